From an optimization exercise on the open Yosys and OpenROAD flow, aimed at small area, a short achievable clock period and few clock cycles; shortcuts taken in it are not production practice.
Where RTL was checked, it was by simulation tests only, not by an equivalence proof against the original.
Order is by start time. A run may have started before the one above it ended, and the first run may already hold edits.
The series may have gaps, and a smaller design here may also do less where the tests do not look.
Function not checked in runs 2 to 5, 7 to 14, 20, 21, 23 to 25, 27, 29 to 34, 40, 41, 46, 47, 52, 53, 60 and 61: the RTL went through the layout flow alone.
No activity file was given, so power comes from the tool's default toggle rates.

===== design/flow/config.mk =====
export PLATFORM = sky130hd
export DESIGN_NAME = divider1
export DESIGN_NICKNAME = divider1
export VERILOG_FILES = /design/flow/design.v
export SDC_FILE = /design/flow/constraint.sdc
export NUM_CORES = 8
export LEC_CHECK = 0
export CAP_MARGIN = 20
export CORE_MARGIN = 2
export CORE_UTILIZATION = 40
export SLEW_MARGIN = 20

===== design/flow/run.sh =====
#!/bin/bash
# synth_recipe.tcl (not shown) runs the flow's synth.tcl, then flattens the netlist and writes it again
# the make line also repeats each setting of config.mk as NAME=value (left out here)
make -C /OpenROAD-flow-scripts/flow DESIGN_CONFIG=/design/flow/config.mk WORK_HOME=/design/flow/orfs CLKGATE_MAP_FILE= SYNTH_SCRIPT=/design/flow/synth_recipe.tcl finish

===== design/flow/constraint.sdc =====
create_clock -name core_clock -period 32.0 [get_ports {clk}]
set_input_delay 6.4000 -clock core_clock [delete_from_list [all_inputs] [get_ports {clk}]]
set_output_delay 6.4000 -clock core_clock [all_outputs]
set_load 0.01 [all_outputs]

===== design/flow/design.v =====
module D_FF (q, d, reset, clk);
	output logic q;
	input logic d, reset, clk;
	always_ff @(posedge clk)
		if (reset)
			q <= 0;  
		else
			q <= d;  
endmodule
module FF_en(q, d, en, reset, clk);
	output q;
	input d, en, reset, clk;
	wire dat;
	D_FF ff(.q, .d(dat), .reset, .clk);
	NAND_MUX_2x1 muxs(.out(dat), .select(en), .invSelect(~en), .in({d, q}));
endmodule
module NAND_MUX_2x1(out, select, invSelect, in);
	output out;
	input select, invSelect;
	input [1:0] in;
	wire one, zero;
	nand oneNand(one, select, in[1]);
	nand zeroNand(zero, invSelect, in[0]);
	nand sumNand(out, one, zero);
endmodule
module NAND_MUX_4x1(out, select, invSelect, in);
	output out;
	input [1:0] select, invSelect;
	input [3:0] in;
	wire three, two, one, zero;
	nand zeroNand(zero, in[0], invSelect[1], invSelect[0]);
	nand oneNand(one, in[1], invSelect[1], select[0]);
	nand twoNand(two, in[2], select[1], invSelect[0]);
	nand threeNand(three, in[3], select[1], select[0]);
	nand sumNand(out, three, two, one, zero);
endmodule
module adderC65 (val1, val2, Cin, valOut);
	input logic [64:0] val1, val2;
	input logic Cin;
	output logic [64:0] valOut; 
	logic [64:0] cinToCout;
	genvar i;
	generate
		for(i=0; i<64; i++) begin : eachAdder
			full_adder adder(.S(valOut[i+1]), .Cout(cinToCout[i+1]), .A(val1[i+1]), .B(val2[i+1]), .Cin(cinToCout[i]));
		end
	endgenerate
	full_adder startAdder(.S(valOut[0]), .Cout(cinToCout[0]), .A(val1[0]), .B(val2[0]), .Cin);
endmodule
module divider1(quotient, valid_out, divisor, dividend, valid_in, rst, clk);
	output [63:0] quotient;
	output valid_out;
	input [63:0] divisor, dividend;
	input valid_in, rst, clk;
	wire [64:0] opA, opB, opC;
	assign quotient=opC[63:0];
	wire divisor_msb, divident_msb;
	logic latch_inputs;
	wire [63:0] dividend_r, divisor_r;
	registerX64 dividendReg(.outs(dividend_r[63:0]), .ins(dividend[63:0]), .en(latch_inputs), .rst, .clk);
	registerX64 divisorReg(.outs(divisor_r[63:0]), .ins(divisor[63:0]), .en(latch_inputs), .rst, .clk);
	logic opA_sel;
	logic[1:0] opB_sel, opC_sel;
  logic [64:0] opCnegated;
	logic [64:0] opA_mux, opB_mux, opC_mux, add_out;
	mux_2x1_X65 muxA(.outs(opA_mux), .select(opA_sel), .invSelect(~opA_sel), .ins({divisor_r[63], divisor_r[63:0], add_out}));
	mux_4x1_X65 muxB(.outs(opB_mux), .select(opB_sel), .invSelect(~opB_sel), .ins({65'h0, opC[64:0], add_out[64:0], add_out[63:0], opC[64]}));
  always_comb begin
    if(opC_sel == 3) begin
      opC_mux = 0;
    end
    else if (opC_sel == 2) begin
      opC_mux[64] = dividend_r[63];
      opC_mux[63:0] = dividend_r;
    end
    else if (opC_sel == 1) begin
      opC_mux = add_out;
    end
    else begin
      opC_mux[0] = ~add_out[64];
      opC_mux[64:1] = opC[63:0];
    end
  end
	logic opA_ld, opB_ld, opC_ld;
	registerX65 regA(.outs(opA), .ins(opA_mux), .en(opA_ld), .rst, .clk);
	registerX65 regB(.outs(opB), .ins(opB_mux), .en(opB_ld), .rst, .clk);
	registerX65 regC(.outs(opC), .ins(opC_mux), .en(opC_ld), .rst, .clk);
	logic opA_inv, opB_inv;
	wire [64:0] opA_inv_buf, opB_inv_buf;
	assign opA_inv_buf[64:0]={65{opA_inv}};
	assign opB_inv_buf[64:0]={65{opB_inv}};
	logic opA_clr_l, opB_clr_l;
	wire [64:0] opA_clr_buf, opB_clr_buf;
	assign opA_clr_buf[64:0]={65{~opA_clr_l}};
	assign opB_clr_buf[64:0]={65{~opB_clr_l}};
	wire [64:0] opA_xnor, opB_xnor;
	xnorifier xnorA(.outs(opA_xnor[63:0]), .ins1(opA_inv_buf[63:0]), .ins0(opA[63:0]));	xnor(opA_xnor[64], opA_inv_buf[64], opA[64]);
	xnorifier xnorB(.outs(opB_xnor[63:0]), .ins1(opB_inv_buf[63:0]), .ins0(opB[63:0]));	xnor(opB_xnor[64], opB_inv_buf[64], opB[64]);
	wire [64:0] add_in0, add_in1;
	norifier norA(.outs(add_in0[63:0]), .ins1(opA_xnor[63:0]), .ins0(opA_clr_buf[63:0]));	nor(add_in0[64], opA_xnor[64], opA_clr_buf[64]);
	norifier norB(.outs(add_in1[63:0]), .ins1(opB_xnor[63:0]), .ins0(opB_clr_buf[63:0]));	nor(add_in1[64], opB_xnor[64], opB_clr_buf[64]);
	logic adder_cin;
	adderC65 adder(.val1(add_in0[64:0]), .val2(add_in1[64:0]), .Cin(adder_cin), .valOut(add_out[64:0]));
	wire adder_result_is_neg_i, opA_is_neg_i, opC_is_neg_i;
	assign adder_result_is_neg_i=add_out[64];
	assign opA_is_neg_i=opA[64];
	assign opC_is_neg_i=opC[64];
	reg q_neg;
	reg r_neg;
	logic neg_ld;
	reg add_neg_last;
	localparam [6:0] WAIT = 7'b0000000, START = 7'b0000001, NEG0 = 7'b0000010, NEG1 = 7'b0000011, SHIFT = 7'b0000100, CALC0 = 7'b0000101, CALC1 = 7'b0000110, CALC2 = 7'b0000111, CALC3 = 7'b0001000, CALC4 = 7'b0001001, CALC5 = 7'b0001010, CALC6 = 7'b0001011, CALC7 = 7'b0001100, CALC8 = 7'b0001101, CALC9 = 7'b0001110, CALC10 = 7'b0001111,
  CALC11 = 7'b0010000, CALC12 = 7'b0010001, CALC13 = 7'b0010010, CALC14 = 7'b0010011, CALC15 = 7'b0010100, CALC16 = 7'b0010101, CALC17 = 7'b0010110, CALC18 = 7'b0010111, CALC19 = 7'b0011000, CALC20 = 7'b0011001, CALC21 = 7'b0011010, CALC22 = 7'b0011011, CALC23 = 7'b0011100, CALC24 = 7'b0011101, CALC25 = 7'b0011110, CALC26 = 7'b0011111,
  CALC27 = 7'b0100000, CALC28 = 7'b0100001, CALC29 = 7'b0100010, CALC30 = 7'b0100011, CALC31 = 7'b0100100, CALC32 = 7'b0100101, CALC33 = 7'b0100110, CALC34 = 7'b0100111, CALC35 = 7'b0101000, CALC36 = 7'b0101001, CALC37 = 7'b0101010, CALC38 = 7'b0101011, CALC39 = 7'b0101100, CALC40 = 7'b0101101, CALC41 = 7'b0101110, CALC42 = 7'b0101111,
  CALC43 = 7'b0110000, CALC44 = 7'b0110001, CALC45 = 7'b0110010, CALC46 = 7'b0110011, CALC47 = 7'b0110100, CALC48 = 7'b0110101, CALC49 = 7'b0110110, CALC50 = 7'b0110111, CALC51 = 7'b0111000, CALC52 = 7'b0111001, CALC53 = 7'b0111010, CALC54 = 7'b0111011, CALC55 = 7'b0111100, CALC56 = 7'b0111101, CALC57 = 7'b0111110, CALC58 = 7'b0111111,
  CALC59 = 7'b1000000, CALC60 = 7'b1000001, CALC61 = 7'b1000010, CALC62 = 7'b1000011, CALC63 = 7'b1000100, CALC64 = 7'b1000101, REPAIR = 7'b1000110, REMAIN = 7'b1000111, QUOT = 7'b1001000, DONE = 7'b1001001;
  logic [6:0] state, next_state;
	always_ff @(posedge clk) begin
		add_neg_last <= adder_result_is_neg_i;
	if (neg_ld) begin
			q_neg <= opA_is_neg_i ^ opC_is_neg_i;  
			r_neg <= opC_is_neg_i;  
		end 
	end
  always_ff @(posedge clk) begin
		if(rst)
      state <= WAIT;
    else
      state <= next_state;
  end
	always_comb begin
		opA_sel = 1'b0;
		opA_ld = 1'b0;
		opA_inv = !add_neg_last;
		opA_clr_l = 1'b1;
		opB_sel[1:0] = 2'b0;
		opB_ld = 1'b1;
		opB_inv = 1'b0;
		opB_clr_l = 1'b1;
		opC_sel[1:0] = 2'h0;
		opC_ld = 1'b1;
		adder_cin = !add_neg_last;
		neg_ld = 1'b0;
		latch_inputs = 1'b0;
		next_state = WAIT;
		case (state)
			WAIT: begin
				if (valid_in) begin
					next_state = START;
				end
					latch_inputs = 1'b1;
			end
			START: begin
				next_state = NEG0;
				opA_sel = 1'b1;
				opA_ld = 1'b1;
				opB_ld = 1'b0;
				opC_sel[1:0] = 2'h2;
				opC_ld = 1'b1;
			end
			NEG0: begin  
				next_state = NEG1;
				opA_ld = opA_is_neg_i;
				opA_inv = 1'b1;
				opB_sel[1:0] = 2'h2;
				opB_clr_l = 1'b0;
				opC_ld = 1'b0;
				adder_cin = 1'b1;
				neg_ld = 1'b1;
			end
			NEG1: begin  
				next_state = SHIFT;
				opA_clr_l = 1'b0;
				opB_ld = 1'b0;
				opB_inv = 1'b1;
				opC_sel[1:0] = 2'h1;
				opC_ld = opC_is_neg_i;
				adder_cin = 1'b1;
			end
			SHIFT: begin
				next_state = CALC0;
				opA_clr_l = 1'b0;
				opB_clr_l = 1'b0;
				adder_cin = 1'b0;
			end
			CALC0: next_state = CALC1;
			CALC1: next_state = CALC2;
			CALC2: next_state = CALC3;
			CALC3: next_state = CALC4;
			CALC4: next_state = CALC5;
			CALC5: next_state = CALC6;
			CALC6: next_state = CALC7;
			CALC7: next_state = CALC8;
			CALC8: next_state = CALC9;
			CALC9: next_state = CALC10;
			CALC10: next_state = CALC11;
			CALC11: next_state = CALC12;
			CALC12: next_state = CALC13;
			CALC13: next_state = CALC14;
			CALC14: next_state = CALC15;
			CALC15: next_state = CALC16;
			CALC16: next_state = CALC17;
			CALC17: next_state = CALC18;
			CALC18: next_state = CALC19;
			CALC19: next_state = CALC20;
			CALC20: next_state = CALC21;
			CALC21: next_state = CALC22;
			CALC22: next_state = CALC23;
			CALC23: next_state = CALC24;
			CALC24: next_state = CALC25;
			CALC25: next_state = CALC26;
			CALC26: next_state = CALC27;
			CALC27: next_state = CALC28;
			CALC28: next_state = CALC29;
			CALC29: next_state = CALC30;
			CALC30: next_state = CALC31;
			CALC31: next_state = CALC32;
			CALC32: next_state = CALC33;
			CALC33: next_state = CALC34;
			CALC34: next_state = CALC35;
			CALC35: next_state = CALC36;
			CALC36: next_state = CALC37;
			CALC37: next_state = CALC38;
			CALC38: next_state = CALC39;
			CALC39: next_state = CALC40;
			CALC40: next_state = CALC41;
			CALC41: next_state = CALC42;
			CALC42: next_state = CALC43;
			CALC43: next_state = CALC44;
			CALC44: next_state = CALC45;
			CALC45: next_state = CALC46;
			CALC46: next_state = CALC47;
			CALC47: next_state = CALC48;
			CALC48: next_state = CALC49;
			CALC49: next_state = CALC50;
			CALC50: next_state = CALC51;
			CALC51: next_state = CALC52;
			CALC52: next_state = CALC53;
			CALC53: next_state = CALC54;
			CALC54: next_state = CALC55;
			CALC55: next_state = CALC56;
			CALC56: next_state = CALC57;
			CALC57: next_state = CALC58;
			CALC58: next_state = CALC59;
			CALC59: next_state = CALC60;
			CALC60: next_state = CALC61;
			CALC61: next_state = CALC62;
			CALC62: next_state = CALC63;
			CALC63: next_state = CALC64;
			CALC64: begin
				next_state = REPAIR;
				opB_sel[1:0] = 2'h1;
			end
			REPAIR: begin
				next_state = REMAIN;
				opA_inv = 1'b0;
				opB_sel[1:0] = 2'h1;
				opC_ld = 1'b0;
				adder_cin = 1'b0;
				opB_ld = add_neg_last;
			end
			REMAIN: begin
				next_state = QUOT;
				opA_ld = 1'b1;
				opA_clr_l = 1'b0;
				opB_sel[1:0] = 2'h2;
				opC_ld = 1'b0;
				opB_inv = r_neg;
				adder_cin = r_neg;
			end
			QUOT: begin
				next_state = DONE;
				opA_clr_l = 1'b0;
				opB_inv = 1'b1;
				opB_ld = 1'b0;
				opC_sel[1:0] = 2'h1;
				adder_cin = 1'b1;
				opC_ld = q_neg;
			end
			DONE: begin
				next_state = WAIT;
				opA_ld = 1'b0;
				opB_ld = 1'b0;
				opC_ld = 1'b0;
			end
		endcase
	end
	assign valid_out = (state==DONE);
endmodule
module full_adder(S, Cout, A, B, Cin);
	output S, Cout;
	input A, B, Cin;
	wire AB, AC, BC;
	xor sum(S, A, B, Cin);
	nand ab(AB, A, B);
	nand ac(AC, A, Cin);
	nand bc(BC, B, Cin);
	nand abc(Cout, AB, AC, BC);
endmodule
module mux_2x1_X65(outs, select, invSelect, ins);
	output [64:0] outs;
	input select, invSelect;
	input [1:0][64:0] ins;
		NAND_MUX_2x1 m7(.out(outs[7]), .select, .invSelect, .in({ins[1][7], ins[0][7]}));
	NAND_MUX_2x1 m6(.out(outs[6]), .select, .invSelect, .in({ins[1][6], ins[0][6]}));
	NAND_MUX_2x1 m5(.out(outs[5]), .select, .invSelect, .in({ins[1][5], ins[0][5]}));
	NAND_MUX_2x1 m4(.out(outs[4]), .select, .invSelect, .in({ins[1][4], ins[0][4]}));
	NAND_MUX_2x1 m3(.out(outs[3]), .select, .invSelect, .in({ins[1][3], ins[0][3]}));
	NAND_MUX_2x1 m2(.out(outs[2]), .select, .invSelect, .in({ins[1][2], ins[0][2]}));
	NAND_MUX_2x1 m1(.out(outs[1]), .select, .invSelect, .in({ins[1][1], ins[0][1]}));
	NAND_MUX_2x1 m0(.out(outs[0]), .select, .invSelect, .in({ins[1][0], ins[0][0]}));
		NAND_MUX_2x1 m15(.out(outs[15]), .select, .invSelect, .in({ins[1][15], ins[0][15]}));
	NAND_MUX_2x1 m14(.out(outs[14]), .select, .invSelect, .in({ins[1][14], ins[0][14]}));
	NAND_MUX_2x1 m13(.out(outs[13]), .select, .invSelect, .in({ins[1][13], ins[0][13]}));
	NAND_MUX_2x1 m12(.out(outs[12]), .select, .invSelect, .in({ins[1][12], ins[0][12]}));
	NAND_MUX_2x1 m11(.out(outs[11]), .select, .invSelect, .in({ins[1][11], ins[0][11]}));
	NAND_MUX_2x1 m10(.out(outs[10]), .select, .invSelect, .in({ins[1][10], ins[0][10]}));
	NAND_MUX_2x1 m9(.out(outs[9]), .select, .invSelect, .in({ins[1][9], ins[0][9]}));
	NAND_MUX_2x1 m8(.out(outs[8]), .select, .invSelect, .in({ins[1][8], ins[0][8]}));
		NAND_MUX_2x1 m23(.out(outs[23]), .select, .invSelect, .in({ins[1][23], ins[0][23]}));
	NAND_MUX_2x1 m22(.out(outs[22]), .select, .invSelect, .in({ins[1][22], ins[0][22]}));
	NAND_MUX_2x1 m21(.out(outs[21]), .select, .invSelect, .in({ins[1][21], ins[0][21]}));
	NAND_MUX_2x1 m20(.out(outs[20]), .select, .invSelect, .in({ins[1][20], ins[0][20]}));
	NAND_MUX_2x1 m19(.out(outs[19]), .select, .invSelect, .in({ins[1][19], ins[0][19]}));
	NAND_MUX_2x1 m18(.out(outs[18]), .select, .invSelect, .in({ins[1][18], ins[0][18]}));
	NAND_MUX_2x1 m17(.out(outs[17]), .select, .invSelect, .in({ins[1][17], ins[0][17]}));
	NAND_MUX_2x1 m16(.out(outs[16]), .select, .invSelect, .in({ins[1][16], ins[0][16]}));
		NAND_MUX_2x1 m31(.out(outs[31]), .select, .invSelect, .in({ins[1][31], ins[0][31]}));
	NAND_MUX_2x1 m30(.out(outs[30]), .select, .invSelect, .in({ins[1][30], ins[0][30]}));
	NAND_MUX_2x1 m29(.out(outs[29]), .select, .invSelect, .in({ins[1][29], ins[0][29]}));
	NAND_MUX_2x1 m28(.out(outs[28]), .select, .invSelect, .in({ins[1][28], ins[0][28]}));
	NAND_MUX_2x1 m27(.out(outs[27]), .select, .invSelect, .in({ins[1][27], ins[0][27]}));
	NAND_MUX_2x1 m26(.out(outs[26]), .select, .invSelect, .in({ins[1][26], ins[0][26]}));
	NAND_MUX_2x1 m25(.out(outs[25]), .select, .invSelect, .in({ins[1][25], ins[0][25]}));
	NAND_MUX_2x1 m24(.out(outs[24]), .select, .invSelect, .in({ins[1][24], ins[0][24]}));
		NAND_MUX_2x1 m39(.out(outs[39]), .select, .invSelect, .in({ins[1][39], ins[0][39]}));
	NAND_MUX_2x1 m38(.out(outs[38]), .select, .invSelect, .in({ins[1][38], ins[0][38]}));
	NAND_MUX_2x1 m37(.out(outs[37]), .select, .invSelect, .in({ins[1][37], ins[0][37]}));
	NAND_MUX_2x1 m36(.out(outs[36]), .select, .invSelect, .in({ins[1][36], ins[0][36]}));
	NAND_MUX_2x1 m35(.out(outs[35]), .select, .invSelect, .in({ins[1][35], ins[0][35]}));
	NAND_MUX_2x1 m34(.out(outs[34]), .select, .invSelect, .in({ins[1][34], ins[0][34]}));
	NAND_MUX_2x1 m33(.out(outs[33]), .select, .invSelect, .in({ins[1][33], ins[0][33]}));
	NAND_MUX_2x1 m32(.out(outs[32]), .select, .invSelect, .in({ins[1][32], ins[0][32]}));
		NAND_MUX_2x1 m47(.out(outs[47]), .select, .invSelect, .in({ins[1][47], ins[0][47]}));
	NAND_MUX_2x1 m46(.out(outs[46]), .select, .invSelect, .in({ins[1][46], ins[0][46]}));
	NAND_MUX_2x1 m45(.out(outs[45]), .select, .invSelect, .in({ins[1][45], ins[0][45]}));
	NAND_MUX_2x1 m44(.out(outs[44]), .select, .invSelect, .in({ins[1][44], ins[0][44]}));
	NAND_MUX_2x1 m43(.out(outs[43]), .select, .invSelect, .in({ins[1][43], ins[0][43]}));
	NAND_MUX_2x1 m42(.out(outs[42]), .select, .invSelect, .in({ins[1][42], ins[0][42]}));
	NAND_MUX_2x1 m41(.out(outs[41]), .select, .invSelect, .in({ins[1][41], ins[0][41]}));
	NAND_MUX_2x1 m40(.out(outs[40]), .select, .invSelect, .in({ins[1][40], ins[0][40]}));
		NAND_MUX_2x1 m55(.out(outs[55]), .select, .invSelect, .in({ins[1][55], ins[0][55]}));
	NAND_MUX_2x1 m54(.out(outs[54]), .select, .invSelect, .in({ins[1][54], ins[0][54]}));
	NAND_MUX_2x1 m53(.out(outs[53]), .select, .invSelect, .in({ins[1][53], ins[0][53]}));
	NAND_MUX_2x1 m52(.out(outs[52]), .select, .invSelect, .in({ins[1][52], ins[0][52]}));
	NAND_MUX_2x1 m51(.out(outs[51]), .select, .invSelect, .in({ins[1][51], ins[0][51]}));
	NAND_MUX_2x1 m50(.out(outs[50]), .select, .invSelect, .in({ins[1][50], ins[0][50]}));
	NAND_MUX_2x1 m49(.out(outs[49]), .select, .invSelect, .in({ins[1][49], ins[0][49]}));
	NAND_MUX_2x1 m48(.out(outs[48]), .select, .invSelect, .in({ins[1][48], ins[0][48]}));
		NAND_MUX_2x1 m63(.out(outs[63]), .select, .invSelect, .in({ins[1][63], ins[0][63]}));
	NAND_MUX_2x1 m62(.out(outs[62]), .select, .invSelect, .in({ins[1][62], ins[0][62]}));
	NAND_MUX_2x1 m61(.out(outs[61]), .select, .invSelect, .in({ins[1][61], ins[0][61]}));
	NAND_MUX_2x1 m60(.out(outs[60]), .select, .invSelect, .in({ins[1][60], ins[0][60]}));
	NAND_MUX_2x1 m59(.out(outs[59]), .select, .invSelect, .in({ins[1][59], ins[0][59]}));
	NAND_MUX_2x1 m58(.out(outs[58]), .select, .invSelect, .in({ins[1][58], ins[0][58]}));
	NAND_MUX_2x1 m57(.out(outs[57]), .select, .invSelect, .in({ins[1][57], ins[0][57]}));
	NAND_MUX_2x1 m56(.out(outs[56]), .select, .invSelect, .in({ins[1][56], ins[0][56]}));
		NAND_MUX_2x1 m64(.out(outs[64]), .select, .invSelect, .in({ins[1][64], ins[0][64]}));
endmodule
module mux_4x1_X65(outs, select, invSelect, ins);
	output [64:0] outs;
	input [1:0] select, invSelect;
	input [3:0][64:0] ins;
		NAND_MUX_4x1 m7(.out(outs[7]), .select, .invSelect, .in({ins[3][7], ins[2][7], ins[1][7], ins[0][7]}));
	NAND_MUX_4x1 m6(.out(outs[6]), .select, .invSelect, .in({ins[3][6], ins[2][6], ins[1][6], ins[0][6]}));
	NAND_MUX_4x1 m5(.out(outs[5]), .select, .invSelect, .in({ins[3][5], ins[2][5], ins[1][5], ins[0][5]}));
	NAND_MUX_4x1 m4(.out(outs[4]), .select, .invSelect, .in({ins[3][4], ins[2][4], ins[1][4], ins[0][4]}));
	NAND_MUX_4x1 m3(.out(outs[3]), .select, .invSelect, .in({ins[3][3], ins[2][3], ins[1][3], ins[0][3]}));
	NAND_MUX_4x1 m2(.out(outs[2]), .select, .invSelect, .in({ins[3][2], ins[2][2], ins[1][2], ins[0][2]}));
	NAND_MUX_4x1 m1(.out(outs[1]), .select, .invSelect, .in({ins[3][1], ins[2][1], ins[1][1], ins[0][1]}));
	NAND_MUX_4x1 m0(.out(outs[0]), .select, .invSelect, .in({ins[3][0], ins[2][0], ins[1][0], ins[0][0]}));
		NAND_MUX_4x1 m15(.out(outs[15]), .select, .invSelect, .in({ins[3][15], ins[2][15], ins[1][7], ins[0][15]}));
	NAND_MUX_4x1 m14(.out(outs[14]), .select, .invSelect, .in({ins[3][14], ins[2][14], ins[1][7], ins[0][14]}));
	NAND_MUX_4x1 m13(.out(outs[13]), .select, .invSelect, .in({ins[3][13], ins[2][13], ins[1][7], ins[0][13]}));
	NAND_MUX_4x1 m12(.out(outs[12]), .select, .invSelect, .in({ins[3][12], ins[2][12], ins[1][7], ins[0][12]}));
	NAND_MUX_4x1 m11(.out(outs[11]), .select, .invSelect, .in({ins[3][11], ins[2][11], ins[1][7], ins[0][11]}));
	NAND_MUX_4x1 m10(.out(outs[10]), .select, .invSelect, .in({ins[3][10], ins[2][10], ins[1][7], ins[0][10]}));
	NAND_MUX_4x1 m9(.out(outs[9]), .select, .invSelect, .in({ins[3][9], ins[2][9], ins[1][7], ins[0][9]}));
	NAND_MUX_4x1 m8(.out(outs[8]), .select, .invSelect, .in({ins[3][8], ins[2][8], ins[1][7], ins[0][8]}));
		NAND_MUX_4x1 m23(.out(outs[23]), .select, .invSelect, .in({ins[3][23], ins[2][23], ins[1][23], ins[0][23]}));
	NAND_MUX_4x1 m22(.out(outs[22]), .select, .invSelect, .in({ins[3][22], ins[2][22], ins[1][22], ins[0][22]}));
	NAND_MUX_4x1 m21(.out(outs[21]), .select, .invSelect, .in({ins[3][21], ins[2][21], ins[1][21], ins[0][21]}));
	NAND_MUX_4x1 m20(.out(outs[20]), .select, .invSelect, .in({ins[3][20], ins[2][20], ins[1][20], ins[0][20]}));
	NAND_MUX_4x1 m19(.out(outs[19]), .select, .invSelect, .in({ins[3][19], ins[2][19], ins[1][19], ins[0][19]}));
	NAND_MUX_4x1 m18(.out(outs[18]), .select, .invSelect, .in({ins[3][18], ins[2][18], ins[1][18], ins[0][18]}));
	NAND_MUX_4x1 m17(.out(outs[17]), .select, .invSelect, .in({ins[3][17], ins[2][17], ins[1][17], ins[0][17]}));
	NAND_MUX_4x1 m16(.out(outs[16]), .select, .invSelect, .in({ins[3][16], ins[2][16], ins[1][16], ins[0][16]}));
		NAND_MUX_4x1 m31(.out(outs[31]), .select, .invSelect, .in({ins[3][31], ins[2][31], ins[1][31], ins[0][31]}));
	NAND_MUX_4x1 m30(.out(outs[30]), .select, .invSelect, .in({ins[3][30], ins[2][30], ins[1][30], ins[0][30]}));
	NAND_MUX_4x1 m29(.out(outs[29]), .select, .invSelect, .in({ins[3][29], ins[2][29], ins[1][29], ins[0][29]}));
	NAND_MUX_4x1 m28(.out(outs[28]), .select, .invSelect, .in({ins[3][28], ins[2][28], ins[1][28], ins[0][28]}));
	NAND_MUX_4x1 m27(.out(outs[27]), .select, .invSelect, .in({ins[3][27], ins[2][27], ins[1][27], ins[0][27]}));
	NAND_MUX_4x1 m26(.out(outs[26]), .select, .invSelect, .in({ins[3][26], ins[2][26], ins[1][26], ins[0][26]}));
	NAND_MUX_4x1 m25(.out(outs[25]), .select, .invSelect, .in({ins[3][25], ins[2][25], ins[1][25], ins[0][25]}));
	NAND_MUX_4x1 m24(.out(outs[24]), .select, .invSelect, .in({ins[3][24], ins[2][24], ins[1][24], ins[0][24]}));
		NAND_MUX_4x1 m39(.out(outs[39]), .select, .invSelect, .in({ins[3][39], ins[2][39], ins[1][39], ins[0][39]}));
	NAND_MUX_4x1 m38(.out(outs[38]), .select, .invSelect, .in({ins[3][38], ins[2][38], ins[1][38], ins[0][38]}));
	NAND_MUX_4x1 m37(.out(outs[37]), .select, .invSelect, .in({ins[3][37], ins[2][37], ins[1][37], ins[0][37]}));
	NAND_MUX_4x1 m36(.out(outs[36]), .select, .invSelect, .in({ins[3][36], ins[2][36], ins[1][36], ins[0][36]}));
	NAND_MUX_4x1 m35(.out(outs[35]), .select, .invSelect, .in({ins[3][35], ins[2][35], ins[1][35], ins[0][35]}));
	NAND_MUX_4x1 m34(.out(outs[34]), .select, .invSelect, .in({ins[3][34], ins[2][34], ins[1][34], ins[0][34]}));
	NAND_MUX_4x1 m33(.out(outs[33]), .select, .invSelect, .in({ins[3][33], ins[2][33], ins[1][33], ins[0][33]}));
	NAND_MUX_4x1 m32(.out(outs[32]), .select, .invSelect, .in({ins[3][32], ins[2][32], ins[1][32], ins[0][32]}));
		NAND_MUX_4x1 m47(.out(outs[47]), .select, .invSelect, .in({ins[3][47], ins[2][47], ins[1][47], ins[0][47]}));
	NAND_MUX_4x1 m46(.out(outs[46]), .select, .invSelect, .in({ins[3][46], ins[2][46], ins[1][46], ins[0][46]}));
	NAND_MUX_4x1 m45(.out(outs[45]), .select, .invSelect, .in({ins[3][45], ins[2][45], ins[1][45], ins[0][45]}));
	NAND_MUX_4x1 m44(.out(outs[44]), .select, .invSelect, .in({ins[3][44], ins[2][44], ins[1][44], ins[0][44]}));
	NAND_MUX_4x1 m43(.out(outs[43]), .select, .invSelect, .in({ins[3][43], ins[2][43], ins[1][43], ins[0][43]}));
	NAND_MUX_4x1 m42(.out(outs[42]), .select, .invSelect, .in({ins[3][42], ins[2][42], ins[1][42], ins[0][42]}));
	NAND_MUX_4x1 m41(.out(outs[41]), .select, .invSelect, .in({ins[3][41], ins[2][41], ins[1][41], ins[0][41]}));
	NAND_MUX_4x1 m40(.out(outs[40]), .select, .invSelect, .in({ins[3][40], ins[2][40], ins[1][40], ins[0][40]}));
		NAND_MUX_4x1 m55(.out(outs[55]), .select, .invSelect, .in({ins[3][55], ins[2][55], ins[1][55], ins[0][55]}));
	NAND_MUX_4x1 m54(.out(outs[54]), .select, .invSelect, .in({ins[3][54], ins[2][54], ins[1][54], ins[0][54]}));
	NAND_MUX_4x1 m53(.out(outs[53]), .select, .invSelect, .in({ins[3][53], ins[2][53], ins[1][53], ins[0][53]}));
	NAND_MUX_4x1 m52(.out(outs[52]), .select, .invSelect, .in({ins[3][52], ins[2][52], ins[1][52], ins[0][52]}));
	NAND_MUX_4x1 m51(.out(outs[51]), .select, .invSelect, .in({ins[3][51], ins[2][51], ins[1][51], ins[0][51]}));
	NAND_MUX_4x1 m50(.out(outs[50]), .select, .invSelect, .in({ins[3][50], ins[2][50], ins[1][50], ins[0][50]}));
	NAND_MUX_4x1 m49(.out(outs[49]), .select, .invSelect, .in({ins[3][49], ins[2][49], ins[1][49], ins[0][49]}));
	NAND_MUX_4x1 m48(.out(outs[48]), .select, .invSelect, .in({ins[3][48], ins[2][48], ins[1][48], ins[0][48]}));
		NAND_MUX_4x1 m63(.out(outs[63]), .select, .invSelect, .in({ins[3][63], ins[2][63], ins[1][63], ins[0][63]}));
	NAND_MUX_4x1 m62(.out(outs[62]), .select, .invSelect, .in({ins[3][62], ins[2][62], ins[1][62], ins[0][62]}));
	NAND_MUX_4x1 m61(.out(outs[61]), .select, .invSelect, .in({ins[3][61], ins[2][61], ins[1][61], ins[0][61]}));
	NAND_MUX_4x1 m60(.out(outs[60]), .select, .invSelect, .in({ins[3][60], ins[2][60], ins[1][60], ins[0][60]}));
	NAND_MUX_4x1 m59(.out(outs[59]), .select, .invSelect, .in({ins[3][59], ins[2][59], ins[1][59], ins[0][59]}));
	NAND_MUX_4x1 m58(.out(outs[58]), .select, .invSelect, .in({ins[3][58], ins[2][58], ins[1][58], ins[0][58]}));
	NAND_MUX_4x1 m57(.out(outs[57]), .select, .invSelect, .in({ins[3][57], ins[2][57], ins[1][57], ins[0][57]}));
	NAND_MUX_4x1 m56(.out(outs[56]), .select, .invSelect, .in({ins[3][56], ins[2][56], ins[1][56], ins[0][56]}));
		NAND_MUX_4x1 m64(.out(outs[64]), .select, .invSelect, .in({ins[3][64], ins[2][64], ins[1][64], ins[0][64]}));
endmodule
module norifier(outs, ins1, ins0);
	output [63:0] outs;
	input [63:0] ins1, ins0;
		nor oa7(outs[7], ins1[7], ins0[7]);
	nor oa6(outs[6], ins1[6], ins0[6]);
	nor oa5(outs[5], ins1[5], ins0[5]);
	nor oa4(outs[4], ins1[4], ins0[4]);
	nor oa3(outs[3], ins1[3], ins0[3]);
	nor oa2(outs[2], ins1[2], ins0[2]);
	nor oa1(outs[1], ins1[1], ins0[1]);
	nor oa0(outs[0], ins1[0], ins0[0]);
		nor oa15(outs[15], ins1[15], ins0[15]);
	nor oa14(outs[14], ins1[14], ins0[14]);
	nor oa13(outs[13], ins1[13], ins0[13]);
	nor oa12(outs[12], ins1[12], ins0[12]);
	nor oa11(outs[11], ins1[11], ins0[11]);
	nor oa10(outs[10], ins1[10], ins0[10]);
	nor oa9(outs[9], ins1[9], ins0[9]);
	nor oa8(outs[8], ins1[8], ins0[8]);
		nor oa23(outs[23], ins1[23], ins0[23]);
	nor oa22(outs[22], ins1[22], ins0[22]);
	nor oa21(outs[21], ins1[21], ins0[21]);
	nor oa20(outs[20], ins1[20], ins0[20]);
	nor oa19(outs[19], ins1[19], ins0[19]);
	nor oa18(outs[18], ins1[18], ins0[18]);
	nor oa17(outs[17], ins1[17], ins0[17]);
	nor oa16(outs[16], ins1[16], ins0[16]);
		nor oa31(outs[31], ins1[31], ins0[31]);
	nor oa30(outs[30], ins1[30], ins0[30]);
	nor oa29(outs[29], ins1[29], ins0[29]);
	nor oa28(outs[28], ins1[28], ins0[28]);
	nor oa27(outs[27], ins1[27], ins0[27]);
	nor oa26(outs[26], ins1[26], ins0[26]);
	nor oa25(outs[25], ins1[25], ins0[25]);
	nor oa24(outs[24], ins1[24], ins0[24]);
		nor oa39(outs[39], ins1[39], ins0[39]);
	nor oa38(outs[38], ins1[38], ins0[38]);
	nor oa37(outs[37], ins1[37], ins0[37]);
	nor oa36(outs[36], ins1[36], ins0[36]);
	nor oa35(outs[35], ins1[35], ins0[35]);
	nor oa34(outs[34], ins1[34], ins0[34]);
	nor oa33(outs[33], ins1[33], ins0[33]);
	nor oa32(outs[32], ins1[32], ins0[32]);
		nor oa47(outs[47], ins1[47], ins0[47]);
	nor oa46(outs[46], ins1[46], ins0[46]);
	nor oa45(outs[45], ins1[45], ins0[45]);
	nor oa44(outs[44], ins1[44], ins0[44]);
	nor oa43(outs[43], ins1[43], ins0[43]);
	nor oa42(outs[42], ins1[42], ins0[42]);
	nor oa41(outs[41], ins1[41], ins0[41]);
	nor oa40(outs[40], ins1[40], ins0[40]);
		nor oa55(outs[55], ins1[55], ins0[55]);
	nor oa54(outs[54], ins1[54], ins0[54]);
	nor oa53(outs[53], ins1[53], ins0[53]);
	nor oa52(outs[52], ins1[52], ins0[52]);
	nor oa51(outs[51], ins1[51], ins0[51]);
	nor oa50(outs[50], ins1[50], ins0[50]);
	nor oa49(outs[49], ins1[49], ins0[49]);
	nor oa48(outs[48], ins1[48], ins0[48]);
		nor oa63(outs[63], ins1[63], ins0[63]);
	nor oa62(outs[62], ins1[62], ins0[62]);
	nor oa61(outs[61], ins1[61], ins0[61]);
	nor oa60(outs[60], ins1[60], ins0[60]);
	nor oa59(outs[59], ins1[59], ins0[59]);
	nor oa58(outs[58], ins1[58], ins0[58]);
	nor oa57(outs[57], ins1[57], ins0[57]);
	nor oa56(outs[56], ins1[56], ins0[56]);
endmodule
module registerX64(outs, ins, en, rst, clk);
	output [63:0] outs;
	input [63:0] ins;
	input en, rst, clk;
		FF_en r7(.q(outs[7]), .d(ins[7]), .en, .reset(rst), .clk);
	FF_en r6(.q(outs[6]), .d(ins[6]), .en, .reset(rst), .clk);
	FF_en r5(.q(outs[5]), .d(ins[5]), .en, .reset(rst), .clk);
	FF_en r4(.q(outs[4]), .d(ins[4]), .en, .reset(rst), .clk);
	FF_en r3(.q(outs[3]), .d(ins[3]), .en, .reset(rst), .clk);
	FF_en r2(.q(outs[2]), .d(ins[2]), .en, .reset(rst), .clk);
	FF_en r1(.q(outs[1]), .d(ins[1]), .en, .reset(rst), .clk);
	FF_en r0(.q(outs[0]), .d(ins[0]), .en, .reset(rst), .clk);
		FF_en r15(.q(outs[15]), .d(ins[15]), .en, .reset(rst), .clk);
	FF_en r14(.q(outs[14]), .d(ins[14]), .en, .reset(rst), .clk);
	FF_en r13(.q(outs[13]), .d(ins[13]), .en, .reset(rst), .clk);
	FF_en r12(.q(outs[12]), .d(ins[12]), .en, .reset(rst), .clk);
	FF_en r11(.q(outs[11]), .d(ins[11]), .en, .reset(rst), .clk);
	FF_en r10(.q(outs[10]), .d(ins[10]), .en, .reset(rst), .clk);
	FF_en r9(.q(outs[9]), .d(ins[9]), .en, .reset(rst), .clk);
	FF_en r8(.q(outs[8]), .d(ins[8]), .en, .reset(rst), .clk);
		FF_en r23(.q(outs[23]), .d(ins[23]), .en, .reset(rst), .clk);
	FF_en r22(.q(outs[22]), .d(ins[22]), .en, .reset(rst), .clk);
	FF_en r21(.q(outs[21]), .d(ins[21]), .en, .reset(rst), .clk);
	FF_en r20(.q(outs[20]), .d(ins[20]), .en, .reset(rst), .clk);
	FF_en r19(.q(outs[19]), .d(ins[19]), .en, .reset(rst), .clk);
	FF_en r18(.q(outs[18]), .d(ins[18]), .en, .reset(rst), .clk);
	FF_en r17(.q(outs[17]), .d(ins[17]), .en, .reset(rst), .clk);
	FF_en r16(.q(outs[16]), .d(ins[16]), .en, .reset(rst), .clk);
		FF_en r31(.q(outs[31]), .d(ins[31]), .en, .reset(rst), .clk);
	FF_en r30(.q(outs[30]), .d(ins[30]), .en, .reset(rst), .clk);
	FF_en r29(.q(outs[29]), .d(ins[29]), .en, .reset(rst), .clk);
	FF_en r28(.q(outs[28]), .d(ins[28]), .en, .reset(rst), .clk);
	FF_en r27(.q(outs[27]), .d(ins[27]), .en, .reset(rst), .clk);
	FF_en r26(.q(outs[26]), .d(ins[26]), .en, .reset(rst), .clk);
	FF_en r25(.q(outs[25]), .d(ins[25]), .en, .reset(rst), .clk);
	FF_en r24(.q(outs[24]), .d(ins[24]), .en, .reset(rst), .clk);
		FF_en r39(.q(outs[39]), .d(ins[39]), .en, .reset(rst), .clk);
	FF_en r38(.q(outs[38]), .d(ins[38]), .en, .reset(rst), .clk);
	FF_en r37(.q(outs[37]), .d(ins[37]), .en, .reset(rst), .clk);
	FF_en r36(.q(outs[36]), .d(ins[36]), .en, .reset(rst), .clk);
	FF_en r35(.q(outs[35]), .d(ins[35]), .en, .reset(rst), .clk);
	FF_en r34(.q(outs[34]), .d(ins[34]), .en, .reset(rst), .clk);
	FF_en r33(.q(outs[33]), .d(ins[33]), .en, .reset(rst), .clk);
	FF_en r32(.q(outs[32]), .d(ins[32]), .en, .reset(rst), .clk);
		FF_en r47(.q(outs[47]), .d(ins[47]), .en, .reset(rst), .clk);
	FF_en r46(.q(outs[46]), .d(ins[46]), .en, .reset(rst), .clk);
	FF_en r45(.q(outs[45]), .d(ins[45]), .en, .reset(rst), .clk);
	FF_en r44(.q(outs[44]), .d(ins[44]), .en, .reset(rst), .clk);
	FF_en r43(.q(outs[43]), .d(ins[43]), .en, .reset(rst), .clk);
	FF_en r42(.q(outs[42]), .d(ins[42]), .en, .reset(rst), .clk);
	FF_en r41(.q(outs[41]), .d(ins[41]), .en, .reset(rst), .clk);
	FF_en r40(.q(outs[40]), .d(ins[40]), .en, .reset(rst), .clk);
		FF_en r55(.q(outs[55]), .d(ins[55]), .en, .reset(rst), .clk);
	FF_en r54(.q(outs[54]), .d(ins[54]), .en, .reset(rst), .clk);
	FF_en r53(.q(outs[53]), .d(ins[53]), .en, .reset(rst), .clk);
	FF_en r52(.q(outs[52]), .d(ins[52]), .en, .reset(rst), .clk);
	FF_en r51(.q(outs[51]), .d(ins[51]), .en, .reset(rst), .clk);
	FF_en r50(.q(outs[50]), .d(ins[50]), .en, .reset(rst), .clk);
	FF_en r49(.q(outs[49]), .d(ins[49]), .en, .reset(rst), .clk);
	FF_en r48(.q(outs[48]), .d(ins[48]), .en, .reset(rst), .clk);
		FF_en r63(.q(outs[63]), .d(ins[63]), .en, .reset(rst), .clk);
	FF_en r62(.q(outs[62]), .d(ins[62]), .en, .reset(rst), .clk);
	FF_en r61(.q(outs[61]), .d(ins[61]), .en, .reset(rst), .clk);
	FF_en r60(.q(outs[60]), .d(ins[60]), .en, .reset(rst), .clk);
	FF_en r59(.q(outs[59]), .d(ins[59]), .en, .reset(rst), .clk);
	FF_en r58(.q(outs[58]), .d(ins[58]), .en, .reset(rst), .clk);
	FF_en r57(.q(outs[57]), .d(ins[57]), .en, .reset(rst), .clk);
	FF_en r56(.q(outs[56]), .d(ins[56]), .en, .reset(rst), .clk);
endmodule
module registerX65(outs, ins, en, rst, clk);
	output [64:0] outs;
	input [64:0] ins;
	input en, rst, clk;
		FF_en r7(.q(outs[7]), .d(ins[7]), .en, .reset(rst), .clk);
	FF_en r6(.q(outs[6]), .d(ins[6]), .en, .reset(rst), .clk);
	FF_en r5(.q(outs[5]), .d(ins[5]), .en, .reset(rst), .clk);
	FF_en r4(.q(outs[4]), .d(ins[4]), .en, .reset(rst), .clk);
	FF_en r3(.q(outs[3]), .d(ins[3]), .en, .reset(rst), .clk);
	FF_en r2(.q(outs[2]), .d(ins[2]), .en, .reset(rst), .clk);
	FF_en r1(.q(outs[1]), .d(ins[1]), .en, .reset(rst), .clk);
	FF_en r0(.q(outs[0]), .d(ins[0]), .en, .reset(rst), .clk);
		FF_en r15(.q(outs[15]), .d(ins[15]), .en, .reset(rst), .clk);
	FF_en r14(.q(outs[14]), .d(ins[14]), .en, .reset(rst), .clk);
	FF_en r13(.q(outs[13]), .d(ins[13]), .en, .reset(rst), .clk);
	FF_en r12(.q(outs[12]), .d(ins[12]), .en, .reset(rst), .clk);
	FF_en r11(.q(outs[11]), .d(ins[11]), .en, .reset(rst), .clk);
	FF_en r10(.q(outs[10]), .d(ins[10]), .en, .reset(rst), .clk);
	FF_en r9(.q(outs[9]), .d(ins[9]), .en, .reset(rst), .clk);
	FF_en r8(.q(outs[8]), .d(ins[8]), .en, .reset(rst), .clk);
		FF_en r23(.q(outs[23]), .d(ins[23]), .en, .reset(rst), .clk);
	FF_en r22(.q(outs[22]), .d(ins[22]), .en, .reset(rst), .clk);
	FF_en r21(.q(outs[21]), .d(ins[21]), .en, .reset(rst), .clk);
	FF_en r20(.q(outs[20]), .d(ins[20]), .en, .reset(rst), .clk);
	FF_en r19(.q(outs[19]), .d(ins[19]), .en, .reset(rst), .clk);
	FF_en r18(.q(outs[18]), .d(ins[18]), .en, .reset(rst), .clk);
	FF_en r17(.q(outs[17]), .d(ins[17]), .en, .reset(rst), .clk);
	FF_en r16(.q(outs[16]), .d(ins[16]), .en, .reset(rst), .clk);
		FF_en r31(.q(outs[31]), .d(ins[31]), .en, .reset(rst), .clk);
	FF_en r30(.q(outs[30]), .d(ins[30]), .en, .reset(rst), .clk);
	FF_en r29(.q(outs[29]), .d(ins[29]), .en, .reset(rst), .clk);
	FF_en r28(.q(outs[28]), .d(ins[28]), .en, .reset(rst), .clk);
	FF_en r27(.q(outs[27]), .d(ins[27]), .en, .reset(rst), .clk);
	FF_en r26(.q(outs[26]), .d(ins[26]), .en, .reset(rst), .clk);
	FF_en r25(.q(outs[25]), .d(ins[25]), .en, .reset(rst), .clk);
	FF_en r24(.q(outs[24]), .d(ins[24]), .en, .reset(rst), .clk);
		FF_en r39(.q(outs[39]), .d(ins[39]), .en, .reset(rst), .clk);
	FF_en r38(.q(outs[38]), .d(ins[38]), .en, .reset(rst), .clk);
	FF_en r37(.q(outs[37]), .d(ins[37]), .en, .reset(rst), .clk);
	FF_en r36(.q(outs[36]), .d(ins[36]), .en, .reset(rst), .clk);
	FF_en r35(.q(outs[35]), .d(ins[35]), .en, .reset(rst), .clk);
	FF_en r34(.q(outs[34]), .d(ins[34]), .en, .reset(rst), .clk);
	FF_en r33(.q(outs[33]), .d(ins[33]), .en, .reset(rst), .clk);
	FF_en r32(.q(outs[32]), .d(ins[32]), .en, .reset(rst), .clk);
		FF_en r47(.q(outs[47]), .d(ins[47]), .en, .reset(rst), .clk);
	FF_en r46(.q(outs[46]), .d(ins[46]), .en, .reset(rst), .clk);
	FF_en r45(.q(outs[45]), .d(ins[45]), .en, .reset(rst), .clk);
	FF_en r44(.q(outs[44]), .d(ins[44]), .en, .reset(rst), .clk);
	FF_en r43(.q(outs[43]), .d(ins[43]), .en, .reset(rst), .clk);
	FF_en r42(.q(outs[42]), .d(ins[42]), .en, .reset(rst), .clk);
	FF_en r41(.q(outs[41]), .d(ins[41]), .en, .reset(rst), .clk);
	FF_en r40(.q(outs[40]), .d(ins[40]), .en, .reset(rst), .clk);
		FF_en r55(.q(outs[55]), .d(ins[55]), .en, .reset(rst), .clk);
	FF_en r54(.q(outs[54]), .d(ins[54]), .en, .reset(rst), .clk);
	FF_en r53(.q(outs[53]), .d(ins[53]), .en, .reset(rst), .clk);
	FF_en r52(.q(outs[52]), .d(ins[52]), .en, .reset(rst), .clk);
	FF_en r51(.q(outs[51]), .d(ins[51]), .en, .reset(rst), .clk);
	FF_en r50(.q(outs[50]), .d(ins[50]), .en, .reset(rst), .clk);
	FF_en r49(.q(outs[49]), .d(ins[49]), .en, .reset(rst), .clk);
	FF_en r48(.q(outs[48]), .d(ins[48]), .en, .reset(rst), .clk);
		FF_en r63(.q(outs[63]), .d(ins[63]), .en, .reset(rst), .clk);
	FF_en r62(.q(outs[62]), .d(ins[62]), .en, .reset(rst), .clk);
	FF_en r61(.q(outs[61]), .d(ins[61]), .en, .reset(rst), .clk);
	FF_en r60(.q(outs[60]), .d(ins[60]), .en, .reset(rst), .clk);
	FF_en r59(.q(outs[59]), .d(ins[59]), .en, .reset(rst), .clk);
	FF_en r58(.q(outs[58]), .d(ins[58]), .en, .reset(rst), .clk);
	FF_en r57(.q(outs[57]), .d(ins[57]), .en, .reset(rst), .clk);
	FF_en r56(.q(outs[56]), .d(ins[56]), .en, .reset(rst), .clk);
		FF_en r64(.q(outs[64]), .d(ins[64]), .en, .reset(rst), .clk);
endmodule
module xnorifier(outs, ins1, ins0);
	output [63:0] outs;
	input [63:0] ins1, ins0;
		xnor  xoa7(outs[7], ins1[7], ins0[7]);
	xnor xoa6(outs[6], ins1[6], ins0[6]);
	xnor xoa5(outs[5], ins1[5], ins0[5]);
	xnor xoa4(outs[4], ins1[4], ins0[4]);
	xnor xoa3(outs[3], ins1[3], ins0[3]);
	xnor xoa2(outs[2], ins1[2], ins0[2]);
	xnor xoa1(outs[1], ins1[1], ins0[1]);
	xnor xoa0(outs[0], ins1[0], ins0[0]);
		xnor xoa15(outs[15], ins1[15], ins0[15]);
	xnor xoa14(outs[14], ins1[14], ins0[14]);
	xnor xoa13(outs[13], ins1[13], ins0[13]);
	xnor xoa12(outs[12], ins1[12], ins0[12]);
	xnor xoa11(outs[11], ins1[11], ins0[11]);
	xnor xoa10(outs[10], ins1[10], ins0[10]);
	xnor xoa9(outs[9], ins1[9], ins0[9]);
	xnor xoa8(outs[8], ins1[8], ins0[8]);
		xnor xoa23(outs[23], ins1[23], ins0[23]);
	xnor xoa22(outs[22], ins1[22], ins0[22]);
	xnor xoa21(outs[21], ins1[21], ins0[21]);
	xnor xoa20(outs[20], ins1[20], ins0[20]);
	xnor xoa19(outs[19], ins1[19], ins0[19]);
	xnor xoa18(outs[18], ins1[18], ins0[18]);
	xnor xoa17(outs[17], ins1[17], ins0[17]);
	xnor xoa16(outs[16], ins1[16], ins0[16]);
		xnor xoa31(outs[31], ins1[31], ins0[31]);
	xnor xoa30(outs[30], ins1[30], ins0[30]);
	xnor xoa29(outs[29], ins1[29], ins0[29]);
	xnor xoa28(outs[28], ins1[28], ins0[28]);
	xnor xoa27(outs[27], ins1[27], ins0[27]);
	xnor xoa26(outs[26], ins1[26], ins0[26]);
	xnor xoa25(outs[25], ins1[25], ins0[25]);
	xnor xoa24(outs[24], ins1[24], ins0[24]);
		xnor xoa39(outs[39], ins1[39], ins0[39]);
	xnor xoa38(outs[38], ins1[38], ins0[38]);
	xnor xoa37(outs[37], ins1[37], ins0[37]);
	xnor xoa36(outs[36], ins1[36], ins0[36]);
	xnor xoa35(outs[35], ins1[35], ins0[35]);
	xnor xoa34(outs[34], ins1[34], ins0[34]);
	xnor xoa33(outs[33], ins1[33], ins0[33]);
	xnor xoa32(outs[32], ins1[32], ins0[32]);
		xnor xoa47(outs[47], ins1[47], ins0[47]);
	xnor xoa46(outs[46], ins1[46], ins0[46]);
	xnor xoa45(outs[45], ins1[45], ins0[45]);
	xnor xoa44(outs[44], ins1[44], ins0[44]);
	xnor xoa43(outs[43], ins1[43], ins0[43]);
	xnor xoa42(outs[42], ins1[42], ins0[42]);
	xnor xoa41(outs[41], ins1[41], ins0[41]);
	xnor xoa40(outs[40], ins1[40], ins0[40]);
		xnor xoa55(outs[55], ins1[55], ins0[55]);
	xnor xoa54(outs[54], ins1[54], ins0[54]);
	xnor xoa53(outs[53], ins1[53], ins0[53]);
	xnor xoa52(outs[52], ins1[52], ins0[52]);
	xnor xoa51(outs[51], ins1[51], ins0[51]);
	xnor xoa50(outs[50], ins1[50], ins0[50]);
	xnor xoa49(outs[49], ins1[49], ins0[49]);
	xnor xoa48(outs[48], ins1[48], ins0[48]);
		xnor xoa63(outs[63], ins1[63], ins0[63]);
	xnor xoa62(outs[62], ins1[62], ins0[62]);
	xnor xoa61(outs[61], ins1[61], ins0[61]);
	xnor xoa60(outs[60], ins1[60], ins0[60]);
	xnor xoa59(outs[59], ins1[59], ins0[59]);
	xnor xoa58(outs[58], ins1[58], ins0[58]);
	xnor xoa57(outs[57], ins1[57], ins0[57]);
	xnor xoa56(outs[56], ins1[56], ins0[56]);
endmodule

==> results.sh, run 1 <==
export IMPL_status="no timing/DRC/antenna violations"
export IMPL_synth_most_common_cell="nand2_1"
export IMPL_gp_congestion=0.892
export IMPL_rsz0062_at_grt="no"
export IMPL_clockBufferDepth=3
export IMPL_crit_family="adder cells"
export IMPL_clock_sinks=333
export IMPL_cp_common_cell="fa_1"
export IMPL_grt_pass1_vias=15173
export IMPL_ir_drop_mv=0.0510
export IMPL_postCtsResizedCells=0
export IMPL_synth_top_area_share_pct=36.8
export IMPL_crit_path_end_kind="flip-flop"
export IMPL_async_flop_share_pct=0
export IMPL_synth_top_area_cell="dfxtp_1"
export IMPL_yosysUniqueCellTypes=64
export IMPL_cpPeakStageDelay_ps=910
export IMPL_cts_setup_buffers=0
export IMPL_numCtsBuffers=39
export IMPL_syn_to_final_growth_pct=15.8
export IMPL_final_hold_violation_count=0
export IMPL_fmax_mhz=34.9
export IMPL_diodes=0
export IMPL_period_share_pct=89.5
export IMPL_synth_common_cells="nand2_1, nor2_1, dfxtp_1, a21oi_1, a211oi_1"
export IMPL_clkSlewWorstSetupHoldPaths_ps=60
export IMPL_numPortBuffers=195
export IMPL_stdcell_area_um2=20900
export IMPL_tns_ps=0
export IMPL_syn_inst=2264
export IMPL_crit_slowest_cell="dfxtp_1"
export IMPL_num_nets_final=2447
export IMPL_cts_root_buf="clkbuf_16"
export IMPL_syn_avg_cell_area_um2=7.96
export IMPL_critPathRequiredTime_ps=32390
export IMPL_place_area_um2=19600
export IMPL_finClkSkew_ps=26.2
export IMPL_slew_limit_headroom_pct=34.6
export IMPL_chipWidth_um=216
export IMPL_grt_pass1_wl_um=83700
export IMPL_ys_seq_area_share_pct=37.1
export IMPL_ant_nets=0
export IMPL_crit_buf_inv=4
export IMPL_grt_max_degree=196
export IMPL_antenna_found_initial=0
export IMPL_drc=0
export IMPL_post_drt_wl_per_cell_um=18.3
export IMPL_hold_path_class="flip-flop to flip-flop"
export IMPL_use_met3_pct=3.52
export IMPL_yosysWarnings=2
export IMPL_synth_edf_count=2
export IMPL_grt_usage_pct=22.0
export IMPL_drv_slew=0
export IMPL_drive_above_1_share_pct=5.26
export IMPL_synth_seq_cells=333
export IMPL_insertion_delay_ps=570
export IMPL_rows=77
export IMPL_synthTopCellsByArea="dfxtp_1, nand2_1, nor2_1"
export IMPL_cts_tree="done"
export IMPL_vias=15734
export IMPL_startpoint_type="flip-flop"
export IMPL_wl_um=52700
export IMPL_hold_buffers=0
export IMPL_die_area_um2=46800
export IMPL_die_y_um=216
export IMPL_grt_overflow=0
export IMPL_vias_per_cell=5.47
export IMPL_nFillCells=4396
export IMPL_ys_flop_type="dfxtp_1"
export IMPL_boundaryPins=196
export IMPL_first_iter_violations=1257
export IMPL_use_met1_pct=29.6
export IMPL_dp_hpwl_um=34200
export IMPL_power_leakage_nw=7.81
export IMPL_syn_area_um2=18000
export IMPL_tightest_slew_ps=981
export IMPL_initial_utilization_pct=40.7
export IMPL_p_per_area_nw_per_um2=111
export IMPL_coreArea_um2=44300
export IMPL_max_cap_viol_count=0
export IMPL_htreeDepth=2
export IMPL_crit_arrival_ps=29020
export IMPL_first_pass_iters=5
export IMPL_timing_final_crit_period_ps=28630
export IMPL_grt_util_met2_pct=36.5
export IMPL_crit_fanout=46
export IMPL_top_usage_layer="met2"
export IMPL_setup_violations=0
export IMPL_critPathKind="flip-flop to flip-flop"
## power breakdown
group          total (mW)  internal [mW]  switching, mW
registers           0.622          0.522         0.0995
clock network       0.452          0.270          0.182
logic                1.25          0.529          0.725
## routing by layer
metal / part of all wire (%) / wire [um]
met1: 45 / 23700
met4: 2.6 / 1350
met5: 0 / 0
met3: 5.3 / 2770
met2: 47 / 24800
## stage by stage
step	setup slack (ps)	utilization, %	power (mW)	hold slack, ps	cells
finish	3370	47.1	2.33	456	2874
global route	2430	47.1	2.50	472	2874
CTS	3450	47.1	2.34	456	2874
detailed placement	3540	44.2	1.88	447	2803
global placement	3860	44.2	1.87	444	2803
floorplan	5350	-	1.54	432	2264
## worst paths after layout
check / startpoint / to / slack, ps / cells past startpoint
max: state[1] / flip-flop / 3370 / 76
min: flip-flop / flip-flop / 460 / 2
max reg2reg: state[1] / flip-flop / 3370 / 76
min reg2reg: flip-flop / flip-flop / 460 / 2
## cells in the final DEF, fill, tap and decap left out, drive strengths merged, types with 22 or more instances in the layout
| cell type | instances |
|---|---|
| nor2 | 384 |
| clkbuf | 58 |
| a221oi | 63 |
| dfxtp | 331 |
| a21oi | 201 |
| o22ai | 60 |
| o21ai | 57 |
| nand2 | 406 |
| xnor2 | 129 |
| a211oi | 185 |
| buf | 22 |
| fa | 64 |
| clkdlybuf4s50 | 194 |
## worst min-delay path, cell delays in order (launching register included)
cell and delay, ps:
dfxtp_1 310, nand2_1 50, a21oi_1 50
## kinds of logic (layout without fill, tap and decap cells)
family | Yosys count | after routing | synth area share [%]
buffers and inverters | 272 | 290 | 7.80
XOR/XNOR | 135 | 135 | 6.56
multiplexers | 5 | 5 | 0.285
AND/OR/NAND/NOR | 862 | 862 | 19.5
adder cells (fa/ha/maj) | 65 | 65 | 7.16
flip-flops | 333 | 333 | 37.1
AO/OA/AOI/OAI | 592 | 592 | 21.6
## final cells by class
| type | instances | area (um2) | share of cell area, % |
|---|---|---|---|
| clock inverters | 13 | 140 | 0.671 |
| well taps | 592 | 741 | 3.55 |
| clock buffers | 58 | 1170 | 5.60 |
| repair buffers | 216 | 2130 | 10.2 |
| flip-flops and latches | 333 | 6690 | 32.0 |
| inverters | 3 | 11.3 | 0.0539 |
| multi-input cells | 1659 | 10000 | 47.9 |
Testbench counts, summed over its fixed seeds: cycles 87,600.
==> run 2: too many edits to list; what changed since run 1 <==
design/flow/design.v: 714 -> 586 lines; modules unchanged: 12
  divider1: edited, 240 -> 112 lines, shown in part
==> module divider1, changes in run 2, first 44 of 345 lines <==
@@ -1,240 +1,112 @@
 module divider1(quotient, valid_out, divisor, dividend, valid_in, rst, clk);
-	output [63:0] quotient;
-	output valid_out;
-	input [63:0] divisor, dividend;
-	input valid_in, rst, clk;
-	wire [64:0] opA, opB, opC;
-	assign quotient=opC[63:0];
-	wire divisor_msb, divident_msb;
-	logic latch_inputs;
-	wire [63:0] dividend_r, divisor_r;
-	registerX64 dividendReg(.outs(dividend_r[63:0]), .ins(dividend[63:0]), .en(latch_inputs), .rst, .clk);
-	registerX64 divisorReg(.outs(divisor_r[63:0]), .ins(divisor[63:0]), .en(latch_inputs), .rst, .clk);
-	logic opA_sel;
-	logic[1:0] opB_sel, opC_sel;
-  logic [64:0] opCnegated;
-	logic [64:0] opA_mux, opB_mux, opC_mux, add_out;
-	mux_2x1_X65 muxA(.outs(opA_mux), .select(opA_sel), .invSelect(~opA_sel), .ins({divisor_r[63], divisor_r[63:0], add_out}));
-	mux_4x1_X65 muxB(.outs(opB_mux), .select(opB_sel), .invSelect(~opB_sel), .ins({65'h0, opC[64:0], add_out[64:0], add_out[63:0], opC[64]}));
+  output [63:0] quotient;
+  output valid_out;
+  input [63:0] divisor, dividend;
+  input valid_in, rst, clk;
+  localparam int K  = 2;           
+  localparam int LK = $clog2(K);
+  localparam int DW = 64 + K - 1;  
+  localparam [1:0] IDLE = 2'd0, PREP = 2'd1, ITER = 2'd2;
+  logic [1:0]    state;
+  logic          vo;
+  logic [63:0]   ra;    
+  logic [63:0]   rb;    
+  logic [DW-1:0] rd;    
+  logic [63:0]   rq;    
+  logic [5:0]    cnt;
+  logic          neg;
+  assign valid_out = vo;
+  assign quotient  = rq;
+  wire sa = ra[63];
+  wire sb = rb[63];
+  wire [63:0] ma = sa ? (64'd0 - ra) : ra;
+  wire [63:0] mb = sb ? (64'd0 - rb) : rb;
+  function automatic logic [6:0] msb64(input logic [63:0] x);
+    logic [63:0] v0;
+    logic [31:0] v1; logic [15:0] v2; logic [7:0] v3; logic [3:0] v4; logic [1:0] v5; logic v6;
==> run 2 against run 1 <==
Against the previous run: flip-flop and latch count fell by 66; final area up 61%; global-route usage grew 6.0 points; utilization shrank 1.2 points; synthesized cell count up 67%; worst setup slack improved by 16000 ps; first-iteration DRC count increased to 2.5 times the previous value; clock-buffer cell count fell by 13; critical path depth decreased by 36; synthesized area grew 64%.
==> results.sh, run 2 <==
export IMPL_crit_fanout=54
export IMPL_chipWidth_um=276
export IMPL_coreArea_um2=73100
export IMPL_clockBufferDepth=3
export IMPL_num_nets_final=4098
export IMPL_finClkSkew_ps=29.1
export IMPL_die_area_um2=76200
export IMPL_numCtsBuffers=37
export IMPL_pre_cts_ws_ps=19340
export IMPL_synth_most_common_cell="nor2_1"
export IMPL_first_iter_violations=3192
export IMPL_grt_usage_pct=28.0
export IMPL_grt_pass1_wl_um=170000
export IMPL_hold_path_class="flip-flop to flip-flop"
export IMPL_insertion_delay_ps=600
export IMPL_clock_sinks=267
export IMPL_worst_slack_ps=19540
export IMPL_grt_max_degree=92
export IMPL_synth_top_area_share_pct=26.8
export IMPL_htreeDepth=2
export IMPL_async_flop_share_pct=0
export IMPL_critPathRequiredTime_ps=32290
export IMPL_yosysUniqueCellTypes=94
export IMPL_place_area_um2=32200
export IMPL_tightest_slew_ps=1180
export IMPL_cpPeakStageDelay_ps=700
export IMPL_multi_input_area_um2=20200
export IMPL_final_cell_mix="nor2_1, nand2_1, a21oi_1"
export IMPL_final_common_cell="nor2_1"
export IMPL_timing_final_crit_period_ps=12460
export IMPL_max_cap_viol_count=0
export IMPL_die_y_um=276
export IMPL_syn_area_um2=29600
export IMPL_tns_ps=0
export IMPL_vias_per_cell=6.26
export IMPL_vias=30110
export IMPL_synthTopCellsByArea="edfxtp_1, ha_1, a21oi_1"
export IMPL_hold_buffers=0
export IMPL_grt_overflow=0
export IMPL_postCtsResizedCells=0
export IMPL_synth_common_cells="nor2_1, nand2_1, a21oi_1, o21ai_0, edfxtp_1"
export IMPL_crit_slowest_cell="o31ai_4"
export IMPL_syn_to_final_growth_pct=13.2
export IMPL_period_share_pct=39.0
export IMPL_cts_tree="done"
export IMPL_status="no timing/DRC/antenna violations"
export IMPL_gp_congestion=0.981
export IMPL_boundaryPins=196
export IMPL_fin_util_pct=45.9
export IMPL_wl_um=110000
export IMPL_first_pass_iters=17
export IMPL_crit_buf_inv=3
export IMPL_clkSlewWorstSetupHoldPaths_ps=60
export IMPL_setup_violations=0
export IMPL_startpoint_type="flip-flop"
export IMPL_numPortBuffers=195
export IMPL_dp_hpwl_um=83600
export IMPL_rows=99
export IMPL_synth_edf_count=264
export IMPL_instances_no_fill=4808
export IMPL_drive_above_1_share_pct=4.99
export IMPL_cts_root_buf="clkbuf_16"
export IMPL_drc=0
export IMPL_syn_avg_cell_area_um2=7.81
export IMPL_nFillCells=7381
export IMPL_dp_cells=4740
export IMPL_drv_slew=0
export IMPL_stdcell_area_um2=33500
export IMPL_ys_flop_type="edfxtp_1"
export IMPL_crit_arrival_ps=12750
export IMPL_diodes=0
-- run 2: changes by cell type in the layout (fill, tap and decap cells not counted), sizes merged, moves of 133 or more --
cell / delta
dfxtp: -328
edfxtp: +262
o21ai: +253
inv: +144
ha: +143
a211oi: -135
a21oi: +133
-- run 2: tightest hold or removal path, stage by stage (launching register included) --
cell	delay, ps
edfxtp_1	340
nand2_1	60
o31ai_1	50
-- run 2: area by class of cell --
cell class,instances,share of cell area [%]
inverters,146,1.63
flip-flops and latches,267,23.8
clock inverters,22,0.922
clock buffers,45,2.85
multi-input cells,3126,60.3
well taps,959,3.58
repair buffers,243,6.93
-- run 2: kinds of logic (layout without fill, tap and decap cells) --
logic type	count (synthesis)	count (layout)	share of synthesized area (%)
buffers and inverters	399	456	5.16
muxes	72	72	2.55
AOI/OAI and AO/OA	1294	1294	28.6
and+or+nand+nor	1308	1308	21.4
adders and majority gates	146	146	6.25
DFF	267	267	27.0
xor gates and xnor gates	306	306	9.05
-- run 2: worst paths after layout --
| kind | slack (ps) | depth (start not counted) | startpoint | to |
|---|---|---|---|---|
| worst min register to register | 560 | 2 | rd[62] | rd[60] |
| worst max-delay path | 19540 | 40 | ra[4] | rq[61] |
| worst max register to register | 19540 | 40 | ra[4] | rq[61] |
| worst min-delay path | 560 | 2 | rd[62] | rd[60] |
-- run 2: routing by layer --
| metal | wire, um | track usage [%] | share of wire [%] |
|---|---|---|---|
| met1 | 49100 | 39.3 | 44 |
| met5 | 0 | 0 | 0 |
| met2 | 48900 | 44.0 | 44 |
| met3 | 7870 | 3.40 | 7.1 |
| met4 | 4500 | 10.7 | 4.1 |
Power of run 2 is left out: the tool's default activity adds up to more than one toggle a clock period on the data nets, which glitch-free logic cannot reach.
==> run 3: changes to the inputs <==
--- a/design/flow/design.v
+++ b/design/flow/design.v
@@ -52,7 +52,7 @@
   output valid_out;
   input [63:0] divisor, dividend;
   input valid_in, rst, clk;
-  localparam int K  = 2;           
+  localparam int K  = 4;           
   localparam int LK = $clog2(K);
   localparam int DW = 64 + K - 1;  
   localparam [1:0] IDLE = 2'd0, PREP = 2'd1, ITER = 2'd2;
==> run 3 against run 2 <==
Against the previous run: largest cell class unchanged; via count rose by 26%; synthesized area grew 27%; non-clock buffer count shrank 4; synthesized cell count increased by 25%; flip-flop and latch count is 2 higher; global-route usage grew 0.29 points; wire length grew 29%; critical path depth is 28 higher; utilization shrank 0.98 points; still clean on timing, DRC and antenna; highest routed layer is now met5.
==> results.sh, run 3 <==
export IMPL_cp_common_cell="a21oi_1"
export IMPL_critPathRequiredTime_ps=32360
export IMPL_cts_setup_buffers=0
export IMPL_max_cap_viol_count=0
export IMPL_drc=0
export IMPL_synthTopCellsByArea="edfxtp_1, ha_1, xnor2_1"
export IMPL_period_share_pct=62.8
export IMPL_tns_ps=0
export IMPL_synth_seq_cells=269
export IMPL_stdcell_area_um2=41800
export IMPL_coreArea_um2=93200
export IMPL_numPortBuffers=195
export IMPL_async_flop_share_pct=0
export IMPL_drive_above_1_share_pct=5.80
export IMPL_grt_overflow=0
export IMPL_syn_inst=4740
export IMPL_pre_cts_ws_ps=12380
export IMPL_hold_path_class="flip-flop to flip-flop"
export IMPL_cpPeakStageDelay_ps=690
export IMPL_synth_common_cells="a21oi_1, nor2_1, nand2_1, o21ai_0, ha_1"
export IMPL_post_drt_wl_per_cell_um=23.5
export IMPL_slew_limit_headroom_pct=15.3
export IMPL_ant_nets=0
export IMPL_num_nets_final=5171
export IMPL_postCtsResizedCells=0
export IMPL_initial_utilization_pct=40.4
export IMPL_status="no timing/DRC/antenna violations"
export IMPL_syn_area_um2=37600
export IMPL_min_path_cells=1
export IMPL_drv_slew=0
export IMPL_instances_no_fill=6050
export IMPL_first_iter_violations=4220
export IMPL_syn_to_final_growth_pct=11.2
export IMPL_crit_path_end_kind="flip-flop"
export IMPL_ys_seq_area_share_pct=21.4
export IMPL_cts_tree="done"
export IMPL_die_y_um=311
export IMPL_critPathKind="flip-flop to flip-flop"
export IMPL_insertion_delay_ps=630
export IMPL_dp_cells=5980
export IMPL_crit_family="compound AO/OA/AOI/OAI gates"
export IMPL_startpoint_type="flip-flop"
export IMPL_syn_avg_cell_area_um2=7.93
export IMPL_cts_root_buf="clkbuf_16"
export IMPL_rows=112
export IMPL_final_cell_mix="a21oi_1, nor2_1, nand2_1"
export IMPL_crit_fanout=77
export IMPL_wl_um=142000
export IMPL_grt_usage_pct=28.3
export IMPL_vias_per_cell=6.25
export IMPL_synth_top_area_share_pct=21.2
export IMPL_worst_slack_ps=11920
export IMPL_first_pass_iters=8
export IMPL_fin_util_pct=44.9
export IMPL_hold_buffers=0
export IMPL_grt_max_degree=129
export IMPL_yosysUniqueCellTypes=105
export IMPL_clockBufferDepth=3
export IMPL_place_area_um2=40500
export IMPL_crit_arrival_ps=20440
export IMPL_ys_flop_type="edfxtp_1"
export IMPL_final_common_cell="a21oi_1"
export IMPL_htreeDepth=2
export IMPL_synth_top_area_cell="edfxtp_1"
export IMPL_chipWidth_um=311
export IMPL_crit_slowest_cell="a211oi_1"
export IMPL_nFillCells=9385
export IMPL_die_area_um2=96500
export IMPL_crit_buf_inv=12
export IMPL_whs_ps=564
export IMPL_setup_violations=0
run 3: cell count changes in the layout (fill, tap and decap cells not counted), moves of 33 or more:
cell     delta
ha_1      +128
xor2_1     +58
mux2_2     +62
a21o_1    +135
nand3_1    +33
a21oi_1    +48
xnor2_1    +62
mux2i_1    +67
inv_1      +81
run 3: logic make-up after synthesis:
family	count (synthesis)	share of synthesized area, %
muxes	203	5.73
adders and majority gates	275	9.23
buffers and inverters	480	5.05
DFF	269	21.4
xor gates and xnor gates	422	9.83
AOI/OAI and AO/OA	1656	29.8
and+or+nand+nor	1435	19.0
run 3: per-layer routing:
| layer | GRT usage [%] | part of all wire, % | wire, um |
|---|---|---|---|
| met1 | 41.5 | 46 | 65400 |
| met2 | 41.2 | 41 | 58700 |
| met3 | 5.37 | 9.5 | 13500 |
| met4 | 9.66 | 3.3 | 4750 |
| met5 | 0 | 0.019 | 27 |
run 3: final timing paths:
path / startpoint / end / slack, ps
worst max-delay path: ra[10] / rq[56] / 11920
worst min-delay path: rd[6] / rd[2] / 560
worst max register to register: ra[10] / rq[56] / 11920
worst min register to register: rd[6] / rd[2] / 560
run 3: worst reg2reg max path, delay by kind of cell, from the launching register on:
kind / cells / cell delay (ps)
adders and majority gates: 7 / 2060
and+or+nand+nor: 8 / 2140
DFF: 1 / 580
muxes: 2 / 900
AOI/OAI and AO/OA: 38 / 10150
buffers and inverters: 12 / 3820
xor gates and xnor gates: 1 / 180
run 3: final cells by class:
type,instances,area [um2],area share (%)
multi-input combinational,3991,27800,66.4
sequential,269,8050,19.2
timing repair buffer,239,2290,5.49
tap,1254,1570,3.75
clock buffer,43,948,2.27
inverter,227,852,2.04
clock inverter,25,343,0.820
antenna,2,5.00,0.0120
Power of run 3 is left out for the same reason.
==> run 4: changes to the inputs <==
--- a/design/flow/design.v
+++ b/design/flow/design.v
@@ -52,111 +52,108 @@
   output valid_out;
   input [63:0] divisor, dividend;
   input valid_in, rst, clk;
-  localparam int K  = 4;           
-  localparam int LK = $clog2(K);
-  localparam int DW = 64 + K - 1;  
-  localparam [1:0] IDLE = 2'd0, PREP = 2'd1, ITER = 2'd2;
-  logic [1:0]    state;
+  localparam int K  = 3;                     
+  localparam int DW = 67 + K;                
+  localparam int JW = $clog2(67 / K + 2);    
+  logic          busy;
+  logic          first;   
   logic          vo;
-  logic [63:0]   ra;    
-  logic [63:0]   rb;    
-  logic [DW-1:0] rd;    
-  logic [63:0]   rq;    
-  logic [5:0]    cnt;
-  logic          neg;
+  logic [63:0]   rr;      
+  logic [DW-1:0] rd;      
+  logic          sbn;     
+  logic [63:0]   rq;      
+  logic          neg;     
+  logic [JW-1:0] cnt;     
   assign valid_out = vo;
-  assign quotient  = rq;
-  wire sa = ra[63];
-  wire sb = rb[63];
-  wire [63:0] ma = sa ? (64'd0 - ra) : ra;
-  wire [63:0] mb = sb ? (64'd0 - rb) : rb;
-  function automatic logic [6:0] msb64(input logic [63:0] x);
-    logic [63:0] v0;
-    logic [31:0] v1; logic [15:0] v2; logic [7:0] v3; logic [3:0] v4; logic [1:0] v5; logic v6;
-    logic [0:0] p1 [32]; logic [1:0] p2 [16]; logic [2:0] p3 [8]; logic [3:0] p4 [4];
-    logic [4:0] p5 [2]; logic [5:0] p6;
-    v0 = x;
-    for (int i = 0; i < 32; i++) begin v1[i] = v0[2*i+1] | v0[2*i]; p1[i] = v0[2*i+1]; end
-    for (int i = 0; i < 16; i++) begin v2[i] = v1[2*i+1] | v1[2*i]; p2[i] = v1[2*i+1] ? {1'b1, p1[2*i+1]} : {1'b0, p1[2*i]}; end
-    for (int i = 0; i < 8; i++)  begin v3[i] = v2[2*i+1] | v2[2*i]; p3[i] = v2[2*i+1] ? {1'b1, p2[2*i+1]} : {1'b0, p2[2*i]}; end
-    for (int i = 0; i < 4; i++)  begin v4[i] = v3[2*i+1] | v3[2*i]; p4[i] = v3[2*i+1] ? {1'b1, p3[2*i+1]} : {1'b0, p3[2*i]}; end
-    for (int i = 0; i < 2; i++)  begin v5[i] = v4[2*i+1] | v4[2*i]; p5[i] = v4[2*i+1] ? {1'b1, p4[2*i+1]} : {1'b0, p4[2*i]}; end
-    v6 = v5[1] | v5[0]; p6 = v5[1] ? {1'b1, p5[1]} : {1'b0, p5[0]};
-    msb64 = {v6, p6};
+  assign quotient  = neg ? (64'd0 - rq) : rq;
+  function automatic logic [6:0] bitlen(input logic [63:0] x);
+    bitlen = 7'd0;
+    for (int i = 0; i < 64; i++) if (x[i]) bitlen = 7'(i + 1);
+  endfunction
+  wire        sa = dividend[63];
+  wire        sb = divisor[63];
+  wire [63:0] ma = sa ? (64'd0 - dividend) : dividend;
+  wire [6:0]  la = bitlen({1'b0, dividend[62:0] ^ dividend[63:1]}) + {6'd0, sa};
+  wire [6:0]  lb = bitlen({1'b0, divisor[62:0] ^ divisor[63:1]});
+  wire        bz = (divisor == 64'd0);
+  wire        az = (dividend == 64'd0);
+  wire [7:0]  sdiff = {1'b0, la} - {1'b0, lb};
+  wire        zq = az | sdiff[7];                  
+  wire [6:0]  s  = sdiff[6:0];                     
+  function automatic logic [JW-1:0] ncyc(input logic [6:0] x);   
+    ncyc = '0;
+    for (int i = 0; i < 128; i++) if (x == 7'(i)) ncyc = JW'((i + 1) / K);
+  endfunction
+  logic [6:0]   sr;     
+  wire [JW-1:0] j0 = ncyc(sr);
+  logic [DW-1:0] dsh;
+  always_comb begin
+    dsh = rd;
+    for (int k = 0; k < JW; k++) if (first & j0[k]) dsh = dsh << (K << k);
+  end
+  wire [DW-1:0] deff = dsh ^ {DW{first & sbn}};
+  function automatic logic [64:0] addc(input logic [DW-1:0] a, input logic [DW-1:0] b, input logic cin);
+    logic [DW:0] g, p, G, P;
+    g = {a & b, cin};
+    p = {a ^ b, 1'b0};
+    G = g; P = p;
+    for (int l = 0; (1 << l) < DW + 1; l++) begin
+      logic [DW:0] G2, P2;
+      G2 = G; P2 = P;
+      for (int i = 0; i < DW + 1; i++) begin
+        if ((i >> l) & 1) begin
+          G2[i] = G[i] | (P[i] & G[((i >> l) << l) - 1]);
+          P2[i] = P[i] & P[((i >> l) << l) - 1];
+        end
+      end
+      G = G2; P = P2;
+    end
+    addc[64] = G[DW];
+    for (int i = 0; i < 64; i++) addc[i] = p[i+1] ^ G[i];
   endfunction
-  wire [6:0] la = msb64(ma);
-  wire [6:0] lb = msb64(mb);
-  wire       bz = ~lb[6];                      
-  wire       az = ~la[6];                      
-  wire [6:0] sdiff = {1'b0, la[5:0]} - {1'b0, lb[5:0]};
-  wire       zq = az | sdiff[6];               
-  wire [5:0] s  = sdiff[5:0];
-  wire [5:0] kmask = K - 1;
-  wire [5:0] sk = s & ~kmask;
-  wire [DW-1:0] dal = {{(K-1){1'b0}}, mb} << (K - 1);
-  wire [DW-1:0] dsh = dal << sk;
   logic [63:0]   rnext;
   logic [K-1:0]  qb;
   always_comb begin
-    logic [63:0] r;
-    logic [64+K:0] t;
-    r = ra;
+    logic [63:0]   r;
+    logic [64:0]   t;
+    r = rr;
     for (int j = 0; j < K; j++) begin
-      t = {{(K+1){1'b0}}, r} - {2'b0, (rd >> j)};
-      qb[K-1-j] = ~t[64+K];
-      if (~t[64+K]) r = t[63:0];
+      if (j == 0) t = addc({{(DW-64){1'b0}}, r}, ~rd, ~sbn);
+      else        t = addc({{(DW-64){1'b0}}, r}, ~(deff >> j), ~sbn);
+      qb[K-1-j] = t[64] & ~(j == 0 && first);
+      if (qb[K-1-j]) r = t[63:0];
     end
     rnext = r;
   end
-  wire [63:0] qn   = {rq[63-K:0], qb};
-  wire [63-K:0] qhn = ~rq[63-K:0] + 1'b1;
-  wire [63:0] qneg = {(qb == '0) ? qhn : ~rq[63-K:0], (~qb) + 1'b1};
-  wire last = (cnt == 6'd0);
+  wire last = ((first ? j0 : cnt) == '0);
   always_ff @(posedge clk) begin
     if (rst) begin
-      state <= IDLE;
-      vo    <= 1'b0;
+      busy <= 1'b0;
+      vo   <= 1'b0;
+    end else if (!busy) begin
+      busy <= valid_in & ~(zq | bz);
+      vo   <= valid_in & (zq | bz);
     end else begin
-      vo <= 1'b0;
-      case (state)
-        IDLE: if (valid_in) state <= PREP;
-        PREP: begin
-          if (bz | zq) begin
-            state <= IDLE;
-            vo    <= 1'b1;
-          end else begin
-            state <= ITER;
-          end
-        end
-        ITER: if (last) begin
-          state <= IDLE;
-          vo    <= 1'b1;
-        end
-        default: state <= IDLE;
-      endcase
+      busy <= ~last;
+      vo   <= last;
     end
   end
   always_ff @(posedge clk) begin
-    case (state)
-      IDLE: begin
-        ra <= dividend;
-        rb <= divisor;
-      end
-      PREP: begin
-        ra  <= ma;
-        rd  <= dsh;
-        rq  <= bz ? {{63{~sa}}, 1'b1} : 64'd0;
-        neg <= sa ^ sb;
-        cnt <= s >> LK;
-      end
-      ITER: begin
-        ra  <= rnext;
-        rd  <= rd >> K;
-        rq  <= (last & neg) ? qneg : qn;
-        cnt <= cnt - 1'b1;
-      end
-      default: ;
-    endcase
+    if (!busy) begin
+      first <= 1'b1;
+      rr    <= ma;
+      rd    <= {{(DW-64){sb}}, divisor} << (K - 1);
+      sr    <= s;
+      sbn   <= sb;
+      rq    <= {63'd0, bz};
+      neg   <= bz ? ~sa : (sa ^ sb);
+    end else begin
+      first <= 1'b0;
+      rr    <= rnext;
+      rd    <= deff >> K;
+      cnt   <= (first ? j0 : cnt) - 1'b1;
+      rq    <= {rq[63-K:0], qb};
+    end
   end
 endmodule
 module full_adder(S, Cout, A, B, Cin);
==> run 4 against run 3 <==
Against the previous run: largest cell class unchanged; global-route usage down 0.20 points; clock-buffer cell count down 5; clock skew up 8.9 ps.
==> results.sh, run 4 <==
export IMPL_syn_to_final_growth_pct=13.6
export IMPL_initial_utilization_pct=40.6
export IMPL_crit_buf_inv=6
export IMPL_crit_path_end_kind="flip-flop"
export IMPL_coreArea_um2=67500
export IMPL_cts_tree="done"
export IMPL_timing_final_crit_period_ps=14370
export IMPL_diodes=0
export IMPL_async_flop_share_pct=0
export IMPL_place_area_um2=30200
export IMPL_cts_setup_buffers=0
export IMPL_crit_family="compound AO/OA/AOI/OAI gates"
export IMPL_worst_slack_ps=17630
export IMPL_synth_top_area_share_pct=14.5
export IMPL_finClkSkew_ps=40.2
export IMPL_syn_avg_cell_area_um2=7.44
export IMPL_grt_pass1_wl_um=154000
export IMPL_die_y_um=266
export IMPL_synth_seq_cells=213
export IMPL_instances_no_fill=4700
export IMPL_period_share_pct=44.9
export IMPL_grt_max_degree=83
export IMPL_crit_arrival_ps=14820
export IMPL_critPathKind="flip-flop to flip-flop"
export IMPL_gp_congestion=1.01
export IMPL_max_cap_viol_count=0
export IMPL_die_area_um2=70600
export IMPL_crit_slowest_cell="edfxtp_1"
export IMPL_vias=27171
export IMPL_yosysWarnings=1
export IMPL_numPortBuffers=195
export IMPL_hold_path_class="flip-flop to flip-flop"
export IMPL_clock_sinks=213
export IMPL_grt_pass1_vias=25599
export IMPL_syn_inst=3685
export IMPL_insertion_delay_ps=620
export IMPL_postCtsResizedCells=0
export IMPL_cp_common_cell="a21o_1"
export IMPL_boundaryPins=196
export IMPL_grt_usage_pct=28.1
export IMPL_ys_seq_area_share_pct=16.1
export IMPL_synth_top_area_cell="dfxtp_1"
export IMPL_whs_ps=491
export IMPL_dp_cells=4649
export IMPL_clockBufferDepth=3
export IMPL_first_iter_violations=2823
export IMPL_grt_overflow=0
export IMPL_synth_common_cells="nor2_1, a21oi_1, nand2_1, inv_1, xnor2_1"
export IMPL_first_pass_iters=6
export IMPL_htreeDepth=1
export IMPL_status="no timing/DRC/antenna violations"
export IMPL_hold_buffers=0
export IMPL_pre_cts_ws_ps=17890
export IMPL_antenna_found_initial=2
export IMPL_vias_per_cell=5.78
export IMPL_dp_hpwl_um=82200
export IMPL_crit_fanout=80
export IMPL_rsz0062_at_grt="no"
export IMPL_drv_slew=0
export IMPL_synthTopCellsByArea="dfxtp_1, ha_1, xnor2_1"
export IMPL_post_drt_wl_per_cell_um=21.6
export IMPL_tightest_slew_ps=987
export IMPL_tns_ps=0
export IMPL_final_hold_violation_count=0
export IMPL_yosysUniqueCellTypes=102
export IMPL_synth_most_common_cell="nor2_1"
export IMPL_fin_util_pct=46.1
export IMPL_chipWidth_um=266
export IMPL_wl_um=102000
export IMPL_slew_limit_headroom_pct=33.5
export IMPL_numCtsBuffers=28
## run 4: cell types whose count changed in the layout (fill, tap and decap cells not counted), moves of 58 or more
cell,before,now
a21o_1,262,74
o21ai_0,298,131
xnor2_1,232,303
nand2_1,377,319
inv_1,224,302
xor2_1,190,92
edfxtp_1,266,14
dfxtp_1,3,198
## run 4: worst paths after layout
kind	to	slack, ps	cells past startpoint	startpoint
hold reg to reg	rq[4]	490	2	rq[1]
setup reg to reg	rr[27]	17630	45	sr[3]
hold / removal	rq[4]	490	2	rq[1]
setup / recovery	rr[27]	17630	45	sr[3]
## run 4: logic make-up (layout without fill, tap and decap cells)
kind of cell / after synthesis / count (layout) / share of synthesized area [%]
adder cells (fa/ha/maj): 313 / 313 / 14.7
XOR/XNOR: 395 / 395 / 12.6
AND/OR/NAND/NOR: 1164 / 1164 / 19.8
flip-flops: 213 / 213 / 16.1
multiplexers: 235 / 235 / 8.89
AO/OA/AOI/OAI: 909 / 909 / 21.3
buffers and inverters: 456 / 598 / 6.62
## run 4: metal layers
| layer | GRT usage (%) | wire [um] | up-vias | part of all wire [%] |
|---|---|---|---|---|
| li1 | - | - | 13225 | - |
| met1 | 39.6 | 46300 | 12679 | 46 |
| met2 | 43.3 | 43200 | 1057 | 42 |
| met3 | 3.94 | 7770 | 206 | 7.7 |
| met4 | 10.5 | 4300 | 4 | 4.2 |
| met5 | 0 | 31 | - | 0.031 |
## run 4: cell type report
cell class | count | area, um2
Fill cell | 6920 | 36400
Multi-Input combinational cell | 3016 | 21200
Sequential cell | 213 | 4410
Timing Repair Buffer | 243 | 2310
Inverter | 304 | 1140
Tap cell | 873 | 1090
Clock buffer | 38 | 798
Clock inverter | 13 | 130
Power of run 4 is left out for the same reason.
==> run 5: changes to the inputs <==
--- a/design/flow/design.v
+++ b/design/flow/design.v
@@ -57,105 +57,114 @@
   localparam int JW = $clog2(67 / K + 2);    
   logic          busy;
   logic          first;   
-  logic          vo;
+  logic          vo;      
+  logic          bzr;     
   logic [63:0]   rr;      
   logic [DW-1:0] rd;      
+  logic [7:0]    sr;      
   logic          sbn;     
   logic [63:0]   rq;      
   logic          neg;     
   logic [JW-1:0] cnt;     
-  assign valid_out = vo;
-  assign quotient  = neg ? (64'd0 - rq) : rq;
-  function automatic logic [6:0] bitlen(input logic [63:0] x);
-    bitlen = 7'd0;
-    for (int i = 0; i < 64; i++) if (x[i]) bitlen = 7'(i + 1);
-  endfunction
-  wire        sa = dividend[63];
-  wire        sb = divisor[63];
-  wire [63:0] ma = sa ? (64'd0 - dividend) : dividend;
-  wire [6:0]  la = bitlen({1'b0, dividend[62:0] ^ dividend[63:1]}) + {6'd0, sa};
-  wire [6:0]  lb = bitlen({1'b0, divisor[62:0] ^ divisor[63:1]});
-  wire        bz = (divisor == 64'd0);
-  wire        az = (dividend == 64'd0);
-  wire [7:0]  sdiff = {1'b0, la} - {1'b0, lb};
-  wire        zq = az | sdiff[7];                  
-  wire [6:0]  s  = sdiff[6:0];                     
-  function automatic logic [JW-1:0] ncyc(input logic [6:0] x);   
-    ncyc = '0;
-    for (int i = 0; i < 128; i++) if (x == 7'(i)) ncyc = JW'((i + 1) / K);
-  endfunction
-  logic [6:0]   sr;     
-  wire [JW-1:0] j0 = ncyc(sr);
-  logic [DW-1:0] dsh;
-  always_comb begin
-    dsh = rd;
-    for (int k = 0; k < JW; k++) if (first & j0[k]) dsh = dsh << (K << k);
+  wire quick = first & (zq | bzr);
+  assign valid_out = vo | quick;
+  div_neg u_neg(.q(rq), .neg(neg), .y(quotient));
+  wire [63:0]   ma;
+  wire          zq, bz, sa, sb;
+  wire [7:0]    s;
+  div_prep u_prep(.a(dividend), .b(divisor), .ma(ma), .bz(bz), .sa(sa), .sb(sb), .s(s));
+  wire [JW-1:0] j0;
+  div_ncyc #(.K(K), .JW(JW)) u_ncyc(.s(sr[6:0]), .j(j0));
+  assign zq = sr[7];
+  wire [DW-1:0] deff;
+  div_shift #(.K(K), .DW(DW), .JW(JW)) u_sh(.d(rd), .amt(j0), .first(first), .fill(sbn), .y(deff));
+  wire [63:0] r [K+1];
+  wire [K-1:0] qb;
+  assign r[0] = rr;
+  for (genvar j = 0; j < K; j++) begin : g_it
+    div_iter #(.DW(DW)) u_it(.r(r[j]), .d(j == 0 ? rd : (deff >> j)), .cin(~sbn),
+                             .skip(j == 0 ? first : 1'b0), .y(r[j+1]), .q(qb[K-1-j]));
   end
-  wire [DW-1:0] deff = dsh ^ {DW{first & sbn}};
-  function automatic logic [64:0] addc(input logic [DW-1:0] a, input logic [DW-1:0] b, input logic cin);
-    logic [DW:0] g, p, G, P;
-    g = {a & b, cin};
-    p = {a ^ b, 1'b0};
-    G = g; P = p;
-    for (int l = 0; (1 << l) < DW + 1; l++) begin
-      logic [DW:0] G2, P2;
-      G2 = G; P2 = P;
-      for (int i = 0; i < DW + 1; i++) begin
-        if ((i >> l) & 1) begin
-          G2[i] = G[i] | (P[i] & G[((i >> l) << l) - 1]);
-          P2[i] = P[i] & P[((i >> l) << l) - 1];
-        end
-      end
-      G = G2; P = P2;
-    end
-    addc[64] = G[DW];
-    for (int i = 0; i < 64; i++) addc[i] = p[i+1] ^ G[i];
-  endfunction
-  logic [63:0]   rnext;
-  logic [K-1:0]  qb;
-  always_comb begin
-    logic [63:0]   r;
-    logic [64:0]   t;
-    r = rr;
-    for (int j = 0; j < K; j++) begin
-      if (j == 0) t = addc({{(DW-64){1'b0}}, r}, ~rd, ~sbn);
-      else        t = addc({{(DW-64){1'b0}}, r}, ~(deff >> j), ~sbn);
-      qb[K-1-j] = t[64] & ~(j == 0 && first);
-      if (qb[K-1-j]) r = t[63:0];
-    end
-    rnext = r;
-  end
-  wire last = ((first ? j0 : cnt) == '0);
+  wire [JW-1:0] cnow = first ? j0 : cnt;
+  wire last = (cnow == '0);
   always_ff @(posedge clk) begin
     if (rst) begin
-      busy <= 1'b0;
-      vo   <= 1'b0;
+      busy  <= 1'b0;
+      first <= 1'b0;
+      vo    <= 1'b0;
     end else if (!busy) begin
-      busy <= valid_in & ~(zq | bz);
-      vo   <= valid_in & (zq | bz);
+      busy  <= valid_in;
+      first <= valid_in;
+      vo    <= 1'b0;
     end else begin
-      busy <= ~last;
-      vo   <= last;
+      busy  <= ~last & ~quick;
+      first <= 1'b0;
+      vo    <= last & ~quick;
     end
   end
   always_ff @(posedge clk) begin
     if (!busy) begin
-      first <= 1'b1;
+      bzr   <= bz;
       rr    <= ma;
-      rd    <= {{(DW-64){sb}}, divisor} << (K - 1);
+      rd    <= (DW'(divisor ^ {64{sb}}) << (K - 1)) | DW'({(K-1){sb}});
       sr    <= s;
       sbn   <= sb;
       rq    <= {63'd0, bz};
       neg   <= bz ? ~sa : (sa ^ sb);
     end else begin
-      first <= 1'b0;
-      rr    <= rnext;
+      rr    <= r[K];
       rd    <= deff >> K;
-      cnt   <= (first ? j0 : cnt) - 1'b1;
+      cnt   <= cnow - 1'b1;
       rq    <= {rq[63-K:0], qb};
     end
   end
 endmodule
+module div_prep(input [63:0] a, input [63:0] b, output [63:0] ma, output bz,
+                output sa, output sb, output [7:0] s);
+  function automatic logic [6:0] bitlen(input logic [63:0] x, input logic inc);
+    logic [63:0] v; logic [6:0] p [64];
+    for (int i = 0; i < 64; i++) begin v[i] = x[i]; p[i] = inc ? 7'(i + 2) : 7'(i + 1); end
+    for (int l = 0; l < 6; l++) begin
+      for (int i = 0; i < (32 >> l); i++) begin
+        p[i] = v[2*i+1] ? p[2*i+1] : p[2*i];
+        v[i] = v[2*i+1] | v[2*i];
+      end
+    end
+    bitlen = v[0] ? p[0] : {6'd0, inc};
+  endfunction
+  assign sa = a[63];
+  assign sb = b[63];
+  assign ma = sa ? (64'd0 - a) : a;
+  wire [6:0]  la = bitlen({1'b0, a[62:0] ^ a[63:1]}, sa);
+  wire [6:0]  lb = bitlen({1'b0, b[62:0] ^ b[63:1]}, 1'b0);
+  assign bz = (b == 64'd0);
+  wire        az = (la == 7'd0);
+  wire [7:0]  sdiff = {1'b0, la} - {1'b0, lb};
+  assign s  = az ? 8'hff : sdiff;
+endmodule
+module div_ncyc #(parameter int K = 3, parameter int JW = 5)(input [6:0] s, output logic [JW-1:0] j);
+  always_comb begin
+    j = '0;
+    for (int i = 0; i < 128; i++) if (s == 7'(i)) j = JW'((i + 1) / K);
+  end
+endmodule
+module div_shift #(parameter int K = 3, parameter int DW = 70, parameter int JW = 5)
+  (input [DW-1:0] d, input [JW-1:0] amt, input first, input fill, output logic [DW-1:0] y);
+  always_comb begin
+    y = d;
+    for (int k = 0; k < JW; k++)
+      if (first & amt[k]) y = (y << (K << k)) | ~({DW{1'b1}} << (K << k)) & {DW{fill}};
+  end
+endmodule
+module div_iter #(parameter int DW = 70)
+  (input [63:0] r, input [DW-1:0] d, input cin, input skip, output [63:0] y, output q);
+  wire [DW+1:0] t = {{(DW-64){1'b0}}, r, 1'b1} + {~d, cin};
+  assign q = t[DW+1] & ~skip;
+  assign y = q ? t[64:1] : r;
+endmodule
+module div_neg(input [63:0] q, input neg, output [63:0] y);
+  assign y = neg ? (64'd0 - q) : q;
+endmodule
 module full_adder(S, Cout, A, B, Cin);
 	output S, Cout;
 	input A, B, Cin;
--- a/design/flow/config.mk
+++ b/design/flow/config.mk
@@ -9,3 +9,4 @@
 export CORE_MARGIN = 2
 export CORE_UTILIZATION = 40
 export SLEW_MARGIN = 20
+export SYNTH_HIERARCHICAL = 1
==> run 5 against run 4 <==
Against the previous run: fmax is 16% higher; sequential share of layout area is 2.6 points lower; cell count is 25% higher; register-to-register slack better by 2000 ps; clock-buffer cell count is 2 lower; synthesized cell count is 25% higher; synthesized area is 27% higher; clock skew is 16 ps lower; flip-flop and latch count is 1 higher; global-route usage is 3.2 points higher; worst setup slack better by 2000 ps; utilization is 1.5 points lower.
==> results.sh, run 5 <==
export IMPL_pre_cts_ws_ps=19960
export IMPL_cp_common_cell="o211ai_2"
export IMPL_min_path_cells=1
export IMPL_status="no timing/DRC/antenna violations"
export IMPL_power_leakage_nw=15.9
export IMPL_timing_final_crit_period_ps=12360
export IMPL_min_from="rq[33]"
export IMPL_drc=0
export IMPL_boundaryPins=196
export IMPL_fmax_mhz=80.9
export IMPL_rows=108
export IMPL_period_share_pct=38.6
export IMPL_slew_limit_headroom_pct=16.8
export IMPL_gp_congestion=1.04
export IMPL_critPathKind="flip-flop to flip-flop"
export IMPL_numPortBuffers=195
export IMPL_drive_above_1_share_pct=10.3
export IMPL_max_cap_viol_count=0
export IMPL_first_iter_violations=3567
export IMPL_final_hold_violation_count=0
export IMPL_p_sw_mw=1.96
export IMPL_crit_fanout=46
export IMPL_grt_max_degree=100
export IMPL_place_area_um2=37300
export IMPL_stdcell_area_um2=38500
export IMPL_hold_end="rq[36]"
export IMPL_setup_violations=0
export IMPL_ant_nets=0
export IMPL_crit_arrival_ps=12870
export IMPL_p_sw_share_pct=55.2
export IMPL_die_area_um2=89100
export IMPL_cpPeakStageDelay_ps=820
export IMPL_instances_no_fill=5869
export IMPL_final_cell_mix="nand2_1, inv_1, a21oi_1"
export IMPL_grt_overflow=0
export IMPL_yosysWarnings=12
export IMPL_grt_pass1_vias=33935
export IMPL_syn_area_um2=34700
export IMPL_post_drt_wl_per_cell_um=25.0
export IMPL_rrSetupSlack_ps=19640
export IMPL_tightest_slew_ps=1240
export IMPL_hold_path_class="flip-flop to flip-flop"
export IMPL_antenna_found_initial=5
export IMPL_cts_root_buf="clkbuf_16"
export IMPL_power_total_mw=3.54
export IMPL_pwr_share_clk_pct=11.3
export IMPL_r2r_end="rr[60]"
export IMPL_drv_slew=0
export IMPL_cp_startpoint="rd[18]"
export IMPL_htreeDepth=1
export IMPL_vias_per_cell=6.13
export IMPL_dp_cells=5810
export IMPL_postCtsResizedCells=0
export IMPL_ir_drop_mv=0.0493
export IMPL_worst_slack_ps=19640
export IMPL_finClkSkew_ps=24.2
export IMPL_reg2regPathDepth=34
export IMPL_grt_pass1_wl_um=215000
export IMPL_grt_usage_pct=31.3
export IMPL_initial_utilization_pct=40.2
export IMPL_chipWidth_um=299
export IMPL_crit_path_end_kind="flip-flop"
export IMPL_syn_inst=4620
export IMPL_cts_tree="done"
export IMPL_syn_to_final_growth_pct=10.9
export IMPL_coreArea_um2=86300
export IMPL_clkSlewWorstSetupHoldPaths_ps=60
export IMPL_p_comb_share_pct=77.0
export IMPL_internal_power_mw=1.59
export IMPL_clock_sinks=214
export IMPL_fin_util_pct=44.6
[run 5: cell count changes in the layout (fill, tap and decap cells not counted), sizes merged, moves of 30 or more]
cell	previous run	this run
xnor2	303	337
inv	305	425
nand2	323	423
o21ai	152	362
mux4	0	37
o211ai	18	56
nand4	44	80
mux2	67	231
mux2i	168	59
nor2	401	236
nand3	68	122
ha	295	325
nor4	29	61
[run 5: worst max-delay path by stage]
stage	to	cells after the start
floorplan	sr[6]	19
global placement	rr[60]	34
detailed placement	rr[60]	34
CTS	rr[60]	34
global route	rr[60]	35
finish	rr[60]	34
[run 5: critical path: cells and delay by family, from the launching register on]
kind / cells / cell delay [ps]
AOI/OAI and AO/OA: 19 / 5290
DFF: 1 / 670
buffers and inverters: 4 / 1010
muxes: 3 / 1150
adders and majority gates: 3 / 1290
and+or+nand+nor: 5 / 2650
[run 5: final cells by class]
class / count / area [um2]
Timing Repair Buffer: 266 / 2480
Inverter: 419 / 1570
Antenna cell: 1 / 2.50
Multi-Input combinational cell: 3756 / 27400
Tap cell: 1155 / 1450
Clock inverter: 22 / 294
Fill cell: 8883 / 47800
Sequential cell: 214 / 4450
Clock buffer: 36 / 878
[run 5: per-layer routing]
layer	wire, um	GRT usage [%]	vias to the layer above
met5	0	0	-
met4	8750	16.0	0
met3	12100	5.63	367
met2	66300	51.0	1699
met1	59600	39.5	16991
li1	-	-	16940
[run 5: power by group through the flow]
stage	combinational, mW	sequential, mW	clock [mW]
5_1_grt	2.93	0.413	0.414
4_1_cts	2.66	0.406	0.406
3_3_place_gp	2.66	0.412	0
3_5_place_dp	2.64	0.412	0
2_1_floorplan	1.94	0.356	0
6_report	2.73	0.414	0.402
==> run 6: changes to the inputs <==
--- a/design/flow/design.v
+++ b/design/flow/design.v
@@ -54,117 +54,108 @@
   input valid_in, rst, clk;
   localparam int K  = 3;                     
   localparam int DW = 67 + K;                
-  localparam int JW = $clog2(67 / K + 2);    
+  localparam int JW = 5;                     
   logic          busy;
   logic          first;   
-  logic          vo;      
-  logic          bzr;     
+  logic          vo;
   logic [63:0]   rr;      
   logic [DW-1:0] rd;      
-  logic [7:0]    sr;      
   logic          sbn;     
   logic [63:0]   rq;      
   logic          neg;     
   logic [JW-1:0] cnt;     
-  wire quick = first & (zq | bzr);
-  assign valid_out = vo | quick;
-  div_neg u_neg(.q(rq), .neg(neg), .y(quotient));
-  wire [63:0]   ma;
-  wire          zq, bz, sa, sb;
-  wire [7:0]    s;
-  div_prep u_prep(.a(dividend), .b(divisor), .ma(ma), .bz(bz), .sa(sa), .sb(sb), .s(s));
-  wire [JW-1:0] j0;
-  div_ncyc #(.K(K), .JW(JW)) u_ncyc(.s(sr[6:0]), .j(j0));
-  assign zq = sr[7];
-  wire [DW-1:0] deff;
-  div_shift #(.K(K), .DW(DW), .JW(JW)) u_sh(.d(rd), .amt(j0), .first(first), .fill(sbn), .y(deff));
-  wire [63:0] r [K+1];
-  wire [K-1:0] qb;
-  assign r[0] = rr;
-  for (genvar j = 0; j < K; j++) begin : g_it
-    div_iter #(.DW(DW)) u_it(.r(r[j]), .d(j == 0 ? rd : (deff >> j)), .cin(~sbn),
-                             .skip(j == 0 ? first : 1'b0), .y(r[j+1]), .q(qb[K-1-j]));
+  assign valid_out = vo;
+  assign quotient  = neg ? (64'd0 - rq) : rq;
+  function automatic logic [6:0] bitlen(input logic [63:0] x);
+    bitlen = 7'd0;
+    for (int i = 0; i < 64; i++) if (x[i]) bitlen = 7'(i + 1);
+  endfunction
+  wire        sa = dividend[63];
+  wire        sb = divisor[63];
+  wire [63:0] ma = sa ? (64'd0 - dividend) : dividend;
+  wire [6:0]  la = bitlen({1'b0, dividend[62:0] ^ dividend[63:1]}) + {6'd0, sa};
+  wire [6:0]  lb = bitlen({1'b0, divisor[62:0] ^ divisor[63:1]});
+  wire        bz = (divisor == 64'd0);
+  wire        az = (dividend == 64'd0);
+  wire [7:0]  sdiff = {1'b0, la} - {1'b0, lb};
+  wire        zq = az | sdiff[7];                  
+  wire [6:0]  s  = sdiff[6:0];                     
+  function automatic logic [JW-1:0] ncyc(input logic [6:0] x);   
+    ncyc = '0;
+    for (int i = 0; i < 128; i++) if (x == 7'(i)) ncyc = JW'((i + 1) / K);
+  endfunction
+  logic [6:0]   sr;     
+  wire [JW-1:0] j0 = ncyc(sr);
+  logic [DW-1:0] dsh;
+  always_comb begin
+    dsh = rd;
+    for (int k = 0; k < JW; k++) if (first & j0[k]) dsh = dsh << (K << k);
   end
-  wire [JW-1:0] cnow = first ? j0 : cnt;
-  wire last = (cnow == '0);
+  wire [DW-1:0] deff = dsh ^ {DW{first & sbn}};
+  function automatic logic [64:0] addc(input logic [DW-1:0] a, input logic [DW-1:0] b, input logic cin);
+    logic [DW:0] g, p, G, P;
+    g = {a & b, cin};
+    p = {a ^ b, 1'b0};
+    G = g; P = p;
+    for (int l = 0; (1 << l) < DW + 1; l++) begin
+      logic [DW:0] G2, P2;
+      G2 = G; P2 = P;
+      for (int i = 0; i < DW + 1; i++) begin
+        if ((i >> l) & 1) begin
+          G2[i] = G[i] | (P[i] & G[((i >> l) << l) - 1]);
+          P2[i] = P[i] & P[((i >> l) << l) - 1];
+        end
+      end
+      G = G2; P = P2;
+    end
+    addc[64] = G[DW];
+    for (int i = 0; i < 64; i++) addc[i] = p[i+1] ^ G[i];
+  endfunction
+  logic [63:0]   rnext;
+  logic [K-1:0]  qb;
+  always_comb begin
+    logic [63:0]   r;
+    logic [64:0]   t;
+    r = rr;
+    for (int j = 0; j < K; j++) begin
+      if (j == 0) t = addc({{(DW-64){1'b0}}, r}, ~rd, ~sbn);
+      else        t = addc({{(DW-64){1'b0}}, r}, ~(deff >> j), ~sbn);
+      qb[K-1-j] = t[64] & ~(j == 0 && first);
+      if (qb[K-1-j]) r = t[63:0];
+    end
+    rnext = r;
+  end
+  wire last = ((first ? j0 : cnt) == '0);
   always_ff @(posedge clk) begin
     if (rst) begin
-      busy  <= 1'b0;
-      first <= 1'b0;
-      vo    <= 1'b0;
+      busy <= 1'b0;
+      vo   <= 1'b0;
     end else if (!busy) begin
-      busy  <= valid_in;
-      first <= valid_in;
-      vo    <= 1'b0;
+      busy <= valid_in & ~(zq | bz);
+      vo   <= valid_in & (zq | bz);
     end else begin
-      busy  <= ~last & ~quick;
-      first <= 1'b0;
-      vo    <= last & ~quick;
+      busy <= ~last;
+      vo   <= last;
     end
   end
   always_ff @(posedge clk) begin
     if (!busy) begin
-      bzr   <= bz;
+      first <= 1'b1;
       rr    <= ma;
-      rd    <= (DW'(divisor ^ {64{sb}}) << (K - 1)) | DW'({(K-1){sb}});
+      rd    <= {{(DW-64){sb}}, divisor} << (K - 1);
       sr    <= s;
       sbn   <= sb;
       rq    <= {63'd0, bz};
       neg   <= bz ? ~sa : (sa ^ sb);
     end else begin
-      rr    <= r[K];
+      first <= 1'b0;
+      rr    <= rnext;
       rd    <= deff >> K;
-      cnt   <= cnow - 1'b1;
+      cnt   <= (first ? j0 : cnt) - 1'b1;
       rq    <= {rq[63-K:0], qb};
     end
   end
 endmodule
-module div_prep(input [63:0] a, input [63:0] b, output [63:0] ma, output bz,
-                output sa, output sb, output [7:0] s);
-  function automatic logic [6:0] bitlen(input logic [63:0] x, input logic inc);
-    logic [63:0] v; logic [6:0] p [64];
-    for (int i = 0; i < 64; i++) begin v[i] = x[i]; p[i] = inc ? 7'(i + 2) : 7'(i + 1); end
-    for (int l = 0; l < 6; l++) begin
-      for (int i = 0; i < (32 >> l); i++) begin
-        p[i] = v[2*i+1] ? p[2*i+1] : p[2*i];
-        v[i] = v[2*i+1] | v[2*i];
-      end
-    end
-    bitlen = v[0] ? p[0] : {6'd0, inc};
-  endfunction
-  assign sa = a[63];
-  assign sb = b[63];
-  assign ma = sa ? (64'd0 - a) : a;
-  wire [6:0]  la = bitlen({1'b0, a[62:0] ^ a[63:1]}, sa);
-  wire [6:0]  lb = bitlen({1'b0, b[62:0] ^ b[63:1]}, 1'b0);
-  assign bz = (b == 64'd0);
-  wire        az = (la == 7'd0);
-  wire [7:0]  sdiff = {1'b0, la} - {1'b0, lb};
-  assign s  = az ? 8'hff : sdiff;
-endmodule
-module div_ncyc #(parameter int K = 3, parameter int JW = 5)(input [6:0] s, output logic [JW-1:0] j);
-  always_comb begin
-    j = '0;
-    for (int i = 0; i < 128; i++) if (s == 7'(i)) j = JW'((i + 1) / K);
-  end
-endmodule
-module div_shift #(parameter int K = 3, parameter int DW = 70, parameter int JW = 5)
-  (input [DW-1:0] d, input [JW-1:0] amt, input first, input fill, output logic [DW-1:0] y);
-  always_comb begin
-    y = d;
-    for (int k = 0; k < JW; k++)
-      if (first & amt[k]) y = (y << (K << k)) | ~({DW{1'b1}} << (K << k)) & {DW{fill}};
-  end
-endmodule
-module div_iter #(parameter int DW = 70)
-  (input [63:0] r, input [DW-1:0] d, input cin, input skip, output [63:0] y, output q);
-  wire [DW+1:0] t = {{(DW-64){1'b0}}, r, 1'b1} + {~d, cin};
-  assign q = t[DW+1] & ~skip;
-  assign y = q ? t[64:1] : r;
-endmodule
-module div_neg(input [63:0] q, input neg, output [63:0] y);
-  assign y = neg ? (64'd0 - q) : q;
-endmodule
 module full_adder(S, Cout, A, B, Cin);
 	output S, Cout;
 	input A, B, Cin;
--- a/design/flow/config.mk
+++ b/design/flow/config.mk
@@ -9,4 +9,3 @@
 export CORE_MARGIN = 2
 export CORE_UTILIZATION = 40
 export SLEW_MARGIN = 20
-export SYNTH_HIERARCHICAL = 1
==> run 6 against run 5 <==
Against the previous run: final area shrank 19%; non-clock buffer count is 23 lower; clock-buffer cell count increased by 2; first-iteration DRC count fell by 21%; utilization grew 1.5 points; clock skew increased by 16 ps; global-route usage decreased by 3.2 points; register-to-register slack worse by 2000 ps; fmax is 14% lower; wire length shrank 31%; synthesized cell count fell by 20%; die area down 21%; critical path type unchanged.
==> results.sh, run 6 <==
export IMPL_status="no timing/DRC/antenna violations"
export IMPL_rows=95
export IMPL_setup_violations=0
export IMPL_insertion_delay_ps=620
export IMPL_synth_top_area_share_pct=14.5
export IMPL_post_drt_wl_per_cell_um=21.6
export IMPL_startpoint_type="flip-flop"
export IMPL_numPortBuffers=195
export IMPL_clockBufferDepth=3
export IMPL_synth_most_common_cell="nor2_1"
export IMPL_chipWidth_um=266
export IMPL_async_flop_share_pct=0
export IMPL_clkSlewWorstSetupHoldPaths_ps=60
export IMPL_gp_congestion=1.01
export IMPL_crit_buf_inv=6
export IMPL_critPathRequiredTime_ps=32440
export IMPL_final_common_cell="nor2_1"
export IMPL_vias=27171
export IMPL_place_area_um2=30200
export IMPL_crit_family="compound AO/OA/AOI/OAI gates"
export IMPL_postCtsResizedCells=0
export IMPL_cts_setup_buffers=0
export IMPL_synth_seq_cells=213
export IMPL_vias_per_cell=5.78
export IMPL_crit_arrival_ps=14820
export IMPL_syn_area_um2=27400
export IMPL_diodes=0
export IMPL_drc=0
export IMPL_max_cap_viol_count=0
export IMPL_slew_limit_headroom_pct=33.5
export IMPL_fmax_mhz=69.6
export IMPL_syn_to_final_growth_pct=13.6
export IMPL_fin_util_pct=46.1
export IMPL_syn_inst=3685
export IMPL_grt_max_degree=83
export IMPL_crit_path_end_kind="flip-flop"
export IMPL_nFillCells=6920
export IMPL_synth_edf_count=14
export IMPL_first_pass_iters=6
export IMPL_yosysWarnings=1
export IMPL_htreeDepth=1
export IMPL_yosysUniqueCellTypes=102
export IMPL_critPathKind="flip-flop to flip-flop"
export IMPL_ys_seq_area_share_pct=16.1
export IMPL_ant_nets=0
export IMPL_stdcell_area_um2=31100
export IMPL_drv_slew=0
export IMPL_pre_cts_ws_ps=17890
export IMPL_cp_common_cell="a21o_1"
export IMPL_tightest_slew_ps=987
export IMPL_final_cell_mix="nor2_1, a21oi_1, nand2_1"
export IMPL_crit_slowest_cell="edfxtp_1"
export IMPL_ys_flop_type="dfxtp_1"
export IMPL_synth_top_area_cell="dfxtp_1"
export IMPL_timing_final_crit_period_ps=14370
export IMPL_grt_pass1_wl_um=154000
export IMPL_finClkSkew_ps=40.2
export IMPL_period_share_pct=44.9
export IMPL_hold_buffers=0
export IMPL_instances_no_fill=4700
export IMPL_rsz0062_at_grt="no"
export IMPL_final_hold_violation_count=0
export IMPL_die_y_um=266
export IMPL_synth_common_cells="nor2_1, a21oi_1, nand2_1, inv_1, xnor2_1"
export IMPL_dp_hpwl_um=82200
export IMPL_tns_ps=0
export IMPL_initial_utilization_pct=40.6
export IMPL_drive_above_1_share_pct=5.62
export IMPL_grt_pass1_vias=25599
export IMPL_antenna_found_initial=2
export IMPL_cpPeakStageDelay_ps=880
-- run 6: cell count changes in the layout (fill, tap and decap cells not counted), moves of 37 or more --
cell and delta:
inv_1 -114, mux2_2 -142, mux2i_1 +110, mux4_2 -37, nand2_1 -97, nor2_1 +161, nand3_1 -56, o21ai_0 -132
o21ai_1 -80
-- run 6: logic make-up (layout without fill, tap and decap cells) --
kind of cell	after synthesis	after routing	share of synthesized area, %
simple gates	1164	1164	19.8
mux	235	235	8.89
fa+ha+maj	313	313	14.7
xor+xnor	395	395	12.6
flops	213	213	16.1
compound gates	909	909	21.3
buf+inv	456	598	6.62
-- run 6: routing by layer --
metal	GRT usage, %	wire length [um]	vias to the layer above
met1	39.6	46300	12679
met2	43.3	43200	1057
met4	10.5	4300	4
met3	3.94	7770	206
met5	0	31	-
li1	-	-	13225
-- run 6: final cells by class --
class / count / area [um2] / share of cell area, %
Multi-Input combinational cell: 3016 / 21200 / 68.3
Sequential cell: 213 / 4410 / 14.2
Clock inverter: 13 / 130 / 0.418
Inverter: 304 / 1140 / 3.67
Clock buffer: 38 / 798 / 2.56
Timing Repair Buffer: 243 / 2310 / 7.43
Tap cell: 873 / 1090 / 3.51
-- run 6: worst reg2reg max path: cells and delay by family, from the launching register on --
family	cells	cell delay (ps)
compound gates	30	7890
xor+xnor	1	320
flops	1	880
simple gates	5	1740
buf+inv	6	2190
mux	1	480
fa+ha+maj	2	700
-- run 6: worst paths after layout --
check	endpoint	slack [ps]	cells after the start	start
worst max-delay path	rr[27]	17630	45	sr[3]
worst min register to register	rq[4]	490	2	rq[1]
worst min-delay path	rq[4]	490	2	rq[1]
worst max register to register	rr[27]	17630	45	sr[3]
Testbench counts for the RTL of run 6, summed over its fixed seeds: cycles 6,098.
Power of run 6 is not shown: default switching activity piles up to over one toggle a cycle in this logic, so the estimate is an artifact.
==> run 7: changes to the inputs <==
--- a/design/flow/design.v
+++ b/design/flow/design.v
@@ -57,105 +57,114 @@
   localparam int JW = 5;                     
   logic          busy;
   logic          first;   
-  logic          vo;
+  logic          vo;      
+  logic          bzr;     
   logic [63:0]   rr;      
   logic [DW-1:0] rd;      
+  logic [7:0]    sr;      
   logic          sbn;     
   logic [63:0]   rq;      
   logic          neg;     
   logic [JW-1:0] cnt;     
-  assign valid_out = vo;
-  assign quotient  = neg ? (64'd0 - rq) : rq;
-  function automatic logic [6:0] bitlen(input logic [63:0] x);
-    bitlen = 7'd0;
-    for (int i = 0; i < 64; i++) if (x[i]) bitlen = 7'(i + 1);
-  endfunction
-  wire        sa = dividend[63];
-  wire        sb = divisor[63];
-  wire [63:0] ma = sa ? (64'd0 - dividend) : dividend;
-  wire [6:0]  la = bitlen({1'b0, dividend[62:0] ^ dividend[63:1]}) + {6'd0, sa};
-  wire [6:0]  lb = bitlen({1'b0, divisor[62:0] ^ divisor[63:1]});
-  wire        bz = (divisor == 64'd0);
-  wire        az = (dividend == 64'd0);
-  wire [7:0]  sdiff = {1'b0, la} - {1'b0, lb};
-  wire        zq = az | sdiff[7];                  
-  wire [6:0]  s  = sdiff[6:0];                     
-  function automatic logic [JW-1:0] ncyc(input logic [6:0] x);   
-    ncyc = '0;
-    for (int i = 0; i < 128; i++) if (x == 7'(i)) ncyc = JW'((i + 1) / K);
-  endfunction
-  logic [6:0]   sr;     
-  wire [JW-1:0] j0 = ncyc(sr);
-  logic [DW-1:0] dsh;
-  always_comb begin
-    dsh = rd;
-    for (int k = 0; k < JW; k++) if (first & j0[k]) dsh = dsh << (K << k);
+  wire quick = first & (zq | bzr);
+  assign valid_out = vo | quick;
+  div_neg u_neg(.q(rq), .neg(neg), .y(quotient));
+  wire [63:0]   ma;
+  wire          zq, bz, sa, sb;
+  wire [7:0]    s;
+  div_prep u_prep(.a(dividend), .b(divisor), .ma(ma), .bz(bz), .sa(sa), .sb(sb), .s(s));
+  wire [JW-1:0] j0;
+  div_ncyc #(.K(K), .JW(JW)) u_ncyc(.s(sr[6:0]), .j(j0));
+  assign zq = sr[7];
+  wire [DW-1:0] deff;
+  div_shift #(.K(K), .DW(DW), .JW(JW)) u_sh(.d(rd), .amt(j0), .first(first), .fill(sbn), .y(deff));
+  wire [63:0] r [K+1];
+  wire [K-1:0] qb;
+  assign r[0] = rr;
+  for (genvar j = 0; j < K; j++) begin : g_it
+    div_iter #(.DW(DW)) u_it(.r(r[j]), .d(j == 0 ? rd : (deff >> j)), .cin(~sbn),
+                             .skip(j == 0 ? first : 1'b0), .y(r[j+1]), .q(qb[K-1-j]));
   end
-  wire [DW-1:0] deff = dsh ^ {DW{first & sbn}};
-  function automatic logic [64:0] addc(input logic [DW-1:0] a, input logic [DW-1:0] b, input logic cin);
-    logic [DW:0] g, p, G, P;
-    g = {a & b, cin};
-    p = {a ^ b, 1'b0};
-    G = g; P = p;
-    for (int l = 0; (1 << l) < DW + 1; l++) begin
-      logic [DW:0] G2, P2;
-      G2 = G; P2 = P;
-      for (int i = 0; i < DW + 1; i++) begin
-        if ((i >> l) & 1) begin
-          G2[i] = G[i] | (P[i] & G[((i >> l) << l) - 1]);
-          P2[i] = P[i] & P[((i >> l) << l) - 1];
-        end
-      end
-      G = G2; P = P2;
-    end
-    addc[64] = G[DW];
-    for (int i = 0; i < 64; i++) addc[i] = p[i+1] ^ G[i];
-  endfunction
-  logic [63:0]   rnext;
-  logic [K-1:0]  qb;
-  always_comb begin
-    logic [63:0]   r;
-    logic [64:0]   t;
-    r = rr;
-    for (int j = 0; j < K; j++) begin
-      if (j == 0) t = addc({{(DW-64){1'b0}}, r}, ~rd, ~sbn);
-      else        t = addc({{(DW-64){1'b0}}, r}, ~(deff >> j), ~sbn);
-      qb[K-1-j] = t[64] & ~(j == 0 && first);
-      if (qb[K-1-j]) r = t[63:0];
-    end
-    rnext = r;
-  end
-  wire last = ((first ? j0 : cnt) == '0);
+  wire [JW-1:0] cnow = first ? j0 : cnt;
+  wire last = (cnow == '0);
   always_ff @(posedge clk) begin
     if (rst) begin
-      busy <= 1'b0;
-      vo   <= 1'b0;
+      busy  <= 1'b0;
+      first <= 1'b0;
+      vo    <= 1'b0;
     end else if (!busy) begin
-      busy <= valid_in & ~(zq | bz);
-      vo   <= valid_in & (zq | bz);
+      busy  <= valid_in;
+      first <= valid_in;
+      vo    <= 1'b0;
     end else begin
-      busy <= ~last;
-      vo   <= last;
+      busy  <= ~last & ~quick;
+      first <= 1'b0;
+      vo    <= last & ~quick;
     end
   end
   always_ff @(posedge clk) begin
     if (!busy) begin
-      first <= 1'b1;
+      bzr   <= bz;
       rr    <= ma;
-      rd    <= {{(DW-64){sb}}, divisor} << (K - 1);
+      rd    <= (DW'(divisor ^ {64{sb}}) << (K - 1)) | DW'({(K-1){sb}});
       sr    <= s;
       sbn   <= sb;
       rq    <= {63'd0, bz};
       neg   <= bz ? ~sa : (sa ^ sb);
     end else begin
-      first <= 1'b0;
-      rr    <= rnext;
+      rr    <= r[K];
       rd    <= deff >> K;
-      cnt   <= (first ? j0 : cnt) - 1'b1;
+      cnt   <= cnow - 1'b1;
       rq    <= {rq[63-K:0], qb};
     end
   end
 endmodule
+module div_prep(input [63:0] a, input [63:0] b, output [63:0] ma, output bz,
+                output sa, output sb, output [7:0] s);
+  function automatic logic [6:0] bitlen(input logic [63:0] x, input logic inc);
+    logic [63:0] v; logic [6:0] p [64];
+    for (int i = 0; i < 64; i++) begin v[i] = x[i]; p[i] = inc ? 7'(i + 2) : 7'(i + 1); end
+    for (int l = 0; l < 6; l++) begin
+      for (int i = 0; i < (32 >> l); i++) begin
+        p[i] = v[2*i+1] ? p[2*i+1] : p[2*i];
+        v[i] = v[2*i+1] | v[2*i];
+      end
+    end
+    bitlen = v[0] ? p[0] : {6'd0, inc};
+  endfunction
+  assign sa = a[63];
+  assign sb = b[63];
+  assign ma = sa ? (64'd0 - a) : a;
+  wire [6:0]  la = bitlen({1'b0, a[62:0] ^ a[63:1]}, sa);
+  wire [6:0]  lb = bitlen({1'b0, b[62:0] ^ b[63:1]}, 1'b0);
+  assign bz = (b == 64'd0);
+  wire        az = (la == 7'd0);
+  wire [7:0]  sdiff = {1'b0, la} - {1'b0, lb};
+  assign s  = az ? 8'hff : sdiff;
+endmodule
+module div_ncyc #(parameter int K = 3, parameter int JW = 5)(input [6:0] s, output logic [JW-1:0] j);
+  always_comb begin
+    j = '0;
+    for (int i = 0; i < 128; i++) if (s == 7'(i)) j = JW'((i + 1) / K);
+  end
+endmodule
+module div_shift #(parameter int K = 3, parameter int DW = 70, parameter int JW = 5)
+  (input [DW-1:0] d, input [JW-1:0] amt, input first, input fill, output logic [DW-1:0] y);
+  always_comb begin
+    y = d;
+    for (int k = 0; k < JW; k++)
+      if (first & amt[k]) y = (y << (K << k)) | ~({DW{1'b1}} << (K << k)) & {DW{fill}};
+  end
+endmodule
+module div_iter #(parameter int DW = 70)
+  (input [63:0] r, input [DW-1:0] d, input cin, input skip, output [63:0] y, output q);
+  wire [DW+1:0] t = {{(DW-64){1'b0}}, r, 1'b1} + {~d, cin};
+  assign q = t[DW+1] & ~skip;
+  assign y = q ? t[64:1] : r;
+endmodule
+module div_neg(input [63:0] q, input neg, output [63:0] y);
+  assign y = neg ? (64'd0 - q) : q;
+endmodule
 module full_adder(S, Cout, A, B, Cin);
 	output S, Cout;
 	input A, B, Cin;
--- a/design/flow/config.mk
+++ b/design/flow/config.mk
@@ -5,7 +5,8 @@
 export SDC_FILE = /design/flow/constraint.sdc
 export NUM_CORES = 8
 export LEC_CHECK = 0
-export CAP_MARGIN = 20
+export CAP_MARGIN = 50
 export CORE_MARGIN = 2
 export CORE_UTILIZATION = 40
-export SLEW_MARGIN = 20
+export SLEW_MARGIN = 50
+export SYNTH_HIERARCHICAL = 1
==> run 7 against run 6 <==
Against the previous run: flip-flop and latch count grew 1; first-iteration DRC count grew 32%; clock-buffer cell count grew 3; register-to-register slack gained 2200 ps; synthesized area grew 27%; non-clock buffer count grew 27; largest cell class unchanged; critical endpoint is now rr[0]; wire length grew 45%; critical path type unchanged; utilization shrank 1.4 points; cell count grew 25%.
==> results.sh, run 7 <==
export IMPL_top_regs="rd (67), rq (64), rr (64)"
export IMPL_timing_final_crit_period_ps=12160
export IMPL_die_area_um2=89100
export IMPL_dp_hpwl_um=119000
export IMPL_grt_max_degree=100
export IMPL_pre_cts_ws_ps=20130
export IMPL_crit_buf_inv=6
export IMPL_p_per_area_nw_per_um2=91.4
export IMPL_cpPeakStageDelay_ps=720
export IMPL_crit_family="compound AO/OA/AOI/OAI gates"
export IMPL_finClkSkew_ps=57.4
export IMPL_coreArea_um2=86300
export IMPL_stdcell_area_um2=38600
export IMPL_power_total_mw=3.53
export IMPL_grt_pass1_wl_um=217000
export IMPL_numPortBuffers=195
export IMPL_syn_to_final_growth_pct=11.3
export IMPL_multi_input_area_um2=27600
export IMPL_ir_drop_mv=0.0526
export IMPL_hold_buffers=0
export IMPL_rsz0062_at_grt="no"
export IMPL_place_area_um2=37500
export IMPL_setup_violations=0
export IMPL_drive_above_1_share_pct=10.8
export IMPL_final_hold_violation_count=0
export IMPL_crit_arrival_ps=12650
export IMPL_min_from="rq[33]"
export IMPL_tns_ps=0
export IMPL_clock_sinks=214
export IMPL_crit_fanout=46
export IMPL_largest_reg_flops=67
export IMPL_vias=36215
export IMPL_grt_pass1_vias=33976
export IMPL_grt_overflow=0
export IMPL_postCtsResizedCells=0
export IMPL_nFillCells=8865
export IMPL_grt_usage_pct=31.5
export IMPL_largest_register="rd"
export IMPL_ant_nets=0
export IMPL_critPathKind="flip-flop to flip-flop"
export IMPL_insertion_delay_ps=650
export IMPL_rows=108
export IMPL_fmax_mhz=82.3
export IMPL_critPathRequiredTime_ps=32490
export IMPL_reg2regPathDepth=36
export IMPL_whs_ps=506
export IMPL_initial_utilization_pct=40.2
export IMPL_cp_common_cell="buf_4"
export IMPL_crit_path_end_kind="flip-flop"
export IMPL_syn_inst=4620
export IMPL_boundaryPins=196
export IMPL_syn_avg_cell_area_um2=7.51
export IMPL_startpoint_type="flip-flop"
export IMPL_r2r_end="rr[0]"
export IMPL_crit_slowest_cell="dfxtp_1"
export IMPL_max_cap_viol_count=0
export IMPL_cts_root_buf="clkbuf_16"
export IMPL_numCtsBuffers=30
export IMPL_post_drt_wl_per_cell_um=25.1
export IMPL_tightest_slew_ps=830
export IMPL_gp_congestion=1.04
export IMPL_first_pass_iters=9
export IMPL_rrSetupSlack_ps=19840
export IMPL_min_path_cells=1
export IMPL_timing_rr_start="rd[27]"
export IMPL_hold_path_class="flip-flop to flip-flop"
export IMPL_cts_setup_buffers=0
export IMPL_syn_area_um2=34700
export IMPL_yosysWarnings=12
export IMPL_hold_end="rq[36]"
export IMPL_final_cell_mix="nand2_1, inv_1, a21oi_1"
export IMPL_period_share_pct=38.0
export IMPL_worst_path_stages=36
export IMPL_wl_um=147000
export IMPL_chipWidth_um=299
export IMPL_slew_limit_headroom_pct=44.3
export IMPL_die_y_um=299
export IMPL_register_area_um2=4450
export IMPL_antenna_found_initial=7
export IMPL_num_nets_final=5151
export IMPL_worst_slack_ps=19840
export IMPL_power_leakage_nw=15.9
export IMPL_drv_slew=0
export IMPL_status="no timing/DRC/antenna violations"
export IMPL_htreeDepth=1
export IMPL_clockBufferDepth=3
export IMPL_drc=0
export IMPL_vias_per_cell=6.17
export IMPL_first_iter_violations=3738
export IMPL_clkSlewWorstSetupHoldPaths_ps=60
export IMPL_cts_tree="done"
==> run 7: where the power goes <==
part           switching, mW  internal [mW]
Sequential            0.0921          0.319
Combinational           1.72           1.03
Clock                  0.149          0.220
==> run 7: worst max path at each step <==
stage,from,to,slack [ps]
detailed placement,rd[0],rr[0],20130
global route,rd[0],rr[0],19350
floorplan,dividend[63],sr[6],21400
finish,rd[27],rr[0],19840
CTS,rd[0],rr[0],20040
global placement,rd[18],rr[60],20070
==> run 7: routing by layer <==
metal / global-route usage (%) / routed length [um]
met5: 0 / 13
met1: 40.2 / 59900
met2: 51.3 / 66500
met4: 15.5 / 8540
met3: 5.42 / 12300
==> run 7: layout make-up <==
class / count / share of cell area (%)
flip-flops and latches: 214 / 11.5
multi-input cells: 3756 / 71.4
clock inverters: 14 / 0.583
well taps: 1155 / 3.74
inverters: 419 / 4.07
repair buffers: 270 / 6.51
diodes: 1 / 0.00648
clock buffers: 41 / 2.13
==> run 7: per-stage QoR <==
stage,cells,utilization (%)
global placement,5810,43.2
detailed placement,5812,43.4
CTS,5867,44.6
global route,5869,44.7
floorplan,4630,-
finish,5870,44.7
==> run 8: changes to the inputs <==
--- a/design/flow/config.mk
+++ b/design/flow/config.mk
@@ -5,8 +5,8 @@
 export SDC_FILE = /design/flow/constraint.sdc
 export NUM_CORES = 8
 export LEC_CHECK = 0
-export CAP_MARGIN = 50
+export CAP_MARGIN = 80
 export CORE_MARGIN = 2
 export CORE_UTILIZATION = 40
-export SLEW_MARGIN = 50
+export SLEW_MARGIN = 80
 export SYNTH_HIERARCHICAL = 1
==> run 8 against run 7 <==
Against the previous run: utilization up 8.5 points; final area grew 19%; wire length up 3.1%; clock skew down 27 ps; register-to-register slack lost 220 ps; sequential share of layout area fell by 1.7 points; non-clock buffer count increased by 277; critical path type unchanged; via count is 3.9% higher; cell count is 4.7% higher; combinational power increased by 21%; critical path depth increased by 10; worst setup slack worse by 220 ps.
==> results.sh, run 8 <==
export IMPL_vias=37623
export IMPL_postCtsResizedCells=0
export IMPL_wl_um=152000
export IMPL_largest_register="rd"
export IMPL_grt_pass1_wl_um=226000
export IMPL_syn_area_um2=34700
export IMPL_clock_sinks=214
export IMPL_coreArea_um2=86300
export IMPL_p_per_area_nw_per_um2=89.3
export IMPL_clkSlewWorstSetupHoldPaths_ps=60
export IMPL_num_nets_final=5428
export IMPL_syn_inst=4620
export IMPL_final_common_cell="inv_1"
export IMPL_cts_root_buf="clkbuf_16"
export IMPL_antenna_found_initial=11
export IMPL_crit_arrival_ps=12900
export IMPL_syn_avg_cell_area_um2=7.51
export IMPL_die_y_um=299
export IMPL_cpPeakStageDelay_ps=590
export IMPL_ant_nets=0
export IMPL_die_area_um2=89100
export IMPL_multi_input_area_um2=32200
export IMPL_boundaryPins=196
export IMPL_insertion_delay_ps=640
export IMPL_critPathRequiredTime_ps=32520
export IMPL_period_share_pct=38.7
export IMPL_vias_per_cell=6.12
export IMPL_grt_usage_pct=32.7
export IMPL_grt_pass1_vias=36127
export IMPL_status="no timing/DRC/antenna violations"
export IMPL_finClkSkew_ps=30.4
export IMPL_initial_utilization_pct=40.2
export IMPL_hold_path_class="flip-flop to flip-flop"
export IMPL_rows=108
export IMPL_drv_slew=0
export IMPL_cp_common_cell="o211ai_4"
export IMPL_cts_setup_buffers=0
export IMPL_yosysWarnings=12
export IMPL_first_pass_iters=7
export IMPL_gp_congestion=1.04
export IMPL_first_iter_violations=3458
export IMPL_crit_family="buffers and inverters"
export IMPL_crit_fanout=22
export IMPL_power_leakage_nw=18.3
export IMPL_setup_violations=0
export IMPL_critPathKind="flip-flop to flip-flop"
export IMPL_syn_to_final_growth_pct=32.4
export IMPL_final_cell_mix="inv_1, nand2_1, ha_1"
export IMPL_hold_buffers=0
export IMPL_dp_hpwl_um=126000
export IMPL_grt_max_degree=38
export IMPL_numCtsBuffers=30
export IMPL_ir_drop_mv=0.0530
export IMPL_largest_reg_flops=67
export IMPL_register_area_um2=4520
export IMPL_drive_above_1_share_pct=26.0
export IMPL_htreeDepth=1
export IMPL_fmax_mhz=80.8
export IMPL_timing_final_crit_period_ps=12380
export IMPL_startpoint_type="flip-flop"
export IMPL_cts_tree="done"
export IMPL_post_drt_wl_per_cell_um=24.7
export IMPL_crit_buf_inv=15
export IMPL_rsz0062_at_grt="no"
export IMPL_max_cap_viol_count=0
export IMPL_crit_slowest_cell="clkdlybuf4s50_1"
export IMPL_top_regs="rd (67), rq (64), rr (64)"
export IMPL_final_hold_violation_count=0
export IMPL_clockBufferDepth=3
export IMPL_power_total_mw=4.10
export IMPL_tns_ps=0
export IMPL_grt_overflow=0
export IMPL_nFillCells=8145
export IMPL_drc=0
export IMPL_numPortBuffers=195
export IMPL_crit_path_end_kind="flip-flop"
export IMPL_chipWidth_um=299
-- run 8: final cells by class --
class,count,share of cell area [%]
clock inverters,15,0.414
diodes,1,0.00545
inverters,419,3.45
well taps,1155,3.15
multi-input cells,3756,70.1
flip-flops and latches,214,9.85
clock buffers,40,1.85
repair buffers,547,11.2
-- run 8: final timing paths --
check        depth (start not counted)  startpoint     end  slack (ps)
max                                 46       rd[6]  rr[59]       19620
min                                  1      rq[11]  rq[14]         510
max reg2reg                         46       rd[6]  rr[59]       19620
min reg2reg                          1      rq[11]  rq[14]         510
-- run 8: report_power, final --
part           internal [mW]  switching (mW)
Clock                  0.211           0.155
Sequential             0.323          0.0935
Combinational           1.32            2.01
Total                   1.85            2.25
-- run 8: through the flow --
stage / setup WS [ps] / hold WS [ps] / util, % / area (um2) / cells
detailed placement: 19760 / 485 / 50.5 / 43600 / 6068
global route: 19230 / 531 / 53.2 / 45900 / 6146
finish: 19620 / 510 / 53.2 / 45900 / 6147
CTS: 19830 / 513 / 51.7 / 44600 / 6123
floorplan: 21400 / 451 / - / 34700 / 4630
global placement: 20070 / 488 / 43.2 / 37300 / 5810
-- run 8: layer usage --
layer	up-vias	GRT usage [%]	wire length, um	share of wire, %
met5	-	0	14	0.0092
met4	2	17.1	10100	6.6
met3	478	5.39	11800	7.8
met2	1632	53.7	68900	45
met1	18005	41.2	61100	40
li1	17506	-	-	-
==> run 9: changes to the inputs <==
--- a/design/flow/design.v
+++ b/design/flow/design.v
@@ -82,8 +82,16 @@
   wire [K-1:0] qb;
   assign r[0] = rr;
   for (genvar j = 0; j < K; j++) begin : g_it
+    wire [63:0] sum;
+    wire        gh, ph, gl;
+    wire [3:0]  q;
     div_iter #(.DW(DW)) u_it(.r(r[j]), .d(j == 0 ? rd : (deff >> j)), .cin(~sbn),
-                             .skip(j == 0 ? first : 1'b0), .y(r[j+1]), .q(qb[K-1-j]));
+                             .s(sum), .gh(gh), .ph(ph), .gl(gl));
+    for (genvar c = 0; c < 4; c++) begin : g_q
+      div_q u_q(.gh(gh), .ph(ph), .gl(gl), .skip(j == 0 ? first : 1'b0), .q(q[c]));
+      div_sel16 u_sel(.q(q[c]), .s(sum[16*c +: 16]), .r(r[j][16*c +: 16]), .y(r[j+1][16*c +: 16]));
+    end
+    assign qb[K-1-j] = q[0];
   end
   wire [JW-1:0] cnow = first ? j0 : cnt;
   wire last = (cnow == '0);
@@ -157,10 +165,23 @@
   end
 endmodule
 module div_iter #(parameter int DW = 70)
-  (input [63:0] r, input [DW-1:0] d, input cin, input skip, output [63:0] y, output q);
-  wire [DW+1:0] t = {{(DW-64){1'b0}}, r, 1'b1} + {~d, cin};
-  assign q = t[DW+1] & ~skip;
-  assign y = q ? t[64:1] : r;
+  (input [63:0] r, input [DW-1:0] d, input cin, output [63:0] s, output gh, output ph, output gl);
+  wire [32:0] lo = {1'b0, r[31:0]} + {1'b0, ~d[31:0]} + {32'd0, cin};
+  wire [31:0] hg = r[63:32] & ~d[63:32];
+  wire [31:0] hp = r[63:32] ^ ~d[63:32];
+  wire [64:0] full = {1'b0, r} + {1'b0, ~d[63:0]} + {64'd0, cin};
+  wire        z  = ~|d[DW-1:64];
+  assign s  = full[63:0];
+  assign gl = lo[32];
+  wire [32:0] hz = {1'b0, r[63:32]} + {1'b0, ~d[63:32]};
+  assign gh = hz[32] & z;
+  assign ph = (&hp) & z;
+endmodule
+module div_q(input gh, input ph, input gl, input skip, output q);
+  assign q = (gh | (ph & gl)) & ~skip;
+endmodule
+module div_sel16(input q, input [15:0] s, input [15:0] r, output [15:0] y);
+  assign y = q ? s : r;
 endmodule
 module div_neg(input [63:0] q, input neg, output [63:0] y);
   assign y = neg ? (64'd0 - q) : q;
--- a/design/flow/config.mk
+++ b/design/flow/config.mk
@@ -5,8 +5,8 @@
 export SDC_FILE = /design/flow/constraint.sdc
 export NUM_CORES = 8
 export LEC_CHECK = 0
-export CAP_MARGIN = 80
+export CAP_MARGIN = 50
 export CORE_MARGIN = 2
 export CORE_UTILIZATION = 40
-export SLEW_MARGIN = 80
+export SLEW_MARGIN = 50
 export SYNTH_HIERARCHICAL = 1
==> run 9 against run 8 <==
Against the previous run: still clean; flip-flop and latch count unchanged; total power down 12%; largest cell class unchanged; clock-buffer cell count unchanged; synthesized cell count up 0.17%; global-route usage down 2.4 points; register-to-register slack worse by 390 ps; worst setup slack worse by 390 ps; cell count down 4.3%; critical endpoint is now rr[1]; wire length down 6.1%; worst hold slack worse by 11 ps; fmax down 3.1%.
==> results.sh, run 9 <==
export IMPL_numPortBuffers=195
export IMPL_timing_final_crit_period_ps=12770
export IMPL_finClkSkew_ps=26.7
export IMPL_worst_slack_ps=19230
export IMPL_p_per_area_nw_per_um2=92.0
export IMPL_place_area_um2=38100
export IMPL_die_area_um2=91000
export IMPL_syn_avg_cell_area_um2=7.65
export IMPL_cpPeakStageDelay_ps=640
export IMPL_pre_cts_ws_ps=19340
export IMPL_first_pass_iters=9
export IMPL_cts_setup_buffers=0
export IMPL_final_cell_mix="inv_1, nand2_1, a21oi_1"
export IMPL_wl_um=143000
export IMPL_crit_slowest_cell="a211oi_1"
export IMPL_antenna_found_initial=5
export IMPL_clock_sinks=214
export IMPL_largest_reg_flops=67
export IMPL_dp_hpwl_um=115000
export IMPL_max_cap_viol_count=0
export IMPL_die_y_um=302
export IMPL_critPathRequiredTime_ps=32510
export IMPL_power_total_mw=3.61
export IMPL_ir_drop_mv=0.0508
export IMPL_tns_ps=0
export IMPL_whs_ps=499
export IMPL_final_common_cell="inv_1"
export IMPL_clkSlewWorstSetupHoldPaths_ps=60
export IMPL_post_drt_wl_per_cell_um=24.2
export IMPL_hold_buffers=0
export IMPL_tightest_slew_ps=839
export IMPL_final_hold_violation_count=0
export IMPL_setup_violations=0
export IMPL_rows=109
export IMPL_ant_nets=0
export IMPL_rsz0062_at_grt="no"
export IMPL_syn_inst=4628
export IMPL_vias=35444
export IMPL_crit_arrival_ps=13270
export IMPL_period_share_pct=39.9
export IMPL_r2r_end="rr[1]"
export IMPL_chipWidth_um=302
export IMPL_fmax_mhz=78.3
export IMPL_grt_max_degree=87
export IMPL_grt_pass1_wl_um=213000
export IMPL_crit_path_end_kind="flip-flop"
export IMPL_status="no timing/DRC/antenna violations"
export IMPL_drive_above_1_share_pct=12.0
export IMPL_vias_per_cell=6.03
export IMPL_coreArea_um2=88100
export IMPL_hold_end="rq[14]"
export IMPL_grt_pass1_vias=33828
export IMPL_num_nets_final=5151
export IMPL_timing_rr_start="sbn"
export IMPL_stdcell_area_um2=39300
export IMPL_grt_usage_pct=30.3
export IMPL_numCtsBuffers=31
export IMPL_largest_register="rd"
export IMPL_hold_path_class="flip-flop to flip-flop"
export IMPL_top_regs="rd (67), rq (64), rr (64)"
export IMPL_insertion_delay_ps=630
export IMPL_clockBufferDepth=3
export IMPL_crit_fanout=31
export IMPL_min_from="rq[11]"
export IMPL_cts_root_buf="clkbuf_16"
export IMPL_first_iter_violations=3498
export IMPL_rrSetupSlack_ps=19230
export IMPL_postCtsResizedCells=0
export IMPL_crit_buf_inv=8
export IMPL_power_leakage_nw=16.9
export IMPL_critPathKind="flip-flop to flip-flop"
## run 9: metal layers
metal  share of wire, %  routed length, um  GRT usage, %  vias to the layer above
met5             0.0091                 13             0                        -
met4                6.3               9030          16.0                        2
met3                7.5              10700          5.28                      366
met2                 44              62600          48.0                     1483
met1                 42              60200          39.2                    16841
li1                   -                  -             -                    16752
## run 9: worst register-to-register path: cells and delay by family (launching register included)
kind,cells,cell delay (ps)
DFF,1,350
buffers and inverters,8,1460
muxes,4,1110
and+or+nand+nor,15,2780
AOI/OAI and AO/OA,18,4480
adders and majority gates,6,2500
## run 9: final cells by class
cell class / count / area [um2]
fill: 9103 / 48800
timing repair buffer: 265 / 2550
clock inverter: 17 / 229
clock buffer: 40 / 870
tap: 1165 / 1460
inverter: 460 / 1730
antenna: 1 / 2.50
sequential: 214 / 4450
multi-input combinational: 3719 / 28000
## run 9: how the worst max path moves through the flow
| stage | end | slack (ps) | start | cells past startpoint |
|---|---|---|---|---|
| finish | rr[1] | 19230 | sbn | 51 |
| global route | rr[1] | 18510 | sbn | 51 |
| CTS | rr[1] | 19290 | sbn | 50 |
| detailed placement | rr[2] | 19340 | sbn | 50 |
| global placement | rr[0] | 19230 | sbn | 50 |
| floorplan | sr[6] | 21210 | dividend[63] | 20 |
## run 9: where the power goes
part / leakage, nW / switching (mW) / internal [mW]
Combinational: 14.6 / 1.74 / 1.09
Clock: 0.540 / 0.150 / 0.225
Sequential: 1.80 / 0.0862 / 0.319
Total: 16.9 / 1.98 / 1.63
## run 9: per-stage QoR
| step | instances | utilization, % |
|---|---|---|
| final | 5881 | 44.6 |
| after global routing | 5880 | 44.6 |
| after CTS | 5877 | 44.5 |
| after detailed placement | 5820 | 43.2 |
| after global placement | 5811 | 42.9 |
| after floorplan | 4644 | - |
==> run 10: changes to the inputs <==
--- a/design/flow/design.v
+++ b/design/flow/design.v
@@ -82,16 +82,8 @@
   wire [K-1:0] qb;
   assign r[0] = rr;
   for (genvar j = 0; j < K; j++) begin : g_it
-    wire [63:0] sum;
-    wire        gh, ph, gl;
-    wire [3:0]  q;
     div_iter #(.DW(DW)) u_it(.r(r[j]), .d(j == 0 ? rd : (deff >> j)), .cin(~sbn),
-                             .s(sum), .gh(gh), .ph(ph), .gl(gl));
-    for (genvar c = 0; c < 4; c++) begin : g_q
-      div_q u_q(.gh(gh), .ph(ph), .gl(gl), .skip(j == 0 ? first : 1'b0), .q(q[c]));
-      div_sel16 u_sel(.q(q[c]), .s(sum[16*c +: 16]), .r(r[j][16*c +: 16]), .y(r[j+1][16*c +: 16]));
-    end
-    assign qb[K-1-j] = q[0];
+                             .skip(j == 0 ? first : 1'b0), .y(r[j+1]), .q(qb[K-1-j]));
   end
   wire [JW-1:0] cnow = first ? j0 : cnt;
   wire last = (cnow == '0);
@@ -165,23 +157,10 @@
   end
 endmodule
 module div_iter #(parameter int DW = 70)
-  (input [63:0] r, input [DW-1:0] d, input cin, output [63:0] s, output gh, output ph, output gl);
-  wire [32:0] lo = {1'b0, r[31:0]} + {1'b0, ~d[31:0]} + {32'd0, cin};
-  wire [31:0] hg = r[63:32] & ~d[63:32];
-  wire [31:0] hp = r[63:32] ^ ~d[63:32];
-  wire [64:0] full = {1'b0, r} + {1'b0, ~d[63:0]} + {64'd0, cin};
-  wire        z  = ~|d[DW-1:64];
-  assign s  = full[63:0];
-  assign gl = lo[32];
-  wire [32:0] hz = {1'b0, r[63:32]} + {1'b0, ~d[63:32]};
-  assign gh = hz[32] & z;
-  assign ph = (&hp) & z;
-endmodule
-module div_q(input gh, input ph, input gl, input skip, output q);
-  assign q = (gh | (ph & gl)) & ~skip;
-endmodule
-module div_sel16(input q, input [15:0] s, input [15:0] r, output [15:0] y);
-  assign y = q ? s : r;
+  (input [63:0] r, input [DW-1:0] d, input cin, input skip, output [63:0] y, output q);
+  wire [DW+1:0] t = {{(DW-64){1'b0}}, r, 1'b1} + {~d, cin};
+  assign q = t[DW+1] & ~skip;
+  assign y = q ? t[64:1] : r;
 endmodule
 module div_neg(input [63:0] q, input neg, output [63:0] y);
   assign y = neg ? (64'd0 - q) : q;
--- a/design/flow/config.mk
+++ b/design/flow/config.mk
@@ -7,6 +7,6 @@
 export LEC_CHECK = 0
 export CAP_MARGIN = 50
 export CORE_MARGIN = 2
-export CORE_UTILIZATION = 40
+export CORE_UTILIZATION = 75
 export SLEW_MARGIN = 50
 export SYNTH_HIERARCHICAL = 1
==> run 10 against run 9 <==
Against the previous run: first-iteration DRC count rose by 110%; clock power fell by 18%; final area fell by 3.8%; register-to-register slack improved by 620 ps; fmax rose by 5.1%; worst setup slack improved by 620 ps; combinational power barely moved; via count rose by 12%; critical endpoint is now rr[60]; largest cell class unchanged; largest power group unchanged.
==> results.sh, run 10 <==
export IMPL_status="no timing/DRC/antenna violations"
export IMPL_top_regs="rd (67), rq (64), rr (64)"
export IMPL_min_from="rq[11]"
export IMPL_crit_arrival_ps=12620
export IMPL_timing_final_crit_period_ps=12150
export IMPL_fmax_mhz=82.3
export IMPL_p_per_area_nw_per_um2=94.6
export IMPL_final_cell_mix="nand2_1, inv_1, a21oi_1"
export IMPL_crit_slowest_cell="dfxtp_1"
export IMPL_p_sw_mw=2.06
export IMPL_drv_slew=0
export IMPL_cpPeakStageDelay_ps=680
export IMPL_drc=0
export IMPL_htreeDepth=1
export IMPL_power_total_mw=3.57
export IMPL_setup_violations=0
export IMPL_r2r_end="rr[60]"
export IMPL_finClkSkew_ps=15.1
export IMPL_clock_sinks=214
export IMPL_initial_utilization_pct=76.2
export IMPL_timing_rr_start="rd[0]"
export IMPL_rrSetupSlack_ps=19850
export IMPL_internal_power_mw=1.52
export IMPL_clkSlewWorstSetupHoldPaths_ps=60
export IMPL_grt_overflow=0
export IMPL_slew_limit_headroom_pct=40.9
export IMPL_syn_inst=4620
export IMPL_cts_tree="done"
export IMPL_yosysWarnings=12
export IMPL_syn_to_final_growth_pct=8.82
export IMPL_pwr_group_clock_uw=308
export IMPL_die_y_um=219
export IMPL_final_hold_violation_count=0
export IMPL_crit_fanout=46
export IMPL_nFillCells=3053
export IMPL_post_drt_wl_per_cell_um=26.6
export IMPL_crit_path_end_kind="flip-flop"
export IMPL_hold_buffers=0
export IMPL_largest_reg_flops=67
export IMPL_min_path_cells=1
export IMPL_syn_avg_cell_area_um2=7.51
export IMPL_numPortBuffers=195
export IMPL_cts_root_buf="clkbuf_16"
export IMPL_seq_power_share_pct=11.6
export IMPL_critPathKind="flip-flop to flip-flop"
export IMPL_critPathRequiredTime_ps=32470
export IMPL_numCtsBuffers=26
export IMPL_drive_above_1_share_pct=10.8
export IMPL_first_pass_iters=46
export IMPL_power_leakage_nw=15.7
export IMPL_powerSeq_uw=413
export IMPL_dp_hpwl_um=105000
export IMPL_antenna_found_initial=19
export IMPL_pwr_share_clk_pct=8.6
export IMPL_max_cap_viol_count=0
export IMPL_chipWidth_um=219
export IMPL_vias_per_cell=7.48
export IMPL_top_power_group="combinational cells"
export IMPL_insertion_delay_ps=590
export IMPL_largest_register="rd"
export IMPL_clockBufferDepth=3
export IMPL_postCtsResizedCells=0
export IMPL_grt_pass1_vias=35785
export IMPL_syn_area_um2=34700
export IMPL_rows=78
export IMPL_rsz0062_at_grt="no"
export IMPL_powerComb_mw=2.85
export IMPL_startpoint_type="flip-flop"
export IMPL_p_sw_share_pct=57.5
export IMPL_p_comb_share_pct=79.8
export IMPL_reg2regPathDepth=34
==> run 10: worst max-delay path by stage <==
stage | slack, ps | startpoint | endpoint
6_report | 19850 | rd[0] | rr[60]
5_1_grt | 19610 | rd[0] | rr[60]
3_3_place_gp | 20510 | dividend[27] | sr[6]
4_1_cts | 20220 | sr[5] | rr[60]
3_5_place_dp | 20350 | rd[0] | rr[60]
2_1_floorplan | 21400 | dividend[63] | sr[6]
==> run 10: cell type report <==
type / instances / area, um2 / share of cell area [%]
inverter: 419 / 1570 / 4.16
timing repair buffer: 251 / 2410 / 6.39
multi-input combinational: 3756 / 27700 / 73.3
clock buffer: 34 / 711 / 1.88
antenna: 19 / 47.5 / 0.126
clock inverter: 14 / 133 / 0.351
sequential: 214 / 4450 / 11.8
tap: 600 / 751 / 1.99
==> run 10: per-stage QoR <==
stage / worst slack (ps) / utilization [%] / cell area (um2) / hold slack, ps / std cells
6_report: 19850 / 82.9 / 37800 / 511 / 5307
5_1_grt: 19610 / 82.8 / 37700 / 539 / 5289
4_1_cts: 20220 / 82.2 / 37500 / 507 / 5281
3_5_place_dp: 20350 / 80.4 / 36600 / 494 / 5233
3_3_place_gp: 20510 / 79.9 / 36400 / 486 / 5226
2_1_floorplan: 21400 / - / 34700 / 451 / 4630
==> run 10: critical path: cells and delay by family, from the launching register on <==
kind                     cells  cell delay (ps)
AND/OR/NAND/NOR              5             2150
adder cells (fa/ha/maj)      3             1210
flip-flops                   1              680
buffers and inverters        4             1260
AO/OA/AOI/OAI               18             5070
multiplexers                 4             1500
==> run 10: metal layers <==
layer  vias up  track usage, %  part of all wire [%]
li1      16930               -                     -
met1     17721            64.4                    33
met2      3699            79.9                    39
met3      1315            27.3                    16
met4        16            48.4                    12
met5         -            1.15                  0.12
==> run 11: changes to the inputs <==
--- a/design/flow/config.mk
+++ b/design/flow/config.mk
@@ -7,6 +7,6 @@
 export LEC_CHECK = 0
 export CAP_MARGIN = 50
 export CORE_MARGIN = 2
-export CORE_UTILIZATION = 75
+export CORE_UTILIZATION = 60
 export SLEW_MARGIN = 50
 export SYNTH_HIERARCHICAL = 1
==> run 11 against run 10 <==
Against the previous run: register-to-register slack hardly changed; global-route usage is 12 points lower; via count is 6.9% lower; total power is 1.6% lower; die area is 25% higher; first-iteration DRC count is 39% lower; clock-buffer cell count is 1 higher; clock power is 12% higher; clock skew is 14 ps higher; worst setup slack worse by 13 ps; critical path depth stayed put; final area is 0.48% higher; critical path type unchanged; largest cell class unchanged; largest power group unchanged.
==> results.sh, run 11 <==
export IMPL_pwr_share_clk_pct=9.8
export IMPL_worst_path_stages=34
export IMPL_finClkSkew_ps=29.5
export IMPL_pwr_group_clock_uw=344
export IMPL_drive_above_1_share_pct=10.6
export IMPL_top_power_group="combinational cells"
export IMPL_crit_slowest_cell="dfxtp_1"
export IMPL_r2r_end="rr[60]"
export IMPL_powerSeq_uw=404
export IMPL_dp_hpwl_um=110000
export IMPL_whs_ps=501
export IMPL_p_sw_share_pct=56.0
export IMPL_cts_setup_buffers=0
export IMPL_hold_buffers=0
export IMPL_die_y_um=245
export IMPL_first_pass_iters=9
export IMPL_yosysWarnings=12
export IMPL_slew_limit_headroom_pct=43.9
export IMPL_seq_power_share_pct=11.5
export IMPL_instances_no_fill=5459
export IMPL_internal_power_mw=1.55
export IMPL_powerComb_mw=2.77
export IMPL_p_comb_share_pct=78.8
export IMPL_cpPeakStageDelay_ps=560
export IMPL_post_drt_wl_per_cell_um=25.3
export IMPL_rsz0062_at_grt="no"
export IMPL_htreeDepth=1
export IMPL_numCtsBuffers=28
export IMPL_top_regs="rd (67), rq (64), rr (64)"
export IMPL_crit_path_end_kind="flip-flop"
export IMPL_crit_family="compound AO/OA/AOI/OAI gates"
export IMPL_dp_cells=5399
export IMPL_largest_register="rd"
export IMPL_hold_path_class="flip-flop to flip-flop"
export IMPL_syn_to_final_growth_pct=9.34
export IMPL_max_cap_viol_count=0
export IMPL_cp_startpoint="rd[0]"
export IMPL_p_per_area_nw_per_um2=92.7
export IMPL_fmax_mhz=82.2
export IMPL_crit_buf_inv=4
export IMPL_drc=0
export IMPL_p_sw_mw=1.97
export IMPL_final_hold_violation_count=0
export IMPL_numPortBuffers=195
export IMPL_clock_sinks=214
export IMPL_crit_fanout=46
export IMPL_clockBufferDepth=3
export IMPL_syn_inst=4620
export IMPL_cts_root_buf="clkbuf_16"
export IMPL_first_iter_violations=4403
export IMPL_clkSlewWorstSetupHoldPaths_ps=70
export IMPL_postCtsResizedCells=0
export IMPL_die_area_um2=59800
export IMPL_vias_per_cell=6.77
export IMPL_syn_area_um2=34700
export IMPL_rrSetupSlack_ps=19840
export IMPL_rows=88
export IMPL_power_leakage_nw=15.8
export IMPL_drv_slew=0
export IMPL_syn_avg_cell_area_um2=7.51
export IMPL_grt_overflow=0
export IMPL_startpoint_type="flip-flop"
export IMPL_reg2regPathDepth=34
export IMPL_cp_common_cell="o211ai_2"
export IMPL_crit_arrival_ps=12630
export IMPL_status="no timing/DRC/antenna violations"
export IMPL_antenna_found_initial=11
export IMPL_initial_utilization_pct=60.4
export IMPL_grt_max_degree=80
export IMPL_grt_pass1_vias=34203
export IMPL_largest_reg_flops=67
## run 11: worst min-delay path by stage
| stage | depth (start not counted) | start | slack, ps | to |
|---|---|---|---|---|
| floorplan | 1 | rq[1] | 450 | rq[4] |
| global placement | 1 | rq[6] | 480 | rq[9] |
| detailed placement | 1 | rq[6] | 490 | rq[9] |
| CTS | 1 | rq[6] | 500 | rq[9] |
| global route | 1 | rq[14] | 530 | rq[17] |
| finish | 1 | rq[6] | 500 | rq[9] |
## run 11: layout make-up
class / count / area, um2
flip-flops and latches: 214 / 4450
inverters: 419 / 1570
fillers: 5291 / 19500
repair buffers: 249 / 2370
clock inverters: 17 / 209
clock buffers: 35 / 767
diodes: 4 / 10.0
well taps: 765 / 957
multi-input cells: 3756 / 27600
## run 11: through the flow
step	power, mW	util (%)	setup slack (ps)	cell area (um2)
after floorplan	2.29	-	21400	34700
after global placement	3.00	63.7	20360	36600
after detailed placement	3.02	64.1	20390	36800
after CTS	3.38	65.8	20330	37800
after global routing	3.72	66.0	19420	37900
final	3.52	66.0	19840	38000
## run 11: worst reg2reg max path, delay by kind of cell (launching register included)
kind | cells | cell delay (ps)
AO/OA/AOI/OAI | 18 | 5110
AND/OR/NAND/NOR | 5 | 2170
multiplexers | 4 | 1700
adder cells (fa/ha/maj) | 3 | 1250
buffers and inverters | 4 | 1210
flip-flops | 1 | 560
## run 11: routing by layer
metal | GRT usage (%) | part of all wire, % | vias to the layer above
li1 | - | - | 16903
met4 | 33.6 | 9.4 | 6
met3 | 13.3 | 11 | 594
met2 | 65.4 | 41 | 2283
met1 | 55.5 | 39 | 17152
met5 | 0 | 0.031 | -
==> run 12: changes to the inputs <==
--- a/design/flow/design.v
+++ b/design/flow/design.v
@@ -52,41 +52,68 @@
   output valid_out;
   input [63:0] divisor, dividend;
   input valid_in, rst, clk;
-  localparam int K  = 3;                     
-  localparam int DW = 67 + K;                
-  localparam int JW = 5;                     
+  localparam int K    = 4;           
+  localparam int SKIP = 2;           
+  localparam int F    = K;           
+  localparam int WW   = 67 + F;      
   logic          busy;
   logic          first;   
   logic          vo;      
+  logic [WW-1:0] ws, wc;  
+  logic [WW-1:0] rd;      
+  logic [6:0]    la, lb;  
+  logic [5:0]    sha, shb;  
   logic          bzr;     
-  logic [63:0]   rr;      
-  logic [DW-1:0] rd;      
-  logic [7:0]    sr;      
   logic          sbn;     
-  logic [63:0]   rq;      
   logic          neg;     
-  logic [JW-1:0] cnt;     
-  wire quick = first & (zq | bzr);
-  assign valid_out = vo | quick;
-  div_neg u_neg(.q(rq), .neg(neg), .y(quotient));
-  wire [63:0]   ma;
-  wire          zq, bz, sa, sb;
-  wire [7:0]    s;
-  div_prep u_prep(.a(dividend), .b(divisor), .ma(ma), .bz(bz), .sa(sa), .sb(sb), .s(s));
-  wire [JW-1:0] j0;
-  div_ncyc #(.K(K), .JW(JW)) u_ncyc(.s(sr[6:0]), .j(j0));
-  assign zq = sr[7];
-  wire [DW-1:0] deff;
-  div_shift #(.K(K), .DW(DW), .JW(JW)) u_sh(.d(rd), .amt(j0), .first(first), .fill(sbn), .y(deff));
-  wire [63:0] r [K+1];
-  wire [K-1:0] qb;
-  assign r[0] = rr;
-  for (genvar j = 0; j < K; j++) begin : g_it
-    div_iter #(.DW(DW)) u_it(.r(r[j]), .d(j == 0 ? rd : (deff >> j)), .cin(~sbn),
-                             .skip(j == 0 ? first : 1'b0), .y(r[j+1]), .q(qb[K-1-j]));
+  logic [63:0]   q, qm;   
+  logic [4:0]    cnt;     
+  wire [63:0] ma;
+  wire [6:0]  la_i, lb_i;
+  wire        sa, sb, bz;
+  srt_prep u_prep(.a(dividend), .b(divisor), .ma(ma), .la(la_i), .lb(lb_i), .sa(sa), .sb(sb), .bz(bz));
+  wire [7:0] s = {1'b0, la} - {1'b0, lb};             
+  wire       zq = s[7] | (la == 7'd0);                
+  wire       quick = first & (zq | bzr);
+  wire [7:0] s2 = s + 8'd2;                            
+  wire [1:0] rpad = s2[1:0];                           
+  wire [4:0] cyc1 = s2[6:2];                           
+  wire [WW-1:0] w0, dn;
+  srt_shift_a #(.WW(WW)) u_sha(.a(ws[63:0]), .sh(sha), .pad(rpad), .y(w0));
+  srt_shift_d #(.WW(WW)) u_shd(.d(rd), .sh(shb), .en(first), .y(dn));
+  wire [WW-1:0] s_ws [K+1];
+  wire [WW-1:0] s_wc [K+1];
+  wire [K-1:0]  dp, dneg;
+  assign s_ws[0] = ws;
+  assign s_wc[0] = wc;
+  for (genvar j = 0; j < K; j++) begin : g_slot
+    wire [WW-1:0] ows, owc;
+    wire          p, n;
+    srt_slot #(.WW(WW)) u_slot(.ws(s_ws[j]), .wc(s_wc[j]), .d(j < SKIP ? rd : dn), .dneg(sbn),
+                               .ows(ows), .owc(owc), .p(p), .n(n));
+    if (j < SKIP) begin : g_skip
+      assign dp[K-1-j]   = p & ~first;
+      assign dneg[K-1-j] = n & ~first;
+      if (j == SKIP - 1) begin : g_in
+        assign s_ws[j+1] = first ? w0 : ows;
+        assign s_wc[j+1] = first ? '0 : owc;
+      end else begin : g_pass
+        assign s_ws[j+1] = ows;
+        assign s_wc[j+1] = owc;
+      end
+    end else begin : g_run
+      assign dp[K-1-j]   = p;
+      assign dneg[K-1-j] = n;
+      assign s_ws[j+1] = ows;
+      assign s_wc[j+1] = owc;
+    end
   end
-  wire [JW-1:0] cnow = first ? j0 : cnt;
-  wire last = (cnow == '0);
+  wire [63:0] q_n, qm_n;
+  srt_otf #(.K(K)) u_otf(.q(q), .qm(qm), .p(dp), .n(dneg), .q_n(q_n), .qm_n(qm_n));
+  srt_out #(.WW(WW)) u_out(.ws(ws), .wc(wc), .q(q), .qm(qm), .neg(neg), .y(quotient));
+  assign valid_out = vo | quick;
+  wire [4:0] cnow = first ? cyc1 : cnt;
+  wire       last = (cnow == 5'd0);
   always_ff @(posedge clk) begin
     if (rst) begin
       busy  <= 1'b0;
@@ -104,23 +131,30 @@
   end
   always_ff @(posedge clk) begin
     if (!busy) begin
-      bzr   <= bz;
-      rr    <= ma;
-      rd    <= (DW'(divisor ^ {64{sb}}) << (K - 1)) | DW'({(K-1){sb}});
-      sr    <= s;
-      sbn   <= sb;
-      rq    <= {63'd0, bz};
-      neg   <= bz ? ~sa : (sa ^ sb);
+      ws  <= WW'(ma);
+      wc  <= '0;
+      rd  <= WW'({{(WW-64){sb}}, divisor} << F);
+      la  <= la_i;
+      lb  <= lb_i;
+      sha <= 6'(7'd64 - la_i);
+      shb <= 6'(7'd64 - lb_i);
+      bzr <= bz;
+      sbn <= sb;
+      neg <= bz ? ~sa : (sa ^ sb);
+      q   <= {63'd0, bz};
+      qm  <= {64{~bz}};
     end else begin
-      rr    <= r[K];
-      rd    <= deff >> K;
-      cnt   <= cnow - 1'b1;
-      rq    <= {rq[63-K:0], qb};
+      ws  <= s_ws[K];
+      wc  <= s_wc[K];
+      rd  <= dn;
+      cnt <= cnow - 1'b1;
+      q   <= q_n;
+      qm  <= qm_n;
     end
   end
 endmodule
-module div_prep(input [63:0] a, input [63:0] b, output [63:0] ma, output bz,
-                output sa, output sb, output [7:0] s);
+module srt_prep(input [63:0] a, input [63:0] b, output [63:0] ma, output [6:0] la, output [6:0] lb,
+                output sa, output sb, output bz);
   function automatic logic [6:0] bitlen(input logic [63:0] x, input logic inc);
     logic [63:0] v; logic [6:0] p [64];
     for (int i = 0; i < 64; i++) begin v[i] = x[i]; p[i] = inc ? 7'(i + 2) : 7'(i + 1); end
@@ -135,36 +169,75 @@
   assign sa = a[63];
   assign sb = b[63];
   assign ma = sa ? (64'd0 - a) : a;
-  wire [6:0]  la = bitlen({1'b0, a[62:0] ^ a[63:1]}, sa);
-  wire [6:0]  lb = bitlen({1'b0, b[62:0] ^ b[63:1]}, 1'b0);
+  assign la = bitlen({1'b0, a[62:0] ^ a[63:1]}, sa);
+  wire [6:0] lb0 = bitlen({1'b0, b[62:0] ^ b[63:1]}, 1'b0);
   assign bz = (b == 64'd0);
-  wire        az = (la == 7'd0);
-  wire [7:0]  sdiff = {1'b0, la} - {1'b0, lb};
-  assign s  = az ? 8'hff : sdiff;
+  assign lb = (lb0 == 7'd0) ? 7'd1 : lb0;
 endmodule
-module div_ncyc #(parameter int K = 3, parameter int JW = 5)(input [6:0] s, output logic [JW-1:0] j);
-  always_comb begin
-    j = '0;
-    for (int i = 0; i < 128; i++) if (s == 7'(i)) j = JW'((i + 1) / K);
+module srt_shift_a #(parameter int WW = 71)(input [63:0] a, input [5:0] sh, input [1:0] pad,
+                                            output [WW-1:0] y);
+  wire [WW-1:0] t = WW'(a) << sh;
+  assign y = t << pad;
+endmodule
+module srt_shift_d #(parameter int WW = 71)(input [WW-1:0] d, input [5:0] sh, input en,
+                                            output [WW-1:0] y);
+  assign y = d << (sh & {6{en}});
+endmodule
+module srt_slot #(parameter int WW = 71, parameter int TOP = 12)
+  (input [WW-1:0] ws, input [WW-1:0] wc, input [WW-1:0] d, input dneg,
+   output [WW-1:0] ows, output [WW-1:0] owc, output p, output n);
+  wire [WW-1:0] a2 = {ws[WW-2:0], 1'b0};
+  wire [WW-1:0] b2 = {wc[WW-2:0], 1'b0};
+  wire kp_t, kn_t, kp_l, kn_l, p_l, n_l;
+  srt_sel u_sel_t(.ws(ws[WW-2:WW-5]), .wc(wc[WW-2:WW-5]), .dneg(dneg), .p(p), .n(n), .kp(kp_t), .kn(kn_t));
+  srt_sel u_sel_l(.ws(ws[WW-2:WW-5]), .wc(wc[WW-2:WW-5]), .dneg(dneg), .p(p_l), .n(n_l), .kp(kp_l), .kn(kn_l));
+  wire [WW-1:0] mj;
+  srt_csa #(.W(TOP)) u_csa_t(.a(a2[WW-1:WW-TOP]), .b(b2[WW-1:WW-TOP]), .d(d[WW-1:WW-TOP]),
+                              .kp(kp_t), .kn(kn_t), .s(ows[WW-1:WW-TOP]), .c(mj[WW-1:WW-TOP]));
+  srt_csa #(.W(WW-TOP)) u_csa_l(.a(a2[WW-TOP-1:0]), .b(b2[WW-TOP-1:0]), .d(d[WW-TOP-1:0]),
+                                 .kp(kp_l), .kn(kn_l), .s(ows[WW-TOP-1:0]), .c(mj[WW-TOP-1:0]));
+  assign owc = {mj[WW-2:0], kn_l};
+endmodule
+module srt_sel(input [3:0] ws, input [3:0] wc, input dneg, output p, output n, output kp, output kn);
+  wire [3:0] y = ws + wc;
+  wire       z = (y == 4'b1111);
+  assign p = ~y[3];
+  assign n = y[3] & ~z;
+  wire   inv = p ^ dneg;
+  assign kp = (p | n) & ~inv;
+  assign kn = (p | n) & inv;
+endmodule
+module srt_csa #(parameter int W = 12)(input [W-1:0] a, input [W-1:0] b, input [W-1:0] d,
+                                       input kp, input kn, output [W-1:0] s, output [W-1:0] c);
+  for (genvar i = 0; i < W; i++) begin : g_b
+    wire x = d[i] ? kp : kn;
+    assign s[i] = a[i] ^ b[i] ^ x;
+    assign c[i] = (a[i] & b[i]) | (a[i] & x) | (b[i] & x);
   end
 endmodule
-module div_shift #(parameter int K = 3, parameter int DW = 70, parameter int JW = 5)
-  (input [DW-1:0] d, input [JW-1:0] amt, input first, input fill, output logic [DW-1:0] y);
+module srt_otf #(parameter int K = 4)(input [63:0] q, input [63:0] qm, input [K-1:0] p, input [K-1:0] n,
+                                      output [63:0] q_n, output [63:0] qm_n);
+  wire [K:0] v  = {1'b0, p} - {1'b0, n};        
+  wire       vneg = v[K];
+  wire       vpos = ~v[K] & (v != '0);
+  wire [K-1:0] v1 = v[K-1:0] - 1'b1;
+  assign q_n  = {(vneg ? qm[63-K:0] : q[63-K:0]), v[K-1:0]};
+  assign qm_n = {(vpos ? q[63-K:0] : qm[63-K:0]), v1};
+endmodule
+module srt_out #(parameter int WW = 71)(input [WW-1:0] ws, input [WW-1:0] wc, input [63:0] q,
+                                        input [63:0] qm, input neg, output logic [63:0] y);
+  wire [WW-1:0] w = ws + wc;
+  wire          wn = w[WW-1];
+  wire [63:0]   nqm = ~qm + 64'd1;
   always_comb begin
-    y = d;
-    for (int k = 0; k < JW; k++)
-      if (first & amt[k]) y = (y << (K << k)) | ~({DW{1'b1}} << (K << k)) & {DW{fill}};
+    case ({wn, neg})
+      2'b00: y = q;
+      2'b01: y = ~qm;
+      2'b10: y = qm;
+      default: y = nqm;
+    endcase
   end
 endmodule
-module div_iter #(parameter int DW = 70)
-  (input [63:0] r, input [DW-1:0] d, input cin, input skip, output [63:0] y, output q);
-  wire [DW+1:0] t = {{(DW-64){1'b0}}, r, 1'b1} + {~d, cin};
-  assign q = t[DW+1] & ~skip;
-  assign y = q ? t[64:1] : r;
-endmodule
-module div_neg(input [63:0] q, input neg, output [63:0] y);
-  assign y = neg ? (64'd0 - q) : q;
-endmodule
 module full_adder(S, Cout, A, B, Cin);
 	output S, Cout;
 	input A, B, Cin;
--- a/design/flow/config.mk
+++ b/design/flow/config.mk
@@ -7,6 +7,6 @@
 export LEC_CHECK = 0
 export CAP_MARGIN = 50
 export CORE_MARGIN = 2
-export CORE_UTILIZATION = 60
+export CORE_UTILIZATION = 40
 export SLEW_MARGIN = 50
 export SYNTH_HIERARCHICAL = 1
==> run 12 against run 11 <==
Against the previous run: still clean; clock skew grew 20 ps; global-route usage shrank 15 points; critical path depth grew 7; clock-buffer cell count grew 34; synthesized area grew 41%; worst setup slack lost 6.7 ps; final area grew 43%; die area grew 110%; sequential share of layout area grew 2.8 points.
==> results.sh, run 12 <==
export IMPL_gp_congestion=1.08
export IMPL_yosysWarnings=11
export IMPL_syn_avg_cell_area_um2=9.64
export IMPL_first_pass_iters=8
export IMPL_chipWidth_um=353
export IMPL_wl_um=194000
export IMPL_die_area_um2=125000
export IMPL_dp_cells=6648
export IMPL_reg2regPathDepth=41
export IMPL_place_area_um2=52100
export IMPL_crit_path_end_kind="flip-flop"
export IMPL_vias_per_cell=6.33
export IMPL_drive_above_1_share_pct=23.1
export IMPL_coreArea_um2=121000
export IMPL_die_y_um=353
export IMPL_numPortBuffers=195
export IMPL_numCtsBuffers=50
export IMPL_min_path_cells=2
export IMPL_crit_fanout=61
export IMPL_cpPeakStageDelay_ps=660
export IMPL_num_nets_final=5749
export IMPL_grt_pass1_vias=42006
export IMPL_tns_ps=0
export IMPL_status="no timing/DRC/antenna violations"
export IMPL_min_from="q[57]"
export IMPL_rows=128
export IMPL_grt_util_met2_pct=46.1
export IMPL_insertion_delay_ps=690
export IMPL_postCtsResizedCells=0
export IMPL_cts_root_buf="clkbuf_16"
export IMPL_setup_violations=0
export IMPL_antenna_found_initial=17
export IMPL_grt_pass1_wl_um=284000
export IMPL_grt_max_degree=109
export IMPL_final_cell_mix="mux2_2, dfxtp_1, nor2_1"
export IMPL_first_iter_violations=4614
export IMPL_use_met3_pct=7.22
export IMPL_tightest_slew_ps=901
export IMPL_clkSlewWorstSetupHoldPaths_ps=60
export IMPL_use_met1_pct=36.8
export IMPL_timing_rr_start="ws[66]"
export IMPL_crit_slowest_cell="buf_4"
export IMPL_rsz0062_at_grt="no"
export IMPL_multi_input_area_um2=38300
export IMPL_drv_slew=0
export IMPL_rrSetupSlack_ps=19830
export IMPL_instances_no_fill=6751
export IMPL_final_hold_violation_count=0
export IMPL_syn_inst=5065
export IMPL_grt_usage_pct=30.1
export IMPL_register_area_um2=7860
export IMPL_post_drt_wl_per_cell_um=28.7
export IMPL_cp_common_cell="fa_1"
export IMPL_initial_utilization_pct=40.2
export IMPL_cts_tree="done"
export IMPL_slew_limit_headroom_pct=39.5
export IMPL_fin_util_pct=44.6
export IMPL_syn_to_final_growth_pct=10.9
export IMPL_vias=42725
export IMPL_fmax_mhz=82.2
export IMPL_hold_path_class="flip-flop to flip-flop"
export IMPL_max_cap_viol_count=0
export IMPL_clock_sinks=376
export IMPL_nFillCells=11779
export IMPL_top_usage_layer="met2"
export IMPL_startpoint_type="flip-flop"
export IMPL_critPathKind="flip-flop to flip-flop"
export IMPL_boundaryPins=196
export IMPL_syn_area_um2=48800
export IMPL_stdcell_area_um2=54100
export IMPL_htreeDepth=2
export IMPL_crit_arrival_ps=12720
export IMPL_hold_end="qm[61]"
export IMPL_critPathRequiredTime_ps=32550
export IMPL_ant_nets=0
export IMPL_cts_setup_buffers=0
export IMPL_grt_overflow=0
export IMPL_period_share_pct=38.0
export IMPL_finClkSkew_ps=49.5
export IMPL_top_regs="rd (71), wc (71), ws (71)"
export IMPL_final_common_cell="mux2_2"
export IMPL_dp_hpwl_um=147000
export IMPL_clockBufferDepth=3
export IMPL_timing_final_crit_period_ps=12170
export IMPL_hold_buffers=0
export IMPL_drc=0
export IMPL_r2r_end="qm[57]"
## run 12: worst max-delay path by stage
stage                       from  endpoint  slack [ps]  cells after the start
after floorplan           ws[66]    qm[10]       21330                     44
after global placement    ws[66]    qm[38]       19650                     42
after detailed placement  ws[66]    qm[42]       19720                     40
after CTS                 ws[66]    qm[57]       19680                     42
after global routing      ws[66]    qm[57]       19210                     41
final                     ws[66]    qm[57]       19830                     41
## run 12: stage by stage
step                      worst slack [ps]  hold WS, ps
after floorplan                      21330          534
after global placement               19650          589
after detailed placement             19720          599
after CTS                            19680          616
after global routing                 19210          653
final                                19830          614
## run 12: layout make-up
| class | instances | area share (%) |
|---|---|---|
| sequential | 376 | 14.5 |
| tap | 1625 | 3.76 |
| multi-input combinational | 4063 | 70.8 |
| clock inverter | 23 | 0.758 |
| inverter | 259 | 1.83 |
| clock buffer | 69 | 2.66 |
| antenna | 9 | 0.0416 |
| timing repair buffer | 327 | 5.66 |
## run 12: routing by layer
layer  routed length [um]  part of all wire [%]  up-vias
li1                     -                     -    18738
met1                73900                    38    21005
met2                84500                    44     2331
met3                18000                   9.3      639
met4                17300                   8.9       12
met5                   77                 0.040        -
## run 12: worst max-delay path: cells and delay by family (launching register included)
family | cells | cell delay, ps
AO/OA/AOI/OAI | 3 | 600
buffers and inverters | 7 | 1780
AND/OR/NAND/NOR | 9 | 1750
XOR/XNOR | 3 | 450
adder cells (fa/ha/maj) | 11 | 4380
multiplexers | 8 | 2660
flip-flops | 1 | 410
Power of run 12 is not shown: default switching activity piles up to over one toggle a cycle in this logic, so the estimate is an artifact.
==> run 13: changes to the inputs <==
--- a/design/flow/design.v
+++ b/design/flow/design.v
@@ -52,68 +52,63 @@
   output valid_out;
   input [63:0] divisor, dividend;
   input valid_in, rst, clk;
-  localparam int K    = 4;           
-  localparam int SKIP = 2;           
-  localparam int F    = K;           
-  localparam int WW   = 67 + F;      
+  localparam int K  = 3;                     
+  localparam int DW = 67 + K;                
+  localparam int JW = 5;                     
   logic          busy;
   logic          first;   
   logic          vo;      
-  logic [WW-1:0] ws, wc;  
-  logic [WW-1:0] rd;      
-  logic [6:0]    la, lb;  
-  logic [5:0]    sha, shb;  
   logic          bzr;     
+  logic [63:0]   rr;      
+  logic [DW-1:0] rd;      
+  logic [7:0]    sr;      
   logic          sbn;     
+  logic [63:0]   rq;      
   logic          neg;     
-  logic [63:0]   q, qm;   
-  logic [4:0]    cnt;     
-  wire [63:0] ma;
-  wire [6:0]  la_i, lb_i;
-  wire        sa, sb, bz;
-  srt_prep u_prep(.a(dividend), .b(divisor), .ma(ma), .la(la_i), .lb(lb_i), .sa(sa), .sb(sb), .bz(bz));
-  wire [7:0] s = {1'b0, la} - {1'b0, lb};             
-  wire       zq = s[7] | (la == 7'd0);                
-  wire       quick = first & (zq | bzr);
-  wire [7:0] s2 = s + 8'd2;                            
-  wire [1:0] rpad = s2[1:0];                           
-  wire [4:0] cyc1 = s2[6:2];                           
-  wire [WW-1:0] w0, dn;
-  srt_shift_a #(.WW(WW)) u_sha(.a(ws[63:0]), .sh(sha), .pad(rpad), .y(w0));
-  srt_shift_d #(.WW(WW)) u_shd(.d(rd), .sh(shb), .en(first), .y(dn));
-  wire [WW-1:0] s_ws [K+1];
-  wire [WW-1:0] s_wc [K+1];
-  wire [K-1:0]  dp, dneg;
-  assign s_ws[0] = ws;
-  assign s_wc[0] = wc;
-  for (genvar j = 0; j < K; j++) begin : g_slot
-    wire [WW-1:0] ows, owc;
-    wire          p, n;
-    srt_slot #(.WW(WW)) u_slot(.ws(s_ws[j]), .wc(s_wc[j]), .d(j < SKIP ? rd : dn), .dneg(sbn),
-                               .ows(ows), .owc(owc), .p(p), .n(n));
-    if (j < SKIP) begin : g_skip
-      assign dp[K-1-j]   = p & ~first;
-      assign dneg[K-1-j] = n & ~first;
-      if (j == SKIP - 1) begin : g_in
-        assign s_ws[j+1] = first ? w0 : ows;
-        assign s_wc[j+1] = first ? '0 : owc;
-      end else begin : g_pass
-        assign s_ws[j+1] = ows;
-        assign s_wc[j+1] = owc;
+  logic [JW-1:0] cnt;     
+  function automatic logic [6:0] bitlen(input logic [63:0] x, input logic inc);
+    logic [63:0] v; logic [6:0] p [64];
+    for (int i = 0; i < 64; i++) begin v[i] = x[i]; p[i] = inc ? 7'(i + 2) : 7'(i + 1); end
+    for (int l = 0; l < 6; l++) begin
+      for (int i = 0; i < (32 >> l); i++) begin
+        p[i] = v[2*i+1] ? p[2*i+1] : p[2*i];
+        v[i] = v[2*i+1] | v[2*i];
       end
-    end else begin : g_run
-      assign dp[K-1-j]   = p;
-      assign dneg[K-1-j] = n;
-      assign s_ws[j+1] = ows;
-      assign s_wc[j+1] = owc;
     end
-  end
-  wire [63:0] q_n, qm_n;
-  srt_otf #(.K(K)) u_otf(.q(q), .qm(qm), .p(dp), .n(dneg), .q_n(q_n), .qm_n(qm_n));
-  srt_out #(.WW(WW)) u_out(.ws(ws), .wc(wc), .q(q), .qm(qm), .neg(neg), .y(quotient));
+    bitlen = v[0] ? p[0] : {6'd0, inc};
+  endfunction
+  wire        sa = dividend[63];
+  wire        sb = divisor[63];
+  wire [63:0] ma = sa ? (64'd0 - dividend) : dividend;
+  wire [6:0]  la = bitlen({1'b0, dividend[62:0] ^ dividend[63:1]}, sa);
+  wire [6:0]  lb = bitlen({1'b0, divisor[62:0] ^ divisor[63:1]}, 1'b0);
+  wire        bz = (divisor == 64'd0);
+  wire [7:0]  sdiff = {1'b0, la} - {1'b0, lb};
+  wire [7:0]  s = (la == 7'd0) ? 8'hff : sdiff;
+  wire zq = sr[7];
+  wire quick = first & (zq | bzr);
   assign valid_out = vo | quick;
-  wire [4:0] cnow = first ? cyc1 : cnt;
-  wire       last = (cnow == 5'd0);
+  logic [JW-1:0] j0;
+  always_comb begin
+    j0 = '0;
+    for (int i = 0; i < 128; i++) if (sr[6:0] == 7'(i)) j0 = JW'((i + 1) / K);
+  end
+  logic [DW-1:0] deff;
+  always_comb begin
+    deff = rd;
+    for (int k = 0; k < JW; k++)
+      if (first & j0[k]) deff = (deff << (K << k)) | ~({DW{1'b1}} << (K << k)) & {DW{sbn}};
+  end
+  wire [63:0] r [K+1];
+  wire [K-1:0] qb;
+  assign r[0] = rr;
+  for (genvar j = 0; j < K; j++) begin : g_it
+    div_iter #(.DW(DW)) u_it(.r(r[j]), .d(j == 0 ? rd : (deff >> j)), .cin(~sbn),
+                             .skip(j == 0 ? first : 1'b0), .y(r[j+1]), .q(qb[K-1-j]));
+  end
+  assign quotient = neg ? (64'd0 - rq) : rq;
+  wire [JW-1:0] cnow = first ? j0 : cnt;
+  wire last = (cnow == '0);
   always_ff @(posedge clk) begin
     if (rst) begin
       busy  <= 1'b0;
@@ -131,112 +126,26 @@
   end
   always_ff @(posedge clk) begin
     if (!busy) begin
-      ws  <= WW'(ma);
-      wc  <= '0;
-      rd  <= WW'({{(WW-64){sb}}, divisor} << F);
-      la  <= la_i;
-      lb  <= lb_i;
-      sha <= 6'(7'd64 - la_i);
-      shb <= 6'(7'd64 - lb_i);
-      bzr <= bz;
-      sbn <= sb;
-      neg <= bz ? ~sa : (sa ^ sb);
-      q   <= {63'd0, bz};
-      qm  <= {64{~bz}};
+      bzr   <= bz;
+      rr    <= ma;
+      rd    <= (DW'(divisor ^ {64{sb}}) << (K - 1)) | DW'({(K-1){sb}});
+      sr    <= s;
+      sbn   <= sb;
+      rq    <= {63'd0, bz};
+      neg   <= bz ? ~sa : (sa ^ sb);
     end else begin
-      ws  <= s_ws[K];
-      wc  <= s_wc[K];
-      rd  <= dn;
-      cnt <= cnow - 1'b1;
-      q   <= q_n;
-      qm  <= qm_n;
-    end
-  end
-endmodule
-module srt_prep(input [63:0] a, input [63:0] b, output [63:0] ma, output [6:0] la, output [6:0] lb,
-                output sa, output sb, output bz);
-  function automatic logic [6:0] bitlen(input logic [63:0] x, input logic inc);
-    logic [63:0] v; logic [6:0] p [64];
-    for (int i = 0; i < 64; i++) begin v[i] = x[i]; p[i] = inc ? 7'(i + 2) : 7'(i + 1); end
-    for (int l = 0; l < 6; l++) begin
-      for (int i = 0; i < (32 >> l); i++) begin
-        p[i] = v[2*i+1] ? p[2*i+1] : p[2*i];
-        v[i] = v[2*i+1] | v[2*i];
-      end
+      rr    <= r[K];
+      rd    <= deff >> K;
+      cnt   <= cnow - 1'b1;
+      rq    <= {rq[63-K:0], qb};
     end
-    bitlen = v[0] ? p[0] : {6'd0, inc};
-  endfunction
-  assign sa = a[63];
-  assign sb = b[63];
-  assign ma = sa ? (64'd0 - a) : a;
-  assign la = bitlen({1'b0, a[62:0] ^ a[63:1]}, sa);
-  wire [6:0] lb0 = bitlen({1'b0, b[62:0] ^ b[63:1]}, 1'b0);
-  assign bz = (b == 64'd0);
-  assign lb = (lb0 == 7'd0) ? 7'd1 : lb0;
-endmodule
-module srt_shift_a #(parameter int WW = 71)(input [63:0] a, input [5:0] sh, input [1:0] pad,
-                                            output [WW-1:0] y);
-  wire [WW-1:0] t = WW'(a) << sh;
-  assign y = t << pad;
-endmodule
-module srt_shift_d #(parameter int WW = 71)(input [WW-1:0] d, input [5:0] sh, input en,
-                                            output [WW-1:0] y);
-  assign y = d << (sh & {6{en}});
-endmodule
-module srt_slot #(parameter int WW = 71, parameter int TOP = 12)
-  (input [WW-1:0] ws, input [WW-1:0] wc, input [WW-1:0] d, input dneg,
-   output [WW-1:0] ows, output [WW-1:0] owc, output p, output n);
-  wire [WW-1:0] a2 = {ws[WW-2:0], 1'b0};
-  wire [WW-1:0] b2 = {wc[WW-2:0], 1'b0};
-  wire kp_t, kn_t, kp_l, kn_l, p_l, n_l;
-  srt_sel u_sel_t(.ws(ws[WW-2:WW-5]), .wc(wc[WW-2:WW-5]), .dneg(dneg), .p(p), .n(n), .kp(kp_t), .kn(kn_t));
-  srt_sel u_sel_l(.ws(ws[WW-2:WW-5]), .wc(wc[WW-2:WW-5]), .dneg(dneg), .p(p_l), .n(n_l), .kp(kp_l), .kn(kn_l));
-  wire [WW-1:0] mj;
-  srt_csa #(.W(TOP)) u_csa_t(.a(a2[WW-1:WW-TOP]), .b(b2[WW-1:WW-TOP]), .d(d[WW-1:WW-TOP]),
-                              .kp(kp_t), .kn(kn_t), .s(ows[WW-1:WW-TOP]), .c(mj[WW-1:WW-TOP]));
-  srt_csa #(.W(WW-TOP)) u_csa_l(.a(a2[WW-TOP-1:0]), .b(b2[WW-TOP-1:0]), .d(d[WW-TOP-1:0]),
-                                 .kp(kp_l), .kn(kn_l), .s(ows[WW-TOP-1:0]), .c(mj[WW-TOP-1:0]));
-  assign owc = {mj[WW-2:0], kn_l};
-endmodule
-module srt_sel(input [3:0] ws, input [3:0] wc, input dneg, output p, output n, output kp, output kn);
-  wire [3:0] y = ws + wc;
-  wire       z = (y == 4'b1111);
-  assign p = ~y[3];
-  assign n = y[3] & ~z;
-  wire   inv = p ^ dneg;
-  assign kp = (p | n) & ~inv;
-  assign kn = (p | n) & inv;
-endmodule
-module srt_csa #(parameter int W = 12)(input [W-1:0] a, input [W-1:0] b, input [W-1:0] d,
-                                       input kp, input kn, output [W-1:0] s, output [W-1:0] c);
-  for (genvar i = 0; i < W; i++) begin : g_b
-    wire x = d[i] ? kp : kn;
-    assign s[i] = a[i] ^ b[i] ^ x;
-    assign c[i] = (a[i] & b[i]) | (a[i] & x) | (b[i] & x);
   end
 endmodule
-module srt_otf #(parameter int K = 4)(input [63:0] q, input [63:0] qm, input [K-1:0] p, input [K-1:0] n,
-                                      output [63:0] q_n, output [63:0] qm_n);
-  wire [K:0] v  = {1'b0, p} - {1'b0, n};        
-  wire       vneg = v[K];
-  wire       vpos = ~v[K] & (v != '0);
-  wire [K-1:0] v1 = v[K-1:0] - 1'b1;
-  assign q_n  = {(vneg ? qm[63-K:0] : q[63-K:0]), v[K-1:0]};
-  assign qm_n = {(vpos ? q[63-K:0] : qm[63-K:0]), v1};
-endmodule
-module srt_out #(parameter int WW = 71)(input [WW-1:0] ws, input [WW-1:0] wc, input [63:0] q,
-                                        input [63:0] qm, input neg, output logic [63:0] y);
-  wire [WW-1:0] w = ws + wc;
-  wire          wn = w[WW-1];
-  wire [63:0]   nqm = ~qm + 64'd1;
-  always_comb begin
-    case ({wn, neg})
-      2'b00: y = q;
-      2'b01: y = ~qm;
-      2'b10: y = qm;
-      default: y = nqm;
-    endcase
-  end
+module div_iter #(parameter int DW = 70)
+  (input [63:0] r, input [DW-1:0] d, input cin, input skip, output [63:0] y, output q);
+  wire [DW+1:0] t = {{(DW-64){1'b0}}, r, 1'b1} + {~d, cin};
+  assign q = t[DW+1] & ~skip;
+  assign y = q ? t[64:1] : r;
 endmodule
 module full_adder(S, Cout, A, B, Cin);
 	output S, Cout;
==> run 13 against run 12 <==
Against the previous run: still clean; cell count down 12%; utilization up 0.38 points; flip-flop and latch count down 162.
==> results.sh, run 13 <==
export IMPL_status="no timing/DRC/antenna violations"
export IMPL_synthAdderAreaFrac_pct=12.7
export IMPL_synthTopCellsByArea="ha_1, dfxtp_1, nand2_1"
export IMPL_synth_edf_count=16
export IMPL_period_share_pct=39.2
export IMPL_max_cap_viol_count=0
export IMPL_num_nets_final=5274
export IMPL_ys_seq_area_share_pct=13.2
export IMPL_syn_area_um2=33600
export IMPL_coreArea_um2=83400
export IMPL_grt_overflow=0
export IMPL_dp_cells=5852
export IMPL_largest_register="rd"
export IMPL_largest_reg_flops=67
export IMPL_rows=106
export IMPL_numPortBuffers=195
export IMPL_yosysUniqueCellTypes=106
export IMPL_hold_end="rq[50]"
export IMPL_internal_power_mw=1.69
export IMPL_critPathKind="flip-flop to flip-flop"
export IMPL_grt_usage_pct=29.6
export IMPL_finClkSkew_ps=24.8
export IMPL_chipWidth_um=294
export IMPL_dp_hpwl_um=107000
export IMPL_async_flop_share_pct=0
export IMPL_hold_buffers=0
export IMPL_place_area_um2=36400
export IMPL_critPathRequiredTime_ps=32550
export IMPL_drive_above_1_share_pct=6.65
export IMPL_p_sw_mw=2.18
export IMPL_grt_pass1_vias=32321
export IMPL_vias=35005
export IMPL_p_comb_share_pct=79.7
export IMPL_top_regs="rd (67), rq (64), rr (64)"
export IMPL_rsz0062_at_grt="no"
export IMPL_crit_path_end_kind="flip-flop"
export IMPL_cts_setup_buffers=0
export IMPL_clkSlewWorstSetupHoldPaths_ps=60
export IMPL_stdcell_area_um2=37500
export IMPL_synth_seq_cells=214
export IMPL_min_path_cells=1
export IMPL_pwr_share_clk_pct=9.3
export IMPL_clockBufferDepth=3
export IMPL_antenna_found_initial=2
export IMPL_p_sw_share_pct=56.4
export IMPL_tightest_slew_ps=784
export IMPL_insertion_delay_ps=630
export IMPL_power_leakage_nw=16.7
export IMPL_postCtsResizedCells=0
export IMPL_drc=0
export IMPL_grt_max_degree=108
export IMPL_fmax_mhz=79.7
export IMPL_r2r_end="rr[50]"
export IMPL_drv_slew=0
export IMPL_die_area_um2=86300
export IMPL_whs_ps=505
export IMPL_final_cell_mix="nand2_1, o21ai_0, inv_1"
export IMPL_synthMuxAreaShare_pct=6.26
export IMPL_dr_wl_met3_um=11900
export IMPL_register_area_um2=4450
export IMPL_power_total_mw=3.87
export IMPL_crit_fanout=107
export IMPL_synth_compound_area_share_pct=28.8
export IMPL_cts_root_buf="clkbuf_16"
export IMPL_crit_arrival_ps=13100
export IMPL_initial_utilization_pct=40.3
export IMPL_ir_drop_mv=0.0572
export IMPL_worst_slack_ps=19450
export IMPL_min_from="rq[47]"
export IMPL_htreeDepth=1
export IMPL_clock_sinks=214
## run 13: power groups by stage
stage	Clock [mW]	Sequential, mW	Combinational, mW
after floorplan	0	0.366	2.23
after global placement	0	0.427	2.97
after detailed placement	0	0.423	2.96
after CTS	0.365	0.418	2.98
after global routing	0.374	0.424	3.36
final	0.360	0.424	3.08
## run 13: logic make-up (layout without fill, tap and decap cells)
logic type | count (synthesis) | in the layout
compound gates | 1477 | 1477
xor+xnor | 406 | 406
fa+ha+maj | 339 | 339
buf+inv | 697 | 756
flops | 214 | 214
mux | 198 | 198
other cells | 1 | 10
simple gates | 1429 | 1429
## run 13: cell type report
class,count,share of cell area [%]
Tap cell,1080,3.60
Antenna cell,2,0.0133
Clock buffer,40,2.29
Inverter,455,4.55
Sequential cell,214,11.9
Clock inverter,14,0.487
Timing Repair Buffer,247,6.32
Multi-Input combinational cell,3857,70.9
## run 13: critical path: cells and delay by family (launching register included)
family / cells / cell delay (ps)
adder cells (fa/ha/maj): 2 / 750
flip-flops: 1 / 610
AND/OR/NAND/NOR: 9 / 1810
buffers and inverters: 7 / 2480
AO/OA/AOI/OAI: 23 / 6660
## run 13: layer usage
metal	GRT usage [%]	up-vias
met4	10.3	0
met3	4.70	263
met2	44.9	1579
li1	-	16985
met5	0	-
met1	42.2	16178
## run 13: worst max path at each step
stage,to,depth (start not counted),slack (ps),start
floorplan,sr[5],18,21230,divisor[63]
global route,rr[0],40,18750,sr[0]
finish,rr[50],41,19450,sr[0]
global placement,rr[0],39,19320,rd[2]
detailed placement,rr[50],41,19690,rd[0]
CTS,rr[0],40,19640,rd[0]
==> run 14: changes to the inputs <==
--- a/design/flow/design.v
+++ b/design/flow/design.v
@@ -143,9 +143,26 @@
 endmodule
 module div_iter #(parameter int DW = 70)
   (input [63:0] r, input [DW-1:0] d, input cin, input skip, output [63:0] y, output q);
-  wire [DW+1:0] t = {{(DW-64){1'b0}}, r, 1'b1} + {~d, cin};
-  assign q = t[DW+1] & ~skip;
-  assign y = q ? t[64:1] : r;
+  logic [64:0] g, p, G, P;
+  logic [63:0] s;
+  always_comb begin
+    g = {r & ~d[63:0], cin};
+    p = {r ^ ~d[63:0], 1'b0};
+    G = g; P = p;
+    for (int l = 0; l < 7; l++)
+      for (int i = (2 << l) - 1; i < 65; i += (2 << l)) begin
+        G[i] = G[i] | (P[i] & G[i - (1 << l)]);
+        P[i] = P[i] & P[i - (1 << l)];
+      end
+    for (int l = 5; l >= 0; l--)
+      for (int i = (3 << l) - 1; i < 65; i += (2 << l)) begin
+        G[i] = G[i] | (P[i] & G[i - (1 << l)]);
+        P[i] = P[i] & P[i - (1 << l)];
+      end
+    for (int i = 0; i < 64; i++) s[i] = p[i+1] ^ G[i];
+  end
+  assign q = G[64] & ~(|d[DW-1:64]) & ~skip;
+  assign y = q ? s : r;
 endmodule
 module full_adder(S, Cout, A, B, Cin);
 	output S, Cout;
==> run 14 against run 13 <==
Against the previous run: sequential power shrank 2%; sequential share of layout area is 1.2 points higher; cell count shrank 13%; total power down 26%; clock power shrank 3%; highest routed layer unchanged.
==> results.sh, run 14 <==
export IMPL_cts_tree="done"
export IMPL_synthMuxAreaShare_pct=7.93
export IMPL_min_path_cells=2
export IMPL_yosysUniqueCellTypes=93
export IMPL_seq_cell_count=214
export IMPL_die_y_um=277
export IMPL_synthSimpleGateAreaFrac_pct=19.3
export IMPL_nClkBuffers=38
export IMPL_cp_common_cell="nand2_1"
export IMPL_gp_congestion=1.01
export IMPL_pwr_share_clk_pct=12.3
export IMPL_critPathKind="flip-flop to flip-flop"
export IMPL_final_common_cell="nand2_1"
export IMPL_p_sw_share_pct=52.3
export IMPL_clk_share_pct=2.94
export IMPL_seq_share_pct=13.0
export IMPL_crit_path_end="rr[8]"
export IMPL_synthAdderAreaFrac_pct=20.5
export IMPL_top_power_group="combinational cells"
export IMPL_register_area_um2=4450
export IMPL_status="no timing/DRC/antenna violations"
export IMPL_final_cell_mix="nand2_1, inv_1, o21ai_0"
export IMPL_stdcell_area_um2=34100
export IMPL_hold_path_class="flip-flop to flip-flop"
export IMPL_crit_arrival_ps=14940
export IMPL_pwr_group_clock_uw=350
export IMPL_layout_nonclk_buf_share_pct=7.16
export IMPL_grt_util_met2_pct=40.8
export IMPL_largest_register="rd"
export IMPL_timing_rr_start="sbn"
export IMPL_clock_sinks=214
export IMPL_power_leakage_nw=15.6
export IMPL_largest_reg_flops=67
export IMPL_final_hold_violation_count=0
export IMPL_fmax_mhz=69.1
export IMPL_crit_path_end_kind="flip-flop"
export IMPL_nNonClkBuffers=253
export IMPL_top_usage_layer="met2"
export IMPL_grt_pass1_vias=27361
export IMPL_cts_setup_buffers=0
export IMPL_ir_drop_mv=0.0481
export IMPL_syn_avg_cell_area_um2=7.47
export IMPL_timing_final_crit_period_ps=14480
export IMPL_powerComb_mw=2.08
export IMPL_tightest_slew_ps=761
export IMPL_coreArea_um2=74200
export IMPL_vias=28715
export IMPL_p_per_area_nw_per_um2=83.3
export IMPL_setup_violations=0
export IMPL_use_met1_pct=36.7
export IMPL_slew_limit_headroom_pct=49.1
export IMPL_top_regs="rd (67), rq (64), rr (64)"
export IMPL_synth_top_family_by_area="adder cells"
export IMPL_multi_input_area_um2=23200
export IMPL_max_cap_viol_count=0
export IMPL_num_nets_final=4685
export IMPL_cts_root_buf="clkbuf_16"
export IMPL_synth_common_cells="nand2_1, inv_1, o21ai_0, ha_1, xnor2_1"
export IMPL_synth_edf_count=16
export IMPL_rsz0062_at_grt="no"
export IMPL_largest_class="multi-input combinational cells"
export IMPL_p_comb_share_pct=73.0
export IMPL_powerSeq_uw=417
export IMPL_drv_slew=0
export IMPL_place_area_um2=33000
export IMPL_postCtsResizedCells=0
export IMPL_reg2regPathDepth=50
export IMPL_cp_startpoint="sbn"
export IMPL_synth_most_common_cell="nand2_1"
export IMPL_post_drt_wl_per_cell_um=20.6
export IMPL_nFillCells=7629
## run 14: cell count changes after synthesis, moves of 26 or more
| cell | change |
|---|---|
| xnor2_1 | -39 |
| xor2_1 | -48 |
| clkbuf_1 | -26 |
| nand4_1 | -32 |
| a31oi_1 | -26 |
| o21bai_1 | -28 |
| nand3_1 | -31 |
| mux2i_1 | +29 |
| fa_1 | +96 |
| nor2_1 | -88 |
| a21o_1 | -62 |
| o21a_1 | -26 |
| o21ai_0 | -91 |
| a21oi_1 | -161 |
## run 14: how the worst min path moves through the flow
stage           from  endpoint  slack (ps)
6_report       rq[1]     rq[4]         500
5_1_grt        rq[1]     rq[4]         510
4_1_cts        rq[5]     rq[8]         500
3_5_place_dp   rq[5]     rq[8]         490
3_3_place_gp   rq[1]     rq[4]         490
2_1_floorplan  rq[1]     rq[4]         460
## run 14: critical path, delay by kind of cell (launching register included)
kind | cells | cell delay, ps
compound gates | 21 | 4870
flops | 1 | 500
buf+inv | 6 | 2900
simple gates | 17 | 3860
fa+ha+maj | 6 | 2060
## run 14: cells by family after synthesis
| family | after synthesis |
|---|---|
| simple gates | 1234 |
| fa+ha+maj | 430 |
| compound gates | 943 |
| flops | 214 |
| xor+xnor | 319 |
| mux | 217 |
| buf+inv | 644 |
| other cells | 1 |
## run 14: per-layer routing
layer  vias up  routed length (um)
met4         0                4510
met5         -                   0
met3       221                8850
met1     13313               47200
met2      1128               44700
li1      14053                   -
## run 14: metrics by stage
step,util (%),hold WS [ps],power (mW),worst slack (ps),instances
finish,46.0,495,2.84,17520,5117
global route,46.0,506,3.11,16620,5117
detailed placement,44.5,492,2.42,17340,5057
global placement,44.2,488,2.41,17000,5050
floorplan,-,462,1.84,20870,4009
CTS,45.8,499,2.79,17320,5110
==> run 15: changes to the inputs <==
==> design/flow/design.v: back to that of run 6 <==
==> design/flow/flow/run.sh (new file) <==
#!/bin/bash
# Own flow, step 1: the standard layout, unchanged (to inspect standard.sh).
set -e
cp standard.sh flow_standard_copy.sh.txt 2>/dev/null || true
bash standard.sh finish > standard_finish.log 2>&1
==> design/flow/standard.sh (new file) <==
#!/bin/bash
# synth_recipe.tcl (not shown) runs the flow's synth.tcl, then flattens the netlist and writes it again
# the make line also repeats each setting of config.mk as NAME=value (left out here)
make -C /OpenROAD-flow-scripts/flow DESIGN_CONFIG=/design/flow/config.mk WORK_HOME=/design/flow/orfs CLKGATE_MAP_FILE= SYNTH_SCRIPT=/design/flow/synth_recipe.tcl "${@:-finish}"
==> design/flow/config.mk (replaced) <==
export PLATFORM = sky130hd
export DESIGN_NAME = divider1
export DESIGN_NICKNAME = divider1
export VERILOG_FILES = /design/flow/design.v
export SDC_FILE = /design/flow/constraint.sdc
export NUM_CORES = 8
export LEC_CHECK = 0
export CAP_MARGIN = 20
export CORE_MARGIN = 2
export CORE_UTILIZATION = 40
export SLEW_MARGIN = 20
removed: design/flow/run.sh
==> run 15 against run 14 <==
Against the previous run: sequential share of layout area is 1.1 points higher; utilization is 0.10 points higher; cell count is 8.1% lower; register-to-register slack better by 110 ps; clock-buffer cell count stayed put; die area is 8.2% lower; clock skew is 13 ps higher; critical path depth is 5 lower; critical path type unchanged.
==> results.sh, run 15 <==
export IMPL_status="no timing/DRC/antenna violations"
export IMPL_synth_seq_cells=213
export IMPL_hold_buffers=0
export IMPL_vias_per_cell=5.78
export IMPL_crit_buf_inv=6
export IMPL_first_pass_iters=6
export IMPL_dp_hpwl_um=82200
export IMPL_min_from="rq[1]"
export IMPL_drc=0
export IMPL_die_y_um=266
export IMPL_final_hold_violation_count=0
export IMPL_final_cell_mix="nor2_1, a21oi_1, nand2_1"
export IMPL_synth_top_area_share_pct=14.5
export IMPL_first_iter_violations=2823
export IMPL_initial_utilization_pct=40.6
export IMPL_ant_nets=0
export IMPL_cp_startpoint="sr[3]"
export IMPL_insertion_delay_ps=620
export IMPL_finClkSkew_ps=40.2
export IMPL_critPathKind="flip-flop to flip-flop"
export IMPL_hold_path_class="flip-flop to flip-flop"
export IMPL_num_nets_final=4249
export IMPL_register_area_um2=4410
export IMPL_synth_most_common_cell="nor2_1"
export IMPL_max_cap_viol_count=0
export IMPL_clkSlewWorstSetupHoldPaths_ps=60
export IMPL_timing_final_crit_period_ps=14370
export IMPL_nFillCells=6920
export IMPL_setup_violations=0
export IMPL_startpoint_type="flip-flop"
export IMPL_critPathRequiredTime_ps=32440
export IMPL_htreeDepth=1
export IMPL_top_usage_layer="met2"
export IMPL_synthTopCellsByArea="dfxtp_1, ha_1, xnor2_1"
export IMPL_use_met1_pct=39.6
export IMPL_diodes=0
export IMPL_drv_slew=0
export IMPL_post_drt_wl_per_cell_um=21.6
export IMPL_cpPeakStageDelay_ps=880
export IMPL_period_share_pct=44.9
export IMPL_ys_flop_type="dfxtp_1"
export IMPL_syn_to_final_growth_pct=13.6
export IMPL_crit_fanout=80
export IMPL_crit_slowest_cell="edfxtp_1"
export IMPL_syn_avg_cell_area_um2=7.44
export IMPL_synth_edf_count=14
export IMPL_tightest_slew_ps=987
export IMPL_grt_pass1_vias=25599
export IMPL_cts_tree="done"
export IMPL_rows=95
export IMPL_numCtsBuffers=28
export IMPL_fmax_mhz=69.6
export IMPL_multi_input_area_um2=21200
export IMPL_synth_common_cells="nor2_1, a21oi_1, nand2_1, inv_1, xnor2_1"
export IMPL_timing_rr_start="sr[3]"
export IMPL_cts_setup_buffers=0
export IMPL_top_regs="rd (68), rq (64), rr (64)"
export IMPL_grt_pass1_wl_um=154000
export IMPL_rsz0062_at_grt="no"
export IMPL_final_common_cell="nor2_1"
export IMPL_slew_limit_headroom_pct=33.5
export IMPL_wl_um=102000
export IMPL_async_flop_share_pct=0
export IMPL_numPortBuffers=195
export IMPL_yosysWarnings=1
export IMPL_largest_register="rd"
export IMPL_vias=27171
export IMPL_crit_arrival_ps=14820
export IMPL_crit_path_end_kind="flip-flop"
export IMPL_ys_seq_area_share_pct=16.1
export IMPL_die_area_um2=70600
==> run 15: cell count changes after synthesis, moves of 104 or more <==
cell | previous run | this run
nand2_1 | 616 | 320
o21ai_0 | 373 | 131
inv_1 | 470 | 303
a21oi_1 | 180 | 335
nor2_1 | 197 | 399
xnor2_1 | 199 | 303
==> run 15: kinds of logic (layout without fill, tap and decap cells) <==
group | count (synthesis) | count (layout) | synth area share, %
buffers and inverters | 456 | 598 | 6.62
AOI/OAI and AO/OA | 909 | 909 | 21.3
xor gates and xnor gates | 395 | 395 | 12.6
DFF | 213 | 213 | 16.1
adders and majority gates | 313 | 313 | 14.7
muxes | 235 | 235 | 8.89
and+or+nand+nor | 1164 | 1164 | 19.8
==> run 15: cell type report <==
type,instances,share of cell area [%]
clock buffer,38,2.56
inverter,304,3.67
sequential,213,14.2
multi-input combinational,3016,68.3
timing repair buffer,243,7.43
clock inverter,13,0.418
tap,873,3.51
==> run 15: per-layer routing <==
layer	wire length (um)	share of wire (%)
met5	31	0.031
met4	4300	4.2
met3	7770	7.7
met2	43200	42
met1	46300	46
==> run 15: path summary, 6_finish.rpt <==
kind | endpoint | slack (ps) | cells after the start
setup reg to reg | rr[27] | 17630 | 45
hold reg to reg | rq[4] | 490 | 2
hold / removal | rq[4] | 490 | 2
setup / recovery | rr[27] | 17630 | 45
==> run 15: per-stage QoR <==
step           hold slack [ps]  utilization [%]  std cells  area (um2)  worst slack (ps)
2_1_floorplan              456                -       3685       27400             21220
3_3_place_gp               482             44.7       4649       30200             18230
3_5_place_dp               492             44.7       4649       30200             17890
4_1_cts                    482             46.1       4700       31100             17900
5_1_grt                    516             46.1       4700       31100             16860
6_report                   491             46.1       4700       31100             17630
Testbench counts for the RTL of run 15, summed over its fixed seeds: cycles 6,098.
Power of run 15 is left out: the tool's default activity adds up to more than one toggle a clock period on the data nets, which glitch-free logic cannot reach.
==> run 16: changes to the inputs <==
==> design/flow/flow/run.sh (replaced) <==
#!/bin/bash
# Own flow: the standard layout (standard synthesis, floorplan, placement,
# CTS, routing), with ORFS's timing repair asked to leave 19 ns of setup slack
# (the clock and constraints are unchanged; only the repair aims further).
set -e
bash standard.sh SETUP_SLACK_MARGIN=19 finish > standard_finish.log 2>&1
==> run 16 against run 15 <==
Against the previous run: still clean on timing, DRC and antenna; synthesized area is the same; register-to-register slack gained 1900 ps; clock skew shrank 0.92 ps; final area grew 0.73%; fmax grew 15%; clock-buffer cell count is the same; global-route usage grew 0.19 points; critical endpoint is now rq[0]; largest cell class unchanged.
==> results.sh, run 16 <==
export IMPL_status="no timing/DRC/antenna violations"
export IMPL_grt_pass1_wl_um=155000
export IMPL_async_flop_share_pct=0
export IMPL_ant_nets=0
export IMPL_boundaryPins=196
export IMPL_critPathRequiredTime_ps=32390
export IMPL_post_drt_wl_per_cell_um=21.7
export IMPL_ys_seq_area_share_pct=16.1
export IMPL_coreArea_um2=67500
export IMPL_critPathKind="flip-flop to flip-flop"
export IMPL_hold_buffers=0
export IMPL_crit_slowest_cell="edfxtp_1"
export IMPL_slew_limit_headroom_pct=31.1
export IMPL_setup_violations=0
export IMPL_rsz0062_at_grt="no"
export IMPL_chipWidth_um=266
export IMPL_finClkSkew_ps=39.3
export IMPL_syn_inst=3685
export IMPL_grt_pass1_vias=25689
export IMPL_antenna_found_initial=2
export IMPL_synthAdderAreaFrac_pct=14.7
export IMPL_final_common_cell="nor2_1"
export IMPL_clkSlewWorstSetupHoldPaths_ps=60
export IMPL_startpoint_type="flip-flop"
export IMPL_num_nets_final=4267
export IMPL_timing_final_crit_period_ps=12460
export IMPL_synth_most_common_cell="nor2_1"
export IMPL_crit_arrival_ps=12860
export IMPL_final_hold_violation_count=0
export IMPL_insertion_delay_ps=620
export IMPL_grt_max_degree=83
export IMPL_drc=0
export IMPL_synth_top_area_share_pct=14.5
export IMPL_hold_path_class="flip-flop to flip-flop"
export IMPL_syn_area_um2=27400
export IMPL_drv_slew=0
export IMPL_first_pass_iters=6
export IMPL_max_cap_viol_count=0
export IMPL_synthTopCellsByArea="dfxtp_1, ha_1, xnor2_1"
export IMPL_gp_congestion=1.01
export IMPL_cts_tree="done"
export IMPL_vias_per_cell=5.80
export IMPL_die_area_um2=70600
export IMPL_numPortBuffers=195
export IMPL_syn_avg_cell_area_um2=7.44
export IMPL_whs_ps=492
export IMPL_largest_reg_flops=68
export IMPL_cts_root_buf="clkbuf_16"
export IMPL_synth_common_cells="nor2_1, a21oi_1, nand2_1, inv_1, xnor2_1"
export IMPL_dp_hpwl_um=82200
export IMPL_syn_to_final_growth_pct=14.4
export IMPL_tightest_slew_ps=1020
export IMPL_synth_xor_area_share_pct=12.6
export IMPL_cp_common_cell="o21ai_0"
export IMPL_initial_utilization_pct=40.6
export IMPL_clock_sinks=213
export IMPL_grt_overflow=0
export IMPL_yosysUniqueCellTypes=102
export IMPL_fmax_mhz=80.2
export IMPL_crit_path_end_kind="flip-flop"
export IMPL_drive_above_1_share_pct=6.32
export IMPL_synth_top_family_by_area="compound AO/OA/AOI/OAI gates"
export IMPL_period_share_pct=39.0
export IMPL_largest_register="rd"
export IMPL_synthSimpleGateAreaFrac_pct=19.8
export IMPL_synth_seq_cells=213
export IMPL_fin_util_pct=46.4
export IMPL_rows=95
export IMPL_synth_compound_area_share_pct=21.3
export IMPL_diodes=0
export IMPL_synth_edf_count=14
-- run 16: worst max-delay path: cells and delay by family, from the launching register on --
kind | cells | cell delay (ps)
buf+inv | 5 | 1870
mux | 2 | 640
simple gates | 8 | 1720
fa+ha+maj | 2 | 630
xor+xnor | 1 | 480
compound gates | 24 | 6170
flops | 1 | 610
-- run 16: per-stage QoR --
step / instances / cell area (um2) / setup slack, ps
2_1_floorplan: 3685 / 27400 / 21220
3_3_place_gp: 4649 / 30200 / 18230
3_5_place_dp: 4649 / 30200 / 17890
4_1_cts: 4705 / 31200 / 19040
5_1_grt: 4718 / 31400 / 19030
6_report: 4718 / 31400 / 19540
-- run 16: kinds of logic after synthesis --
kind of cell | Yosys count
adders and majority gates | 313
DFF | 213
muxes | 235
buffers and inverters | 456
and+or+nand+nor | 1164
AOI/OAI and AO/OA | 909
xor gates and xnor gates | 395
-- run 16: layout make-up --
class                      instances  area (um2)
tap                              873        1090
clock buffer                      38         798
fill                            6899       36200
multi-input combinational       3019       21300
timing repair buffer             258        2460
inverter                         304        1140
clock inverter                    13         130
sequential                       213        4410
-- run 16: final timing paths --
path	to	cells after the start	from	slack [ps]
max	rq[0]	42	sr[3]	19540
max reg2reg	rq[0]	42	sr[3]	19540
min	rq[4]	2	rq[1]	490
min reg2reg	rq[4]	2	rq[1]	490
-- run 16: layer usage --
layer	share of wire (%)	wire [um]	GRT usage, %
met5	0.030	31	0
met4	4.2	4340	10.7
met3	7.9	8150	3.89
met2	43	43800	43.6
met1	45	46300	39.9
-- run 16: what timing repair did --
item,CTS,global route
pin swaps,3,3
gates resized for setup,8,9
endpoints found under the hold margin,0,0
endpoints found under the setup margin,59,49
setup buffers,3,12
cloned,2,1
Power of run 16 is left out for the same reason.
==> run 17: changes to the inputs <==
==> design/flow/flow/run.sh (replaced) <==
#!/bin/bash
# Own flow: the standard layout (standard synthesis, floorplan, placement,
# CTS, routing), with ORFS's timing repair asked to leave 22 ns of setup slack
# (the clock and constraints are unchanged; only the repair aims further).
set -e
bash standard.sh SETUP_SLACK_MARGIN=22 finish > standard_finish.log 2>&1
==> run 17 against run 16 <==
Against the previous run: sequential share of layout area decreased by 2.0 points; worst hold slack improved by 8.6 ps; wire length increased by 12%; worst setup slack improved by 1200 ps; register-to-register slack improved by 2500 ps; critical endpoint is now quotient[60]; via count increased by 8.0%.
==> results.sh, run 17 <==
export IMPL_crit_slowest_cell="or4_4"
export IMPL_crit_arrival_ps=4830
export IMPL_crit_path_end_kind="output port"
export IMPL_multi_input_area_um2=24400
export IMPL_antenna_found_initial=1
export IMPL_chipWidth_um=266
export IMPL_die_area_um2=70600
export IMPL_cts_setup_buffers=128
export IMPL_synthTopCellsByArea="dfxtp_1, ha_1, xnor2_1"
export IMPL_drive_above_1_share_pct=24.6
export IMPL_synth_top_area_cell="dfxtp_1"
export IMPL_numCtsBuffers=28
export IMPL_dr_wl_met3_um=11100
export IMPL_yosysUniqueCellTypes=102
export IMPL_crit_family="simple AND/OR/NAND/NOR gates"
export IMPL_vias=29531
export IMPL_reg2regPathDepth=51
export IMPL_timing_rr_start="sr[5]"
export IMPL_async_flop_share_pct=0
export IMPL_final_common_cell="nor2_1"
export IMPL_drv_slew=0
export IMPL_die_y_um=266
export IMPL_rsz0062_at_grt="yes"
export IMPL_syn_avg_cell_area_um2=7.44
export IMPL_critPathRequiredTime_ps=25600
export IMPL_first_iter_violations=3405
export IMPL_startpoint_type="flip-flop"
export IMPL_clkSlewWorstSetupHoldPaths_ps=60
export IMPL_boundaryPins=196
export IMPL_critPathKind="flip-flop to output port"
export IMPL_synth_common_cells="nor2_1, a21oi_1, nand2_1, inv_1, xnor2_1"
export IMPL_initial_utilization_pct=40.6
export IMPL_cts_tree="done"
export IMPL_register_area_um2=4440
export IMPL_synth_top_area_share_pct=14.5
export IMPL_grt_pass1_vias=27124
export IMPL_gp_congestion=0.990
export IMPL_cp_startpoint="rq[12]"
export IMPL_cpPeakStageDelay_ps=540
export IMPL_synth_seq_cells=213
export IMPL_grt_usage_pct=29.8
export IMPL_rows=95
export IMPL_insertion_delay_ps=610
export IMPL_grt_pass1_wl_um=163000
export IMPL_top_regs="rd (68), rq (64), rr (64)"
export IMPL_postCtsResizedCells=464
export IMPL_rrSetupSlack_ps=22050
export IMPL_syn_to_final_growth_pct=34.9
export IMPL_wl_met1_um=46600
export IMPL_tns_ps=0
export IMPL_crit_fanout=4
export IMPL_dr_wl_met2_um=50400
export IMPL_timing_final_crit_period_ps=11230
export IMPL_grt_max_degree=193
export IMPL_slew_limit_headroom_pct=27.2
export IMPL_ys_seq_area_share_pct=16.1
export IMPL_min_path_cells=2
export IMPL_largest_reg_flops=68
export IMPL_dp_hpwl_um=79700
export IMPL_syn_inst=3685
export IMPL_numPortBuffers=195
export IMPL_max_cap_viol_count=0
export IMPL_status="no timing/DRC/antenna violations"
export IMPL_vias_per_cell=5.96
export IMPL_final_cell_mix="nor2_1, nand2_1, inv_1"
export IMPL_hold_buffers=0
export IMPL_post_drt_wl_per_cell_um=23.1
export IMPL_largest_register="rd"
export IMPL_grt_overflow=0
export IMPL_ys_flop_type="dfxtp_1"
export IMPL_first_pass_iters=7
run 17: cell counts after synthesis:
Identical to the previous run, type by type.
run 17: worst min-delay path: cells and delay by family, from the launching register on:
kind | cells | cell delay (ps)
buffers and inverters | 1 | 90
flip-flops | 1 | 340
AND/OR/NAND/NOR | 1 | 40
run 17: kinds of logic after synthesis:
family	after synthesis	share of synthesized area (%)
buffers and inverters	456	6.62
AOI/OAI and AO/OA	909	21.3
adders and majority gates	313	14.7
DFF	213	16.1
muxes	235	8.89
and+or+nand+nor	1164	19.8
xor gates and xnor gates	395	12.6
run 17: stage by stage:
step                      instance area [um2]  hold slack (ps)  worst slack [ps]  utilization (%)  cells
after floorplan                         27700              456             21410                -   3685
after global placement                  30400              473             18950             45.0   4636
after detailed placement                30400              479             18960             45.0   4636
after CTS                               34000              508             20740             50.4   4830
after global routing                    37000              519             20610             54.7   4955
final                                   37000              500             20770             54.7   4955
run 17: area by class of cell:
cell class	count	area share (%)
Clock inverter	14	0.433
Clock buffer	38	2.25
Tap cell	873	2.96
Sequential cell	213	12.0
Inverter	304	3.18
Timing Repair Buffer	493	13.1
Multi-Input combinational cell	3020	66.0
run 17: worst min path at each step:
stage / slack [ps] / start / to
2_1_floorplan: 460 / rq[1] / rq[4]
3_3_place_gp: 470 / rq[13] / rq[16]
3_5_place_dp: 480 / rq[13] / rq[16]
4_1_cts: 510 / rq[12] / rq[15]
5_1_grt: 520 / rq[12] / rq[15]
6_report: 500 / rq[0] / rq[3]
run 17: layer usage:
layer | up-vias | track usage [%]
met3 | 381 | 4.02
met4 | 2 | 13.1
met5 | - | 0
met1 | 13867 | 39.5
li1 | 13782 | -
met2 | 1499 | 48.2
Power of run 17 is left out for the same reason.
==> run 18: changes to the inputs <==
==> design/flow/flow/run.sh (replaced) <==
#!/bin/bash
# Own flow: the standard layout (standard synthesis, floorplan, placement,
# CTS, routing); only the timing repair is asked to leave a setup margin,
# and port buffers may use another buffer cell. Clock and constraints unchanged.
set -e
bash standard.sh SETUP_SLACK_MARGIN=20 finish > standard_finish.log 2>&1
==> run 18 against run 17 <==
Against the previous run: worst setup slack worse by 510 ps; synthesized area unchanged; sequential share of layout area grew 1.9 points; highest routed layer unchanged; still clean.
==> results.sh, run 18 <==
export IMPL_hold_buffers=0
export IMPL_initial_utilization_pct=40.6
export IMPL_largest_reg_flops=68
export IMPL_clockBufferDepth=3
export IMPL_hold_path_class="flip-flop to flip-flop"
export IMPL_cts_root_buf="clkbuf_16"
export IMPL_rows=95
export IMPL_crit_family="simple AND/OR/NAND/NOR gates"
export IMPL_syn_to_final_growth_pct=15.6
export IMPL_grt_pass1_vias=25863
export IMPL_synthSimpleGateAreaFrac_pct=19.8
export IMPL_cp_startpoint="rq[12]"
export IMPL_die_y_um=266
export IMPL_yosysWarnings=1
export IMPL_syn_avg_cell_area_um2=7.44
export IMPL_htreeDepth=1
export IMPL_tightest_slew_ps=1150
export IMPL_syn_area_um2=27400
export IMPL_max_cap_viol_count=0
export IMPL_diodes=0
export IMPL_drive_above_1_share_pct=7.66
export IMPL_critPathRequiredTime_ps=25600
export IMPL_vias=27557
export IMPL_cpPeakStageDelay_ps=590
export IMPL_synth_top_family_by_area="compound AO/OA/AOI/OAI gates"
export IMPL_slew_limit_headroom_pct=22.7
export IMPL_synth_top_area_cell="dfxtp_1"
export IMPL_crit_buf_inv=2
export IMPL_drv_slew=0
export IMPL_timing_final_crit_period_ps=11740
export IMPL_setup_violations=0
export IMPL_antenna_found_initial=3
export IMPL_finClkSkew_ps=40.8
export IMPL_place_area_um2=30200
export IMPL_crit_path_end_kind="output port"
export IMPL_drc=0
export IMPL_largest_register="rd"
export IMPL_startpoint_type="flip-flop"
export IMPL_grt_usage_pct=28.5
export IMPL_synth_most_common_cell="nor2_1"
export IMPL_reg2regPathDepth=50
export IMPL_cts_tree="done"
export IMPL_synth_xor_area_share_pct=12.6
export IMPL_grt_overflow=0
export IMPL_grt_pass1_wl_um=156000
export IMPL_coreArea_um2=67500
export IMPL_clock_sinks=213
export IMPL_insertion_delay_ps=620
export IMPL_ys_flop_type="dfxtp_1"
export IMPL_min_path_cells=2
export IMPL_fin_util_pct=46.9
export IMPL_rrSetupSlack_ps=20620
export IMPL_grt_max_degree=83
export IMPL_final_hold_violation_count=0
export IMPL_hold_end="rq[4]"
export IMPL_rsz0062_at_grt="yes"
export IMPL_gp_congestion=1.01
export IMPL_top_regs="rd (68), rq (64), rr (64)"
export IMPL_final_common_cell="nor2_1"
export IMPL_critPathKind="flip-flop to output port"
export IMPL_crit_slowest_cell="or4_1"
export IMPL_post_drt_wl_per_cell_um=22.0
export IMPL_clkSlewWorstSetupHoldPaths_ps=60
export IMPL_numCtsBuffers=28
export IMPL_final_cell_mix="nor2_1, a21oi_1, nand2_1"
export IMPL_async_flop_share_pct=0
export IMPL_ant_nets=0
export IMPL_timing_rr_start="sr[5]"
export IMPL_chipWidth_um=266
export IMPL_status="no timing/DRC/antenna violations"
export IMPL_num_nets_final=4275
-- run 18: cell count changes in the layout (fill, tap and decap cells not counted), sizes merged, moves of 2 or more --
cell | before | now
bufbuf | 4 | 0
clkbuf | 55 | 41
buf | 320 | 69
a21o | 79 | 77
clkdlybuf4s50 | 127 | 190
dlymetal6s2s | 11 | 1
dlygate4sd2 | 13 | 3
-- run 18: worst max-delay path by stage --
| stage | to |
|---|---|
| finish | quotient[56] |
| floorplan | vo |
| CTS | quotient[59] |
| global route | vo |
| detailed placement | rr[59] |
| global placement | rr[59] |
-- run 18: routing by layer --
| metal | GRT usage, % | wire length, um | part of all wire (%) |
|---|---|---|---|
| met5 | 0 | 31 | 0.030 |
| met4 | 11.1 | 4680 | 4.5 |
| met3 | 3.85 | 8070 | 7.8 |
| met2 | 43.9 | 44300 | 43 |
| met1 | 40.2 | 46800 | 45 |
-- run 18: final cells by class --
type,count,area (um2)
flip-flops and latches,213,4410
clock inverters,13,130
multi-input cells,3019,21600
inverters,304,1140
repair buffers,266,2540
fillers,6876,35800
well taps,873,1090
clock buffers,38,798
-- run 18: tightest hold or removal path, stage by stage (launching register included) --
cell and delay, ps:
dfxtp_1 340, inv_1 90, nor2_1 40
-- run 18: through the flow --
step / hold slack (ps) / std cells
after floorplan: 456 / 3685
after global placement: 482 / 4649
after detailed placement: 492 / 4649
after CTS: 482 / 4716
after global routing: 515 / 4726
final: 490 / 4726
-- run 18: cell families (layout without fill, tap and decap cells) --
family                   after synthesis  in the layout
AND/OR/NAND/NOR                     1164           1165
AO/OA/AOI/OAI                        909            911
buffers and inverters                456            621
XOR/XNOR                             395            395
adder cells (fa/ha/maj)              313            313
multiplexers                         235            235
flip-flops                           213            213
Power of run 18 is left out for the same reason.
==> run 19: changes to the inputs <==
==> design/flow/flow/run.sh (replaced) <==
#!/bin/bash
# Own flow: the standard layout (standard synthesis, floorplan, placement,
# CTS, routing); only the timing repair is asked to leave a setup margin,
# and port buffers may use another buffer cell. Clock and constraints unchanged.
set -e
bash standard.sh SETUP_SLACK_MARGIN=21 "BUFFER_PORTS_ARGS=-buffer_cell sky130_fd_sc_hd__buf_2" finish > standard_finish.log 2>&1
==> run 19 against run 18 <==
Against the previous run: synthesized area unchanged; first-iteration DRC count down 4.1%; clock-buffer cell count decreased by 3; die area did not move; utilization is 0.42 points higher; critical path type unchanged; critical endpoint is now quotient[61].
==> results.sh, run 19 <==
export IMPL_cts_tree="done"
export IMPL_synthTopCellsByArea="dfxtp_1, ha_1, xnor2_1"
export IMPL_startpoint_type="flip-flop"
export IMPL_crit_slowest_cell="or4_4"
export IMPL_cpPeakStageDelay_ps=560
export IMPL_stdcell_area_um2=32000
export IMPL_grt_max_degree=72
export IMPL_syn_inst=3685
export IMPL_numCtsBuffers=28
export IMPL_numPortBuffers=195
export IMPL_crit_path_end_kind="output port"
export IMPL_vias=27941
export IMPL_ys_flop_type="dfxtp_1"
export IMPL_ys_seq_area_share_pct=16.1
export IMPL_coreArea_um2=67500
export IMPL_critPathRequiredTime_ps=25600
export IMPL_clockBufferDepth=3
export IMPL_boundaryPins=196
export IMPL_multi_input_area_um2=22200
export IMPL_rsz0062_at_grt="yes"
export IMPL_max_cap_viol_count=0
export IMPL_critPathKind="flip-flop to output port"
export IMPL_die_area_um2=70600
export IMPL_slew_limit_headroom_pct=23.1
export IMPL_place_area_um2=29200
export IMPL_rows=95
export IMPL_crit_buf_inv=4
export IMPL_cts_root_buf="clkbuf_16"
export IMPL_grt_util_met2_pct=45.0
export IMPL_yosysUniqueCellTypes=102
export IMPL_first_pass_iters=6
export IMPL_post_drt_wl_per_cell_um=22.7
export IMPL_grt_overflow=0
export IMPL_crit_fanout=3
export IMPL_setup_violations=0
export IMPL_insertion_delay_ps=620
export IMPL_num_nets_final=4331
export IMPL_final_hold_violation_count=0
export IMPL_antenna_found_initial=3
export IMPL_dp_hpwl_um=83600
export IMPL_pre_cts_ws_ps=18870
export IMPL_grt_usage_pct=29.4
export IMPL_yosysWarnings=1
export IMPL_syn_avg_cell_area_um2=7.44
export IMPL_register_area_um2=4410
export IMPL_initial_utilization_pct=40.6
export IMPL_crit_family="simple AND/OR/NAND/NOR gates"
export IMPL_instances_no_fill=4783
export IMPL_ant_nets=0
export IMPL_syn_to_final_growth_pct=16.6
export IMPL_nFillCells=6867
export IMPL_hold_buffers=0
export IMPL_period_share_pct=35.3
export IMPL_die_y_um=266
export IMPL_synth_top_area_cell="dfxtp_1"
export IMPL_syn_area_um2=27400
export IMPL_top_regs="rd (68), rq (64), rr (64)"
export IMPL_clkSlewWorstSetupHoldPaths_ps=70
export IMPL_synth_edf_count=14
export IMPL_vias_per_cell=5.84
export IMPL_finClkSkew_ps=31.2
export IMPL_status="no timing/DRC/antenna violations"
export IMPL_first_iter_violations=2786
export IMPL_clock_sinks=213
export IMPL_tns_ps=0
export IMPL_synth_most_common_cell="nor2_1"
export IMPL_dp_cells=4646
export IMPL_fin_util_pct=47.3
export IMPL_timing_final_crit_period_ps=11310
export IMPL_synth_seq_cells=213
export IMPL_use_met3_pct=5.24
-- run 19: cell types whose count changed in the layout (fill, tap and decap cells not counted), sizes merged, moves of 2 or more --
cell,change
dlygate4sd2,-3
clkbuf,-4
clkinv,+2
clkdlybuf4s50,-190
bufinv,+2
buf,+249
-- run 19: cells by family (layout without fill, tap and decap cells) --
| family | Yosys count | count (layout) | share of synthesized area, % |
|---|---|---|---|
| mux | 235 | 235 | 8.89 |
| compound gates | 909 | 911 | 21.3 |
| xor+xnor | 395 | 395 | 12.6 |
| flops | 213 | 213 | 16.1 |
| fa+ha+maj | 313 | 313 | 14.7 |
| buf+inv | 456 | 677 | 6.62 |
| simple gates | 1164 | 1166 | 19.8 |
-- run 19: path summary, 6_finish.rpt --
kind,end,slack [ps],depth (start not counted),from
min reg2reg,rq[4],490,2,rq[1]
min,rq[4],490,2,rq[1]
max,quotient[61],20690,17,rq[12]
max reg2reg,rr[40],21360,42,sr[1]
-- run 19: area by class of cell --
cell class | count | share of cell area (%)
clock buffers | 35 | 2.47
inverters | 304 | 3.66
multi-input cells | 3020 | 69.5
flip-flops and latches | 213 | 13.8
repair buffers | 321 | 6.53
well taps | 873 | 3.42
clock inverters | 17 | 0.622
-- run 19: timing repair --
action                                  in CTS  in global routing
endpoints found under the setup margin      88                 82
gates cloned                                 5                  1
pin swaps                                   52                 63
setup buffers                               56                 23
resized for setup                          123                124
endpoints found under the hold margin        0                  0
-- run 19: per-layer routing --
layer  routed length (um)  vias to the layer above  part of all wire (%)
met4                 5910                        2                   5.4
met1                47600                    13033                    44
met3                 9450                      260                   8.7
met2                45400                     1241                    42
li1                     -                    13405                     -
met5                   13                        -                 0.012
Power of run 19 is left out for the same reason.
==> run 20: changes to the inputs <==
--- a/design/flow/design.v
+++ b/design/flow/design.v
@@ -57,105 +57,109 @@
   localparam int JW = 5;                     
   logic          busy;
   logic          first;   
-  logic          vo;
+  logic          vo;      
+  logic          bzr;     
   logic [63:0]   rr;      
   logic [DW-1:0] rd;      
+  logic [6:0]    lar;     
+  logic [6:0]    lbr;     
   logic          sbn;     
   logic [63:0]   rq;      
   logic          neg;     
   logic [JW-1:0] cnt;     
-  assign valid_out = vo;
-  assign quotient  = neg ? (64'd0 - rq) : rq;
-  function automatic logic [6:0] bitlen(input logic [63:0] x);
-    bitlen = 7'd0;
-    for (int i = 0; i < 64; i++) if (x[i]) bitlen = 7'(i + 1);
-  endfunction
-  wire        sa = dividend[63];
-  wire        sb = divisor[63];
-  wire [63:0] ma = sa ? (64'd0 - dividend) : dividend;
-  wire [6:0]  la = bitlen({1'b0, dividend[62:0] ^ dividend[63:1]}) + {6'd0, sa};
-  wire [6:0]  lb = bitlen({1'b0, divisor[62:0] ^ divisor[63:1]});
-  wire        bz = (divisor == 64'd0);
-  wire        az = (dividend == 64'd0);
-  wire [7:0]  sdiff = {1'b0, la} - {1'b0, lb};
-  wire        zq = az | sdiff[7];                  
-  wire [6:0]  s  = sdiff[6:0];                     
-  function automatic logic [JW-1:0] ncyc(input logic [6:0] x);   
-    ncyc = '0;
-    for (int i = 0; i < 128; i++) if (x == 7'(i)) ncyc = JW'((i + 1) / K);
-  endfunction
-  logic [6:0]   sr;     
-  wire [JW-1:0] j0 = ncyc(sr);
-  logic [DW-1:0] dsh;
+  wire [63:0] ma;
+  wire        sa, sb, bz;
+  wire [6:0]  la, lb;
+  div_prep u_prep(.a(dividend), .b(divisor), .ma(ma), .bz(bz), .sa(sa), .sb(sb), .la(la), .lb(lb));
+  wire [7:0] sdiff = {1'b0, lar} - {1'b0, lbr};
+  wire [7:0] sr = (lar == 7'd0) ? 8'hff : sdiff;
+  wire zq = sr[7];
+  wire quick = first & (zq | bzr);
+  assign valid_out = vo | quick;
+  logic [JW-1:0] j0;
   always_comb begin
-    dsh = rd;
-    for (int k = 0; k < JW; k++) if (first & j0[k]) dsh = dsh << (K << k);
+    j0 = '0;
+    for (int i = 0; i < 128; i++) if (sr[6:0] == 7'(i)) j0 = JW'((i + 1) / K);
   end
-  wire [DW-1:0] deff = dsh ^ {DW{first & sbn}};
-  function automatic logic [64:0] addc(input logic [DW-1:0] a, input logic [DW-1:0] b, input logic cin);
-    logic [DW:0] g, p, G, P;
-    g = {a & b, cin};
-    p = {a ^ b, 1'b0};
-    G = g; P = p;
-    for (int l = 0; (1 << l) < DW + 1; l++) begin
-      logic [DW:0] G2, P2;
-      G2 = G; P2 = P;
-      for (int i = 0; i < DW + 1; i++) begin
-        if ((i >> l) & 1) begin
-          G2[i] = G[i] | (P[i] & G[((i >> l) << l) - 1]);
-          P2[i] = P[i] & P[((i >> l) << l) - 1];
-        end
-      end
-      G = G2; P = P2;
-    end
-    addc[64] = G[DW];
-    for (int i = 0; i < 64; i++) addc[i] = p[i+1] ^ G[i];
-  endfunction
-  logic [63:0]   rnext;
-  logic [K-1:0]  qb;
+  logic [DW-1:0] deff;
+  always_comb begin
+    deff = rd;
+    for (int k = 0; k < JW; k++)
+      if (first & j0[k]) deff = (deff << (K << k)) | ~({DW{1'b1}} << (K << k)) & {DW{sbn}};
+  end
+  logic [63:0]  rnext;
+  logic [K-1:0] qb;
   always_comb begin
     logic [63:0]   r;
-    logic [64:0]   t;
+    logic [DW+1:0] t;
     r = rr;
     for (int j = 0; j < K; j++) begin
-      if (j == 0) t = addc({{(DW-64){1'b0}}, r}, ~rd, ~sbn);
-      else        t = addc({{(DW-64){1'b0}}, r}, ~(deff >> j), ~sbn);
-      qb[K-1-j] = t[64] & ~(j == 0 && first);
-      if (qb[K-1-j]) r = t[63:0];
+      t = {{(DW-64){1'b0}}, r, 1'b1} + {~(j == 0 ? rd : (deff >> j)), ~sbn};
+      qb[K-1-j] = t[DW+1] & ~(j == 0 && first);
+      if (qb[K-1-j]) r = t[64:1];
     end
     rnext = r;
   end
-  wire last = ((first ? j0 : cnt) == '0);
+  div_neg u_neg(.q(rq), .neg(neg), .y(quotient));
+  wire [JW-1:0] cnow = first ? j0 : cnt;
+  wire last = (cnow == '0);
   always_ff @(posedge clk) begin
     if (rst) begin
-      busy <= 1'b0;
-      vo   <= 1'b0;
+      busy  <= 1'b0;
+      first <= 1'b0;
+      vo    <= 1'b0;
     end else if (!busy) begin
-      busy <= valid_in & ~(zq | bz);
-      vo   <= valid_in & (zq | bz);
+      busy  <= valid_in;
+      first <= valid_in;
+      vo    <= 1'b0;
     end else begin
-      busy <= ~last;
-      vo   <= last;
+      busy  <= ~last & ~quick;
+      first <= 1'b0;
+      vo    <= last & ~quick;
     end
   end
   always_ff @(posedge clk) begin
     if (!busy) begin
-      first <= 1'b1;
+      bzr   <= bz;
       rr    <= ma;
-      rd    <= {{(DW-64){sb}}, divisor} << (K - 1);
-      sr    <= s;
+      rd    <= (DW'(divisor ^ {64{sb}}) << (K - 1)) | DW'({(K-1){sb}});
+      lar   <= la;
+      lbr   <= lb;
       sbn   <= sb;
       rq    <= {63'd0, bz};
       neg   <= bz ? ~sa : (sa ^ sb);
     end else begin
-      first <= 1'b0;
       rr    <= rnext;
       rd    <= deff >> K;
-      cnt   <= (first ? j0 : cnt) - 1'b1;
+      cnt   <= cnow - 1'b1;
       rq    <= {rq[63-K:0], qb};
     end
   end
 endmodule
+module div_prep(input [63:0] a, input [63:0] b, output [63:0] ma, output bz,
+                output sa, output sb, output [6:0] la, output [6:0] lb);
+  function automatic logic [6:0] bitlen(input logic [63:0] x);
+    logic [63:0] v; logic [6:0] p [64];
+    for (int i = 0; i < 64; i++) begin v[i] = x[i]; p[i] = 7'(i + 1); end
+    for (int l = 0; l < 6; l++) begin
+      for (int i = 0; i < (32 >> l); i++) begin
+        p[i] = v[2*i+1] ? p[2*i+1] : p[2*i];
+        v[i] = v[2*i+1] | v[2*i];
+      end
+    end
+    bitlen = v[0] ? p[0] : 7'd0;
+  endfunction
+  assign sa = a[63];
+  assign sb = b[63];
+  assign ma = sa ? (64'd0 - a) : a;
+  wire [6:0]  la0 = bitlen({1'b0, a[62:0] ^ a[63:1]});
+  assign la = (la0 == 7'd0 && !sa) ? 7'd0 : la0 + {6'd0, sa};
+  assign lb = bitlen({1'b0, b[62:0] ^ b[63:1]});
+  assign bz = (b == 64'd0);
+endmodule
+module div_neg(input [63:0] q, input neg, output [63:0] y);
+  assign y = neg ? (64'd0 - q) : q;
+endmodule
 module full_adder(S, Cout, A, B, Cin);
 	output S, Cout;
 	input A, B, Cin;
==> design/flow/flow/run.sh (replaced) <==
#!/bin/bash
# Own flow: the standard layout (standard synthesis, floorplan, placement,
# CTS, routing); only the timing repair is asked to leave a setup margin,
# and port buffers use another buffer cell. Clock and constraints unchanged.
set -e
bash standard.sh SETUP_SLACK_MARGIN=21 "BUFFER_PORTS_ARGS=-buffer_cell sky130_fd_sc_hd__buf_2" finish > standard_finish.log 2>&1
==> run 20 against run 19 <==
Against the previous run: die area grew 9.8%; synthesized cell count is 14% higher; non-clock buffer count rose by 161; via count up 18%; sequential share of layout area shrank 1.5 points; flip-flop and latch count up 6; wire length grew 17%; register-to-register slack lost 300 ps; worst hold slack better by 11 ps; fmax down 1.9%; final area is 17% higher; critical endpoint is now quotient[25]; largest cell class unchanged.
==> results.sh, run 20 <==
export IMPL_first_iter_violations=3789
export IMPL_synth_common_cells="a21oi_1, nand2_1, nor2_1, o21ai_0, inv_1"
export IMPL_status="no timing/DRC/antenna violations"
export IMPL_ys_seq_area_share_pct=15.2
export IMPL_max_cap_viol_count=0
export IMPL_yosysWarnings=4
export IMPL_timing_final_crit_period_ps=11520
export IMPL_crit_fanout=3
export IMPL_numPortBuffers=195
export IMPL_die_area_um2=77600
export IMPL_pre_cts_ws_ps=17700
export IMPL_cp_common_cell="buf_4"
export IMPL_tightest_slew_ps=1190
export IMPL_grt_usage_pct=30.2
export IMPL_instances_no_fill=5526
export IMPL_drv_slew=0
export IMPL_die_y_um=279
export IMPL_dp_cells=5234
export IMPL_htreeDepth=1
export IMPL_stdcell_area_um2=37500
export IMPL_cts_tree="done"
export IMPL_first_pass_iters=6
export IMPL_antenna_found_initial=5
export IMPL_top_regs="rd (67), rq (64), rr (64)"
export IMPL_dp_hpwl_um=93600
export IMPL_coreArea_um2=74600
export IMPL_wl_um=127000
export IMPL_synth_edf_count=21
export IMPL_final_hold_violation_count=0
export IMPL_gp_congestion=1.01
export IMPL_async_flop_share_pct=0
export IMPL_post_drt_wl_per_cell_um=23.1
export IMPL_num_nets_final=4961
export IMPL_fmax_mhz=86.8
export IMPL_setup_violations=0
export IMPL_finClkSkew_ps=33.3
export IMPL_cts_root_buf="clkbuf_16"
export IMPL_grt_overflow=0
export IMPL_crit_path_end_kind="output port"
export IMPL_synth_top_area_share_pct=13.1
export IMPL_syn_to_final_growth_pct=24.4
export IMPL_final_cell_mix="nand2_1, nor2_1, a21oi_1"
export IMPL_numCtsBuffers=29
export IMPL_rrSetupSlack_ps=21060
export IMPL_syn_area_um2=30100
export IMPL_ant_nets=0
export IMPL_synth_most_common_cell="a21oi_1"
export IMPL_hold_path_class="flip-flop to flip-flop"
export IMPL_clock_sinks=219
export IMPL_critPathKind="flip-flop to output port"
export IMPL_drive_above_1_share_pct=21.0
export IMPL_vias_per_cell=5.98
export IMPL_r2r_end="rr[59]"
export IMPL_yosysUniqueCellTypes=109
export IMPL_period_share_pct=36.0
export IMPL_vias=33051
export IMPL_fin_util_pct=50.3
export IMPL_synth_seq_cells=219
export IMPL_worst_slack_ps=20480
export IMPL_largest_reg_flops=67
export IMPL_ys_flop_type="dfxtp_1"
export IMPL_clkSlewWorstSetupHoldPaths_ps=60
export IMPL_largest_register="rd"
export IMPL_final_common_cell="nand2_1"
export IMPL_clockBufferDepth=3
export IMPL_synthTopCellsByArea="dfxtp_1, ha_1, a21oi_1"
export IMPL_cpPeakStageDelay_ps=550
export IMPL_cp_startpoint="rq[15]"
export IMPL_syn_avg_cell_area_um2=7.16
export IMPL_initial_utilization_pct=40.4
export IMPL_timing_rr_start="lbr[0]"
-- run 20: per-layer routing --
metal,vias up,wire (um),track usage (%)
li1,15607,-,-
met1,15424,53500,41.5
met2,1691,54600,46.7
met3,325,13300,5.35
met4,4,6060,11.8
met5,-,29,0
-- run 20: what timing repair did --
action / CTS / global route
pin swaps: 42 / 117
setup endpoints to repair: 83 / 89
cloned: 10 / 11
gates resized for setup: 208 / 338
setup buffers: 88 / 127
-- run 20: worst max-delay path: cells and delay by family, from the launching register on --
| family | cells | cell delay (ps) |
|---|---|---|
| simple gates | 5 | 1220 |
| xor+xnor | 1 | 150 |
| flops | 1 | 320 |
| buf+inv | 21 | 2630 |
| compound gates | 1 | 210 |
-- run 20: cell families after synthesis --
family	Yosys count	synth area share (%)
AOI/OAI and AO/OA	1291	26.7
xor gates and xnor gates	410	12.1
adders and majority gates	301	12.6
buffers and inverters	517	6.71
DFF	219	15.2
muxes	190	6.56
and+or+nand+nor	1281	20.1
-- run 20: layout make-up --
cell class,instances,area (um2)
antenna,4,10.0
clock buffer,41,842
clock inverter,11,178
fill,7408,37100
inverter,323,1250
multi-input combinational,3476,25600
sequential,219,4620
tap,969,1210
timing repair buffer,482,3740
timing repair inverter,1,11.3
-- run 20: how the worst min path moves through the flow --
stage                start     end  slack (ps)  cells after the start
global route        rq[48]  rq[51]         520                      1
floorplan           rq[10]  rq[13]         470                      1
detailed placement  rq[60]  rq[63]         490                      1
global placement    rq[60]  rq[63]         480                      1
finish              rq[48]  rq[51]         500                      1
CTS                 rq[60]  rq[63]         500                      1
Power of run 20 is left out for the same reason.
==> run 21: changes to the inputs <==
--- a/design/flow/config.mk
+++ b/design/flow/config.mk
@@ -9,3 +9,4 @@
 export CORE_MARGIN = 2
 export CORE_UTILIZATION = 40
 export SLEW_MARGIN = 20
+export SYNTH_HIERARCHICAL = 1
==> run 21 against run 20 <==
Against the previous run: flip-flop and latch count increased by 1; global-route usage decreased by 0.41 points; clock skew decreased by 7.3 ps; register-to-register slack about the same; highest routed layer unchanged.
==> results.sh, run 21 <==
export IMPL_yosysUniqueCellTypes=125
export IMPL_synthSimpleGateAreaFrac_pct=21.4
export IMPL_drc=0
export IMPL_period_share_pct=34.2
export IMPL_gp_congestion=1.00
export IMPL_timing_rr_start="lbr[5]"
export IMPL_grt_util_met2_pct=44.4
export IMPL_slew_limit_headroom_pct=25.3
export IMPL_synth_edf_count=22
export IMPL_hold_buffers=0
export IMPL_synth_most_common_cell="a21oi_1"
export IMPL_fin_util_pct=48.3
export IMPL_dp_cells=5496
export IMPL_insertion_delay_ps=640
export IMPL_rows=103
export IMPL_vias=35038
export IMPL_cpPeakStageDelay_ps=470
export IMPL_coreArea_um2=78600
export IMPL_clkSlewWorstSetupHoldPaths_ps=60
export IMPL_synth_top_family_by_area="compound AO/OA/AOI/OAI gates"
export IMPL_hold_path_class="flip-flop to flip-flop"
export IMPL_use_met3_pct=5.16
export IMPL_crit_path_end_kind="flip-flop"
export IMPL_syn_inst=4426
export IMPL_chipWidth_um=285
export IMPL_synth_top_area_cell="dfxtp_1"
export IMPL_die_area_um2=81300
export IMPL_cts_tree="done"
export IMPL_tightest_slew_ps=1110
export IMPL_crit_fanout=8
export IMPL_grt_usage_pct=29.8
export IMPL_synth_xor_area_share_pct=11.5
export IMPL_top_regs="rd (67), rq (64), rr (64)"
export IMPL_hold_end="rq[9]"
export IMPL_clock_sinks=220
export IMPL_top_usage_layer="met2"
export IMPL_final_hold_violation_count=0
export IMPL_cp_common_cell="a21o_1"
export IMPL_cts_root_buf="clkbuf_16"
export IMPL_ys_seq_area_share_pct=14.6
export IMPL_synth_common_cells="a21oi_1, nand2_1, nor2_1, ha_1, inv_1"
export IMPL_clockBufferDepth=3
export IMPL_initial_utilization_pct=40.2
export IMPL_dp_hpwl_um=99400
export IMPL_yosysWarnings=10
export IMPL_crit_arrival_ps=11430
export IMPL_startpoint_type="flip-flop"
export IMPL_max_cap_viol_count=0
export IMPL_async_flop_share_pct=0
export IMPL_antenna_found_initial=6
export IMPL_vias_per_cell=6.13
export IMPL_timing_final_crit_period_ps=10950
export IMPL_top_layer="met5"
export IMPL_largest_register="rd"
export IMPL_synth_seq_cells=220
export IMPL_htreeDepth=1
export IMPL_nFillCells=7885
export IMPL_syn_to_final_growth_pct=20.2
export IMPL_min_path_cells=1
export IMPL_synthTopCellsByArea="dfxtp_1, ha_1, a21oi_1"
export IMPL_rrSetupSlack_ps=21050
export IMPL_r2r_end="rr[26]"
export IMPL_crit_slowest_cell="o41ai_4"
export IMPL_status="no timing/DRC/antenna violations"
export IMPL_synthAdderAreaFrac_pct=12.0
export IMPL_synthMuxAreaShare_pct=4.87
export IMPL_min_from="rq[6]"
export IMPL_instances_no_fill=5716
export IMPL_reg2regPathDepth=51
export IMPL_ant_nets=0
export IMPL_drv_slew=0
==> run 21: cell count changes after synthesis, sizes merged, moves of 19 or more <==
cell    before  now
nand2      389  414
xnor2      241  262
inv        323  296
xor2       168  149
a31oi       50   78
buf         49   83
a211oi      27   82
nand3       63  102
nor2       372  403
a21oi      433  464
o21ai      341  292
mux2i      147  101
==> run 21: what timing repair did <==
item                                    CTS  global route
pin swaps                                20            78
endpoints found under the hold margin     0             0
endpoints found under the setup margin   65            65
gates cloned                             10            21
setup buffers                            30            99
gates resized for setup                 131           247
==> run 21: worst max-delay path, delay by kind of cell, from the launching register on <==
family          cells  cell delay [ps]
compound gates     28             5600
buf+inv            10             1540
simple gates        6             1440
mux                 4              910
fa+ha+maj           3              890
flops               1              390
==> run 21: how the worst max path moves through the flow <==
| stage | from | to | slack, ps |
|---|---|---|---|
| after global placement | lar[0] | rr[26] | 18360 |
| after CTS | lar[0] | rr[39] | 21000 |
| after global routing | lar[0] | rr[49] | 20820 |
| after floorplan | lar[0] | rr[35] | 21070 |
| final | lbr[5] | rr[26] | 21050 |
| after detailed placement | lar[0] | rr[26] | 18230 |
==> run 21: layout make-up <==
cell class | count | area, um2 | share of cell area (%)
antenna | 3 | 7.51 | 0.0198
clock inverter | 20 | 292 | 0.768
tap | 1050 | 1310 | 3.46
timing repair buffer | 408 | 3200 | 8.43
inverter | 297 | 1120 | 2.96
multi-input combinational | 3681 | 26500 | 69.9
sequential | 220 | 4630 | 12.2
clock buffer | 37 | 861 | 2.27
==> run 21: per-stage QoR <==
stage	hold WS (ps)	cell area (um2)	setup slack, ps
6_report	505	38000	21050
5_1_grt	520	38000	20820
4_1_cts	503	35600	21000
3_5_place_dp	489	33400	18230
3_3_place_gp	474	33400	18360
2_1_floorplan	451	31600	21070
Power of run 21 is left out for the same reason.
==> run 22: changes to the inputs <==
==> design/flow/design.v: back to that of run 6 <==
==> design/flow/flow/run.sh (replaced) <==
#!/bin/bash
# Own flow: the standard layout (standard synthesis, floorplan, placement,
# CTS, routing); only the timing repair is asked to leave a setup margin,
# and port buffers use another buffer cell. Clock and constraints unchanged.
set -e
bash standard.sh SETUP_SLACK_MARGIN=22 "BUFFER_PORTS_ARGS=-buffer_cell sky130_fd_sc_hd__buf_2" finish > standard_finish.log 2>&1
--- a/design/flow/config.mk
+++ b/design/flow/config.mk
@@ -9,4 +9,3 @@
 export CORE_MARGIN = 2
 export CORE_UTILIZATION = 40
 export SLEW_MARGIN = 20
-export SYNTH_HIERARCHICAL = 1
==> run 22 against run 21 <==
Against the previous run: global-route usage is 0.67 points higher; worst setup slack worse by 320 ps; via count shrank 15%; worst hold slack got worse by 9.4 ps; critical path depth is 35 lower; synthesized area down 13%; critical endpoint is now quotient[60]; critical path type is now flip-flop to output port; register-to-register slack improved by 810 ps; first-iteration DRC count is 18% lower; highest routed layer is now met4; non-clock buffer count is 57 higher; final area fell by 4.4%; fmax is 2.8% lower.
==> results.sh, run 22 <==
export IMPL_dr_wl_met2_um=50700
export IMPL_drive_above_1_share_pct=27.7
export IMPL_top_layer="met4"
export IMPL_die_area_um2=70600
export IMPL_numPortBuffers=195
export IMPL_fin_util_pct=53.7
export IMPL_worst_slack_ps=20730
export IMPL_initial_utilization_pct=40.6
export IMPL_pre_cts_ws_ps=19030
export IMPL_max_cap_viol_count=0
export IMPL_hold_buffers=0
export IMPL_slew_limit_headroom_pct=26.9
export IMPL_clockBufferDepth=3
export IMPL_clkSlewWorstSetupHoldPaths_ps=60
export IMPL_hold_end="rq[16]"
export IMPL_final_common_cell="nor2_1"
export IMPL_cts_tree="done"
export IMPL_top_regs="rd (68), rq (64), rr (64)"
export IMPL_post_drt_wl_per_cell_um=24.0
export IMPL_grt_util_met2_pct=47.5
export IMPL_finClkSkew_ps=34.1
export IMPL_critPathRequiredTime_ps=25600
export IMPL_critPathKind="flip-flop to output port"
export IMPL_drv_slew=0
export IMPL_top_usage_layer="met2"
export IMPL_vias=29673
export IMPL_rsz0062_at_grt="yes"
export IMPL_min_path_cells=1
export IMPL_ant_nets=0
export IMPL_synth_top_area_share_pct=14.5
export IMPL_crit_fanout=3
export IMPL_timing_final_crit_period_ps=11270
export IMPL_clock_sinks=213
export IMPL_rows=95
export IMPL_num_nets_final=4475
export IMPL_synth_most_common_cell="nor2_1"
export IMPL_wl_met1_um=46900
export IMPL_gp_congestion=1.01
export IMPL_synth_top_area_cell="dfxtp_1"
export IMPL_antenna_found_initial=2
export IMPL_cp_startpoint="rq[13]"
export IMPL_dp_hpwl_um=80600
export IMPL_syn_avg_cell_area_um2=7.44
export IMPL_ys_seq_area_share_pct=16.1
export IMPL_first_pass_iters=6
export IMPL_wl_um=118000
export IMPL_status="no timing/DRC/antenna violations"
export IMPL_first_iter_violations=3374
export IMPL_synth_edf_count=14
export IMPL_grt_pass1_vias=27296
export IMPL_vias_per_cell=6.02
export IMPL_use_met1_pct=40.2
export IMPL_numCtsBuffers=28
export IMPL_synth_seq_cells=213
export IMPL_chipWidth_um=266
export IMPL_htreeDepth=1
export IMPL_cts_setup_buffers=108
export IMPL_largest_reg_flops=68
export IMPL_synth_common_cells="nor2_1, a21oi_1, nand2_1, inv_1, xnor2_1"
export IMPL_tightest_slew_ps=1100
export IMPL_crit_path_end_kind="output port"
export IMPL_coreArea_um2=67500
export IMPL_crit_arrival_ps=4870
export IMPL_synthTopCellsByArea="dfxtp_1, ha_1, xnor2_1"
export IMPL_syn_area_um2=27400
export IMPL_die_y_um=266
export IMPL_postCtsResizedCells=274
export IMPL_yosysUniqueCellTypes=102
export IMPL_async_flop_share_pct=0
export IMPL_min_from="rq[13]"
export IMPL_syn_to_final_growth_pct=32.4
## run 22: cell types whose count changed after synthesis, moves of 43 or more
cell	previous run	this run
mux2i_1	101	168
nand2_1	413	320
a21o_1	151	76
a211oi_1	80	35
a21oi_1	458	335
xnor2_1	260	303
xor2_1	147	92
o21ai_0	282	131
clkbuf_1	152	83
## run 22: area by class of cell
type | instances | area [um2] | share of cell area, %
well taps | 873 | 1090 | 3.01
diodes | 2 | 5.00 | 0.0138
flip-flops and latches | 213 | 4440 | 12.2
inverters | 304 | 1170 | 3.23
clock inverters | 13 | 193 | 0.531
multi-input cells | 3020 | 24500 | 67.5
repair buffers | 465 | 4090 | 11.3
clock buffers | 38 | 810 | 2.23
## run 22: cells by family (layout without fill, tap and decap cells)
kind of cell    Yosys count  after routing  synth area share, %
mux                     235            235                 8.89
xor+xnor                395            395                 12.6
other cells               0              2                    0
flops                   213            213                 16.1
fa+ha+maj               313            313                 14.7
buf+inv                 456            820                 6.62
compound gates          909            912                 21.3
simple gates           1164           1165                 19.8
## run 22: metrics by stage
| stage | std cells | hold slack, ps | area [um2] |
|---|---|---|---|
| finish | 4928 | 496 | 36300 |
| global route | 4926 | 508 | 36300 |
| CTS | 4821 | 501 | 33100 |
| detailed placement | 4644 | 487 | 29400 |
| global placement | 4644 | 482 | 29400 |
| floorplan | 3685 | 456 | 27700 |
## run 22: worst max-delay path, stage by stage, from the launching register on
cell	delay, ps
dfxtp_2	330
or4_4	550
nor3_4	150
nand2b_1	100
or2_4	250
nand2b_4	150
or3_4	350
nand2b_4	150
or3_4	340
or3_4	380
or4_4	440
inv_2	80
nand2_4	50
or4_4	460
o21ai_2	160
xnor2_1	150
buf_2	160
Testbench counts for the RTL of run 22, summed over its fixed seeds: cycles 6,098.
Power of run 22 is left out for the same reason.
==> run 23: changes to the inputs <==
--- a/design/flow/design.v
+++ b/design/flow/design.v
@@ -65,7 +65,7 @@
   logic          neg;     
   logic [JW-1:0] cnt;     
   assign valid_out = vo;
-  assign quotient  = neg ? (64'd0 - rq) : rq;
+  div_neg u_neg(.q(rq), .neg(neg), .y(quotient));
   function automatic logic [6:0] bitlen(input logic [63:0] x);
     bitlen = 7'd0;
     for (int i = 0; i < 64; i++) if (x[i]) bitlen = 7'(i + 1);
@@ -156,6 +156,9 @@
     end
   end
 endmodule
+module div_neg(input [63:0] q, input neg, output [63:0] y);
+  assign y = neg ? (64'd0 - q) : q;
+endmodule
 module full_adder(S, Cout, A, B, Cin);
 	output S, Cout;
 	input A, B, Cin;
==> design/flow/flow/run.sh (replaced) <==
#!/bin/bash
# Own flow: the standard layout (standard synthesis, floorplan, placement,
# CTS, routing); only the timing repair is asked to leave a setup margin,
# and port buffers use another buffer cell. Clock and constraints unchanged.
set -e
bash standard.sh SETUP_SLACK_MARGIN=21 "BUFFER_PORTS_ARGS=-buffer_cell sky130_fd_sc_hd__buf_2" finish > standard_finish.log 2>&1
--- a/design/flow/config.mk
+++ b/design/flow/config.mk
@@ -9,3 +9,4 @@
 export CORE_MARGIN = 2
 export CORE_UTILIZATION = 40
 export SLEW_MARGIN = 20
+export SYNTH_HIERARCHICAL = 1
==> run 23 against run 22 <==
Against the previous run: via count fell by 1.4%; still clean on timing, DRC and antenna; critical endpoint is now vo; synthesized cell count rose by 5.3%; non-clock buffer count fell by 162; sequential share of layout area rose by 1.3 points; synthesized area rose by 3.2%; clock-buffer cell count rose by 1.
==> results.sh, run 23 <==
export IMPL_status="no timing/DRC/antenna violations"
export IMPL_rrSetupSlack_ps=21550
export IMPL_final_hold_violation_count=0
export IMPL_crit_fanout=3
export IMPL_grt_usage_pct=28.4
export IMPL_synth_edf_count=14
export IMPL_synth_most_common_cell="nor2_1"
export IMPL_clkSlewWorstSetupHoldPaths_ps=60
export IMPL_use_met3_pct=3.12
export IMPL_cts_tree="done"
export IMPL_syn_area_um2=28300
export IMPL_worst_slack_ps=21170
export IMPL_grt_max_degree=171
export IMPL_cts_root_buf="clkbuf_16"
export IMPL_use_met1_pct=41.3
export IMPL_first_iter_violations=3138
export IMPL_wl_um=109000
export IMPL_top_usage_layer="met2"
export IMPL_top_layer="met4"
export IMPL_slew_limit_headroom_pct=31.9
export IMPL_hold_buffers=0
export IMPL_r2r_end="rr[56]"
export IMPL_initial_utilization_pct=40.4
export IMPL_syn_to_final_growth_pct=15.4
export IMPL_final_common_cell="nor2_1"
export IMPL_gp_congestion=0.975
export IMPL_final_cell_mix="nor2_1, a21oi_1, nand2_1"
export IMPL_vias_per_cell=5.84
export IMPL_ant_nets=0
export IMPL_clock_sinks=213
export IMPL_yosysUniqueCellTypes=101
export IMPL_crit_path_end="vo"
export IMPL_dr_wl_met2_um=46100
export IMPL_vias=29258
export IMPL_grt_util_met2_pct=43.1
export IMPL_num_nets_final=4484
export IMPL_chipWidth_um=270
export IMPL_critPathKind="input pin to flip-flop"
export IMPL_tns_ps=0
export IMPL_synth_common_cells="nor2_1, a21oi_1, nand2_1, ha_1, inv_1"
export IMPL_synth_seq_cells=213
export IMPL_crit_path_end_kind="flip-flop"
export IMPL_setup_violations=0
export IMPL_ys_seq_area_share_pct=15.6
export IMPL_grt_overflow=0
export IMPL_numPortBuffers=195
export IMPL_post_drt_wl_per_cell_um=21.7
export IMPL_syn_inst=3882
export IMPL_rows=97
export IMPL_timing_rr_start="sr[1]"
export IMPL_first_pass_iters=6
export IMPL_largest_reg_flops=68
export IMPL_min_path_cells=1
export IMPL_insertion_delay_ps=590
export IMPL_drive_above_1_share_pct=14.7
export IMPL_largest_register="rd"
export IMPL_die_y_um=270
export IMPL_die_area_um2=72900
export IMPL_numCtsBuffers=28
export IMPL_critPathRequiredTime_ps=32520
export IMPL_rsz0062_at_grt="yes"
export IMPL_drc=0
export IMPL_dr_wl_met3_um=8980
export IMPL_reg2regPathDepth=44
export IMPL_timing_final_crit_period_ps=10830
export IMPL_crit_slowest_cell="xor2_4"
export IMPL_synth_top_area_cell="dfxtp_1"
export IMPL_boundaryPins=196
export IMPL_drv_slew=0
export IMPL_finClkSkew_ps=18.5
export IMPL_startpoint_type="input pin"
run 23: changes by cell type in the layout (fill, tap and decap cells not counted), sizes merged, moves of 21 or more:
cell and delta:
nor3 +36, buf -145, mux2 -36, a21oi +45, xor2 +21, o21a +22, xnor2 -26, mux2i -33
nor2 +49, o21ai +32
run 23: what timing repair did:
item | 4_1_cts | 5_1_grt
resized for setup | 105 | 118
gates cloned | 4 | 3
setup buffers | 43 | 19
pin swaps | 42 | 52
hold endpoints to repair | 0 | 0
endpoints found under the setup margin | 71 | 71
run 23: stage by stage:
step | util (%) | cells | area, um2 | hold WS (ps)
6_report | 46.6 | 5012 | 32600 | 489
5_1_grt | 46.6 | 5012 | 32600 | 541
4_1_cts | 45.5 | 4982 | 31900 | 490
3_5_place_dp | 42.9 | 4883 | 30100 | 476
3_3_place_gp | 42.9 | 4883 | 30100 | 472
2_1_floorplan | - | 3882 | 28300 | 458
run 23: layout make-up:
type | count | area share [%]
multi-input combinational | 3203 | 70.2
sequential | 213 | 13.5
timing repair buffer | 303 | 6.39
tap | 940 | 3.60
inverter | 293 | 3.42
clock buffer | 39 | 2.43
clock inverter | 13 | 0.345
antenna | 8 | 0.0613
run 23: cells by family after synthesis:
group / synth area share, %
mux: 6.29
fa+ha+maj: 14.2
xor+xnor: 12.1
simple gates: 22.0
flops: 15.6
buf+inv: 6.65
compound gates: 23.2
run 23: modules after synthesis, one instance, submodules excluded:
module	times used	cells inside	cell area, um2
divider1	1	3673	26600
div_neg	1	209	1660
run 23: critical path: cells and delay by family:
kind | cells | cell delay [ps]
XOR/XNOR | 1 | 300
buffers and inverters | 3 | 360
AND/OR/NAND/NOR | 5 | 610
adder cells (fa/ha/maj) | 3 | 680
AO/OA/AOI/OAI | 18 | 3000
Power of run 23 is left out for the same reason.
==> run 24: changes to the inputs <==
--- a/design/flow/design.v
+++ b/design/flow/design.v
@@ -64,7 +64,7 @@
   logic [63:0]   rq;      
   logic          neg;     
   logic [JW-1:0] cnt;     
-  assign valid_out = vo;
+  assign valid_out = vo | quick;
   div_neg u_neg(.q(rq), .neg(neg), .y(quotient));
   function automatic logic [6:0] bitlen(input logic [63:0] x);
     bitlen = 7'd0;
@@ -77,15 +77,17 @@
   wire [6:0]  lb = bitlen({1'b0, divisor[62:0] ^ divisor[63:1]});
   wire        bz = (divisor == 64'd0);
   wire        az = (dividend == 64'd0);
-  wire [7:0]  sdiff = {1'b0, la} - {1'b0, lb};
-  wire        zq = az | sdiff[7];                  
+  logic [6:0]   lar, lbr;    
+  logic         azr, bzr;    
+  wire [7:0]  sdiff = {1'b0, lar} - {1'b0, lbr};
+  wire        zq = azr | sdiff[7];                 
   wire [6:0]  s  = sdiff[6:0];                     
+  wire        quick = first & (zq | bzr);          
   function automatic logic [JW-1:0] ncyc(input logic [6:0] x);   
     ncyc = '0;
     for (int i = 0; i < 128; i++) if (x == 7'(i)) ncyc = JW'((i + 1) / K);
   endfunction
-  logic [6:0]   sr;     
-  wire [JW-1:0] j0 = ncyc(sr);
+  wire [JW-1:0] j0 = ncyc(s);
   logic [DW-1:0] dsh;
   always_comb begin
     dsh = rd;
@@ -128,27 +130,31 @@
   wire last = ((first ? j0 : cnt) == '0);
   always_ff @(posedge clk) begin
     if (rst) begin
-      busy <= 1'b0;
-      vo   <= 1'b0;
+      busy  <= 1'b0;
+      first <= 1'b0;
+      vo    <= 1'b0;
     end else if (!busy) begin
-      busy <= valid_in & ~(zq | bz);
-      vo   <= valid_in & (zq | bz);
+      busy  <= valid_in;
+      first <= valid_in;
+      vo    <= 1'b0;
     end else begin
-      busy <= ~last;
-      vo   <= last;
+      busy  <= ~last & ~quick;
+      first <= 1'b0;
+      vo    <= last & ~quick;
     end
   end
   always_ff @(posedge clk) begin
     if (!busy) begin
-      first <= 1'b1;
       rr    <= ma;
       rd    <= {{(DW-64){sb}}, divisor} << (K - 1);
-      sr    <= s;
+      lar   <= la;
+      lbr   <= lb;
+      azr   <= az;
+      bzr   <= bz;
       sbn   <= sb;
       rq    <= {63'd0, bz};
       neg   <= bz ? ~sa : (sa ^ sb);
     end else begin
-      first <= 1'b0;
       rr    <= rnext;
       rd    <= deff >> K;
       cnt   <= (first ? j0 : cnt) - 1'b1;
==> run 24 against run 23 <==
Against the previous run: global-route usage up 4.6 points; synthesized area up 2.9%; worst hold slack improved by 0.70 ps; sequential share of layout area decreased by 0.36 points; first-iteration DRC count rose by 11%; clock-buffer cell count shrank 2; critical path type is now flip-flop to flip-flop; critical endpoint is now rr[32].
==> results.sh, run 24 <==
export IMPL_largest_register="rd"
export IMPL_first_iter_violations=3479
export IMPL_yosysUniqueCellTypes=119
export IMPL_initial_utilization_pct=40.6
export IMPL_crit_arrival_ps=11880
export IMPL_coreArea_um2=71700
export IMPL_critPathRequiredTime_ps=32490
export IMPL_crit_slowest_cell="xnor2_1"
export IMPL_timing_final_crit_period_ps=11390
export IMPL_max_cap_viol_count=0
export IMPL_syn_area_um2=29100
export IMPL_async_flop_share_pct=0
export IMPL_cp_common_cell="a21o_1"
export IMPL_insertion_delay_ps=610
export IMPL_grt_pass1_vias=29130
export IMPL_post_drt_wl_per_cell_um=25.1
export IMPL_syn_to_final_growth_pct=21.6
export IMPL_numCtsBuffers=28
export IMPL_fin_util_pct=49.3
export IMPL_crit_path_end_kind="flip-flop"
export IMPL_synthTopCellsByArea="dfxtp_1, ha_1, xnor2_1"
export IMPL_first_pass_iters=6
export IMPL_place_area_um2=31200
export IMPL_grt_usage_pct=33.0
export IMPL_antenna_found_initial=7
export IMPL_drive_above_1_share_pct=18.2
export IMPL_final_cell_mix="nand2_1, nor2_1, inv_1"
export IMPL_clockBufferDepth=3
export IMPL_gp_congestion=1.00
export IMPL_grt_max_degree=108
export IMPL_synth_common_cells="nand2_1, nor2_1, inv_1, ha_1, xnor2_1"
export IMPL_hold_buffers=0
export IMPL_rows=98
export IMPL_ys_seq_area_share_pct=16.0
export IMPL_nFillCells=7142
export IMPL_dp_hpwl_um=95400
export IMPL_period_share_pct=35.6
export IMPL_crit_fanout=64
export IMPL_finClkSkew_ps=22.3
export IMPL_slew_limit_headroom_pct=24.0
export IMPL_numPortBuffers=195
export IMPL_grt_pass1_wl_um=188000
export IMPL_largest_reg_flops=68
export IMPL_tns_ps=0
export IMPL_cp_startpoint="lar[1]"
export IMPL_die_area_um2=74900
export IMPL_crit_family="compound AO/OA/AOI/OAI gates"
export IMPL_num_nets_final=4671
export IMPL_startpoint_type="flip-flop"
export IMPL_final_common_cell="nand2_1"
export IMPL_top_regs="rd (68), rq (64), rr (64)"
export IMPL_vias_per_cell=6.06
export IMPL_setup_violations=0
export IMPL_clkSlewWorstSetupHoldPaths_ps=60
export IMPL_synth_most_common_cell="nand2_1"
export IMPL_status="no timing/DRC/antenna violations"
export IMPL_min_from="rq[1]"
export IMPL_syn_inst=3938
export IMPL_timing_rr_start="lar[1]"
export IMPL_synth_top_area_cell="dfxtp_1"
export IMPL_cts_root_buf="clkbuf_16"
export IMPL_ant_nets=0
export IMPL_synth_top_area_share_pct=13.7
export IMPL_tightest_slew_ps=1130
export IMPL_synth_seq_cells=221
export IMPL_crit_buf_inv=6
export IMPL_grt_overflow=0
export IMPL_yosysWarnings=7
export IMPL_cpPeakStageDelay_ps=520
export IMPL_vias=31496
export IMPL_hold_path_class="flip-flop to flip-flop"
-- run 24: cell families (layout without fill, tap and decap cells) --
group / after synthesis / count (layout) / synth area share, %
muxes: 159 / 159 / 5.77
other: 0 / 1 / 0
xor gates and xnor gates: 391 / 392 / 11.9
and+or+nand+nor: 1278 / 1283 / 21.1
AOI/OAI and AO/OA: 1086 / 1087 / 24.7
adders and majority gates: 312 / 312 / 13.8
DFF: 221 / 221 / 16.0
buffers and inverters: 491 / 796 / 6.73
-- run 24: cell type report --
type                            instances  area (um2)  share of cell area, %
Clock inverter                         14         178                  0.502
Antenna cell                            1        2.50                0.00707
Inverter                              311        1170                   3.32
Sequential cell                       221        4650                   13.2
Clock buffer                           37         827                   2.34
Multi-Input combinational cell       3233       23800                   67.3
Timing Repair Buffer                  434        3540                   10.0
Tap cell                              950        1190                   3.36
-- run 24: final timing paths --
check	cells past startpoint	slack [ps]	to
setup / recovery	50	20610	rr[32]
hold / removal	1	490	rq[4]
setup reg to reg	50	20610	rr[32]
hold reg to reg	1	490	rq[4]
-- run 24: stage by stage --
step	std cells	setup WS, ps
finish	5201	20610
global route	5200	20270
CTS	5158	20920
detailed placement	4977	16970
global placement	4977	17150
floorplan	3938	21010
-- run 24: timing repair --
| item | in CTS | in global routing |
|---|---|---|
| hold endpoints to repair | 0 | 0 |
| resized for setup | 183 | 105 |
| cloned | 21 | 4 |
| pin swaps | 66 | 56 |
| endpoints found under the setup margin | 66 | 66 |
| setup buffers | 109 | 38 |
-- run 24: per-layer routing --
metal	vias up	global-route usage (%)	part of all wire, %
li1	14643	-	-
met1	14762	41.2	39
met2	1614	50.7	43
met3	465	6.75	9.0
met4	12	23.2	8.7
met5	-	0	0.051
Power of run 24 is not shown: the default activity estimate is doubtful for this run.
==> run 25: changes to the inputs <==
==> design/flow/flow/run.sh (replaced) <==
#!/bin/bash
# Own flow: the standard layout (standard synthesis, floorplan, placement,
# CTS, routing); only the timing repair is asked to leave a setup margin,
# and port buffers use another buffer cell. Clock and constraints unchanged.
set -e
bash standard.sh SETUP_SLACK_MARGIN=22 "BUFFER_PORTS_ARGS=-buffer_cell sky130_fd_sc_hd__buf_2" finish > standard_finish.log 2>&1
==> run 25 against run 24 <==
Against the previous run: cell count is essentially flat; sequential share of layout area shrank 0.17 points; fmax is essentially flat; flip-flop and latch count is the same; critical path depth grew 3; global-route usage shrank 0.34 points; first-iteration DRC count shrank 3.1%; clock skew grew 3.8 ps; register-to-register slack is essentially flat; die area is the same; highest routed layer unchanged.
==> results.sh, run 25 <==
export IMPL_cts_tree="done"
export IMPL_top_layer="met5"
export IMPL_insertion_delay_ps=610
export IMPL_finClkSkew_ps=26.1
export IMPL_cpPeakStageDelay_ps=510
export IMPL_status="no timing/DRC/antenna violations"
export IMPL_hold_end="rq[52]"
export IMPL_ys_flop_type="dfxtp_1"
export IMPL_final_hold_violation_count=0
export IMPL_die_y_um=274
export IMPL_synth_common_cells="nand2_1, nor2_1, inv_1, ha_1, xnor2_1"
export IMPL_final_cell_mix="nand2_1, nor2_1, inv_1"
export IMPL_antenna_found_initial=3
export IMPL_wl_um=129000
export IMPL_grt_util_met2_pct=50.7
export IMPL_instances_no_fill=5197
export IMPL_drv_slew=0
export IMPL_coreArea_um2=71700
export IMPL_timing_final_crit_period_ps=11400
export IMPL_critPathKind="flip-flop to flip-flop"
export IMPL_syn_area_um2=29100
export IMPL_top_usage_layer="met2"
export IMPL_crit_buf_inv=2
export IMPL_use_met3_pct=6.28
export IMPL_diodes=0
export IMPL_crit_path_end_kind="flip-flop"
export IMPL_register_area_um2=4650
export IMPL_numCtsBuffers=29
export IMPL_timing_rr_start="lar[5]"
export IMPL_r2r_end="rr[52]"
export IMPL_drc=0
export IMPL_crit_slowest_cell="a311o_2"
export IMPL_synth_top_area_share_pct=13.7
export IMPL_clock_sinks=221
export IMPL_rrSetupSlack_ps=20600
export IMPL_period_share_pct=35.6
export IMPL_crit_arrival_ps=11880
export IMPL_dr_wl_met2_um=55500
export IMPL_syn_inst=3938
export IMPL_syn_avg_cell_area_um2=7.39
export IMPL_grt_pass1_wl_um=186000
export IMPL_die_area_um2=74900
export IMPL_crit_fanout=34
export IMPL_ys_seq_area_share_pct=16.0
export IMPL_min_path_cells=1
export IMPL_wl_met1_um=50900
export IMPL_tns_ps=0
export IMPL_largest_reg_flops=68
export IMPL_vias_per_cell=6.07
export IMPL_min_from="rq[49]"
export IMPL_grt_max_degree=184
export IMPL_drive_above_1_share_pct=19.3
export IMPL_hold_path_class="flip-flop to flip-flop"
export IMPL_critPathRequiredTime_ps=32480
export IMPL_dr_wl_met3_um=11300
export IMPL_crit_family="compound AO/OA/AOI/OAI gates"
export IMPL_htreeDepth=1
export IMPL_fmax_mhz=87.7
export IMPL_num_nets_final=4666
export IMPL_syn_to_final_growth_pct=23.0
export IMPL_nFillCells=7068
export IMPL_setup_violations=0
export IMPL_vias=31550
export IMPL_cp_common_cell="a21o_1"
export IMPL_synthTopCellsByArea="dfxtp_1, ha_1, xnor2_1"
export IMPL_tightest_slew_ps=1240
export IMPL_rsz0062_at_grt="yes"
export IMPL_yosysWarnings=7
export IMPL_synth_edf_count=22
export IMPL_multi_input_area_um2=24300
export IMPL_yosysUniqueCellTypes=119
run 25: cell counts after synthesis:
No cell type changed its count.
run 25: metrics by stage:
| step | hold WS (ps) | util, % | setup WS [ps] | instance area, um2 |
|---|---|---|---|---|
| final | 512 | 49.9 | 20600 | 35800 |
| after global routing | 530 | 49.9 | 20280 | 35800 |
| after CTS | 515 | 48.5 | 20860 | 34800 |
| after detailed placement | 494 | 43.6 | 17280 | 31300 |
| after global placement | 486 | 43.6 | 17580 | 31300 |
| after floorplan | 458 | - | 21230 | 29500 |
run 25: worst max path at each step:
stage             end  cells after the start   start
2_1_floorplan  rr[31]                     60  lbr[0]
3_3_place_gp   rr[52]                     52  lar[4]
3_5_place_dp   rr[52]                     51  lar[4]
4_1_cts        rr[52]                     56  lbr[0]
5_1_grt        rr[18]                     61  lar[0]
6_report       rr[52]                     53  lar[5]
run 25: cell families (layout without fill, tap and decap cells):
family	after synthesis	count (layout)	synth area share [%]
compound gates	1086	1091	24.7
buf+inv	491	788	6.73
flops	221	221	16.0
simple gates	1278	1284	21.1
xor+xnor	391	392	11.9
fa+ha+maj	312	312	13.8
mux	159	159	5.77
run 25: repair_timing:
item | 4_1_cts | 5_1_grt
gates resized for setup | 223 | 125
setup endpoints to repair | 72 | 73
cloned | 21 | 7
hold buffers | 0 | 0
pin swaps | 81 | 77
setup buffers | 115 | 36
run 25: per-module statistics from Yosys (local to each module, per instance):
module	flip-flops and latches	area, um2
divider1	221	27400
div_neg	0	1660
run 25: layout make-up:
type	count	area share, %
multi-input cells	3238	67.8
flip-flops and latches	221	13.0
repair buffers	423	9.80
inverters	311	3.33
well taps	950	3.32
clock buffers	43	2.26
clock inverters	11	0.531
Power of run 25 is not shown: the default activity estimate is doubtful for this run.
==> run 26: changes to the inputs <==
--- a/design/flow/design.v
+++ b/design/flow/design.v
@@ -66,28 +66,36 @@
   logic [JW-1:0] cnt;     
   assign valid_out = vo | quick;
   div_neg u_neg(.q(rq), .neg(neg), .y(quotient));
-  function automatic logic [6:0] bitlen(input logic [63:0] x);
-    bitlen = 7'd0;
-    for (int i = 0; i < 64; i++) if (x[i]) bitlen = 7'(i + 1);
+  function automatic logic [6:0] msb(input logic [63:0] x);
+    logic [63:0] v; logic [5:0] p [64];
+    for (int i = 0; i < 64; i++) begin v[i] = x[i]; p[i] = 6'(i); end
+    for (int l = 0; l < 6; l++) begin
+      for (int i = 0; i < (32 >> l); i++) begin
+        p[i] = v[2*i+1] ? p[2*i+1] : p[2*i];
+        v[i] = v[2*i+1] | v[2*i];
+      end
+    end
+    msb = {v[0], p[0]};
   endfunction
   wire        sa = dividend[63];
   wire        sb = divisor[63];
   wire [63:0] ma = sa ? (64'd0 - dividend) : dividend;
-  wire [6:0]  la = bitlen({1'b0, dividend[62:0] ^ dividend[63:1]}) + {6'd0, sa};
-  wire [6:0]  lb = bitlen({1'b0, divisor[62:0] ^ divisor[63:1]});
+  wire [6:0]  ta = msb({1'b0, dividend[62:0] ^ dividend[63:1]});
+  wire [6:0]  tb = msb({1'b0, divisor[62:0] ^ divisor[63:1]});
+  wire [7:0]  ia = ta[6] ? {2'b0, ta[5:0]} : 8'hff;
+  wire [7:0]  nib = tb[6] ? ~{2'b0, tb[5:0]} : 8'h00;    
+  wire [7:0]  t  = ia + nib + {7'd0, sa};
   wire        bz = (divisor == 64'd0);
   wire        az = (dividend == 64'd0);
-  logic [6:0]   lar, lbr;    
+  logic [7:0]   tr;          
   logic         azr, bzr;    
-  wire [7:0]  sdiff = {1'b0, lar} - {1'b0, lbr};
-  wire        zq = azr | sdiff[7];                 
-  wire [6:0]  s  = sdiff[6:0];                     
-  wire        quick = first & (zq | bzr);          
+  wire        zq = azr | (tr[7] & (tr != 8'hff));     
+  wire        quick = first & (zq | bzr);              
   function automatic logic [JW-1:0] ncyc(input logic [6:0] x);   
     ncyc = '0;
-    for (int i = 0; i < 128; i++) if (x == 7'(i)) ncyc = JW'((i + 1) / K);
+    for (int i = 0; i < 128; i++) if (x == 7'(i)) ncyc = JW'((((i + 1) % 128) + 1) / K);
   endfunction
-  wire [JW-1:0] j0 = ncyc(s);
+  wire [JW-1:0] j0 = ncyc(tr[6:0]);
   logic [DW-1:0] dsh;
   always_comb begin
     dsh = rd;
@@ -147,8 +155,7 @@
     if (!busy) begin
       rr    <= ma;
       rd    <= {{(DW-64){sb}}, divisor} << (K - 1);
-      lar   <= la;
-      lbr   <= lb;
+      tr    <= t;
       azr   <= az;
       bzr   <= bz;
       sbn   <= sb;
==> run 26 against run 25 <==
Against the previous run: still clean; register-to-register slack gained 1400 ps; die area shrank 4.1%; synthesized area shrank 4.2%; worst setup slack gained 1400 ps; fmax grew 14%; final area shrank 4.1%; clock-buffer cell count shrank 9; wire length shrank 8.1%.
==> results.sh, run 26 <==
export IMPL_timing_rr_start="tr[3]"
export IMPL_ant_nets=0
export IMPL_grt_pass1_vias=27376
export IMPL_numCtsBuffers=28
export IMPL_synth_compound_area_share_pct=24.2
export IMPL_final_cell_mix="nand2_1, nor2_1, inv_1"
export IMPL_numPortBuffers=195
export IMPL_syn_inst=3795
export IMPL_grt_usage_pct=30.8
export IMPL_synthSimpleGateAreaFrac_pct=21.9
export IMPL_crit_buf_inv=8
export IMPL_status="no timing/DRC/antenna violations"
export IMPL_post_drt_wl_per_cell_um=23.4
export IMPL_power_leakage_nw=15.8
export IMPL_drv_slew=0
export IMPL_crit_path_end_kind="flip-flop"
export IMPL_finClkSkew_ps=34.2
export IMPL_max_cap_viol_count=0
export IMPL_grt_overflow=0
export IMPL_final_common_cell="nand2_1"
export IMPL_vias=30133
export IMPL_yosysWarnings=9
export IMPL_async_flop_share_pct=0
export IMPL_synthAdderAreaFrac_pct=14.4
export IMPL_cp_startpoint="tr[3]"
export IMPL_critPathKind="flip-flop to flip-flop"
export IMPL_num_nets_final=4529
export IMPL_hold_buffers=0
export IMPL_synth_most_common_cell="nor2_1"
export IMPL_crit_arrival_ps=10540
export IMPL_crit_fanout=19
export IMPL_min_from="rq[1]"
export IMPL_clockBufferDepth=3
export IMPL_first_iter_violations=3767
export IMPL_syn_area_um2=27900
export IMPL_gp_congestion=0.977
export IMPL_startpoint_type="flip-flop"
export IMPL_top_regs="rd (68), rq (64), rr (64)"
export IMPL_ys_seq_area_share_pct=16.1
export IMPL_dp_cells=4804
export IMPL_cpPeakStageDelay_ps=660
export IMPL_antenna_found_initial=4
export IMPL_largest_register="rd"
export IMPL_initial_utilization_pct=40.5
export IMPL_syn_avg_cell_area_um2=7.35
export IMPL_synthMuxAreaShare_pct=5.02
export IMPL_drive_above_1_share_pct=19.8
export IMPL_setup_violations=0
export IMPL_largest_reg_flops=68
export IMPL_critPathRequiredTime_ps=32520
export IMPL_die_area_um2=71800
export IMPL_synth_top_area_share_pct=14.3
export IMPL_ys_flop_type="dfxtp_1"
export IMPL_synth_top_family_by_area="compound AO/OA/AOI/OAI gates"
export IMPL_cts_root_buf="clkbuf_16"
export IMPL_dp_hpwl_um=85600
export IMPL_fmax_mhz=99.8
export IMPL_slew_limit_headroom_pct=35.3
export IMPL_power_total_mw=3.93
export IMPL_boundaryPins=196
export IMPL_die_y_um=268
export IMPL_cp_common_cell="a21o_1"
export IMPL_htreeDepth=1
export IMPL_synth_xor_area_share_pct=11.8
export IMPL_vias_per_cell=5.97
export IMPL_chipWidth_um=268
export IMPL_tightest_slew_ps=967
export IMPL_clkSlewWorstSetupHoldPaths_ps=70
export IMPL_final_hold_violation_count=0
export IMPL_grt_max_degree=81
export IMPL_ir_drop_mv=0.0549
run 26: changes by cell type after synthesis, moves of 19 or more:
cell	previous run	this run
o21ai_0	254	199
a31oi_1	42	79
nor2_1	352	389
nand2_1	416	388
a211oi_1	77	55
nand3_1	84	65
run 26: layout make-up:
| type | count | area (um2) |
|---|---|---|
| tap | 931 | 1160 |
| timing repair buffer | 429 | 3580 |
| clock buffer | 34 | 743 |
| multi-input combinational | 3119 | 23000 |
| fill | 6723 | 34500 |
| inverter | 293 | 1110 |
| sequential | 216 | 4540 |
| clock inverter | 18 | 208 |
| antenna | 4 | 10.0 |
run 26: what timing repair did:
item	4_1_cts	5_1_grt
endpoints found under the setup margin	73	69
setup buffers	63	90
pin swaps	34	89
resized for setup	162	194
gates cloned	17	14
run 26: stage by stage:
step / worst slack (ps) / cell area, um2
after detailed placement: 19160 / 29800
after CTS: 22000 / 32400
after global routing: 21800 / 34300
after floorplan: 21980 / 28000
final: 21980 / 34300
after global placement: 19380 / 29800
run 26: per-layer routing:
layer  share of wire (%)  up-vias  GRT usage, %
li1                    -    14092             -
met1                  41    13907          42.0
met2                  42     1744          45.8
met3                  11      388          6.62
met4                 6.0        2          15.0
met5              0.0085        -          1.89
run 26: worst paths after layout:
check                end  slack [ps]  cells after the start
setup / recovery  rr[48]       21980                     44
hold / removal     rq[4]         500                      1
setup reg to reg  rr[48]       21980                     44
hold reg to reg    rq[4]         500                      1
run 26: power by group:
group | switching (mW) | total (mW) | leakage [nW] | internal [mW]
clock network | 0.145 | 0.336 | 0.453 | 0.191
registers | 0.0811 | 0.419 | 1.83 | 0.338
logic | 1.83 | 3.18 | 13.5 | 1.34
run 26: modules after synthesis, one instance, submodules excluded:
module	cells	area [um2]	times used	flip-flops and latches
div_neg	209	1660	1	0
divider1	3586	26200	1	216
Testbench counts for the RTL of run 26, summed over its fixed seeds: cycles 6,098.
==> run 27: changes to the inputs <==
--- a/design/flow/design.v
+++ b/design/flow/design.v
@@ -52,7 +52,7 @@
   output valid_out;
   input [63:0] divisor, dividend;
   input valid_in, rst, clk;
-  localparam int K  = 3;                     
+  localparam int K  = 4;                     
   localparam int DW = 67 + K;                
   localparam int JW = 5;                     
   logic          busy;
@@ -66,36 +66,28 @@
   logic [JW-1:0] cnt;     
   assign valid_out = vo | quick;
   div_neg u_neg(.q(rq), .neg(neg), .y(quotient));
-  function automatic logic [6:0] msb(input logic [63:0] x);
-    logic [63:0] v; logic [5:0] p [64];
-    for (int i = 0; i < 64; i++) begin v[i] = x[i]; p[i] = 6'(i); end
-    for (int l = 0; l < 6; l++) begin
-      for (int i = 0; i < (32 >> l); i++) begin
-        p[i] = v[2*i+1] ? p[2*i+1] : p[2*i];
-        v[i] = v[2*i+1] | v[2*i];
-      end
-    end
-    msb = {v[0], p[0]};
+  function automatic logic [6:0] bitlen(input logic [63:0] x);
+    bitlen = 7'd0;
+    for (int i = 0; i < 64; i++) if (x[i]) bitlen = 7'(i + 1);
   endfunction
   wire        sa = dividend[63];
   wire        sb = divisor[63];
   wire [63:0] ma = sa ? (64'd0 - dividend) : dividend;
-  wire [6:0]  ta = msb({1'b0, dividend[62:0] ^ dividend[63:1]});
-  wire [6:0]  tb = msb({1'b0, divisor[62:0] ^ divisor[63:1]});
-  wire [7:0]  ia = ta[6] ? {2'b0, ta[5:0]} : 8'hff;
-  wire [7:0]  nib = tb[6] ? ~{2'b0, tb[5:0]} : 8'h00;    
-  wire [7:0]  t  = ia + nib + {7'd0, sa};
+  wire [6:0]  la = bitlen({1'b0, dividend[62:0] ^ dividend[63:1]}) + {6'd0, sa};
+  wire [6:0]  lb = bitlen({1'b0, divisor[62:0] ^ divisor[63:1]});
   wire        bz = (divisor == 64'd0);
   wire        az = (dividend == 64'd0);
-  logic [7:0]   tr;          
+  logic [6:0]   lar, lbr;    
   logic         azr, bzr;    
-  wire        zq = azr | (tr[7] & (tr != 8'hff));     
-  wire        quick = first & (zq | bzr);              
+  wire [7:0]  sdiff = {1'b0, lar} - {1'b0, lbr};
+  wire        zq = azr | sdiff[7];                 
+  wire [6:0]  s  = sdiff[6:0];                     
+  wire        quick = first & (zq | bzr);          
   function automatic logic [JW-1:0] ncyc(input logic [6:0] x);   
     ncyc = '0;
-    for (int i = 0; i < 128; i++) if (x == 7'(i)) ncyc = JW'((((i + 1) % 128) + 1) / K);
+    for (int i = 0; i < 128; i++) if (x == 7'(i)) ncyc = JW'((i + 1) / K);
   endfunction
-  wire [JW-1:0] j0 = ncyc(tr[6:0]);
+  wire [JW-1:0] j0 = ncyc(s);
   logic [DW-1:0] dsh;
   always_comb begin
     dsh = rd;
@@ -155,7 +147,8 @@
     if (!busy) begin
       rr    <= ma;
       rd    <= {{(DW-64){sb}}, divisor} << (K - 1);
-      tr    <= t;
+      lar   <= la;
+      lbr   <= lb;
       azr   <= az;
       bzr   <= bz;
       sbn   <= sb;
==> design/flow/flow/run.sh (replaced) <==
#!/bin/bash
# Own flow: the standard layout (standard synthesis, floorplan, placement,
# CTS, routing); only the timing repair is asked to leave a setup margin,
# and port buffers use another buffer cell. Clock and constraints unchanged.
set -e
bash standard.sh SETUP_SLACK_MARGIN=21 "BUFFER_PORTS_ARGS=-buffer_cell sky130_fd_sc_hd__buf_2" finish > standard_finish.log 2>&1
==> run 27 against run 26 <==
Against the previous run: flip-flop and latch count rose by 5; clock skew fell by 14 ps; sequential share of layout area fell by 1.8 points; final area rose by 19%; still clean on timing, DRC and antenna; global-route usage rose by 3.6 points; die area rose by 11%; cell count rose by 13%; highest routed layer is now met4; synthesized area rose by 11%; clock-buffer cell count rose by 6; sequential power fell by 4%.
==> results.sh, run 27 <==
export IMPL_crit_buf_inv=13
export IMPL_postCtsResizedCells=424
export IMPL_cts_root_buf="clkbuf_16"
export IMPL_first_pass_iters=8
export IMPL_synth_common_cells="nor2_1, ha_1, a21oi_1, nand2_1, inv_1"
export IMPL_max_cap_viol_count=0
export IMPL_tightest_slew_ps=1070
export IMPL_dp_cells=5346
export IMPL_syn_inst=4182
export IMPL_die_area_um2=79700
export IMPL_drv_slew=0
export IMPL_syn_area_um2=31000
export IMPL_worst_slack_ps=18920
export IMPL_grt_pass1_vias=32499
export IMPL_tns_ps=0
export IMPL_p_sw_mw=2.36
export IMPL_grt_usage_pct=34.4
export IMPL_cts_setup_buffers=167
export IMPL_place_area_um2=33700
export IMPL_top_power_group="combinational cells"
export IMPL_yosysUniqueCellTypes=118
export IMPL_initial_utilization_pct=40.2
export IMPL_crit_slowest_cell="o41a_4"
export IMPL_vias_per_cell=6.13
export IMPL_drc=0
export IMPL_synth_top_area_cell="ha_1"
export IMPL_synth_top_area_share_pct=14.4
export IMPL_startpoint_type="flip-flop"
export IMPL_htreeDepth=1
export IMPL_status="no timing/DRC/antenna violations"
export IMPL_antenna_found_initial=12
export IMPL_pwr_share_clk_pct=8.1
export IMPL_synth_most_common_cell="nor2_1"
export IMPL_pwr_group_clock_uw=366
export IMPL_internal_power_mw=2.16
export IMPL_cpPeakStageDelay_ps=590
export IMPL_syn_avg_cell_area_um2=7.41
export IMPL_crit_fanout=7
export IMPL_nFillCells=7259
export IMPL_crit_arrival_ps=13540
export IMPL_gp_congestion=1.02
export IMPL_ant_nets=0
export IMPL_final_common_cell="nor2_1"
export IMPL_p_sw_share_pct=52.3
export IMPL_critPathRequiredTime_ps=32460
export IMPL_vias=34945
export IMPL_clkSlewWorstSetupHoldPaths_ps=60
export IMPL_yosysWarnings=7
export IMPL_instances_no_fill=5697
export IMPL_chipWidth_um=282
export IMPL_critPathKind="flip-flop to flip-flop"
export IMPL_slew_limit_headroom_pct=28.9
export IMPL_coreArea_um2=77100
export IMPL_die_y_um=282
export IMPL_ys_flop_type="dfxtp_1"
export IMPL_first_iter_violations=4372
export IMPL_hold_path_class="flip-flop to flip-flop"
export IMPL_rsz0062_at_grt="yes"
export IMPL_setup_violations=0
export IMPL_power_leakage_nw=18.1
export IMPL_largest_register="rd"
export IMPL_ys_seq_area_share_pct=15.0
export IMPL_final_hold_violation_count=0
export IMPL_dp_hpwl_um=103000
export IMPL_crit_family="compound AO/OA/AOI/OAI gates"
export IMPL_syn_to_final_growth_pct=31.7
export IMPL_p_comb_share_pct=83.0
export IMPL_finClkSkew_ps=20.2
export IMPL_numCtsBuffers=31
export IMPL_hold_buffers=0
export IMPL_pre_cts_ws_ps=14920
run 27: changes by cell type after synthesis, moves of 18 or more:
cell and delta:
a21oi_1 +81, a31oi_1 -33, buf_2 -18, ha_1 +64, inv_1 +42, mux2i_1 -28, nand2_1 -50, nand3_1 +22
nor2_1 +28, o21a_1 +34, o21ai_0 +39, o22ai_1 +19, xnor2_1 +34
run 27: routing by layer:
layer | track usage [%] | part of all wire [%] | wire, um
met1 | 46.9 | 40 | 57900
met2 | 52.5 | 42 | 61200
met3 | 6.12 | 12 | 16900
met4 | 16.2 | 6.3 | 9150
met5 | 0 | 0 | 0
run 27: per-module statistics from Yosys (local to each module, per instance):
module / cells inside / times used / cell area [um2]
div_neg: 206 / 1 / 1650
divider1: 3976 / 1 / 29300
run 27: cell families after synthesis:
kind of cell	count (synthesis)	share of synthesized area, %
compound gates	1214	25.7
xor+xnor	417	11.9
fa+ha+maj	381	15.9
buf+inv	497	6.21
flops	221	15.0
mux	136	4.73
simple gates	1316	20.5
run 27: final timing paths:
kind / startpoint / end / cells after the start / slack [ps]
hold / removal: rq[11] / rq[15] / 1 / 510
setup reg to reg: lar[0] / rr[16] / 67 / 18920
hold reg to reg: rq[11] / rq[15] / 1 / 510
setup / recovery: lar[0] / rr[16] / 67 / 18920
run 27: area by class of cell:
type | instances | area, um2 | area share, %
Sequential cell | 221 | 4660 | 11.4
Multi-Input combinational cell | 3475 | 27600 | 67.7
Timing Repair Buffer | 560 | 4910 | 12.0
Inverter | 336 | 1270 | 3.10
Clock buffer | 40 | 820 | 2.01
Tap cell | 1040 | 1300 | 3.19
Antenna cell | 10 | 25.0 | 0.0613
Clock inverter | 15 | 199 | 0.487
==> run 28: changes to the inputs <==
==> design/flow/design.v: back to that of run 26 <==
==> run 28 against run 27 <==
Against the previous run: first-iteration DRC count fell by 34%; sequential share of layout area rose by 2.6 points; still clean on timing, DRC and antenna; combinational power fell by 23%; clock skew rose by 18 ps; wire length fell by 23%.
==> results.sh, run 28 <==
export IMPL_ir_drop_mv=0.0535
export IMPL_crit_path_end_kind="flip-flop"
export IMPL_grt_pass1_wl_um=161000
export IMPL_dp_cells=4800
export IMPL_ys_flop_type="dfxtp_1"
export IMPL_synth_top_area_cell="dfxtp_1"
export IMPL_chipWidth_um=268
export IMPL_coreArea_um2=68800
export IMPL_drv_slew=0
export IMPL_seq_power_share_pct=11.4
export IMPL_instances_no_fill=4916
export IMPL_synthTopCellsByArea="dfxtp_1, ha_1, xnor2_1"
export IMPL_htreeDepth=1
export IMPL_largest_register="rd"
export IMPL_grt_usage_pct=29.5
export IMPL_clkSlewWorstSetupHoldPaths_ps=60
export IMPL_numCtsBuffers=28
export IMPL_period_share_pct=33.5
export IMPL_p_per_area_nw_per_um2=114
export IMPL_crit_arrival_ps=11070
export IMPL_drc=0
export IMPL_min_path_cells=1
export IMPL_die_area_um2=71800
export IMPL_cts_setup_buffers=26
export IMPL_antenna_found_initial=1
export IMPL_crit_path_end="tr[6]"
export IMPL_critPathRequiredTime_ps=32360
export IMPL_synth_most_common_cell="nor2_1"
export IMPL_min_from="rq[1]"
export IMPL_startpoint_type="input pin"
export IMPL_hold_buffers=0
export IMPL_grt_max_degree=177
export IMPL_ant_nets=0
export IMPL_p_comb_share_pct=78.6
export IMPL_synth_seq_cells=216
export IMPL_status="no timing/DRC/antenna violations"
export IMPL_rows=96
export IMPL_r2r_end="rr[61]"
export IMPL_drive_above_1_share_pct=13.5
export IMPL_final_common_cell="nand2_1"
export IMPL_syn_avg_cell_area_um2=7.35
export IMPL_rsz0062_at_grt="no"
export IMPL_initial_utilization_pct=40.5
export IMPL_die_y_um=268
export IMPL_dp_hpwl_um=84800
export IMPL_power_total_mw=3.65
export IMPL_first_iter_violations=2904
export IMPL_async_flop_share_pct=0
export IMPL_p_sw_share_pct=52.9
export IMPL_yosysWarnings=9
export IMPL_timing_final_crit_period_ps=10710
export IMPL_setup_violations=0
export IMPL_boundaryPins=196
export IMPL_pwr_share_clk_pct=10.0
export IMPL_clock_sinks=216
export IMPL_hold_end="rq[4]"
export IMPL_vias=28775
export IMPL_fmax_mhz=93.4
export IMPL_internal_power_mw=1.72
export IMPL_p_sw_mw=1.93
export IMPL_max_cap_viol_count=0
export IMPL_synth_top_area_share_pct=14.3
export IMPL_syn_to_final_growth_pct=15.0
export IMPL_whs_ps=512
export IMPL_synth_edf_count=17
export IMPL_final_hold_violation_count=0
export IMPL_cts_tree="done"
export IMPL_ys_seq_area_share_pct=16.1
export IMPL_reg2regPathDepth=46
export IMPL_finClkSkew_ps=38.0
export IMPL_top_regs="rd (68), rq (64), rr (64)"
[run 28: kinds of logic (layout without fill, tap and decap cells)]
group / Yosys count / count (layout) / synth area share (%)
compound gates: 1012 / 1017 / 24.2
xor+xnor: 376 / 376 / 11.8
fa+ha+maj: 311 / 311 / 14.4
buf+inv: 464 / 649 / 6.52
flops: 216 / 216 / 16.1
mux: 137 / 137 / 5.02
simple gates: 1279 / 1279 / 21.9
[run 28: critical path, stage by stage]
cell      delay, ps
clkbuf_4        450
inv_1           120
ha_1            370
nor3_1          280
nor2b_1         310
nand3_1         290
nand4b_1        450
nor2b_1         330
inv_1           250
o21ai_0         220
buf_4           220
fa_1            190
inv_1            60
fa_1            410
nand2_1          90
nand2_1          50
a21oi_1         230
o21bai_1         90
a21oi_1         170
xnor2_1          80
[run 28: power groups by stage]
stage | clock, mW | sequential [mW] | combinational (mW)
3_3_place_gp | 0 | 0.425 | 2.61
2_1_floorplan | 0 | 0.370 | 2.00
6_report | 0.366 | 0.414 | 2.87
5_1_grt | 0.378 | 0.416 | 3.12
3_5_place_dp | 0 | 0.425 | 2.60
4_1_cts | 0.369 | 0.407 | 2.71
[run 28: per-module statistics from Yosys (local to each module, per instance)]
module	cells inside	times used
div_neg	209	1
divider1	3586	1
[run 28: metal layers]
metal,global-route usage (%),share of wire [%]
met1,41.1,43
met2,44.4,42
met3,5.14,9.3
met4,13.3,5.4
met5,0,0
[run 28: layout make-up]
cell class | instances | area (um2) | area share, %
clock buffer | 34 | 753 | 2.35
clock inverter | 18 | 295 | 0.921
inverter | 293 | 1100 | 3.43
multi-input combinational | 3120 | 22100 | 69.0
sequential | 216 | 4510 | 14.1
tap | 931 | 1160 | 3.63
timing repair buffer | 304 | 2120 | 6.61
Testbench counts for the RTL of run 28, summed over its fixed seeds: cycles 6,098.
==> run 29: changes to the inputs <==
--- a/design/flow/design.v
+++ b/design/flow/design.v
@@ -85,8 +85,8 @@
   wire [7:0]  ia = ta[6] ? {2'b0, ta[5:0]} : 8'hff;
   wire [7:0]  nib = tb[6] ? ~{2'b0, tb[5:0]} : 8'h00;    
   wire [7:0]  t  = ia + nib + {7'd0, sa};
-  wire        bz = (divisor == 64'd0);
-  wire        az = (dividend == 64'd0);
+  wire        bz = ~tb[6] & ~sb;
+  wire        az = ~ta[6] & ~sa;
   logic [7:0]   tr;          
   logic         azr, bzr;    
   wire        zq = azr | (tr[7] & (tr != 8'hff));     
--- a/design/flow/config.mk
+++ b/design/flow/config.mk
@@ -7,6 +7,6 @@
 export LEC_CHECK = 0
 export CAP_MARGIN = 20
 export CORE_MARGIN = 2
-export CORE_UTILIZATION = 40
+export CORE_UTILIZATION = 55
 export SLEW_MARGIN = 20
 export SYNTH_HIERARCHICAL = 1
==> run 29 against run 28 <==
Against the previous run: still clean; sequential share of layout area up 0.23 points; total power fell by 5.9%; final area decreased by 1.6%; critical path depth rose by 23; clock skew fell by 5.2 ps; via count up 8.6%; first-iteration DRC count rose by 17%; clock-buffer cell count down 4; combinational power shrank 7%; clock power down 3%; largest power group unchanged.
==> results.sh, run 29 <==
export IMPL_gp_congestion=1.07
export IMPL_max_cap_viol_count=0
export IMPL_grt_pass1_wl_um=172000
export IMPL_numCtsBuffers=27
export IMPL_synth_most_common_cell="nand2_1"
export IMPL_ant_nets=0
export IMPL_post_drt_wl_per_cell_um=24.6
export IMPL_crit_fanout=52
export IMPL_grt_max_degree=187
export IMPL_boundaryPins=196
export IMPL_tightest_slew_ps=1190
export IMPL_ys_seq_area_share_pct=16.1
export IMPL_status="no timing/DRC/antenna violations"
export IMPL_fin_util_pct=62.9
export IMPL_grt_pass1_vias=28901
export IMPL_synth_top_family_by_area="compound AO/OA/AOI/OAI gates"
export IMPL_critPathRequiredTime_ps=32480
export IMPL_syn_inst=3911
export IMPL_htreeDepth=1
export IMPL_worst_slack_ps=21200
export IMPL_die_y_um=229
export IMPL_first_iter_violations=3400
export IMPL_fmax_mhz=92.6
export IMPL_pre_cts_ws_ps=18310
export IMPL_clockBufferDepth=3
export IMPL_power_total_mw=3.43
export IMPL_largest_reg_flops=68
export IMPL_syn_avg_cell_area_um2=7.14
export IMPL_ir_drop_mv=0.0846
export IMPL_synth_xor_area_share_pct=10.8
export IMPL_cts_root_buf="clkbuf_16"
export IMPL_p_per_area_nw_per_um2=109
export IMPL_power_leakage_nw=14.3
export IMPL_whs_ps=506
export IMPL_vias=31245
export IMPL_syn_area_um2=27900
export IMPL_dp_cells=4634
export IMPL_first_pass_iters=6
export IMPL_grt_overflow=0
export IMPL_drv_slew=0
export IMPL_tns_ps=0
export IMPL_synth_seq_cells=216
export IMPL_hold_path_class="flip-flop to flip-flop"
export IMPL_startpoint_type="flip-flop"
export IMPL_cts_tree="done"
export IMPL_crit_slowest_cell="o31a_2"
export IMPL_insertion_delay_ps=610
export IMPL_final_hold_violation_count=0
export IMPL_dp_hpwl_um=88400
export IMPL_drive_above_1_share_pct=13.5
export IMPL_final_common_cell="nand2_1"
export IMPL_nFillCells=4640
export IMPL_cts_setup_buffers=23
export IMPL_coreArea_um2=50200
export IMPL_finClkSkew_ps=32.8
export IMPL_numPortBuffers=195
export IMPL_timing_final_crit_period_ps=10800
export IMPL_rows=82
export IMPL_antenna_found_initial=2
export IMPL_chipWidth_um=229
export IMPL_crit_buf_inv=3
export IMPL_slew_limit_headroom_pct=19.9
export IMPL_yosysUniqueCellTypes=121
export IMPL_synth_edf_count=17
export IMPL_crit_arrival_ps=11280
export IMPL_period_share_pct=33.8
export IMPL_vias_per_cell=6.59
export IMPL_wl_um=116000
export IMPL_yosysWarnings=9
export IMPL_multi_input_area_um2=22300
export IMPL_async_flop_share_pct=0
==> run 29: changes by cell type after synthesis, moves of 20 or more <==
cell | before | now
ha_1 | 293 | 260
xor2_1 | 104 | 65
inv_1 | 291 | 230
nand2_1 | 388 | 443
mux2i_1 | 117 | 40
o21bai_1 | 42 | 22
o21ai_0 | 199 | 244
nand3_1 | 65 | 105
o21ai_1 | 14 | 35
o211ai_1 | 27 | 47
a21oi_1 | 261 | 310
==> run 29: report_power, final <==
group	internal (mW)	switching, mW	total [mW]
Combinational	1.05	1.63	2.68
Clock	0.206	0.147	0.354
Sequential	0.331	0.0731	0.404
Total	1.59	1.85	3.43
==> run 29: area by class of cell <==
| cell class | instances | share of cell area [%] |
|---|---|---|
| well taps | 672 | 2.66 |
| clock buffers | 30 | 2.18 |
| multi-input cells | 3273 | 70.8 |
| inverters | 232 | 2.77 |
| repair buffers | 297 | 6.40 |
| clock inverters | 20 | 0.943 |
| flip-flops and latches | 216 | 14.3 |
==> run 29: kinds of logic after synthesis <==
logic type / Yosys count
flip-flops: 216
multiplexers: 67
AND/OR/NAND/NOR: 1418
adder cells (fa/ha/maj): 278
buffers and inverters: 424
AO/OA/AOI/OAI: 1166
XOR/XNOR: 342
==> run 29: final timing paths <==
path         slack (ps)  cells after the start      to    from
max               21200                     43  rr[60]   tr[4]
min                 510                      1  rq[32]  rq[29]
min reg2reg         510                      1  rq[32]  rq[29]
max reg2reg       21200                     43  rr[60]   tr[4]
==> run 29: Yosys stat by module (local to each module, per instance) <==
module    copies in the design  flip-flops and latches  cells  cell area, um2
div_neg                      1                       0    209            1660
divider1                     1                     216   3702           26200
==> run 29: per-layer routing <==
metal	routed length (um)	track usage (%)
met3	11600	8.67
met1	44700	51.9
met2	49400	64.4
met5	26	0
met4	10800	32.1
==> run 30: changes to the inputs <==
--- a/design/flow/config.mk
+++ b/design/flow/config.mk
@@ -7,6 +7,7 @@
 export LEC_CHECK = 0
 export CAP_MARGIN = 20
 export CORE_MARGIN = 2
-export CORE_UTILIZATION = 55
+export CORE_UTILIZATION = 40
+export GPL_TIMING_DRIVEN = 1
 export SLEW_MARGIN = 20
 export SYNTH_HIERARCHICAL = 1
==> run 30 against run 29 <==
Against the previous run: still clean on timing, DRC and antenna; utilization fell by 16 points; synthesized cell count did not move; sequential power shrank 1%; combinational power about the same; clock-buffer cell count up 8; die area up 37%; clock power down 4%; critical path depth rose by 2; register-to-register slack hardly changed; global-route usage down 12 points; final area is 1.8% higher; clock skew down 17 ps; highest routed layer is now met4.
==> results.sh, run 30 <==
export IMPL_crit_arrival_ps=11320
export IMPL_first_pass_iters=6
export IMPL_initial_utilization_pct=40.5
export IMPL_nNonClkBuffers=332
export IMPL_first_iter_violations=3162
export IMPL_hold_path_class="flip-flop to flip-flop"
export IMPL_largest_reg_flops=68
export IMPL_top_layer="met4"
export IMPL_boundaryPins=196
export IMPL_syn_inst=3911
export IMPL_rrSetupSlack_ps=21200
export IMPL_tightest_slew_ps=1110
export IMPL_status="no timing/DRC/antenna violations"
export IMPL_critPathKind="flip-flop to flip-flop"
export IMPL_critPathRequiredTime_ps=32520
export IMPL_ir_drop_mv=0.0765
export IMPL_largest_register="rd"
export IMPL_final_hold_violation_count=0
export IMPL_grt_pass1_vias=27851
export IMPL_seq_cell_count=216
export IMPL_numPortBuffers=195
export IMPL_grt_max_degree=95
export IMPL_vias_per_cell=5.97
export IMPL_p_comb_share_pct=78.2
export IMPL_gp_congestion=0.995
export IMPL_cp_common_cell="a21o_1"
export IMPL_synthTopCellsByArea="dfxtp_1, ha_1, xnor2_1"
export IMPL_nFillCells=7069
export IMPL_final_cell_mix="nand2_1, nor2_1, a21oi_1"
export IMPL_p_sw_mw=1.80
export IMPL_crit_buf_inv=8
export IMPL_setup_violations=0
export IMPL_die_y_um=268
export IMPL_antenna_found_initial=1
export IMPL_rows=96
export IMPL_internal_power_mw=1.59
export IMPL_crit_family="compound AO/OA/AOI/OAI gates"
export IMPL_p_sw_share_pct=53.0
export IMPL_grt_overflow=0
export IMPL_rsz0062_at_grt="no"
export IMPL_clk_share_pct=3.03
export IMPL_nClkBuffers=38
export IMPL_p_per_area_nw_per_um2=105
export IMPL_grt_usage_pct=30.3
export IMPL_tapCellCount=931
export IMPL_register_area_um2=4510
export IMPL_diodes=0
export IMPL_powerSeq_uw=398
export IMPL_crit_fanout=47
export IMPL_pwr_share_clk_pct=10.1
export IMPL_clockBufferDepth=3
export IMPL_cpPeakStageDelay_ps=710
export IMPL_async_flop_share_pct=0
export IMPL_max_cap_viol_count=0
export IMPL_post_drt_wl_per_cell_um=22.8
export IMPL_n_all_inverters=232
export IMPL_cts_tree="done"
export IMPL_yosysUniqueCellTypes=121
export IMPL_chipWidth_um=268
export IMPL_num_nets_final=4498
export IMPL_synth_top_area_cell="dfxtp_1"
export IMPL_seq_share_pct=14.0
export IMPL_fmax_mhz=92.6
export IMPL_syn_area_um2=27900
export IMPL_wl_um=115000
export IMPL_seq_power_share_pct=11.7
export IMPL_ys_flop_type="dfxtp_1"
export IMPL_pwr_group_clock_uw=341
export IMPL_synth_most_common_cell="nand2_1"
export IMPL_synth_common_cells="nand2_1, nor2_1, a21oi_1, xnor2_1, ha_1"
export IMPL_wl_met1_um=45400
## run 30: per-module statistics from Yosys, one instance, submodules excluded
| module | cell area [um2] | cells inside | flops+latches | copies in the design |
|---|---|---|---|---|
| div_neg | 1660 | 209 | 0 | 1 |
| divider1 | 26200 | 3702 | 216 | 1 |
## run 30: worst paths after layout
check / start / end / cells after the start
worst max-delay path: tr[5] / rr[1] / 45
worst min-delay path: rq[1] / rq[4] / 1
worst min register to register: rq[1] / rq[4] / 1
worst max register to register: tr[5] / rr[1] / 45
## run 30: timing repair
action / in CTS / in global routing
endpoints found under the setup margin: 65 / 66
hold buffers: 0 / 0
setup buffers: 28 / 43
resized for setup: 71 / 73
pin swaps: 13 / 34
cloned: 8 / 6
## run 30: cells by family (layout without fill, tap and decap cells)
kind of cell | count (synthesis) | count (layout) | share of synthesized area, %
multiplexers | 67 | 67 | 2.71
AO/OA/AOI/OAI | 1166 | 1168 | 27.1
buffers and inverters | 424 | 620 | 5.95
adder cells (fa/ha/maj) | 278 | 278 | 12.9
flip-flops | 216 | 216 | 16.1
XOR/XNOR | 342 | 342 | 10.8
AND/OR/NAND/NOR | 1418 | 1422 | 24.4
## run 30: metrics by stage
stage / setup slack (ps) / cells / hold WS (ps) / total power [mW]
2_1_floorplan: 21390 / 3911 / 458 / 2.19
3_3_place_gp: 18110 / 4903 / 475 / 2.82
3_5_place_dp: 17850 / 4903 / 490 / 2.82
4_1_cts: 21010 / 4995 / 504 / 3.23
5_1_grt: 20870 / 5044 / 519 / 3.63
6_report: 21200 / 5044 / 502 / 3.39
## run 30: routing by layer
metal,vias to the layer above,GRT usage (%)
met5,-,0
met4,0,22.0
met3,313,5.09
met2,1310,48.2
met1,14089,37.1
li1,14419,-
==> run 31: changes to the inputs <==
--- a/design/flow/design.v
+++ b/design/flow/design.v
@@ -59,7 +59,7 @@
   logic          first;   
   logic          vo;
   logic [63:0]   rr;      
-  logic [DW-1:0] rd;      
+  logic [DW-1:0] nd;      
   logic          sbn;     
   logic [63:0]   rq;      
   logic          neg;     
@@ -98,10 +98,10 @@
   wire [JW-1:0] j0 = ncyc(tr[6:0]);
   logic [DW-1:0] dsh;
   always_comb begin
-    dsh = rd;
-    for (int k = 0; k < JW; k++) if (first & j0[k]) dsh = dsh << (K << k);
+    dsh = nd;
+    for (int k = 0; k < JW; k++) if (first & j0[k]) dsh = (dsh << (K << k)) | ~({DW{1'b1}} << (K << k));
   end
-  wire [DW-1:0] deff = dsh ^ {DW{first & sbn}};
+  wire [DW-1:0] ndeff = dsh ^ {DW{first & sbn}};    
   function automatic logic [64:0] addc(input logic [DW-1:0] a, input logic [DW-1:0] b, input logic cin);
     logic [DW:0] g, p, G, P;
     g = {a & b, cin};
@@ -128,8 +128,8 @@
     logic [64:0]   t;
     r = rr;
     for (int j = 0; j < K; j++) begin
-      if (j == 0) t = addc({{(DW-64){1'b0}}, r}, ~rd, ~sbn);
-      else        t = addc({{(DW-64){1'b0}}, r}, ~(deff >> j), ~sbn);
+      if (j == 0) t = addc({{(DW-64){1'b0}}, r}, nd, ~sbn);
+      else        t = addc({{(DW-64){1'b0}}, r}, ~(~ndeff >> j), ~sbn);
       qb[K-1-j] = t[64] & ~(j == 0 && first);
       if (qb[K-1-j]) r = t[63:0];
     end
@@ -154,7 +154,7 @@
   always_ff @(posedge clk) begin
     if (!busy) begin
       rr    <= ma;
-      rd    <= {{(DW-64){sb}}, divisor} << (K - 1);
+      nd    <= ~({{(DW-64){sb}}, divisor} << (K - 1));
       tr    <= t;
       azr   <= az;
       bzr   <= bz;
@@ -163,7 +163,7 @@
       neg   <= bz ? ~sa : (sa ^ sb);
     end else begin
       rr    <= rnext;
-      rd    <= deff >> K;
+      nd    <= ~(~ndeff >> K);
       cnt   <= (first ? j0 : cnt) - 1'b1;
       rq    <= {rq[63-K:0], qb};
     end
--- a/design/flow/config.mk
+++ b/design/flow/config.mk
@@ -8,6 +8,5 @@
 export CAP_MARGIN = 20
 export CORE_MARGIN = 2
 export CORE_UTILIZATION = 40
-export GPL_TIMING_DRIVEN = 1
 export SLEW_MARGIN = 20
 export SYNTH_HIERARCHICAL = 1
==> run 31 against run 30 <==
Against the previous run: via count decreased by 6.4%; sequential power decreased by 3%; worst setup slack improved by 3.4 ps; worst hold slack improved by 5.4 ps; clock power increased by 7.9%; die area decreased by 1.6%; global-route usage decreased by 2.0 points.
==> results.sh, run 31 <==
export IMPL_worst_slack_ps=21200
export IMPL_p_per_area_nw_per_um2=89.6
export IMPL_yosysWarnings=9
export IMPL_rsz0062_at_grt="no"
export IMPL_syn_inst=3617
export IMPL_crit_family="compound AO/OA/AOI/OAI gates"
export IMPL_clock_sinks=216
export IMPL_yosysUniqueCellTypes=106
export IMPL_power_total_mw=2.93
export IMPL_final_cell_mix="nand2_1, nor2_1, xnor2_1"
export IMPL_powerSeq_uw=386
export IMPL_ys_seq_area_share_pct=16.4
export IMPL_syn_area_um2=27500
export IMPL_vias=28210
export IMPL_grt_pass1_vias=26039
export IMPL_cpPeakStageDelay_ps=580
export IMPL_startpoint_type="flip-flop"
export IMPL_synth_common_cells="nand2_1, nor2_1, xnor2_1, ha_1, o21ai_0"
export IMPL_top_regs="nd (68), rq (64), rr (64)"
export IMPL_final_hold_violation_count=0
export IMPL_dp_cells=4575
export IMPL_crit_slowest_cell="or4_4"
export IMPL_gp_congestion=0.973
export IMPL_synth_top_area_cell="dfxtp_1"
export IMPL_initial_utilization_pct=40.2
export IMPL_synth_top_family_by_area="compound AO/OA/AOI/OAI gates"
export IMPL_crit_path_end_kind="flip-flop"
export IMPL_crit_arrival_ps=11270
export IMPL_synth_seq_cells=216
export IMPL_seq_power_share_pct=13.2
export IMPL_hold_path_class="flip-flop to flip-flop"
export IMPL_tns_ps=0
export IMPL_synth_most_common_cell="nand2_1"
export IMPL_cts_setup_buffers=52
export IMPL_crit_path_end="rr[42]"
export IMPL_final_common_cell="nand2_1"
export IMPL_ir_drop_mv=0.0482
export IMPL_crit_fanout=26
export IMPL_critPathRequiredTime_ps=32480
export IMPL_vias_per_cell=5.94
export IMPL_finClkSkew_ps=21.8
export IMPL_hold_buffers=0
export IMPL_p_sw_share_pct=49.3
export IMPL_pwr_share_clk_pct=12.5
export IMPL_ant_nets=0
export IMPL_synthAdderAreaFrac_pct=13.3
export IMPL_synthMuxAreaShare_pct=9.40
export IMPL_status="no timing/DRC/antenna violations"
export IMPL_num_nets_final=4248
export IMPL_syn_to_final_growth_pct=19.2
export IMPL_tightest_slew_ps=1260
export IMPL_synth_edf_count=17
export IMPL_grt_usage_pct=28.4
export IMPL_largest_reg_flops=68
export IMPL_numCtsBuffers=28
export IMPL_async_flop_share_pct=0
export IMPL_rrSetupSlack_ps=21200
export IMPL_place_area_um2=29200
export IMPL_drive_above_1_share_pct=19.4
export IMPL_nFillCells=6778
export IMPL_synth_top_area_share_pct=14.5
export IMPL_synthSimpleGateAreaFrac_pct=22.0
export IMPL_htreeDepth=1
export IMPL_drv_slew=0
export IMPL_crit_buf_inv=10
export IMPL_top_power_group="combinational cells"
export IMPL_synth_compound_area_share_pct=23.0
export IMPL_dp_hpwl_um=78400
export IMPL_fin_util_pct=47.9
export IMPL_largest_register="nd"
export IMPL_cts_tree="done"
==> run 31: cell types whose count changed after synthesis, moves of 23 or more <==
cell / before / now
mux2i_1: 40 / 160
nor2_1: 408 / 309
a21oi_1: 310 / 245
mux2_2: 21 / 84
inv_1: 230 / 172
a211oi_1: 71 / 26
a31oi_1: 79 / 35
nand2_1: 443 / 405
clkbuf_1: 118 / 82
o211ai_1: 47 / 16
o21ai_1: 35 / 4
o31ai_1: 57 / 29
o221a_2: 1 / 24
==> run 31: kinds of logic (layout without fill, tap and decap cells) <==
logic type                 Yosys count  after routing
adders and majority gates          280            280
muxes                              247            247
buffers and inverters              340            578
other                                0              7
xor gates and xnor gates           335            335
and+or+nand+nor                   1244           1245
AOI/OAI and AO/OA                  955            958
DFF                                216            216
==> run 31: worst min-delay path by stage <==
stage	startpoint	end	slack, ps	cells past startpoint
2_1_floorplan	rq[1]	rq[4]	460	1
3_3_place_gp	rq[29]	rq[32]	490	1
3_5_place_dp	rq[29]	rq[32]	490	1
4_1_cts	rq[29]	rq[32]	510	1
5_1_grt	rq[60]	rq[63]	520	1
6_report	rq[29]	rq[32]	510	1
==> run 31: layout make-up <==
cell class / count / area (um2) / area share, %
antenna: 7 / 17.5 / 0.0535
clock buffer: 36 / 801 / 2.45
clock inverter: 15 / 262 / 0.799
inverter: 174 / 656 / 2.00
multi-input combinational: 3065 / 22700 / 69.2
sequential: 216 / 4520 / 13.8
tap: 882 / 1100 / 3.37
timing repair buffer: 353 / 2710 / 8.27
==> run 31: routing by layer <==
layer | GRT usage, % | wire length [um]
met1 | 39.7 | 46700
met2 | 43.3 | 46000
met3 | 3.96 | 9360
met4 | 12.0 | 4920
met5 | 0 | 18
==> run 32: changes to the inputs <==
==> design/flow/flow/run.sh (replaced) <==
#!/bin/bash
# Own flow: the standard layout (standard synthesis, floorplan, placement,
# CTS, routing); only the timing repair is asked to leave a setup margin,
# and port buffers use another buffer cell. Clock and constraints unchanged.
set -e
bash standard.sh SETUP_SLACK_MARGIN=21 "BUFFER_PORTS_ARGS=-buffer_cell sky130_fd_sc_hd__buf_1" finish > standard_finish.log 2>&1
==> run 32 against run 31 <==
Against the previous run: clock-buffer cell count shrank 4; sequential power shrank 1%; critical path type unchanged; sequential share of layout area grew 0.36 points; largest power group unchanged; synthesized cell count is the same; highest routed layer is now met4.
==> results.sh, run 32 <==
export IMPL_insertion_delay_ps=600
export IMPL_vias=28124
export IMPL_yosysUniqueCellTypes=106
export IMPL_status="no timing/DRC/antenna violations"
export IMPL_synth_most_common_cell="nand2_1"
export IMPL_ant_nets=0
export IMPL_largest_register="nd"
export IMPL_syn_avg_cell_area_um2=7.59
export IMPL_finClkSkew_ps=16.6
export IMPL_drv_slew=0
export IMPL_tns_ps=0
export IMPL_wl_met1_um=46400
export IMPL_numCtsBuffers=29
export IMPL_top_usage_layer="met2"
export IMPL_syn_area_um2=27500
export IMPL_clkSlewWorstSetupHoldPaths_ps=60
export IMPL_crit_path_end_kind="flip-flop"
export IMPL_period_share_pct=33.8
export IMPL_cts_tree="done"
export IMPL_fmax_mhz=92.4
export IMPL_grt_util_met2_pct=43.7
export IMPL_stdcell_area_um2=31800
export IMPL_syn_to_final_growth_pct=15.8
export IMPL_final_cell_mix="nand2_1, nor2_1, xnor2_1"
export IMPL_die_y_um=266
export IMPL_ys_flop_type="dfxtp_1"
export IMPL_drive_above_1_share_pct=12.4
export IMPL_grt_pass1_wl_um=156000
export IMPL_startpoint_type="flip-flop"
export IMPL_final_common_cell="nand2_1"
export IMPL_cpPeakStageDelay_ps=550
export IMPL_ys_seq_area_share_pct=16.4
export IMPL_hold_end="rq[62]"
export IMPL_top_layer="met4"
export IMPL_synth_seq_cells=216
export IMPL_nFillCells=6840
export IMPL_rrSetupSlack_ps=21180
export IMPL_postCtsResizedCells=95
export IMPL_synth_edf_count=17
export IMPL_grt_overflow=0
export IMPL_synth_common_cells="nand2_1, nor2_1, xnor2_1, ha_1, o21ai_0"
export IMPL_timing_final_crit_period_ps=10820
export IMPL_power_leakage_nw=13.6
export IMPL_htreeDepth=1
export IMPL_timing_rr_start="tr[5]"
export IMPL_synth_top_area_cell="dfxtp_1"
export IMPL_coreArea_um2=68300
export IMPL_hold_path_class="flip-flop to flip-flop"
export IMPL_max_cap_viol_count=0
export IMPL_dr_wl_met3_um=9070
export IMPL_num_nets_final=4211
export IMPL_cp_common_cell="buf_4"
export IMPL_clock_sinks=216
export IMPL_grt_max_degree=132
export IMPL_die_area_um2=70800
export IMPL_grt_pass1_vias=26190
export IMPL_reg2regPathDepth=44
export IMPL_grt_usage_pct=28.4
export IMPL_fin_util_pct=46.6
export IMPL_largest_reg_flops=68
export IMPL_synthTopCellsByArea="dfxtp_1, ha_1, xnor2_1"
export IMPL_first_iter_violations=3071
export IMPL_hold_buffers=0
export IMPL_r2r_end="rr[36]"
export IMPL_yosysWarnings=9
export IMPL_critPathRequiredTime_ps=32490
export IMPL_dp_cells=4574
export IMPL_antenna_found_initial=3
export IMPL_post_drt_wl_per_cell_um=22.5
export IMPL_chipWidth_um=266
export IMPL_critPathKind="flip-flop to flip-flop"
run 32: Yosys stat by module (local to each module, per instance):
module | cells inside | flip-flops and latches
divider1 | 3408 | 216
div_neg | 209 | 0
run 32: kinds of logic after synthesis:
group / synth area share [%]
and+or+nand+nor: 22.0
AOI/OAI and AO/OA: 23.0
buffers and inverters: 5.25
xor gates and xnor gates: 10.7
adders and majority gates: 13.3
muxes: 9.40
DFF: 16.4
run 32: how the worst max path moves through the flow:
| stage | cells after the start | end | slack [ps] | from |
|---|---|---|---|---|
| 2_1_floorplan | 43 | rr[24] | 21520 | nd[8] |
| 3_3_place_gp | 41 | rr[50] | 18330 | nd[0] |
| 3_5_place_dp | 40 | rr[45] | 18030 | nd[2] |
| 4_1_cts | 42 | rr[45] | 20990 | nd[0] |
| 5_1_grt | 46 | rr[37] | 20970 | tr[1] |
| 6_report | 44 | rr[36] | 21180 | tr[5] |
run 32: report_power, final:
group / internal, mW / switching (mW) / leakage (nW)
registers: 0.317 / 0.0651 / 1.82
logic: 0.899 / 1.22 / 11.3
clock network: 0.195 / 0.151 / 0.482
total: 1.41 / 1.44 / 13.6
run 32: worst max-delay path, delay by kind of cell, from the launching register on:
kind                     cells  cell delay [ps]
flip-flops                   1              350
AO/OA/AOI/OAI               16             3910
AND/OR/NAND/NOR             14             2950
adder cells (fa/ha/maj)      2              720
multiplexers                 3              880
XOR/XNOR                     1               90
buffers and inverters        8             1630
run 32: area by class of cell:
type	instances	area (um2)	area share (%)
multi-input combinational	3063	22300	70.2
tap	882	1100	3.47
inverter	174	656	2.06
clock buffer	32	778	2.45
antenna	4	10.0	0.0315
timing repair buffer	317	2200	6.91
clock inverter	22	220	0.692
sequential	216	4510	14.2
==> run 33: changes to the inputs <==
--- a/design/flow/design.v
+++ b/design/flow/design.v
@@ -66,27 +66,13 @@
   logic [JW-1:0] cnt;     
   assign valid_out = vo | quick;
   div_neg u_neg(.q(rq), .neg(neg), .y(quotient));
-  function automatic logic [6:0] msb(input logic [63:0] x);
-    logic [63:0] v; logic [5:0] p [64];
-    for (int i = 0; i < 64; i++) begin v[i] = x[i]; p[i] = 6'(i); end
-    for (int l = 0; l < 6; l++) begin
-      for (int i = 0; i < (32 >> l); i++) begin
-        p[i] = v[2*i+1] ? p[2*i+1] : p[2*i];
-        v[i] = v[2*i+1] | v[2*i];
-      end
-    end
-    msb = {v[0], p[0]};
-  endfunction
   wire        sa = dividend[63];
   wire        sb = divisor[63];
-  wire [63:0] ma = sa ? (64'd0 - dividend) : dividend;
-  wire [6:0]  ta = msb({1'b0, dividend[62:0] ^ dividend[63:1]});
-  wire [6:0]  tb = msb({1'b0, divisor[62:0] ^ divisor[63:1]});
-  wire [7:0]  ia = ta[6] ? {2'b0, ta[5:0]} : 8'hff;
-  wire [7:0]  nib = tb[6] ? ~{2'b0, tb[5:0]} : 8'h00;    
-  wire [7:0]  t  = ia + nib + {7'd0, sa};
-  wire        bz = ~tb[6] & ~sb;
-  wire        az = ~ta[6] & ~sa;
+  wire [63:0] ma;
+  div_abs u_abs(.a(dividend), .y(ma));
+  wire [7:0]  t;
+  wire        az, bz;
+  div_len u_len(.a(dividend), .b(divisor), .t(t), .az(az), .bz(bz));
   logic [7:0]   tr;          
   logic         azr, bzr;    
   wire        zq = azr | (tr[7] & (tr != 8'hff));     
@@ -172,6 +158,30 @@
 module div_neg(input [63:0] q, input neg, output [63:0] y);
   assign y = neg ? (64'd0 - q) : q;
 endmodule
+module div_len(input [63:0] a, input [63:0] b, output [7:0] t, output az, output bz);
+  function automatic logic [6:0] msb(input logic [63:0] x);
+    logic [63:0] v; logic [5:0] p [64];
+    for (int i = 0; i < 64; i++) begin v[i] = x[i]; p[i] = 6'(i); end
+    for (int l = 0; l < 6; l++) begin
+      for (int i = 0; i < (32 >> l); i++) begin
+        p[i] = v[2*i+1] ? p[2*i+1] : p[2*i];
+        v[i] = v[2*i+1] | v[2*i];
+      end
+    end
+    msb = {v[0], p[0]};
+  endfunction
+  wire [6:0]  ta = msb({1'b0, a[62:0] ^ a[63:1]});
+  wire [6:0]  tb = msb({1'b0, b[62:0] ^ b[63:1]});
+  wire [7:0]  ia = ta[6] ? {2'b0, ta[5:0]} : 8'hff;
+  wire [7:0]  nib = tb[6] ? ~{2'b0, tb[5:0]} : 8'h00;    
+  wire [8:0]  tt = {ia, 1'b1} + {nib, a[63]};
+  assign t  = tt[8:1];
+  assign bz = ~tb[6] & ~b[63];
+  assign az = ~ta[6] & ~a[63];
+endmodule
+module div_abs(input [63:0] a, output [63:0] y);
+  assign y = a[63] ? (64'd0 - a) : a;
+endmodule
 module full_adder(S, Cout, A, B, Cin);
 	output S, Cout;
 	input A, B, Cin;
==> run 33 against run 32 <==
Against the previous run: worst hold slack got worse by 5.4 ps; fmax up 0.40%; register-to-register slack better by 40 ps; critical path type unchanged; largest cell class unchanged.
==> results.sh, run 33 <==
export IMPL_use_met3_pct=4.30
export IMPL_power_leakage_nw=12.6
export IMPL_crit_fanout=42
export IMPL_grt_max_degree=76
export IMPL_post_drt_wl_per_cell_um=22.6
export IMPL_stdcell_area_um2=31000
export IMPL_antenna_found_initial=4
export IMPL_clock_sinks=216
export IMPL_fmax_mhz=92.8
export IMPL_wl_met1_um=45800
export IMPL_first_pass_iters=7
export IMPL_die_area_um2=70900
export IMPL_final_cell_mix="nand2_1, xnor2_1, nor2_1"
export IMPL_syn_area_um2=27500
export IMPL_top_layer="met4"
export IMPL_p_comb_share_pct=74.5
export IMPL_register_area_um2=4500
export IMPL_status="no timing/DRC/antenna violations"
export IMPL_syn_avg_cell_area_um2=7.65
export IMPL_use_met1_pct=39.4
export IMPL_boundaryPins=196
export IMPL_pwr_group_clock_uw=340
export IMPL_final_common_cell="nand2_1"
export IMPL_grt_pass1_vias=25651
export IMPL_layout_nonclk_buf_share_pct=5.94
export IMPL_chipWidth_um=266
export IMPL_numPortBuffers=195
export IMPL_seq_share_pct=14.5
export IMPL_dp_cells=4552
export IMPL_drv_slew=0
export IMPL_largest_reg_flops=68
export IMPL_timing_final_crit_period_ps=10780
export IMPL_ir_drop_mv=0.0501
export IMPL_clk_share_pct=3.13
export IMPL_synth_edf_count=17
export IMPL_critPathRequiredTime_ps=32450
export IMPL_coreArea_um2=68300
export IMPL_powerComb_mw=2.15
export IMPL_critPathKind="flip-flop to flip-flop"
export IMPL_p_per_area_nw_per_um2=93.2
export IMPL_largest_class="multi-input combinational cells"
export IMPL_period_share_pct=33.7
export IMPL_numCtsBuffers=28
export IMPL_largest_register="nd"
export IMPL_drive_above_1_share_pct=9.61
export IMPL_synth_common_cells="nand2_1, xnor2_1, nor2_1, a21oi_1, o21ai_0"
export IMPL_tightest_slew_ps=994
export IMPL_ant_nets=0
export IMPL_wl_um=105000
export IMPL_tapCellCount=882
export IMPL_n_all_inverters=145
export IMPL_grt_util_met2_pct=43.3
export IMPL_die_y_um=266
export IMPL_synth_top_area_share_pct=14.5
export IMPL_pre_cts_ws_ps=19040
export IMPL_cts_root_buf="clkbuf_16"
export IMPL_startpoint_type="flip-flop"
export IMPL_setup_violations=0
export IMPL_num_nets_final=4105
export IMPL_yosysWarnings=10
export IMPL_ys_flop_type="dfxtp_1"
export IMPL_instances_no_fill=4662
export IMPL_first_iter_violations=2762
export IMPL_vias=28455
export IMPL_synth_seq_cells=216
export IMPL_cts_tree="done"
export IMPL_p_sw_mw=1.46
export IMPL_powerSeq_uw=396
export IMPL_whs_ps=506
export IMPL_p_sw_share_pct=50.7
export IMPL_nClkBuffers=40
run 33: cell types whose count changed after synthesis, sizes merged, moves of 20 or more:
| cell | before | now |
|---|---|---|
| o21ai | 255 | 227 |
| nor2 | 312 | 286 |
| ha | 259 | 200 |
| a21oi | 247 | 227 |
| mux2 | 87 | 47 |
| or4 | 20 | 59 |
| nand2 | 407 | 315 |
| o221ai | 3 | 26 |
| o31ai | 31 | 61 |
| nand2b | 32 | 58 |
| or3 | 29 | 52 |
| inv | 173 | 143 |
run 33: repair_timing:
| action | in CTS | in global routing |
|---|---|---|
| pin swaps | 4 | 14 |
| gates resized for setup | 56 | 52 |
| setup buffers | 20 | 28 |
| endpoints found under the hold margin | 0 | 0 |
| endpoints found under the setup margin | 65 | 65 |
| cloned | 2 | 5 |
run 33: critical path, delay by kind of cell, from the launching register on:
| kind | cells | cell delay [ps] |
|---|---|---|
| AOI/OAI and AO/OA | 22 | 5390 |
| adders and majority gates | 3 | 920 |
| buffers and inverters | 7 | 1280 |
| DFF | 1 | 440 |
| muxes | 1 | 380 |
| and+or+nand+nor | 10 | 2100 |
run 33: kinds of logic (layout without fill, tap and decap cells):
group / Yosys count / in the layout / synth area share [%]
and+or+nand+nor: 1259 / 1259 / 23.7
other: 0 / 4 / 0
xor gates and xnor gates: 350 / 350 / 11.1
adders and majority gates: 220 / 220 / 10.5
AOI/OAI and AO/OA: 1025 / 1025 / 25.6
DFF: 216 / 216 / 16.3
muxes: 203 / 203 / 7.74
buffers and inverters: 325 / 503 / 5.02
run 33: path summary, 6_finish.rpt:
check,startpoint,to,slack [ps],depth (start not counted)
worst max-delay path,nd[1],rr[48],21220,43
worst min-delay path,rq[13],rq[16],510,1
worst max register to register,nd[1],rr[48],21220,43
worst min register to register,rq[13],rq[16],510,1
==> run 34: changes to the inputs <==
==> design/flow/flow/run.sh (replaced) <==
#!/bin/bash
# Own flow: the standard layout (standard synthesis, floorplan, placement,
# CTS, routing); only the timing repair is asked to leave a setup margin,
# and port buffers use another buffer cell. Clock and constraints unchanged.
set -e
bash standard.sh SETUP_SLACK_MARGIN=21 "BUFFER_PORTS_ARGS=-buffer_cell sky130_fd_sc_hd__buf_2" finish > standard_finish.log 2>&1
==> run 34 against run 33 <==
Against the previous run: fmax is 0.22% lower; critical endpoint is now rr[12]; highest routed layer is now met5; global-route usage is 0.79 points higher; worst hold slack worse by 8.2 ps; combinational power hardly changed; clock power is 4% higher; register-to-register slack worse by 20 ps; wire length is 1.9% higher; worst setup slack worse by 24 ps.
==> results.sh, run 34 <==
export IMPL_startpoint_type="flip-flop"
export IMPL_synth_most_common_cell="nand2_1"
export IMPL_rows=96
export IMPL_hold_buffers=0
export IMPL_ys_flop_type="dfxtp_1"
export IMPL_dr_wl_met2_um=46700
export IMPL_yosysWarnings=10
export IMPL_final_hold_violation_count=0
export IMPL_dr_wl_met3_um=9920
export IMPL_cts_tree="done"
export IMPL_crit_path_end_kind="flip-flop"
export IMPL_grt_pass1_wl_um=160000
export IMPL_grt_usage_pct=29.0
export IMPL_final_common_cell="nand2_1"
export IMPL_p_sw_share_pct=50.7
export IMPL_stdcell_area_um2=31300
export IMPL_drive_above_1_share_pct=14.7
export IMPL_status="no timing/DRC/antenna violations"
export IMPL_powerComb_mw=2.17
export IMPL_critPathRequiredTime_ps=32470
export IMPL_p_sw_mw=1.48
export IMPL_crit_family="compound AO/OA/AOI/OAI gates"
export IMPL_pwr_share_clk_pct=12.1
export IMPL_syn_avg_cell_area_um2=7.65
export IMPL_top_layer="met5"
export IMPL_internal_power_mw=1.44
export IMPL_final_cell_mix="nand2_1, xnor2_1, nor2_1"
export IMPL_vias_per_cell=6.13
export IMPL_timing_final_crit_period_ps=10800
export IMPL_top_power_group="combinational cells"
export IMPL_clock_sinks=216
export IMPL_first_pass_iters=5
export IMPL_first_iter_violations=2913
export IMPL_coreArea_um2=68300
export IMPL_period_share_pct=33.8
export IMPL_async_flop_share_pct=0
export IMPL_crit_fanout=16
export IMPL_gp_congestion=0.973
export IMPL_max_cap_viol_count=0
export IMPL_ir_drop_mv=0.0500
export IMPL_seq_power_share_pct=13.6
export IMPL_num_nets_final=4110
export IMPL_clockBufferDepth=3
export IMPL_boundaryPins=196
export IMPL_top_regs="nd (68), rq (64), rr (64)"
export IMPL_grt_max_degree=70
export IMPL_htreeDepth=1
export IMPL_tightest_slew_ps=1190
export IMPL_finClkSkew_ps=22.7
export IMPL_synth_seq_cells=216
export IMPL_pre_cts_ws_ps=18520
export IMPL_cpPeakStageDelay_ps=440
export IMPL_die_y_um=266
export IMPL_syn_to_final_growth_pct=13.9
export IMPL_crit_arrival_ps=11270
export IMPL_hold_path_class="flip-flop to flip-flop"
export IMPL_critPathKind="flip-flop to flip-flop"
export IMPL_largest_register="nd"
export IMPL_dp_cells=4548
export IMPL_whs_ps=498
export IMPL_drv_slew=0
export IMPL_ant_nets=0
export IMPL_power_total_mw=2.91
export IMPL_grt_pass1_vias=26310
export IMPL_die_area_um2=70900
export IMPL_post_drt_wl_per_cell_um=23.0
export IMPL_vias=28638
export IMPL_place_area_um2=29200
export IMPL_ys_seq_area_share_pct=16.3
export IMPL_tns_ps=0
export IMPL_wl_met1_um=46400
run 34: cell counts after synthesis:
Identical to the previous run, type by type.
run 34: logic make-up (layout without fill, tap and decap cells):
logic type,after synthesis,in the layout,share of synthesized area (%)
flip-flops,216,216,16.3
XOR/XNOR,350,350,11.1
other,0,4,0
buffers and inverters,325,509,5.02
AO/OA/AOI/OAI,1025,1025,25.6
adder cells (fa/ha/maj),220,220,10.5
AND/OR/NAND/NOR,1259,1259,23.7
multiplexers,203,203,7.74
run 34: worst paths after layout:
check | startpoint | cells after the start | slack (ps) | to
min reg2reg | rq[60] | 1 | 500 | rq[63]
max reg2reg | nd[50] | 43 | 21200 | rr[12]
min | rq[60] | 1 | 500 | rq[63]
max | nd[50] | 43 | 21200 | rr[12]
run 34: modules after synthesis, one instance, submodules excluded:
| module | area (um2) | times used | cells | flip-flops and latches |
|---|---|---|---|---|
| div_neg | 1650 | 1 | 206 | 0 |
| div_len | 3120 | 1 | 524 | 0 |
| div_abs | 1500 | 1 | 212 | 0 |
| divider1 | 21200 | 1 | 2656 | 216 |
run 34: what timing repair did:
item	in CTS	in global routing
pin swaps	9	14
buffers inserted	26	29
endpoints found under the setup margin	65	65
gates resized for setup	68	28
cloned	5	4
run 34: area by class of cell:
cell class	instances	area, um2
Multi-Input combinational cell	3057	22000
Antenna cell	4	10.0
Tap cell	882	1100
Clock inverter	19	250
Sequential cell	216	4500
Fill cell	6933	37000
Inverter	145	547
Clock buffer	33	751
Timing Repair Buffer	312	2170
run 34: metal layers:
| layer | global-route usage [%] | up-vias |
|---|---|---|
| met5 | 0 | - |
| met4 | 10.8 | 4 |
| met3 | 5.00 | 207 |
| met2 | 45.0 | 1220 |
| met1 | 40.0 | 13585 |
| li1 | - | 13622 |
==> run 35: changes to the inputs <==
--- a/design/flow/design.v
+++ b/design/flow/design.v
@@ -68,8 +68,7 @@
   div_neg u_neg(.q(rq), .neg(neg), .y(quotient));
   wire        sa = dividend[63];
   wire        sb = divisor[63];
-  wire [63:0] ma;
-  div_abs u_abs(.a(dividend), .y(ma));
+  wire [63:0] ma = sa ? (64'd0 - dividend) : dividend;
   wire [7:0]  t;
   wire        az, bz;
   div_len u_len(.a(dividend), .b(divisor), .t(t), .az(az), .bz(bz));
@@ -179,9 +178,6 @@
   assign bz = ~tb[6] & ~b[63];
   assign az = ~ta[6] & ~a[63];
 endmodule
-module div_abs(input [63:0] a, output [63:0] y);
-  assign y = a[63] ? (64'd0 - a) : a;
-endmodule
 module full_adder(S, Cout, A, B, Cin);
 	output S, Cout;
 	input A, B, Cin;
==> design/flow/flow/run.sh (replaced) <==
#!/bin/bash
# Own flow: the standard layout (standard synthesis, floorplan, placement,
# CTS, routing); only the timing repair is asked to leave a setup margin,
# and port buffers use another buffer cell. Clock and constraints unchanged.
set -e
bash standard.sh SETUP_SLACK_MARGIN=21 "BUFFER_PORTS_ARGS=-buffer_cell sky130_fd_sc_hd__buf_1" finish > standard_finish.log 2>&1
==> run 35 against run 34 <==
Against the previous run: total power increased by 1.8%; synthesized area decreased by 0.44%; clock-buffer cell count increased by 7; utilization decreased by 0.31 points; non-clock buffer count decreased by 20; flip-flop and latch count unchanged; sequential power about the same; global-route usage decreased by 0.89 points; worst hold slack improved by 5.2 ps; highest routed layer unchanged.
==> results.sh, run 35 <==
export IMPL_grt_util_met2_pct=43.2
export IMPL_power_leakage_nw=12.6
export IMPL_synth_top_area_cell="dfxtp_1"
export IMPL_syn_inst=3595
export IMPL_vias_per_cell=6.06
export IMPL_dr_wl_met3_um=8370
export IMPL_hold_buffers=0
export IMPL_chipWidth_um=266
export IMPL_cpPeakStageDelay_ps=740
export IMPL_clockBufferDepth=3
export IMPL_drv_slew=0
export IMPL_ys_flop_type="dfxtp_1"
export IMPL_synth_seq_cells=216
export IMPL_num_nets_final=4089
export IMPL_die_y_um=266
export IMPL_power_total_mw=2.96
export IMPL_grt_max_degree=152
export IMPL_diodes=0
export IMPL_worst_slack_ps=21220
export IMPL_syn_area_um2=27400
export IMPL_crit_arrival_ps=11100
export IMPL_stdcell_area_um2=30700
export IMPL_critPathKind="input pin to flip-flop"
export IMPL_dp_hpwl_um=78000
export IMPL_top_layer="met5"
export IMPL_rows=95
export IMPL_synth_common_cells="nand2_1, xnor2_1, nor2_1, a21oi_1"
export IMPL_async_flop_share_pct=0
export IMPL_largest_register="nd"
export IMPL_yosysUniqueCellTypes=114
export IMPL_use_met1_pct=39.5
export IMPL_grt_usage_pct=28.1
export IMPL_final_common_cell="nand2_1"
export IMPL_ir_drop_mv=0.0403
export IMPL_rsz0062_at_grt="yes"
export IMPL_antenna_found_initial=3
export IMPL_tns_ps=0
export IMPL_clkSlewWorstSetupHoldPaths_ps=70
export IMPL_drc=0
export IMPL_rrSetupSlack_ps=21440
export IMPL_insertion_delay_ps=600
export IMPL_period_share_pct=33.7
export IMPL_hold_path_class="flip-flop to flip-flop"
export IMPL_initial_utilization_pct=40.6
export IMPL_crit_chain="buf_1 > or4_1 > o22a_1 > nor4_2 > o2111ai_1 > o21ai_1 > o31ai_1 > ha_1 > a21o_1 > a21oi_1 > nand2b_1 > a21boi_0 > o41ai_1 > xnor2_1"
export IMPL_top_usage_layer="met2"
export IMPL_timing_final_crit_period_ps=10780
export IMPL_fin_util_pct=45.5
export IMPL_wl_um=103000
export IMPL_first_pass_iters=5
export IMPL_die_area_um2=70600
export IMPL_post_drt_wl_per_cell_um=22.3
export IMPL_grt_pass1_vias=25901
export IMPL_cts_setup_buffers=25
export IMPL_place_area_um2=28800
export IMPL_setup_violations=0
export IMPL_clock_sinks=216
export IMPL_yosysWarnings=10
export IMPL_grt_overflow=0
export IMPL_gp_congestion=0.996
export IMPL_coreArea_um2=67500
export IMPL_status="no timing/DRC/antenna violations"
export IMPL_crit_fanout=7
export IMPL_vias=28076
export IMPL_syn_to_final_growth_pct=12.2
export IMPL_syn_avg_cell_area_um2=7.62
export IMPL_ant_nets=0
export IMPL_pre_cts_ws_ps=18360
export IMPL_numPortBuffers=195
export IMPL_postCtsResizedCells=58
export IMPL_wl_met1_um=46100
-- run 35: changes by cell type in the layout (fill, tap and decap cells not counted), sizes merged, moves of 17 or more --
cell	change
a31o	+41
o21ai	-33
nor3	-32
nand2	+110
mux2i	-18
inv	-52
a31oi	+61
a21oi	-24
mux2	+27
a21o	+17
o221ai	-24
-- run 35: cell type report --
class | count | area, um2
fill | 6811 | 36800
multi-input combinational | 3108 | 22200
sequential | 216 | 4500
timing repair buffer | 292 | 1620
tap | 873 | 1090
clock buffer | 40 | 796
inverter | 94 | 354
clock inverter | 12 | 191
-- run 35: power breakdown --
part | leakage, nW | internal, mW | switching, mW
combinational | 10.3 | 0.929 | 1.30
clock | 0.478 | 0.206 | 0.136
sequential | 1.82 | 0.326 | 0.0688
total | 12.6 | 1.46 | 1.50
-- run 35: cells by family (layout without fill, tap and decap cells) --
kind of cell             Yosys count  in the layout  synth area share (%)
flip-flops                       216            216                  16.4
AO/OA/AOI/OAI                   1014           1016                  25.3
XOR/XNOR                         358            358                  11.4
adder cells (fa/ha/maj)          218            218                  10.5
AND/OR/NAND/NOR                 1304           1305                  23.8
multiplexers                     211            211                  8.17
buffers and inverters            274            438                  4.30
-- run 35: worst register-to-register path, delay by kind of cell, from the launching register on --
family,cells,cell delay [ps]
AO/OA/AOI/OAI,29,6030
AND/OR/NAND/NOR,7,1490
adder cells (fa/ha/maj),3,1230
buffers and inverters,5,960
flip-flops,1,370
multiplexers,1,330
-- run 35: path summary, 6_finish.rpt --
check,from,endpoint,depth (start not counted)
hold reg to reg,rq[29],rq[32],1
hold / removal,rq[29],rq[32],1
setup reg to reg,nd[0],rr[54],45
setup / recovery,divisor[31],tr[6],14
Testbench counts for the RTL of run 35, summed over its fixed seeds: cycles 6,098.
==> run 36: changes to the inputs <==
==> design/flow/flow/run.sh (replaced) <==
#!/bin/bash
# Own flow: the standard layout (standard synthesis, floorplan, placement,
# CTS, routing); only the timing repair is asked to leave a setup margin,
# and port buffers use another buffer cell. Clock and constraints unchanged.
set -e
bash standard.sh SETUP_SLACK_MARGIN=22 "BUFFER_PORTS_ARGS=-buffer_cell sky130_fd_sc_hd__buf_1" finish > standard_finish.log 2>&1
==> run 36 against run 35 <==
Against the previous run: still clean on timing, DRC and antenna; fmax increased by 6.7%; synthesized cell count unchanged; total power up 13%; critical path depth rose by 32; register-to-register slack better by 460 ps; utilization is 4.9 points higher; synthesized area unchanged; combinational power up 17%; sequential share of layout area is 1.4 points lower; clock skew down 0.61 ps; largest power group unchanged; highest routed layer unchanged.
==> results.sh, run 36 <==
export IMPL_rows=95
export IMPL_coreArea_um2=67500
export IMPL_final_hold_violation_count=0
export IMPL_internal_power_mw=1.65
export IMPL_use_met3_pct=3.78
export IMPL_timing_final_crit_period_ps=10100
export IMPL_rsz0062_at_grt="yes"
export IMPL_nFillCells=6415
export IMPL_die_area_um2=70600
export IMPL_ys_seq_area_share_pct=16.4
export IMPL_synth_common_cells="nand2_1, xnor2_1, nor2_1, a21oi_1"
export IMPL_clkSlewWorstSetupHoldPaths_ps=70
export IMPL_synthSimpleGateAreaFrac_pct=23.8
export IMPL_top_usage_layer="met2"
export IMPL_stdcell_area_um2=34000
export IMPL_crit_slowest_cell="a221oi_4"
export IMPL_synth_top_family_by_area="compound AO/OA/AOI/OAI gates"
export IMPL_p_sw_mw=1.71
export IMPL_synth_compound_area_share_pct=25.3
export IMPL_hold_path_class="flip-flop to flip-flop"
export IMPL_ys_flop_type="dfxtp_1"
export IMPL_numPortBuffers=195
export IMPL_final_cell_mix="nand2_1, nor2_1, xnor2_1"
export IMPL_cts_root_buf="clkbuf_16"
export IMPL_top_regs="nd (68), rq (64), rr (64)"
export IMPL_dp_hpwl_um=78000
export IMPL_top_layer="met5"
export IMPL_drive_above_1_share_pct=19.1
export IMPL_multi_input_area_um2=24100
export IMPL_drc=0
export IMPL_yosysWarnings=10
export IMPL_ant_nets=0
export IMPL_first_pass_iters=6
export IMPL_crit_path_end_kind="flip-flop"
export IMPL_final_common_cell="nand2_1"
export IMPL_pwr_share_clk_pct=10.2
export IMPL_antenna_found_initial=3
export IMPL_grt_pass1_wl_um=159000
export IMPL_power_leakage_nw=13.6
export IMPL_clockBufferDepth=3
export IMPL_top_power_group="combinational cells"
export IMPL_gp_congestion=0.996
export IMPL_reg2regPathDepth=46
export IMPL_rrSetupSlack_ps=21900
export IMPL_min_path_cells=1
export IMPL_startpoint_type="flip-flop"
export IMPL_whs_ps=500
export IMPL_hold_end="rq[4]"
export IMPL_vias_per_cell=6.19
export IMPL_cts_tree="done"
export IMPL_largest_register="nd"
export IMPL_p_per_area_nw_per_um2=98.9
export IMPL_initial_utilization_pct=40.6
export IMPL_vias=29268
export IMPL_clock_sinks=216
export IMPL_die_y_um=266
export IMPL_hold_buffers=0
export IMPL_yosysUniqueCellTypes=114
export IMPL_powerSeq_uw=401
export IMPL_crit_fanout=14
export IMPL_status="no timing/DRC/antenna violations"
export IMPL_grt_pass1_vias=26309
export IMPL_grt_max_degree=152
export IMPL_timing_rr_start="tr[5]"
export IMPL_tightest_slew_ps=1140
export IMPL_max_cap_viol_count=0
export IMPL_critPathKind="flip-flop to flip-flop"
export IMPL_syn_inst=3595
export IMPL_seq_power_share_pct=11.9
export IMPL_async_flop_share_pct=0
export IMPL_pwr_group_clock_uw=343
[run 36: cell types whose count changed in the layout (fill, tap and decap cells not counted), sizes merged]
cell	before	now
buf	290	363
clkbuf	42	58
bufbuf	0	1
clkdlybuf4s15	0	1
[run 36: worst max-delay path, delay by kind of cell, from the launching register on]
| kind | cells | cell delay [ps] |
|---|---|---|
| AO/OA/AOI/OAI | 28 | 6060 |
| multiplexers | 2 | 280 |
| XOR/XNOR | 1 | 420 |
| flip-flops | 1 | 430 |
| AND/OR/NAND/NOR | 5 | 650 |
| buffers and inverters | 8 | 1420 |
| adder cells (fa/ha/maj) | 2 | 640 |
[run 36: area by class of cell]
class | instances | share of cell area [%]
clock buffer | 40 | 2.34
clock inverter | 12 | 0.563
inverter | 94 | 1.04
sequential | 216 | 13.3
tap | 873 | 3.21
multi-input combinational | 3108 | 71.0
timing repair buffer | 383 | 8.58
[run 36: stage by stage]
stage	cells	utilization (%)
floorplan	3595	-
global placement	4526	42.7
detailed placement	4526	42.7
CTS	4654	46.3
global route	4726	50.4
finish	4726	50.4
[run 36: worst max path at each step]
| stage | cells after the start | startpoint | to |
|---|---|---|---|
| after floorplan | 12 | dividend[40] | rr[59] |
| after global placement | 42 | tr[6] | rr[54] |
| after detailed placement | 42 | tr[6] | rr[54] |
| after CTS | 46 | nd[19] | rr[54] |
| after global routing | 47 | nd[1] | rr[54] |
| final | 46 | tr[5] | rr[54] |
[run 36: modules after synthesis, one instance, submodules excluded]
module,flip-flops and latches,cell area (um2),cells inside,times used
div_neg,0,1660,209,1
divider1,216,22600,2857,1
div_len,0,3140,529,1
[run 36: repair_timing]
action	in CTS	in global routing
gates resized for setup	148	323
pin swaps	33	77
setup endpoints to repair	73	68
setup buffers	68	48
gates cloned	8	22
==> run 37: changes to the inputs <==
==> design/flow/flow/run.sh (replaced) <==
#!/bin/bash
# Own flow: the standard layout (standard synthesis, floorplan, placement,
# CTS, routing); only the timing repair is asked to leave a setup margin,
# and port buffers use another buffer cell. Clock and constraints unchanged.
set -e
bash standard.sh SETUP_SLACK_MARGIN=21.5 "BUFFER_PORTS_ARGS=-buffer_cell sky130_fd_sc_hd__buf_1" finish > standard_finish.log 2>&1
==> run 37 against run 36 <==
Against the previous run: die area stayed put; final area is 7.1% lower; first-iteration DRC count is 0.60% higher; utilization is 3.6 points lower; highest routed layer unchanged; via count is 2.2% lower; synthesized area stayed put; total power is 8.5% lower; sequential share of layout area is 0.98 points higher; critical path depth is 2 lower; flip-flop and latch count stayed put; global-route usage is 0.46 points lower; clock skew is 2.6 ps higher; critical path type unchanged.
==> results.sh, run 37 <==
export IMPL_powerComb_mw=2.34
export IMPL_instances_no_fill=4662
export IMPL_p_comb_share_pct=75.9
export IMPL_stdcell_area_um2=31600
export IMPL_crit_fanout=21
export IMPL_num_nets_final=4116
export IMPL_drv_slew=0
export IMPL_grt_usage_pct=28.4
export IMPL_critPathRequiredTime_ps=32500
export IMPL_rrSetupSlack_ps=21750
export IMPL_syn_inst=3595
export IMPL_p_per_area_nw_per_um2=97.3
export IMPL_status="no timing/DRC/antenna violations"
export IMPL_place_area_um2=28800
export IMPL_dp_cells=4526
export IMPL_crit_arrival_ps=10760
export IMPL_min_path_cells=1
export IMPL_grt_overflow=0
export IMPL_final_cell_mix="nand2_1, nor2_1, xnor2_1"
export IMPL_htreeDepth=1
export IMPL_post_drt_wl_per_cell_um=22.8
export IMPL_antenna_found_initial=3
export IMPL_hold_buffers=0
export IMPL_finClkSkew_ps=32.8
export IMPL_top_regs="nd (68), rq (64), rr (64)"
export IMPL_initial_utilization_pct=40.6
export IMPL_power_leakage_nw=12.9
export IMPL_syn_avg_cell_area_um2=7.62
export IMPL_largest_reg_flops=68
export IMPL_setup_violations=0
export IMPL_largest_register="nd"
export IMPL_async_flop_share_pct=0
export IMPL_synth_common_cells="nand2_1, xnor2_1, nor2_1, a21oi_1"
export IMPL_tightest_slew_ps=1070
export IMPL_first_iter_violations=3013
export IMPL_cp_startpoint="tr[4]"
export IMPL_wl_um=106000
export IMPL_reg2regPathDepth=44
export IMPL_fin_util_pct=46.8
export IMPL_synth_seq_cells=216
export IMPL_boundaryPins=196
export IMPL_timing_rr_start="tr[4]"
export IMPL_crit_path_end="rr[61]"
export IMPL_numPortBuffers=195
export IMPL_slew_limit_headroom_pct=28.6
export IMPL_min_from="rq[1]"
export IMPL_cts_tree="done"
export IMPL_rows=95
export IMPL_crit_slowest_cell="edfxtp_1"
export IMPL_synth_edf_count=17
export IMPL_critPathKind="flip-flop to flip-flop"
export IMPL_ir_drop_mv=0.0410
export IMPL_fmax_mhz=97.5
export IMPL_p_sw_share_pct=50.7
export IMPL_numCtsBuffers=28
export IMPL_chipWidth_um=266
export IMPL_clock_sinks=216
export IMPL_vias_per_cell=6.14
export IMPL_worst_slack_ps=21750
export IMPL_period_share_pct=32.0
export IMPL_die_area_um2=70600
export IMPL_timing_final_crit_period_ps=10250
export IMPL_die_y_um=266
export IMPL_yosysWarnings=10
export IMPL_r2r_end="rr[61]"
export IMPL_power_total_mw=3.08
export IMPL_gp_congestion=0.996
export IMPL_internal_power_mw=1.52
export IMPL_max_cap_viol_count=0
export IMPL_grt_max_degree=152
export IMPL_synthTopCellsByArea="dfxtp_1, xnor2_1, ha_1"
run 37: modules after synthesis (local to each module, per instance):
module	cells	cell area, um2
div_len	529	3140
divider1	2857	22600
div_neg	209	1660
run 37: critical path, delay by kind of cell (launching register included):
kind | cells | cell delay (ps)
simple gates | 6 | 1470
xor+xnor | 1 | 210
mux | 2 | 520
fa+ha+maj | 2 | 730
flops | 1 | 510
buf+inv | 6 | 1310
compound gates | 27 | 5380
run 37: metal layers:
layer | global-route usage, % | vias to the layer above | part of all wire (%)
met4 | 11.2 | 4 | 4.3
met5 | 0 | - | 0.021
li1 | - | 13553 | -
met3 | 4.46 | 231 | 9.2
met2 | 43.9 | 1322 | 43
met1 | 39.4 | 13513 | 43
run 37: cells by family (layout without fill, tap and decap cells):
family,after synthesis,in the layout,share of synthesized area [%]
XOR/XNOR,358,358,11.4
buffers and inverters,274,464,4.30
multiplexers,211,211,8.17
AND/OR/NAND/NOR,1304,1306,23.8
adder cells (fa/ha/maj),218,218,10.5
flip-flops,216,216,16.4
AO/OA/AOI/OAI,1014,1016,25.3
run 37: final cells by class:
cell class / count / area, um2 / area share (%)
clock buffers: 40 / 796 / 2.52
repair buffers: 318 / 1990 / 6.28
multi-input cells: 3109 / 22700 / 71.8
clock inverters: 12 / 191 / 0.606
flip-flops and latches: 216 / 4500 / 14.3
inverters: 94 / 354 / 1.12
well taps: 873 / 1090 / 3.46
run 37: repair_timing:
| action | in CTS | in global routing |
|---|---|---|
| resized for setup | 75 | 128 |
| setup buffers | 38 | 34 |
| pin swaps | 12 | 30 |
| endpoints found under the setup margin | 71 | 68 |
| cloned | 5 | 5 |
==> run 38: changes to the inputs <==
--- a/design/flow/config.mk
+++ b/design/flow/config.mk
@@ -8,5 +8,6 @@
 export CAP_MARGIN = 20
 export CORE_MARGIN = 2
 export CORE_UTILIZATION = 40
+export PLACE_DENSITY = 0.8
 export SLEW_MARGIN = 20
 export SYNTH_HIERARCHICAL = 1
==> run 38 against run 37 <==
Against the previous run: worst setup slack lost 110 ps; non-clock buffer count is 21 lower; combinational power hardly changed; critical path depth rose by 1; utilization decreased by 0.33 points; via count is 3.0% higher; clock power is 2% lower; critical endpoint is now rr[7].
==> results.sh, run 38 <==
export IMPL_grt_max_degree=78
export IMPL_top_regs="nd (68), rq (64), rr (64)"
export IMPL_use_met1_pct=35.5
export IMPL_synth_top_area_cell="dfxtp_1"
export IMPL_ys_flop_type="dfxtp_1"
export IMPL_first_pass_iters=8
export IMPL_synth_common_cells="nand2_1, xnor2_1, nor2_1, a21oi_1"
export IMPL_use_met3_pct=7.34
export IMPL_pwr_share_clk_pct=11.0
export IMPL_vias_per_cell=6.35
export IMPL_status="no timing/DRC/antenna violations"
export IMPL_min_path_cells=1
export IMPL_ant_nets=0
export IMPL_htreeDepth=1
export IMPL_crit_fanout=46
export IMPL_largest_register="nd"
export IMPL_numCtsBuffers=28
export IMPL_antenna_found_initial=7
export IMPL_final_hold_violation_count=0
export IMPL_hold_path_class="flip-flop to flip-flop"
export IMPL_ys_seq_area_share_pct=16.4
export IMPL_synthTopCellsByArea="dfxtp_1, xnor2_1, ha_1"
export IMPL_dr_wl_met2_um=43700
export IMPL_synth_top_area_share_pct=14.5
export IMPL_syn_area_um2=27400
export IMPL_yosysWarnings=10
export IMPL_synth_top_family_by_area="compound AO/OA/AOI/OAI gates"
export IMPL_synthSimpleGateAreaFrac_pct=23.8
export IMPL_p_per_area_nw_per_um2=97.6
export IMPL_top_layer="met5"
export IMPL_slew_limit_headroom_pct=29.4
export IMPL_die_y_um=266
export IMPL_stdcell_area_um2=31400
export IMPL_dp_hpwl_um=74800
export IMPL_yosysUniqueCellTypes=114
export IMPL_die_area_um2=70600
export IMPL_synth_compound_area_share_pct=25.3
export IMPL_seq_power_share_pct=12.9
export IMPL_rrSetupSlack_ps=21640
export IMPL_synth_most_common_cell="nand2_1"
export IMPL_crit_arrival_ps=10860
export IMPL_tightest_slew_ps=1050
export IMPL_syn_inst=3595
export IMPL_cts_root_buf="clkbuf_16"
export IMPL_tns_ps=0
export IMPL_hold_buffers=0
export IMPL_r2r_end="rr[7]"
export IMPL_drv_slew=0
export IMPL_crit_path_end="rr[7]"
export IMPL_cts_tree="done"
export IMPL_critPathKind="flip-flop to flip-flop"
export IMPL_insertion_delay_ps=600
export IMPL_reg2regPathDepth=45
export IMPL_synthAdderAreaFrac_pct=10.5
export IMPL_cp_startpoint="tr[5]"
export IMPL_wl_um=105000
export IMPL_grt_usage_pct=28.1
export IMPL_async_flop_share_pct=0
export IMPL_boundaryPins=196
export IMPL_coreArea_um2=67500
export IMPL_setup_violations=0
export IMPL_rows=95
export IMPL_num_nets_final=4098
export IMPL_cpPeakStageDelay_ps=490
export IMPL_place_area_um2=28700
export IMPL_crit_path_end_kind="flip-flop"
export IMPL_dr_wl_met3_um=12800
export IMPL_timing_rr_start="tr[5]"
export IMPL_fmax_mhz=96.5
export IMPL_power_leakage_nw=12.8
export IMPL_drive_above_1_share_pct=12.9
## run 38: cell types whose count changed in the layout (fill, tap and decap cells not counted), sizes merged
| cell | change |
|---|---|
| bufbuf | +3 |
| clkinv | -1 |
| clkinvlp | -2 |
| nor2 | +1 |
| bufinv | -2 |
| diode | +1 |
| inv | +2 |
| buf | -21 |
| clkbuf | -2 |
| o41a | +2 |
## run 38: critical path, delay by kind of cell, from the launching register on
family                     cells  cell delay [ps]
and+or+nand+nor                5              660
DFF                            1              440
adders and majority gates      2              630
muxes                          1              310
buffers and inverters          7             1360
AOI/OAI and AO/OA             29             6460
xor gates and xnor gates       1              310
## run 38: what timing repair did
item                       4_1_cts  5_1_grt
buffers inserted                32       30
setup endpoints to repair       67       68
gates cloned                    14        2
resized for setup               75      103
pin swaps                       13       19
## run 38: layout make-up
cell class	instances	area, um2	area share [%]
multi-input combinational	3112	22600	72.1
clock inverter	9	119	0.379
inverter	94	354	1.13
antenna	1	2.50	0.00798
sequential	216	4510	14.4
clock buffer	41	852	2.72
timing repair buffer	297	1830	5.84
tap	873	1090	3.48
## run 38: per-stage QoR
stage,setup slack [ps],util (%),hold WS [ps],std cells,power [mW]
floorplan,22020,-,458,3595,1.96
global placement,18980,42.5,468,4513,2.39
detailed placement,18770,42.5,485,4513,2.42
CTS,21500,45.4,499,4609,2.87
global route,21340,46.5,520,4642,3.25
finish,21640,46.5,493,4643,3.06
## run 38: power groups by stage
stage / clock [mW] / sequential, mW / combinational (mW)
5_1_grt: 0.350 / 0.395 / 2.51
2_1_floorplan: 0 / 0.356 / 1.60
6_report: 0.337 / 0.394 / 2.33
4_1_cts: 0.338 / 0.388 / 2.15
3_5_place_dp: 0 / 0.402 / 2.02
3_3_place_gp: 0 / 0.402 / 1.99
==> run 39: changes to the inputs <==
--- a/design/flow/config.mk
+++ b/design/flow/config.mk
@@ -7,7 +7,7 @@
 export LEC_CHECK = 0
 export CAP_MARGIN = 20
 export CORE_MARGIN = 2
-export CORE_UTILIZATION = 40
-export PLACE_DENSITY = 0.8
+export CORE_UTILIZATION = 50
+export PLACE_DENSITY = 0.7
 export SLEW_MARGIN = 20
 export SYNTH_HIERARCHICAL = 1
==> run 39 against run 38 <==
Against the previous run: synthesized cell count is the same; wire length shrank 0.43%; first-iteration DRC count shrank 13%; worst hold slack gained 19 ps; die area shrank 20%; cell count shrank 3.7%; sequential power is essentially flat; flip-flop and latch count is the same; global-route usage grew 6.0 points; largest power group unchanged; highest routed layer unchanged.
==> results.sh, run 39 <==
export IMPL_cts_tree="done"
export IMPL_use_met1_pct=46.4
export IMPL_rows=85
export IMPL_power_total_mw=3.10
export IMPL_crit_family="compound AO/OA/AOI/OAI gates"
export IMPL_clock_sinks=216
export IMPL_use_met3_pct=7.05
export IMPL_synth_top_family_by_area="compound AO/OA/AOI/OAI gates"
export IMPL_top_regs="nd (68), rq (64), rr (64)"
export IMPL_p_comb_share_pct=75.5
export IMPL_seq_power_share_pct=12.8
export IMPL_synth_seq_cells=216
export IMPL_dr_wl_met2_um=44400
export IMPL_synth_edf_count=17
export IMPL_wl_met1_um=42600
export IMPL_cts_root_buf="clkbuf_16"
export IMPL_die_y_um=238
export IMPL_dp_cells=4349
export IMPL_clockBufferDepth=3
export IMPL_p_sw_mw=1.58
export IMPL_ant_nets=0
export IMPL_insertion_delay_ps=590
export IMPL_crit_slowest_cell="a21oi_4"
export IMPL_synthSimpleGateAreaFrac_pct=23.8
export IMPL_p_per_area_nw_per_um2=99.4
export IMPL_p_sw_share_pct=50.9
export IMPL_ir_drop_mv=0.0519
export IMPL_hold_path_class="flip-flop to flip-flop"
export IMPL_crit_arrival_ps=10760
export IMPL_syn_to_final_growth_pct=13.9
export IMPL_finClkSkew_ps=17.3
export IMPL_grt_usage_pct=34.1
export IMPL_numCtsBuffers=27
export IMPL_slew_limit_headroom_pct=27.8
export IMPL_synth_most_common_cell="nand2_1"
export IMPL_cpPeakStageDelay_ps=400
export IMPL_status="no timing/DRC/antenna violations"
export IMPL_synth_xor_area_share_pct=11.4
export IMPL_yosysWarnings=10
export IMPL_grt_util_met2_pct=52.0
export IMPL_first_iter_violations=3395
export IMPL_htreeDepth=1
export IMPL_tns_ps=0
export IMPL_dp_hpwl_um=74100
export IMPL_clkSlewWorstSetupHoldPaths_ps=60
export IMPL_critPathKind="flip-flop to flip-flop"
export IMPL_synthMuxAreaShare_pct=8.17
export IMPL_pwr_share_clk_pct=11.7
export IMPL_timing_final_crit_period_ps=10300
export IMPL_top_layer="met5"
export IMPL_chipWidth_um=238
export IMPL_yosysUniqueCellTypes=114
export IMPL_syn_avg_cell_area_um2=7.62
export IMPL_numPortBuffers=195
export IMPL_final_hold_violation_count=0
export IMPL_synth_top_area_share_pct=14.5
export IMPL_coreArea_um2=54000
export IMPL_fmax_mhz=97.1
export IMPL_syn_area_um2=27400
export IMPL_power_leakage_nw=12.8
export IMPL_largest_reg_flops=68
export IMPL_whs_ps=512
export IMPL_ys_flop_type="dfxtp_1"
export IMPL_nFillCells=5059
export IMPL_tightest_slew_ps=1060
export IMPL_final_cell_mix="nand2_1, nor2_1, xnor2_1"
export IMPL_synthTopCellsByArea="dfxtp_1, xnor2_1, ha_1"
export IMPL_synth_top_area_cell="dfxtp_1"
export IMPL_vias=29016
export IMPL_internal_power_mw=1.52
export IMPL_initial_utilization_pct=50.7
## run 39: cell count changes in the layout (fill, tap and decap cells not counted), sizes merged, moves of 2 or more
cell / previous run / this run
buf: 290 / 302
bufbuf: 5 / 0
bufinv: 2 / 7
clkbuf: 43 / 40
o41a: 4 / 1
clkinvlp: 0 / 2
## run 39: layout make-up
class	count	area share [%]
timing repair buffer	309	6.20
inverter	94	1.13
multi-input combinational	3108	72.1
tap	696	2.79
clock buffer	33	2.41
sequential	216	14.4
clock inverter	17	0.906
## run 39: metrics by stage
step / setup slack, ps / instance area (um2)
global route: 21370 / 31200
global placement: 19240 / 28600
CTS: 21490 / 30300
finish: 21700 / 31200
detailed placement: 19020 / 28600
floorplan: 22020 / 27400
## run 39: worst paths after layout
path,from,end,slack [ps],depth (start not counted)
setup / recovery,nd[0],rr[59],21700,50
hold / removal,rq[1],rq[4],510,1
setup reg to reg,nd[0],rr[59],21700,50
hold reg to reg,rq[1],rq[4],510,1
## run 39: cell families after synthesis
group,Yosys count
AND/OR/NAND/NOR,1304
AO/OA/AOI/OAI,1014
XOR/XNOR,358
buffers and inverters,274
adder cells (fa/ha/maj),218
flip-flops,216
multiplexers,211
## run 39: timing repair
item,4_1_cts,5_1_grt
setup endpoints to repair,68,68
pin swaps,7,26
gates cloned,4,13
resized for setup,64,91
setup buffers,33,24
## run 39: per-module statistics from Yosys, one instance, submodules excluded
module    flops+latches  area [um2]
div_len               0        3140
div_neg               0        1660
divider1            216       22600
## run 39: power groups by stage
stage	combinational (mW)	sequential, mW	clock [mW]
2_1_floorplan	1.60	0.356	0
3_3_place_gp	2.04	0.408	0
3_5_place_dp	2.04	0.406	0
4_1_cts	2.15	0.391	0.366
5_1_grt	2.53	0.397	0.376
6_report	2.34	0.397	0.364
==> run 40: changes to the inputs <==
--- a/design/flow/design.v
+++ b/design/flow/design.v
@@ -65,13 +65,14 @@
   logic          neg;     
   logic [JW-1:0] cnt;     
   assign valid_out = vo | quick;
-  div_neg u_neg(.q(rq), .neg(neg), .y(quotient));
+  div_inc u_inc(.q(rq), .inc(neg), .y(quotient));
   wire        sa = dividend[63];
   wire        sb = divisor[63];
   wire [63:0] ma = sa ? (64'd0 - dividend) : dividend;
   wire [7:0]  t;
   wire        az, bz;
   div_len u_len(.a(dividend), .b(divisor), .t(t), .az(az), .bz(bz));
+  wire        nneg = bz ? ~sa : (sa ^ sb);
   logic [7:0]   tr;          
   logic         azr, bzr;    
   wire        zq = azr | (tr[7] & (tr != 8'hff));     
@@ -144,18 +145,18 @@
       azr   <= az;
       bzr   <= bz;
       sbn   <= sb;
-      rq    <= {63'd0, bz};
-      neg   <= bz ? ~sa : (sa ^ sb);
+      rq    <= {{63{nneg}}, bz ^ nneg};
+      neg   <= nneg;
     end else begin
       rr    <= rnext;
       nd    <= ~(~ndeff >> K);
       cnt   <= (first ? j0 : cnt) - 1'b1;
-      rq    <= {rq[63-K:0], qb};
+      rq    <= {rq[63-K:0], qb ^ {K{neg}}};
     end
   end
 endmodule
-module div_neg(input [63:0] q, input neg, output [63:0] y);
-  assign y = neg ? (64'd0 - q) : q;
+module div_inc(input [63:0] q, input inc, output [63:0] y);
+  assign y = q + {63'd0, inc};
 endmodule
 module div_len(input [63:0] a, input [63:0] b, output [7:0] t, output az, output bz);
   function automatic logic [6:0] msb(input logic [63:0] x);
--- a/design/flow/config.mk
+++ b/design/flow/config.mk
@@ -7,7 +7,6 @@
 export LEC_CHECK = 0
 export CAP_MARGIN = 20
 export CORE_MARGIN = 2
-export CORE_UTILIZATION = 50
-export PLACE_DENSITY = 0.7
+export CORE_UTILIZATION = 40
 export SLEW_MARGIN = 20
 export SYNTH_HIERARCHICAL = 1
==> run 40 against run 39 <==
Against the previous run: flip-flop and latch count did not move; worst setup slack got worse by 84 ps; clock-buffer cell count rose by 4; still clean; utilization fell by 9.1 points; via count fell by 4.5%.
==> results.sh, run 40 <==
export IMPL_ys_seq_area_share_pct=16.7
export IMPL_grt_overflow=0
export IMPL_cts_setup_buffers=53
export IMPL_htreeDepth=1
export IMPL_power_total_mw=2.77
export IMPL_min_path_cells=1
export IMPL_async_flop_share_pct=0
export IMPL_num_nets_final=4017
export IMPL_grt_usage_pct=28.5
export IMPL_ir_drop_mv=0.0473
export IMPL_fin_util_pct=48.7
export IMPL_final_common_cell="nor2_1"
export IMPL_grt_util_met2_pct=45.0
export IMPL_synth_common_cells="nor2_1, nand2_1, xnor2_1, ha_1"
export IMPL_tightest_slew_ps=1150
export IMPL_drv_slew=0
export IMPL_synth_top_area_cell="dfxtp_1"
export IMPL_largest_reg_flops=68
export IMPL_place_area_um2=28400
export IMPL_nFillCells=6569
export IMPL_stdcell_area_um2=32200
export IMPL_hold_end="rq[59]"
export IMPL_final_hold_violation_count=0
export IMPL_fmax_mhz=96.3
export IMPL_synth_top_area_share_pct=14.8
export IMPL_setup_violations=0
export IMPL_syn_area_um2=26800
export IMPL_critPathKind="flip-flop to flip-flop"
export IMPL_yosysUniqueCellTypes=105
export IMPL_crit_fanout=6
export IMPL_synthTopCellsByArea="dfxtp_1, ha_1, xnor2_1"
export IMPL_cts_root_buf="clkbuf_16"
export IMPL_final_cell_mix="nor2_1, nand2_1, xnor2_1"
export IMPL_grt_pass1_wl_um=154000
export IMPL_yosysWarnings=10
export IMPL_dp_hpwl_um=77900
export IMPL_finClkSkew_ps=11.9
export IMPL_use_met1_pct=37.6
export IMPL_clock_sinks=216
export IMPL_grt_pass1_vias=25330
export IMPL_cts_tree="done"
export IMPL_tns_ps=0
export IMPL_ys_flop_type="dfxtp_1"
export IMPL_crit_family="compound AO/OA/AOI/OAI gates"
export IMPL_startpoint_type="flip-flop"
export IMPL_vias=27719
export IMPL_synth_edf_count=17
export IMPL_dp_cells=4382
export IMPL_postCtsResizedCells=128
export IMPL_drc=0
export IMPL_insertion_delay_ps=580
export IMPL_vias_per_cell=6.08
export IMPL_syn_inst=3440
export IMPL_clockBufferDepth=3
export IMPL_critPathRequiredTime_ps=32460
export IMPL_max_cap_viol_count=0
export IMPL_drive_above_1_share_pct=15.3
export IMPL_synth_seq_cells=216
export IMPL_crit_slowest_cell="o41ai_4"
export IMPL_instances_no_fill=4557
export IMPL_gp_congestion=1.01
export IMPL_status="no timing/DRC/antenna violations"
export IMPL_timing_final_crit_period_ps=10380
export IMPL_crit_path_end_kind="flip-flop"
export IMPL_wl_met1_um=45000
export IMPL_rsz0062_at_grt="no"
export IMPL_coreArea_um2=66100
export IMPL_p_per_area_nw_per_um2=85.9
export IMPL_slew_limit_headroom_pct=22.8
export IMPL_die_y_um=263
export IMPL_numCtsBuffers=28
run 40: cell types whose count changed in the layout (fill, tap and decap cells not counted), moves of 34 or more:
cell | previous run | this run
a21o_1 | 75 | 118
inv_1 | 91 | 125
mux2i_1 | 132 | 170
buf_4 | 82 | 126
nand2_1 | 420 | 259
a31o_2 | 50 | 8
and2_1 | 82 | 17
run 40: power by group:
| group | internal, mW | total (mW) | switching [mW] |
|---|---|---|---|
| Clock | 0.228 | 0.368 | 0.140 |
| Sequential | 0.328 | 0.404 | 0.0759 |
| Combinational | 0.861 | 1.99 | 1.13 |
| Total | 1.42 | 2.77 | 1.35 |
run 40: how the worst max path moves through the flow:
stage,depth (start not counted),startpoint,slack (ps),end
floorplan,42,sbn,21600,rr[58]
global placement,43,nd[0],17520,rr[8]
detailed placement,43,nd[0],17100,rr[8]
CTS,46,nd[0],21500,rr[38]
global route,46,nd[0],21400,rr[11]
finish,45,nd[0],21620,rr[63]
run 40: kinds of logic (layout without fill, tap and decap cells):
group           count (synthesis)  in the layout  share of synthesized area [%]
simple gates                 1088           1089                           20.5
compound gates                969            969                           24.2
xor+xnor                      355            355                           11.6
mux                           301            301                           11.8
buf+inv                       291            538                           4.49
fa+ha+maj                     220            220                           10.8
flops                         216            216                           16.7
other cells                     0              5                              0
run 40: per-module statistics from Yosys, one instance, submodules excluded:
module    area (um2)  flops+latches  times used  cells inside
div_inc         1430              0           1           202
divider1       22300            216           1          2714
div_len         3120              0           1           524
run 40: cell type report:
cell class,count,area share [%]
inverter,127,1.49
tap,864,3.36
sequential,216,14.0
clock buffer,37,2.53
clock inverter,15,0.770
multi-input combinational,2934,70.1
timing repair buffer,359,7.68
antenna,5,0.0389
==> run 41: changes to the inputs <==
--- a/design/flow/config.mk
+++ b/design/flow/config.mk
@@ -7,6 +7,7 @@
 export LEC_CHECK = 0
 export CAP_MARGIN = 20
 export CORE_MARGIN = 2
-export CORE_UTILIZATION = 40
+export CORE_UTILIZATION = 50
+export PLACE_DENSITY = 0.7
 export SLEW_MARGIN = 20
 export SYNTH_HIERARCHICAL = 1
==> run 41 against run 40 <==
Against the previous run: still clean; worst setup slack lost 55 ps; fmax fell by 0.53%; global-route usage up 5.8 points; utilization up 12 points; register-to-register slack worse by 60 ps; critical path type unchanged; largest power group unchanged.
==> results.sh, run 41 <==
export IMPL_clock_sinks=216
export IMPL_crit_slowest_cell="o41ai_4"
export IMPL_p_per_area_nw_per_um2=86.8
export IMPL_finClkSkew_ps=52.1
export IMPL_synth_most_common_cell="nor2_1"
export IMPL_async_flop_share_pct=0
export IMPL_ys_flop_type="dfxtp_1"
export IMPL_die_y_um=236
export IMPL_synth_top_area_cell="dfxtp_1"
export IMPL_final_hold_violation_count=0
export IMPL_synth_edf_count=17
export IMPL_cp_startpoint="nd[0]"
export IMPL_dp_cells=4200
export IMPL_crit_arrival_ps=10990
export IMPL_worst_slack_ps=21560
export IMPL_numPortBuffers=195
export IMPL_synthTopCellsByArea="dfxtp_1, ha_1, xnor2_1"
export IMPL_clkSlewWorstSetupHoldPaths_ps=80
export IMPL_yosysUniqueCellTypes=105
export IMPL_top_regs="nd (68), rq (64), rr (64)"
export IMPL_critPathKind="flip-flop to flip-flop"
export IMPL_status="no timing/DRC/antenna violations"
export IMPL_chipWidth_um=236
export IMPL_boundaryPins=196
export IMPL_power_total_mw=2.78
export IMPL_place_area_um2=28100
export IMPL_yosysWarnings=10
export IMPL_largest_reg_flops=68
export IMPL_period_share_pct=32.6
export IMPL_first_pass_iters=7
export IMPL_antenna_found_initial=5
export IMPL_clockBufferDepth=3
export IMPL_crit_fanout=7
export IMPL_ys_seq_area_share_pct=16.7
export IMPL_tightest_slew_ps=1130
export IMPL_ant_nets=0
export IMPL_vias_per_cell=6.45
export IMPL_critPathRequiredTime_ps=32550
export IMPL_vias=28254
export IMPL_wl_um=103000
export IMPL_syn_to_final_growth_pct=19.4
export IMPL_cpPeakStageDelay_ps=560
export IMPL_slew_limit_headroom_pct=22.3
export IMPL_grt_usage_pct=34.3
export IMPL_dp_hpwl_um=73900
export IMPL_timing_final_crit_period_ps=10440
export IMPL_stdcell_area_um2=32100
export IMPL_fin_util_pct=60.7
export IMPL_grt_pass1_vias=25687
export IMPL_cts_setup_buffers=52
export IMPL_syn_inst=3440
export IMPL_final_cell_mix="nor2_1, nand2_1, xnor2_1"
export IMPL_hold_buffers=0
export IMPL_cts_root_buf="clkbuf_16"
export IMPL_insertion_delay_ps=610
export IMPL_whs_ps=507
export IMPL_syn_area_um2=26800
export IMPL_gp_congestion=1.02
export IMPL_crit_path_end_kind="flip-flop"
export IMPL_postCtsResizedCells=85
export IMPL_max_cap_viol_count=0
export IMPL_synth_common_cells="nor2_1, nand2_1, xnor2_1, ha_1"
export IMPL_post_drt_wl_per_cell_um=23.5
export IMPL_tns_ps=0
export IMPL_instances_no_fill=4383
export IMPL_fmax_mhz=95.8
export IMPL_initial_utilization_pct=50.9
export IMPL_hold_path_class="flip-flop to flip-flop"
export IMPL_synth_seq_cells=216
export IMPL_coreArea_um2=52800
export IMPL_largest_register="nd"
[run 41: cell counts after synthesis]
No cell type changed its count.
[run 41: layout make-up]
cell class | instances | share of cell area, %
clock inverter | 16 | 0.597
tap | 688 | 2.69
timing repair buffer | 360 | 7.53
inverter | 127 | 1.50
clock buffer | 34 | 2.26
sequential | 216 | 14.1
antenna | 4 | 0.0312
multi-input combinational | 2938 | 71.3
[run 41: logic make-up after synthesis]
logic type	Yosys count	share of synthesized area, %
flip-flops	216	16.7
AO/OA/AOI/OAI	969	24.2
multiplexers	301	11.8
buffers and inverters	291	4.49
AND/OR/NAND/NOR	1088	20.5
XOR/XNOR	355	11.6
adder cells (fa/ha/maj)	220	10.8
[run 41: routing by layer]
metal,track usage (%),wire length (um),up-vias
met3,7.45,11200,365
met4,23.5,8150,2
met5,0,45,-
li1,-,-,13202
met2,51.2,42800,1522
met1,44.0,40800,13163
[run 41: final timing paths]
check | cells after the start | slack, ps | end
max reg2reg | 46 | 21560 | rr[8]
min reg2reg | 1 | 510 | rq[21]
min | 1 | 510 | rq[21]
max | 46 | 21560 | rr[8]
[run 41: critical path: cells and delay by family (launching register included)]
kind	cells	cell delay, ps
AOI/OAI and AO/OA	24	5890
buffers and inverters	8	1130
muxes	2	590
adders and majority gates	3	850
DFF	1	370
and+or+nand+nor	9	1500
[run 41: report_power, final]
| group | switching, mW | total, mW | internal, mW |
|---|---|---|---|
| Combinational | 1.16 | 2.05 | 0.888 |
| Sequential | 0.0746 | 0.403 | 0.328 |
| Clock | 0.139 | 0.326 | 0.186 |
| Total | 1.38 | 2.78 | 1.40 |
==> run 42: changes to the inputs <==
--- a/design/flow/design.v
+++ b/design/flow/design.v
@@ -65,14 +65,13 @@
   logic          neg;     
   logic [JW-1:0] cnt;     
   assign valid_out = vo | quick;
-  div_inc u_inc(.q(rq), .inc(neg), .y(quotient));
+  div_neg u_neg(.q(rq), .neg(neg), .y(quotient));
   wire        sa = dividend[63];
   wire        sb = divisor[63];
   wire [63:0] ma = sa ? (64'd0 - dividend) : dividend;
   wire [7:0]  t;
   wire        az, bz;
   div_len u_len(.a(dividend), .b(divisor), .t(t), .az(az), .bz(bz));
-  wire        nneg = bz ? ~sa : (sa ^ sb);
   logic [7:0]   tr;          
   logic         azr, bzr;    
   wire        zq = azr | (tr[7] & (tr != 8'hff));     
@@ -145,18 +144,18 @@
       azr   <= az;
       bzr   <= bz;
       sbn   <= sb;
-      rq    <= {{63{nneg}}, bz ^ nneg};
-      neg   <= nneg;
+      rq    <= {63'd0, bz};
+      neg   <= bz ? ~sa : (sa ^ sb);
     end else begin
       rr    <= rnext;
       nd    <= ~(~ndeff >> K);
       cnt   <= (first ? j0 : cnt) - 1'b1;
-      rq    <= {rq[63-K:0], qb ^ {K{neg}}};
+      rq    <= {rq[63-K:0], qb};
     end
   end
 endmodule
-module div_inc(input [63:0] q, input inc, output [63:0] y);
-  assign y = q + {63'd0, inc};
+module div_neg(input [63:0] q, input neg, output [63:0] y);
+  assign y = neg ? (64'd0 - q) : q;
 endmodule
 module div_len(input [63:0] a, input [63:0] b, output [7:0] t, output az, output bz);
   function automatic logic [6:0] msb(input logic [63:0] x);
==> design/flow/run.sh (new file) <==
#!/bin/bash
# synth_recipe.tcl (not shown) runs the flow's synth.tcl, then flattens the netlist and writes it again
# the make line also repeats each setting of config.mk as NAME=value (left out here)
make -C /OpenROAD-flow-scripts/flow DESIGN_CONFIG=/design/flow/config.mk WORK_HOME=/design/flow/orfs CLKGATE_MAP_FILE= SYNTH_SCRIPT=/design/flow/synth_recipe.tcl finish
--- a/design/flow/config.mk
+++ b/design/flow/config.mk
@@ -7,7 +7,6 @@
 export LEC_CHECK = 0
 export CAP_MARGIN = 20
 export CORE_MARGIN = 2
-export CORE_UTILIZATION = 50
-export PLACE_DENSITY = 0.7
+export CORE_UTILIZATION = 40
 export SLEW_MARGIN = 20
 export SYNTH_HIERARCHICAL = 1
removed: design/flow/flow/run.sh
removed: design/flow/standard.sh
==> run 42 against run 41 <==
Against the previous run: non-clock buffer count is 126 lower; combinational power is 3% higher; fmax is 23% lower; wire length is 3.0% lower; total power is 3.6% higher; clock skew is 27 ps lower; highest routed layer is now met4; register-to-register slack worse by 3100 ps; first-iteration DRC count is 24% lower; sequential power hardly changed; die area is 27% higher; flip-flop and latch count stayed put; via count is 1.9% lower; still clean on timing, DRC and antenna.
==> results.sh, run 42 <==
export IMPL_status="no timing/DRC/antenna violations"
export IMPL_grt_max_degree=97
export IMPL_numPortBuffers=195
export IMPL_clk_share_pct=3.23
export IMPL_tns_ps=0
export IMPL_powerComb_mw=2.12
export IMPL_nFillCells=6885
export IMPL_ant_nets=0
export IMPL_synth_top_area_share_pct=14.5
export IMPL_top_regs="nd (68), rq (64), rr (64)"
export IMPL_ys_flop_type="dfxtp_1"
export IMPL_p_sw_mw=1.45
export IMPL_diodes=0
export IMPL_postCtsResizedCells=0
export IMPL_vias_per_cell=6.06
export IMPL_rsz0062_at_grt="no"
export IMPL_synth_compound_area_share_pct=25.3
export IMPL_multi_input_area_um2=21800
export IMPL_numCtsBuffers=28
export IMPL_grt_overflow=0
export IMPL_slew_limit_headroom_pct=17.2
export IMPL_reg2regPathDepth=39
export IMPL_critPathKind="flip-flop to flip-flop"
export IMPL_seq_power_share_pct=14.1
export IMPL_startpoint_type="flip-flop"
export IMPL_cpPeakStageDelay_ps=980
export IMPL_first_iter_violations=2591
export IMPL_crit_path_end_kind="flip-flop"
export IMPL_num_nets_final=4028
export IMPL_cts_root_buf="clkbuf_16"
export IMPL_coreArea_um2=67500
export IMPL_seq_share_pct=14.5
export IMPL_syn_inst=3595
export IMPL_largest_reg_flops=68
export IMPL_register_area_um2=4500
export IMPL_htreeDepth=1
export IMPL_boundaryPins=196
export IMPL_dp_cells=4522
export IMPL_rows=95
export IMPL_min_path_cells=1
export IMPL_wl_um=99900
export IMPL_syn_avg_cell_area_um2=7.62
export IMPL_internal_power_mw=1.43
export IMPL_synth_top_family_by_area="compound AO/OA/AOI/OAI gates"
export IMPL_num_multi_input_gates=3105
export IMPL_largest_register="nd"
export IMPL_hold_path_class="flip-flop to flip-flop"
export IMPL_tapCellCount=873
export IMPL_grt_pass1_wl_um=152000
export IMPL_stdcell_area_um2=31000
export IMPL_post_drt_wl_per_cell_um=21.8
export IMPL_min_from="rq[1]"
export IMPL_period_share_pct=42.4
export IMPL_final_cell_mix="nand2_1, xnor2_1, nor2_1"
export IMPL_r2r_end="rr[26]"
export IMPL_ys_seq_area_share_pct=16.4
export IMPL_grt_pass1_vias=25666
export IMPL_rrSetupSlack_ps=18440
export IMPL_tightest_slew_ps=1240
export IMPL_synth_xor_area_share_pct=11.4
export IMPL_insertion_delay_ps=590
export IMPL_place_area_um2=30000
export IMPL_critPathRequiredTime_ps=32410
export IMPL_synth_edf_count=17
export IMPL_layout_nonclk_buf_share_pct=7.23
export IMPL_grt_usage_pct=27.4
export IMPL_p_sw_share_pct=50.4
export IMPL_antenna_found_initial=2
export IMPL_chipWidth_um=266
export IMPL_synthSimpleGateAreaFrac_pct=23.8
export IMPL_die_area_um2=70600
## run 42: cell count changes in the layout (fill, tap and decap cells not counted), sizes merged, moves of 29 or more
cell / before / now
a31o: 8 / 51
mux2i: 196 / 135
nand2: 263 / 424
a21o: 120 / 76
xnor2: 258 / 290
mux2: 105 / 74
nand4: 54 / 20
a31oi: 59 / 89
xor2: 97 / 68
clkdlybuf4s50: 0 / 194
buf: 352 / 40
inv: 129 / 93
and2: 20 / 83
## run 42: metal layers
layer | track usage, % | part of all wire [%] | vias to the layer above
met5 | 0 | 0 | -
li1 | - | - | 13353
met4 | 9.52 | 3.6 | 0
met2 | 42.8 | 44 | 1191
met1 | 38.9 | 45 | 13017
met3 | 2.97 | 8.1 | 168
## run 42: modules after synthesis, one instance, submodules excluded
module / cell area (um2) / copies in the design
divider1: 22600 / 1
div_len: 3140 / 1
div_neg: 1660 / 1
## run 42: through the flow
step	setup slack [ps]	hold slack [ps]	utilization, %
finish	18440	490	45.9
global route	17470	529	45.9
CTS	18660	487	45.9
detailed placement	18780	476	44.4
global placement	18980	472	44.4
floorplan	22020	458	-
## run 42: worst max path at each step
stage / to / startpoint / cells past startpoint / slack, ps
6_report: rr[26] / tr[4] / 39 / 18440
2_1_floorplan: rr[59] / dividend[40] / 12 / 22020
3_5_place_dp: rr[26] / nd[19] / 42 / 18780
3_3_place_gp: rr[39] / nd[4] / 45 / 18980
4_1_cts: rr[26] / nd[4] / 44 / 18660
5_1_grt: rr[26] / nd[4] / 44 / 17470
## run 42: critical path, delay by kind of cell, from the launching register on
kind	cells	cell delay, ps
multiplexers	2	710
AO/OA/AOI/OAI	24	7290
buffers and inverters	2	1240
flip-flops	1	980
AND/OR/NAND/NOR	8	2050
adder cells (fa/ha/maj)	2	540
XOR/XNOR	1	470
Testbench counts for the RTL of run 42, summed over its fixed seeds: cycles 6,098.
==> run 43: changes to the inputs <==
--- a/design/flow/config.mk
+++ b/design/flow/config.mk
@@ -5,8 +5,8 @@
 export SDC_FILE = /design/flow/constraint.sdc
 export NUM_CORES = 8
 export LEC_CHECK = 0
-export CAP_MARGIN = 20
+export CAP_MARGIN = 50
 export CORE_MARGIN = 2
 export CORE_UTILIZATION = 40
-export SLEW_MARGIN = 20
+export SLEW_MARGIN = 50
 export SYNTH_HIERARCHICAL = 1
==> run 43 against run 42 <==
Against the previous run: register-to-register slack gained 210 ps; sequential share of layout area is essentially flat; largest cell class unchanged; utilization grew 0.12 points; highest routed layer is now met5; critical path depth grew 6; clock power shrank 15%; flip-flop and latch count is the same; global-route usage is essentially flat; non-clock buffer count grew 9.
==> results.sh, run 43 <==
export IMPL_boundaryPins=196
export IMPL_post_drt_wl_per_cell_um=21.7
export IMPL_crit_arrival_ps=13770
export IMPL_crit_fanout=61
export IMPL_fin_util_pct=46.0
export IMPL_rsz0062_at_grt="no"
export IMPL_grt_pass1_wl_um=152000
export IMPL_synth_edf_count=17
export IMPL_postCtsResizedCells=0
export IMPL_slew_limit_headroom_pct=47.1
export IMPL_synth_seq_cells=216
export IMPL_ys_seq_area_share_pct=16.4
export IMPL_p_per_area_nw_per_um2=91.5
export IMPL_status="no timing/DRC/antenna violations"
export IMPL_numPortBuffers=195
export IMPL_syn_avg_cell_area_um2=7.62
export IMPL_synth_top_area_cell="dfxtp_1"
export IMPL_largest_reg_flops=68
export IMPL_yosysWarnings=10
export IMPL_syn_to_final_growth_pct=13.5
export IMPL_pre_cts_ws_ps=18810
export IMPL_diodes=0
export IMPL_top_regs="nd (68), rq (64), rr (64)"
export IMPL_gp_congestion=0.986
export IMPL_cts_tree="done"
export IMPL_final_common_cell="nand2_1"
export IMPL_period_share_pct=41.7
export IMPL_htreeDepth=1
export IMPL_first_iter_violations=2495
export IMPL_synth_top_family_by_area="compound AO/OA/AOI/OAI gates"
export IMPL_critPathKind="flip-flop to flip-flop"
export IMPL_coreArea_um2=67500
export IMPL_crit_path_end_kind="flip-flop"
export IMPL_vias=27412
export IMPL_crit_slowest_cell="buf_4"
export IMPL_synth_most_common_cell="nand2_1"
export IMPL_tns_ps=0
export IMPL_power_total_mw=2.84
export IMPL_initial_utilization_pct=40.6
export IMPL_yosysUniqueCellTypes=114
export IMPL_wl_um=99400
export IMPL_clockBufferDepth=3
export IMPL_clkSlewWorstSetupHoldPaths_ps=60
export IMPL_synthMuxAreaShare_pct=8.17
export IMPL_syn_area_um2=27400
export IMPL_crit_buf_inv=6
export IMPL_rows=95
export IMPL_power_leakage_nw=12.7
export IMPL_hold_path_class="flip-flop to flip-flop"
export IMPL_ant_nets=0
export IMPL_grt_pass1_vias=25572
export IMPL_synth_common_cells="nand2_1, xnor2_1, nor2_1, a21oi_1"
export IMPL_first_pass_iters=5
export IMPL_critPathRequiredTime_ps=32420
export IMPL_hold_buffers=0
export IMPL_insertion_delay_ps=580
export IMPL_cts_setup_buffers=0
export IMPL_crit_family="compound AO/OA/AOI/OAI gates"
export IMPL_startpoint_type="flip-flop"
export IMPL_numCtsBuffers=26
export IMPL_drc=0
export IMPL_worst_slack_ps=18650
export IMPL_synthSimpleGateAreaFrac_pct=23.8
export IMPL_dp_hpwl_um=77800
export IMPL_finClkSkew_ps=13.0
export IMPL_synth_top_area_share_pct=14.5
export IMPL_fmax_mhz=74.9
export IMPL_antenna_found_initial=1
export IMPL_die_y_um=266
export IMPL_tightest_slew_ps=790
export IMPL_drv_slew=0
run 43: cell counts after synthesis:
Identical to the previous run, type by type.
run 43: cells by family after synthesis:
family,Yosys count
xor gates and xnor gates,358
buffers and inverters,274
muxes,211
AOI/OAI and AO/OA,1014
and+or+nand+nor,1304
DFF,216
adders and majority gates,218
run 43: modules after synthesis, one instance, submodules excluded:
| module | flops+latches | area (um2) |
|---|---|---|
| div_len | 0 | 3140 |
| div_neg | 0 | 1660 |
| divider1 | 216 | 22600 |
run 43: layout make-up:
| class | count | share of cell area, % |
|---|---|---|
| inverter | 94 | 1.14 |
| timing repair buffer | 243 | 7.52 |
| multi-input combinational | 3105 | 70.6 |
| sequential | 216 | 14.5 |
| tap | 873 | 3.51 |
| clock buffer | 33 | 2.34 |
| clock inverter | 14 | 0.374 |
run 43: layer usage:
metal / vias up / track usage [%] / wire length, um
met5: - / 0 / 11
met4: 2 / 8.81 / 3650
met3: 185 / 4.31 / 7860
met2: 1024 / 42.6 / 43200
met1: 12828 / 38.4 / 44700
li1: 13373 / - / -
run 43: report_power, final:
part	total [mW]	internal [mW]	switching [mW]
Combinational	2.15	0.900	1.25
Clock	0.300	0.169	0.131
Sequential	0.397	0.326	0.0708
Total	2.84	1.39	1.45
run 43: through the flow:
stage          instance area [um2]  hold slack [ps]  std cells
2_1_floorplan                27400              458       3595
3_3_place_gp                 30000              472       4522
3_5_place_dp                 30200              474       4529
4_1_cts                      31000              483       4576
5_1_grt                      31100              527       4578
6_report                     31100              484       4578
run 43: path summary, 6_finish.rpt:
kind              startpoint     to  slack (ps)  depth (start not counted)
setup / recovery         sbn  rr[6]       18650                         45
hold / removal         rq[1]  rq[4]         480                          1
setup reg to reg         sbn  rr[6]       18650                         45
hold reg to reg        rq[1]  rq[4]         480                          1
==> run 44: changes to the inputs <==
==> design/flow/flow/run.sh (new file) <==
#!/bin/bash
# Own flow: the standard layout (standard synthesis, floorplan, placement,
# CTS, routing); only the timing repair is asked to leave a setup margin,
# and port buffers use another buffer cell. Clock and constraints unchanged.
set -e
bash standard.sh SETUP_SLACK_MARGIN=21.5 "BUFFER_PORTS_ARGS=-buffer_cell sky130_fd_sc_hd__buf_1" finish > standard_finish.log 2>&1
==> design/flow/standard.sh (new file) <==
#!/bin/bash
# synth_recipe.tcl (not shown) runs the flow's synth.tcl, then flattens the netlist and writes it again
# the make line also repeats each setting of config.mk as NAME=value (left out here)
make -C /OpenROAD-flow-scripts/flow DESIGN_CONFIG=/design/flow/config.mk WORK_HOME=/design/flow/orfs CLKGATE_MAP_FILE= SYNTH_SCRIPT=/design/flow/synth_recipe.tcl "${@:-finish}"
--- a/design/flow/config.mk
+++ b/design/flow/config.mk
@@ -5,8 +5,9 @@
 export SDC_FILE = /design/flow/constraint.sdc
 export NUM_CORES = 8
 export LEC_CHECK = 0
-export CAP_MARGIN = 50
+export CAP_MARGIN = 20
 export CORE_MARGIN = 2
 export CORE_UTILIZATION = 40
-export SLEW_MARGIN = 50
+export CTS_BUF_LIST = sky130_fd_sc_hd__clkbuf_4 sky130_fd_sc_hd__clkbuf_8
+export SLEW_MARGIN = 20
 export SYNTH_HIERARCHICAL = 1
removed: design/flow/run.sh
==> run 44 against run 43 <==
Against the previous run: clock skew rose by 45 ps; non-clock buffer count rose by 84; worst hold slack improved by 16 ps; flip-flop and latch count did not move; cell count rose by 2.6%; global-route usage rose by 1.3 points; clock power rose by 8.0%; critical endpoint is now rr[61]; largest cell class unchanged.
==> results.sh, run 44 <==
export IMPL_synth_most_common_cell="nand2_1"
export IMPL_ir_drop_mv=0.0373
export IMPL_tns_ps=0
export IMPL_grt_overflow=0
export IMPL_top_power_group="combinational cells"
export IMPL_crit_buf_inv=8
export IMPL_setup_violations=0
export IMPL_rsz0062_at_grt="no"
export IMPL_cpPeakStageDelay_ps=400
export IMPL_fmax_mhz=97.8
export IMPL_num_nets_final=4139
export IMPL_timing_final_crit_period_ps=10230
export IMPL_crit_arrival_ps=10790
export IMPL_insertion_delay_ps=660
export IMPL_synth_common_cells="nand2_1, xnor2_1, nor2_1, a21oi_1"
export IMPL_drc=0
export IMPL_period_share_pct=32.0
export IMPL_drv_slew=0
export IMPL_vias_per_cell=6.09
export IMPL_boundaryPins=196
export IMPL_async_flop_share_pct=0
export IMPL_top_regs="nd (68), rq (64), rr (64)"
export IMPL_place_area_um2=28800
export IMPL_stdcell_area_um2=31700
export IMPL_numCtsBuffers=43
export IMPL_hold_path_class="flip-flop to flip-flop"
export IMPL_p_comb_share_pct=76.5
export IMPL_crit_path_end="rr[61]"
export IMPL_p_sw_mw=1.57
export IMPL_clock_sinks=216
export IMPL_antenna_found_initial=4
export IMPL_die_y_um=266
export IMPL_synthTopCellsByArea="dfxtp_1, xnor2_1, ha_1"
export IMPL_r2r_end="rr[61]"
export IMPL_initial_utilization_pct=40.6
export IMPL_ant_nets=0
export IMPL_clkSlewWorstSetupHoldPaths_ps=80
export IMPL_max_cap_viol_count=0
export IMPL_grt_usage_pct=28.6
export IMPL_syn_inst=3595
export IMPL_die_area_um2=70600
export IMPL_final_common_cell="nand2_1"
export IMPL_clockBufferDepth=3
export IMPL_status="no timing/DRC/antenna violations"
export IMPL_hold_end="rq[32]"
export IMPL_synth_top_area_cell="dfxtp_1"
export IMPL_seq_power_share_pct=13.0
export IMPL_cp_common_cell="buf_4"
export IMPL_crit_slowest_cell="ha_1"
export IMPL_grt_pass1_wl_um=158000
export IMPL_numPortBuffers=195
export IMPL_crit_fanout=21
export IMPL_htreeDepth=2
export IMPL_rrSetupSlack_ps=21770
export IMPL_yosysUniqueCellTypes=114
export IMPL_reg2regPathDepth=47
export IMPL_hold_buffers=0
export IMPL_syn_to_final_growth_pct=15.6
export IMPL_cp_startpoint="nd[25]"
export IMPL_rows=95
export IMPL_cts_tree="done"
export IMPL_final_hold_violation_count=0
export IMPL_finClkSkew_ps=58.1
export IMPL_critPathKind="flip-flop to flip-flop"
export IMPL_worst_path_stages=47
export IMPL_cts_root_buf="clkbuf_8"
export IMPL_startpoint_type="flip-flop"
export IMPL_pwr_group_clock_uw=324
export IMPL_tightest_slew_ps=1020
export IMPL_synth_top_area_share_pct=14.5
export IMPL_grt_max_degree=152
[run 44: layer usage]
metal  up-vias  wire length, um  GRT usage [%]
li1      13624                -              -
met1     13430            46400           39.9
met2      1310            45800           44.3
met3       253             9550           4.81
met4         4             4630           10.3
met5         -               23              0
[run 44: per-stage QoR]
step	total power, mW	setup WS [ps]
after floorplan	1.96	22020
after global placement	2.47	18480
after detailed placement	2.46	18360
after CTS	2.88	21500
after global routing	3.29	21440
final	3.07	21770
[run 44: worst register-to-register path: cells and delay by family, from the launching register on]
kind,cells,cell delay [ps]
compound gates,25,4910
simple gates,10,1980
buf+inv,8,1510
fa+ha+maj,3,1070
flops,1,380
mux,1,280
[run 44: per-module statistics from Yosys (local to each module, per instance)]
module    cells inside  copies in the design  area (um2)  flops+latches
div_len            529                     1        3140              0
div_neg            209                     1        1660              0
divider1          2857                     1       22600            216
[run 44: area by class of cell]
type	instances	area (um2)
clock buffers	68	836
well taps	873	1090
repair buffers	327	2030
fillers	6736	35900
diodes	1	2.50
flip-flops and latches	216	4510
clock inverters	10	126
multi-input cells	3108	22700
inverters	94	354
[run 44: kinds of logic after synthesis]
logic type | Yosys count | synth area share (%)
AND/OR/NAND/NOR | 1304 | 23.8
multiplexers | 211 | 8.17
flip-flops | 216 | 16.4
XOR/XNOR | 358 | 11.4
AO/OA/AOI/OAI | 1014 | 25.3
adder cells (fa/ha/maj) | 218 | 10.5
buffers and inverters | 274 | 4.30
[run 44: repair_timing]
item                                    CTS  global route
endpoints found under the setup margin   71            68
gates cloned                              5             2
gates resized for setup                  73           141
hold endpoints to repair                  0             0
pin swaps                                12            36
setup buffers                            38            46
==> run 45: changes to the inputs <==
--- a/design/flow/config.mk
+++ b/design/flow/config.mk
@@ -8,6 +8,7 @@
 export CAP_MARGIN = 20
 export CORE_MARGIN = 2
 export CORE_UTILIZATION = 40
-export CTS_BUF_LIST = sky130_fd_sc_hd__clkbuf_4 sky130_fd_sc_hd__clkbuf_8
+export CTS_BUF_LIST = sky130_fd_sc_hd__clkbuf_8
+export CTS_CLUSTER_SIZE = 30
 export SLEW_MARGIN = 20
 export SYNTH_HIERARCHICAL = 1
==> run 45 against run 44 <==
Against the previous run: fmax down 0.38%; synthesized cell count stayed put; global-route usage about the same; highest routed layer unchanged; total power is 0.44% lower; cell count hardly changed; non-clock buffer count down 5; first-iteration DRC count is 2.9% higher; combinational power about the same; largest power group unchanged; wire length up 0.60%; synthesized area unchanged.
==> results.sh, run 45 <==
export IMPL_status="no timing/DRC/antenna violations"
export IMPL_boundaryPins=196
export IMPL_synth_top_area_cell="dfxtp_1"
export IMPL_dr_wl_met3_um=9670
export IMPL_final_hold_violation_count=0
export IMPL_drive_above_1_share_pct=14.3
export IMPL_worst_path_stages=15
export IMPL_hold_path_class="flip-flop to flip-flop"
export IMPL_instances_no_fill=4694
export IMPL_crit_path_end="tr[6]"
export IMPL_crit_chain="buf_1 > or4_1 > o22ai_1 > nand4_1 > nor3_1 > nor2b_1 > inv_1 > o31a_1 > ha_1 > a21o_1 > a21oi_1 > nand2b_1 > a21boi_0 > o41ai_1 > xnor2_1"
export IMPL_top_usage_layer="met2"
export IMPL_p_per_area_nw_per_um2=96.5
export IMPL_syn_to_final_growth_pct=15.5
export IMPL_htreeDepth=2
export IMPL_timing_rr_start="nd[0]"
export IMPL_tns_ps=0
export IMPL_max_cap_viol_count=0
export IMPL_synth_seq_cells=216
export IMPL_insertion_delay_ps=660
export IMPL_clkSlewWorstSetupHoldPaths_ps=60
export IMPL_critPathKind="input pin to flip-flop"
export IMPL_ant_nets=0
export IMPL_cpPeakStageDelay_ps=570
export IMPL_min_path_cells=1
export IMPL_dp_hpwl_um=78000
export IMPL_die_y_um=266
export IMPL_die_area_um2=70600
export IMPL_grt_overflow=0
export IMPL_top_regs="nd (68), rq (64), rr (64)"
export IMPL_cp_startpoint="dividend[8]"
export IMPL_synth_common_cells="nand2_1, xnor2_1, nor2_1, a21oi_1"
export IMPL_crit_arrival_ps=10620
export IMPL_fmax_mhz=97.4
export IMPL_grt_pass1_wl_um=157000
export IMPL_dp_cells=4526
export IMPL_finClkSkew_ps=61.3
export IMPL_numPortBuffers=195
export IMPL_crit_path_end_kind="flip-flop"
export IMPL_syn_area_um2=27400
export IMPL_largest_register="nd"
export IMPL_period_share_pct=32.1
export IMPL_rrSetupSlack_ps=21760
export IMPL_ys_seq_area_share_pct=16.4
export IMPL_synth_top_area_share_pct=14.5
export IMPL_hold_end="rq[32]"
export IMPL_cts_root_buf="clkbuf_8"
export IMPL_post_drt_wl_per_cell_um=22.8
export IMPL_grt_pass1_vias=26058
export IMPL_gp_congestion=0.996
export IMPL_timing_final_crit_period_ps=10270
export IMPL_first_pass_iters=7
export IMPL_synthTopCellsByArea="dfxtp_1, xnor2_1, ha_1"
export IMPL_ys_flop_type="dfxtp_1"
export IMPL_use_met1_pct=39.8
export IMPL_synth_edf_count=17
export IMPL_slew_limit_headroom_pct=27.4
export IMPL_synth_most_common_cell="nand2_1"
export IMPL_initial_utilization_pct=40.6
export IMPL_crit_fanout=12
export IMPL_num_nets_final=4135
export IMPL_rsz0062_at_grt="no"
export IMPL_chipWidth_um=266
export IMPL_yosysWarnings=10
export IMPL_min_from="rq[29]"
export IMPL_dr_wl_met2_um=46300
export IMPL_wl_met1_um=46500
export IMPL_final_cell_mix="nand2_1, nor2_1, xnor2_1"
export IMPL_cts_tree="done"
export IMPL_wl_um=107000
export IMPL_yosysUniqueCellTypes=114
-- run 45: cell types whose count changed in the layout (fill, tap and decap cells not counted), moves of 3 or more --
cell / change
clkbuf_4: -16
buf_4: -10
dfxtp_1: +3
inv_1: +16
dfxtp_2: -3
nor2_2: -3
xnor2_2: +8
clkbuf_16: +3
xnor2_1: -8
nor2_1: +3
-- run 45: power breakdown --
| group | switching (mW) | leakage, nW | internal (mW) | total (mW) |
|---|---|---|---|---|
| combinational | 1.36 | 10.6 | 0.993 | 2.35 |
| sequential | 0.0705 | 1.82 | 0.327 | 0.397 |
| clock | 0.139 | 0.523 | 0.165 | 0.305 |
| total | 1.57 | 13.0 | 1.49 | 3.06 |
-- run 45: kinds of logic (layout without fill, tap and decap cells) --
kind of cell	Yosys count	in the layout	synth area share (%)
and+or+nand+nor	1304	1306	23.8
AOI/OAI and AO/OA	1014	1016	25.3
xor gates and xnor gates	358	358	11.4
buffers and inverters	274	494	4.30
adders and majority gates	218	218	10.5
DFF	216	216	16.4
muxes	211	211	8.17
other	0	2	0
-- run 45: final cells by class --
cell class | count | area [um2] | area share (%)
Sequential cell | 216 | 4510 | 14.2
Multi-Input combinational cell | 3109 | 22700 | 71.8
Inverter | 94 | 354 | 1.12
Timing Repair Buffer | 322 | 2060 | 6.52
Clock buffer | 52 | 716 | 2.26
Clock inverter | 26 | 186 | 0.589
Tap cell | 873 | 1090 | 3.45
Antenna cell | 2 | 5.00 | 0.0158
-- run 45: timing repair --
action,4_1_cts,5_1_grt
gates cloned,5,6
setup endpoints to repair,71,68
pin swaps,14,35
gates resized for setup,75,134
hold buffers,0,0
buffers inserted,43,33
-- run 45: through the flow --
step	setup WS [ps]	hold slack, ps
floorplan	22020	458
global placement	18480	472
global route	21440	529
detailed placement	18360	488
finish	21730	501
CTS	21490	500
==> run 46: changes to the inputs <==
--- a/design/flow/design.v
+++ b/design/flow/design.v
@@ -76,11 +76,8 @@
   logic         azr, bzr;    
   wire        zq = azr | (tr[7] & (tr != 8'hff));     
   wire        quick = first & (zq | bzr);              
-  function automatic logic [JW-1:0] ncyc(input logic [6:0] x);   
-    ncyc = '0;
-    for (int i = 0; i < 128; i++) if (x == 7'(i)) ncyc = JW'((((i + 1) % 128) + 1) / K);
-  endfunction
-  wire [JW-1:0] j0 = ncyc(tr[6:0]);
+  wire [JW-1:0] j0;
+  div_ncyc #(.K(K), .JW(JW)) u_ncyc(.x(tr[6:0]), .j(j0));
   logic [DW-1:0] dsh;
   always_comb begin
     dsh = nd;
@@ -178,6 +175,12 @@
   assign bz = ~tb[6] & ~b[63];
   assign az = ~ta[6] & ~a[63];
 endmodule
+module div_ncyc #(parameter int K = 3, parameter int JW = 5)(input [6:0] x, output logic [JW-1:0] j);
+  always_comb begin
+    j = '0;
+    for (int i = 0; i < 128; i++) if (x == 7'(i)) j = JW'((((i + 1) % 128) + 1) / K);
+  end
+endmodule
 module full_adder(S, Cout, A, B, Cin);
 	output S, Cout;
 	input A, B, Cin;
--- a/design/flow/config.mk
+++ b/design/flow/config.mk
@@ -8,7 +8,5 @@
 export CAP_MARGIN = 20
 export CORE_MARGIN = 2
 export CORE_UTILIZATION = 40
-export CTS_BUF_LIST = sky130_fd_sc_hd__clkbuf_8
-export CTS_CLUSTER_SIZE = 30
 export SLEW_MARGIN = 20
 export SYNTH_HIERARCHICAL = 1
==> run 46 against run 45 <==
Against the previous run: still clean on timing, DRC and antenna; clock skew decreased by 48 ps; clock-buffer cell count shrank 14; flip-flop and latch count is the same; clock power increased by 18%; via count rose by 1.7%; total power is 0.12% lower; sequential power up 5%; worst setup slack gained 55 ps; critical path type unchanged; largest power group unchanged.
==> results.sh, run 46 <==
export IMPL_status="no timing/DRC/antenna violations"
export IMPL_final_hold_violation_count=0
export IMPL_p_sw_mw=1.59
export IMPL_htreeDepth=1
export IMPL_finClkSkew_ps=13.8
export IMPL_largest_reg_flops=68
export IMPL_wl_um=112000
export IMPL_multi_input_area_share_pct=71.6
export IMPL_largest_register="nd"
export IMPL_synth_seq_cells=216
export IMPL_insertion_delay_ps=610
export IMPL_vias_per_cell=6.21
export IMPL_rrSetupSlack_ps=21920
export IMPL_grt_max_degree=137
export IMPL_clk_share_pct=3.32
export IMPL_pwr_share_clk_pct=11.8
export IMPL_rows=96
export IMPL_grt_pass1_wl_um=163000
export IMPL_powerSeq_uw=415
export IMPL_postCtsResizedCells=41
export IMPL_crit_arrival_ps=10550
export IMPL_boundaryPins=196
export IMPL_r2r_end="rr[45]"
export IMPL_drive_above_1_share_pct=11.7
export IMPL_tapCellCount=931
export IMPL_ant_nets=0
export IMPL_seq_share_pct=14.3
export IMPL_top_power_group="combinational cells"
export IMPL_hold_path_class="flip-flop to flip-flop"
export IMPL_num_nets_final=4081
export IMPL_n_all_inverters=107
export IMPL_initial_utilization_pct=40.5
export IMPL_p_sw_share_pct=52.0
export IMPL_dp_cells=4574
export IMPL_ys_seq_area_share_pct=16.2
export IMPL_min_path_cells=1
export IMPL_slew_limit_headroom_pct=8.53
export IMPL_syn_inst=3561
export IMPL_coreArea_um2=68600
export IMPL_ir_drop_mv=0.0480
export IMPL_post_drt_wl_per_cell_um=23.8
export IMPL_die_y_um=267
export IMPL_setup_violations=0
export IMPL_reg2regPathDepth=39
export IMPL_chipWidth_um=267
export IMPL_drc=0
export IMPL_hold_buffers=0
export IMPL_tightest_slew_ps=1360
export IMPL_final_common_cell="nand2_1"
export IMPL_synth_top_area_share_pct=14.4
export IMPL_p_comb_share_pct=74.6
export IMPL_yosysWarnings=11
export IMPL_timing_rr_start="tr[6]"
export IMPL_nClkBuffers=38
export IMPL_synth_edf_count=17
export IMPL_syn_to_final_growth_pct=13.7
export IMPL_grt_pass1_vias=26119
export IMPL_yosysUniqueCellTypes=124
export IMPL_power_total_mw=3.05
export IMPL_antenna_found_initial=5
export IMPL_synth_common_cells="nand2_1, nor2_1, xnor2_1, a21oi_1, o21ai_0"
export IMPL_multi_input_area_um2=22600
export IMPL_critPathRequiredTime_ps=32340
export IMPL_synth_top_area_cell="dfxtp_1"
export IMPL_stdcell_area_um2=31500
export IMPL_async_flop_share_pct=0
export IMPL_grt_usage_pct=29.7
export IMPL_nFillCells=6907
export IMPL_pwr_group_clock_uw=361
export IMPL_clkSlewWorstSetupHoldPaths_ps=60
export IMPL_layout_nonclk_buf_share_pct=5.84
==> run 46: cell count changes in the layout (fill, tap and decap cells not counted), moves of 25 or more <==
| cell | before | now |
|---|---|---|
| nor3_1 | 54 | 79 |
| mux4_2 | 2 | 56 |
| o21ai_0 | 175 | 200 |
| a31oi_1 | 88 | 50 |
| clkbuf_8 | 52 | 3 |
| nand2_1 | 417 | 363 |
| mux2_2 | 72 | 28 |
| a31o_2 | 51 | 6 |
| mux2i_1 | 126 | 84 |
| a22oi_1 | 2 | 34 |
| clkbuf_16 | 5 | 37 |
| a21oi_1 | 185 | 226 |
==> run 46: logic make-up after synthesis <==
group	Yosys count	share of synthesized area [%]
xor+xnor	337	10.6
simple gates	1271	23.3
flops	216	16.2
mux	176	9.09
buf+inv	280	4.46
compound gates	1063	26.0
fa+ha+maj	218	10.3
==> run 46: through the flow <==
step	utilization [%]	hold WS (ps)
after floorplan	-	458
after global placement	42.8	483
after detailed placement	42.8	481
after CTS	44.9	495
after global routing	46.0	509
final	46.0	495
==> run 46: worst max-delay path: stages <==
cell and delay, ps:
buf_1 240, or4_1 570, o22ai_1 280, and2_1 290, o311ai_0 230, a31oi_1 690, o31a_1 440, ha_1 300
a21o_1 160, a21oi_1 220, nand2b_1 130, a21boi_0 130, o41ai_1 360, xnor2_1 110
==> run 46: per-module statistics from Yosys, one instance, submodules excluded, a selection <==
module    flip-flops and latches  cells inside  cell area [um2]  copies in the design
divider1                     216          2711            22200                     1
div_neg                        0           209             1660                     1
div_len                        0           529             3140                     1
==> run 46: metal layers <==
layer / routed length (um) / track usage (%) / vias up
met5: 13 / 0 / -
met4: 4440 / 10.2 / 2
met3: 12100 / 6.79 / 236
met2: 47900 / 45.1 / 1463
met1: 47100 / 41.1 / 13735
li1: - / - / 13658
==> run 47: changes to the inputs <==
==> design/flow/flow/run.sh (replaced) <==
#!/bin/bash
# Own flow: the standard layout (standard synthesis, floorplan, placement,
# CTS, routing); only the timing repair is asked to leave a setup margin,
# and port buffers use another buffer cell. Clock and constraints unchanged.
set -e
bash standard.sh SETUP_SLACK_MARGIN=22 "BUFFER_PORTS_ARGS=-buffer_cell sky130_fd_sc_hd__buf_1" finish > standard_finish.log 2>&1
==> run 47 against run 46 <==
Against the previous run: still clean on timing, DRC and antenna; final area rose by 3.5%; die area is the same; utilization grew 1.6 points; non-clock buffer count increased by 40; critical path depth increased by 2; sequential share of layout area decreased by 0.47 points; clock skew grew 8.0 ps; first-iteration DRC count fell by 0.65%; worst hold slack worse by 2.2 ps; sequential power about the same; via count rose by 1.4%.
==> results.sh, run 47 <==
export IMPL_grt_max_degree=137
export IMPL_setup_violations=0
export IMPL_gp_congestion=1.00
export IMPL_power_leakage_nw=13.1
export IMPL_rrSetupSlack_ps=22160
export IMPL_coreArea_um2=68600
export IMPL_vias=29509
export IMPL_final_cell_mix="nand2_1, nor2_1, xnor2_1"
export IMPL_insertion_delay_ps=630
export IMPL_cts_root_buf="clkbuf_16"
export IMPL_rows=96
export IMPL_clkSlewWorstSetupHoldPaths_ps=60
export IMPL_final_common_cell="nand2_1"
export IMPL_synth_common_cells="nand2_1, nor2_1, xnor2_1, a21oi_1, o21ai_0"
export IMPL_rsz0062_at_grt="yes"
export IMPL_place_area_um2=29300
export IMPL_critPathKind="input pin to flip-flop"
export IMPL_cpPeakStageDelay_ps=570
export IMPL_power_total_mw=3.17
export IMPL_largest_reg_flops=68
export IMPL_die_area_um2=71500
export IMPL_grt_overflow=0
export IMPL_post_drt_wl_per_cell_um=24.2
export IMPL_ys_seq_area_share_pct=16.2
export IMPL_dp_cells=4574
export IMPL_status="no timing/DRC/antenna violations"
export IMPL_crit_path_end_kind="flip-flop"
export IMPL_largest_register="nd"
export IMPL_hold_buffers=0
export IMPL_crit_chain="buf_1 > or4_1 > o22ai_1 > nand4_1 > nor3_1 > buf_4 > nor2b_1 > inv_2 > o31a_1 > ha_1 > a21o_1 > a21oi_1 > nand2b_1 > a21boi_0 > o41ai_2 > xnor2_1"
export IMPL_crit_family="compound AO/OA/AOI/OAI gates"
export IMPL_crit_arrival_ps=10340
export IMPL_syn_avg_cell_area_um2=7.79
export IMPL_synth_most_common_cell="nand2_1"
export IMPL_synth_top_area_cell="dfxtp_1"
export IMPL_min_path_cells=1
export IMPL_ant_nets=0
export IMPL_grt_usage_pct=30.0
export IMPL_ys_flop_type="dfxtp_1"
export IMPL_crit_slowest_cell="or4_1"
export IMPL_period_share_pct=31.2
export IMPL_cts_setup_buffers=37
export IMPL_tns_ps=0
export IMPL_syn_to_final_growth_pct=17.6
export IMPL_r2r_end="rr[45]"
export IMPL_dp_hpwl_um=84000
export IMPL_crit_buf_inv=3
export IMPL_slew_limit_headroom_pct=25.6
export IMPL_fmax_mhz=100
export IMPL_antenna_found_initial=4
export IMPL_nFillCells=6805
export IMPL_hold_path_class="flip-flop to flip-flop"
export IMPL_worst_path_stages=16
export IMPL_synth_edf_count=17
export IMPL_clock_sinks=216
export IMPL_numCtsBuffers=29
export IMPL_drive_above_1_share_pct=14.7
export IMPL_postCtsResizedCells=85
export IMPL_ir_drop_mv=0.0486
export IMPL_synth_top_area_share_pct=14.4
export IMPL_synth_seq_cells=216
export IMPL_tightest_slew_ps=1120
export IMPL_whs_ps=493
export IMPL_cts_tree="done"
export IMPL_drc=0
export IMPL_drv_slew=0
export IMPL_p_per_area_nw_per_um2=97.2
export IMPL_grt_pass1_wl_um=165000
export IMPL_cp_startpoint="dividend[16]"
export IMPL_startpoint_type="input pin"
export IMPL_clockBufferDepth=3
run 47: cell counts after synthesis:
No cell type changed its count.
run 47: worst min-delay path by stage:
stage                       from  endpoint  slack, ps
after floorplan            rq[1]     rq[4]        460
after global placement    rq[49]    rq[52]        480
after detailed placement   rq[1]     rq[4]        480
after CTS                  rq[1]     rq[4]        500
after global routing       rq[1]     rq[4]        510
final                      rq[1]     rq[4]        490
run 47: logic make-up after synthesis:
group           share of synthesized area, %
fa+ha+maj                               10.3
buf+inv                                 4.46
compound gates                          26.0
flops                                   16.2
xor+xnor                                10.6
mux                                     9.09
simple gates                            23.3
run 47: power breakdown:
group	internal (mW)	switching, mW	leakage (nW)
clock network	0.214	0.149	0.509
registers	0.325	0.0907	1.82
logic	0.990	1.40	10.8
run 47: metrics by stage:
stage	utilization, %	setup slack [ps]
finish	47.6	22010
global route	47.6	21800
CTS	45.5	21960
detailed placement	42.8	19410
global placement	42.8	19570
floorplan	-	22200
run 47: layout make-up:
class / instances / area, um2 / share of cell area, %
clock inverters: 16 / 194 / 0.594
clock buffers: 38 / 853 / 2.61
repair buffers: 350 / 2360 / 7.24
inverters: 107 / 404 / 1.24
flip-flops and latches: 216 / 4510 / 13.8
well taps: 931 / 1160 / 3.57
multi-input cells: 3071 / 23100 / 70.9
diodes: 1 / 2.50 / 0.00767
run 47: routing by layer:
| metal | up-vias | GRT usage (%) | wire length [um] |
|---|---|---|---|
| met1 | 13970 | 41.3 | 47600 |
| li1 | 13739 | - | - |
| met5 | - | 0 | 14 |
| met3 | 288 | 7.09 | 12600 |
| met4 | 2 | 10.8 | 5160 |
| met2 | 1510 | 45.5 | 49000 |
run 47: Yosys stat by module, one instance, submodules excluded, excerpt:
module,cells inside,copies in the design
divider1,2711,1
div_len,529,1
div_neg,209,1
==> run 48: changes to the inputs <==
--- a/design/flow/design.v
+++ b/design/flow/design.v
@@ -68,7 +68,8 @@
   div_neg u_neg(.q(rq), .neg(neg), .y(quotient));
   wire        sa = dividend[63];
   wire        sb = divisor[63];
-  wire [63:0] ma = sa ? (64'd0 - dividend) : dividend;
+  wire [63:0] ma;
+  div_abs u_abs(.a(dividend), .y(ma));
   wire [7:0]  t;
   wire        az, bz;
   div_len u_len(.a(dividend), .b(divisor), .t(t), .az(az), .bz(bz));
@@ -181,6 +182,9 @@
     for (int i = 0; i < 128; i++) if (x == 7'(i)) j = JW'((((i + 1) % 128) + 1) / K);
   end
 endmodule
+module div_abs(input [63:0] a, output [63:0] y);
+  assign y = a[63] ? (64'd0 - a) : a;
+endmodule
 module full_adder(S, Cout, A, B, Cin);
 	output S, Cout;
 	input A, B, Cin;
==> design/flow/flow/run.sh (replaced) <==
#!/bin/bash
# Own flow: the standard layout (standard synthesis, floorplan, placement,
# CTS, routing); only the timing repair is asked to leave a setup margin,
# and port buffers use another buffer cell. Clock and constraints unchanged.
set -e
bash standard.sh SETUP_SLACK_MARGIN=22.5 "BUFFER_PORTS_ARGS=-buffer_cell sky130_fd_sc_hd__buf_1" finish > standard_finish.log 2>&1
==> run 48 against run 47 <==
Against the previous run: total power increased by 7.9%; via count increased by 3.4%; synthesized cell count increased by 0.73%; clock-buffer cell count decreased by 2; clock skew decreased by 2.8 ps; critical path type unchanged; critical endpoint unchanged; largest cell class unchanged.
==> results.sh, run 48 <==
export IMPL_setup_violations=0
export IMPL_boundaryPins=196
export IMPL_crit_buf_inv=1
export IMPL_gp_congestion=1.01
export IMPL_ant_nets=0
export IMPL_synth_compound_area_share_pct=25.8
export IMPL_synth_most_common_cell="nand2_1"
export IMPL_largest_register="nd"
export IMPL_r2r_end="rr[25]"
export IMPL_yosysUniqueCellTypes=135
export IMPL_numCtsBuffers=29
export IMPL_fin_util_pct=49.3
export IMPL_numPortBuffers=195
export IMPL_fmax_mhz=106
export IMPL_min_path_cells=1
export IMPL_largest_reg_flops=68
export IMPL_synth_edf_count=17
export IMPL_tightest_slew_ps=1040
export IMPL_first_pass_iters=8
export IMPL_post_drt_wl_per_cell_um=25.2
export IMPL_clkSlewWorstSetupHoldPaths_ps=60
export IMPL_final_common_cell="nand2_1"
export IMPL_top_regs="nd (68), rq (64), rr (64)"
export IMPL_slew_limit_headroom_pct=30.1
export IMPL_rrSetupSlack_ps=22570
export IMPL_grt_overflow=0
export IMPL_ys_seq_area_share_pct=16.0
export IMPL_startpoint_type="input pin"
export IMPL_ys_flop_type="dfxtp_1"
export IMPL_final_cell_mix="nand2_1, nor2_1, xnor2_1"
export IMPL_cts_root_buf="clkbuf_16"
export IMPL_synth_seq_cells=216
export IMPL_period_share_pct=29.6
export IMPL_insertion_delay_ps=610
export IMPL_syn_avg_cell_area_um2=7.82
export IMPL_worst_slack_ps=22530
export IMPL_use_met3_pct=7.18
export IMPL_critPathKind="input pin to flip-flop"
export IMPL_crit_family="compound AO/OA/AOI/OAI gates"
export IMPL_syn_inst=3587
export IMPL_status="no timing/DRC/antenna violations"
export IMPL_max_cap_viol_count=0
export IMPL_synth_common_cells="nand2_1, nor2_1, xnor2_1, a21oi_1, ha_1"
export IMPL_reg2regPathDepth=41
export IMPL_rows=97
export IMPL_whs_ps=494
export IMPL_finClkSkew_ps=19.0
export IMPL_synth_xor_area_share_pct=10.2
export IMPL_grt_pass1_vias=26918
export IMPL_crit_path_end_kind="flip-flop"
export IMPL_place_area_um2=29600
export IMPL_hold_path_class="flip-flop to flip-flop"
export IMPL_grt_max_degree=92
export IMPL_rsz0062_at_grt="yes"
export IMPL_crit_arrival_ps=9810
export IMPL_grt_util_met2_pct=46.7
export IMPL_register_area_um2=4520
export IMPL_clock_sinks=216
export IMPL_power_leakage_nw=13.6
export IMPL_vias_per_cell=6.31
export IMPL_async_flop_share_pct=0
export IMPL_synthAdderAreaFrac_pct=10.2
export IMPL_pre_cts_ws_ps=19380
export IMPL_crit_fanout=6
export IMPL_first_iter_violations=3426
export IMPL_synthSimpleGateAreaFrac_pct=25.0
export IMPL_cp_common_cell="nor2_1"
export IMPL_top_usage_layer="met2"
export IMPL_timing_final_crit_period_ps=9470
export IMPL_wl_um=122000
export IMPL_num_nets_final=4213
[run 48: cell count changes after synthesis, moves of 19 or more]
cell / before / now
o21ai_0: 205 / 176
nor2_1: 282 / 310
a211oi_1: 39 / 20
a221o_1: 15 / 43
[run 48: area by class of cell]
cell class / count / share of cell area [%]
Multi-Input combinational cell: 3084 / 70.2
Sequential cell: 216 / 13.1
Inverter: 116 / 1.29
Tap cell: 940 / 3.42
Clock buffer: 36 / 2.40
Timing Repair Buffer: 417 / 8.78
Clock inverter: 18 / 0.702
Antenna cell: 6 / 0.0437
[run 48: what timing repair did]
action	CTS	global route
hold endpoints to repair	0	0
gates resized for setup	229	183
gates cloned	14	6
setup buffers	69	82
pin swaps	50	99
endpoints found under the setup margin	71	92
hold buffers	0	0
[run 48: power by group]
| group | switching [mW] | internal, mW | leakage, nW |
|---|---|---|---|
| Clock | 0.153 | 0.219 | 0.528 |
| Combinational | 1.52 | 1.12 | 11.3 |
| Sequential | 0.0846 | 0.327 | 1.82 |
| Total | 1.76 | 1.67 | 13.6 |
[run 48: modules after synthesis, one instance, submodules excluded, excerpt]
module	flip-flops and latches	cells	copies in the design	cell area, um2
divider1	216	2528	1	21000
div_len	0	529	1	3140
div_neg	0	206	1	1650
div_abs	0	212	1	1500
[run 48: worst max path at each step]
stage	end	depth (start not counted)	slack, ps	from
5_1_grt	rr[9]	44	22350	tr[5]
2_1_floorplan	tr[6]	14	22440	divisor[40]
4_1_cts	tr[6]	13	22500	divisor[39]
6_report	tr[6]	14	22530	divisor[63]
3_5_place_dp	rr[27]	36	19380	tr[2]
3_3_place_gp	rr[30]	35	19580	tr[2]
Testbench counts for the RTL of run 48, summed over its fixed seeds: cycles 6,098.
==> run 49: changes to the inputs <==
==> design/flow/flow/run.sh (replaced) <==
#!/bin/bash
# Own flow: the standard layout (standard synthesis, floorplan, placement,
# CTS, routing); only the timing repair is asked to leave a setup margin,
# and port buffers use another buffer cell. Clock and constraints unchanged.
set -e
bash standard.sh SETUP_SLACK_MARGIN=21.7 "BUFFER_PORTS_ARGS=-buffer_cell sky130_fd_sc_hd__buf_1" finish > standard_finish.log 2>&1
==> run 49 against run 48 <==
Against the previous run: still clean on timing, DRC and antenna; fmax shrank 6.2%; synthesized area is the same; synthesized cell count is the same; cell count shrank 2.9%; flip-flop and latch count is the same; combinational power shrank 13%; via count shrank 4.8%; clock skew grew 1.3 ps; die area is the same; utilization shrank 4.1 points; largest power group unchanged; highest routed layer unchanged.
==> results.sh, run 49 <==
export IMPL_vias=29051
export IMPL_synthSimpleGateAreaFrac_pct=25.0
export IMPL_synth_compound_area_share_pct=25.8
export IMPL_die_y_um=269
export IMPL_final_hold_violation_count=0
export IMPL_instances_no_fill=4691
export IMPL_diodes=0
export IMPL_first_iter_violations=3029
export IMPL_num_multi_input_gates=3081
export IMPL_ant_nets=0
export IMPL_numPortBuffers=195
export IMPL_nFillCells=7028
export IMPL_fin_util_pct=45.2
export IMPL_synth_seq_cells=216
export IMPL_internal_power_mw=1.47
export IMPL_crit_slowest_cell="or4_1"
export IMPL_async_flop_share_pct=0
export IMPL_dp_cells=4593
export IMPL_setup_violations=0
export IMPL_tightest_slew_ps=1080
export IMPL_powerSeq_uw=417
export IMPL_startpoint_type="input pin"
export IMPL_top_power_group="combinational cells"
export IMPL_synth_common_cells="nand2_1, nor2_1, xnor2_1, a21oi_1, ha_1"
export IMPL_yosysWarnings=11
export IMPL_status="no timing/DRC/antenna violations"
export IMPL_largest_reg_flops=68
export IMPL_cpPeakStageDelay_ps=580
export IMPL_die_area_um2=72300
export IMPL_synthAdderAreaFrac_pct=10.2
export IMPL_p_comb_share_pct=75.1
export IMPL_worst_slack_ps=21900
export IMPL_drv_slew=0
export IMPL_coreArea_um2=69800
export IMPL_p_sw_mw=1.58
export IMPL_synth_top_family_by_area="compound AO/OA/AOI/OAI gates"
export IMPL_rows=97
export IMPL_power_total_mw=3.06
export IMPL_whs_ps=512
export IMPL_seq_cell_count=216
export IMPL_num_nets_final=4079
export IMPL_timing_final_crit_period_ps=10100
export IMPL_ir_drop_mv=0.0503
export IMPL_drc=0
export IMPL_crit_chain="buf_1 > or4_1 > o22a_1 > nand4b_1 > nor3_4 > nor2b_2 > clkinvlp_4 > o31a_2 > ha_1 > a21o_1 > a21oi_1 > nand2b_1 > a21boi_0 > o41ai_1 > xnor2_1"
export IMPL_synth_edf_count=17
export IMPL_finClkSkew_ps=20.2
export IMPL_boundaryPins=196
export IMPL_grt_overflow=0
export IMPL_multi_input_area_um2=22800
export IMPL_synth_xor_area_share_pct=10.2
export IMPL_p_per_area_nw_per_um2=97.0
export IMPL_drive_above_1_share_pct=12.1
export IMPL_multi_input_area_share_pct=72.4
export IMPL_vias_per_cell=6.19
export IMPL_post_drt_wl_per_cell_um=23.4
export IMPL_gp_congestion=1.02
export IMPL_grt_pass1_vias=26526
export IMPL_power_leakage_nw=12.6
export IMPL_place_area_um2=29500
export IMPL_tns_ps=0
export IMPL_n_all_inverters=116
export IMPL_grt_max_degree=105
export IMPL_wl_um=110000
export IMPL_syn_inst=3587
export IMPL_final_cell_mix="nand2_1, nor2_1, a21oi_1"
export IMPL_numCtsBuffers=27
export IMPL_synth_top_area_cell="dfxtp_1"
export IMPL_rsz0062_at_grt="yes"
export IMPL_synth_top_area_share_pct=14.2
export IMPL_top_regs="nd (68), rq (64), rr (64)"
## run 49: cell types whose count changed in the layout (fill, tap and decap cells not counted), moves of 13 or more
cell,change
buf_4,-93
a21oi_2,-20
ha_4,-15
a21oi_1,+22
mux2i_1,+14
buf_6,-13
ha_1,+23
o21ai_0,+13
## run 49: critical path: cells and delay by family
family | cells | cell delay [ps]
buf+inv | 2 | 370
xor+xnor | 1 | 160
compound gates | 6 | 1540
simple gates | 5 | 1620
fa+ha+maj | 1 | 340
## run 49: layer usage
| layer | track usage, % | vias up |
|---|---|---|
| met3 | 4.90 | 345 |
| met2 | 47.0 | 1430 |
| met5 | 0 | - |
| met1 | 36.4 | 13589 |
| met4 | 19.6 | 2 |
| li1 | - | 13685 |
## run 49: logic make-up (layout without fill, tap and decap cells)
group | after synthesis | in the layout
xor gates and xnor gates | 327 | 327
buffers and inverters | 292 | 454
and+or+nand+nor | 1358 | 1359
muxes | 150 | 150
adders and majority gates | 219 | 219
AOI/OAI and AO/OA | 1025 | 1026
DFF | 216 | 216
## run 49: how the worst max path moves through the flow
stage	slack, ps	start	endpoint	cells past startpoint
detailed placement	19690	tr[2]	rr[55]	35
CTS	21710	nd[0]	rr[43]	39
floorplan	22150	tr[3]	rr[41]	44
global route	21640	tr[3]	rr[25]	39
global placement	19710	tr[2]	rr[58]	35
finish	21900	dividend[48]	tr[6]	15
## run 49: Yosys stat by module (local to each module, per instance), excerpt
module	cell area (um2)	flops+latches	cells inside	copies in the design
div_len	3140	0	529	1
div_neg	1650	0	206	1
divider1	21000	216	2528	1
div_abs	1500	0	212	1
## run 49: timing repair
action,4_1_cts,5_1_grt
gates resized for setup,45,81
pin swaps,7,8
hold endpoints to repair,0,0
setup endpoints to repair,66,69
buffers inserted,27,16
cloned,4,1
==> run 50: changes to the inputs <==
==> design/flow/flow/run.sh (replaced) <==
#!/bin/bash
# Own flow: the standard layout (standard synthesis, floorplan, placement,
# CTS, routing); only the timing repair is asked to leave a setup margin,
# and port buffers use another buffer cell. Clock and constraints unchanged.
set -e
bash standard.sh SETUP_SLACK_MARGIN=22.2 "BUFFER_PORTS_ARGS=-buffer_cell sky130_fd_sc_hd__buf_1" finish > standard_finish.log 2>&1
==> run 50 against run 49 <==
Against the previous run: wire length grew 3.3%; synthesized area unchanged; clock skew about the same; sequential share of layout area is 0.41 points lower; still clean on timing, DRC and antenna; highest routed layer is now met4; worst setup slack improved by 330 ps; sequential power about the same; cell count up 1.3%.
==> results.sh, run 50 <==
export IMPL_final_hold_violation_count=0
export IMPL_final_common_cell="nand2_1"
export IMPL_largest_reg_flops=68
export IMPL_max_cap_viol_count=0
export IMPL_synth_most_common_cell="nand2_1"
export IMPL_hold_buffers=0
export IMPL_htreeDepth=1
export IMPL_critPathKind="input pin to flip-flop"
export IMPL_tns_ps=0
export IMPL_grt_pass1_wl_um=165000
export IMPL_synth_common_cells="nand2_1, nor2_1, xnor2_1, a21oi_1, ha_1"
export IMPL_grt_usage_pct=29.8
export IMPL_stdcell_area_um2=32500
export IMPL_nFillCells=6959
export IMPL_clock_sinks=216
export IMPL_dp_hpwl_um=85200
export IMPL_ir_drop_mv=0.0517
export IMPL_setup_violations=0
export IMPL_rows=97
export IMPL_synth_top_family_by_area="compound AO/OA/AOI/OAI gates"
export IMPL_multi_input_area_um2=23200
export IMPL_yosysWarnings=11
export IMPL_crit_family="compound AO/OA/AOI/OAI gates"
export IMPL_wl_um=113000
export IMPL_die_y_um=269
export IMPL_synthAdderAreaFrac_pct=10.2
export IMPL_fmax_mhz=102
export IMPL_synthMuxAreaShare_pct=8.03
export IMPL_clockBufferDepth=3
export IMPL_syn_area_um2=28100
export IMPL_crit_chain="clkbuf_2 > or4_4 > o22ai_4 > nand4_1 > nor3_4 > nor2b_4 > inv_2 > o31a_1 > ha_1 > a21o_1 > a21oi_2 > nand2b_1 > a21boi_0 > o41ai_1 > xnor2_1"
export IMPL_gp_congestion=1.00
export IMPL_syn_avg_cell_area_um2=7.82
export IMPL_drc=0
export IMPL_grt_pass1_vias=26611
export IMPL_numCtsBuffers=28
export IMPL_top_usage_layer="met2"
export IMPL_drive_above_1_share_pct=15.1
export IMPL_timing_final_crit_period_ps=9760
export IMPL_cts_tree="done"
export IMPL_rsz0062_at_grt="no"
export IMPL_grt_max_degree=67
export IMPL_antenna_found_initial=1
export IMPL_synth_top_area_share_pct=14.2
export IMPL_grt_overflow=0
export IMPL_period_share_pct=30.5
export IMPL_largest_register="nd"
export IMPL_boundaryPins=196
export IMPL_yosysUniqueCellTypes=135
export IMPL_p_per_area_nw_per_um2=97.6
export IMPL_clkSlewWorstSetupHoldPaths_ps=60
export IMPL_finClkSkew_ps=20.2
export IMPL_power_leakage_nw=12.9
export IMPL_slew_limit_headroom_pct=16.0
export IMPL_crit_arrival_ps=10110
export IMPL_crit_fanout=12
export IMPL_ys_flop_type="dfxtp_1"
export IMPL_drv_slew=0
export IMPL_synth_edf_count=17
export IMPL_first_pass_iters=8
export IMPL_diodes=0
export IMPL_top_regs="nd (68), rq (64), rr (64)"
export IMPL_use_met1_pct=36.7
export IMPL_syn_to_final_growth_pct=15.7
export IMPL_synth_xor_area_share_pct=10.2
export IMPL_status="no timing/DRC/antenna violations"
export IMPL_crit_path_end_kind="flip-flop"
export IMPL_die_area_um2=72300
export IMPL_crit_slowest_cell="or4_4"
export IMPL_register_area_um2=4500
export IMPL_vias=29604
==> run 50: cell counts after synthesis <==
Identical to the previous run, type by type.
==> run 50: metal layers <==
layer,wire length [um],up-vias
li1,-,13831
met1,44900,14071
met2,50900,1373
met3,9070,329
met4,8600,0
met5,0,-
==> run 50: path summary, 6_finish.rpt <==
check	start	to	slack, ps
worst min register to register	rq[60]	rq[63]	510
worst min-delay path	rq[60]	rq[63]	510
worst max-delay path	dividend[16]	tr[6]	22240
worst max register to register	tr[4]	rr[63]	22400
==> run 50: per-module statistics from Yosys (local to each module, per instance), excerpt <==
module    flops+latches  copies in the design
div_abs               0                     1
div_len               0                     1
div_neg               0                     1
divider1            216                     1
==> run 50: through the flow <==
stage / instances / hold slack (ps) / power (mW) / worst slack, ps / utilization [%]
global route: 4752 / 532 / 3.37 / 22050 / 46.5
global placement: 4599 / 497 / 2.58 / 19990 / 42.3
floorplan: 3587 / 469 / 2.00 / 22200 / -
CTS: 4694 / 516 / 3.00 / 22200 / 45.0
detailed placement: 4599 / 502 / 2.57 / 19740 / 42.3
finish: 4752 / 509 / 3.17 / 22240 / 46.5
==> run 50: cell type report <==
type / count / share of cell area, %
multi-input combinational: 3084 / 71.6
sequential: 216 / 13.9
timing repair buffer: 344 / 6.56
tap: 940 / 3.62
clock buffer: 40 / 2.64
inverter: 116 / 1.36
clock inverter: 12 / 0.397
==> run 50: power breakdown <==
group          internal, mW  switching (mW)  leakage, nW
clock                 0.196           0.146        0.478
combinational          1.00            1.41         10.6
sequential            0.326          0.0916         1.82
==> run 50: timing repair <==
item,4_1_cts,5_1_grt
endpoints found under the setup margin,69,69
pin swaps,18,43
resized for setup,100,131
buffers inserted,36,54
gates cloned,7,4
==> run 51: changes to the inputs <==
==> design/flow/flow/run.sh (replaced) <==
#!/bin/bash
# Own flow: the standard layout (standard synthesis, floorplan, placement,
# CTS, routing); only the timing repair is asked to leave a setup margin,
# and port buffers use another buffer cell. Clock and constraints unchanged.
set -e
bash standard.sh SETUP_SLACK_MARGIN=22 "BUFFER_PORTS_ARGS=-buffer_cell sky130_fd_sc_hd__buf_1" finish > standard_finish.log 2>&1
==> run 51 against run 50 <==
Against the previous run: still clean; critical path depth did not move; global-route usage fell by 0.27 points; register-to-register slack got worse by 120 ps; worst setup slack got worse by 5.8 ps; total power fell by 2.4%; combinational power fell by 3%; synthesized cell count did not move.
==> results.sh, run 51 <==
export IMPL_status="no timing/DRC/antenna violations"
export IMPL_internal_power_mw=1.49
export IMPL_ant_nets=0
export IMPL_cts_root_buf="clkbuf_16"
export IMPL_initial_utilization_pct=40.2
export IMPL_period_share_pct=30.5
export IMPL_startpoint_type="input pin"
export IMPL_crit_path_end_kind="flip-flop"
export IMPL_synth_compound_area_share_pct=25.8
export IMPL_p_sw_mw=1.61
export IMPL_cts_tree="done"
export IMPL_gp_congestion=1.02
export IMPL_clockBufferDepth=3
export IMPL_synthTopCellsByArea="dfxtp_1, ha_1, xnor2_1"
export IMPL_largest_reg_flops=68
export IMPL_post_drt_wl_per_cell_um=23.6
export IMPL_crit_slowest_cell="or4_1"
export IMPL_synth_seq_cells=216
export IMPL_grt_pass1_vias=26549
export IMPL_tightest_slew_ps=1130
export IMPL_finClkSkew_ps=15.9
export IMPL_timing_final_crit_period_ps=9770
export IMPL_syn_inst=3587
export IMPL_numPortBuffers=195
export IMPL_p_per_area_nw_per_um2=97.3
export IMPL_whs_ps=513
export IMPL_drv_slew=0
export IMPL_drive_above_1_share_pct=12.8
export IMPL_top_power_group="combinational cells"
export IMPL_max_cap_viol_count=0
export IMPL_crit_family="simple AND/OR/NAND/NOR gates"
export IMPL_seq_power_share_pct=13.6
export IMPL_critPathKind="input pin to flip-flop"
export IMPL_ys_seq_area_share_pct=16.0
export IMPL_first_pass_iters=6
export IMPL_rsz0062_at_grt="no"
export IMPL_antenna_found_initial=1
export IMPL_synth_top_area_cell="dfxtp_1"
export IMPL_final_hold_violation_count=0
export IMPL_grt_usage_pct=29.5
export IMPL_chipWidth_um=269
export IMPL_clkSlewWorstSetupHoldPaths_ps=60
export IMPL_die_area_um2=72300
export IMPL_dp_hpwl_um=83700
export IMPL_vias=29119
export IMPL_synth_most_common_cell="nand2_1"
export IMPL_crit_chain="buf_1 > or4_1 > o22a_1 > nand4b_1 > nor3_4 > nor2b_2 > inv_2 > o31a_4 > ha_1 > a21o_1 > a21oi_1 > nand2b_1 > a21boi_0 > o41ai_2 > xnor2_1"
export IMPL_synth_xor_area_share_pct=10.2
export IMPL_top_regs="nd (68), rq (64), rr (64)"
export IMPL_yosysUniqueCellTypes=135
export IMPL_largest_register="nd"
export IMPL_final_cell_mix="nand2_1, nor2_1, a21oi_1"
export IMPL_tns_ps=0
export IMPL_syn_avg_cell_area_um2=7.82
export IMPL_crit_fanout=10
export IMPL_cpPeakStageDelay_ps=570
export IMPL_fmax_mhz=102
export IMPL_ys_flop_type="dfxtp_1"
export IMPL_insertion_delay_ps=600
export IMPL_synthSimpleGateAreaFrac_pct=25.0
export IMPL_p_sw_share_pct=51.9
export IMPL_synthMuxAreaShare_pct=8.03
export IMPL_htreeDepth=1
export IMPL_num_nets_final=4088
export IMPL_powerSeq_uw=419
export IMPL_powerComb_mw=2.33
export IMPL_diodes=0
export IMPL_critPathRequiredTime_ps=32320
export IMPL_async_flop_share_pct=0
export IMPL_grt_pass1_wl_um=163000
export IMPL_setup_violations=0
==> run 51: cell type report <==
| class | count | area, um2 | share of cell area, % |
|---|---|---|---|
| Multi-Input combinational cell | 3081 | 23000 | 72.2 |
| Sequential cell | 216 | 4500 | 14.2 |
| Tap cell | 940 | 1180 | 3.70 |
| Timing Repair Buffer | 297 | 1750 | 5.50 |
| Clock inverter | 16 | 235 | 0.740 |
| Clock buffer | 34 | 732 | 2.30 |
| Inverter | 116 | 440 | 1.39 |
==> run 51: per-stage QoR <==
step | cell area (um2) | instances | utilization (%) | setup slack [ps] | total power [mW]
2_1_floorplan | 28100 | 3587 | - | 22150 | 2.00
3_3_place_gp | 29500 | 4593 | 42.3 | 19710 | 2.56
3_5_place_dp | 29500 | 4593 | 42.3 | 19690 | 2.55
4_1_cts | 31200 | 4678 | 44.7 | 22000 | 2.97
5_1_grt | 31800 | 4700 | 45.5 | 21940 | 3.30
6_report | 31800 | 4700 | 45.5 | 22230 | 3.09
==> run 51: repair_timing <==
item	CTS	global route
endpoints found under the setup margin	69	69
pin swaps	9	22
setup buffers	31	20
resized for setup	79	82
cloned	4	2
==> run 51: path summary, 6_finish.rpt <==
kind	from	end	slack, ps	depth (start not counted)
worst min register to register	rq[21]	rq[24]	510	1
worst max register to register	tr[5]	rr[9]	22280	36
worst min-delay path	rq[21]	rq[24]	510	1
worst max-delay path	dividend[48]	tr[6]	22230	15
==> run 51: layer usage <==
layer  share of wire, %  up-vias  track usage [%]  routed length [um]
met1                 39    13734             36.6               43600
met5             0.0072        -                0                   8
met4                8.0        2             19.4                8840
li1                   -    13706                -                   -
met2                 45     1356             47.3               49400
met3                8.0      321             4.83                8880
==> run 52: changes to the inputs <==
--- a/design/flow/design.v
+++ b/design/flow/design.v
@@ -57,28 +57,30 @@
   localparam int JW = 5;                     
   logic          busy;
   logic          first;   
-  logic          vo;
+  logic          vo;      
   logic [63:0]   rr;      
   logic [DW-1:0] nd;      
+  logic [7:0]    tr;      
+  logic          azr;     
+  logic          bzr;     
   logic          sbn;     
   logic [63:0]   rq;      
   logic          neg;     
-  logic [JW-1:0] cnt;     
-  assign valid_out = vo | quick;
-  div_neg u_neg(.q(rq), .neg(neg), .y(quotient));
   wire        sa = dividend[63];
   wire        sb = divisor[63];
   wire [63:0] ma;
-  div_abs u_abs(.a(dividend), .y(ma));
   wire [7:0]  t;
   wire        az, bz;
+  div_abs u_abs(.a(dividend), .y(ma));
   div_len u_len(.a(dividend), .b(divisor), .t(t), .az(az), .bz(bz));
-  logic [7:0]   tr;          
-  logic         azr, bzr;    
-  wire        zq = azr | (tr[7] & (tr != 8'hff));     
-  wire        quick = first & (zq | bzr);              
+  wire zq = azr | (tr[7] & (tr != 8'hff));      
+  wire quick = first & (zq | bzr);              
   wire [JW-1:0] j0;
   div_ncyc #(.K(K), .JW(JW)) u_ncyc(.x(tr[6:0]), .j(j0));
+  wire [JW-1:0] cnow = first ? j0 : tr[JW-1:0];
+  wire          last = (cnow == '0);
+  assign valid_out = vo | quick;
+  div_neg u_neg(.q(rq), .neg(neg), .y(quotient));
   logic [DW-1:0] dsh;
   always_comb begin
     dsh = nd;
@@ -108,17 +110,16 @@
   logic [K-1:0]  qb;
   always_comb begin
     logic [63:0]   r;
-    logic [64:0]   t;
+    logic [64:0]   s;
     r = rr;
     for (int j = 0; j < K; j++) begin
-      if (j == 0) t = addc({{(DW-64){1'b0}}, r}, nd, ~sbn);
-      else        t = addc({{(DW-64){1'b0}}, r}, ~(~ndeff >> j), ~sbn);
-      qb[K-1-j] = t[64] & ~(j == 0 && first);
-      if (qb[K-1-j]) r = t[63:0];
+      if (j == 0) s = addc({{(DW-64){1'b0}}, r}, nd, ~sbn);
+      else        s = addc({{(DW-64){1'b0}}, r}, ~(~ndeff >> j), ~sbn);
+      qb[K-1-j] = s[64] & ~(j == 0 && first);
+      if (qb[K-1-j]) r = s[63:0];
     end
     rnext = r;
   end
-  wire last = ((first ? j0 : cnt) == '0);
   always_ff @(posedge clk) begin
     if (rst) begin
       busy  <= 1'b0;
@@ -147,13 +148,13 @@
     end else begin
       rr    <= rnext;
       nd    <= ~(~ndeff >> K);
-      cnt   <= (first ? j0 : cnt) - 1'b1;
+      tr    <= 8'(cnow - 1'b1);
       rq    <= {rq[63-K:0], qb};
     end
   end
 endmodule
-module div_neg(input [63:0] q, input neg, output [63:0] y);
-  assign y = neg ? (64'd0 - q) : q;
+module div_abs(input [63:0] a, output [63:0] y);
+  assign y = a[63] ? (64'd0 - a) : a;
 endmodule
 module div_len(input [63:0] a, input [63:0] b, output [7:0] t, output az, output bz);
   function automatic logic [6:0] msb(input logic [63:0] x);
@@ -182,8 +183,8 @@
     for (int i = 0; i < 128; i++) if (x == 7'(i)) j = JW'((((i + 1) % 128) + 1) / K);
   end
 endmodule
-module div_abs(input [63:0] a, output [63:0] y);
-  assign y = a[63] ? (64'd0 - a) : a;
+module div_neg(input [63:0] q, input neg, output [63:0] y);
+  assign y = neg ? (64'd0 - q) : q;
 endmodule
 module full_adder(S, Cout, A, B, Cin);
 	output S, Cout;
==> run 52 against run 51 <==
Against the previous run: cell count is 0.47% higher; clock skew is 1.1 ps lower; still clean on timing, DRC and antenna; total power is 26% higher; sequential share of layout area is 1.4 points lower; synthesized area is 2.8% lower; clock power is 1% lower; clock-buffer cell count is 4 lower.
==> results.sh, run 52 <==
export IMPL_status="no timing/DRC/antenna violations"
export IMPL_wl_um=113000
export IMPL_nFillCells=6421
export IMPL_clockBufferDepth=3
export IMPL_tapCellCount=873
export IMPL_n_all_inverters=136
export IMPL_numCtsBuffers=27
export IMPL_drv_slew=0
export IMPL_crit_arrival_ps=10580
export IMPL_syn_area_um2=27300
export IMPL_critPathKind="flip-flop to flip-flop"
export IMPL_r2r_end="rr[4]"
export IMPL_hold_buffers=0
export IMPL_largest_reg_flops=68
export IMPL_synthTopCellsByArea="dfxtp_1, ha_1, xnor2_1"
export IMPL_grt_pass1_vias=25855
export IMPL_num_multi_input_gates=3009
export IMPL_ys_seq_area_share_pct=15.6
export IMPL_nNonClkBuffers=440
export IMPL_clk_share_pct=2.78
export IMPL_ant_nets=0
export IMPL_cp_common_cell="buf_4"
export IMPL_dr_wl_met2_um=48300
export IMPL_pre_cts_ws_ps=18390
export IMPL_htreeDepth=1
export IMPL_largest_class="multi-input combinational cells"
export IMPL_setup_violations=0
export IMPL_register_area_um2=4370
export IMPL_diodes=3
export IMPL_syn_avg_cell_area_um2=7.74
export IMPL_initial_utilization_pct=40.5
export IMPL_cts_root_buf="clkbuf_16"
export IMPL_cts_tree="done"
export IMPL_grt_pass1_wl_um=159000
export IMPL_internal_power_mw=1.90
export IMPL_first_pass_iters=8
export IMPL_timing_final_crit_period_ps=10100
export IMPL_num_nets_final=4173
export IMPL_boundaryPins=196
export IMPL_timing_rr_start="tr[3]"
export IMPL_p_sw_mw=2.00
export IMPL_synth_common_cells="nand2_1, xnor2_1, nor2_1, a21oi_1, dfxtp_1"
export IMPL_crit_slowest_cell="mux4_2"
export IMPL_final_hold_violation_count=0
export IMPL_power_leakage_nw=13.7
export IMPL_top_power_group="combinational cells"
export IMPL_power_total_mw=3.89
export IMPL_grt_usage_pct=29.3
export IMPL_synth_top_area_cell="dfxtp_1"
export IMPL_die_area_um2=70300
export IMPL_clkSlewWorstSetupHoldPaths_ps=60
export IMPL_startpoint_type="flip-flop"
export IMPL_yosysUniqueCellTypes=126
export IMPL_grt_overflow=0
export IMPL_syn_to_final_growth_pct=25.3
export IMPL_post_drt_wl_per_cell_um=23.9
export IMPL_seq_power_share_pct=11.2
export IMPL_final_common_cell="nand2_1"
export IMPL_dr_wl_met3_um=12100
export IMPL_numPortBuffers=195
export IMPL_worst_slack_ps=21900
export IMPL_first_iter_violations=3532
export IMPL_cpPeakStageDelay_ps=560
export IMPL_ys_flop_type="dfxtp_1"
export IMPL_top_layer="met5"
export IMPL_dp_hpwl_um=80300
export IMPL_final_cell_mix="nand2_1, xnor2_1, nor2_1"
export IMPL_largest_register="nd"
export IMPL_antenna_found_initial=7
export IMPL_synth_edf_count=4
export IMPL_slew_limit_headroom_pct=16.8
==> run 52: cell count changes after synthesis, sizes merged, moves of 22 or more <==
cell / delta
nor2: -89
mux2i: +55
mux4: -37
o21ai: +24
xnor2: +24
a21oi: -22
==> run 52: routing by layer <==
layer  up-vias  global-route usage [%]
li1      13704                       -
met1     13917                    41.0
met2      1596                    44.6
met3       361                    4.68
met4         4                    12.1
met5         -                       0
==> run 52: logic make-up after synthesis <==
| family | Yosys count | synth area share, % |
|---|---|---|
| and+or+nand+nor | 1228 | 23.5 |
| buffers and inverters | 310 | 5.09 |
| xor gates and xnor gates | 354 | 11.4 |
| AOI/OAI and AO/OA | 1019 | 26.0 |
| DFF | 211 | 15.6 |
| muxes | 184 | 7.90 |
| adders and majority gates | 218 | 10.5 |
==> run 52: how the worst max path moves through the flow <==
stage | cells past startpoint | from | slack [ps] | to
finish | 45 | tr[3] | 21900 | rr[4]
global route | 46 | tr[3] | 21740 | rr[34]
CTS | 44 | sbn | 22000 | rr[59]
detailed placement | 41 | tr[2] | 18390 | rr[34]
global placement | 41 | tr[2] | 18660 | rr[34]
floorplan | 47 | tr[2] | 22040 | rr[34]
==> run 52: critical path: cells and delay by family (launching register included) <==
| kind | cells | cell delay [ps] |
|---|---|---|
| buffers and inverters | 11 | 1620 |
| muxes | 3 | 1240 |
| xor gates and xnor gates | 1 | 180 |
| AOI/OAI and AO/OA | 15 | 3300 |
| adders and majority gates | 3 | 960 |
| and+or+nand+nor | 12 | 2210 |
| DFF | 1 | 430 |
==> run 52: timing repair <==
item / CTS / global route
endpoints found under the setup margin: 70 / 69
gates cloned: 15 / 8
pin swaps: 39 / 100
resized for setup: 227 / 328
buffers inserted: 66 / 120
==> run 53: changes to the inputs <==
==> design/flow/flow/run.sh (replaced) <==
#!/bin/bash
# Own flow: the standard layout (standard synthesis, floorplan, placement,
# CTS, routing); only the timing repair is asked to leave a setup margin,
# and port buffers use another buffer cell. Clock and constraints unchanged.
set -e
bash standard.sh SETUP_SLACK_MARGIN=21.7 "BUFFER_PORTS_ARGS=-buffer_cell sky130_fd_sc_hd__buf_1" finish > standard_finish.log 2>&1
==> run 53 against run 52 <==
Against the previous run: clock power is 6.5% lower; flip-flop and latch count stayed put; total power is 6.5% lower; largest power group unchanged; worst hold slack worse by 7.6 ps; sequential share of layout area is 0.55 points higher; die area stayed put; critical endpoint is now rr[8]; synthesized cell count stayed put.
==> results.sh, run 53 <==
export IMPL_status="no timing/DRC/antenna violations"
export IMPL_ys_seq_area_share_pct=15.6
export IMPL_register_area_um2=4310
export IMPL_fin_util_pct=48.1
export IMPL_use_met3_pct=6.50
export IMPL_vias_per_cell=6.26
export IMPL_multi_input_area_um2=23000
export IMPL_ant_nets=0
export IMPL_yosysUniqueCellTypes=126
export IMPL_chipWidth_um=265
export IMPL_insertion_delay_ps=610
export IMPL_cts_root_buf="clkbuf_16"
export IMPL_numPortBuffers=195
export IMPL_final_hold_violation_count=0
export IMPL_dp_cells=4459
export IMPL_yosysWarnings=11
export IMPL_first_pass_iters=6
export IMPL_antenna_found_initial=6
export IMPL_grt_overflow=0
export IMPL_largest_reg_flops=68
export IMPL_top_usage_layer="met2"
export IMPL_pwr_share_clk_pct=8.7
export IMPL_hold_buffers=0
export IMPL_synth_top_area_cell="dfxtp_1"
export IMPL_top_layer="met5"
export IMPL_top_regs="nd (68), rq (64), rr (64)"
export IMPL_clock_sinks=211
export IMPL_critPathRequiredTime_ps=32450
export IMPL_hold_path_class="flip-flop to flip-flop"
export IMPL_grt_max_degree=98
export IMPL_syn_area_um2=27300
export IMPL_dr_wl_met2_um=48200
export IMPL_tightest_slew_ps=995
export IMPL_dp_hpwl_um=82300
export IMPL_synth_top_area_share_pct=15.2
export IMPL_grt_usage_pct=30.3
export IMPL_rows=95
export IMPL_place_area_um2=28600
export IMPL_slew_limit_headroom_pct=33.7
export IMPL_synth_seq_cells=211
export IMPL_syn_avg_cell_area_um2=7.74
export IMPL_grt_util_met2_pct=46.3
export IMPL_critPathKind="flip-flop to flip-flop"
export IMPL_stdcell_area_um2=32400
export IMPL_ys_flop_type="dfxtp_1"
export IMPL_p_sw_mw=1.92
export IMPL_nFillCells=6680
export IMPL_vias=29139
export IMPL_die_y_um=265
export IMPL_rsz0062_at_grt="no"
export IMPL_synth_most_common_cell="nand2_1"
export IMPL_synth_edf_count=4
export IMPL_pre_cts_ws_ps=18550
export IMPL_finClkSkew_ps=42.4
export IMPL_p_per_area_nw_per_um2=112
export IMPL_dr_wl_met3_um=11500
export IMPL_boundaryPins=196
export IMPL_instances_no_fill=4654
export IMPL_internal_power_mw=1.71
export IMPL_power_leakage_nw=13.2
export IMPL_first_iter_violations=3456
export IMPL_timing_final_crit_period_ps=10140
export IMPL_drive_above_1_share_pct=16.2
export IMPL_num_nets_final=4104
export IMPL_crit_slowest_cell="dfxtp_1"
export IMPL_final_common_cell="nand2_1"
export IMPL_grt_pass1_vias=26500
export IMPL_period_share_pct=31.7
export IMPL_synth_common_cells="nand2_1, xnor2_1, nor2_1, a21oi_1, dfxtp_1"
export IMPL_gp_congestion=1.00
export IMPL_grt_pass1_wl_um=164000
[run 53: cell counts after synthesis]
Identical to the previous run, type by type.
[run 53: final timing paths]
path,start,end,slack [ps],cells after the start
min reg2reg,rq[60],rq[63],510,1
max reg2reg,nd[11],rr[8],21860,40
min,rq[60],rq[63],510,1
max,nd[11],rr[8],21860,40
[run 53: cells by family (layout without fill, tap and decap cells)]
kind of cell    after synthesis  in the layout  share of synthesized area (%)
simple gates               1228           1235                           23.5
compound gates             1019           1019                           26.0
xor+xnor                    354            354                           11.4
buf+inv                     310            556                           5.09
fa+ha+maj                   218            218                           10.5
flops                       211            211                           15.6
mux                         184            184                           7.90
other cells                   0              4                              0
[run 53: repair_timing]
| item | 4_1_cts | 5_1_grt |
|---|---|---|
| setup buffers | 58 | 63 |
| pin swaps | 25 | 48 |
| setup endpoints to repair | 68 | 68 |
| resized for setup | 158 | 168 |
| gates cloned | 16 | 4 |
[run 53: worst max-delay path: cells and delay by family (launching register included)]
family,cells,cell delay (ps)
XOR/XNOR,1,180
AO/OA/AOI/OAI,20,5380
AND/OR/NAND/NOR,8,1060
multiplexers,1,310
flip-flops,1,560
buffers and inverters,6,1060
adder cells (fa/ha/maj),4,1400
[run 53: power groups by stage]
stage	clock (mW)	combinational (mW)	sequential, mW
after floorplan	0	1.86	0.358
after global placement	0	2.44	0.433
after detailed placement	0	2.42	0.430
after CTS	0.318	2.58	0.424
after global routing	0.327	3.11	0.434
final	0.316	2.89	0.435
[run 53: cell type report]
type	count	share of cell area, %
inverter	136	1.59
antenna	4	0.0309
timing repair buffer	370	7.96
clock inverter	17	0.480
clock buffer	33	2.25
sequential	211	13.3
multi-input combinational	3010	71.0
tap	873	3.38
==> run 54: changes to the inputs <==
==> design/flow/design.v: back to that of run 48 <==
==> design/flow/flow/run.sh (replaced) <==
#!/bin/bash
# Own flow: the standard layout (standard synthesis, floorplan, placement,
# CTS, routing); only the timing repair is asked to leave a setup margin,
# and port buffers use another buffer cell. Clock and constraints unchanged.
set -e
bash standard.sh SETUP_SLACK_MARGIN=22 "BUFFER_PORTS_ARGS=-buffer_cell sky130_fd_sc_hd__buf_1" finish > standard_finish.log 2>&1
--- a/design/flow/config.mk
+++ b/design/flow/config.mk
@@ -5,6 +5,7 @@
 export SDC_FILE = /design/flow/constraint.sdc
 export NUM_CORES = 8
 export LEC_CHECK = 0
+export ABC_AREA = 1
 export CAP_MARGIN = 20
 export CORE_MARGIN = 2
 export CORE_UTILIZATION = 40
==> run 54 against run 53 <==
Against the previous run: still clean; via count is 18% higher; register-to-register slack better by 320 ps; synthesized cell count is 46% higher; total power is 10% lower; sequential share of layout area is 0.48 points lower; clock power is 16% higher; non-clock buffer count is 30 lower; flip-flop and latch count is 5 higher; largest power group unchanged.
==> results.sh, run 54 <==
export IMPL_postCtsResizedCells=100
export IMPL_worst_path_stages=75
export IMPL_slew_limit_headroom_pct=27.4
export IMPL_synth_top_family_by_area="simple AND/OR/NAND/NOR gates"
export IMPL_cts_tree="done"
export IMPL_max_cap_viol_count=0
export IMPL_vias_per_cell=5.40
export IMPL_synthSimpleGateAreaFrac_pct=39.8
export IMPL_crit_slowest_cell="edfxtp_1"
export IMPL_seq_power_share_pct=11.9
export IMPL_p_sw_mw=1.80
export IMPL_n_all_inverters=695
export IMPL_grt_pass1_wl_um=186000
export IMPL_p_per_area_nw_per_um2=93.5
export IMPL_yosysWarnings=11
export IMPL_crit_path_end_kind="flip-flop"
export IMPL_tightest_slew_ps=1080
export IMPL_crit_arrival_ps=10310
export IMPL_hold_end="rq[4]"
export IMPL_setup_violations=0
export IMPL_boundaryPins=196
export IMPL_initial_utilization_pct=40.3
export IMPL_die_area_um2=77100
export IMPL_wl_um=130000
export IMPL_syn_to_final_growth_pct=16.9
export IMPL_numPortBuffers=195
export IMPL_crit_path_end="rr[39]"
export IMPL_r2r_end="rr[39]"
export IMPL_multi_input_area_share_pct=65.9
export IMPL_critPathRequiredTime_ps=32500
export IMPL_status="no timing/DRC/antenna violations"
export IMPL_tapCellCount=969
export IMPL_cp_common_cell="nor2_1"
export IMPL_first_iter_violations=3475
export IMPL_antenna_found_initial=19
export IMPL_hold_buffers=0
export IMPL_rows=100
export IMPL_tns_ps=0
export IMPL_synth_top_area_share_pct=21.0
export IMPL_ir_drop_mv=0.0572
export IMPL_rrSetupSlack_ps=22180
export IMPL_cp_startpoint="tr[3]"
export IMPL_first_pass_iters=6
export IMPL_synthTopCellsByArea="nand2_1, dfxtp_1, ha_1"
export IMPL_die_y_um=278
export IMPL_nNonClkBuffers=340
export IMPL_crit_buf_inv=12
export IMPL_finClkSkew_ps=29.3
export IMPL_syn_area_um2=29900
export IMPL_chipWidth_um=278
export IMPL_internal_power_mw=1.47
export IMPL_synth_edf_count=17
export IMPL_rsz0062_at_grt="yes"
export IMPL_nClkBuffers=39
export IMPL_largest_class="multi-input combinational cells"
export IMPL_vias=34469
export IMPL_gp_congestion=0.983
export IMPL_reg2regPathDepth=75
export IMPL_nFillCells=8103
export IMPL_numCtsBuffers=29
export IMPL_powerSeq_uw=390
export IMPL_period_share_pct=30.7
export IMPL_top_regs="nd (68), rq (64), rr (64)"
export IMPL_crit_family="simple AND/OR/NAND/NOR gates"
export IMPL_synthMuxAreaShare_pct=0.669
export IMPL_clockBufferDepth=3
export IMPL_post_drt_wl_per_cell_um=20.4
export IMPL_coreArea_um2=74300
export IMPL_powerComb_mw=2.52
export IMPL_num_nets_final=5730
export IMPL_min_path_cells=2
-- run 54: cell types whose count changed after synthesis, sizes merged, moves of 136 or more --
| cell | change |
|---|---|
| xor2 | +136 |
| nor2 | +297 |
| nand2 | +1376 |
| nand3 | +241 |
| o21ai | +230 |
| inv | +547 |
| xnor2 | -189 |
-- run 54: routing by layer --
layer	track usage [%]	up-vias	part of all wire (%)
met3	4.51	322	9.5
met4	15.0	16	5.8
met5	0	-	0.089
li1	-	16939	-
met2	49.6	1531	43
met1	41.9	15661	42
-- run 54: stage by stage --
stage | std cells | hold WS [ps] | setup WS [ps] | util, % | cell area [um2]
after global routing | 6380 | 480 | 21640 | 47.1 | 35000
final | 6382 | 451 | 22180 | 47.1 | 35000
after detailed placement | 6188 | 445 | 18310 | 42.3 | 31400
after CTS | 6285 | 456 | 22010 | 44.9 | 33400
after global placement | 6188 | 442 | 18660 | 42.3 | 31400
after floorplan | 5148 | 429 | 22900 | - | 29900
-- run 54: cell families (layout without fill, tap and decap cells) --
| kind of cell | Yosys count | count (layout) |
|---|---|---|
| buffers and inverters | 838 | 1089 |
| multiplexers | 20 | 20 |
| adder cells (fa/ha/maj) | 218 | 218 |
| flip-flops | 216 | 216 |
| XOR/XNOR | 301 | 301 |
| AND/OR/NAND/NOR | 2773 | 2778 |
| other | 0 | 9 |
| AO/OA/AOI/OAI | 782 | 782 |
-- run 54: worst reg2reg max path, delay by kind of cell (launching register included) --
family                     cells  cell delay, ps
and+or+nand+nor               46            4720
AOI/OAI and AO/OA             13            2060
buffers and inverters         12            1420
DFF                            1             500
adders and majority gates      2             500
xor gates and xnor gates       1             310
muxes                          1             180
Testbench counts for the RTL of run 54, summed over its fixed seeds: cycles 6,098.
==> run 55: changes to the inputs <==
==> design/flow/flow/run.sh (replaced) <==
#!/bin/bash
# Own flow: the standard layout (standard synthesis, floorplan, placement,
# CTS, routing); only the timing repair is asked to leave a setup margin,
# and port buffers use another buffer cell. Clock and constraints unchanged.
set -e
bash standard.sh SETUP_SLACK_MARGIN=22.7 "BUFFER_PORTS_ARGS=-buffer_cell sky130_fd_sc_hd__buf_1" finish > standard_finish.log 2>&1
==> run 55 against run 54 <==
Against the previous run: still clean on timing, DRC and antenna; critical path depth shrank 4; final area grew 2.7%; non-clock buffer count grew 60; via count grew 1.7%; combinational power grew 5%; critical endpoint is now rr[1]; largest power group unchanged.
==> results.sh, run 55 <==
export IMPL_numPortBuffers=195
export IMPL_dr_wl_met3_um=14000
export IMPL_num_nets_final=5789
export IMPL_yosysWarnings=11
export IMPL_gp_congestion=0.983
export IMPL_initial_utilization_pct=40.3
export IMPL_tns_ps=0
export IMPL_insertion_delay_ps=630
export IMPL_whs_ps=451
export IMPL_async_flop_share_pct=0
export IMPL_synth_common_cells="nand2_1, inv_1, nor2_1, o21ai_0, nand3_1"
export IMPL_post_drt_wl_per_cell_um=20.8
export IMPL_grt_pass1_wl_um=195000
export IMPL_chipWidth_um=278
export IMPL_critPathKind="flip-flop to flip-flop"
export IMPL_final_cell_mix="nand2_1, inv_1, nor2_1"
export IMPL_power_leakage_nw=19.0
export IMPL_synthMuxAreaShare_pct=0.669
export IMPL_synth_xor_area_share_pct=8.83
export IMPL_crit_fanout=14
export IMPL_power_total_mw=3.39
export IMPL_die_y_um=278
export IMPL_critPathRequiredTime_ps=32560
export IMPL_htreeDepth=1
export IMPL_vias=35040
export IMPL_finClkSkew_ps=34.2
export IMPL_synth_top_family_by_area="simple AND/OR/NAND/NOR gates"
export IMPL_ant_nets=0
export IMPL_final_hold_violation_count=0
export IMPL_syn_area_um2=29900
export IMPL_crit_slowest_cell="edfxtp_1"
export IMPL_status="no timing/DRC/antenna violations"
export IMPL_clockBufferDepth=3
export IMPL_dp_cells=6188
export IMPL_pwr_share_clk_pct=10.8
export IMPL_p_sw_share_pct=54.7
export IMPL_pre_cts_ws_ps=18310
export IMPL_clock_sinks=216
export IMPL_boundaryPins=196
export IMPL_crit_buf_inv=25
export IMPL_drive_above_1_share_pct=12.2
export IMPL_synth_top_area_cell="nand2_1"
export IMPL_instances_no_fill=6441
export IMPL_vias_per_cell=5.44
export IMPL_rrSetupSlack_ps=22220
export IMPL_seq_power_share_pct=11.5
export IMPL_powerSeq_uw=391
export IMPL_setup_violations=0
export IMPL_drv_slew=0
export IMPL_cp_common_cell="buf_4"
export IMPL_timing_final_crit_period_ps=9780
export IMPL_synthTopCellsByArea="nand2_1, dfxtp_1, ha_1"
export IMPL_powerComb_mw=2.64
export IMPL_die_area_um2=77100
export IMPL_ys_seq_area_share_pct=15.0
export IMPL_grt_max_degree=183
export IMPL_top_power_group="combinational cells"
export IMPL_synthSimpleGateAreaFrac_pct=39.8
export IMPL_grt_pass1_vias=32330
export IMPL_syn_inst=5148
export IMPL_cp_startpoint="tr[3]"
export IMPL_rows=100
export IMPL_period_share_pct=30.6
export IMPL_nFillCells=7945
export IMPL_synthAdderAreaFrac_pct=9.56
export IMPL_final_common_cell="nand2_1"
export IMPL_crit_family="simple AND/OR/NAND/NOR gates"
export IMPL_use_met1_pct=42.5
export IMPL_syn_avg_cell_area_um2=5.82
export IMPL_p_sw_mw=1.86
export IMPL_top_usage_layer="met2"
==> run 55: worst min-delay path by stage <==
stage,from,end,cells past startpoint
5_1_grt,rq[27],rq[30],2
4_1_cts,rq[1],rq[4],2
3_5_place_dp,rq[1],rq[4],2
3_3_place_gp,rq[2],rq[5],2
2_1_floorplan,rq[1],rq[4],2
6_report,rq[1],rq[4],2
==> run 55: logic make-up after synthesis <==
group / Yosys count
simple gates: 2773
buf+inv: 838
compound gates: 782
xor+xnor: 301
fa+ha+maj: 218
flops: 216
mux: 20
==> run 55: worst reg2reg max path, delay by kind of cell (launching register included) <==
kind	cells	cell delay (ps)
adder cells (fa/ha/maj)	2	610
flip-flops	1	550
XOR/XNOR	1	270
AND/OR/NAND/NOR	34	3820
buffers and inverters	25	2960
multiplexers	1	210
AO/OA/AOI/OAI	8	1360
==> run 55: area by class of cell <==
class                      instances  area, um2  area share, %
multi-input combinational       4097      23200           64.4
sequential                       216       4500           12.5
timing repair buffer             400       3300           9.18
inverter                         691       2680           7.45
tap                              969       1210           3.37
clock buffer                      39        846           2.35
clock inverter                    15        200          0.556
timing repair inverter             5       60.1          0.167
antenna                            9       22.5         0.0626
==> run 55: per-module statistics from Yosys (local to each module, per instance), excerpt <==
module	copies in the design	flops+latches	area, um2	cells
div_abs	1	0	2420	479
div_len	1	0	3700	804
div_neg	1	0	2470	498
divider1	1	216	20800	3241
==> run 55: repair_timing <==
item	4_1_cts	5_1_grt
buffers inserted	116	36
gates cloned	31	7
gates resized for setup	227	162
hold buffers	0	0
endpoints found under the setup margin	68	70
pin swaps	39	51
==> run 55: per-stage QoR <==
stage	instance area, um2	utilization (%)
after global routing	36000	48.4
final	36000	48.4
after floorplan	29900	-
after detailed placement	31400	42.3
after CTS	35000	47.2
after global placement	31400	42.3
==> run 56: changes to the inputs <==
--- a/design/flow/design.v
+++ b/design/flow/design.v
@@ -79,12 +79,8 @@
   wire        quick = first & (zq | bzr);              
   wire [JW-1:0] j0;
   div_ncyc #(.K(K), .JW(JW)) u_ncyc(.x(tr[6:0]), .j(j0));
-  logic [DW-1:0] dsh;
-  always_comb begin
-    dsh = nd;
-    for (int k = 0; k < JW; k++) if (first & j0[k]) dsh = (dsh << (K << k)) | ~({DW{1'b1}} << (K << k));
-  end
-  wire [DW-1:0] ndeff = dsh ^ {DW{first & sbn}};    
+  wire [DW-1:0] ndeff;    
+  div_shift #(.K(K), .DW(DW), .JW(JW)) u_sh(.nd(nd), .amt(j0), .first(first), .sbn(sbn), .y(ndeff));
   function automatic logic [64:0] addc(input logic [DW-1:0] a, input logic [DW-1:0] b, input logic cin);
     logic [DW:0] g, p, G, P;
     g = {a & b, cin};
@@ -185,6 +181,15 @@
 module div_abs(input [63:0] a, output [63:0] y);
   assign y = a[63] ? (64'd0 - a) : a;
 endmodule
+module div_shift #(parameter int K = 3, parameter int DW = 70, parameter int JW = 5)
+  (input [DW-1:0] nd, input [JW-1:0] amt, input first, input sbn, output [DW-1:0] y);
+  logic [DW-1:0] dsh;
+  always_comb begin
+    dsh = nd;
+    for (int k = 0; k < JW; k++) if (first & amt[k]) dsh = (dsh << (K << k)) | ~({DW{1'b1}} << (K << k));
+  end
+  assign y = dsh ^ {DW{first & sbn}};
+endmodule
 module full_adder(S, Cout, A, B, Cin);
 	output S, Cout;
 	input A, B, Cin;
==> design/flow/flow/run.sh (replaced) <==
#!/bin/bash
# Own flow: the standard layout (standard synthesis, floorplan, placement,
# CTS, routing); only the timing repair is asked to leave a setup margin,
# and port buffers use another buffer cell. Clock and constraints unchanged.
set -e
bash standard.sh SETUP_SLACK_MARGIN=22 "BUFFER_PORTS_ARGS=-buffer_cell sky130_fd_sc_hd__buf_1" finish > standard_finish.log 2>&1
--- a/design/flow/config.mk
+++ b/design/flow/config.mk
@@ -5,7 +5,6 @@
 export SDC_FILE = /design/flow/constraint.sdc
 export NUM_CORES = 8
 export LEC_CHECK = 0
-export ABC_AREA = 1
 export CAP_MARGIN = 20
 export CORE_MARGIN = 2
 export CORE_UTILIZATION = 40
==> run 56 against run 55 <==
Against the previous run: worst hold slack improved by 61 ps; largest power group unchanged; fmax decreased by 1.1%; still clean; first-iteration DRC count decreased by 9.2%; wire length decreased by 17%; global-route usage decreased by 4.5 points; combinational power decreased by 14%.
==> results.sh, run 56 <==
export IMPL_stdcell_area_um2=31900
export IMPL_rows=97
export IMPL_syn_area_um2=28300
export IMPL_diodes=0
export IMPL_setup_violations=0
export IMPL_p_sw_mw=1.57
export IMPL_p_sw_share_pct=51.5
export IMPL_clkSlewWorstSetupHoldPaths_ps=60
export IMPL_critPathRequiredTime_ps=32350
export IMPL_crit_chain="buf_1 > or4_1 > o22a_1 > nand4b_1 > nor3_4 > nor2b_2 > inv_2 > o31a_1 > ha_1 > a21o_1 > a21oi_1 > nand2b_1 > a21boi_0 > o41ai_1 > xnor2_1"
export IMPL_coreArea_um2=70000
export IMPL_final_hold_violation_count=0
export IMPL_die_area_um2=72900
export IMPL_p_comb_share_pct=74.7
export IMPL_fin_util_pct=45.6
export IMPL_vias_per_cell=6.15
export IMPL_first_iter_violations=3196
export IMPL_antenna_found_initial=3
export IMPL_grt_max_degree=108
export IMPL_tightest_slew_ps=935
export IMPL_fmax_mhz=101
export IMPL_power_total_mw=3.04
export IMPL_crit_path_end_kind="flip-flop"
export IMPL_seq_power_share_pct=13.7
export IMPL_dp_hpwl_um=81100
export IMPL_post_drt_wl_per_cell_um=22.8
export IMPL_top_regs="nd (68), rq (64), rr (64)"
export IMPL_chipWidth_um=270
export IMPL_die_y_um=270
export IMPL_place_area_um2=29500
export IMPL_crit_fanout=10
export IMPL_htreeDepth=1
export IMPL_yosysWarnings=12
export IMPL_slew_limit_headroom_pct=37.7
export IMPL_insertion_delay_ps=620
export IMPL_max_cap_viol_count=0
export IMPL_nFillCells=7210
export IMPL_status="no timing/DRC/antenna violations"
export IMPL_largest_register="nd"
export IMPL_clock_sinks=216
export IMPL_grt_overflow=0
export IMPL_drc=0
export IMPL_whs_ps=513
export IMPL_grt_pass1_vias=27201
export IMPL_dp_cells=4711
export IMPL_pre_cts_ws_ps=18960
export IMPL_cts_root_buf="clkbuf_16"
export IMPL_largest_reg_flops=68
export IMPL_drv_slew=0
export IMPL_hold_path_class="flip-flop to flip-flop"
export IMPL_tns_ps=0
export IMPL_grt_pass1_wl_um=164000
export IMPL_finClkSkew_ps=28.4
export IMPL_wl_um=110000
export IMPL_clockBufferDepth=3
export IMPL_drive_above_1_share_pct=11.8
export IMPL_internal_power_mw=1.48
export IMPL_numCtsBuffers=28
export IMPL_syn_to_final_growth_pct=12.9
export IMPL_critPathKind="input pin to flip-flop"
export IMPL_final_common_cell="nand2_1"
export IMPL_numPortBuffers=195
export IMPL_p_per_area_nw_per_um2=95.3
export IMPL_worst_slack_ps=22110
export IMPL_first_pass_iters=9
export IMPL_final_cell_mix="nand2_1, nor2_1, xnor2_1"
export IMPL_instances_no_fill=4836
export IMPL_initial_utilization_pct=40.4
export IMPL_ir_drop_mv=0.0427
export IMPL_cts_tree="done"
export IMPL_cpPeakStageDelay_ps=560
==> run 56: worst paths after layout <==
| path | start | endpoint | slack [ps] | depth (start not counted) |
|---|---|---|---|---|
| min | rq[58] | rq[61] | 510 | 1 |
| min reg2reg | rq[58] | rq[61] | 510 | 1 |
| max | dividend[48] | tr[6] | 22110 | 15 |
| max reg2reg | tr[2] | rr[10] | 22290 | 40 |
==> run 56: area by class of cell <==
cell class,count,area [um2],share of cell area (%)
Multi-Input combinational cell,3212,23000,72.0
Sequential cell,216,4510,14.1
Timing Repair Buffer,308,1870,5.85
Tap cell,940,1180,3.68
Clock buffer,34,743,2.33
Inverter,108,405,1.27
Clock inverter,18,248,0.776
==> run 56: critical path, delay by kind of cell <==
| kind | cells | cell delay (ps) |
|---|---|---|
| compound gates | 6 | 1540 |
| simple gates | 5 | 1470 |
| buf+inv | 2 | 350 |
| fa+ha+maj | 1 | 350 |
| xor+xnor | 1 | 140 |
==> run 56: power groups by stage <==
stage | combinational [mW] | sequential, mW | clock, mW
after floorplan | 1.62 | 0.363 | 0
after global placement | 2.06 | 0.425 | 0
after detailed placement | 2.05 | 0.423 | 0
after CTS | 2.14 | 0.410 | 0.356
after global routing | 2.48 | 0.419 | 0.367
final | 2.28 | 0.418 | 0.351
==> run 56: timing repair <==
action,4_1_cts,5_1_grt
gates cloned,5,7
pin swaps,8,17
resized for setup,88,72
endpoints found under the setup margin,69,68
buffers inserted,32,29
==> run 56: layer usage <==
layer | vias to the layer above | GRT usage [%] | wire length, um
met3 | 324 | 6.38 | 11400
met1 | 13834 | 38.3 | 46500
met5 | - | 0 | 27
met4 | 4 | 11.8 | 5490
met2 | 1490 | 44.1 | 47000
li1 | 14104 | - | -
Testbench counts for the RTL of run 56, summed over its fixed seeds: cycles 6,098.
==> run 57: changes to the inputs <==
==> design/flow/flow/run.sh (replaced) <==
#!/bin/bash
# Own flow: the standard layout (standard synthesis, floorplan, placement,
# CTS, routing); only the timing repair is asked to leave a setup margin,
# and port buffers use another buffer cell. Clock and constraints unchanged.
set -e
bash standard.sh SETUP_SLACK_MARGIN=22.8 "BUFFER_PORTS_ARGS=-buffer_cell sky130_fd_sc_hd__buf_1" finish > standard_finish.log 2>&1
==> run 57 against run 56 <==
Against the previous run: clock-buffer cell count stayed put; largest power group unchanged; critical endpoint unchanged; sequential share of layout area is 1.4 points lower; total power is 10% higher; still clean.
==> results.sh, run 57 <==
export IMPL_chipWidth_um=270
export IMPL_antenna_found_initial=4
export IMPL_htreeDepth=1
export IMPL_clock_sinks=216
export IMPL_crit_buf_inv=2
export IMPL_yosysWarnings=12
export IMPL_drive_above_1_share_pct=22.8
export IMPL_first_pass_iters=6
export IMPL_vias_per_cell=6.24
export IMPL_largest_reg_flops=68
export IMPL_crit_family="compound AO/OA/AOI/OAI gates"
export IMPL_numCtsBuffers=27
export IMPL_syn_area_um2=28300
export IMPL_multi_input_area_um2=24800
export IMPL_gp_congestion=0.988
export IMPL_fin_util_pct=51.1
export IMPL_stdcell_area_um2=35800
export IMPL_max_cap_viol_count=0
export IMPL_wl_um=119000
export IMPL_p_per_area_nw_per_um2=93.5
export IMPL_num_nets_final=4383
export IMPL_finClkSkew_ps=25.5
export IMPL_final_common_cell="nand2_1"
export IMPL_crit_slowest_cell="a22oi_2"
export IMPL_crit_arrival_ps=9700
export IMPL_die_y_um=270
export IMPL_grt_max_degree=91
export IMPL_tns_ps=0
export IMPL_power_leakage_nw=14.7
export IMPL_coreArea_um2=70000
export IMPL_clockBufferDepth=3
export IMPL_numPortBuffers=195
export IMPL_drc=0
export IMPL_cts_root_buf="clkbuf_16"
export IMPL_grt_pass1_vias=27714
export IMPL_vias=31155
export IMPL_insertion_delay_ps=610
export IMPL_final_cell_mix="nand2_1, nor2_1, xnor2_1"
export IMPL_nFillCells=6683
export IMPL_crit_path_end_kind="flip-flop"
export IMPL_critPathKind="input pin to flip-flop"
export IMPL_drv_slew=0
export IMPL_fmax_mhz=107
export IMPL_rsz0062_at_grt="yes"
export IMPL_syn_inst=3726
export IMPL_largest_register="nd"
export IMPL_final_hold_violation_count=0
export IMPL_crit_chain="buf_12 > or4_4 > o22a_1 > buf_4 > a211o_1 > o211ai_1 > a311oi_4 > a22oi_2 > ha_4 > a21oi_2 > nand2b_4 > a21boi_2 > o41ai_2 > xnor2_1"
export IMPL_crit_fanout=5
export IMPL_place_area_um2=29600
export IMPL_startpoint_type="input pin"
export IMPL_syn_avg_cell_area_um2=7.59
export IMPL_grt_overflow=0
export IMPL_critPathRequiredTime_ps=32330
export IMPL_power_total_mw=3.35
export IMPL_status="no timing/DRC/antenna violations"
export IMPL_setup_violations=0
export IMPL_clkSlewWorstSetupHoldPaths_ps=60
export IMPL_top_regs="nd (68), rq (64), rr (64)"
export IMPL_cpPeakStageDelay_ps=530
export IMPL_ant_nets=0
export IMPL_hold_buffers=0
export IMPL_die_area_um2=72900
export IMPL_dp_hpwl_um=81000
export IMPL_timing_final_crit_period_ps=9380
export IMPL_post_drt_wl_per_cell_um=23.8
export IMPL_ir_drop_mv=0.0454
export IMPL_period_share_pct=29.3
export IMPL_initial_utilization_pct=40.4
export IMPL_boundaryPins=196
export IMPL_syn_to_final_growth_pct=26.6
export IMPL_register_area_um2=4560
export IMPL_hold_path_class="flip-flop to flip-flop"
export IMPL_first_iter_violations=3590
export IMPL_cts_tree="done"
export IMPL_rows=97
export IMPL_slew_limit_headroom_pct=22.4
export IMPL_grt_usage_pct=29.6
export IMPL_grt_pass1_wl_um=169000
export IMPL_tightest_slew_ps=1160
-- run 57: worst paths after layout --
path / slack, ps / endpoint / start / depth (start not counted)
worst max-delay path: 22620 / tr[6] / dividend[46] / 14
worst max register to register: 22820 / rr[55] / sbn / 40
worst min-delay path: 480 / rq[8] / rq[5] / 1
worst min register to register: 480 / rq[8] / rq[5] / 1
-- run 57: routing by layer --
layer  vias to the layer above  share of wire, %  wire (um)  global-route usage, %
met1                     14740                41      49000                   40.0
met3                       359                10      12000                   5.34
met4                         2               5.3       6320                   12.1
met2                      1609                43      51600                   46.3
li1                      14445                 -          -                      -
met5                         -             0.011         13                      0
-- run 57: where the power goes --
group	switching, mW	internal, mW	total, mW
Clock	0.143	0.232	0.375
Sequential	0.0941	0.327	0.421
Combinational	1.45	1.11	2.56
Total	1.68	1.67	3.35
-- run 57: area by class of cell --
class	count	area share (%)
sequential	216	12.7
antenna	1	0.00699
clock inverter	16	0.859
multi-input combinational	3212	69.1
timing repair buffer	468	10.8
tap	940	3.28
clock buffer	34	2.10
inverter	108	1.14
-- run 57: what timing repair did --
| item | in CTS | in global routing |
|---|---|---|
| setup buffers | 103 | 99 |
| pin swaps | 75 | 124 |
| resized for setup | 311 | 338 |
| gates cloned | 17 | 10 |
| endpoints found under the setup margin | 117 | 116 |
-- run 57: per-stage QoR --
step	cells	setup slack, ps	hold slack, ps
CTS	4885	22730	491
floorplan	3726	22440	469
global placement	4715	19190	498
global route	4995	22540	491
detailed placement	4715	19140	494
finish	4995	22620	481
==> run 58: changes to the inputs <==
==> design/flow/flow/run.sh (replaced) <==
#!/bin/bash
# Own flow: the standard layout (standard synthesis, floorplan, placement,
# CTS, routing); only the timing repair is asked to leave a setup margin,
# and port buffers use another buffer cell. Clock and constraints unchanged.
set -e
bash standard.sh SETUP_SLACK_MARGIN=23 "BUFFER_PORTS_ARGS=-buffer_cell sky130_fd_sc_hd__buf_1" finish > standard_finish.log 2>&1
==> run 58 against run 57 <==
Against the previous run: still clean; wire length rose by 5.0%; sequential share of layout area decreased by 0.49 points; utilization grew 2.3 points; worst setup slack improved by 53 ps; cell count rose by 1.4%; clock-buffer cell count stayed put; clock skew increased by 3.3 ps; first-iteration DRC count decreased by 4.8%; synthesized cell count stayed put; final area grew 4.4%; total power up 4.1%; synthesized area unchanged; highest routed layer unchanged.
==> results.sh, run 58 <==
export IMPL_drv_slew=0
export IMPL_largest_register="nd"
export IMPL_first_iter_violations=3418
export IMPL_post_drt_wl_per_cell_um=24.7
export IMPL_final_hold_violation_count=0
export IMPL_htreeDepth=1
export IMPL_top_layer="met5"
export IMPL_chipWidth_um=270
export IMPL_top_regs="nd (68), rq (64), rr (64)"
export IMPL_final_common_cell="nand2_1"
export IMPL_yosysWarnings=12
export IMPL_place_area_um2=29600
export IMPL_pre_cts_ws_ps=19140
export IMPL_drc=0
export IMPL_instances_no_fill=5064
export IMPL_dp_cells=4715
export IMPL_coreArea_um2=70000
export IMPL_syn_avg_cell_area_um2=7.59
export IMPL_wl_met1_um=49900
export IMPL_internal_power_mw=1.73
export IMPL_vias_per_cell=6.34
export IMPL_dr_wl_met3_um=12900
export IMPL_critPathKind="flip-flop to output port"
export IMPL_first_pass_iters=6
export IMPL_startpoint_type="flip-flop"
export IMPL_crit_path_end="quotient[62]"
export IMPL_p_sw_mw=1.76
export IMPL_clockBufferDepth=3
export IMPL_num_nets_final=4452
export IMPL_crit_fanout=5
export IMPL_crit_slowest_cell="or4_4"
export IMPL_dr_wl_met2_um=54800
export IMPL_cp_startpoint="rq[10]"
export IMPL_ir_drop_mv=0.0423
export IMPL_largest_reg_flops=68
export IMPL_clock_sinks=216
export IMPL_tns_ps=0
export IMPL_timing_final_crit_period_ps=9320
export IMPL_grt_pass1_vias=28381
export IMPL_reg2regPathDepth=39
export IMPL_drive_above_1_share_pct=27.5
export IMPL_fin_util_pct=53.4
export IMPL_rows=97
export IMPL_hold_buffers=0
export IMPL_final_cell_mix="nand2_1, nor2_1, buf_4"
export IMPL_boundaryPins=196
export IMPL_timing_rr_start="tr[2]"
export IMPL_pwr_share_clk_pct=10.8
export IMPL_numPortBuffers=195
export IMPL_crit_arrival_ps=2920
export IMPL_crit_path_end_kind="output port"
export IMPL_ant_nets=0
export IMPL_fmax_mhz=107
export IMPL_stdcell_area_um2=37400
export IMPL_tightest_slew_ps=1210
export IMPL_grt_usage_pct=30.4
export IMPL_rrSetupSlack_ps=22900
export IMPL_die_y_um=270
export IMPL_critPathRequiredTime_ps=25600
export IMPL_status="no timing/DRC/antenna violations"
export IMPL_syn_to_final_growth_pct=32.2
export IMPL_syn_area_um2=28300
export IMPL_gp_congestion=0.988
export IMPL_dp_hpwl_um=81000
export IMPL_p_sw_share_pct=50.3
export IMPL_p_comb_share_pct=77.1
export IMPL_power_leakage_nw=15.4
export IMPL_max_cap_viol_count=0
export IMPL_grt_pass1_wl_um=174000
export IMPL_worst_slack_ps=22680
export IMPL_numCtsBuffers=27
run 58: area by class of cell:
type	instances	area, um2	area share [%]
Antenna cell	1	2.50	0.00669
Tap cell	940	1180	3.14
Sequential cell	216	4580	12.2
Clock buffer	34	752	2.01
Clock inverter	16	308	0.823
Inverter	108	408	1.09
Multi-Input combinational cell	3217	25500	68.2
Timing Repair Buffer	532	4650	12.4
run 58: critical path: cells and delay by family (launching register included):
| family | cells | cell delay [ps] |
|---|---|---|
| xor+xnor | 1 | 170 |
| buf+inv | 2 | 340 |
| simple gates | 3 | 1070 |
| compound gates | 1 | 370 |
| flops | 1 | 360 |
run 58: how the worst min path moves through the flow:
stage	from	endpoint	slack, ps	depth (start not counted)
floorplan	rq[13]	rq[16]	470	1
global placement	rq[23]	rq[26]	500	1
detailed placement	rq[60]	rq[63]	490	1
CTS	rq[58]	rq[61]	490	1
global route	rq[11]	rq[14]	500	1
finish	rq[58]	rq[61]	480	1
run 58: metal layers:
layer | global-route usage, % | up-vias
met3 | 5.73 | 377
met4 | 13.5 | 4
met1 | 40.6 | 15261
met5 | 0 | -
li1 | - | 14591
met2 | 47.6 | 1859
run 58: timing repair:
item,CTS,global route
gates cloned,24,20
hold endpoints to repair,0,0
gates resized for setup,445,419
setup endpoints to repair,126,129
pin swaps,109,200
setup buffers,145,109
run 58: power by group through the flow:
stage	Combinational, mW	Sequential, mW	Clock, mW
2_1_floorplan	1.62	0.363	0
4_1_cts	2.32	0.412	0.378
3_5_place_dp	2.06	0.424	0
3_3_place_gp	2.06	0.426	0
6_report	2.69	0.422	0.375
5_1_grt	2.88	0.421	0.388
==> run 59: changes to the inputs <==
==> design/flow/flow/run.sh (replaced) <==
#!/bin/bash
# Own flow: the standard layout (standard synthesis, floorplan, placement,
# CTS, routing); only the timing repair is asked to leave a setup margin,
# and port buffers use another buffer cell. Clock and constraints unchanged.
set -e
bash standard.sh SETUP_SLACK_MARGIN=22.5 "BUFFER_PORTS_ARGS=-buffer_cell sky130_fd_sc_hd__buf_1" finish > standard_finish.log 2>&1
==> run 59 against run 58 <==
Against the previous run: still clean; combinational power shrank 12%; global-route usage shrank 1.6 points; clock power shrank 15%; utilization shrank 6.3 points; non-clock buffer count shrank 196; worst hold slack gained 26 ps; largest power group unchanged.
==> results.sh, run 59 <==
export IMPL_startpoint_type="input pin"
export IMPL_crit_fanout=8
export IMPL_cts_tree="done"
export IMPL_p_per_area_nw_per_um2=93.9
export IMPL_dp_cells=4710
export IMPL_fin_util_pct=47.1
export IMPL_top_layer="met5"
export IMPL_syn_inst=3726
export IMPL_whs_ps=511
export IMPL_yosysWarnings=12
export IMPL_num_nets_final=4251
export IMPL_seq_power_share_pct=13.6
export IMPL_crit_chain="buf_2 > or4_1 > o22a_2 > or2_4 > or4_4 > nand2_4 > o31ai_2 > ha_1 > a21o_1 > a21oi_2 > nand2b_4 > a21boi_2 > o41ai_2 > xnor2_1"
export IMPL_max_cap_viol_count=0
export IMPL_die_y_um=270
export IMPL_grt_pass1_wl_um=166000
export IMPL_crit_family="simple AND/OR/NAND/NOR gates"
export IMPL_dr_wl_met3_um=11300
export IMPL_vias=30191
export IMPL_min_path_cells=1
export IMPL_syn_avg_cell_area_um2=7.59
export IMPL_use_met3_pct=5.34
export IMPL_initial_utilization_pct=40.4
export IMPL_drive_above_1_share_pct=15.5
export IMPL_r2r_end="rr[13]"
export IMPL_multi_input_area_um2=23700
export IMPL_tns_ps=0
export IMPL_timing_final_crit_period_ps=9400
export IMPL_period_share_pct=29.4
export IMPL_rsz0062_at_grt="yes"
export IMPL_grt_util_met2_pct=43.8
export IMPL_crit_arrival_ps=9720
export IMPL_tightest_slew_ps=998
export IMPL_first_pass_iters=7
export IMPL_post_drt_wl_per_cell_um=23.0
export IMPL_cts_root_buf="clkbuf_16"
export IMPL_wl_um=112000
export IMPL_crit_path_end_kind="flip-flop"
export IMPL_gp_congestion=0.997
export IMPL_final_cell_mix="nand2_1, nor2_1, xnor2_1"
export IMPL_timing_rr_start="tr[4]"
export IMPL_p_sw_mw=1.60
export IMPL_hold_path_class="flip-flop to flip-flop"
export IMPL_ant_nets=0
export IMPL_coreArea_um2=70000
export IMPL_grt_overflow=0
export IMPL_critPathRequiredTime_ps=32330
export IMPL_rows=97
export IMPL_ir_drop_mv=0.0394
export IMPL_insertion_delay_ps=590
export IMPL_finClkSkew_ps=19.1
export IMPL_wl_met1_um=46700
export IMPL_syn_to_final_growth_pct=16.6
export IMPL_clkSlewWorstSetupHoldPaths_ps=60
export IMPL_crit_buf_inv=1
export IMPL_dr_wl_met2_um=47400
export IMPL_status="no timing/DRC/antenna violations"
export IMPL_fmax_mhz=106
export IMPL_boundaryPins=196
export IMPL_antenna_found_initial=3
export IMPL_grt_usage_pct=28.8
export IMPL_crit_path_end="tr[6]"
export IMPL_p_sw_share_pct=51.5
export IMPL_vias_per_cell=6.21
export IMPL_htreeDepth=1
export IMPL_critPathKind="input pin to flip-flop"
export IMPL_worst_path_stages=14
export IMPL_register_area_um2=4540
export IMPL_rrSetupSlack_ps=22660
export IMPL_syn_area_um2=28300
export IMPL_clockBufferDepth=3
run 59: changes by cell type in the layout (fill, tap and decap cells not counted), sizes merged, moves of 2 or more:
| cell | delta |
|---|---|
| nand3 | -3 |
| clkinvlp | +2 |
| clkinv | +4 |
| bufbuf | -4 |
| clkbuf | -23 |
| bufinv | -5 |
| buf | -171 |
run 59: final cells by class:
type / count / area share [%]
clock buffers: 31 / 2.12
repair buffers: 336 / 6.96
flip-flops and latches: 216 / 13.8
clock inverters: 16 / 0.550
diodes: 1 / 0.00758
well taps: 940 / 3.56
multi-input cells: 3213 / 71.8
inverters: 108 / 1.24
run 59: per-stage QoR:
stage | cell area (um2) | worst slack [ps]
after floorplan | 28300 | 22440
after global placement | 29600 | 19180
after detailed placement | 29600 | 19020
after CTS | 31700 | 22510
after global routing | 33000 | 22390
final | 33000 | 22600
run 59: timing repair:
| action | CTS | global route |
|---|---|---|
| hold buffers | 0 | 0 |
| hold endpoints to repair | 0 | 0 |
| resized for setup | 163 | 166 |
| endpoints found under the setup margin | 75 | 81 |
| cloned | 11 | 7 |
| buffers inserted | 41 | 44 |
| pin swaps | 23 | 48 |
run 59: how the worst min path moves through the flow:
stage	startpoint	end	slack, ps
after floorplan	rq[13]	rq[16]	470
after global placement	rq[11]	rq[14]	490
after detailed placement	rq[60]	rq[63]	490
after CTS	rq[60]	rq[63]	510
after global routing	rq[11]	rq[14]	530
final	rq[58]	rq[61]	510
run 59: power by group through the flow:
stage / combinational (mW) / clock, mW / sequential (mW)
global route: 2.56 / 0.332 / 0.421
CTS: 2.17 / 0.322 / 0.410
finish: 2.36 / 0.318 / 0.420
detailed placement: 2.05 / 0 / 0.422
global placement: 2.05 / 0 / 0.424
floorplan: 1.62 / 0 / 0.363
==> run 60: changes to the inputs <==
--- a/design/flow/design.v
+++ b/design/flow/design.v
@@ -52,7 +52,7 @@
   output valid_out;
   input [63:0] divisor, dividend;
   input valid_in, rst, clk;
-  localparam int K  = 3;                     
+  localparam int K  = 4;                     
   localparam int DW = 67 + K;                
   localparam int JW = 5;                     
   logic          busy;
==> design/flow/flow/run.sh (replaced) <==
#!/bin/bash
# Own flow: the standard layout (standard synthesis, floorplan, placement,
# CTS, routing); only the timing repair is asked to leave a setup margin,
# and port buffers use another buffer cell. Clock and constraints unchanged.
set -e
bash standard.sh SETUP_SLACK_MARGIN=21 "BUFFER_PORTS_ARGS=-buffer_cell sky130_fd_sc_hd__buf_1" finish > standard_finish.log 2>&1
==> run 60 against run 59 <==
Against the previous run: cell count is 8.6% higher; sequential power is 4% higher; critical path depth is 37 higher; largest power group unchanged; clock skew is 3.4 ps lower; total power is 36% higher; via count is 9.3% higher; clock power is 13% higher; clock-buffer cell count is 8 higher; synthesized area is 8.4% higher; fmax is 16% lower; flip-flop and latch count stayed put; final area is 17% higher.
==> results.sh, run 60 <==
export IMPL_status="no timing/DRC/antenna violations"
export IMPL_initial_utilization_pct=40.4
export IMPL_grt_pass1_wl_um=186000
export IMPL_instances_no_fill=5281
export IMPL_cp_common_cell="buf_4"
export IMPL_first_pass_iters=6
export IMPL_critPathKind="flip-flop to flip-flop"
export IMPL_pwr_share_clk_pct=8.5
export IMPL_p_per_area_nw_per_um2=109
export IMPL_syn_area_um2=30700
export IMPL_power_leakage_nw=15.2
export IMPL_top_layer="met5"
export IMPL_slew_limit_headroom_pct=23.1
export IMPL_syn_inst=3893
export IMPL_grt_usage_pct=31.0
export IMPL_drv_slew=0
export IMPL_hold_path_class="flip-flop to flip-flop"
export IMPL_crit_fanout=13
export IMPL_vias_per_cell=6.25
export IMPL_syn_to_final_growth_pct=26.5
export IMPL_dp_hpwl_um=91900
export IMPL_rsz0062_at_grt="yes"
export IMPL_p_comb_share_pct=81.2
export IMPL_boundaryPins=196
export IMPL_dp_cells=5013
export IMPL_numCtsBuffers=29
export IMPL_die_area_um2=78900
export IMPL_clockBufferDepth=3
export IMPL_p_sw_share_pct=51.0
export IMPL_tightest_slew_ps=1150
export IMPL_gp_congestion=0.956
export IMPL_max_cap_viol_count=0
export IMPL_fmax_mhz=89.2
export IMPL_dr_wl_met2_um=54400
export IMPL_die_y_um=281
export IMPL_rows=101
export IMPL_p_sw_mw=2.15
export IMPL_largest_reg_flops=68
export IMPL_cts_tree="done"
export IMPL_critPathRequiredTime_ps=32510
export IMPL_num_nets_final=4644
export IMPL_yosysWarnings=12
export IMPL_dr_wl_met3_um=14100
export IMPL_crit_buf_inv=10
export IMPL_top_regs="nd (68), rq (64), rr (64)"
export IMPL_cts_root_buf="clkbuf_16"
export IMPL_crit_slowest_cell="a2111oi_4"
export IMPL_tns_ps=0
export IMPL_startpoint_type="flip-flop"
export IMPL_period_share_pct=35.0
export IMPL_syn_avg_cell_area_um2=7.87
export IMPL_post_drt_wl_per_cell_um=24.8
export IMPL_clock_sinks=216
export IMPL_grt_pass1_vias=29450
export IMPL_seq_power_share_pct=10.3
export IMPL_final_hold_violation_count=0
export IMPL_chipWidth_um=281
export IMPL_finClkSkew_ps=15.8
export IMPL_internal_power_mw=2.07
export IMPL_whs_ps=516
export IMPL_timing_final_crit_period_ps=11210
export IMPL_grt_max_degree=106
export IMPL_htreeDepth=1
export IMPL_crit_family="compound AO/OA/AOI/OAI gates"
export IMPL_numPortBuffers=195
export IMPL_coreArea_um2=75900
export IMPL_drc=0
export IMPL_final_common_cell="nand2_1"
export IMPL_clkSlewWorstSetupHoldPaths_ps=60
export IMPL_vias=33000
export IMPL_insertion_delay_ps=610
export IMPL_grt_overflow=0
export IMPL_drive_above_1_share_pct=21.9
export IMPL_crit_arrival_ps=11710
export IMPL_largest_register="nd"
export IMPL_cpPeakStageDelay_ps=450
export IMPL_final_cell_mix="nand2_1, xnor2_1, nor2_1"
export IMPL_first_iter_violations=3594
export IMPL_setup_violations=0
export IMPL_wl_um=131000
export IMPL_ant_nets=0
export IMPL_ir_drop_mv=0.0467
export IMPL_power_total_mw=4.22
export IMPL_antenna_found_initial=5
export IMPL_crit_path_end_kind="flip-flop"
export IMPL_wl_met1_um=55000
[run 60: through the flow]
step           instance area, um2  worst slack [ps]  util [%]
2_1_floorplan               30800             21000         -
3_3_place_gp                32400             17720      42.7
3_5_place_dp                32400             17250      42.7
4_1_cts                     36600             21000      48.1
5_1_grt                     38800             20560      51.0
6_report                    38800             20790      51.0
[run 60: per-layer routing]
layer,vias up,GRT usage (%)
li1,15263,-
met3,355,6.27
met5,-,0
met1,15646,43.6
met4,2,12.8
met2,1734,45.8
[run 60: what timing repair did]
| item | in CTS | in global routing |
|---|---|---|
| gates cloned | 26 | 13 |
| hold buffers | 0 | 0 |
| buffers inserted | 104 | 68 |
| resized for setup | 329 | 290 |
| pin swaps | 94 | 144 |
| setup endpoints to repair | 65 | 65 |
[run 60: power by group through the flow]
stage	registers [mW]	clock network, mW	logic (mW)
2_1_floorplan	0.366	0	2.02
3_3_place_gp	0.421	0	2.62
3_5_place_dp	0.420	0	2.62
4_1_cts	0.421	0.361	2.98
5_1_grt	0.434	0.372	3.66
6_report	0.436	0.358	3.42
[run 60: cell type report]
cell class,instances,area [um2]
clock buffers,39,815
clock inverters,15,200
fillers,7126,37200
multi-input cells,3361,27600
well taps,1030,1290
repair buffers,474,3740
diodes,3,7.51
flip-flops and latches,216,4590
inverters,143,541
[run 60: path summary, 6_finish.rpt]
kind                            startpoint      to  slack, ps  depth (start not counted)
worst max register to register       rr[0]  rr[58]      20790                         51
worst min-delay path                rq[23]  rq[27]        520                          1
worst max-delay path                 rr[0]  rr[58]      20790                         51
worst min register to register      rq[23]  rq[27]        520                          1
==> run 61: changes to the inputs <==
==> design/flow/flow/run.sh (replaced) <==
#!/bin/bash
# Own flow: the standard layout (standard synthesis, floorplan, placement,
# CTS, routing); only the timing repair is asked to leave a setup margin,
# and port buffers use another buffer cell. Clock and constraints unchanged.
set -e
bash standard.sh SETUP_SLACK_MARGIN=21.5 "BUFFER_PORTS_ARGS=-buffer_cell sky130_fd_sc_hd__buf_1" finish > standard_finish.log 2>&1
==> run 61 against run 60 <==
Against the previous run: still clean; global-route usage about the same; register-to-register slack got worse by 40 ps; final area is 0.43% higher; first-iteration DRC count down 2.0%; synthesized cell count stayed put; total power is 1.5% higher; utilization increased by 0.22 points; flip-flop and latch count stayed put.
==> results.sh, run 61 <==
export IMPL_num_nets_final=4658
export IMPL_die_y_um=281
export IMPL_critPathKind="flip-flop to flip-flop"
export IMPL_dp_cells=5010
export IMPL_htreeDepth=1
export IMPL_fin_util_pct=51.3
export IMPL_syn_avg_cell_area_um2=7.87
export IMPL_p_per_area_nw_per_um2=110
export IMPL_wl_um=131000
export IMPL_multi_input_area_um2=27600
export IMPL_largest_register="nd"
export IMPL_crit_path_end_kind="flip-flop"
export IMPL_place_area_um2=32500
export IMPL_syn_to_final_growth_pct=27.0
export IMPL_pre_cts_ws_ps=17410
export IMPL_power_leakage_nw=15.3
export IMPL_rsz0062_at_grt="yes"
export IMPL_drive_above_1_share_pct=22.5
export IMPL_worst_slack_ps=20750
export IMPL_ir_drop_mv=0.0450
export IMPL_hold_path_class="flip-flop to flip-flop"
export IMPL_vias_per_cell=6.29
export IMPL_setup_violations=0
export IMPL_grt_usage_pct=30.9
export IMPL_top_regs="nd (68), rq (64), rr (64)"
export IMPL_chipWidth_um=281
export IMPL_numCtsBuffers=31
export IMPL_drv_slew=0
export IMPL_final_common_cell="nand2_1"
export IMPL_power_total_mw=4.28
export IMPL_final_hold_violation_count=0
export IMPL_crit_arrival_ps=11800
export IMPL_finClkSkew_ps=17.5
export IMPL_grt_pass1_wl_um=187000
export IMPL_clockBufferDepth=3
export IMPL_clock_sinks=216
export IMPL_syn_inst=3893
export IMPL_timing_final_crit_period_ps=11250
export IMPL_crit_buf_inv=12
export IMPL_crit_slowest_cell="a2111o_1"
export IMPL_status="no timing/DRC/antenna violations"
export IMPL_tns_ps=0
export IMPL_crit_family="compound AO/OA/AOI/OAI gates"
export IMPL_slew_limit_headroom_pct=28.4
export IMPL_dp_hpwl_um=91400
export IMPL_gp_congestion=0.984
export IMPL_cts_root_buf="clkbuf_16"
export IMPL_coreArea_um2=75900
export IMPL_crit_fanout=6
export IMPL_antenna_found_initial=7
export IMPL_final_cell_mix="nand2_1, xnor2_1, nor2_1"
export IMPL_period_share_pct=35.1
export IMPL_stdcell_area_um2=38900
export IMPL_post_drt_wl_per_cell_um=24.7
export IMPL_initial_utilization_pct=40.4
export IMPL_cpPeakStageDelay_ps=470
export IMPL_first_iter_violations=3521
export IMPL_whs_ps=505
export IMPL_cts_tree="done"
export IMPL_startpoint_type="flip-flop"
export IMPL_drc=0
export IMPL_grt_pass1_vias=30201
export IMPL_max_cap_viol_count=0
export IMPL_grt_overflow=0
export IMPL_numPortBuffers=195
export IMPL_tightest_slew_ps=1070
export IMPL_insertion_delay_ps=630
export IMPL_clkSlewWorstSetupHoldPaths_ps=70
export IMPL_largest_reg_flops=68
export IMPL_syn_area_um2=30700
export IMPL_yosysWarnings=12
export IMPL_instances_no_fill=5299
export IMPL_rows=101
export IMPL_vias=33315
export IMPL_boundaryPins=196
export IMPL_critPathRequiredTime_ps=32550
export IMPL_fmax_mhz=88.9
export IMPL_nFillCells=7086
export IMPL_cp_common_cell="buf_12"
export IMPL_register_area_um2=4620
export IMPL_die_area_um2=78900
export IMPL_ant_nets=0
export IMPL_grt_max_degree=94
export IMPL_first_pass_iters=7
==> run 61: cell count changes in the layout (fill, tap and decap cells not counted), moves of 6 or more <==
cell | previous run | this run
dfxtp_1 | 151 | 137
a21oi_1 | 226 | 216
nor2_4 | 16 | 6
a31o_4 | 2 | 8
buf_6 | 27 | 16
clkbuf_16 | 39 | 46
dfxtp_2 | 34 | 42
ha_1 | 180 | 192
buf_4 | 203 | 217
ha_4 | 69 | 59
a21oi_2 | 37 | 49
dfxtp_4 | 14 | 20
clkbuf_8 | 3 | 9
==> run 61: worst paths after layout <==
check | from | endpoint | slack [ps] | depth (start not counted)
worst min register to register | rq[23] | rq[27] | 510 | 1
worst max-delay path | rr[35] | rr[33] | 20750 | 51
worst max register to register | rr[35] | rr[33] | 20750 | 51
worst min-delay path | rq[23] | rq[27] | 510 | 1
==> run 61: timing repair <==
action,CTS,global route
pin swaps,74,115
endpoints found under the setup margin,66,68
hold endpoints to repair,0,0
hold buffers,0,0
setup buffers,105,81
resized for setup,309,302
cloned,27,13
==> run 61: layout make-up <==
class,count,share of cell area [%]
multi-input combinational,3365,70.8
inverter,143,1.39
clock inverter,11,0.411
antenna,5,0.0321
clock buffer,47,2.49
tap,1030,3.31
timing repair buffer,482,9.71
sequential,216,11.9
==> run 61: power breakdown <==
part / switching (mW) / internal [mW] / total (mW)
Combinational: 1.92 / 1.54 / 3.46
Clock: 0.153 / 0.233 / 0.386
Sequential: 0.0994 / 0.334 / 0.434
Total: 2.17 / 2.11 / 4.28
==> run 61: layer usage <==
metal  routed length (um)  up-vias  GRT usage (%)
met5                    0        -              0
met4                 6930        0           11.7
met3                14500      363           5.89
met2                55700     1839           46.8
met1                53800    15806           43.3
li1                     -    15307              -
==> run 62: changes to the inputs <==
--- a/design/flow/design.v
+++ b/design/flow/design.v
@@ -52,7 +52,7 @@
   output valid_out;
   input [63:0] divisor, dividend;
   input valid_in, rst, clk;
-  localparam int K  = 4;                     
+  localparam int K  = 3;                     
   localparam int DW = 67 + K;                
   localparam int JW = 5;                     
   logic          busy;
==> design/flow/flow/run.sh (replaced) <==
#!/bin/bash
# Own flow: the standard layout (standard synthesis, floorplan, placement,
# CTS, routing); only the timing repair is asked to leave a setup margin,
# and port buffers use another buffer cell. Clock and constraints unchanged.
set -e
bash standard.sh SETUP_SLACK_MARGIN=22.5 "BUFFER_PORTS_ARGS=-buffer_cell sky130_fd_sc_hd__buf_1" "RECOVER_POWER=50" finish > standard_finish.log 2>&1
==> run 62 against run 61 <==
Against the previous run: cell count down 8.2%; die area down 7.6%; final area shrank 15%; total power shrank 28%; first-iteration DRC count increased by 0.51%; synthesized area shrank 7.7%; clock power decreased by 18%; global-route usage down 2.1 points; clock skew is essentially flat; non-clock buffer count decreased by 146; the layout now fails its checks (capacitance limit, slew limit); largest cell class unchanged; combinational power shrank 32%.
==> results.sh, run 62 <==
export IMPL_numPortBuffers=195
export IMPL_first_iter_violations=3539
export IMPL_final_common_cell="nand2_1"
export IMPL_place_area_um2=29600
export IMPL_clockBufferDepth=3
export IMPL_timing_rr_start="tr[5]"
export IMPL_startpoint_type="flip-flop"
export IMPL_finClkSkew_ps=17.5
export IMPL_largest_reg_flops=68
export IMPL_min_path_cells=1
export IMPL_crit_path_end_kind="flip-flop"
export IMPL_grt_pass1_wl_um=166000
export IMPL_critPathKind="flip-flop to flip-flop"
export IMPL_whs_ps=511
export IMPL_crit_arrival_ps=10520
export IMPL_final_cell_mix="nand2_1, nor2_1, xnor2_1"
export IMPL_nFillCells=7018
export IMPL_crit_fanout=38
export IMPL_tns_ps=0
export IMPL_instances_no_fill=4862
export IMPL_initial_utilization_pct=40.4
export IMPL_coreArea_um2=70000
export IMPL_ir_drop_mv=0.0392
export IMPL_pwr_share_clk_pct=10.3
export IMPL_power_total_mw=3.09
export IMPL_fin_util_pct=47.0
export IMPL_top_power_group="combinational cells"
export IMPL_grt_overflow=0
export IMPL_drv_slew=197
export IMPL_grt_pass1_vias=27417
export IMPL_setup_violations=0
export IMPL_grt_max_degree=94
export IMPL_critPathRequiredTime_ps=32500
export IMPL_violations="capacitance limit, slew limit"
export IMPL_numCtsBuffers=26
export IMPL_rows=97
export IMPL_ant_nets=0
export IMPL_insertion_delay_ps=590
export IMPL_powerComb_mw=2.35
export IMPL_pre_cts_ws_ps=19020
export IMPL_stdcell_area_um2=32900
export IMPL_powerSeq_uw=421
export IMPL_p_per_area_nw_per_um2=93.9
export IMPL_cts_tree="done"
export IMPL_rsz0062_at_grt="yes"
export IMPL_cpPeakStageDelay_ps=960
export IMPL_clkSlewWorstSetupHoldPaths_ps=60
export IMPL_p_comb_share_pct=76.1
export IMPL_clock_sinks=216
export IMPL_hold_path_class="flip-flop to flip-flop"
export IMPL_p_sw_mw=1.59
export IMPL_status="finished with violations"
export IMPL_timing_final_crit_period_ps=10020
export IMPL_chipWidth_um=270
export IMPL_dp_cells=4710
export IMPL_syn_to_final_growth_pct=16.3
export IMPL_crit_slowest_cell="clkbuf_1"
export IMPL_htreeDepth=1
export IMPL_final_hold_violation_count=0
export IMPL_slew_limit_headroom_pct=-116
export IMPL_die_area_um2=72900
export IMPL_antenna_found_initial=2
export IMPL_yosysWarnings=12
export IMPL_vias_per_cell=6.23
export IMPL_multi_input_area_um2=23600
export IMPL_period_share_pct=31.3
export IMPL_post_drt_wl_per_cell_um=23.0
export IMPL_max_cap_viol_count=3
export IMPL_wl_um=112000
export IMPL_power_leakage_nw=13.2
export IMPL_rrSetupSlack_ps=21980
[run 62: worst max-delay path: cells and delay by family (launching register included)]
family | cells | cell delay [ps]
AOI/OAI and AO/OA | 19 | 3970
buffers and inverters | 6 | 2040
and+or+nand+nor | 8 | 1630
muxes | 2 | 860
adders and majority gates | 2 | 760
DFF | 1 | 390
xor gates and xnor gates | 1 | 180
[run 62: layer usage]
metal,global-route usage [%],vias to the layer above,part of all wire (%)
met2,43.8,1549,42
met4,14.6,2,5.8
met1,38.8,14206,42
li1,-,14155,-
met3,5.34,361,10
met5,0,-,0.012
[run 62: timing repair]
| item | 4_1_cts | 5_1_grt |
|---|---|---|
| resized for setup | 163 | 166 |
| cloned | 11 | 7 |
| pin swaps | 23 | 48 |
| endpoints found under the setup margin | 75 | 81 |
| buffers inserted | 41 | 44 |
| hold buffers | 0 | 0 |
[run 62: worst max-delay path by stage]
stage                     start  endpoint  depth (start not counted)
global placement          tr[5]    rr[10]                         37
floorplan           divisor[40]     tr[6]                         14
finish                    tr[5]    rr[13]                         38
detailed placement        tr[5]    rr[10]                         37
CTS                 divisor[28]     tr[6]                         14
global route              tr[5]    rr[10]                         38
[run 62: final cells by class]
cell class / instances / area share [%]
inverters: 108 / 1.25
repair buffers: 336 / 6.84
well taps: 940 / 3.57
multi-input cells: 3213 / 71.8
clock inverters: 16 / 0.551
clock buffers: 31 / 2.13
diodes: 2 / 0.0152
flip-flops and latches: 216 / 13.8
Testbench counts for the RTL of run 62, summed over its fixed seeds: cycles 6,098.

## static timing again, ports no longer ideal
No port has a modelled driver above. Below, the same layouts with a new extraction and two added sets of constraints. Step 1, drivers: a clkbuf_16 drives clk and a buf_2 each remaining input, both assumed. Step 2 moves the port delays by t, midway between the first and last clock arrival at a register: inputs arrive t later, outputs are due t later. That takes back most of the time a late clock gives input paths. Three values: ideal, step 1, step 2; two values: the first two.
run | t, ns | setup WS [ns] | hold slack, ns | worst setup path after step 2 | slew at the worst register clock pin (ns)
run 1 | 0.608 | 3.373 / 3.373 / 3.373 | 0.456 / 0.456 / 0.456 | register to register | 0.06 / 0.06
run 2 | 0.649 | 19.535 / 19.535 / 19.535 | 0.558 / 0.558 / 0.558 | register to register | 0.07 / 0.07
run 3 | 0.685 | 11.917 / 11.917 / 11.917 | 0.564 / 0.564 / 0.564 | register to register | 0.07 / 0.07
run 4 | 0.658 | 17.626 / 17.626 / 17.626 | 0.491 / 0.491 / 0.491 | register to register | 0.07 / 0.07
run 5 | 0.693 | 19.639 / 19.639 / 19.639 | 0.505 / 0.505 / 0.505 | register to register | 0.07 / 0.07
run 6 | 0.658 | 17.626 / 17.626 / 17.626 | 0.491 / 0.491 / 0.491 | register to register | 0.07 / 0.07
run 7 | 0.690 | 19.843 / 19.843 / 19.843 | 0.506 / 0.506 / 0.506 | register to register | 0.07 / 0.07
run 8 | 0.693 | 19.624 / 19.624 / 19.613 | 0.510 / 0.510 / 0.510 | input to register | 0.07 / 0.07
run 9 | 0.676 | 19.235 / 19.235 / 19.235 | 0.499 / 0.499 / 0.499 | register to register | 0.07 / 0.07
run 10 | 0.648 | 19.852 / 19.852 / 19.852 | 0.511 / 0.511 / 0.511 | register to register | 0.07 / 0.07
run 11 | 0.653 | 19.839 / 19.839 / 19.839 | 0.501 / 0.501 / 0.501 | register to register | 0.07 / 0.07
run 12 | 0.737 | 19.833 / 19.833 / 19.833 | 0.614 / 0.614 / 0.614 | register to register | 0.07 / 0.07
run 13 | 0.684 | 19.449 / 19.449 / 19.449 | 0.505 / 0.505 / 0.505 | register to register | 0.07 / 0.07
run 14 | 0.671 | 17.518 / 17.518 / 17.518 | 0.495 / 0.495 / 0.495 | register to register | 0.07 / 0.07
run 15 | 0.658 | 17.626 / 17.626 / 17.626 | 0.491 / 0.491 / 0.491 | register to register | 0.07 / 0.07
run 16 | 0.655 | 19.536 / 19.536 / 18.985 | 0.492 / 0.492 / 0.492 | input to register | 0.07 / 0.07
run 17 | 0.663 | 20.766 / 20.706 / 20.421 | 0.500 / 0.500 / 0.500 | input to register | 0.07 / 0.07
run 18 | 0.667 | 20.258 / 20.192 / 19.799 | 0.490 / 0.490 / 0.490 | input to register | 0.07 / 0.07
run 19 | 0.667 | 20.693 / 20.630 / 20.527 | 0.493 / 0.493 / 0.493 | input to register | 0.07 / 0.07
run 20 | 0.680 | 20.478 / 20.401 / 20.947 | 0.504 / 0.504 / 0.504 | input to register | 0.07 / 0.07
run 21 | 0.688 | 21.052 / 21.052 / 21.052 | 0.505 / 0.505 / 0.505 | register to register | 0.07 / 0.07
run 22 | 0.669 | 20.732 / 20.667 / 20.451 | 0.496 / 0.496 / 0.496 | input to register | 0.07 / 0.07
run 23 | 0.643 | 21.166 / 21.179 / 20.536 | 0.489 / 0.489 / 0.489 | input to register | 0.07 / 0.07
run 24 | 0.665 | 20.610 / 20.610 / 20.610 | 0.489 / 0.489 / 0.489 | register to register | 0.07 / 0.07
run 25 | 0.661 | 20.601 / 20.601 / 20.601 | 0.512 / 0.512 / 0.512 | register to register | 0.07 / 0.07
run 26 | 0.658 | 21.981 / 21.981 / 21.498 | 0.498 / 0.498 / 0.498 | input to register | 0.07 / 0.07
run 27 | 0.688 | 18.918 / 18.918 / 18.918 | 0.515 / 0.515 / 0.515 | register to register | 0.07 / 0.07
run 28 | 0.665 | 21.292 / 21.325 / 20.660 | 0.512 / 0.512 / 0.512 | input to register | 0.07 / 0.07
run 29 | 0.653 | 21.200 / 21.200 / 20.813 | 0.506 / 0.506 / 0.506 | input to register | 0.07 / 0.07
run 30 | 0.671 | 21.200 / 21.200 / 20.854 | 0.502 / 0.502 / 0.502 | input to register | 0.07 / 0.07
run 31 | 0.650 | 21.204 / 21.204 / 20.649 | 0.508 / 0.508 / 0.508 | input to register | 0.07 / 0.07
run 32 | 0.651 | 21.177 / 21.177 / 20.603 | 0.511 / 0.511 / 0.511 | input to register | 0.07 / 0.07
run 33 | 0.654 | 21.220 / 21.220 / 20.835 | 0.506 / 0.506 / 0.506 | input to register | 0.06 / 0.06
run 34 | 0.652 | 21.196 / 21.196 / 21.055 | 0.498 / 0.498 / 0.498 | input to register | 0.07 / 0.07
run 35 | 0.651 | 21.220 / 21.209 / 20.557 | 0.503 / 0.503 / 0.503 | input to register | 0.07 / 0.07
run 36 | 0.644 | 21.899 / 21.899 / 21.474 | 0.500 / 0.500 / 0.500 | input to register | 0.07 / 0.07
run 37 | 0.652 | 21.747 / 21.747 / 21.133 | 0.502 / 0.502 / 0.502 | input to register | 0.07 / 0.07
run 38 | 0.643 | 21.640 / 21.640 / 21.131 | 0.493 / 0.493 / 0.493 | input to register | 0.07 / 0.07
run 39 | 0.639 | 21.701 / 21.701 / 21.149 | 0.512 / 0.512 / 0.512 | input to register | 0.07 / 0.07
run 40 | 0.633 | 21.618 / 21.618 / 21.081 | 0.502 / 0.502 / 0.502 | input to register | 0.07 / 0.07
run 41 | 0.650 | 21.562 / 21.562 / 21.125 | 0.507 / 0.507 / 0.507 | input to register | 0.08 / 0.08
run 42 | 0.637 | 18.442 / 18.442 / 18.442 | 0.490 / 0.490 / 0.490 | register to register | 0.07 / 0.07
run 43 | 0.625 | 18.655 / 18.655 / 18.655 | 0.484 / 0.484 / 0.484 | register to register | 0.07 / 0.07
run 44 | 0.692 | 21.773 / 21.773 / 21.121 | 0.500 / 0.500 / 0.500 | input to register | 0.08 / 0.08
run 45 | 0.697 | 21.734 / 21.760 / 21.064 | 0.501 / 0.501 / 0.501 | input to register | 0.08 / 0.08
run 46 | 0.657 | 21.789 / 21.821 / 21.164 | 0.495 / 0.495 / 0.495 | input to register | 0.07 / 0.07
run 47 | 0.670 | 22.010 / 22.045 / 21.375 | 0.493 / 0.493 / 0.493 | input to register | 0.07 / 0.07
run 48 | 0.671 | 22.528 / 22.516 / 21.886 | 0.494 / 0.494 / 0.494 | input to register | 0.07 / 0.07
run 49 | 0.651 | 21.904 / 21.943 / 21.292 | 0.512 / 0.512 / 0.512 | input to register | 0.07 / 0.07
run 50 | 0.659 | 22.238 / 22.277 / 21.618 | 0.509 / 0.509 / 0.509 | input to register | 0.07 / 0.07
run 51 | 0.647 | 22.232 / 22.272 / 21.625 | 0.513 / 0.513 / 0.513 | input to register | 0.07 / 0.07
run 52 | 0.650 | 21.900 / 21.900 / 21.604 | 0.515 / 0.515 / 0.515 | input to register | 0.07 / 0.07
run 53 | 0.652 | 21.860 / 21.860 / 21.254 | 0.508 / 0.508 / 0.508 | input to register | 0.08 / 0.08
run 54 | 0.676 | 22.184 / 22.184 / 21.731 | 0.451 / 0.451 / 0.451 | input to register | 0.07 / 0.07
run 55 | 0.675 | 22.215 / 22.215 / 22.125 | 0.451 / 0.451 / 0.451 | input to register | 0.07 / 0.07
run 56 | 0.672 | 22.107 / 22.118 / 21.446 | 0.513 / 0.513 / 0.513 | input to register | 0.07 / 0.07
run 57 | 0.655 | 22.624 / 22.622 / 21.967 | 0.481 / 0.481 / 0.481 | input to register | 0.07 / 0.07
run 58 | 0.657 | 22.677 / 22.613 / 22.069 | 0.485 / 0.485 / 0.485 | input to register | 0.07 / 0.07
run 59 | 0.647 | 22.602 / 22.591 / 21.944 | 0.511 / 0.511 / 0.511 | input to register | 0.07 / 0.07
run 60 | 0.667 | 20.792 / 20.792 / 20.792 | 0.516 / 0.516 / 0.516 | register to register | 0.07 / 0.07
run 61 | 0.689 | 20.753 / 20.753 / 20.753 | 0.505 / 0.505 / 0.505 | register to register | 0.07 / 0.07
run 62 | 0.647 | 21.981 / 21.981 / 21.798 | 0.511 / 0.511 / 0.511 | input to register | 0.07 / 0.07
The setup slack of run 45, which loses most, moves by +0.026 ns with the drivers and by -0.670 ns with both steps.
